This is an optimization exercise on Yosys and OpenROAD, whose aim is small area and a short achievable clock period, not a production implementation.
Where RTL was checked, it was by simulation tests only, not by an equivalence proof against the original.
The runs stand in the order in which they began. Some may have run side by side, so a run need not build on the results above it, and the first need not be the original design.
Not every run is shown, and edits may drop behaviour that the tests do not exercise.
Only the layout flow was run in runs 2 to 9, 12, 13, 23, 24, 34 and 35; the RTL was not checked for function there.
Power and IR drop assume default switching activity.

## run.sh

```bash
#!/bin/bash
# synth_recipe.tcl (not shown) runs the flow's synth.tcl, then flattens the netlist and writes it again
# the make line also repeats each setting of config.mk as NAME=value (left out here)
make -C /OpenROAD-flow-scripts/flow DESIGN_CONFIG=/design/flow/config.mk WORK_HOME=/design/flow/orfs CLKGATE_MAP_FILE= SYNTH_SCRIPT=/design/flow/synth_recipe.tcl finish
```

## constraint.sdc

```tcl
create_clock -name core_clock -period 3.0 [get_ports {clk}]
set_input_delay 0.6000 -clock core_clock [delete_from_list [all_inputs] [get_ports {clk}]]
set_output_delay 0.6000 -clock core_clock [all_outputs]
set_load 0.01 [all_outputs]
```

## config.mk

```make
export PLATFORM = sky130hd
export DESIGN_NAME = fifo
export DESIGN_NICKNAME = fifo
export VERILOG_FILES = /design/flow/design.v
export SDC_FILE = /design/flow/constraint.sdc
export NUM_CORES = 4
export LEC_CHECK = 0
export CAP_MARGIN = 20
export CORE_MARGIN = 2
export CORE_UTILIZATION = 40
export SLEW_MARGIN = 20
```

## design.v

```verilog
`timescale 1ns / 1ps
module fifo(clk, rst, buf_in, buf_out, wr_en, rd_en, buf_empty, buf_full, fifo_counter);
input clk, rst, wr_en, rd_en;
input [7:0]buf_in;
output [7:0]buf_out;
output buf_full, buf_empty;
output [6:0]fifo_counter;
reg [7:0]buf_out;
reg buf_full, buf_empty;
reg [6:0]fifo_counter;
reg [6:0]rd_ptr, wr_ptr;
reg [7:0]buf_mem[63:0];
          always@(fifo_counter)begin
            buf_empty = (fifo_counter == 0);
            buf_full = (fifo_counter == 64); 
          end
          always@(posedge clk)begin
            if(rst)
              fifo_counter <= 0;
            else if((!buf_empty && rd_en) && (!buf_full && wr_en))
              fifo_counter <= fifo_counter;
            else if(!buf_full && wr_en)
              fifo_counter <= fifo_counter+1;
            else if(!buf_empty && rd_en)
              fifo_counter <= fifo_counter-1;
            else
              fifo_counter <= fifo_counter;
          end
          always@(posedge clk)begin
            if(!buf_full && wr_en)
              buf_mem[wr_ptr[5:0]] <= buf_in;
            else
             buf_mem[wr_ptr[5:0]] <=  buf_mem[wr_ptr[5:0]];
          end
          always@(posedge clk)begin
            if(rst)
              buf_out <= 0;
            else if(!buf_empty && rd_en)
              buf_out <= buf_mem[rd_ptr[5:0]];
            else
              buf_out <= buf_out;
          end
          always@(posedge clk)begin
            if(rst)begin
              rd_ptr <= 0;
              wr_ptr <= 0;
            end 
            else begin
            if(!buf_full && wr_en)
              wr_ptr <= wr_ptr+1;
            else 
              wr_ptr <= wr_ptr;
            if(!buf_empty && rd_en)
              rd_ptr <= rd_ptr+1;
            else
              rd_ptr <= rd_ptr;
           end
         end                
endmodule
```

==> summary.txt, run 1 <==
Floorplan
  – Row cnt: 84
  – Die H: 235 um
  – Initial Utilization: 0.405
  – Die Area: 55000 um2
  – I/O pin count: 29
  – Core ar.: 52600 um2
  – Die W: around 230 um

Finish
  – Share of post-route cells with drive strength above 1: 0.264
  – Design Area, Final: 24900 um2
  – Layout area overhead: 17.0%
  – Final nets: between 1000 and 1500

Global route
  – GR met3 Demand/Resource: 0.0321
  – Initial antenna violation count: 0
  – Largest net degree at the start of global routing: 65
  – GR Util met1: 0.248
  – M2 GR Usage: 0.280
  – GRT Max-Usage Layer: met2
  – First-pass GRT wire length: 72.2 mm
  – GRT Overall Usage: 0.176
  – Vias in the first global route: 11003
  – Grt ovf: 0

Synth
  – Top post-synthesis cells by count: edfxtp_1 (512), mux4_2 (102), nor2_1 (90)
  – Top-area cell type share of the netlist area: 0.723
  – Synth area leaders: edfxtp_1 (72%), mux4_2 (11%), mux2i_1 (3.7%)
  – Mapped Cells: between 1000 and 1500
  – Library cells used by synthesis: 55
  – Number of synthesized register bits: 539
  – Dominant cell type by area after synthesis: edfxtp_1
  – Post-synthesis sequential area ratio: 0.748
  – Most frequent cell after synthesis: edfxtp_1
  – Syn_area_per_cell: between 15 and 20 um2
  – Yosys warning count: 1
  – Synth Net Count: 1114
  – Synth Cell Area: 21300 um2
  – Number of synthesized flops with an enable pin: 512
  – Top FF cell, synth: edfxtp_1
  – Asr flop ratio synth: 0

Clocking
  – Root buffer cell: clkbuf_16
  – Clk slew on worst S/H paths: 0.06 ns
  – Num CTS Buffers: 55
  – CTS tree: built
  – Worst-Skew Late Latency: 0.60 ns
  – Total clock sinks: approximately 540
  – Post-CTS sizing: 0
  – Clock buffer depth: 3
  – Post-CTS Setup Repair Bufs: 0
  – CTS H-tree depth: 2
  – CTS Hold Buffers Added: 0

Timing
  – Clock Skew: ~0.018 ns
  – Actual slew at the worst max-slew pin: 1.05 ns
  – RSZ-0062 raised after global routing: no
  – Period Utilization, post-route: 0.906
  – Final hold violation count: 0
  – Minimum clock period: 2.72 ns
  – Fmax: 368 MHz
  – Count of final setup violators: 0
  – Worst hold slack: ~0.43 ns
  – Final worst slack: ~0.28 ns
  – Setup TNS: 0 ns
  – Slew HR: 0.302
  – Slew Viols, Final: 0

Route
  – Remaining DRCs: 0
  – Drt total wl: 48.1 mm
  – Wire per inst: 24.2 um
  – DR pass1 iterations: 5
  – Vias per inst: 5.42
  – Vias: 10764
  – Post-detailed-route count of antenna-violating nets: 0
  – DRT iter0 DRCs: 930

Power
  – Tot Pwr: 0.0189 W
  – Maximum VDD drop: approximately 0.44 mV
  – PwrDens: ~760 nW/um2
  – Static Leak: 8.08 nW

Worst setup path
  – Critical path's top delay family: simple AND/OR/NAND/NOR gates
  – Required @ worst endpoint: 2.40 ns
  – Max incr delay on CP: 0.54 ns
  – Crit-path cells: nor4_4, and3_1, clkdlybuf4s50_1
  – WS Path Type: reg2out
  – Max stage delay cell, worst path: clkdlybuf4s50_1
  – Reg2Reg Depth: 7
  – Worst Path Arrival: 2.12 ns
  – Buf/Inv on CP: 1
  – Critical Path End Type: output pin
  – CP startpoint kind: flop
  – WP depth: 3
  – Peak fanout along the critical path: 5

Min path
  – Hold crit path type: in2reg
  – Hold-critical path depth: 1

Place
  – PortBufs: 28
  – Placed instance area: roughly 23000 um2
  – DP Worst Slack: roughly 0.19 ns
  – DP HPWL: 30.5 mm
  – Gpl congestion: 0.779

Run status
  – Status: timing/DRC/antenna clean

Job
  – Max cap viols: 0
[path summary, 6_finish.rpt]
check                   from             to  slack, ns
min reg2reg       buf_out[1]     buf_out[1]       0.51
min                buf_in[7]  buf_mem[2][7]       0.43
max          fifo_counter[2]      buf_empty       0.28
max reg2reg        rd_ptr[0]     buf_out[4]       0.49
[cell type report]
class / count / area, um2
Clock inverter: 39 / 379
Sequential cell: 539 / 15900
Timing Repair Buffer: 158 / 1340
Antenna cell: 1 / 2.50
Fill cell: 4417 / 27700
Clock buffer: 65 / 1440
Tap cell: 688 / 861
Multi-Input combinational cell: 489 / 4920
Inverter: 7 / 26.3
[worst reg2reg max path, stage by stage (launching register included)]
cell and delay, ns:
dfxtp_4 0.45, buf_12 0.19, mux4_2 0.53, nand2_1 0.10, a21oi_1 0.08, a2111oi_0 0.58
a2111oi_0 0.21, a211o_1 0.26
[cells in the final DEF, fill, tap and decap left out, drive strengths merged, types with 4 or more instances in the layout]
| cell | instances |
|---|---|
| a2111oi | 6 |
| a211oi | 12 |
| a21oi | 21 |
| a22oi | 5 |
| a32oi | 7 |
| and3 | 5 |
| buf | 138 |
| bufinv | 7 |
| clkbuf | 65 |
| clkdlybuf4s50 | 20 |
| clkinv | 26 |
| clkinvlp | 4 |
| dfxtp | 27 |
| edfxtp | 512 |
| ha | 7 |
| inv | 9 |
| mux2i | 78 |
| mux4 | 103 |
| nand2 | 36 |
| nand3 | 12 |
| nand3b | 11 |
| nor2 | 90 |
| nor3 | 6 |
| o21ai | 16 |
| o221ai | 13 |
| o22ai | 19 |
| xnor2 | 7 |
| xor2 | 6 |
[per-stage QoR]
| step | utilization | std cells |
|---|---|---|
| after CTS | 0.474 | 1985 |
| after global placement | 0.439 | 1881 |
| after global routing | 0.474 | 1985 |
| final | 0.474 | 1986 |
| after floorplan | - | 1094 |
| after detailed placement | 0.439 | 1881 |
[power breakdown]
part / leakage, nW / internal, W / switching (W) / total (W)
combinational: 2.37 / 0.00173 / 0.00171 / 0.00344
sequential: 4.83 / 0.00837 / 0.000194 / 0.00857
clock: 0.888 / 0.00404 / 0.00281 / 0.00685
[state kept, by name (all words and copies together), names as in the netlist]
| signal | cells |
|---|---|
| buf_out | 8 |
| buf_mem | 512 |
| rd_ptr | 6 |
| wr_ptr | 6 |
| fifo_counter | 7 |
[logic make-up after synthesis]
| kind of cell | share of synthesized area |
|---|---|
| xor gates and xnor gates | 0.00535 |
| DFF | 0.748 |
| buffers and inverters | 0.0208 |
| and+or+nand+nor | 0.0388 |
| AOI/OAI and AO/OA | 0.0359 |
| muxes | 0.146 |
| adders and majority gates | 0.00506 |
[metal layers]
metal / vias to the layer above / share of wire
li1: 4764 / -
met3: 68 / 0.052
met4: 0 / 0.022
met2: 283 / 0.48
met1: 5649 / 0.45
met5: - / 0
==> inputs of run 2 (changes only) <==
==> design.v (replaced) <==
`timescale 1ns / 1ps
module fifo(clk, rst, buf_in, buf_out, wr_en, rd_en, buf_empty, buf_full, fifo_counter);
input clk, rst, wr_en, rd_en;
input [7:0] buf_in;
output [7:0] buf_out;
output buf_full, buf_empty;
output [6:0] fifo_counter;
reg [7:0] buf_out;
reg [6:0] fifo_counter;
reg empty_r;
reg [511:0] store;
wire full = fifo_counter[6];
wire wr = wr_en & ~full;
wire rd = rd_en & ~empty_r;
assign buf_full = full;
assign buf_empty = empty_r;
reg [7:0] head;
integer i;
always @* begin
  head = 8'd0;
  for (i = 0; i < 64; i = i + 1)
    if (fifo_counter[5:0] == ((i + 1) & 63))
      head = head | store[8*i +: 8];
end
always @(posedge clk)
  if (wr)
    store <= {store[503:0], buf_in};
wire [6:0] cnt_inc = fifo_counter + 7'd1;
wire [6:0] cnt_dec = fifo_counter - 7'd1;
wire cnt_is1 = (fifo_counter == 7'd1);
always @(posedge clk) begin
  if (rst) begin
    fifo_counter <= 7'd0;
    empty_r <= 1'b1;
    buf_out <= 8'd0;
  end else begin
    if (wr & ~rd)
      fifo_counter <= cnt_inc;
    else if (rd & ~wr)
      fifo_counter <= cnt_dec;
    if (wr)
      empty_r <= 1'b0;
    else if (rd & cnt_is1)
      empty_r <= 1'b1;
    if (rd)
      buf_out <= head;
  end
end
endmodule
==> run 2 against run 1 <==
Clock skew increased by 0.0043 ns. Clock-buffer cell count increased by 9. Highest routed layer is now met5. Core utilization increased by 0.67 points. Register-to-register slack got worse by 0.38 ns.
==> summary.txt, run 2 <==
Worst setup path
  – Peak fanout along the critical path: 12 (+7)
  – Reg2Reg Depth: 7 (unchanged)
  – Required @ worst endpoint: 3.51 ns (+1.11 ns)
  – Max incr delay on CP: 0.80 ns (+0.26 ns)
  – Critical Path End Type: flop
  – Max stage delay cell, worst path: nor2_1
  – Crit-path cells: ha_1, nand3b_2, nor2_1, a22oi_1, nand4_1, nor4_1, a311oi_1
  – Worst Path Arrival: 3.40 ns (+1.28 ns)
  – WS Path Type: reg2reg
  – CP startpoint kind: flop

Floorplan
  – Initial Utilization: 0.403 (-0.00139)
  – Die H: 228 um (-2.6%)
  – Row cnt: 82 (-2.4%)
  – Core ar.: 50000 um2 (-4.9%)
  – I/O pin count: 29 (unchanged)
  – Die W: 228 um (-2.6%)
  – Die Area: 52200 um2 (-5.2%)

Clocking
  – CTS tree: built
  – Root buffer cell: clkbuf_16
  – Post-CTS sizing: 0 (unchanged)
  – Num CTS Buffers: 53 (-3.6%)
  – Post-CTS Setup Repair Bufs: 0 (unchanged)
  – Clock buffer depth: 3 (unchanged)
  – Worst-Skew Late Latency: 0.60 ns (about the same)
  – CTS H-tree depth: 2 (unchanged)
  – CTS Hold Buffers Added: 0 (unchanged)
  – Clk slew on worst S/H paths: 0.07 ns (about the same)
  – Total clock sinks: 528 (-2.0%)

Power
  – Maximum VDD drop: 0.453 mV (+2.5%)
  – PwrDens: 976 nW/um2 (+29%)
  – Static Leak: 8.17 nW (+1.0%)

Synth
  – Simple-gate portion of the synthesized area: 0.0793 (+0.0406)
  – Number of synthesized flops with an enable pin: 512 (unchanged)
  – Synth Net Count: 1230 (+10%)
  – Post-synthesis sequential area ratio: 0.779 (+0.0305)
  – Top-area cell type share of the netlist area: 0.763 (+0.0400)
  – Syn_area_per_cell: 16.6 um2 (-14%)
  – Synth Cell Area: 20200 um2 (-5.2%)
  – Mux cell area share after synthesis: 0.0113 (-0.135)
  – Synth area leaders: edfxtp_1 (76%), a22oi_1 (3.2%), a32oi_1 (2.7%)
  – Mapped Cells: 1212 (+11%)
  – Yosys warning count: 1 (unchanged)
  – Asr flop ratio synth: 0 (unchanged)
  – Largest family of logic cells by synthesized area: compound AO/OA/AOI/OAI gates
  – Post-synthesis adder-cell area fraction: 0.00372 (-0.00133)
  – Most frequent cell after synthesis: edfxtp_1
  – Library cells used by synthesis: 58 (+5.5%)
  – Compound-Gate Fraction of Synth Area: 0.106 (+0.0705)
  – Top FF cell, synth: edfxtp_1
  – Top post-synthesis cells by count: edfxtp_1 (512), a22oi_1 (86), a32oi_1 (62)
  – Post-synthesis xor/xnor area fraction: 0.00174 (-0.00361)
  – Dominant cell type by area after synthesis: edfxtp_1
  – Number of synthesized register bits: 528 (-2.0%)

Global route
  – GRT Overall Usage: 0.261 (+0.0848)
  – Largest net degree at the start of global routing: 73 (+12%)
  – First-pass GRT wire length: 96.8 mm (+34%)
  – Vias in the first global route: 12940 (+18%)
  – Initial antenna violation count: 1 (+1)
  – Grt ovf: 0 (unchanged)

Route
  – Post-detailed-route count of antenna-violating nets: 0 (unchanged)
  – Vias: 13607 (+26%)
  – Vias per inst: 6.52 (+20%)
  – DRT iter0 DRCs: 2371 (+150%)
  – Wire per inst: 33.4 um (+38%)
  – DR pass1 iterations: 8 (+3)
  – Remaining DRCs: 0 (unchanged)
  – Drt total wl: 69.6 mm (+45%)

Finish
  – Share of post-route cells with drive strength above 1: 0.188 (-0.0756)
  – Final nets: 1387 (+9.2%)
  – Most frequent cells in the layout: edfxtp_1 (512), buf_4 (140), a22oi_1 (86), a32oi_1 (62), clkbuf_16 (55)
  – Commonest non-fill, non-tap cell in the layout: edfxtp_1
  – Fin cells: 2086 (+5.0%)
  – Largest register FFs: 512 (unchanged)
  – Design Area, Final: 24000 um2 (-3.6%)
  – Antenna cells: 0 (-1)
  – Layout area overhead: 19.1%

Timing
  – Slew HR: 0.168 (-0.134)
  – Count of final setup violators: 0 (unchanged)
  – Clock Skew: 0.0221 ns (+0.00427 ns)
  – Minimum clock period: 2.89 ns (+0.173 ns)
  – RSZ-0062 raised after global routing: no
  – Slew Viols, Final: 0 (unchanged)
  – Final hold violation count: 0 (unchanged)
  – Fmax: 346 MHz (-6.0%)
  – Actual slew at the worst max-slew pin: 1.24 ns (+0.196 ns)
  – Period Utilization, post-route: 0.963 (+0.0577)

Place
  – Gpl congestion: 0.979 (+26%)
  – Placed instance area: 22200 um2 (-4.0%)
  – Placed insts: 1986 (+5.6%)
  – PortBufs: 28 (unchanged)
  – DP HPWL: 48.5 mm (+59%)

Min path
  – Hold-critical path depth: 0 (-1)
  – Hold crit path type: reg2reg

Run status
  – Status: timing/DRC/antenna clean

Job
  – Max cap viols: 0 (unchanged)
## run 2: changes by cell type after synthesis, moves of 14 or more
cell      before  now
nand4_1        2   38
a32oi_1        7   62
mux4_2       102    0
and3_1         5   29
nand3_1       11   54
a22o_1         0   24
a22oi_1        5   86
o22ai_1       19    5
clkbuf_1      20   38
nor2_1        90   55
nor4_1         1   17
mux2i_1       78   16
## run 2: final timing paths
kind	slack [ns]	start	to
worst min register to register	0.44	store[195]	store[203]
worst min-delay path	0.44	store[195]	store[203]
worst max-delay path	0.11	fifo_counter[1]	buf_out[3]
worst max register to register	0.11	fifo_counter[1]	buf_out[3]
## run 2: through the flow
stage	hold slack [ns]	util	total power [W]	worst slack (ns)	TNS [ns]
after floorplan	0.417	-	0.0139	-6.81	-2973.50
after global placement	0.423	0.443	0.0163	0.164	0
after detailed placement	0.426	0.443	0.0163	0.193	0
after CTS	0.445	0.480	0.0233	0.241	0
after global routing	0.452	0.480	0.0240	0.0315	0
final	0.444	0.480	0.0234	0.110	0
## run 2: critical path: cells and delay by family, from the launching register on
kind,cells,cell delay [ns]
AO/OA/AOI/OAI,2,0.50
flip-flops,1,0.45
adder cells (fa/ha/maj),1,0.63
AND/OR/NAND/NOR,4,1.20
## run 2: cells by family (layout without fill, tap and decap cells)
group | count (synthesis) | count (layout)
compound gates | 277 | 277
xor+xnor | 4 | 4
fa+ha+maj | 6 | 6
buf+inv | 79 | 281
flops | 528 | 528
mux | 22 | 22
simple gates | 296 | 296
## run 2: layout make-up
type / count / area (um2)
flip-flops and latches: 528 / 15700
fillers: 4225 / 26000
clock inverters: 26 / 310
clock buffers: 74 / 1540
multi-input cells: 605 / 4140
inverters: 7 / 26.3
repair buffers: 174 / 1450
well taps: 672 / 841
## run 2: where the power goes
group	leakage, nW	switching (W)	internal, W
Combinational	2.15	0.00316	0.00144
Clock	0.908	0.00285	0.00411
Sequential	5.11	0.00138	0.0105
## run 2: metal layers
layer	GRT usage	up-vias	wire length, um
li1	-	5346	-
met1	0.361	6821	26300
met2	0.378	1189	29600
met3	0.0687	249	9410
met4	0.137	2	4300
met5	0	-	32
==> inputs of run 3 (changes only) <==
--- a/config.mk
+++ b/config.mk
@@ -9,3 +9,4 @@
 export CORE_MARGIN = 2
-export CORE_UTILIZATION = 40
+export CORE_UTILIZATION = 60
+export SETUP_SLACK_MARGIN = 1.2
 export SLEW_MARGIN = 20
==> run 3 against run 2 <==
Sequential power barely moved. Die area decreased by 33%. Critical path type unchanged. Synthesized cell count is the same. Via count grew 5.5%. Flip-flop and latch count stayed put. Power grew 3.0%. Area after synthesis is the same. Largest cell class unchanged.
==> summary.txt, run 3 <==
Power
  – Internal power: 0.0164 W (+1.9%)
  – Clock power frac: 0.257 (-0.040)
  – Static Leak: 8.64 nW (+5.8%)
  – Flop pwr share: 0.487 (-0.019)
  – Comb pwr share: 0.256 (+0.060)
  – Sw Ratio: 0.322 (+0.00679)
  – PwrDens: 962 nW/um2 (-1.5%)
  – Maximum VDD drop: 0.642 mV (+42%)
  – Net switching power: 0.00777 W (+5.2%)

Synth
  – Syn_area_per_cell: 16.6 um2 (unchanged)
  – Asr flop ratio synth: 0 (unchanged)
  – Synth Net Count: 1230 (unchanged)
  – Post-synthesis sequential area ratio: 0.779 (unchanged)
  – Number of synthesized register bits: 528 (unchanged)
  – Library cells used by synthesis: 58 (unchanged)
  – Dominant cell type by area after synthesis: edfxtp_1
  – Top FF cell, synth: edfxtp_1
  – Number of synthesized flops with an enable pin: 512 (unchanged)
  – Yosys warning count: 1 (unchanged)
  – Mapped Cells: 1212 (unchanged)
  – Top post-synthesis cells by count: edfxtp_1 (512), a22oi_1 (86), a32oi_1 (62)
  – Synth Cell Area: 20200 um2 (unchanged)
  – Top-area cell type share of the netlist area: 0.763 (unchanged)
  – Most frequent cell after synthesis: edfxtp_1
  – Synth area leaders: edfxtp_1 (76%), a22oi_1 (3.2%), a32oi_1 (2.7%)

Global route
  – Vias in the first global route: 13256 (+2.4%)
  – First-pass GRT wire length: 95.9 mm (-0.98%)
  – Initial antenna violation count: 0 (-1)
  – Grt ovf: 0 (unchanged)
  – GRT Overall Usage: 0.395 (+0.134)
  – Largest net degree at the start of global routing: 155 (+110%)

Finish
  – Final nets: 1463 (+5.5%)
  – Largest register FFs: 512 (unchanged)
  – Layout area overhead: 24.4%
  – Antenna cells: 0 (unchanged)
  – Commonest non-fill, non-tap cell in the layout: edfxtp_1
  – Fin cells: 1935 (-7.2%)
  – Most frequent cells in the layout: edfxtp_1 (512), buf_4 (160), a22oi_1 (79), clkbuf_16 (57), a32oi_1 (56)
  – Share of post-route cells with drive strength above 1: 0.296 (+0.108)
  – Design Area, Final: 25100 um2 (+4.5%)

Worst setup path
  – Required @ worst endpoint: 3.43 ns (-0.08 ns)
  – Critical Path End Type: flop
  – Peak fanout along the critical path: 7 (-5)
  – WS Path Type: reg2reg
  – Worst Path Arrival: 2.81 ns (-0.59 ns)
  – RR Endpoint: buf_out[7]
  – Max stage delay cell, worst path: dfxtp_4
  – R2R Setup Slk: 0.62 ns (+0.51 ns)
  – RR Startpoint: fifo_counter[1]
  – Max incr delay on CP: 0.40 ns (-0.40 ns)
  – CP startpoint kind: flop
  – Reg2Reg Depth: 9 (+2)
  – Crit-path cells: inv_4, ha_4, and3b_4, and2_4, buf_4, a32oi_1, nand4_1, nor4_2, a311oi_1

Clocking
  – Root buffer cell: clkbuf_16
  – Clk slew on worst S/H paths: 0.06 ns (about the same)
  – Clock buffer depth: 3 (unchanged)
  – CTS H-tree depth: 2 (unchanged)
  – CTS Hold Buffers Added: 0 (unchanged)
  – Num CTS Buffers: 52 (-1.9%)
  – Worst-Skew Late Latency: 0.62 ns (+0.02 ns)
  – Total clock sinks: 528 (unchanged)
  – CTS tree: built

Floorplan
  – I/O pin count: 29 (unchanged)
  – Core ar.: 33300 um2 (-33%)
  – Initial Utilization: 0.606 (+0.202)
  – Die Area: 35100 um2 (-33%)
  – Die W: 187 um (-18%)
  – Die H: 187 um (-18%)
  – Row cnt: 67 (-18%)

Route
  – Drt total wl: 69.9 mm (+0.33%)
  – Vias per inst: 7.42 (+14%)
  – Wire per inst: 36.1 um (+8.2%)
  – Remaining DRCs: 0 (unchanged)
  – DRT iter0 DRCs: 3062 (+29%)
  – Post-detailed-route count of antenna-violating nets: 0 (unchanged)
  – DR pass1 iterations: 6 (-2)
  – Vias: 14352 (+5.5%)

Timing
  – Worst hold slack: 0.443 ns (-0.00129 ns)
  – Slew Viols, Final: 0 (unchanged)
  – RSZ-0062 raised after global routing: yes
  – Period Utilization, post-route: 0.793 (-0.170)
  – Actual slew at the worst max-slew pin: 1.02 ns (-0.222 ns)
  – Slew HR: 0.316 (+0.149)
  – Clock Skew: 0.0318 ns (+0.00973 ns)
  – Count of final setup violators: 0 (unchanged)
  – Final worst slack: 0.621 ns (+0.510 ns)
  – Final hold violation count: 0 (unchanged)
  – Fmax: 420 MHz (+21%)
  – Minimum clock period: 2.38 ns (-0.510 ns)

Min path
  – Hold crit path type: reg2reg
  – Hold-critical path depth: 0 (unchanged)
  – Min-Delay Startpoint: store[92]
  – WHS Endpoint: store[100]

Run status
  – Status: timing/DRC/antenna clean

Place
  – DP HPWL: 45.7 mm (-5.9%)
  – DP Worst Slack: 0.355 ns (+0.161 ns)
  – PortBufs: 28 (unchanged)
  – Placed insts: 1736 (-13%)
  – Gpl congestion: 0.973 (-0.55%)
  – Placed instance area: 21800 um2 (-1.7%)

Job
  – Max cap viols: 0 (unchanged)
[run 3: cell count changes in the layout (fill, tap and decap cells not counted), moves of 8 or more]
cell             before  now
buf_4               140  160
nor4_2                0   10
clkinv_1              0    8
nor2_2                1   11
buf_6                 0   40
and3_4                0   12
nor2_4                1   10
and3_1               29   17
nor4_1               17    7
dfxtp_1              12    1
nor2_1               53   34
clkdlybuf4s50_1      28   10
clkbuf_1             10   20
buf_12                6   15
[run 3: cell families after synthesis]
logic type,Yosys count,share of synthesized area
AO/OA/AOI/OAI,277,0.106
XOR/XNOR,4,0.00174
adder cells (fa/ha/maj),6,0.00372
buffers and inverters,79,0.0188
flip-flops,528,0.779
multiplexers,22,0.0113
AND/OR/NAND/NOR,296,0.0793
[run 3: metrics by stage]
stage	util	total power, W	setup TNS [ns]
after floorplan	-	0.0140	-2973.50
after global placement	0.654	0.0162	0
after detailed placement	0.654	0.0162	0
after CTS	0.745	0.0235	0
after global routing	0.754	0.0246	0
final	0.754	0.0241	0
[run 3: power by group through the flow]
stage	clock, W	sequential (W)	combinational [W]
after global routing	0.00652	0.0118	0.00627
after CTS	0.00623	0.0117	0.00562
after global placement	0	0.0118	0.00437
after detailed placement	0	0.0118	0.00438
after floorplan	0	0.0115	0.00251
final	0.00620	0.0118	0.00617
[run 3: how the worst max path moves through the flow]
stage | start | endpoint | cells past startpoint | slack (ns)
2_1_floorplan | wr_en | fifo_counter[5] | 7 | -6.81
3_3_place_gp | rd_en | fifo_counter[2] | 9 | 0.40
3_5_place_dp | rd_en | buf_out[0] | 8 | 0.35
4_1_cts | fifo_counter[3] | fifo_counter[3] | 2 | 0.69
5_1_grt | fifo_counter[1] | buf_out[7] | 11 | 0.57
6_report | fifo_counter[1] | buf_out[7] | 9 | 0.62
[run 3: timing repair]
item	in CTS	in global routing
setup buffers	88	11
cloned	0	4
gates resized for setup	234	32
pin swaps	57	16
endpoints found under the setup margin	250	291
[run 3: area by class of cell]
| class | count | area (um2) |
|---|---|---|
| Tap cell | 448 | 561 |
| Sequential cell | 528 | 15700 |
| Inverter | 7 | 31.3 |
| Timing Repair Buffer | 251 | 2420 |
| Multi-Input combinational cell | 605 | 4740 |
| Clock inverter | 19 | 125 |
| Fill cell | 2019 | 8200 |
| Clock buffer | 77 | 1470 |
[run 3: layer usage]
layer,wire length (um),vias up,global-route usage,share of wire
li1,-,5495,-,-
met1,24900,7021,0.550,0.36
met2,28700,1513,0.549,0.41
met3,11400,323,0.142,0.16
met4,4800,0,0.209,0.069
met5,0,-,0,0
[run 3: critical path: cells and delay by family, from the launching register on]
| family | cells | cell delay, ns |
|---|---|---|
| adders and majority gates | 1 | 0.21 |
| buffers and inverters | 2 | 0.25 |
| and+or+nand+nor | 4 | 0.93 |
| DFF | 1 | 0.40 |
| AOI/OAI and AO/OA | 2 | 0.43 |
==> inputs of run 4 (changes only) <==
--- a/design.v
+++ b/design.v
@@ -11,2 +11,4 @@
 reg [511:0] store;
+reg [7:0] sel_lo;    
+reg [7:0] sel_hi;    
 wire full = fifo_counter[6];
@@ -16,9 +18,14 @@
 assign buf_empty = empty_r;
+reg [7:0] grp [0:7];
 reg [7:0] head;
-integer i;
+integer j, m;
 always @* begin
+  for (j = 0; j < 8; j = j + 1) begin
+    grp[j] = 8'd0;
+    for (m = 0; m < 8; m = m + 1)
+      grp[j] = grp[j] | ({8{sel_lo[m]}} & store[8*((8*j + m + 63) % 64) +: 8]);
+  end
   head = 8'd0;
-  for (i = 0; i < 64; i = i + 1)
-    if (fifo_counter[5:0] == ((i + 1) & 63))
-      head = head | store[8*i +: 8];
+  for (j = 0; j < 8; j = j + 1)
+    head = head | ({8{sel_hi[j]}} & grp[j]);
 end
@@ -27,4 +34,4 @@
     store <= {store[503:0], buf_in};
-wire [6:0] cnt_inc = fifo_counter + 7'd1;
-wire [6:0] cnt_dec = fifo_counter - 7'd1;
+wire inc = wr & ~rd;
+wire dec = rd & ~wr;
 wire cnt_is1 = (fifo_counter == 7'd1);
@@ -35,7 +42,16 @@
     buf_out <= 8'd0;
+    sel_lo <= 8'd1;
+    sel_hi <= 8'd1;
   end else begin
-    if (wr & ~rd)
-      fifo_counter <= cnt_inc;
-    else if (rd & ~wr)
-      fifo_counter <= cnt_dec;
+    if (inc) begin
+      fifo_counter <= fifo_counter + 7'd1;
+      sel_lo <= {sel_lo[6:0], sel_lo[7]};
+      if (sel_lo[7])
+        sel_hi <= {sel_hi[6:0], sel_hi[7]};
+    end else if (dec) begin
+      fifo_counter <= fifo_counter - 7'd1;
+      sel_lo <= {sel_lo[0], sel_lo[7:1]};
+      if (sel_lo[0])
+        sel_hi <= {sel_hi[0], sel_hi[7:1]};
+    end
     if (wr)
--- a/config.mk
+++ b/config.mk
@@ -9,4 +9,4 @@
 export CORE_MARGIN = 2
-export CORE_UTILIZATION = 60
-export SETUP_SLACK_MARGIN = 1.2
+export CORE_UTILIZATION = 65
+export SETUP_SLACK_MARGIN = 1.3
 export SLEW_MARGIN = 20
==> run 4 against run 3 <==
Highest routed layer unchanged. Non-clock buffer count fell by 108. Hold slack got worse by 0.0069 ns. Critical endpoint is now buf_out[1]. Area after synthesis fell by 2.0%. Final cell count fell by 14%.
==> summary.txt, run 4 <==
Route
  – Vias per inst: 7.17 (-3.3%)
  – Drt total wl: 50.9 mm (-27%)
  – Vias: 11873 (-17%)
  – DRT iter0 DRCs: 1801 (-41%)
  – Remaining DRCs: 0 (unchanged)
  – DR pass1 iterations: 6 (unchanged)
  – Post-detailed-route count of antenna-violating nets: 0 (unchanged)
  – Wire per inst: 30.8 um (-15%)

Synth
  – Synth Cell Area: 19800 um2 (-2.0%)
  – Yosys warning count: 2 (+1)
  – Number of synthesized flops with an enable pin: 512 (unchanged)
  – Number of synthesized register bits: 544 (+3.0%)
  – Post-synthesis sequential area ratio: 0.811 (+0.0322)
  – Top FF cell, synth: edfxtp_1
  – Most frequent cell after synthesis: edfxtp_1
  – Top-area cell type share of the netlist area: 0.778 (+0.0157)
  – Top post-synthesis cells by count: edfxtp_1 (512), a22oi_1 (272), nand4_1 (66)
  – Mapped Cells: 1101 (-9.2%)
  – Asr flop ratio synth: 0 (unchanged)
  – Synth area leaders: edfxtp_1 (78%), a22oi_1 (10%), dfxtp_1 (3.2%)
  – Synth Net Count: 1118 (-9.1%)
  – Library cells used by synthesis: 36 (-38%)
  – Dominant cell type by area after synthesis: edfxtp_1
  – Syn_area_per_cell: 17.9 um2 (+7.9%)

Global route
  – Vias in the first global route: 11486 (-13%)
  – Initial antenna violation count: 0 (unchanged)
  – Largest net degree at the start of global routing: 99 (-36%)
  – Grt ovf: 0 (unchanged)
  – First-pass GRT wire length: 73.2 mm (-24%)
  – GRT Overall Usage: 0.319 (-0.0756)

Worst setup path
  – Worst setup endpoint: buf_out[1]
  – Max stage delay cell, worst path: a222oi_1
  – R2R Setup Slk: 1.01 ns (+0.39 ns)
  – Crit path launch: sel_lo[4]
  – Crit-path cells: buf_12, buf_16, a22oi_2, nand4_1, a222oi_1, and3_4, a31oi_2
  – Reg2Reg Depth: 7 (-2)
  – Critical Path End Type: flop
  – RR Endpoint: buf_out[1]
  – Peak fanout along the critical path: 7 (unchanged)
  – RR Startpoint: sel_lo[4]
  – Required @ worst endpoint: 3.43 ns (about the same)
  – Worst Path Arrival: 2.42 ns (-0.39 ns)
  – CP startpoint kind: flop
  – WS Path Type: reg2reg
  – Max incr delay on CP: 0.46 ns (+0.06 ns)

Place
  – PortBufs: 28 (unchanged)
  – Gpl congestion: 0.771 (-21%)
  – Placed insts: 1470 (-15%)
  – DP HPWL: 22.1 mm (-52%)

Power
  – Comb pwr share: 0.172 (-0.084)
  – PwrDens: 948 nW/um2 (-1.5%)
  – Clock power frac: 0.288 (+0.031)
  – Flop pwr share: 0.541 (+0.054)
  – Net switching power: 0.00631 W (-19%)
  – Maximum VDD drop: 0.605 mV (-5.7%)
  – Static Leak: 8.00 nW (-7.4%)
  – Sw Ratio: 0.278 (-0.0440)
  – Internal power: 0.0164 W (+0.11%)

Timing
  – Slew HR: 0.266 (-0.0505)
  – Fmax: 503 MHz (+20%)
  – Minimum clock period: 1.99 ns (-0.392 ns)
  – Slew Viols, Final: 0 (unchanged)
  – Final hold violation count: 0 (unchanged)
  – RSZ-0062 raised after global routing: yes
  – Actual slew at the worst max-slew pin: 1.10 ns (+0.0775 ns)
  – Period Utilization, post-route: 0.662 (-0.131)
  – Clock Skew: 0.0148 ns (-0.0171 ns)
  – Count of final setup violators: 0 (unchanged)

Finish
  – Fill count: 1485 (-26%)
  – Largest register FFs: 512 (unchanged)
  – Most frequent cells in the layout: edfxtp_1 (512), a22oi_1 (224), nand4_1 (66), clkbuf_16 (55), buf_4 (54)
  – Antenna cells: 0 (unchanged)
  – Fin cells: 1655 (-14%)
  – Layout area overhead: 21.2%
  – Final nets: 1240 (-15%)
  – Commonest non-fill, non-tap cell in the layout: edfxtp_1
  – Fin util: 0.803 (+0.0499)
  – Share of post-route cells with drive strength above 1: 0.242 (-0.0540)

Clocking
  – Clk slew on worst S/H paths: 0.07 ns (about the same)
  – Num CTS Buffers: 52 (unchanged)
  – Clock buffer depth: 3 (unchanged)
  – CTS Hold Buffers Added: 0 (unchanged)
  – Root buffer cell: clkbuf_16
  – CTS H-tree depth: 2 (unchanged)
  – Total clock sinks: 544 (+3.0%)
  – CTS tree: built
  – Worst-Skew Late Latency: 0.56 ns (-0.06 ns)

Floorplan
  – Core ar.: 29800 um2 (-10%)
  – Die Area: 31800 um2 (-9.3%)
  – Initial Utilization: 0.663 (+0.0572)
  – Die H: 178 um (-4.8%)
  – Die W: 178 um (-4.8%)
  – I/O pin count: 29 (unchanged)
  – Row cnt: 63 (-6.0%)

Min path
  – Hold-critical path depth: 0 (unchanged)
  – Hold crit path type: reg2reg

Job
  – Max cap viols: 0 (unchanged)

Run status
  – Status: timing/DRC/antenna clean
==> run 4: worst min path at each step <==
stage	start	slack, ns	endpoint
after floorplan	store[93]	0.43	store[101]
after global placement	store[287]	0.43	store[295]
after detailed placement	store[391]	0.43	store[399]
after CTS	store[452]	0.43	store[460]
after global routing	store[96]	0.44	store[104]
final	store[452]	0.44	store[460]
==> run 4: cells by family (layout without fill, tap and decap cells) <==
| kind of cell | Yosys count | in the layout | share of synthesized area |
|---|---|---|---|
| buffers and inverters | 81 | 244 | 0.0183 |
| muxes | 16 | 16 | 0.00817 |
| DFF | 544 | 544 | 0.811 |
| AOI/OAI and AO/OA | 321 | 322 | 0.121 |
| and+or+nand+nor | 127 | 127 | 0.0352 |
| xor gates and xnor gates | 7 | 7 | 0.00310 |
| adders and majority gates | 5 | 5 | 0.00317 |
==> run 4: power groups by stage <==
stage / logic (W) / registers, W / clock network (W)
2_1_floorplan: 0.00193 / 0.0121 / 0
3_3_place_gp: 0.00267 / 0.0122 / 0
3_5_place_dp: 0.00272 / 0.0123 / 0
4_1_cts: 0.00360 / 0.0122 / 0.00656
5_1_grt: 0.00413 / 0.0124 / 0.00686
6_report: 0.00390 / 0.0123 / 0.00652
==> run 4: layout make-up <==
| class | count | area, um2 | area share |
|---|---|---|---|
| sequential | 544 | 16100 | 0.672 |
| multi-input combinational | 477 | 3790 | 0.158 |
| timing repair buffer | 143 | 1880 | 0.0786 |
| clock buffer | 66 | 1380 | 0.0574 |
| tap | 390 | 488 | 0.0204 |
| clock inverter | 30 | 294 | 0.0123 |
| inverter | 5 | 18.8 | 0.000784 |
==> run 4: layer usage <==
metal | vias to the layer above | track usage | wire [um]
li1 | 4880 | - | -
met1 | 6024 | 0.459 | 19600
met2 | 862 | 0.506 | 24400
met3 | 107 | 0.0575 | 5450
met4 | 0 | 0.103 | 1520
met5 | - | 0 | 0
==> run 4: critical path: cells and delay by family (launching register included) <==
kind | cells | cell delay [ns]
AOI/OAI and AO/OA | 3 | 0.69
and+or+nand+nor | 2 | 0.44
DFF | 1 | 0.43
buffers and inverters | 2 | 0.30
==> run 4: through the flow <==
| stage | area (um2) | TNS, ns | hold slack, ns | power (W) | setup slack (ns) |
|---|---|---|---|---|---|
| after detailed placement | 20500 | 0 | 0.434 | 0.0150 | 0.300 |
| after global placement | 20500 | 0 | 0.429 | 0.0149 | 0.365 |
| after CTS | 23700 | 0 | 0.433 | 0.0223 | 1.18 |
| final | 23900 | 0 | 0.436 | 0.0227 | 1.01 |
| after floorplan | 19800 | -3083.20 | 0.427 | 0.0140 | -6.90 |
| after global routing | 23900 | 0 | 0.438 | 0.0234 | 1.02 |
==> run 4: timing repair <==
item                                    in CTS  in global routing
gates resized for setup                    186                 40
pin swaps                                   43                 30
buffers inserted                            64                  8
cloned                                      14                  3
hold endpoints to repair                     0                  0
endpoints found under the setup margin     524                151
==> inputs of run 5 (changes only) <==
==> design.v (replaced) <==
`timescale 1ns / 1ps
module fifo(clk, rst, buf_in, buf_out, wr_en, rd_en, buf_empty, buf_full, fifo_counter);
input clk, rst, wr_en, rd_en;
input [7:0] buf_in;
output [7:0] buf_out;
output buf_full, buf_empty;
output [6:0] fifo_counter;
reg [7:0] buf_out;
reg [6:0] fifo_counter;
reg empty_r;
reg [511:0] store;
wire full = fifo_counter[6];
wire wr = wr_en & ~full;
wire rd = rd_en & ~empty_r;
assign buf_full = full;
assign buf_empty = empty_r;
wire [5:0] c = fifo_counter[5:0];
wire [7:0] sel_lo, sel_hi;
genvar k, j;
generate
  for (k = 0; k < 8; k = k + 1) begin : g_dec
    assign sel_lo[k] = (c[2:0] == k);
    assign sel_hi[k] = (c[5:3] == k);
  end
endgenerate
wire [7:0] grp [0:7];
wire [7:0] head;
generate
  for (j = 0; j < 8; j = j + 1) begin : g_grp
    reg [7:0] g;
    integer m;
    always @* begin
      g = 8'd0;
      for (m = 0; m < 8; m = m + 1)
        g = g | ({8{sel_lo[m]}} & store[8*((8*j + m + 63) % 64) +: 8]);
    end
    assign grp[j] = g;
  end
endgenerate
reg [7:0] h;
integer n;
always @* begin
  h = 8'd0;
  for (n = 0; n < 8; n = n + 1)
    h = h | ({8{sel_hi[n]}} & grp[n]);
end
assign head = h;
always @(posedge clk)
  if (wr)
    store <= {store[503:0], buf_in};
wire [6:0] cnt_inc = fifo_counter + 7'd1;
wire [6:0] cnt_dec = fifo_counter - 7'd1;
wire cnt_is1 = (fifo_counter == 7'd1);
always @(posedge clk) begin
  if (rst) begin
    fifo_counter <= 7'd0;
    empty_r <= 1'b1;
    buf_out <= 8'd0;
  end else begin
    if (wr & ~rd)
      fifo_counter <= cnt_inc;
    else if (rd & ~wr)
      fifo_counter <= cnt_dec;
    if (wr)
      empty_r <= 1'b0;
    else if (rd & cnt_is1)
      empty_r <= 1'b1;
    if (rd)
      buf_out <= head;
  end
end
endmodule
==> run 5 against run 4 <==
Cell area shrank 2.4%. Core utilization shrank 1.5 points. Sequential power shrank 3%. Wire length shrank 7.5%. Clock skew grew 0.0090 ns. Register-to-register slack lost 0.47 ns.
==> summary.txt, run 5 <==
Synth
  – Yosys warning count: 1 (-1)
  – Library cells used by synthesis: 53 (+47%)
  – Asr flop ratio synth: 0 (unchanged)
  – Top post-synthesis cells by count: edfxtp_1 (512), a222oi_1 (112), nand2_1 (52)
  – Number of synthesized flops with an enable pin: 512 (unchanged)
  – Mapped Cells: 1055 (-4.2%)
  – Top FF cell, synth: edfxtp_1
  – Synth area leaders: edfxtp_1 (79%), a222oi_1 (5.7%), a22oi_1 (1.8%)
  – Post-synthesis sequential area ratio: 0.803 (-0.00757)
  – Most frequent cell after synthesis: edfxtp_1
  – Syn_area_per_cell: 18.5 um2 (+3.2%)
  – Top-area cell type share of the netlist area: 0.787 (+0.00847)
  – Synth Cell Area: 19500 um2 (-1.1%)
  – Synth Net Count: 1075 (-3.8%)
  – Number of synthesized register bits: 528 (-2.9%)
  – Dominant cell type by area after synthesis: edfxtp_1

Worst setup path
  – Critical path's most frequent cell: a222oi_1
  – R2R Setup Slk: 0.55 ns (-0.47 ns)
  – Critical Path End Type: flop
  – Reg2Reg Depth: 8 (+1)
  – CP startpoint kind: flop
  – Max stage delay cell, worst path: a222oi_1
  – RR Startpoint: fifo_counter[0]
  – Max incr delay on CP: 0.56 ns (+0.10 ns)
  – Worst Path Arrival: 2.89 ns (+0.47 ns)
  – Required @ worst endpoint: 3.44 ns (about the same)
  – Crit-path cells: inv_4, ha_4, buf_6, a222oi_1, nand2_1, a222oi_1, o22a_1, a311oi_1
  – RR Endpoint: buf_out[5]
  – WS Path Type: reg2reg
  – Peak fanout along the critical path: 10 (+3)

Timing
  – Worst hold slack: 0.435 ns (-0.00104 ns)
  – Slew Viols, Final: 0 (unchanged)
  – Clock Skew: 0.0238 ns (+0.00899 ns)
  – Actual slew at the worst max-slew pin: 0.631 ns (-0.469 ns)
  – Final hold violation count: 0 (unchanged)
  – Fmax: 408 MHz (-19%)
  – Minimum clock period: 2.45 ns (+0.466 ns)
  – Count of final setup violators: 0 (unchanged)
  – Slew HR: 0.578 (+0.312)
  – RSZ-0062 raised after global routing: yes
  – Period Utilization, post-route: 0.818 (+0.155)
  – Setup TNS: 0 ns (unchanged)

Route
  – Highest Signal Layer: met5
  – Drt total wl: 47.1 mm (-7.5%)
  – DRT iter0 DRCs: 2046 (+14%)
  – Vias: 11579 (-2.5%)
  – Wire per inst: 29.3 um (-4.6%)
  – Met1 Wirelength: 18.8 mm (-3.9%)
  – WL met3: 4.74 mm (-13%)
  – DR pass1 iterations: 8 (+2)
  – Remaining DRCs: 0 (unchanged)
  – Post-detailed-route count of antenna-violating nets: 0 (unchanged)
  – Met2 WL: 22.0 mm (-9.9%)
  – Vias per inst: 7.21 (+0.50%)

Clocking
  – CTS H-tree depth: 2 (unchanged)
  – Root buffer cell: clkbuf_16
  – Total clock sinks: 528 (-2.9%)
  – Clock buffer depth: 3 (unchanged)
  – Clk slew on worst S/H paths: 0.06 ns (about the same)
  – Num CTS Buffers: 52 (unchanged)
  – CTS tree: built
  – Worst-Skew Late Latency: 0.57 ns (about the same)

Global route
  – Largest net degree at the start of global routing: 62 (-37%)
  – Grt ovf: 0 (unchanged)
  – Vias in the first global route: 11291 (-1.7%)
  – GRT Overall Usage: 0.302 (-0.0171)
  – Initial antenna violation count: 1 (+1)
  – First-pass GRT wire length: 70.4 mm (-3.8%)

Floorplan
  – Core ar.: 29600 um2 (-0.53%)
  – Die W: 177 um (-0.53%)
  – I/O pin count: 29 (unchanged)
  – Die Area: 31500 um2 (-1.1%)
  – Die H: 177 um (-0.53%)
  – Row cnt: 63 (unchanged)
  – Initial Utilization: 0.659 (-0.00365)

Finish
  – Fin cells: 1606 (-3.0%)
  – Fill count: 1550 (+4.4%)
  – Commonest non-fill, non-tap cell in the layout: edfxtp_1
  – Antenna cells: 0 (unchanged)
  – Layout area overhead: 19.6%
  – Largest register FFs: 512 (unchanged)
  – Share of post-route cells with drive strength above 1: 0.232 (-0.00999)
  – Area of the multi-input gates: 3640 um2 (-4.0%)
  – Most frequent cells in the layout: edfxtp_1 (512), a222oi_1 (112), buf_4 (68), clkbuf_16 (56), nand2_1 (52)
  – Storage element area: 15700 um2 (-2.2%)
  – Final nets: 1195 (-3.6%)

Min path
  – Hold-critical path depth: 0 (unchanged)
  – Min-Delay Startpoint: store[469]
  – Hold crit path type: reg2reg
  – WHS Endpoint: store[477]

Power
  – Maximum VDD drop: 0.894 mV (+48%)
  – Static Leak: 7.91 nW (-1.1%)
  – Tot Pwr: 0.0260 W (+15%)
  – PwrDens: 1110 nW/um2 (+17%)

Place
  – DP HPWL: 24.2 mm (+9.8%)
  – PortBufs: 28 (unchanged)
  – Placed insts: 1450 (-1.4%)
  – Gpl congestion: 0.787 (+2.1%)

Run status
  – Status: timing/DRC/antenna clean

Job
  – Max cap viols: 0 (unchanged)
[run 5: layout make-up]
cell class                      instances  share of cell area
Sequential cell                       528               0.673
Inverter                                5             0.00155
Clock buffer                           73              0.0634
Timing Repair Buffer                  144              0.0754
Tap cell                              390              0.0209
Clock inverter                         22              0.0101
Multi-Input combinational cell        444               0.156
[run 5: worst max path at each step]
stage                          startpoint               to  slack, ns  cells after the start
final                     fifo_counter[0]       buf_out[5]       0.55                      8
after global routing      fifo_counter[1]       buf_out[2]       0.50                      9
after CTS                 fifo_counter[1]       buf_out[2]       0.61                      9
after detailed placement            rd_en  fifo_counter[6]       0.29                     10
after global placement              rd_en  fifo_counter[6]       0.33                     10
after floorplan                     wr_en  fifo_counter[5]      -6.81                      7
[run 5: metal layers]
layer / vias to the layer above / global-route usage
li1: 4806 / -
met4: 2 / 0.106
met5: - / 0
met3: 109 / 0.0484
met1: 5899 / 0.457
met2: 763 / 0.457
[run 5: repair_timing]
action,4_1_cts,5_1_grt
setup buffers,43,6
endpoints found under the setup margin,453,217
resized for setup,128,16
pin swaps,26,20
hold buffers,0,0
cloned,10,2
[run 5: critical path: cells and delay by family, from the launching register on]
family / cells / cell delay, ns
AO/OA/AOI/OAI: 4 / 1.31
flip-flops: 1 / 0.39
buffers and inverters: 2 / 0.22
adder cells (fa/ha/maj): 1 / 0.21
AND/OR/NAND/NOR: 1 / 0.20
[run 5: per-stage QoR]
step	instance area [um2]	utilization	setup WS [ns]
floorplan	19800	-	-6.81
detailed placement	20600	0.696	0.285
global placement	20600	0.696	0.328
global route	23400	0.789	0.495
CTS	23200	0.783	0.615
finish	23400	0.789	0.547
[run 5: power by group]
part | internal, W | switching, W | total, W
clock network | 0.00386 | 0.00267 | 0.00653
registers | 0.0108 | 0.00111 | 0.0119
logic | 0.00340 | 0.00418 | 0.00758
total | 0.0180 | 0.00796 | 0.0260
[run 5: cell families after synthesis]
family,synth area share
muxes,0.0166
buffers and inverters,0.0222
xor gates and xnor gates,0.00269
adders and majority gates,0.00512
and+or+nand+nor,0.0252
AOI/OAI and AO/OA,0.125
DFF,0.803
==> inputs of run 6 (changes only) <==
==> design.v (replaced) <==
`timescale 1ns / 1ps
module fifo(clk, rst, buf_in, buf_out, wr_en, rd_en, buf_empty, buf_full, fifo_counter);
input clk, rst, wr_en, rd_en;
input [7:0] buf_in;
output [7:0] buf_out;
output buf_full, buf_empty;
output [6:0] fifo_counter;
reg [7:0] buf_out;
reg [6:0] fifo_counter;
reg empty_r;
reg [511:0] store;
reg [7:0] sel_lo;    
reg [7:0] sel_hi;    
wire full = fifo_counter[6];
wire wr = wr_en & ~full;
wire rd = rd_en & ~empty_r;
assign buf_full = full;
assign buf_empty = empty_r;
wire [7:0] head;
genvar b, j, q;
generate
  for (b = 0; b < 8; b = b + 1) begin : g_bit
    wire [7:0] grp;
    for (j = 0; j < 8; j = j + 1) begin : g_grp
      wire [7:0] d;
      for (q = 0; q < 8; q = q + 1) begin : g_ent
        assign d[q] = store[8*((8*j + q + 63) % 64) + b];
      end
      fifo_sel8 u_lo (.s(sel_lo), .d(d), .y(grp[j]));
    end
    fifo_sel8 u_hi (.s(sel_hi), .d(grp), .y(head[b]));
  end
endgenerate
always @(posedge clk)
  if (wr)
    store <= {store[503:0], buf_in};
wire inc = wr & ~rd;
wire dec = rd & ~wr;
wire cnt_is1 = (fifo_counter == 7'd1);
always @(posedge clk) begin
  if (rst) begin
    fifo_counter <= 7'd0;
    empty_r <= 1'b1;
    buf_out <= 8'd0;
    sel_lo <= 8'd1;
    sel_hi <= 8'd1;
  end else begin
    if (inc) begin
      fifo_counter <= fifo_counter + 7'd1;
      sel_lo <= {sel_lo[6:0], sel_lo[7]};
      if (sel_lo[7])
        sel_hi <= {sel_hi[6:0], sel_hi[7]};
    end else if (dec) begin
      fifo_counter <= fifo_counter - 7'd1;
      sel_lo <= {sel_lo[0], sel_lo[7:1]};
      if (sel_lo[0])
        sel_hi <= {sel_hi[0], sel_hi[7:1]};
    end
    if (wr)
      empty_r <= 1'b0;
    else if (rd & cnt_is1)
      empty_r <= 1'b1;
    if (rd)
      buf_out <= head;
  end
end
endmodule
module fifo_sel8(s, d, y);
input [7:0] s, d;
output y;
assign y = |(s & d);
endmodule
--- a/config.mk
+++ b/config.mk
@@ -10,3 +10,4 @@
 export CORE_UTILIZATION = 65
-export SETUP_SLACK_MARGIN = 1.3
+export SETUP_SLACK_MARGIN = 1.4
 export SLEW_MARGIN = 20
+export SYNTH_HIERARCHICAL = 1
==> run 6 against run 5 <==
Clock-buffer cell count up 3. Non-clock buffer count down 4. Largest power group unchanged. Combinational power is 35% lower. Flip-flop and latch count increased by 16.
==> summary.txt, run 6 <==
Route
  – Vias: 11815 (+2.0%)
  – DR pass1 iterations: 6 (-2)
  – Remaining DRCs: 0 (unchanged)
  – Wire per inst: 30.2 um (+2.8%)
  – Drt total wl: 50.1 mm (+6.2%)
  – Vias per inst: 7.12 (-1.3%)
  – DRT iter0 DRCs: 1611 (-21%)
  – Post-detailed-route count of antenna-violating nets: 0 (unchanged)

Clocking
  – Num CTS Buffers: 52 (unchanged)
  – CTS H-tree depth: 2 (unchanged)
  – Worst-Skew Late Latency: 0.58 ns (about the same)
  – Root buffer cell: clkbuf_16
  – CTS tree: built
  – Clk slew on worst S/H paths: 0.07 ns (about the same)
  – Clock buffer depth: 3 (unchanged)
  – CTS Hold Buffers Added: 0 (unchanged)
  – Total clock sinks: 544 (+3.0%)

Power
  – Static Leak: 7.95 nW (+0.47%)
  – PwrDens: 1010 nW/um2 (-8.9%)
  – Maximum VDD drop: 0.732 mV (-18%)

Place
  – Placed insts: 1488 (+2.6%)
  – PortBufs: 28 (unchanged)
  – DP HPWL: 22.5 mm (-7.2%)
  – Gpl congestion: 0.799 (+1.6%)

Timing
  – Slew Viols, Final: 0 (unchanged)
  – Minimum clock period: 1.88 ns (-0.577 ns)
  – Count of final setup violators: 0 (unchanged)
  – RSZ-0062 raised after global routing: yes
  – Final hold violation count: 0 (unchanged)
  – Slew HR: 0.239 (-0.338)
  – Clock Skew: 0.0229 ns (-0.000856 ns)
  – Setup TNS: 0 ns (unchanged)
  – Actual slew at the worst max-slew pin: 1.14 ns (+0.508 ns)
  – Fmax: 533 MHz (+31%)
  – Period Utilization, post-route: 0.626 (-0.192)

Global route
  – Initial antenna violation count: 0 (-1)
  – Grt ovf: 0 (unchanged)
  – Vias in the first global route: 11278 (-0.12%)
  – First-pass GRT wire length: 69.2 mm (-1.7%)
  – GRT Overall Usage: 0.303 (+0.00101)
  – Largest net degree at the start of global routing: 70 (+13%)

Min path
  – Min-Delay Startpoint: store[343]
  – Hold crit path type: reg2reg
  – WHS Endpoint: store[351]
  – Hold-critical path depth: 0 (unchanged)

Floorplan
  – Core ar.: 29600 um2 (-0.27%)
  – Initial Utilization: 0.658 (-0.000866)
  – I/O pin count: 29 (unchanged)
  – Die W: 177 um (-0.19%)
  – Die Area: 31300 um2 (-0.39%)
  – Die H: 177 um (-0.19%)
  – Row cnt: 63 (unchanged)

Synth
  – Top post-synthesis cells by count: edfxtp_1 (512), a22oi_1 (288), nand4_1 (74)
  – Synth Net Count: 1060 (-1.4%)
  – Post-synthesis sequential area ratio: 0.823 (+0.0197)
  – Mapped Cells: 1044 (-1.0%)
  – Most frequent cell after synthesis: edfxtp_1
  – Syn_area_per_cell: 18.6 um2 (+0.65%)
  – Number of synthesized register bits: 544 (+3.0%)
  – Yosys warning count: 7 (+6)
  – Library cells used by synthesis: 33 (-38%)
  – Synth Cell Area: 19500 um2 (-0.40%)
  – Top-area cell type share of the netlist area: 0.790 (+0.00314)
  – Number of synthesized flops with an enable pin: 512 (unchanged)
  – Asr flop ratio synth: 0 (unchanged)
  – Top FF cell, synth: edfxtp_1
  – Synth area leaders: edfxtp_1 (79%), a22oi_1 (11%), dfxtp_1 (3.3%)
  – Dominant cell type by area after synthesis: edfxtp_1

Finish
  – Commonest non-fill, non-tap cell in the layout: edfxtp_1
  – Final nets: 1243 (+4.0%)
  – Most frequent cells in the layout: edfxtp_1 (512), a22oi_1 (214), nand4_1 (74), a22oi_2 (74), clkbuf_16 (67)
  – Share of post-route cells with drive strength above 1: 0.262 (+0.0303)
  – Largest register FFs: 512 (unchanged)
  – Antenna cells: 0 (unchanged)
  – Fin cells: 1660 (+3.4%)
  – Layout area overhead: 23.8%

Worst setup path
  – R2R Setup Slk: 1.12 ns (+0.58 ns)
  – Critical Path End Type: flop
  – CP startpoint kind: flop
  – RR Endpoint: sel_hi[3]
  – WS Path Type: reg2reg
  – Worst Path Arrival: 2.34 ns (-0.55 ns)
  – Reg2Reg Depth: 10 (+2)
  – Peak fanout along the critical path: 7 (-3)
  – RR Startpoint: empty_r
  – Required @ worst endpoint: 3.46 ns (+0.02 ns)

Job
  – Max cap viols: 0 (unchanged)

Run status
  – Status: timing/DRC/antenna clean
run 6: worst max-delay path by stage:
stage	startpoint	endpoint	slack, ns	depth (start not counted)
floorplan	wr_en	fifo_counter[6]	-6.95	8
global placement	rd_en	fifo_counter[6]	0.12	8
detailed placement	rd_en	fifo_counter[6]	0.13	8
CTS	empty_r	fifo_counter[5]	1.20	8
global route	empty_r	sel_hi[3]	1.01	10
finish	empty_r	sel_hi[3]	1.12	10
run 6: critical path: stages, from the launching register on:
cell and delay (ns):
dfxtp_2 0.33, nor2b_4 0.14, inv_4 0.05, ha_4 0.18
buf_6 0.12, buf_8 0.13, nand2b_4 0.15, a21oi_4 0.18
buf_6 0.16, nor2_1 0.04, a211oi_1 0.29
run 6: kinds of logic (layout without fill, tap and decap cells):
family,count (synthesis),count (layout),share of synthesized area
buffers and inverters,16,242,0.00366
AND/OR/NAND/NOR,134,134,0.0375
multiplexers,15,15,0.00778
XOR/XNOR,5,5,0.00225
AO/OA/AOI/OAI,326,326,0.123
adder cells (fa/ha/maj),4,4,0.00257
flip-flops,544,544,0.823
run 6: repair_timing:
action | CTS | global route
setup endpoints to repair | 493 | 298
gates cloned | 9 | 13
pin swaps | 18 | 65
gates resized for setup | 169 | 130
buffers inserted | 36 | 17
run 6: report_power, final:
| part | total, W | internal, W | switching, W | leakage [nW] |
|---|---|---|---|---|
| Sequential | 0.0130 | 0.0114 | 0.00164 | 5.25 |
| Combinational | 0.00489 | 0.00212 | 0.00277 | 1.87 |
| Clock | 0.00651 | 0.00377 | 0.00273 | 0.830 |
| Total | 0.0244 | 0.0173 | 0.00715 | 7.95 |
run 6: per-layer routing:
layer	GRT usage	vias to the layer above	wire length [um]
met2	0.447	808	23000
li1	-	4884	-
met3	0.0623	134	6050
met4	0.120	0	1770
met5	0	-	0
met1	0.453	5989	19300
run 6: per-module statistics from Yosys, one instance, submodules excluded:
module / cells / cell area, um2 / copies in the design
fifo: 684 / 16800 / 1
fifo_sel8: 5 / 36.3 / 72
run 6: final cells by class:
class	instances	area [um2]
sequential	544	16100
fill	1451	5460
multi-input combinational	484	3870
timing repair buffer	140	1940
clock buffer	76	1480
tap	390	488
clock inverter	21	211
inverter	5	21.3
run 6: stage by stage:
step	hold slack [ns]	area (um2)	utilization	worst slack (ns)	power (W)
final	0.441	24100	0.815	1.12	0.0244
after global routing	0.446	24100	0.815	1.01	0.0252
after global placement	0.429	20600	0.697	0.117	0.0163
after floorplan	0.427	19500	-	-6.95	0.0145
after CTS	0.445	23100	0.782	1.20	0.0236
after detailed placement	0.433	20600	0.697	0.128	0.0164
==> inputs of run 7 (changes only) <==
--- a/config.mk
+++ b/config.mk
@@ -10,2 +10,4 @@
 export CORE_UTILIZATION = 65
+export CTS_CLUSTER_DIAMETER = 60
+export CTS_CLUSTER_SIZE = 22
 export SETUP_SLACK_MARGIN = 1.4
==> run 7 against run 6 <==
Power shrank 7.7%. Combinational power decreased by 9.0%. Clock power shrank 21%. Non-clock buffer count down 21. Critical path depth down 2. Cell area down 5.3%. Synthesized cell count is the same. Area after synthesis is the same. Hold slack gained 0.0045 ns. Clock-buffer cell count fell by 29. Register-to-register slack better by 0.02 ns.
==> summary.txt, run 7 <==
Run status
  – Status: timing/DRC/antenna clean

Place
  – Placed instance area: 20600 um2 (unchanged)
  – Gpl congestion: 0.799 (unchanged)
  – DP HPWL: 22.5 mm (unchanged)
  – Placed insts: 1488 (unchanged)
  – PortBufs: 28 (unchanged)

Min path
  – Hold crit path type: reg2reg

Worst setup path
  – Worst Path Arrival: 2.26 ns (-0.08 ns)
  – CP startpoint kind: primary input
  – Max stage delay cell, worst path: or4b_4
  – Crit-path cells: clkdlybuf4s15_2, nor2b_4, inv_4, ha_4, or4b_4, o22ai_2, a21oi_1, a31o_2
  – Peak fanout along the critical path: 4 (-3)
  – Max incr delay on CP: 0.50 ns (+0.17 ns)
  – Critical Path End Type: flop
  – WS Path Type: in2reg
  – Critical path's top delay family: simple AND/OR/NAND/NOR gates
  – Required @ worst endpoint: 3.40 ns (-0.06 ns)
  – Buf/Inv on CP: 2 (-2)

Clocking
  – Root buffer cell: clkbuf_16
  – CTS Hold Buffers Added: 0 (unchanged)
  – CTS H-tree depth: 2 (unchanged)
  – Total clock sinks: 544 (unchanged)
  – Num CTS Buffers: 35 (-33%)
  – Clk slew on worst S/H paths: 0.09 ns (+0.02 ns)
  – Clock buffer depth: 3 (unchanged)
  – Worst-Skew Late Latency: 0.53 ns (-0.05 ns)
  – CTS tree: built

Timing
  – Final hold violation count: 0 (unchanged)
  – Period Utilization, post-route: 0.620 (-0.00544)
  – Setup TNS: 0 ns (unchanged)
  – Count of final setup violators: 0 (unchanged)
  – Slew Viols, Final: 0 (unchanged)
  – Fmax: 538 MHz (+0.88%)
  – Slew HR: 0.310 (+0.0708)
  – Minimum clock period: 1.86 ns (-0.0163 ns)
  – RSZ-0062 raised after global routing: yes
  – Clock Skew: 0.0267 ns (+0.00378 ns)
  – Actual slew at the worst max-slew pin: 1.03 ns (-0.106 ns)

Global route
  – Vias in the first global route: 11085 (-1.7%)
  – GRT Overall Usage: 0.299 (-0.00378)
  – Largest net degree at the start of global routing: 70 (unchanged)
  – First-pass GRT wire length: 68.5 mm (-1.0%)
  – Grt ovf: 0 (unchanged)
  – Initial antenna violation count: 0 (unchanged)

Floorplan
  – Core ar.: 29600 um2 (unchanged)
  – I/O pin count: 29 (unchanged)
  – Die Area: 31300 um2 (unchanged)
  – Die W: 177 um (unchanged)
  – Row cnt: 63 (unchanged)
  – Initial Utilization: 0.658 (unchanged)
  – Die H: 177 um (unchanged)

Route
  – DRT iter0 DRCs: 1600 (-0.68%)
  – Highest Signal Layer: met4
  – Post-detailed-route count of antenna-violating nets: 0 (unchanged)
  – Remaining DRCs: 0 (unchanged)
  – Vias per inst: 7.09 (-0.40%)
  – Wire per inst: 29.3 um (-2.8%)
  – Drt total wl: 47.1 mm (-6.0%)
  – DR pass1 iterations: 6 (unchanged)
  – Vias: 11378 (-3.7%)
  – WL met3: 4.65 mm (-23%)
  – Met2 WL: 21.5 mm (-6.4%)
  – Met1 Wirelength: 19.0 mm (-1.2%)

Job
  – Max cap viols: 0 (unchanged)

Synth
  – Number of synthesized register bits: 544 (unchanged)
  – Top-area cell type share of the netlist area: 0.790 (unchanged)
  – Mapped Cells: 1044 (unchanged)
  – Yosys warning count: 7 (unchanged)
  – Synth area leaders: edfxtp_1 (79%), a22oi_1 (11%), dfxtp_1 (3.3%)
  – Syn_area_per_cell: 18.6 um2 (unchanged)
  – Library cells used by synthesis: 33 (unchanged)
  – Number of synthesized flops with an enable pin: 512 (unchanged)
  – Most frequent cell after synthesis: edfxtp_1
  – Synth Cell Area: 19500 um2 (unchanged)
  – Top FF cell, synth: edfxtp_1
  – Dominant cell type by area after synthesis: edfxtp_1
  – Top post-synthesis cells by count: edfxtp_1 (512), a22oi_1 (288), nand4_1 (74)
  – Asr flop ratio synth: 0 (unchanged)
  – Synth Net Count: 1060 (unchanged)
  – Post-synthesis sequential area ratio: 0.823 (unchanged)

Finish
  – Share of post-route cells with drive strength above 1: 0.188 (-0.0737)
  – Layout area overhead: 17.3%
  – Final nets: 1205 (-3.1%)
  – Most frequent cells in the layout: edfxtp_1 (512), a22oi_1 (276), nand4_1 (74), buf_4 (46), clkbuf_16 (39)
  – Largest register FFs: 512 (unchanged)
  – Commonest non-fill, non-tap cell in the layout: edfxtp_1
  – Design Area, Final: 22800 um2 (-5.3%)
  – Antenna cells: 0 (unchanged)
  – Fin cells: 1605 (-3.3%)

Power
  – Static Leak: 7.46 nW (-6.2%)
  – PwrDens: 987 nW/um2 (-2.6%)
  – Maximum VDD drop: 0.566 mV (-23%)
==> run 7: changes by cell type in the layout (fill, tap and decap cells not counted), sizes merged <==
cell           delta
clkbuf           -41
buf              -13
clkinv           -12
inv               +6
bufbuf            +2
clkdlybuf4s15     +2
clkinvlp          +1
==> run 7: path summary, 6_finish.rpt <==
| path | from | endpoint | slack [ns] | cells past startpoint |
|---|---|---|---|---|
| max | rd_en | fifo_counter[6] | 1.14 | 8 |
| min | store[323] | store[331] | 0.45 | 0 |
| max reg2reg | empty_r | fifo_counter[6] | 1.14 | 7 |
| min reg2reg | store[323] | store[331] | 0.45 | 0 |
==> run 7: layout make-up <==
type	instances	area, um2
inverters	5	21.3
repair buffers	119	1480
clock buffers	47	963
clock inverters	16	223
fillers	1681	6740
well taps	390	488
flip-flops and latches	544	16100
multi-input cells	484	3580
==> run 7: kinds of logic (layout without fill, tap and decap cells) <==
logic type	count (synthesis)	after routing	synth area share
mux	15	15	0.00778
buf+inv	16	187	0.00366
compound gates	326	326	0.123
fa+ha+maj	4	4	0.00257
flops	544	544	0.823
xor+xnor	5	5	0.00225
simple gates	134	134	0.0375
==> run 7: power breakdown <==
group	total, W	internal (W)	switching, W
clock network	0.00516	0.00268	0.00248
logic	0.00445	0.00188	0.00257
registers	0.0129	0.0113	0.00158
==> run 7: worst reg2reg max path, stage by stage (launching register included) <==
cell and delay (ns):
dfxtp_2 0.34, nor2b_4 0.15, inv_4 0.05, ha_4 0.18, or4b_4 0.50, o22ai_2 0.20
a21oi_1 0.10, a31o_2 0.22
==> run 7: metal layers <==
metal,vias up,global-route usage
met4,0,0.116
met2,673,0.440
met3,129,0.0468
li1,4793,-
met5,-,0
met1,5783,0.460
==> run 7: modules after synthesis, one instance, submodules excluded <==
module	flops+latches	cells inside	times used
fifo_sel8	0	5	72
fifo	544	684	1
==> run 7: timing repair <==
action,CTS,global route
endpoints found under the setup margin,548,134
resized for setup,151,54
cloned,9,1
setup buffers,34,10
pin swaps,18,19
==> run 7: metrics by stage <==
stage                     power, W  setup slack [ns]  hold slack [ns]  utilization
final                       0.0225              1.14            0.445        0.772
after global routing        0.0234              1.09            0.449        0.772
after CTS                   0.0221              1.15            0.446        0.762
after detailed placement    0.0164             0.128            0.433        0.697
after global placement      0.0163             0.117            0.429        0.697
after floorplan             0.0145             -6.95            0.427            -
==> inputs of run 8 (changes only) <==
==> design.v (replaced) <==
`timescale 1ns / 1ps
module fifo(clk, rst, buf_in, buf_out, wr_en, rd_en, buf_empty, buf_full, fifo_counter);
input clk, rst, wr_en, rd_en;
input [7:0] buf_in;
output [7:0] buf_out;
output buf_full, buf_empty;
output [6:0] fifo_counter;
reg [7:0] buf_out;
reg [6:0] fifo_counter;   
reg buf_full;             
reg buf_empty;            
reg [6:0] cnt;            
reg empty_r;              
reg [511:0] store;
reg [7:0] sel_lo;         
reg [7:0] sel_hi;         
wire wr = wr_en & ~cnt[6];
wire rd = rd_en & ~empty_r;
wire inc = wr & ~rd;
wire dec = rd & ~wr;
wire inc_hi = inc & sel_lo[7];
wire dec_hi = dec & sel_lo[0];
wire rd_last = rd_en & (cnt == 7'd1);
wire [7:0] head;
genvar b, j, q;
generate
  for (b = 0; b < 8; b = b + 1) begin : g_bit
    wire [7:0] grp;
    for (j = 0; j < 8; j = j + 1) begin : g_grp
      wire [7:0] d;
      for (q = 0; q < 8; q = q + 1) begin : g_ent
        assign d[q] = store[8*((8*j + q + 63) % 64) + b];
      end
      fifo_sel8 u_lo (.s(sel_lo), .d(d), .y(grp[j]));
    end
    fifo_sel8 u_hi (.s(sel_hi), .d(grp), .y(head[b]));
  end
endgenerate
always @(posedge clk)
  if (wr)
    store <= {store[503:0], buf_in};
wire [6:0] cnt_inc = cnt + 7'd1;
wire [6:0] cnt_dec = cnt - 7'd1;
wire up = inc & ~rst;
wire dn = dec & ~rst;
wire keep = ~inc & ~dec & ~rst;
wire up_hi = inc_hi & ~rst;
wire dn_hi = dec_hi & ~rst;
wire keep_hi = ~inc_hi & ~dec_hi & ~rst;
wire [6:0] cnt_nx, cnt_out_nx;
wire [7:0] lo_nx, hi_nx;
wire full_nx, empty_nx, empty_out_nx;
generate
  for (q = 0; q < 7; q = q + 1) begin : g_cnt
    fifo_upd u_c (.i(up), .d(dn), .h(keep), .a(cnt_inc[q]), .b(cnt_dec[q]), .c(cnt[q]),
                  .y(cnt_nx[q]));
    fifo_upd u_o (.i(up), .d(dn), .h(keep), .a(cnt_inc[q]), .b(cnt_dec[q]), .c(cnt[q]),
                  .y(cnt_out_nx[q]));
  end
  for (q = 0; q < 8; q = q + 1) begin : g_ring
    if (q == 0) begin : g_first
      fifo_upd_set u_l (.r(rst), .i(up), .d(dn), .h(keep), .a(sel_lo[7]), .b(sel_lo[1]),
                        .c(sel_lo[0]), .y(lo_nx[0]));
      fifo_upd_set u_h (.r(rst), .i(up_hi), .d(dn_hi), .h(keep_hi), .a(sel_hi[7]),
                        .b(sel_hi[1]), .c(sel_hi[0]), .y(hi_nx[0]));
    end else begin : g_rest
      fifo_upd u_l (.i(up), .d(dn), .h(keep), .a(sel_lo[q-1]), .b(sel_lo[(q+1)%8]),
                    .c(sel_lo[q]), .y(lo_nx[q]));
      fifo_upd u_h (.i(up_hi), .d(dn_hi), .h(keep_hi), .a(sel_hi[q-1]), .b(sel_hi[(q+1)%8]),
                    .c(sel_hi[q]), .y(hi_nx[q]));
    end
  end
endgenerate
fifo_upd u_full (.i(up), .d(dn), .h(keep), .a(cnt_inc[6]), .b(cnt_dec[6]), .c(cnt[6]),
                 .y(full_nx));
fifo_eupd u_e (.rst(rst), .wr(wr), .last(rd_last), .e(empty_r), .y(empty_nx));
fifo_eupd u_eo (.rst(rst), .wr(wr), .last(rd_last), .e(empty_r), .y(empty_out_nx));
always @(posedge clk) begin
  cnt <= cnt_nx;
  fifo_counter <= cnt_out_nx;
  buf_full <= full_nx;
  empty_r <= empty_nx;
  buf_empty <= empty_out_nx;
  sel_lo <= lo_nx;
  sel_hi <= hi_nx;
  if (rst)
    buf_out <= 8'd0;
  else if (rd)
    buf_out <= head;
end
endmodule
module fifo_sel8(s, d, y);
input [7:0] s, d;
output y;
assign y = |(s & d);
endmodule
module fifo_upd(i, d, h, a, b, c, y);
input i, d, h, a, b, c;
output y;
assign y = (i & a) | (d & b) | (h & c);
endmodule
module fifo_upd_set(r, i, d, h, a, b, c, y);
input r, i, d, h, a, b, c;
output y;
assign y = r | (i & a) | (d & b) | (h & c);
endmodule
module fifo_eupd(rst, wr, last, e, y);
input rst, wr, last, e;
output y;
assign y = rst | (~wr & (e | last));
endmodule
--- a/config.mk
+++ b/config.mk
@@ -12,3 +12,3 @@
 export CTS_CLUSTER_SIZE = 22
-export SETUP_SLACK_MARGIN = 1.4
+export SETUP_SLACK_MARGIN = 1.7
 export SLEW_MARGIN = 20
==> run 8 against run 7 <==
Hold slack improved by 0.0048 ns. Global-route usage rose by 6.3 points. Power fell by 24%. Wire length rose by 36%.
==> summary.txt, run 8 <==
Clocking
  – CTS H-tree depth: 2 (unchanged)
  – Worst-Skew Late Latency: 0.55 ns (+0.02 ns)
  – Num CTS Buffers: 35 (unchanged)
  – Clock buffer depth: 3 (unchanged)
  – Total clock sinks: 553 (+1.7%)
  – Root buffer cell: clkbuf_16
  – CTS tree: built
  – Clk slew on worst S/H paths: 0.09 ns (about the same)

Timing
  – Fmax: 472 MHz (-12%)
  – Final hold violation count: 0 (unchanged)
  – RSZ-0062 raised after global routing: yes
  – Final worst slack: 0.883 ns (-0.257 ns)
  – Slew Viols, Final: 0 (unchanged)
  – Count of final setup violators: 0 (unchanged)
  – Minimum clock period: 2.12 ns (+0.257 ns)
  – Actual slew at the worst max-slew pin: 1.03 ns (-0.00149 ns)
  – Slew HR: 0.311 (+0.000992)
  – Worst hold slack: 0.450 ns (+0.00478 ns)
  – Period Utilization, post-route: 0.706 (+0.0857)
  – Setup TNS: 0 ns (unchanged)
  – Clock Skew: 0.0199 ns (-0.00680 ns)

Synth
  – Number of synthesized register bits: 553 (+1.7%)
  – Simple-gate portion of the synthesized area: 0.0336 (-0.00391)
  – Top FF cell, synth: edfxtp_1
  – Mux cell area share after synthesis: 0 (-0.00778)
  – Number of synthesized flops with an enable pin: 512 (unchanged)
  – Asr flop ratio synth: 0 (unchanged)
  – Yosys warning count: 7 (unchanged)
  – Synth Net Count: 1067 (+0.66%)
  – Syn_area_per_cell: 18.8 um2 (+0.74%)
  – Synth area leaders: edfxtp_1 (78%), a22oi_1 (11%), dfxtp_1 (4.2%)
  – Largest family of logic cells by synthesized area: compound AO/OA/AOI/OAI gates
  – Mapped Cells: 1050 (+0.57%)
  – Post-synthesis sequential area ratio: 0.821 (-0.00157)
  – Top post-synthesis cells by count: edfxtp_1 (512), a22oi_1 (290), nand4_1 (72)
  – Synth Cell Area: 19700 um2 (+1.3%)
  – Most frequent cell after synthesis: edfxtp_1
  – Post-synthesis adder-cell area fraction: 0.00317 (+0.000601)
  – Library cells used by synthesis: 28 (-15%)
  – Post-synthesis xor/xnor area fraction: 0.00444 (+0.00219)
  – Dominant cell type by area after synthesis: edfxtp_1
  – Compound-Gate Fraction of Synth Area: 0.129 (+0.00595)
  – Top-area cell type share of the netlist area: 0.780 (-0.0103)

Worst setup path
  – Reg2Reg Depth: 7 (unchanged)
  – Critical Path End Type: flop
  – RR Endpoint: buf_out[3]
  – Worst Path Arrival: 2.54 ns (+0.28 ns)
  – Max stage delay cell, worst path: dfxtp_4
  – CP startpoint kind: flop
  – WS Path Type: reg2reg
  – Required @ worst endpoint: 3.42 ns (+0.02 ns)
  – Max incr delay on CP: 0.44 ns (-0.06 ns)
  – RR Startpoint: sel_lo[3]
  – Critical path's most frequent cell: nand4_1
  – R2R Setup Slk: 0.88 ns (-0.26 ns)
  – Crit-path cells: buf_12, a22oi_1, nand4_1, a22oi_2, nand4_1, nand2_1, a21oi_1
  – Peak fanout along the critical path: 27 (+23)

Finish
  – Most frequent cells in the layout: edfxtp_1 (512), a22oi_1 (256), buf_16 (73), nand4_1 (72), clkbuf_16 (50)
  – Share of post-route cells with drive strength above 1: 0.278 (+0.0899)
  – Fill count: 976 (-42%)
  – Largest register FFs: 512 (unchanged)
  – Final nets: 1354 (+12%)
  – Design Area, Final: 26300 um2 (+15%)
  – Commonest non-fill, non-tap cell in the layout: edfxtp_1
  – Antenna cells: 0 (unchanged)
  – Layout area overhead: 33.3%

Global route
  – Largest net degree at the start of global routing: 28 (-60%)
  – Initial antenna violation count: 0 (unchanged)
  – Grt ovf: 0 (unchanged)
  – First-pass GRT wire length: 82.4 mm (+20%)
  – GRT Overall Usage: 0.363 (+0.0630)
  – Vias in the first global route: 12674 (+14%)

Route
  – DR pass1 iterations: 8 (+2)
  – DRT iter0 DRCs: 2485 (+55%)
  – Wire per inst: 36.7 um (+25%)
  – Vias per inst: 7.75 (+9.3%)
  – Remaining DRCs: 0 (unchanged)
  – Vias: 13545 (+19%)
  – Drt total wl: 64.2 mm (+36%)
  – Post-detailed-route count of antenna-violating nets: 0 (unchanged)

Place
  – DP HPWL: 23.8 mm (+6.0%)
  – PortBufs: 28 (unchanged)
  – DP Worst Slack: 0.353 ns (+0.225 ns)
  – Placed instance area: 20900 um2 (+1.6%)
  – Gpl congestion: 0.797 (-0.26%)

Power
  – Static Leak: 9.24 nW (+24%)
  – PwrDens: 650 nW/um2 (-34%)
  – Tot Pwr: 0.0171 W (-24%)
  – Maximum VDD drop: 0.773 mV (+37%)

Floorplan
  – Core ar.: 29700 um2 (+0.53%)
  – Initial Utilization: 0.664 (+0.00514)
  – Die W: 178 um (+0.64%)
  – Row cnt: 63 (unchanged)
  – I/O pin count: 29 (unchanged)
  – Die H: 178 um (+0.64%)
  – Die Area: 31700 um2 (+1.3%)

Min path
  – Min-Delay Startpoint: store[47]
  – WHS Endpoint: store[55]
  – Hold-critical path depth: 0 (unchanged)
  – Hold crit path type: reg2reg

Run status
  – Status: timing/DRC/antenna clean

Job
  – Max cap viols: 0 (unchanged)
## run 8: critical path: cells and delay by family, from the launching register on
family,cells,cell delay (ns)
AND/OR/NAND/NOR,3,0.74
AO/OA/AOI/OAI,3,0.59
flip-flops,1,0.44
buffers and inverters,1,0.20
## run 8: area by class of cell
| cell class | count | area, um2 | area share |
|---|---|---|---|
| Clock inverter | 19 | 239 | 0.00909 |
| Inverter | 34 | 134 | 0.00509 |
| Sequential cell | 553 | 16300 | 0.619 |
| Clock buffer | 39 | 933 | 0.0355 |
| Multi-Input combinational cell | 462 | 3690 | 0.141 |
| Tap cell | 390 | 488 | 0.0186 |
| Timing Repair Buffer | 251 | 4530 | 0.172 |
## run 8: worst max-delay path by stage
stage	startpoint	cells past startpoint	endpoint
final	sel_lo[3]	7	buf_out[3]
after floorplan	wr_en	6	sel_hi[1]
after global routing	sel_lo[5]	8	buf_out[3]
after CTS	buf_out[5]	1	buf_out[5]
after global placement	wr_en	7	sel_lo[5]
after detailed placement	rd_en	7	fifo_counter[3]
## run 8: logic make-up (layout without fill, tap and decap cells)
logic type	count (synthesis)	in the layout
compound gates	332	332
xor+xnor	10	10
fa+ha+maj	5	5
buf+inv	38	343
flops	553	553
simple gates	112	115
## run 8: timing repair
item	CTS	global route
endpoints found under the setup margin	570	570
buffers inserted	85	15
resized for setup	278	74
gates cloned	72	17
pin swaps	41	50
hold buffers	0	0
endpoints found under the hold margin	0	0
## run 8: power by group
part,switching [W],total [W],internal (W)
logic,0.000946,0.00200,0.00105
registers,0.000495,0.00971,0.00922
clock network,0.00273,0.00538,0.00265
## run 8: Yosys stat by module, one instance, submodules excluded
module / times used / cell area [um2]
fifo_upd_set: 2 / 16.3
fifo_upd: 29 / 13.8
fifo_eupd: 2 / 15.0
fifo_sel8: 72 / 36.3
fifo: 1 / 16600
## run 8: per-stage QoR
stage,cells,utilization
after floorplan,1050,-
after detailed placement,1501,0.704
after global routing,1748,0.885
after global placement,1501,0.704
final,1748,0.885
after CTS,1716,0.858
## run 8: routing by layer
| layer | global-route usage | routed length (um) | part of all wire |
|---|---|---|---|
| met5 | 0 | 0 | 0 |
| met4 | 0.150 | 3710 | 0.058 |
| met3 | 0.0761 | 8300 | 0.13 |
| met2 | 0.582 | 31000 | 0.48 |
| met1 | 0.492 | 21200 | 0.33 |
==> inputs of run 9 (changes only) <==
--- a/config.mk
+++ b/config.mk
@@ -12,3 +12,3 @@
 export CTS_CLUSTER_SIZE = 22
-export SETUP_SLACK_MARGIN = 1.7
+export SETUP_SLACK_MARGIN = 1.4
 export SLEW_MARGIN = 20
==> run 9 against run 8 <==
Combinational power shrank 45%. Maximum frequency grew 19%. Final cell count fell by 8.1%. Power decreased by 6.8%. Still clean on timing, DRC and antenna. Wire length fell by 26%. Sequential share of layout area grew 8.0 points. Via count decreased by 15%. Highest routed layer unchanged. Flip-flop and latch count stayed put. Hold slack worse by 0.0014 ns. First-iteration DRC count decreased by 34%. Area after synthesis is the same.
==> summary.txt, run 9 <==
Finish
  – Antenna cells: 0 (unchanged)
  – Storage element area: 16300 um2 (about the same)
  – Share of post-route cells with drive strength above 1: 0.198 (-0.0803)
  – Largest register FFs: 512 (unchanged)
  – Fin cells: 1607 (-8.1%)
  – Layout area overhead: 18.0%
  – Final nets: 1209 (-11%)
  – Most frequent cells in the layout: edfxtp_1 (512), a22oi_1 (248), nand4_1 (72), clkbuf_16 (44), a22oi_2 (42)
  – Fill count: 1558 (+60%)
  – Commonest non-fill, non-tap cell in the layout: edfxtp_1
  – Area of the multi-input gates: 3700 um2 (+0.14%)

Clocking
  – Num CTS Buffers: 37 (+5.7%)
  – Clk slew on worst S/H paths: 0.09 ns (about the same)
  – CTS H-tree depth: 2 (unchanged)
  – CTS tree: built
  – CTS Hold Buffers Added: 0 (unchanged)
  – Root buffer cell: clkbuf_16
  – Clock buffer depth: 3 (unchanged)
  – Total clock sinks: 553 (unchanged)
  – Worst-Skew Late Latency: 0.54 ns (about the same)

Timing
  – Fmax: 564 MHz (+19%)
  – RSZ-0062 raised after global routing: yes
  – Setup TNS: 0 ns (unchanged)
  – Actual slew at the worst max-slew pin: 0.985 ns (-0.0463 ns)
  – Minimum clock period: 1.77 ns (-0.343 ns)
  – Worst hold slack: 0.449 ns (-0.00142 ns)
  – Count of final setup violators: 0 (unchanged)
  – Final hold violation count: 0 (unchanged)
  – Clock Skew: 0.0133 ns (-0.00657 ns)
  – Slew HR: 0.342 (+0.0309)
  – Slew Viols, Final: 0 (unchanged)
  – Final worst slack: 1.23 ns (+0.343 ns)
  – Period Utilization, post-route: 0.592 (-0.114)

Place
  – Gpl congestion: 0.750 (-6.0%)
  – DP HPWL: 22.8 mm (-4.2%)
  – PortBufs: 28 (unchanged)
  – DP Worst Slack: 0.347 ns (-0.00587 ns)
  – Placed insts: 1496 (-0.33%)

Synth
  – Synth area leaders: edfxtp_1 (78%), a22oi_1 (11%), dfxtp_1 (4.2%)
  – Mapped Cells: 1050 (unchanged)
  – Library cells used by synthesis: 28 (unchanged)
  – Number of synthesized flops with an enable pin: 512 (unchanged)
  – Top post-synthesis cells by count: edfxtp_1 (512), a22oi_1 (290), nand4_1 (72)
  – Number of synthesized register bits: 553 (unchanged)
  – Synth Cell Area: 19700 um2 (unchanged)
  – Dominant cell type by area after synthesis: edfxtp_1
  – Asr flop ratio synth: 0 (unchanged)
  – Most frequent cell after synthesis: edfxtp_1
  – Top-area cell type share of the netlist area: 0.780 (unchanged)
  – Synth Net Count: 1067 (unchanged)
  – Syn_area_per_cell: 18.8 um2 (unchanged)
  – Top FF cell, synth: edfxtp_1
  – Post-synthesis sequential area ratio: 0.821 (unchanged)
  – Yosys warning count: 7 (unchanged)

Worst setup path
  – Buf/Inv on CP: 1 (unchanged)
  – CP startpoint kind: flop
  – Critical path's top delay family: simple AND/OR/NAND/NOR gates
  – Critical path's most frequent cell: nand4_1
  – Crit-path cells: buf_12, a22oi_2, nand4_1, a22oi_1, nand4_1, nand2_1, a21oi_1
  – Max incr delay on CP: 0.44 ns (about the same)
  – Worst Path Arrival: 2.19 ns (-0.35 ns)
  – Critical Path End Type: flop
  – Required @ worst endpoint: 3.42 ns (about the same)
  – Max stage delay cell, worst path: dfxtp_4
  – WS Path Type: reg2reg
  – Peak fanout along the critical path: 7 (-74%)

Global route
  – Grt ovf: 0 (unchanged)
  – First-pass GRT wire length: 68.7 mm (-17%)
  – Initial antenna violation count: 0 (unchanged)
  – Vias in the first global route: 11295 (-11%)
  – GRT Overall Usage: 0.294 (-0.0682)
  – Largest net degree at the start of global routing: 135 (+380%)

Route
  – Drt total wl: 47.4 mm (-26%)
  – Vias: 11449 (-15%)
  – DRT iter0 DRCs: 1634 (-34%)
  – Post-detailed-route count of antenna-violating nets: 0 (unchanged)
  – Vias per inst: 7.12 (-8.1%)
  – Remaining DRCs: 0 (unchanged)
  – Wire per inst: 29.5 um (-20%)
  – DR pass1 iterations: 7 (-1)

Job
  – Max cap viols: 0 (unchanged)

Power
  – Maximum VDD drop: 0.618 mV (-20%)
  – Static Leak: 7.81 nW (-16%)
  – PwrDens: 685 nW/um2 (+5.3%)

Floorplan
  – I/O pin count: 29 (unchanged)
  – Die H: 178 um (unchanged)
  – Initial Utilization: 0.664 (unchanged)
  – Die Area: 31700 um2 (unchanged)
  – Row cnt: 63 (unchanged)
  – Die W: 178 um (unchanged)
  – Core ar.: 29700 um2 (unchanged)

Run status
  – Status: timing/DRC/antenna clean

Min path
  – Hold crit path type: reg2reg
[run 9: changes by cell type in the layout (fill, tap and decap cells not counted), moves of 3 or more]
cell / previous run / this run
dfxtp_2: 9 / 14
buf_4: 38 / 28
buf_6: 38 / 15
buf_12: 45 / 10
clkbuf_16: 50 / 44
clkbuf_1: 2 / 5
a22oi_1: 256 / 248
dfxtp_4: 16 / 11
clkinv_2: 0 / 5
buf_16: 73 / 16
a22oi_2: 34 / 42
buf_8: 23 / 9
[run 9: worst register-to-register path, stage by stage (launching register included)]
cell and delay [ns]:
dfxtp_4 0.44, buf_12 0.18, a22oi_2 0.19, nand4_1 0.14, a22oi_1 0.22, nand4_1 0.29
nand2_1 0.15, a21oi_1 0.07
[run 9: path summary, 6_finish.rpt]
path | from | to | slack, ns | cells after the start
min | store[369] | store[377] | 0.45 | 0
max reg2reg | sel_lo[5] | buf_out[6] | 1.23 | 7
max | sel_lo[5] | buf_out[6] | 1.23 | 7
min reg2reg | store[369] | store[377] | 0.45 | 0
[run 9: per-module statistics from Yosys (local to each module, per instance)]
module | flip-flops and latches | cells inside | area, um2
fifo | 553 | 622 | 16600
fifo_sel8 | 0 | 5 | 36.3
fifo_upd_set | 0 | 3 | 16.3
fifo_eupd | 0 | 2 | 15.0
fifo_upd | 0 | 2 | 13.8
[run 9: report_power, final]
group          internal, W  leakage (nW)  switching [W]
Combinational     0.000442          1.88       0.000660
Clock              0.00261         0.581        0.00261
Sequential         0.00922          5.34       0.000397
Total               0.0123          7.81        0.00366
[run 9: cells by family after synthesis]
group,share of synthesized area
AO/OA/AOI/OAI,0.129
XOR/XNOR,0.00444
adder cells (fa/ha/maj),0.00317
buffers and inverters,0.00819
flip-flops,0.821
AND/OR/NAND/NOR,0.0336
[run 9: metal layers]
metal,global-route usage,vias up,part of all wire
met5,0,-,0
met4,0.0972,0,0.028
met3,0.0712,83,0.10
met2,0.457,663,0.48
met1,0.419,5849,0.39
li1,-,4854,-
[run 9: layout make-up]
cell class,instances,share of cell area
Clock buffer,42,0.0406
Clock inverter,22,0.0109
Inverter,34,0.00570
Multi-Input combinational cell,462,0.159
Sequential cell,553,0.698
Tap cell,390,0.0210
Timing Repair Buffer,104,0.0645
[run 9: timing repair]
action	CTS	global route
cloned	14	10
gates resized for setup	178	48
pin swaps	46	49
setup buffers	17	6
endpoints found under the hold margin	0	0
endpoints found under the setup margin	533	361
[run 9: per-stage QoR]
stage	total power, W	util	instance area [um2]
3_5_place_dp	0.0106	0.701	20800
3_3_place_gp	0.0106	0.701	20800
6_report	0.0159	0.783	23300
2_1_floorplan	0.0103	-	19700
5_1_grt	0.0164	0.783	23300
4_1_cts	0.0159	0.767	22800
==> inputs of run 10 (changes only) <==
--- a/design.v
+++ b/design.v
@@ -23,3 +23,6 @@
 wire rd_last = rd_en & (cnt == 7'd1);
-wire [7:0] head;
+wire rd_go = rd & ~rst;
+wire rd_hold = ~rd & ~rst;
+wire [7:0] sel_rd = sel_hi & {8{rd_go}};
+wire [7:0] out_nx;
 genvar b, j, q;
@@ -35,3 +38,3 @@
     end
-    fifo_sel8 u_hi (.s(sel_hi), .d(grp), .y(head[b]));
+    fifo_sel8h u_hi (.s(sel_rd), .d(grp), .h(rd_hold), .q(buf_out[b]), .y(out_nx[b]));
   end
@@ -85,6 +88,3 @@
   sel_hi <= hi_nx;
-  if (rst)
-    buf_out <= 8'd0;
-  else if (rd)
-    buf_out <= head;
+  buf_out <= out_nx;
 end
@@ -95,2 +95,8 @@
 assign y = |(s & d);
+endmodule
+module fifo_sel8h(s, d, h, q, y);
+input [7:0] s, d;
+input h, q;
+output y;
+assign y = |(s & d) | (h & q);
 endmodule
==> flow/run.sh (new file) <==
#!/bin/bash
# The standard ORFS layout, with three changes:
#  - the port buffers are plain buf cells (buffer_ports would otherwise pick
#    a delay cell that the footprint-matching resizer can never swap out);
#  - the resizer may swap cells across footprints (MATCH_CELL_FOOTPRINT=0);
#  - clock tree synthesis inserts no dummy loads.
# The make output goes to standard.log; ORFS keeps each step's log under orfs/logs.
set -euo pipefail
export BUFFER_PORTS_ARGS="-buffer_cell sky130_fd_sc_hd__buf_2"
export CTS_ARGS="-sink_clustering_enable -repair_clock_nets -sink_clustering_size 22 -sink_clustering_max_diameter 60 -dont_use_dummy_load"
bash standard.sh MATCH_CELL_FOOTPRINT=0 finish > standard.log 2>&1
==> standard.sh (new file) <==
#!/bin/bash
# synth_recipe.tcl (not shown) runs the flow's synth.tcl, then flattens the netlist and writes it again
# the make line also repeats each setting of config.mk as NAME=value (left out here)
make -C /OpenROAD-flow-scripts/flow DESIGN_CONFIG=/design/flow/config.mk WORK_HOME=/design/flow/orfs CLKGATE_MAP_FILE= SYNTH_SCRIPT=/design/flow/synth_recipe.tcl "${@:-finish}"
--- a/config.mk
+++ b/config.mk
@@ -10,4 +10,2 @@
 export CORE_UTILIZATION = 65
-export CTS_CLUSTER_DIAMETER = 60
-export CTS_CLUSTER_SIZE = 22
 export SETUP_SLACK_MARGIN = 1.4
removed: run.sh
==> run 10 against run 9 <==
Sequential power barely moved. Via count grew 3.1%. Clock power decreased by 17%.
==> summary.txt, run 10 <==
Run status
  – Status: timing/DRC/antenna clean

Finish
  – Layout area overhead: 17.7%
  – Design Area, Final: 23200 um2 (-0.17%)
  – Fin cells: 1591 (-1.0%)
  – Antenna cells: 0 (unchanged)
  – Final nets: 1220 (+0.91%)
  – Fill count: 1590 (+2.1%)
  – Share of post-route cells with drive strength above 1: 0.209 (+0.0110)
  – Most frequent cells in the layout: edfxtp_1 (512), a22oi_1 (238), nand4_1 (64), clkbuf_16 (55), a222oi_1 (37)
  – Commonest non-fill, non-tap cell in the layout: edfxtp_1
  – Largest register FFs: 512 (unchanged)

Min path
  – WHS Endpoint: store[5]
  – Hold crit path type: in2reg
  – Hold-critical path depth: 1 (+1)
  – Min-Delay Startpoint: buf_in[5]

Synth
  – Synth area leaders: edfxtp_1 (78%), a22oi_1 (10%), dfxtp_1 (4.2%)
  – Top-area cell type share of the netlist area: 0.779 (-0.000939)
  – Top FF cell, synth: edfxtp_1
  – Dominant cell type by area after synthesis: edfxtp_1
  – Yosys warning count: 7 (unchanged)
  – Number of synthesized register bits: 553 (unchanged)
  – Mapped Cells: 1033 (-1.6%)
  – Top post-synthesis cells by count: edfxtp_1 (512), a22oi_1 (266), nand4_1 (64)
  – Asr flop ratio synth: 0 (unchanged)
  – Synth Cell Area: 19700 um2 (+0.12%)
  – Number of synthesized flops with an enable pin: 512 (unchanged)
  – Most frequent cell after synthesis: edfxtp_1
  – Synth Net Count: 1050 (-1.6%)
  – Syn_area_per_cell: 19.1 um2 (+1.8%)
  – Post-synthesis sequential area ratio: 0.820 (-0.000989)
  – Library cells used by synthesis: 26 (-7.1%)

Power
  – Net switching power: 0.00338 W (-7.8%)
  – Clock power frac: 0.287 (-0.040)
  – Tot Pwr: 0.0151 W (-5.5%)
  – Static Leak: 7.90 nW (+1.2%)
  – Flop pwr share: 0.638 (+0.035)
  – Sw Ratio: 0.224 (-0.00567)
  – Maximum VDD drop: 0.549 mV (-11%)
  – Internal power: 0.0117 W (-4.8%)
  – PwrDens: 648 nW/um2 (-5.3%)
  – Comb pwr share: 0.076 (+0.007)

Place
  – Placed instance area: 20700 um2 (-0.64%)
  – Placed insts: 1476 (-1.3%)
  – DP HPWL: 21.6 mm (-5.5%)
  – PortBufs: 28 (unchanged)
  – Gpl congestion: 0.742 (-1.0%)

Timing
  – Fmax: 565 MHz (+0.26%)
  – Count of final setup violators: 0 (unchanged)
  – Minimum clock period: 1.77 ns (-0.00464 ns)
  – Slew HR: 0.639 (+0.297)
  – Period Utilization, post-route: 0.590 (-0.00155)
  – Slew Viols, Final: 0 (unchanged)
  – Actual slew at the worst max-slew pin: 0.541 ns (-0.444 ns)
  – Setup TNS: 0 ns (unchanged)
  – RSZ-0062 raised after global routing: yes
  – Clock Skew: 0.0476 ns (+0.0343 ns)
  – Worst hold slack: 0.237 ns (-0.211 ns)
  – Final hold violation count: 0 (unchanged)

Floorplan
  – Row cnt: 63 (unchanged)
  – Die W: 178 um (about the same)
  – Initial Utilization: 0.663 (-0.000957)
  – Die H: 178 um (about the same)
  – I/O pin count: 29 (unchanged)
  – Die Area: 31800 um2 (+0.12%)
  – Core ar.: 29800 um2 (+0.27%)

Global route
  – Largest net degree at the start of global routing: 185 (+37%)
  – Grt ovf: 0 (unchanged)
  – GRT Max-Usage Layer: met2
  – GR Util met1: 0.470 (+0.0519)
  – Vias in the first global route: 11425 (+1.2%)
  – GRT Overall Usage: 0.318 (+0.0240)
  – Initial antenna violation count: 0 (unchanged)
  – M2 GR Usage: 0.490 (+0.0321)
  – GR met3 Demand/Resource: 0.0776 (+0.00639)
  – First-pass GRT wire length: 72.6 mm (+5.6%)

Clocking
  – CTS H-tree depth: 2 (unchanged)
  – Worst-Skew Late Latency: 0.54 ns (about the same)
  – Clk slew on worst S/H paths: 0.08 ns (about the same)
  – Clock buffer depth: 3 (unchanged)
  – CTS tree: built
  – Num CTS Buffers: 34 (-8.1%)
  – Total clock sinks: 553 (unchanged)
  – Root buffer cell: clkbuf_16

Route
  – DR pass1 iterations: 8 (+1)
  – Vias: 11808 (+3.1%)
  – DRT iter0 DRCs: 1652 (+1.1%)
  – Drt total wl: 51.4 mm (+8.5%)
  – Vias per inst: 7.42 (+4.2%)
  – Wire per inst: 32.3 um (+9.6%)
  – Post-detailed-route count of antenna-violating nets: 0 (unchanged)
  – Remaining DRCs: 0 (unchanged)

Worst setup path
  – Reg2Reg Depth: 5 (-2)
  – RR Endpoint: buf_out[0]
  – RR Startpoint: sel_lo[0]
  – Critical Path End Type: flop
  – CP startpoint kind: flop
  – Worst Path Arrival: 2.14 ns (-0.05 ns)
  – Required @ worst endpoint: 3.37 ns (-0.05 ns)
  – WS Path Type: reg2reg
  – Peak fanout along the critical path: 14 (+7)
  – R2R Setup Slk: 1.23 ns (about the same)

Job
  – Max cap viols: 0 (unchanged)
## run 10: changes by cell type in the layout (fill, tap and decap cells not counted), sizes merged, moves of 9 or more
cell    before  now
clkinv      12    0
buf         85  113
and2         1   10
nand3        3   12
nand2       21    4
a22oi      290  266
## run 10: per-layer routing
| layer | share of wire | vias to the layer above |
|---|---|---|
| li1 | - | 4830 |
| met1 | 0.38 | 6001 |
| met2 | 0.46 | 883 |
| met3 | 0.14 | 94 |
| met4 | 0.021 | 0 |
| met5 | 0 | - |
## run 10: power groups by stage
stage / clock [W] / sequential, W / combinational, W
after floorplan: 0 / 0.00980 / 0.000496
after global placement: 0 / 0.00974 / 0.000789
after detailed placement: 0 / 0.00976 / 0.000802
after CTS: 0.00434 / 0.00958 / 0.00103
after global routing: 0.00459 / 0.00967 / 0.00120
final: 0.00432 / 0.00960 / 0.00114
## run 10: logic make-up (layout without fill, tap and decap cells)
| family | count (synthesis) | after routing | synth area share |
|---|---|---|---|
| XOR/XNOR | 10 | 10 | 0.00444 |
| AO/OA/AOI/OAI | 324 | 324 | 0.132 |
| buffers and inverters | 36 | 203 | 0.00761 |
| adder cells (fa/ha/maj) | 5 | 5 | 0.00317 |
| flip-flops | 553 | 553 | 0.820 |
| AND/OR/NAND/NOR | 105 | 106 | 0.0328 |
## run 10: modules after synthesis, one instance, submodules excluded
| module | cells | area [um2] | copies in the design |
|---|---|---|---|
| fifo_upd | 2 | 13.8 | 29 |
| fifo_sel8 | 5 | 36.3 | 64 |
| fifo_eupd | 2 | 15.0 | 2 |
| fifo | 605 | 16600 | 1 |
| fifo_upd_set | 3 | 16.3 | 2 |
| fifo_sel8h | 5 | 46.3 | 8 |
## run 10: worst max-delay path, stage by stage (launching register included)
cell,delay (ns)
dfxtp_4,0.41
buf_12,0.19
a22oi_1,0.19
nand4_1,0.25
a222oi_1,0.49
nand3_1,0.12
## run 10: worst max path at each step
stage,from,to,cells after the start
finish,sel_lo[0],buf_out[0],5
detailed placement,wr_en,sel_hi[2],8
global placement,wr_en,sel_hi[4],8
floorplan,wr_en,sel_hi[1],6
CTS,cnt[6],store[213],4
global route,sel_lo[3],buf_out[0],5
## run 10: timing repair
action / CTS / global route
setup buffers: 38 / 5
pin swaps: 43 / 38
setup endpoints to repair: 542 / 543
cloned: 26 / 12
hold buffers: 0 / 0
gates resized for setup: 85 / 40
## run 10: cell type report
| class | count | area, um2 | share of cell area |
|---|---|---|---|
| clock buffers | 34 | 851 | 0.0366 |
| inverters | 34 | 131 | 0.00565 |
| multi-input cells | 445 | 3610 | 0.155 |
| flip-flops and latches | 553 | 16300 | 0.699 |
| well taps | 390 | 488 | 0.0210 |
| repair buffers | 135 | 1900 | 0.0819 |
## run 10: metrics by stage
stage	util	setup WS [ns]
after floorplan	-	-6.73
after global placement	0.695	0.696
after detailed placement	0.695	0.650
after CTS	0.767	1.18
after global routing	0.780	1.24
final	0.780	1.23
==> inputs of run 11 (changes only) <==
==> run.sh (new file) <==
#!/bin/bash
# synth_recipe.tcl (not shown) runs the flow's synth.tcl, then flattens the netlist and writes it again
# the make line also repeats each setting of config.mk as NAME=value (left out here)
make -C /OpenROAD-flow-scripts/flow DESIGN_CONFIG=/design/flow/config.mk WORK_HOME=/design/flow/orfs CLKGATE_MAP_FILE= SYNTH_SCRIPT=/design/flow/synth_recipe.tcl finish
--- a/config.mk
+++ b/config.mk
@@ -10,2 +10,4 @@
 export CORE_UTILIZATION = 65
+export CTS_CLUSTER_DIAMETER = 60
+export CTS_CLUSTER_SIZE = 22
 export SETUP_SLACK_MARGIN = 1.4
removed: flow/run.sh
removed: standard.sh
==> run 11 against run 10 <==
Still clean on timing, DRC and antenna. Wire length is 1.4% lower. Final cell count is 2.1% higher. Sequential share of layout area is 1.7 points lower. Register-to-register slack better by 0.09 ns. Clock-buffer cell count is 9 higher. Via count is 0.75% higher. Combinational power is 4% higher. Critical path type unchanged. Largest cell class unchanged.
==> summary.txt, run 11 <==
Finish
  – Commonest non-fill, non-tap cell in the layout: edfxtp_1
  – Largest register FFs: 512 (unchanged)
  – Final nets: 1228 (+0.66%)
  – Share of post-route cells with drive strength above 1: 0.239 (+0.0299)
  – Storage element area: 16300 um2 (about the same)
  – Antenna cells: 0 (unchanged)
  – Area of the multi-input gates: 3780 um2 (+4.8%)
  – Most frequent cells in the layout: edfxtp_1 (512), a22oi_1 (212), nand4_1 (64), a22oi_2 (54), clkbuf_16 (45)
  – Fill count: 1515 (-4.7%)
  – Fin cells: 1625 (+2.1%)
  – Layout area overhead: 20.7%
  – Fin util: 0.800 (+0.0202)

Synth
  – Top-area cell type share of the netlist area: 0.779 (unchanged)
  – Dominant cell type by area after synthesis: edfxtp_1
  – Synth area leaders: edfxtp_1 (78%), a22oi_1 (10%), dfxtp_1 (4.2%)
  – Library cells used by synthesis: 26 (unchanged)
  – Top post-synthesis cells by count: edfxtp_1 (512), a22oi_1 (266), nand4_1 (64)
  – Mapped Cells: 1033 (unchanged)
  – Synth Cell Area: 19700 um2 (unchanged)
  – Synth Net Count: 1050 (unchanged)
  – Top FF cell, synth: edfxtp_1
  – Number of synthesized register bits: 553 (unchanged)
  – Number of synthesized flops with an enable pin: 512 (unchanged)
  – Most frequent cell after synthesis: edfxtp_1
  – Post-synthesis sequential area ratio: 0.820 (unchanged)
  – Asr flop ratio synth: 0 (unchanged)
  – Yosys warning count: 7 (unchanged)
  – Syn_area_per_cell: 19.1 um2 (unchanged)

Worst setup path
  – WS Path Type: reg2reg
  – Critical Path End Type: flop
  – CP startpoint kind: flop
  – Peak fanout along the critical path: 8 (-6)
  – Worst Path Arrival: 2.08 ns (-0.06 ns)
  – Required @ worst endpoint: 3.39 ns (+0.02 ns)

Timing
  – Minimum clock period: 1.68 ns (-0.0857 ns)
  – Clock Skew: 0.0216 ns (-0.0261 ns)
  – Fmax: 594 MHz (+5.1%)
  – Final worst slack: 1.32 ns (+0.0857 ns)
  – Actual slew at the worst max-slew pin: 0.355 ns (-0.186 ns)
  – Slew Viols, Final: 0 (unchanged)
  – Final hold violation count: 0 (unchanged)
  – Slew HR: 0.763 (+0.124)
  – RSZ-0062 raised after global routing: yes
  – Period Utilization, post-route: 0.561 (-0.0286)
  – Count of final setup violators: 0 (unchanged)

Global route
  – GRT Overall Usage: 0.312 (-0.00587)
  – Largest net degree at the start of global routing: 63 (-66%)
  – Vias in the first global route: 11219 (-1.8%)
  – First-pass GRT wire length: 71.8 mm (-1.1%)
  – Grt ovf: 0 (unchanged)
  – Initial antenna violation count: 0 (unchanged)

Clocking
  – Total clock sinks: 553 (unchanged)
  – Num CTS Buffers: 35 (+2.9%)
  – Root buffer cell: clkbuf_16
  – Clk slew on worst S/H paths: 0.09 ns (about the same)
  – CTS Hold Buffers Added: 0 (unchanged)
  – Clock buffer depth: 3 (unchanged)
  – Worst-Skew Late Latency: 0.54 ns (about the same)
  – CTS H-tree depth: 2 (unchanged)
  – CTS tree: built

Route
  – DRT iter0 DRCs: 1956 (+18%)
  – DR pass1 iterations: 7 (-1)
  – Remaining DRCs: 0 (unchanged)
  – Wire per inst: 31.2 um (-3.5%)
  – Vias: 11897 (+0.75%)
  – Drt total wl: 50.7 mm (-1.4%)
  – Post-detailed-route count of antenna-violating nets: 0 (unchanged)
  – Vias per inst: 7.32 (-1.4%)

Place
  – Gpl congestion: 0.785 (+5.7%)
  – DP Worst Slack: 0.428 ns (-0.222 ns)
  – PortBufs: 28 (unchanged)
  – DP HPWL: 22.7 mm (+5.0%)
  – Placed insts: 1488 (+0.81%)

Floorplan
  – Initial Utilization: 0.663 (unchanged)
  – Die Area: 31800 um2 (unchanged)
  – Die W: 178 um (unchanged)
  – Core ar.: 29800 um2 (unchanged)
  – I/O pin count: 29 (unchanged)
  – Row cnt: 63 (unchanged)
  – Die H: 178 um (unchanged)

Power
  – Static Leak: 8.11 nW (+2.7%)
  – PwrDens: 671 nW/um2 (+3.5%)
  – Maximum VDD drop: 0.484 mV (-12%)

Job
  – Max cap viols: 0 (unchanged)

Run status
  – Status: timing/DRC/antenna clean

Min path
  – Hold crit path type: reg2reg
## run 11: cell counts after synthesis
No cell type changed its count.
## run 11: cell families after synthesis
logic type      count (synthesis)  share of synthesized area
flops                         553                      0.820
compound gates                324                      0.132
simple gates                  105                     0.0328
buf+inv                        36                    0.00761
xor+xnor                       10                    0.00444
fa+ha+maj                       5                    0.00317
## run 11: timing repair
action | 4_1_cts | 5_1_grt
setup buffers | 39 | 12
gates resized for setup | 183 | 66
pin swaps | 48 | 62
cloned | 16 | 9
endpoints found under the setup margin | 502 | 298
## run 11: where the power goes
group / total (W) / internal (W) / switching [W]
sequential: 0.00963 / 0.00921 / 0.000413
combinational: 0.00118 / 0.000486 / 0.000693
clock: 0.00518 / 0.00258 / 0.00261
## run 11: worst paths after layout
path,start,to,slack (ns),cells past startpoint
setup / recovery,sel_lo[2],buf_out[6],1.32,7
hold reg to reg,store[442],store[450],0.45,0
hold / removal,store[442],store[450],0.45,0
setup reg to reg,sel_lo[2],buf_out[6],1.32,7
## run 11: Yosys stat by module, one instance, submodules excluded
module,copies in the design,flip-flops and latches,cell area (um2)
fifo,1,553,16600
fifo_sel8h,8,0,46.3
fifo_sel8,64,0,36.3
fifo_upd_set,2,0,16.3
fifo_eupd,2,0,15.0
fifo_upd,29,0,13.8
## run 11: cell type report
cell class | instances | share of cell area
timing repair buffer | 140 | 0.0843
inverter | 34 | 0.00562
clock inverter | 18 | 0.00871
sequential | 553 | 0.682
tap | 390 | 0.0205
clock buffer | 43 | 0.0398
multi-input combinational | 447 | 0.159
## run 11: worst max-delay path, stage by stage, from the launching register on
cell and delay (ns):
dfxtp_4 0.40, buf_12 0.16, buf_16 0.16, a22oi_1 0.18
nand4_1 0.13, a22o_1 0.24, a221oi_2 0.16, nand3_1 0.12
## run 11: per-layer routing
layer  routed length, um  GRT usage  vias up
met1               19300      0.478     6030
met4                1250     0.0820        0
met5                   0          0        -
li1                    -          -     4887
met2               23500      0.466      884
met3                6600     0.0682       96
## run 11: through the flow
step	total power, W	TNS [ns]	hold WS (ns)	cell area, um2
floorplan	0.0103	-3186.64	0.427	19800
CTS	0.0159	0	0.449	23300
global placement	0.0106	0	0.429	20900
global route	0.0164	0	0.457	23800
detailed placement	0.0106	0	0.434	20900
finish	0.0160	0	0.446	23800
==> inputs of run 12 (changes only) <==
--- a/design.v
+++ b/design.v
@@ -14,3 +14,3 @@
 reg [511:0] store;
-reg [7:0] sel_lo;         
+reg [31:0] sel_lo;        
 reg [7:0] sel_hi;         
@@ -36,3 +36,3 @@
       end
-      fifo_sel8 u_lo (.s(sel_lo), .d(d), .y(grp[j]));
+      fifo_sel8 u_lo (.s(sel_lo[8*(b/2) +: 8]), .d(d), .y(grp[j]));
     end
@@ -53,3 +53,4 @@
 wire [6:0] cnt_nx, cnt_out_nx;
-wire [7:0] lo_nx, hi_nx;
+wire [31:0] lo_nx;
+wire [7:0] hi_nx;
 wire full_nx, empty_nx, empty_out_nx;
@@ -64,4 +65,2 @@
     if (q == 0) begin : g_first
-      fifo_upd_set u_l (.r(rst), .i(up), .d(dn), .h(keep), .a(sel_lo[7]), .b(sel_lo[1]),
-                        .c(sel_lo[0]), .y(lo_nx[0]));
       fifo_upd_set u_h (.r(rst), .i(up_hi), .d(dn_hi), .h(keep_hi), .a(sel_hi[7]),
@@ -69,6 +68,13 @@
     end else begin : g_rest
-      fifo_upd u_l (.i(up), .d(dn), .h(keep), .a(sel_lo[q-1]), .b(sel_lo[(q+1)%8]),
-                    .c(sel_lo[q]), .y(lo_nx[q]));
       fifo_upd u_h (.i(up_hi), .d(dn_hi), .h(keep_hi), .a(sel_hi[q-1]), .b(sel_hi[(q+1)%8]),
                     .c(sel_hi[q]), .y(hi_nx[q]));
+    end
+  end
+  for (q = 0; q < 32; q = q + 1) begin : g_lo
+    if (q % 8 == 0) begin : g_first
+      fifo_upd_set u_l (.r(rst), .i(up), .d(dn), .h(keep), .a(sel_lo[q+7]), .b(sel_lo[q+1]),
+                        .c(sel_lo[q]), .y(lo_nx[q]));
+    end else begin : g_rest
+      fifo_upd u_l (.i(up), .d(dn), .h(keep), .a(sel_lo[q-1]), .b(sel_lo[q-q%8+(q+1)%8]),
+                    .c(sel_lo[q]), .y(lo_nx[q]));
     end
==> run 12 against run 11 <==
Setup slack lost 0.027 ns. Via count decreased by 1.2%. Wire length shrank 11%. Largest power group unchanged.
==> summary.txt, run 12 <==
Run status
  – Status: timing/DRC/antenna clean

Clocking
  – CTS H-tree depth: 2 (unchanged)
  – CTS tree: built
  – CTS Hold Buffers Added: 0 (unchanged)
  – Total clock sinks: 577 (+4.3%)
  – Root buffer cell: clkbuf_16
  – Clock buffer depth: 3 (unchanged)
  – Num CTS Buffers: 37 (+5.7%)
  – Clk slew on worst S/H paths: 0.09 ns (about the same)
  – Worst-Skew Late Latency: 0.54 ns (about the same)

Floorplan
  – Core ar.: 31300 um2 (+5.1%)
  – Initial Utilization: 0.657 (-0.00593)
  – I/O pin count: 29 (unchanged)
  – Row cnt: 65 (+3.2%)
  – Die W: 182 um (+2.0%)
  – Die H: 182 um (+2.0%)
  – Die Area: 33100 um2 (+4.1%)

Worst setup path
  – Critical Path End Type: flop
  – WS Path Type: reg2reg
  – Peak fanout along the critical path: 8 (unchanged)
  – CP startpoint kind: flop
  – Buf/Inv on CP: 2 (unchanged)
  – Max incr delay on CP: 0.41 ns (about the same)
  – Crit-path cells: nand2b_4, buf_4, nor2_4, and2_4, buf_4, a222oi_1, nand3_1
  – Critical path's top delay family: simple AND/OR/NAND/NOR gates
  – Worst Path Arrival: 2.11 ns (+0.03 ns)
  – RR Endpoint: buf_out[2]
  – Required @ worst endpoint: 3.39 ns (about the same)
  – Critical path's most frequent cell: buf_4
  – R2R Setup Slk: 1.29 ns (-0.03 ns)
  – Reg2Reg Depth: 7 (unchanged)
  – RR Startpoint: empty_r
  – Max stage delay cell, worst path: a222oi_1

Place
  – Placed instance area: 21600 um2 (+3.0%)
  – Gpl congestion: 0.764 (-2.6%)
  – Placed insts: 1555 (+4.5%)
  – PortBufs: 28 (unchanged)
  – DP Worst Slack: 0.0648 ns (-0.363 ns)
  – DP HPWL: 22.8 mm (+0.81%)

Min path
  – Hold crit path type: reg2reg
  – WHS Endpoint: store[419]
  – Min-Delay Startpoint: store[411]
  – Hold-critical path depth: 0 (unchanged)

Synth
  – Top-area cell type share of the netlist area: 0.748 (-0.0310)
  – Top FF cell, synth: edfxtp_1
  – Yosys warning count: 7 (unchanged)
  – Number of synthesized flops with an enable pin: 512 (unchanged)
  – Library cells used by synthesis: 26 (unchanged)
  – Post-synthesis sequential area ratio: 0.811 (-0.00928)
  – Number of synthesized register bits: 577 (+4.3%)
  – Mapped Cells: 1108 (+7.3%)
  – Most frequent cell after synthesis: edfxtp_1
  – Synth Net Count: 1125 (+7.1%)
  – Asr flop ratio synth: 0 (unchanged)
  – Dominant cell type by area after synthesis: edfxtp_1
  – Syn_area_per_cell: 18.6 um2 (-2.9%)
  – Synth Cell Area: 20600 um2 (+4.1%)
  – Top post-synthesis cells by count: edfxtp_1 (512), a22oi_1 (269), dfxtp_1 (65)
  – Synth area leaders: edfxtp_1 (75%), a22oi_1 (9.8%), dfxtp_1 (6.3%)

Timing
  – Final hold violation count: 0 (unchanged)
  – Count of final setup violators: 0 (unchanged)
  – Final worst slack: 1.29 ns (-0.0274 ns)
  – Minimum clock period: 1.71 ns (+0.0274 ns)
  – Fmax: 584 MHz (-1.6%)
  – Worst hold slack: 0.441 ns (-0.00522 ns)
  – RSZ-0062 raised after global routing: yes
  – Slew HR: 0.643 (-0.120)
  – Slew Viols, Final: 0 (unchanged)
  – Period Utilization, post-route: 0.571 (+0.00913)
  – Actual slew at the worst max-slew pin: 0.536 ns (+0.181 ns)
  – Clock Skew: 0.0229 ns (+0.00134 ns)

Power
  – Net switching power: 0.00364 W (-1.9%)
  – Comb pwr share: 0.058 (-0.016)
  – Sw Ratio: 0.223 (-0.00940)
  – PwrDens: 689 nW/um2 (+2.7%)
  – Clock power frac: 0.330 (+0.006)
  – Maximum VDD drop: 0.615 mV (+27%)
  – Static Leak: 8.16 nW (+0.55%)
  – Internal power: 0.0127 W (+3.5%)
  – Flop pwr share: 0.612 (+0.010)

Global route
  – First-pass GRT wire length: 66.4 mm (-7.5%)
  – Grt ovf: 0 (unchanged)
  – Vias in the first global route: 11200 (-0.17%)
  – Initial antenna violation count: 1 (+1)
  – Largest net degree at the start of global routing: 76 (+21%)
  – GRT Overall Usage: 0.265 (-0.0473)

Finish
  – Layout area overhead: 15.4%
  – Storage element area: 16800 um2 (+3.4%)
  – Final nets: 1259 (+2.5%)
  – Most frequent cells in the layout: edfxtp_1 (512), a22oi_1 (257), nand4_1 (64), a222oi_1 (58), inv_1 (53)
  – Largest register FFs: 512 (unchanged)
  – Fin cells: 1670 (+2.8%)
  – Design Area, Final: 23700 um2 (-0.43%)
  – Fin util: 0.758 (-0.0420)
  – Area of the multi-input gates: 3860 um2 (+2.0%)
  – Fill count: 1763 (+16%)
  – Share of post-route cells with drive strength above 1: 0.195 (-0.0439)
  – Commonest non-fill, non-tap cell in the layout: edfxtp_1

Route
  – Vias: 11760 (-1.2%)
  – DR pass1 iterations: 9 (+2)
  – Drt total wl: 44.9 mm (-11%)
  – DRT iter0 DRCs: 1615 (-17%)
  – Vias per inst: 7.04 (-3.8%)
  – Post-detailed-route count of antenna-violating nets: 0 (unchanged)
  – Wire per inst: 26.9 um (-14%)
  – Remaining DRCs: 0 (unchanged)

Job
  – Max cap viols: 0 (unchanged)
run 12: cell count changes after synthesis, sizes merged:
cell / delta
a21oi: +3
nand2: +3
dfxtp: +24
a222oi: +21
inv: +21
a22oi: +3
run 12: cells by family (layout without fill, tap and decap cells):
family,Yosys count,count (layout),share of synthesized area
DFF,577,577,0.811
AOI/OAI and AO/OA,351,351,0.138
and+or+nand+nor,108,112,0.0320
buffers and inverters,57,212,0.0111
xor gates and xnor gates,10,10,0.00426
adders and majority gates,5,5,0.00304
other,0,1,0
run 12: metrics by stage:
stage	total power, W	TNS (ns)
2_1_floorplan	0.0107	-3347.17
6_report	0.0164	0
3_5_place_dp	0.0110	0
5_1_grt	0.0169	0
4_1_cts	0.0164	0
3_3_place_gp	0.0109	0
run 12: modules after synthesis (local to each module, per instance):
module / flops+latches / cell area, um2
fifo_sel8h: 0 / 46.3
fifo_eupd: 0 / 15.0
fifo_upd_set: 0 / 16.3
fifo: 577 / 17100
fifo_sel8: 0 / 36.3
fifo_upd: 0 / 13.8
run 12: power by group through the flow:
| stage | sequential [W] | clock [W] | combinational [W] |
|---|---|---|---|
| 2_1_floorplan | 0.0101 | 0 | 0.000522 |
| 3_3_place_gp | 0.0102 | 0 | 0.000750 |
| 3_5_place_dp | 0.0102 | 0 | 0.000763 |
| 4_1_cts | 0.0100 | 0.00549 | 0.000862 |
| 5_1_grt | 0.0101 | 0.00577 | 0.00103 |
| 6_report | 0.0100 | 0.00539 | 0.000951 |
run 12: what timing repair did:
| action | in CTS | in global routing |
|---|---|---|
| endpoints found under the hold margin | 0 | 0 |
| gates cloned | 8 | 5 |
| pin swaps | 31 | 27 |
| endpoints found under the setup margin | 573 | 437 |
| setup buffers | 8 | 29 |
| resized for setup | 170 | 60 |
run 12: final cells by class:
cell class / count / share of cell area
antenna: 1 / 0.000105
clock inverter: 25 / 0.0124
timing repair buffer: 93 / 0.0467
tap: 402 / 0.0212
clock buffer: 39 / 0.0397
inverter: 55 / 0.00886
multi-input combinational: 478 / 0.162
sequential: 577 / 0.709
run 12: worst max path at each step:
| stage | from | slack [ns] | to | cells after the start |
|---|---|---|---|---|
| 3_5_place_dp | wr_en | 0.06 | sel_hi[7] | 8 |
| 2_1_floorplan | wr_en | -6.73 | sel_hi[1] | 7 |
| 6_report | empty_r | 1.29 | buf_out[2] | 7 |
| 5_1_grt | cnt[6] | 1.20 | sel_hi[6] | 7 |
| 4_1_cts | cnt[6] | 1.31 | sel_hi[7] | 7 |
| 3_3_place_gp | wr_en | 0.12 | sel_hi[1] | 8 |
run 12: worst register-to-register path, cell delays in order (launching register included):
cell and delay [ns]:
dfxtp_2 0.33, nand2b_4 0.14, buf_4 0.12, nor2_4 0.05
and2_4 0.17, buf_4 0.17, a222oi_1 0.42, nand3_1 0.18
run 12: layer usage:
layer,routed length [um],GRT usage,part of all wire,vias to the layer above
met2,20800,0.396,0.46,628
li1,-,-,-,5098
met1,18800,0.412,0.42,5961
met5,0,0,0,-
met3,4190,0.0427,0.093,73
met4,1100,0.0790,0.024,0
==> inputs of run 13 (changes only) <==
==> flow/run.sh (new file) <==
#!/bin/bash
# The standard ORFS layout, with three changes:
#  - the port buffers are plain buf cells (buffer_ports would otherwise pick
#    a delay cell that the footprint-matching resizer can never swap out);
#  - the resizer may swap cells across footprints (MATCH_CELL_FOOTPRINT=0);
#  - clock tree synthesis inserts no dummy loads.
# The make output goes to standard.log; ORFS keeps each step's log under orfs/logs.
set -euo pipefail
export BUFFER_PORTS_ARGS="-buffer_cell sky130_fd_sc_hd__buf_2"
export CTS_ARGS="-sink_clustering_enable -repair_clock_nets -sink_clustering_size 22 -sink_clustering_max_diameter 60 -dont_use_dummy_load"
bash standard.sh MATCH_CELL_FOOTPRINT=0 finish > standard.log 2>&1
==> standard.sh (new file) <==
#!/bin/bash
# synth_recipe.tcl (not shown) runs the flow's synth.tcl, then flattens the netlist and writes it again
# the make line also repeats each setting of config.mk as NAME=value (left out here)
make -C /OpenROAD-flow-scripts/flow DESIGN_CONFIG=/design/flow/config.mk WORK_HOME=/design/flow/orfs CLKGATE_MAP_FILE= SYNTH_SCRIPT=/design/flow/synth_recipe.tcl "${@:-finish}"
--- a/config.mk
+++ b/config.mk
@@ -10,4 +10,2 @@
 export CORE_UTILIZATION = 65
-export CTS_CLUSTER_DIAMETER = 60
-export CTS_CLUSTER_SIZE = 22
 export SETUP_SLACK_MARGIN = 1.4
removed: run.sh
==> run 13 against run 12 <==
Clock-buffer cell count down 3. First-iteration DRC count up 7.0%. Clock power down 17%. Maximum frequency down 5.2%. Die area unchanged. Final cell count down 1.9%. Area after synthesis unchanged. Still clean. Largest cell class unchanged. Via count down 1.6%. Wire length up 1.1%.
==> summary.txt, run 13 <==
Power
  – Static Leak: 7.99 nW (-2.0%)
  – Maximum VDD drop: 0.577 mV (-6.1%)
  – Tot Pwr: 0.0155 W (-5.4%)
  – PwrDens: 664 nW/um2 (-3.7%)

Synth
  – Dominant cell type by area after synthesis: edfxtp_1
  – Synth Net Count: 1125 (unchanged)
  – Top FF cell, synth: edfxtp_1
  – Synth Cell Area: 20600 um2 (unchanged)
  – Yosys warning count: 7 (unchanged)
  – Synth area leaders: edfxtp_1 (75%), a22oi_1 (9.8%), dfxtp_1 (6.3%)
  – Number of synthesized register bits: 577 (unchanged)
  – Asr flop ratio synth: 0 (unchanged)
  – Most frequent cell after synthesis: edfxtp_1
  – Syn_area_per_cell: 18.6 um2 (unchanged)
  – Post-synthesis sequential area ratio: 0.811 (unchanged)
  – Number of synthesized flops with an enable pin: 512 (unchanged)
  – Top-area cell type share of the netlist area: 0.748 (unchanged)
  – Library cells used by synthesis: 26 (unchanged)
  – Top post-synthesis cells by count: edfxtp_1 (512), a22oi_1 (269), dfxtp_1 (65)
  – Mapped Cells: 1108 (unchanged)

Worst setup path
  – Worst Path Arrival: 2.20 ns (+0.09 ns)
  – CP startpoint kind: flop
  – WS Path Type: reg2reg
  – Critical Path End Type: flop
  – Required @ worst endpoint: 3.39 ns (about the same)
  – Peak fanout along the critical path: 8 (unchanged)
  – Reg2Reg Depth: 7 (unchanged)

Floorplan
  – Die H: 182 um (unchanged)
  – Die W: 182 um (unchanged)
  – Initial Utilization: 0.657 (unchanged)
  – Row cnt: 65 (unchanged)
  – Die Area: 33100 um2 (unchanged)
  – Core ar.: 31300 um2 (unchanged)
  – I/O pin count: 29 (unchanged)

Clocking
  – Num CTS Buffers: 36 (-2.7%)
  – Root buffer cell: clkbuf_16
  – CTS H-tree depth: 2 (unchanged)
  – Clk slew on worst S/H paths: 0.08 ns (about the same)
  – CTS Hold Buffers Added: 0 (unchanged)
  – Total clock sinks: 577 (unchanged)
  – Worst-Skew Late Latency: 0.53 ns (about the same)
  – CTS tree: built
  – Clock buffer depth: 3 (unchanged)

Timing
  – Count of final setup violators: 0 (unchanged)
  – Slew HR: 0.387 (-0.256)
  – Setup TNS: 0 ns (unchanged)
  – Fmax: 554 MHz (-5.2%)
  – Period Utilization, post-route: 0.602 (+0.0310)
  – RSZ-0062 raised after global routing: yes
  – Slew Viols, Final: 0 (unchanged)
  – Minimum clock period: 1.80 ns (+0.0930 ns)
  – Final hold violation count: 0 (unchanged)
  – Actual slew at the worst max-slew pin: 0.920 ns (+0.384 ns)
  – Clock Skew: 0.0281 ns (+0.00518 ns)

Finish
  – Commonest non-fill, non-tap cell in the layout: edfxtp_1
  – Share of post-route cells with drive strength above 1: 0.181 (-0.0144)
  – Most frequent cells in the layout: edfxtp_1 (512), a22oi_1 (263), nand4_1 (64), a222oi_1 (58), inv_1 (54)
  – Layout area overhead: 13.4%
  – Largest register FFs: 512 (unchanged)
  – Fill count: 1823 (+3.4%)
  – Fin cells: 1638 (-1.9%)
  – Final nets: 1254 (-0.40%)

Global route
  – GRT Overall Usage: 0.263 (-0.00210)
  – Vias in the first global route: 11054 (-1.3%)
  – Grt ovf: 0 (unchanged)
  – Largest net degree at the start of global routing: 222 (+190%)
  – Initial antenna violation count: 1 (unchanged)
  – First-pass GRT wire length: 65.9 mm (-0.78%)

Run status
  – Status: timing/DRC/antenna clean

Min path
  – Hold crit path type: in2reg
  – Hold-critical path depth: 1 (+1)

Route
  – Vias: 11575 (-1.6%)
  – DRT iter0 DRCs: 1728 (+7.0%)
  – Remaining DRCs: 0 (unchanged)
  – DR pass1 iterations: 9 (unchanged)
  – Wire per inst: 27.7 um (+3.1%)
  – Vias per inst: 7.07 (+0.35%)
  – Post-detailed-route count of antenna-violating nets: 0 (unchanged)
  – Drt total wl: 45.4 mm (+1.1%)

Place
  – Gpl congestion: 0.779 (+1.9%)
  – PortBufs: 28 (unchanged)
  – Placed insts: 1542 (-0.84%)
  – DP HPWL: 22.4 mm (-2.1%)

Job
  – Max cap viols: 0 (unchanged)
[run 13: final timing paths]
kind / from / end / slack, ns
hold / removal: buf_in[4] / store[4] / 0.24
setup reg to reg: cnt[6] / sel_hi[2] / 1.20
hold reg to reg: store[269] / store[277] / 0.44
setup / recovery: cnt[6] / sel_hi[2] / 1.20
[run 13: cells by family after synthesis]
family	after synthesis	share of synthesized area
flops	577	0.811
compound gates	351	0.138
simple gates	108	0.0320
buf+inv	57	0.0111
xor+xnor	10	0.00426
fa+ha+maj	5	0.00304
[run 13: layer usage]
layer,track usage,vias up,routed length (um)
met4,0.0823,0,1240
met3,0.0459,77,4180
met1,0.405,5851,19000
met2,0.393,589,21000
met5,0,-,0
li1,-,5058,-
[run 13: worst max-delay path: stages (launching register included)]
cell and delay [ns]:
dfxtp_4 0.36, nand2b_4 0.13, clkinvlp_4 0.17, ha_4 0.23, nor2b_4 0.17, and2_4 0.20
a222oi_1 0.32, inv_1 0.09
[run 13: metrics by stage]
step / hold WS (ns) / util / area (um2) / setup slack, ns
after global routing: 0.227 / 0.745 / 23300 / 1.12
final: 0.241 / 0.745 / 23300 / 1.20
after detailed placement: 0.433 / 0.681 / 21300 / 0.410
after floorplan: 0.427 / - / 20600 / -6.73
after global placement: 0.427 / 0.681 / 21300 / 0.464
after CTS: 0.223 / 0.727 / 22800 / 1.13
[run 13: layout make-up]
type,instances,area [um2],share of cell area
repair buffers,90,1040,0.0446
diodes,1,2.50,0.000107
multi-input cells,477,3840,0.165
clock buffers,36,901,0.0386
flip-flops and latches,577,16800,0.721
inverters,55,210,0.00901
well taps,402,503,0.0216
[run 13: repair_timing]
action                                 CTS  global route
cloned                                   9             5
gates resized for setup                110            41
buffers inserted                        12            33
endpoints found under the hold margin    0             0
setup endpoints to repair              504           494
pin swaps                               16            44
[run 13: power breakdown]
part	leakage [nW]	internal (W)	switching, W
registers	5.55	0.00954	0.000464
logic	1.99	0.000391	0.000577
clock network	0.444	0.00214	0.00236
total	7.99	0.0121	0.00340
[run 13: Yosys stat by module (local to each module, per instance)]
module	flip-flops and latches	copies in the design
fifo_upd_set	0	5
fifo_sel8	0	64
fifo_eupd	0	2
fifo	577	1
fifo_sel8h	0	8
fifo_upd	0	50
==> inputs of run 14 (changes only) <==
--- a/design.v
+++ b/design.v
@@ -14,3 +14,3 @@
 reg [511:0] store;
-reg [31:0] sel_lo;        
+reg [7:0] sel_lo;         
 reg [7:0] sel_hi;         
@@ -36,3 +36,3 @@
       end
-      fifo_sel8 u_lo (.s(sel_lo[8*(b/2) +: 8]), .d(d), .y(grp[j]));
+      fifo_sel8 u_lo (.s(sel_lo), .d(d), .y(grp[j]));
     end
@@ -53,4 +53,3 @@
 wire [6:0] cnt_nx, cnt_out_nx;
-wire [31:0] lo_nx;
-wire [7:0] hi_nx;
+wire [7:0] lo_nx, hi_nx;
 wire full_nx, empty_nx, empty_out_nx;
@@ -65,2 +64,4 @@
     if (q == 0) begin : g_first
+      fifo_upd_set u_l (.r(rst), .i(up), .d(dn), .h(keep), .a(sel_lo[7]), .b(sel_lo[1]),
+                        .c(sel_lo[0]), .y(lo_nx[0]));
       fifo_upd_set u_h (.r(rst), .i(up_hi), .d(dn_hi), .h(keep_hi), .a(sel_hi[7]),
@@ -68,13 +69,6 @@
     end else begin : g_rest
+      fifo_upd u_l (.i(up), .d(dn), .h(keep), .a(sel_lo[q-1]), .b(sel_lo[(q+1)%8]),
+                    .c(sel_lo[q]), .y(lo_nx[q]));
       fifo_upd u_h (.i(up_hi), .d(dn_hi), .h(keep_hi), .a(sel_hi[q-1]), .b(sel_hi[(q+1)%8]),
                     .c(sel_hi[q]), .y(hi_nx[q]));
-    end
-  end
-  for (q = 0; q < 32; q = q + 1) begin : g_lo
-    if (q % 8 == 0) begin : g_first
-      fifo_upd_set u_l (.r(rst), .i(up), .d(dn), .h(keep), .a(sel_lo[q+7]), .b(sel_lo[q+1]),
-                        .c(sel_lo[q]), .y(lo_nx[q]));
-    end else begin : g_rest
-      fifo_upd u_l (.i(up), .d(dn), .h(keep), .a(sel_lo[q-1]), .b(sel_lo[q-q%8+(q+1)%8]),
-                    .c(sel_lo[q]), .y(lo_nx[q]));
     end
==> run.sh (new file) <==
#!/bin/bash
# synth_recipe.tcl (not shown) runs the flow's synth.tcl, then flattens the netlist and writes it again
# the make line also repeats each setting of config.mk as NAME=value (left out here)
make -C /OpenROAD-flow-scripts/flow DESIGN_CONFIG=/design/flow/config.mk WORK_HOME=/design/flow/orfs CLKGATE_MAP_FILE= SYNTH_SCRIPT=/design/flow/synth_recipe.tcl finish
--- a/config.mk
+++ b/config.mk
@@ -10,3 +10,5 @@
 export CORE_UTILIZATION = 65
-export SETUP_SLACK_MARGIN = 1.4
+export CTS_CLUSTER_DIAMETER = 60
+export CTS_CLUSTER_SIZE = 22
+export SETUP_SLACK_MARGIN = 1.2
 export SLEW_MARGIN = 20
removed: flow/run.sh
removed: standard.sh
==> run 14 against run 13 <==
Clock skew is 0.017 ns lower. Non-clock buffer count is 5 higher. Power is 0.48% higher. Cell area is 2.7% lower. First-iteration DRC count is 11% higher. Flip-flop and latch count is 24 lower. Maximum frequency is 1.2% lower. Via count is 1.9% lower.
==> summary.txt, run 14 <==
Global route
  – Grt ovf: 0 (unchanged)
  – GRT Overall Usage: 0.281 (+0.0177)
  – Vias in the first global route: 10862 (-1.7%)
  – Largest net degree at the start of global routing: 93 (-58%)
  – Initial antenna violation count: 0 (-1)
  – First-pass GRT wire length: 65.9 mm (about the same)

Clocking
  – Total clock sinks: 553 (-4.2%)
  – Num CTS Buffers: 35 (-2.8%)
  – Root buffer cell: clkbuf_16
  – CTS tree: built
  – Worst-Skew Late Latency: 0.54 ns (about the same)
  – Clk slew on worst S/H paths: 0.08 ns (about the same)
  – CTS Hold Buffers Added: 0 (unchanged)
  – CTS H-tree depth: 2 (unchanged)
  – Clock buffer depth: 3 (unchanged)

Job
  – Max cap viols: 0 (unchanged)

Finish
  – Share of post-route cells with drive strength above 1: 0.151 (-0.0292)
  – Largest register FFs: 512 (unchanged)
  – Most frequent cells in the layout: edfxtp_1 (512), a22oi_1 (255), nand4_1 (64), clkbuf_16 (44), a222oi_1 (37)
  – Fill count: 1658 (-9.1%)
  – Design Area, Final: 22700 um2 (-2.7%)
  – Commonest non-fill, non-tap cell in the layout: edfxtp_1
  – Layout area overhead: 14.9%
  – Antenna cells: 0 (-1)
  – Final nets: 1181 (-5.8%)

Min path
  – Min-Delay Startpoint: store[155]
  – Hold crit path type: reg2reg

Route
  – Vias: 11359 (-1.9%)
  – DRT iter0 DRCs: 1920 (+11%)
  – Remaining DRCs: 0 (unchanged)
  – Drt total wl: 46.5 mm (+2.4%)
  – Vias per inst: 7.19 (+1.8%)
  – Wire per inst: 29.5 um (+6.3%)
  – Post-detailed-route count of antenna-violating nets: 0 (unchanged)
  – DR pass1 iterations: 8 (-1)

Power
  – Tot Pwr: 0.0155 W (+0.48%)
  – Static Leak: 7.67 nW (-4.1%)
  – Maximum VDD drop: 0.532 mV (-7.7%)
  – PwrDens: 686 nW/um2 (+3.3%)

Floorplan
  – Die Area: 31800 um2 (-3.9%)
  – Row cnt: 63 (-3.1%)
  – Core ar.: 29800 um2 (-4.8%)
  – Die H: 178 um (-2.0%)
  – I/O pin count: 29 (unchanged)
  – Die W: 178 um (-2.0%)
  – Initial Utilization: 0.663 (+0.00593)

Synth
  – Number of synthesized flops with an enable pin: 512 (unchanged)
  – Top FF cell, synth: edfxtp_1
  – Yosys warning count: 7 (unchanged)
  – Asr flop ratio synth: 0 (unchanged)
  – Synth Net Count: 1050 (-6.7%)
  – Post-synthesis sequential area ratio: 0.820 (+0.00928)
  – Synth Cell Area: 19700 um2 (-4.0%)
  – Dominant cell type by area after synthesis: edfxtp_1
  – Most frequent cell after synthesis: edfxtp_1
  – Mapped Cells: 1033 (-6.8%)
  – Library cells used by synthesis: 26 (unchanged)
  – Number of synthesized register bits: 553 (-4.2%)
  – Syn_area_per_cell: 19.1 um2 (+3.0%)
  – Top post-synthesis cells by count: edfxtp_1 (512), a22oi_1 (266), nand4_1 (64)
  – Synth area leaders: edfxtp_1 (78%), a22oi_1 (10%), dfxtp_1 (4.2%)
  – Top-area cell type share of the netlist area: 0.779 (+0.0310)

Place
  – DP HPWL: 23.2 mm (+3.8%)
  – Gpl congestion: 0.763 (-2.1%)
  – PortBufs: 28 (unchanged)
  – Placed instance area: 21000 um2 (-1.7%)

Worst setup path
  – Crit path launch: sel_lo[0]
  – RR Startpoint: sel_lo[0]
  – WS Path Type: reg2reg
  – Worst Path Arrival: 2.20 ns (about the same)
  – CP startpoint kind: flop
  – R2R Setup Slk: 1.17 ns (-0.02 ns)
  – Peak fanout along the critical path: 35 (+27)
  – Required @ worst endpoint: 3.38 ns (about the same)
  – Reg2Reg Depth: 5 (-2)
  – Worst setup endpoint: buf_out[4]
  – Critical Path End Type: flop
  – RR Endpoint: buf_out[4]

Timing
  – RSZ-0062 raised after global routing: yes
  – Fmax: 548 MHz (-1.2%)
  – Clock Skew: 0.0112 ns (-0.0169 ns)
  – Count of final setup violators: 0 (unchanged)
  – Period Utilization, post-route: 0.609 (+0.00715)
  – Actual slew at the worst max-slew pin: 0.522 ns (-0.398 ns)
  – Slew Viols, Final: 0 (unchanged)
  – Slew HR: 0.651 (+0.264)
  – Final hold violation count: 0 (unchanged)
  – Minimum clock period: 1.83 ns (+0.0214 ns)

Run status
  – Status: timing/DRC/antenna clean
-- run 14: metal layers --
| layer | wire length [um] | global-route usage | vias to the layer above | share of wire |
|---|---|---|---|---|
| met5 | 0 | 0 | - | 0 |
| met4 | 975 | 0.0671 | 0 | 0.021 |
| met1 | 18400 | 0.432 | 5665 | 0.39 |
| met3 | 5500 | 0.0571 | 84 | 0.12 |
| li1 | - | - | 4796 | - |
| met2 | 21700 | 0.422 | 814 | 0.47 |
-- run 14: worst max-delay path, stage by stage, from the launching register on --
cell      delay (ns)
dfxtp_4         0.39
buf_12          0.20
a22oi_2         0.23
nand4_1         0.19
a222oi_1        0.47
nand3_1         0.19
-- run 14: per-module statistics from Yosys, one instance, submodules excluded --
module,times used,cells inside,flops+latches
fifo,1,605,553
fifo_eupd,2,2,0
fifo_sel8,64,5,0
fifo_sel8h,8,5,0
fifo_upd,29,2,0
fifo_upd_set,2,3,0
-- run 14: repair_timing --
item | CTS | global route
buffers inserted | 14 | 9
endpoints found under the hold margin | 0 | 0
endpoints found under the setup margin | 382 | 239
cloned | 3 | 7
gates resized for setup | 53 | 33
pin swaps | 6 | 13
-- run 14: cells by family after synthesis --
family,Yosys count,share of synthesized area
flip-flops,553,0.820
AND/OR/NAND/NOR,105,0.0328
XOR/XNOR,10,0.00444
adder cells (fa/ha/maj),5,0.00317
buffers and inverters,36,0.00761
AO/OA/AOI/OAI,324,0.132
-- run 14: worst min path at each step --
| stage | end | depth (start not counted) |
|---|---|---|
| floorplan | store[104] | 0 |
| global placement | store[54] | 0 |
| detailed placement | store[140] | 0 |
| CTS | store[44] | 0 |
| global route | store[163] | 0 |
| finish | store[163] | 0 |
-- run 14: report_power, final --
part           switching [W]  internal, W  leakage [nW]
clock network        0.00254      0.00241         0.532
logic               0.000642     0.000351          1.80
registers           0.000384      0.00921          5.34
total                0.00357       0.0120          7.67
-- run 14: layout make-up --
class / instances / area (um2) / area share
sequential: 553 / 16200 / 0.716
multi-input combinational: 445 / 3500 / 0.154
timing repair buffer: 95 / 1200 / 0.0529
clock buffer: 44 / 952 / 0.0420
tap: 390 / 488 / 0.0215
clock inverter: 18 / 166 / 0.00734
inverter: 34 / 131 / 0.00579
-- run 14: per-stage QoR --
step                std cells  hold slack, ns  utilization  setup TNS [ns]  setup WS (ns)
finish                   1579           0.448        0.761               0           1.17
global route             1579           0.449        0.761               0           1.12
CTS                      1563           0.446        0.749               0           1.20
detailed placement       1484           0.433        0.703               0          0.484
global placement         1484           0.428        0.703               0          0.536
floorplan                1033           0.427            -        -3186.64          -6.73
==> inputs of run 15 (changes only) <==
--- a/config.mk
+++ b/config.mk
@@ -12,3 +12,3 @@
 export CTS_CLUSTER_SIZE = 22
-export SETUP_SLACK_MARGIN = 1.2
+export SETUP_SLACK_MARGIN = 1.55
 export SLEW_MARGIN = 20
==> run 15 against run 14 <==
Cell area up 13%. Critical endpoint is now buf_out[1]. Via count rose by 16%. Clock-buffer cell count did not move. Wire length grew 35%. Setup slack lost 0.077 ns. Still clean. Clock skew is 0.013 ns higher. Highest routed layer unchanged.
==> summary.txt, run 15 <==
Route
  – DRT iter0 DRCs: 2432 (+27%)
  – Drt total wl: 62.8 mm (+35%)
  – Vias per inst: 7.69 (+6.9%)
  – Wire per inst: 36.8 um (+25%)
  – Remaining DRCs: 0 (unchanged)
  – Vias: 13123 (+16%)
  – Post-detailed-route count of antenna-violating nets: 0 (unchanged)
  – DR pass1 iterations: 7 (-1)

Synth
  – Yosys warning count: 7 (unchanged)
  – Synth Cell Area: 19700 um2 (unchanged)
  – Mapped Cells: 1033 (unchanged)
  – Syn_area_per_cell: 19.1 um2 (unchanged)
  – Post-synthesis sequential area ratio: 0.820 (unchanged)
  – Most frequent cell after synthesis: edfxtp_1
  – Dominant cell type by area after synthesis: edfxtp_1
  – Asr flop ratio synth: 0 (unchanged)
  – Top-area cell type share of the netlist area: 0.779 (unchanged)
  – Synth Net Count: 1050 (unchanged)
  – Number of synthesized register bits: 553 (unchanged)
  – Top FF cell, synth: edfxtp_1
  – Library cells used by synthesis: 26 (unchanged)
  – Synth area leaders: edfxtp_1 (78%), a22oi_1 (10%), dfxtp_1 (4.2%)
  – Top post-synthesis cells by count: edfxtp_1 (512), a22oi_1 (266), nand4_1 (64)
  – Number of synthesized flops with an enable pin: 512 (unchanged)

Finish
  – Fill count: 1193 (-28%)
  – Area of the multi-input gates: 3790 um2 (+8.1%)
  – Largest register FFs: 512 (unchanged)
  – Fin cells: 1707 (+8.1%)
  – Storage element area: 16300 um2 (+0.17%)
  – Design Area, Final: 25600 um2 (+13%)
  – Layout area overhead: 29.5%
  – Commonest non-fill, non-tap cell in the layout: edfxtp_1
  – Share of post-route cells with drive strength above 1: 0.284 (+0.132)
  – Most frequent cells in the layout: edfxtp_1 (512), a22oi_1 (216), nand4_1 (64), clkbuf_16 (59), a22oi_2 (50)
  – Final nets: 1306 (+11%)
  – Fin util: 0.858 (+0.0971)

Floorplan
  – I/O pin count: 29 (unchanged)
  – Core ar.: 29800 um2 (unchanged)
  – Die W: 178 um (unchanged)
  – Die Area: 31800 um2 (unchanged)
  – Row cnt: 63 (unchanged)
  – Die H: 178 um (unchanged)
  – Initial Utilization: 0.663 (unchanged)

Timing
  – Slew HR: 0.737 (+0.0869)
  – Minimum clock period: 1.90 ns (+0.0768 ns)
  – RSZ-0062 raised after global routing: yes
  – Count of final setup violators: 0 (unchanged)
  – Fmax: 526 MHz (-4.0%)
  – Final hold violation count: 0 (unchanged)
  – Actual slew at the worst max-slew pin: 0.394 ns (-0.128 ns)
  – Period Utilization, post-route: 0.634 (+0.0256)
  – Clock Skew: 0.0239 ns (+0.0128 ns)
  – Slew Viols, Final: 0 (unchanged)

Worst setup path
  – WS Path Type: reg2reg
  – Crit-path cells: buf_12, buf_16, a22oi_2, nand4_1, a222oi_1, nand3_1
  – CP startpoint kind: flop
  – Crit path launch: sel_lo[5]
  – Max incr delay on CP: 0.44 ns (-0.03 ns)
  – Reg2Reg Depth: 6 (+1)
  – Worst Path Arrival: 2.31 ns (+0.11 ns)
  – RR Startpoint: sel_lo[5]
  – Max stage delay cell, worst path: a222oi_1
  – Worst setup endpoint: buf_out[1]
  – RR Endpoint: buf_out[1]
  – Critical Path End Type: flop
  – Critical path's top delay family: compound AO/OA/AOI/OAI gates
  – WP depth: 6 (+1)
  – Buf/Inv on CP: 2 (+1)
  – Peak fanout along the critical path: 10 (-71%)
  – R2R Setup Slk: 1.10 ns (-0.08 ns)
  – Required @ worst endpoint: 3.41 ns (+0.03 ns)

Global route
  – Vias in the first global route: 12228 (+13%)
  – GRT Overall Usage: 0.358 (+0.0769)
  – Initial antenna violation count: 1 (+1)
  – Grt ovf: 0 (unchanged)
  – Largest net degree at the start of global routing: 35 (-62%)
  – First-pass GRT wire length: 80.6 mm (+22%)

Clocking
  – Num CTS Buffers: 35 (unchanged)
  – CTS H-tree depth: 2 (unchanged)
  – Clock buffer depth: 3 (unchanged)
  – Root buffer cell: clkbuf_16
  – Total clock sinks: 553 (unchanged)
  – Clk slew on worst S/H paths: 0.09 ns (about the same)
  – CTS tree: built
  – Worst-Skew Late Latency: 0.55 ns (about the same)
  – CTS Hold Buffers Added: 0 (unchanged)

Job
  – Max cap viols: 0 (unchanged)

Place
  – Gpl congestion: 0.754 (-1.1%)
  – Placed insts: 1471 (-0.88%)
  – DP HPWL: 21.1 mm (-9.4%)
  – Placed instance area: 20800 um2 (-0.51%)
  – PortBufs: 28 (unchanged)

Min path
  – Hold crit path type: reg2reg

Run status
  – Status: timing/DRC/antenna clean

Power
  – Static Leak: 8.92 nW (+16%)
  – PwrDens: 646 nW/um2 (-5.8%)
  – Maximum VDD drop: 0.490 mV (-8.0%)
## run 15: per-module statistics from Yosys (local to each module, per instance)
module / flops+latches / cell area (um2)
fifo: 553 / 16600
fifo_upd: 0 / 13.8
fifo_eupd: 0 / 15.0
fifo_sel8h: 0 / 46.3
fifo_sel8: 0 / 36.3
fifo_upd_set: 0 / 16.3
## run 15: cell type report
class | instances | area share
clock buffer | 44 | 0.0360
sequential | 553 | 0.636
clock inverter | 18 | 0.00832
antenna | 3 | 0.000294
tap | 390 | 0.0191
timing repair buffer | 219 | 0.147
multi-input combinational | 446 | 0.148
inverter | 34 | 0.00524
## run 15: cell families (layout without fill, tap and decap cells)
kind of cell	after synthesis	count (layout)	synth area share
other	0	3	0
AND/OR/NAND/NOR	105	107	0.0328
XOR/XNOR	10	10	0.00444
buffers and inverters	36	315	0.00761
adder cells (fa/ha/maj)	5	5	0.00317
AO/OA/AOI/OAI	324	324	0.132
flip-flops	553	553	0.820
## run 15: power breakdown
group          switching [W]  internal [W]
registers           0.000459       0.00922
clock network        0.00264       0.00251
logic               0.000855      0.000827
total                0.00396        0.0126
## run 15: per-stage QoR
step,worst slack [ns],total power [W],TNS [ns],hold WS [ns]
after floorplan,-6.73,0.0103,-3186.61,0.427
after global placement,0.535,0.0106,0,0.429
after detailed placement,0.461,0.0106,0,0.433
after CTS,1.35,0.0160,0,0.444
after global routing,1.08,0.0168,0,0.458
final,1.10,0.0165,0,0.452
## run 15: worst min path at each step
stage / from / to / depth (start not counted) / slack (ns)
floorplan: store[96] / store[104] / 0 / 0.43
global placement: store[108] / store[116] / 0 / 0.43
detailed placement: store[485] / store[493] / 0 / 0.43
CTS: store[105] / store[113] / 0 / 0.44
global route: store[69] / store[77] / 0 / 0.46
finish: store[339] / store[347] / 0 / 0.45
## run 15: routing by layer
layer  wire [um]  global-route usage  share of wire
met1       21300               0.497           0.34
met2       28900               0.553           0.46
met3        9000              0.0846           0.14
met4        3660               0.152          0.058
met5           0                   0              0
## run 15: timing repair
item | 4_1_cts | 5_1_grt
cloned | 36 | 29
resized for setup | 194 | 102
setup endpoints to repair | 546 | 517
buffers inserted | 76 | 30
pin swaps | 32 | 55
==> inputs of run 16 (changes only) <==
--- a/design.v
+++ b/design.v
@@ -14,3 +14,3 @@
 reg [511:0] store;
-reg [7:0] sel_lo;         
+reg [31:0] sel_lo;        
 reg [7:0] sel_hi;         
@@ -18,6 +18,2 @@
 wire rd = rd_en & ~empty_r;
-wire inc = wr & ~rd;
-wire dec = rd & ~wr;
-wire inc_hi = inc & sel_lo[7];
-wire dec_hi = dec & sel_lo[0];
 wire rd_last = rd_en & (cnt == 7'd1);
@@ -36,3 +32,3 @@
       end
-      fifo_sel8 u_lo (.s(sel_lo), .d(d), .y(grp[j]));
+      fifo_sel8 u_lo (.s(sel_lo[8*(b/2) +: 8]), .d(d), .y(grp[j]));
     end
@@ -46,10 +42,22 @@
 wire [6:0] cnt_dec = cnt - 7'd1;
-wire up = inc & ~rst;
-wire dn = dec & ~rst;
-wire keep = ~inc & ~dec & ~rst;
-wire up_hi = inc_hi & ~rst;
-wire dn_hi = dec_hi & ~rst;
-wire keep_hi = ~inc_hi & ~dec_hi & ~rst;
+wire [3:0] up, dn, keep;      
+wire up_c, dn_c, keep_c;      
+wire up_o, dn_o, keep_o;      
+wire up_hi, dn_hi, keep_hi;   
+genvar k;
+generate
+  for (k = 0; k < 4; k = k + 1) begin : g_ctl
+    fifo_ctl u_k (.w(wr_en), .r(rd_en), .rst(rst), .full(cnt[6]), .empty(empty_r),
+                  .up(up[k]), .dn(dn[k]), .keep(keep[k]));
+  end
+endgenerate
+fifo_ctl u_ctl_c (.w(wr_en), .r(rd_en), .rst(rst), .full(cnt[6]), .empty(empty_r),
+                  .up(up_c), .dn(dn_c), .keep(keep_c));
+fifo_ctl u_ctl_o (.w(wr_en), .r(rd_en), .rst(rst), .full(cnt[6]), .empty(empty_r),
+                  .up(up_o), .dn(dn_o), .keep(keep_o));
+fifo_ctl_hi u_ctl_h (.w(wr_en), .r(rd_en), .rst(rst), .full(cnt[6]), .empty(empty_r),
+                     .eu(sel_lo[7]), .ed(sel_lo[0]), .up(up_hi), .dn(dn_hi), .keep(keep_hi));
 wire [6:0] cnt_nx, cnt_out_nx;
-wire [7:0] lo_nx, hi_nx;
+wire [31:0] lo_nx;
+wire [7:0] hi_nx;
 wire full_nx, empty_nx, empty_out_nx;
@@ -57,5 +65,5 @@
   for (q = 0; q < 7; q = q + 1) begin : g_cnt
-    fifo_upd u_c (.i(up), .d(dn), .h(keep), .a(cnt_inc[q]), .b(cnt_dec[q]), .c(cnt[q]),
+    fifo_upd u_c (.i(up_c), .d(dn_c), .h(keep_c), .a(cnt_inc[q]), .b(cnt_dec[q]), .c(cnt[q]),
                   .y(cnt_nx[q]));
-    fifo_upd u_o (.i(up), .d(dn), .h(keep), .a(cnt_inc[q]), .b(cnt_dec[q]), .c(cnt[q]),
+    fifo_upd u_o (.i(up_o), .d(dn_o), .h(keep_o), .a(cnt_inc[q]), .b(cnt_dec[q]), .c(cnt[q]),
                   .y(cnt_out_nx[q]));
@@ -64,4 +72,2 @@
     if (q == 0) begin : g_first
-      fifo_upd_set u_l (.r(rst), .i(up), .d(dn), .h(keep), .a(sel_lo[7]), .b(sel_lo[1]),
-                        .c(sel_lo[0]), .y(lo_nx[0]));
       fifo_upd_set u_h (.r(rst), .i(up_hi), .d(dn_hi), .h(keep_hi), .a(sel_hi[7]),
@@ -69,4 +75,2 @@
     end else begin : g_rest
-      fifo_upd u_l (.i(up), .d(dn), .h(keep), .a(sel_lo[q-1]), .b(sel_lo[(q+1)%8]),
-                    .c(sel_lo[q]), .y(lo_nx[q]));
       fifo_upd u_h (.i(up_hi), .d(dn_hi), .h(keep_hi), .a(sel_hi[q-1]), .b(sel_hi[(q+1)%8]),
@@ -75,4 +79,13 @@
   end
+  for (q = 0; q < 32; q = q + 1) begin : g_lo
+    if (q % 8 == 0) begin : g_first
+      fifo_upd_set u_l (.r(rst), .i(up[q/8]), .d(dn[q/8]), .h(keep[q/8]), .a(sel_lo[q+7]), .b(sel_lo[q+1]),
+                        .c(sel_lo[q]), .y(lo_nx[q]));
+    end else begin : g_rest
+      fifo_upd u_l (.i(up[q/8]), .d(dn[q/8]), .h(keep[q/8]), .a(sel_lo[q-1]), .b(sel_lo[q-q%8+(q+1)%8]),
+                    .c(sel_lo[q]), .y(lo_nx[q]));
+    end
+  end
 endgenerate
-fifo_upd u_full (.i(up), .d(dn), .h(keep), .a(cnt_inc[6]), .b(cnt_dec[6]), .c(cnt[6]),
+fifo_upd u_full (.i(up_o), .d(dn_o), .h(keep_o), .a(cnt_inc[6]), .b(cnt_dec[6]), .c(cnt[6]),
                  .y(full_nx));
@@ -102,2 +115,20 @@
 endmodule
+module fifo_ctl(w, r, rst, full, empty, up, dn, keep);
+input w, r, rst, full, empty;
+output up, dn, keep;
+wire wa = w & ~full;
+wire ra = r & ~empty;
+assign up = ~rst & wa & ~ra;
+assign dn = ~rst & ra & ~wa;
+assign keep = ~rst & ~(wa ^ ra);
+endmodule
+module fifo_ctl_hi(w, r, rst, full, empty, eu, ed, up, dn, keep);
+input w, r, rst, full, empty, eu, ed;
+output up, dn, keep;
+wire wa = w & ~full;
+wire ra = r & ~empty;
+assign up = ~rst & wa & ~ra & eu;
+assign dn = ~rst & ra & ~wa & ed;
+assign keep = ~rst & ~(wa & ~ra & eu) & ~(ra & ~wa & ed);
+endmodule
 module fifo_upd(i, d, h, a, b, c, y);
--- a/config.mk
+++ b/config.mk
@@ -12,3 +12,3 @@
 export CTS_CLUSTER_SIZE = 22
-export SETUP_SLACK_MARGIN = 1.55
+export SETUP_SLACK_MARGIN = 1.4
 export SLEW_MARGIN = 20
==> run 16 against run 15 <==
Still clean. Clock power grew 4.1%. Area after synthesis grew 5.6%. Flip-flop and latch count grew 24. Global-route usage shrank 9.7 points. First-iteration DRC count shrank 19%. Sequential share of layout area grew 5.0 points. Wire length shrank 27%. Setup slack gained 0.29 ns. Clock skew grew 0.0071 ns. Synthesized cell count grew 11%. Critical endpoint is now buf_out[7]. Largest power group unchanged. Highest routed layer unchanged.
==> summary.txt, run 16 <==
Worst setup path
  – Worst Path Arrival: 1.02 ns (-1.29 ns)
  – WS Path Type: reg2out
  – Crit-path cells: buf_6
  – Max incr delay on CP: 0.37 ns (-0.07 ns)
  – Max stage delay cell, worst path: dfxtp_4
  – Peak fanout along the critical path: 2 (-8)
  – Buf/Inv on CP: 1 (-1)
  – Required @ worst endpoint: 2.40 ns (-1.01 ns)
  – Critical Path End Type: output pin
  – Critical path's top delay family: flip-flops
  – CP startpoint kind: flop

Clocking
  – Root buffer cell: clkbuf_16
  – Num CTS Buffers: 37 (+5.7%)
  – CTS Hold Buffers Added: 0 (unchanged)
  – Worst-Skew Late Latency: 0.54 ns (about the same)
  – Clk slew on worst S/H paths: 0.08 ns (about the same)
  – CTS H-tree depth: 2 (unchanged)
  – Clock buffer depth: 3 (unchanged)
  – CTS tree: built
  – Total clock sinks: 577 (+4.3%)

Timing
  – Slew Viols, Final: 0 (unchanged)
  – Count of final setup violators: 0 (unchanged)
  – Period Utilization, post-route: 0.538 (-0.0958)
  – Actual slew at the worst max-slew pin: 0.560 ns (+0.166 ns)
  – Final worst slack: 1.38 ns (+0.287 ns)
  – Slew HR: 0.625 (-0.113)
  – RSZ-0062 raised after global routing: yes
  – Fmax: 619 MHz (+18%)
  – Final hold violation count: 0 (unchanged)
  – Setup TNS: 0 ns (unchanged)
  – Clock Skew: 0.0311 ns (+0.00715 ns)
  – Minimum clock period: 1.62 ns (-0.287 ns)

Job
  – Max cap viols: 0 (unchanged)

Route
  – DRT iter0 DRCs: 1971 (-19%)
  – Drt total wl: 46.0 mm (-27%)
  – Vias: 12151 (-7.4%)
  – DR pass1 iterations: 9 (+2)
  – Wire per inst: 26.2 um (-29%)
  – Vias per inst: 6.93 (-9.8%)
  – Remaining DRCs: 0 (unchanged)
  – Post-detailed-route count of antenna-violating nets: 0 (unchanged)

Finish
  – Most frequent cells in the layout: edfxtp_1 (512), a22oi_1 (241), buf_4 (70), nand4_1 (64), a222oi_1 (58)
  – Largest register FFs: 512 (unchanged)
  – Final nets: 1341 (+2.7%)
  – Commonest non-fill, non-tap cell in the layout: edfxtp_1
  – Layout area overhead: 17.8%
  – Share of post-route cells with drive strength above 1: 0.240 (-0.0440)
  – Fin cells: 1753 (+2.7%)
  – Antenna cells: 0 (-3)

Synth
  – Syn_area_per_cell: 18.1 um2 (-5.1%)
  – Compound-Gate Fraction of Synth Area: 0.137 (+0.00550)
  – Asr flop ratio synth: 0 (unchanged)
  – Mapped Cells: 1149 (+11%)
  – Yosys warning count: 7 (unchanged)
  – Most frequent cell after synthesis: edfxtp_1
  – Simple-gate portion of the synthesized area: 0.0436 (+0.0109)
  – Largest family of logic cells by synthesized area: compound AO/OA/AOI/OAI gates
  – Library cells used by synthesis: 33 (+27%)
  – Post-synthesis sequential area ratio: 0.800 (-0.0205)
  – Number of synthesized register bits: 577 (+4.3%)
  – Synth area leaders: edfxtp_1 (74%), a22oi_1 (9.7%), dfxtp_1 (6.2%)
  – Dominant cell type by area after synthesis: edfxtp_1
  – Post-synthesis xor/xnor area fraction: 0.00672 (+0.00229)
  – Top FF cell, synth: edfxtp_1
  – Mux cell area share after synthesis: 0 (unchanged)
  – Top post-synthesis cells by count: edfxtp_1 (512), a22oi_1 (269), dfxtp_1 (65)
  – Top-area cell type share of the netlist area: 0.737 (-0.0413)
  – Synth Cell Area: 20800 um2 (+5.6%)
  – Number of synthesized flops with an enable pin: 512 (unchanged)
  – Synth Net Count: 1164 (+11%)
  – Post-synthesis adder-cell area fraction: 0.00180 (-0.00137)

Place
  – DP HPWL: 24.0 mm (+14%)
  – Placed insts: 1602 (+8.9%)
  – DP Worst Slack: 0.416 ns (-0.0455 ns)
  – Gpl congestion: 0.825 (+9.4%)
  – PortBufs: 28 (unchanged)

Run status
  – Status: timing/DRC/antenna clean

Power
  – Static Leak: 8.59 nW (-3.7%)
  – Maximum VDD drop: 0.638 mV (+30%)
  – PwrDens: 670 nW/um2 (+3.7%)

Floorplan
  – Die Area: 33500 um2 (+5.5%)
  – I/O pin count: 29 (unchanged)
  – Core ar.: 31600 um2 (+5.9%)
  – Die H: 183 um (+2.7%)
  – Die W: 183 um (+2.7%)
  – Initial Utilization: 0.661 (-0.00189)
  – Row cnt: 65 (+3.2%)

Min path
  – Hold crit path type: reg2reg

Global route
  – Largest net degree at the start of global routing: 57 (+63%)
  – First-pass GRT wire length: 66.8 mm (-17%)
  – Vias in the first global route: 11486 (-6.1%)
  – GRT Overall Usage: 0.260 (-0.0973)
  – Grt ovf: 0 (unchanged)
  – Initial antenna violation count: 0 (-1)
==> run 16: cell count changes in the layout (fill, tap and decap cells not counted), moves of 22 or more <==
cell | before | now
buf_16 | 47 | 6
a22oi_1 | 216 | 241
buf_12 | 42 | 19
buf_4 | 47 | 70
dfxtp_4 | 15 | 38
a22oi_2 | 50 | 28
==> run 16: metrics by stage <==
| stage | util | cell area, um2 | power [W] | hold WS [ns] |
|---|---|---|---|---|
| 2_1_floorplan | - | 20900 | 0.0107 | 0.427 |
| 3_5_place_dp | 0.695 | 21900 | 0.0111 | 0.433 |
| 6_report | 0.778 | 24500 | 0.0164 | 0.440 |
| 5_1_grt | 0.778 | 24500 | 0.0170 | 0.458 |
| 3_3_place_gp | 0.695 | 21900 | 0.0110 | 0.428 |
| 4_1_cts | 0.744 | 23500 | 0.0164 | 0.438 |
==> run 16: layout make-up <==
class,instances,area (um2)
flip-flops and latches,577,16800
well taps,402,503
clock inverters,18,226
clock buffers,46,1000
multi-input cells,516,4230
fillers,1772,7010
inverters,54,203
repair buffers,140,1560
==> run 16: cell families (layout without fill, tap and decap cells) <==
family | after synthesis | count (layout)
flip-flops | 577 | 577
AO/OA/AOI/OAI | 353 | 353
AND/OR/NAND/NOR | 144 | 144
buffers and inverters | 56 | 258
XOR/XNOR | 16 | 16
adder cells (fa/ha/maj) | 3 | 3
==> run 16: worst paths after layout <==
path / start / to / slack (ns) / cells after the start
worst min register to register: store[434] / store[442] / 0.44 / 0
worst max register to register: sel_lo[5] / buf_out[0] / 1.40 / 5
worst max-delay path: buf_out[7] / buf_out[7] / 1.38 / 1
worst min-delay path: store[434] / store[442] / 0.44 / 0
==> run 16: repair_timing <==
action | in CTS | in global routing
gates cloned | 4 | 0
pin swaps | 7 | 45
endpoints found under the setup margin | 585 | 185
gates resized for setup | 164 | 100
setup buffers | 7 | 76
==> run 16: report_power, final <==
| group | internal (W) | switching (W) |
|---|---|---|
| clock | 0.00272 | 0.00265 |
| combinational | 0.000454 | 0.000632 |
| sequential | 0.00953 | 0.000465 |
| total | 0.0127 | 0.00374 |
==> run 16: modules after synthesis (local to each module, per instance) <==
module,flops+latches,cells inside,area [um2]
fifo,577,619,17000
fifo_ctl_hi,0,9,71.3
fifo_ctl,0,7,47.5
fifo_sel8h,0,5,46.3
fifo_sel8,0,5,36.3
fifo_upd_set,0,3,16.3
fifo_eupd,0,2,15.0
fifo_upd,0,2,13.8
==> run 16: metal layers <==
layer	share of wire	track usage	up-vias
li1	-	-	5321
met1	0.43	0.414	6079
met2	0.46	0.390	673
met3	0.097	0.0395	78
met4	0.022	0.0576	0
met5	0	0	-
==> inputs of run 17 (changes only) <==
==> flow/run.sh (new file) <==
#!/bin/bash
# The standard ORFS layout; only clock tree synthesis differs: it inserts
# no dummy loads and clusters up to 22 sinks within 60 um per leaf buffer.
# The make output goes to standard.log; ORFS keeps each step's log under orfs/logs.
set -euo pipefail
export CTS_ARGS="-sink_clustering_enable -repair_clock_nets -sink_clustering_size 22 -sink_clustering_max_diameter 60 -dont_use_dummy_load"
bash standard.sh finish > standard.log 2>&1
==> standard.sh (new file) <==
#!/bin/bash
# synth_recipe.tcl (not shown) runs the flow's synth.tcl, then flattens the netlist and writes it again
# the make line also repeats each setting of config.mk as NAME=value (left out here)
make -C /OpenROAD-flow-scripts/flow DESIGN_CONFIG=/design/flow/config.mk WORK_HOME=/design/flow/orfs CLKGATE_MAP_FILE= SYNTH_SCRIPT=/design/flow/synth_recipe.tcl "${@:-finish}"
removed: run.sh
==> run 17 against run 16 <==
Maximum frequency about the same. First-iteration DRC count fell by 22%. Register-to-register slack hardly changed. Critical path depth unchanged. Final cell count shrank 3.4%. Clock-buffer cell count down 9. Power shrank 5.1%. Clock skew rose by 0.0043 ns. Combinational power decreased by 4%. Setup slack improved by 0.00056 ns. Wire length decreased by 2.5%. Clock power decreased by 15%.
==> summary.txt, run 17 <==
Timing
  – Period Utilization, post-route: 0.538 (about the same)
  – Clock Skew: 0.0354 ns (+0.00432 ns)
  – Slew HR: 0.619 (-0.00559)
  – RSZ-0062 raised after global routing: yes
  – Count of final setup violators: 0 (unchanged)
  – Setup TNS: 0 ns (unchanged)
  – Minimum clock period: 1.61 ns (-0.000560 ns)
  – Final worst slack: 1.39 ns (+0.000560 ns)
  – Slew Viols, Final: 0 (unchanged)
  – Fmax: 619 MHz (about the same)
  – Actual slew at the worst max-slew pin: 0.569 ns (+0.00934 ns)
  – Final hold violation count: 0 (unchanged)
  – Worst hold slack: 0.422 ns (-0.0183 ns)

Global route
  – First-pass GRT wire length: 66.6 mm (-0.32%)
  – Largest net degree at the start of global routing: 57 (unchanged)
  – Grt ovf: 0 (unchanged)
  – Vias in the first global route: 11496 (+0.087%)
  – GRT Overall Usage: 0.259 (-0.000926)
  – Initial antenna violation count: 0 (unchanged)

Clocking
  – CTS tree: built
  – Clock buffer depth: 3 (unchanged)
  – Total clock sinks: 577 (unchanged)
  – Worst-Skew Late Latency: 0.54 ns (about the same)
  – Num CTS Buffers: 37 (unchanged)
  – CTS Hold Buffers Added: 0 (unchanged)
  – Clk slew on worst S/H paths: 0.09 ns (about the same)
  – CTS H-tree depth: 2 (unchanged)
  – Root buffer cell: clkbuf_16

Worst setup path
  – Max incr delay on CP: 0.37 ns (about the same)
  – Worst Path Arrival: 1.01 ns (about the same)
  – Peak fanout along the critical path: 2 (unchanged)
  – Required @ worst endpoint: 2.40 ns (about the same)
  – Critical path's top delay family: flip-flops
  – Reg2Reg Depth: 5 (unchanged)
  – WS Path Type: reg2out
  – Crit path launch: buf_out[7]
  – CP startpoint kind: flop
  – Buf/Inv on CP: 1 (unchanged)
  – RR Startpoint: sel_lo[27]
  – Max stage delay cell, worst path: dfxtp_4
  – WP depth: 1 (unchanged)
  – Worst setup endpoint: buf_out[7]
  – R2R Setup Slk: 1.40 ns (about the same)
  – Crit-path cells: buf_6
  – Critical Path End Type: output pin
  – RR Endpoint: buf_out[7]

Finish
  – Share of post-route cells with drive strength above 1: 0.193 (-0.0471)
  – Storage element area: 16800 um2 (about the same)
  – Layout area overhead: 14.2%
  – Fin util: 0.755 (-0.0232)
  – Antenna cells: 0 (unchanged)
  – Most frequent cells in the layout: edfxtp_1 (512), a22oi_1 (263), nand4_1 (64), a222oi_1 (58), inv_1 (53)
  – Area of the multi-input gates: 4130 um2 (-2.3%)
  – Fill count: 1843 (+4.0%)
  – Largest register FFs: 512 (unchanged)
  – Commonest non-fill, non-tap cell in the layout: edfxtp_1
  – Final nets: 1309 (-2.4%)

Floorplan
  – Initial Utilization: 0.661 (unchanged)
  – Die W: 183 um (unchanged)
  – Row cnt: 65 (unchanged)
  – Core ar.: 31600 um2 (unchanged)
  – Die H: 183 um (unchanged)
  – I/O pin count: 29 (unchanged)
  – Die Area: 33500 um2 (unchanged)

Route
  – Vias per inst: 7.01 (+1.1%)
  – Vias: 11869 (-2.3%)
  – DR pass1 iterations: 6 (-3)
  – Wire per inst: 26.4 um (+0.86%)
  – Post-detailed-route count of antenna-violating nets: 0 (unchanged)
  – Drt total wl: 44.8 mm (-2.5%)
  – DRT iter0 DRCs: 1536 (-22%)
  – Remaining DRCs: 0 (unchanged)

Place
  – PortBufs: 28 (unchanged)
  – Gpl congestion: 0.825 (unchanged)
  – DP HPWL: 24.0 mm (unchanged)
  – DP Worst Slack: 0.416 ns (unchanged)

Synth
  – Synth Cell Area: 20800 um2 (unchanged)
  – Syn_area_per_cell: 18.1 um2 (unchanged)
  – Most frequent cell after synthesis: edfxtp_1
  – Library cells used by synthesis: 33 (unchanged)
  – Number of synthesized flops with an enable pin: 512 (unchanged)
  – Top-area cell type share of the netlist area: 0.737 (unchanged)
  – Synth Net Count: 1164 (unchanged)
  – Mapped Cells: 1149 (unchanged)
  – Top FF cell, synth: edfxtp_1
  – Asr flop ratio synth: 0 (unchanged)
  – Synth area leaders: edfxtp_1 (74%), a22oi_1 (9.7%), dfxtp_1 (6.2%)
  – Yosys warning count: 7 (unchanged)
  – Post-synthesis sequential area ratio: 0.800 (unchanged)
  – Top post-synthesis cells by count: edfxtp_1 (512), a22oi_1 (269), dfxtp_1 (65)
  – Dominant cell type by area after synthesis: edfxtp_1
  – Number of synthesized register bits: 577 (unchanged)

Min path
  – Hold-critical path depth: 0 (unchanged)
  – Hold crit path type: reg2reg

Power
  – PwrDens: 655 nW/um2 (-2.1%)
  – Maximum VDD drop: 0.504 mV (-21%)
  – Static Leak: 8.25 nW (-3.9%)

Run status
  – Status: timing/DRC/antenna clean

Job
  – Max cap viols: 0 (unchanged)
==> run 17: modules after synthesis, one instance, submodules excluded <==
| module | area (um2) | cells |
|---|---|---|
| fifo_eupd | 15.0 | 2 |
| fifo_ctl | 47.5 | 7 |
| fifo_ctl_hi | 71.3 | 9 |
| fifo_sel8 | 36.3 | 5 |
| fifo_upd_set | 16.3 | 3 |
| fifo_upd | 13.8 | 2 |
| fifo_sel8h | 46.3 | 5 |
| fifo | 17000 | 619 |
==> run 17: layer usage <==
metal / up-vias / wire (um) / track usage
met3: 70 / 4190 / 0.0381
met4: 0 / 880 / 0.0589
li1: 5207 / - / -
met2: 633 / 20500 / 0.392
met1: 5959 / 19200 / 0.409
met5: - / 0 / 0
==> run 17: power by group <==
group | internal, W | switching [W] | total, W
Sequential | 0.00953 | 0.000465 | 0.0100
Combinational | 0.000437 | 0.000616 | 0.00105
Clock | 0.00219 | 0.00237 | 0.00456
Total | 0.0122 | 0.00345 | 0.0156
==> run 17: layout make-up <==
| class | instances | area share |
|---|---|---|
| repair buffers | 108 | 0.0514 |
| well taps | 402 | 0.0211 |
| multi-input cells | 516 | 0.173 |
| inverters | 54 | 0.00862 |
| clock buffers | 37 | 0.0389 |
| flip-flops and latches | 577 | 0.707 |
==> run 17: repair_timing <==
action,CTS,global route
endpoints found under the setup margin,573,202
cloned,4,2
setup buffers,7,42
pin swaps,4,20
gates resized for setup,158,65
==> run 17: metrics by stage <==
step                      power, W  cell area, um2  std cells
after CTS                   0.0156           23200       1650
after floorplan             0.0107           20900       1149
after global placement      0.0110           21900       1602
after global routing        0.0161           23800       1694
final                       0.0156           23800       1694
after detailed placement    0.0111           21900       1602
==> run 17: kinds of logic after synthesis <==
group	count (synthesis)	share of synthesized area
flops	577	0.800
xor+xnor	16	0.00672
fa+ha+maj	3	0.00180
buf+inv	56	0.0108
simple gates	144	0.0436
compound gates	353	0.137
==> run 17: how the worst min path moves through the flow <==
stage	startpoint	endpoint	slack, ns
final	store[131]	store[139]	0.42
after global routing	store[488]	store[496]	0.43
after CTS	store[64]	store[72]	0.42
after detailed placement	store[478]	store[486]	0.43
after global placement	store[481]	store[489]	0.43
after floorplan	store[96]	store[104]	0.43
==> run 17: worst reg2reg max path, delay by kind of cell, from the launching register on <==
kind,cells,cell delay (ns)
buffers and inverters,1,0.21
AO/OA/AOI/OAI,2,0.56
flip-flops,1,0.42
AND/OR/NAND/NOR,2,0.30
==> inputs of run 18 (changes only) <==
==> flow/run.sh (replaced) <==
#!/bin/bash
# The standard ORFS layout; only clock tree synthesis differs: it inserts
# no dummy loads and clusters up to 30 sinks within 80 um per leaf buffer.
# The make output goes to standard.log; ORFS keeps each step's log under orfs/logs.
set -euo pipefail
export CTS_ARGS="-sink_clustering_enable -repair_clock_nets -sink_clustering_size 30 -sink_clustering_max_diameter 80 -dont_use_dummy_load"
bash standard.sh finish > standard.log 2>&1
==> run 18 against run 17 <==
Still clean. First-iteration DRC count up 23%. Non-clock buffer count up 28. Clock-buffer cell count down 13. Critical endpoint is now buf_out[4]. Largest cell class unchanged. Highest routed layer unchanged.
==> summary.txt, run 18 <==
Power
  – Net switching power: 0.00334 W (-3.2%)
  – Static Leak: 8.25 nW (about the same)
  – Flop pwr share: 0.676 (+0.036)
  – Sw Ratio: 0.226 (+0.00498)
  – Clock power frac: 0.249 (-0.043)
  – Internal power: 0.0114 W (-6.0%)
  – PwrDens: 621 nW/um2 (-5.2%)
  – Comb pwr share: 0.076 (+0.009)
  – Tot Pwr: 0.0148 W (-5.4%)
  – Maximum VDD drop: 0.499 mV (-1.1%)

Worst setup path
  – Worst Path Arrival: 1.07 ns (+0.06 ns)
  – Crit-path cells: buf_6
  – Reg2Reg Depth: 7 (+2)
  – Critical path's top delay family: flip-flops
  – Critical Path End Type: output pin
  – Buf/Inv on CP: 1 (unchanged)
  – RR Startpoint: sel_lo[11]
  – CP startpoint kind: flop
  – Max incr delay on CP: 0.38 ns (about the same)
  – Max stage delay cell, worst path: dfxtp_4
  – R2R Setup Slk: 1.40 ns (about the same)
  – RR Endpoint: buf_out[2]
  – WS Path Type: reg2out
  – Peak fanout along the critical path: 2 (unchanged)
  – Required @ worst endpoint: 2.40 ns (about the same)

Place
  – Placed insts: 1602 (unchanged)
  – PortBufs: 28 (unchanged)
  – Gpl congestion: 0.825 (unchanged)
  – DP HPWL: 24.0 mm (unchanged)
  – Placed instance area: 21900 um2 (unchanged)
  – DP Worst Slack: 0.416 ns (unchanged)

Route
  – DR pass1 iterations: 9 (+3)
  – Vias per inst: 7.02 (+0.14%)
  – Vias: 11991 (+1.0%)
  – Wire per inst: 26.8 um (+1.2%)
  – DRT iter0 DRCs: 1883 (+23%)
  – Drt total wl: 45.7 mm (+2.1%)
  – Remaining DRCs: 0 (unchanged)
  – Post-detailed-route count of antenna-violating nets: 0 (unchanged)

Synth
  – Syn_area_per_cell: 18.1 um2 (unchanged)
  – Top FF cell, synth: edfxtp_1
  – Post-synthesis sequential area ratio: 0.800 (unchanged)
  – Synth Cell Area: 20800 um2 (unchanged)
  – Post-synthesis adder-cell area fraction: 0.00180 (unchanged)
  – Dominant cell type by area after synthesis: edfxtp_1
  – Yosys warning count: 7 (unchanged)
  – Top-area cell type share of the netlist area: 0.737 (unchanged)
  – Simple-gate portion of the synthesized area: 0.0436 (unchanged)
  – Top post-synthesis cells by count: edfxtp_1 (512), a22oi_1 (269), dfxtp_1 (65)
  – Number of synthesized register bits: 577 (unchanged)
  – Synth Net Count: 1164 (unchanged)
  – Synth area leaders: edfxtp_1 (74%), a22oi_1 (9.7%), dfxtp_1 (6.2%)
  – Mapped Cells: 1149 (unchanged)
  – Number of synthesized flops with an enable pin: 512 (unchanged)
  – Post-synthesis xor/xnor area fraction: 0.00672 (unchanged)
  – Asr flop ratio synth: 0 (unchanged)
  – Most frequent cell after synthesis: edfxtp_1
  – Compound-Gate Fraction of Synth Area: 0.137 (unchanged)
  – Largest family of logic cells by synthesized area: compound AO/OA/AOI/OAI gates
  – Mux cell area share after synthesis: 0 (unchanged)
  – Library cells used by synthesis: 33 (unchanged)

Clocking
  – CTS tree: built
  – Clk slew on worst S/H paths: 0.11 ns (+0.02 ns)
  – Worst-Skew Late Latency: 0.57 ns (+0.03 ns)
  – Num CTS Buffers: 24 (-35%)
  – CTS H-tree depth: 1 (-1)
  – Root buffer cell: clkbuf_16
  – CTS Hold Buffers Added: 0 (unchanged)
  – Clock buffer depth: 3 (unchanged)
  – Total clock sinks: 577 (unchanged)

Finish
  – Most frequent cells in the layout: edfxtp_1 (512), a22oi_1 (247), buf_4 (75), nand4_1 (64), a222oi_1 (58)
  – Largest register FFs: 512 (unchanged)
  – Commonest non-fill, non-tap cell in the layout: edfxtp_1
  – Fin cells: 1709 (+0.89%)
  – Layout area overhead: 14.1%
  – Final nets: 1324 (+1.1%)
  – Fill count: 1843 (unchanged)
  – Share of post-route cells with drive strength above 1: 0.216 (+0.0230)
  – Design Area, Final: 23800 um2 (-0.15%)
  – Antenna cells: 0 (unchanged)

Timing
  – Final hold violation count: 0 (unchanged)
  – Clock Skew: 0.0329 ns (-0.00249 ns)
  – Actual slew at the worst max-slew pin: 0.554 ns (-0.0152 ns)
  – Period Utilization, post-route: 0.557 (+0.0187)
  – Count of final setup violators: 0 (unchanged)
  – Fmax: 598 MHz (-3.4%)
  – Slew Viols, Final: 0 (unchanged)
  – Final worst slack: 1.33 ns (-0.0560 ns)
  – Worst hold slack: 0.432 ns (+0.00956 ns)
  – RSZ-0062 raised after global routing: yes
  – Minimum clock period: 1.67 ns (+0.0560 ns)
  – Slew HR: 0.629 (+0.00949)

Floorplan
  – Core ar.: 31600 um2 (unchanged)
  – Row cnt: 65 (unchanged)
  – Die H: 183 um (unchanged)
  – Die W: 183 um (unchanged)
  – Die Area: 33500 um2 (unchanged)
  – I/O pin count: 29 (unchanged)
  – Initial Utilization: 0.661 (unchanged)

Run status
  – Status: timing/DRC/antenna clean

Global route
  – First-pass GRT wire length: 65.8 mm (-1.2%)
  – Grt ovf: 0 (unchanged)
  – GRT Overall Usage: 0.256 (-0.00303)
  – Initial antenna violation count: 0 (unchanged)
  – Vias in the first global route: 11195 (-2.6%)
  – Largest net degree at the start of global routing: 57 (unchanged)

Min path
  – Min-Delay Startpoint: store[485]
  – Hold-critical path depth: 0 (unchanged)
  – WHS Endpoint: store[493]
  – Hold crit path type: reg2reg

Job
  – Max cap viols: 0 (unchanged)
## run 18: cells by family (layout without fill, tap and decap cells)
group                      Yosys count  count (layout)
xor gates and xnor gates            16              16
and+or+nand+nor                    144             144
AOI/OAI and AO/OA                  353             353
buffers and inverters               56             214
adders and majority gates            3               3
DFF                                577             577
## run 18: cell type report
class / instances / area, um2 / area share
Multi-Input combinational cell: 516 / 4210 / 0.177
Clock buffer: 24 / 601 / 0.0253
Tap cell: 402 / 503 / 0.0212
Sequential cell: 577 / 16800 / 0.708
Timing Repair Buffer: 136 / 1430 / 0.0600
Inverter: 54 / 203 / 0.00852
## run 18: power groups by stage
stage               registers (W)  clock network, W  logic [W]
floorplan                  0.0101                 0   0.000559
global placement           0.0102                 0   0.000851
detailed placement         0.0102                 0   0.000868
CTS                        0.0100           0.00373   0.000930
global route               0.0101           0.00397    0.00120
finish                    0.00998           0.00367    0.00112
## run 18: stage by stage
stage / TNS [ns] / util
finish: 0 / 0.754
global route: 0 / 0.754
CTS: 0 / 0.726
detailed placement: 0 / 0.695
global placement: 0 / 0.695
floorplan: -2938.30 / -
## run 18: how the worst max path moves through the flow
stage	startpoint	end	slack (ns)	depth (start not counted)
final	buf_out[4]	buf_out[4]	1.33	1
after CTS	buf_out[1]	buf_out[1]	1.31	1
after global placement	wr_en	sel_hi[3]	0.50	6
after detailed placement	wr_en	sel_hi[5]	0.42	6
after global routing	buf_out[4]	buf_out[4]	1.30	1
after floorplan	wr_en	store[0]	-5.72	1
## run 18: routing by layer
layer	wire length [um]	GRT usage	share of wire	up-vias
li1	-	-	-	5238
met1	19500	0.411	0.43	6048
met3	4660	0.0379	0.10	55
met2	20700	0.382	0.45	650
met5	0	0	0	-
met4	842	0.0531	0.018	0
## run 18: repair_timing
item / CTS / global route
hold endpoints to repair: 0 / 0
setup buffers: 8 / 72
endpoints found under the setup margin: 572 / 117
gates resized for setup: 182 / 70
gates cloned: 3 / 0
pin swaps: 8 / 47
## run 18: worst reg2reg max path: cells and delay by family, from the launching register on
family	cells	cell delay, ns
AND/OR/NAND/NOR	2	0.23
flip-flops	1	0.39
buffers and inverters	2	0.29
AO/OA/AOI/OAI	3	0.55
## run 18: per-module statistics from Yosys (local to each module, per instance), excerpt
module,times used,flip-flops and latches,cells inside,cell area (um2)
fifo_ctl,6,0,7,47.5
fifo,1,577,619,17000
fifo_upd_set,5,0,3,16.3
fifo_sel8h,8,0,5,46.3
fifo_sel8,64,0,5,36.3
fifo_eupd,2,0,2,15.0
==> inputs of run 19 (changes only) <==
==> flow/run.sh (replaced) <==
#!/bin/bash
# The standard ORFS layout with two changes: clock tree synthesis inserts
# no dummy loads, and the port buffers are plain buf cells (buffer_ports
# would otherwise pick a slow delay cell).
# The make output goes to standard.log; ORFS keeps each step's log under orfs/logs.
set -euo pipefail
export CTS_ARGS="-sink_clustering_enable -repair_clock_nets -sink_clustering_size 22 -sink_clustering_max_diameter 60 -dont_use_dummy_load"
export BUFFER_PORTS_ARGS="-buffer_cell sky130_fd_sc_hd__buf_2"
bash standard.sh finish > standard.log 2>&1
==> run 19 against run 18 <==
Area after synthesis unchanged. Critical endpoint is now buf_out[2]. Synthesized cell count is the same. Clock skew down 0.0047 ns. Setup slack gained 0.057 ns. Still clean. Non-clock buffer count down 51.
==> summary.txt, run 19 <==
Floorplan
  – Die W: 183 um (unchanged)
  – Die Area: 33500 um2 (unchanged)
  – I/O pin count: 29 (unchanged)
  – Core ar.: 31600 um2 (unchanged)
  – Die H: 183 um (unchanged)
  – Row cnt: 65 (unchanged)
  – Initial Utilization: 0.661 (unchanged)

Timing
  – RSZ-0062 raised after global routing: yes
  – Actual slew at the worst max-slew pin: 0.810 ns (+0.256 ns)
  – Count of final setup violators: 0 (unchanged)
  – Final hold violation count: 0 (unchanged)
  – Fmax: 619 MHz (+3.5%)
  – Worst hold slack: 0.243 ns (-0.188 ns)
  – Slew HR: 0.460 (-0.169)
  – Minimum clock period: 1.61 ns (-0.0566 ns)
  – Final worst slack: 1.39 ns (+0.0566 ns)
  – Clock Skew: 0.0282 ns (-0.00473 ns)
  – Slew Viols, Final: 0 (unchanged)
  – Period Utilization, post-route: 0.538 (-0.0189)

Synth
  – Top post-synthesis cells by count: edfxtp_1 (512), a22oi_1 (269), dfxtp_1 (65)
  – Mapped Cells: 1149 (unchanged)
  – Synth area leaders: edfxtp_1 (74%), a22oi_1 (9.7%), dfxtp_1 (6.2%)
  – Number of synthesized register bits: 577 (unchanged)
  – Synth Cell Area: 20800 um2 (unchanged)
  – Yosys warning count: 7 (unchanged)
  – Synth Net Count: 1164 (unchanged)
  – Most frequent cell after synthesis: edfxtp_1
  – Asr flop ratio synth: 0 (unchanged)
  – Top-area cell type share of the netlist area: 0.737 (unchanged)
  – Number of synthesized flops with an enable pin: 512 (unchanged)
  – Library cells used by synthesis: 33 (unchanged)
  – Top FF cell, synth: edfxtp_1
  – Dominant cell type by area after synthesis: edfxtp_1
  – Syn_area_per_cell: 18.1 um2 (unchanged)
  – Post-synthesis sequential area ratio: 0.800 (unchanged)

Place
  – PortBufs: 28 (unchanged)
  – Gpl congestion: 0.777 (-5.8%)
  – DP Worst Slack: 0.642 ns (+0.226 ns)
  – Placed instance area: 21600 um2 (-1.3%)
  – DP HPWL: 23.5 mm (-2.3%)

Route
  – Post-detailed-route count of antenna-violating nets: 0 (unchanged)
  – DRT iter0 DRCs: 1454 (-23%)
  – Drt total wl: 44.1 mm (-3.5%)
  – Vias per inst: 7.05 (+0.48%)
  – DR pass1 iterations: 6 (-3)
  – Remaining DRCs: 0 (unchanged)
  – Wire per inst: 26.4 um (-1.3%)
  – Vias: 11781 (-1.8%)

Finish
  – Area of the multi-input gates: 4130 um2 (-1.9%)
  – Final nets: 1286 (-2.9%)
  – Storage element area: 16800 um2 (about the same)
  – Antenna cells: 0 (unchanged)
  – Layout area overhead: 12.6%
  – Fill count: 1908 (+3.5%)
  – Largest register FFs: 512 (unchanged)
  – Design Area, Final: 23500 um2 (-1.3%)
  – Share of post-route cells with drive strength above 1: 0.189 (-0.0266)
  – Most frequent cells in the layout: edfxtp_1 (512), a22oi_1 (254), nand4_1 (64), a222oi_1 (58), inv_1 (53)
  – Commonest non-fill, non-tap cell in the layout: edfxtp_1

Power
  – Maximum VDD drop: 0.554 mV (+11%)
  – PwrDens: 661 nW/um2 (+6.4%)
  – Tot Pwr: 0.0155 W (+5.1%)
  – Static Leak: 8.07 nW (-2.1%)

Worst setup path
  – Required @ worst endpoint: 3.37 ns (+0.97 ns)
  – CP startpoint kind: flop
  – Worst Path Arrival: 1.99 ns (+0.92 ns)
  – Peak fanout along the critical path: 8 (+6)
  – Critical Path End Type: flop
  – WS Path Type: reg2reg

Global route
  – Initial antenna violation count: 0 (unchanged)
  – GR Util met1: 0.396 (-0.0148)
  – GR met3 Demand/Resource: 0.0365 (-0.00139)
  – First-pass GRT wire length: 65.9 mm (+0.24%)
  – GRT Overall Usage: 0.258 (+0.00143)
  – Grt ovf: 0 (unchanged)
  – M2 GR Usage: 0.396 (+0.0141)
  – GRT Max-Usage Layer: met1
  – Vias in the first global route: 11340 (+1.3%)
  – Largest net degree at the start of global routing: 78 (+37%)

Min path
  – Hold crit path type: in2reg

Job
  – Max cap viols: 0 (unchanged)

Clocking
  – Clock buffer depth: 3 (unchanged)
  – Clk slew on worst S/H paths: 0.08 ns (-0.03 ns)
  – Worst-Skew Late Latency: 0.53 ns (-0.04 ns)
  – CTS H-tree depth: 2 (+1)
  – CTS tree: built
  – Total clock sinks: 577 (unchanged)
  – Num CTS Buffers: 37 (+54%)
  – Root buffer cell: clkbuf_16
  – CTS Hold Buffers Added: 0 (unchanged)

Run status
  – Status: timing/DRC/antenna clean
## run 19: final timing paths
check | startpoint | end | depth (start not counted) | slack (ns)
worst max-delay path | sel_lo[13] | buf_out[2] | 6 | 1.39
worst min-delay path | buf_in[3] | store[3] | 1 | 0.24
worst max register to register | sel_lo[13] | buf_out[2] | 6 | 1.39
worst min register to register | store[17] | store[25] | 0 | 0.42
## run 19: stage by stage
stage,utilization,cells,TNS [ns]
finish,0.744,1671,0
global route,0.744,1671,0
CTS,0.730,1649,0
detailed placement,0.686,1590,0
global placement,0.686,1590,0
floorplan,-,1149,-2938.30
## run 19: final cells by class
class	instances	area share
flip-flops and latches	577	0.717
multi-input cells	516	0.176
clock buffers	37	0.0394
repair buffers	85	0.0375
well taps	402	0.0214
inverters	54	0.00863
## run 19: worst max-delay path, cell delays in order (launching register included)
cell      delay, ns
dfxtp_4        0.41
buf_4          0.15
a22oi_2        0.17
nand4_1        0.21
a22o_1         0.27
a221oi_2       0.16
nand3_1        0.10
## run 19: power by group
group | internal [W] | switching [W] | total, W | leakage (nW)
Combinational | 0.000386 | 0.000582 | 0.000968 | 2.06
Clock | 0.00219 | 0.00235 | 0.00455 | 0.456
Sequential | 0.00953 | 0.000473 | 0.0100 | 5.55
## run 19: routing by layer
metal,wire length [um],up-vias
li1,-,5182
met1,18900,5929
met2,20500,597
met3,3800,73
met4,1020,0
met5,0,-
## run 19: cell families (layout without fill, tap and decap cells)
group           Yosys count  after routing  synth area share
fa+ha+maj                 3              3           0.00180
flops                   577            577             0.800
xor+xnor                 16             16           0.00672
buf+inv                  56            176            0.0108
compound gates          353            353             0.137
simple gates            144            144            0.0436
## run 19: Yosys stat by module (local to each module, per instance), a selection
| module | flops+latches | copies in the design | cell area, um2 |
|---|---|---|---|
| fifo | 577 | 1 | 17000 |
| fifo_ctl | 0 | 6 | 47.5 |
| fifo_eupd | 0 | 2 | 15.0 |
| fifo_sel8 | 0 | 64 | 36.3 |
| fifo_sel8h | 0 | 8 | 46.3 |
| fifo_upd | 0 | 50 | 13.8 |
| fifo_upd_set | 0 | 5 | 16.3 |
## run 19: repair_timing
| item | in CTS | in global routing |
|---|---|---|
| pin swaps | 4 | 33 |
| gates resized for setup | 88 | 68 |
| endpoints found under the setup margin | 570 | 244 |
| buffers inserted | 19 | 20 |
| endpoints found under the hold margin | 0 | 0 |
| gates cloned | 3 | 2 |
==> inputs of run 20 (changes only) <==
==> flow/run.sh (replaced) <==
#!/bin/bash
# The standard ORFS layout with two changes: clock tree synthesis inserts
# no dummy loads and builds its tree from clkbuf_8 cells, and the port
# buffers are plain buf cells (buffer_ports would otherwise pick a slow
# delay cell).
# The make output goes to standard.log; ORFS keeps each step's log under orfs/logs.
set -euo pipefail
export CTS_ARGS="-sink_clustering_enable -repair_clock_nets -sink_clustering_size 16 -sink_clustering_max_diameter 50 -dont_use_dummy_load -buf_list sky130_fd_sc_hd__clkbuf_8"
export BUFFER_PORTS_ARGS="-buffer_cell sky130_fd_sc_hd__buf_2"
bash standard.sh finish > standard.log 2>&1
==> run 20 against run 19 <==
Clock-buffer cell count rose by 10. Final cell count rose by 1.1%. Still clean on timing, DRC and antenna. Critical path type is now reg2out. Global-route usage rose by 0.13 points. Register-to-register slack barely moved.
==> summary.txt, run 20 <==
Run status
  – Status: timing/DRC/antenna clean

Worst setup path
  – WP depth: 1 (-5)
  – Buf/Inv on CP: 1 (unchanged)
  – Worst Path Arrival: 1.08 ns (-0.91 ns)
  – Crit-path cells: buf_6
  – Required @ worst endpoint: 2.40 ns (-0.97 ns)
  – Critical Path End Type: output pin
  – WS Path Type: reg2out
  – Max incr delay on CP: 0.37 ns (-0.04 ns)
  – Peak fanout along the critical path: 2 (-6)
  – Reg2Reg Depth: 5 (-1)
  – CP startpoint kind: flop
  – Critical path's top delay family: flip-flops
  – Max stage delay cell, worst path: dfxtp_2

Place
  – Placed instance area: 21600 um2 (unchanged)
  – DP HPWL: 23.5 mm (unchanged)
  – Gpl congestion: 0.777 (unchanged)
  – PortBufs: 28 (unchanged)

Min path
  – Hold crit path type: in2reg
  – Hold-critical path depth: 1 (unchanged)

Finish
  – Antenna cells: 0 (unchanged)
  – Fin util: 0.740 (-0.00428)
  – Share of post-route cells with drive strength above 1: 0.205 (+0.0158)
  – Design Area, Final: 23300 um2 (-0.58%)
  – Largest register FFs: 512 (unchanged)
  – Most frequent cells in the layout: edfxtp_1 (512), a22oi_1 (251), nand4_1 (64), a222oi_1 (58), inv_1 (53)
  – Layout area overhead: 11.9%
  – Commonest non-fill, non-tap cell in the layout: edfxtp_1
  – Final nets: 1305 (+1.5%)

Synth
  – Top FF cell, synth: edfxtp_1
  – Top post-synthesis cells by count: edfxtp_1 (512), a22oi_1 (269), dfxtp_1 (65)
  – Syn_area_per_cell: 18.1 um2 (unchanged)
  – Yosys warning count: 7 (unchanged)
  – Dominant cell type by area after synthesis: edfxtp_1
  – Synth Net Count: 1164 (unchanged)
  – Most frequent cell after synthesis: edfxtp_1
  – Mapped Cells: 1149 (unchanged)
  – Number of synthesized flops with an enable pin: 512 (unchanged)
  – Synth area leaders: edfxtp_1 (74%), a22oi_1 (9.7%), dfxtp_1 (6.2%)
  – Library cells used by synthesis: 33 (unchanged)
  – Top-area cell type share of the netlist area: 0.737 (unchanged)
  – Asr flop ratio synth: 0 (unchanged)
  – Number of synthesized register bits: 577 (unchanged)
  – Synth Cell Area: 20800 um2 (unchanged)
  – Post-synthesis sequential area ratio: 0.800 (unchanged)

Floorplan
  – I/O pin count: 29 (unchanged)
  – Initial Utilization: 0.661 (unchanged)
  – Die H: 183 um (unchanged)
  – Die Area: 33500 um2 (unchanged)
  – Row cnt: 65 (unchanged)
  – Die W: 183 um (unchanged)
  – Core ar.: 31600 um2 (unchanged)

Clocking
  – CTS tree: built
  – Root buffer cell: clkbuf_8
  – CTS Hold Buffers Added: 0 (unchanged)
  – Clk slew on worst S/H paths: 0.10 ns (+0.02 ns)
  – CTS H-tree depth: 2 (unchanged)
  – Clock buffer depth: 3 (unchanged)
  – Total clock sinks: 577 (unchanged)
  – Worst-Skew Late Latency: 0.61 ns (+0.08 ns)
  – Num CTS Buffers: 47 (+27%)

Power
  – PwrDens: 629 nW/um2 (-4.8%)
  – Maximum VDD drop: 0.582 mV (+5.1%)
  – Static Leak: 8.01 nW (-0.75%)
  – Tot Pwr: 0.0147 W (-5.4%)

Global route
  – Vias in the first global route: 11364 (+0.21%)
  – Initial antenna violation count: 0 (unchanged)
  – Largest net degree at the start of global routing: 83 (+6.4%)
  – Grt ovf: 0 (unchanged)
  – First-pass GRT wire length: 66.2 mm (+0.32%)
  – GRT Overall Usage: 0.259 (+0.00133)

Route
  – Post-detailed-route count of antenna-violating nets: 0 (unchanged)
  – Drt total wl: 45.2 mm (+2.5%)
  – Remaining DRCs: 0 (unchanged)
  – Vias per inst: 7.07 (+0.34%)
  – Wire per inst: 26.8 um (+1.4%)
  – DR pass1 iterations: 8 (+2)
  – Vias: 11956 (+1.5%)
  – DRT iter0 DRCs: 1509 (+3.8%)

Timing
  – RSZ-0062 raised after global routing: yes
  – Period Utilization, post-route: 0.561 (+0.0234)
  – Slew HR: 0.464 (+0.00416)
  – Clock Skew: 0.0525 ns (+0.0243 ns)
  – Fmax: 594 MHz (-4.2%)
  – Final hold violation count: 0 (unchanged)
  – Setup TNS: 0 ns (unchanged)
  – Slew Viols, Final: 0 (unchanged)
  – Minimum clock period: 1.68 ns (+0.0701 ns)
  – Actual slew at the worst max-slew pin: 0.804 ns (-0.00624 ns)
  – Worst hold slack: 0.167 ns (-0.0768 ns)
  – Count of final setup violators: 0 (unchanged)

Job
  – Max cap viols: 0 (unchanged)
-- run 20: cell counts after synthesis --
Identical to the previous run, type by type.
-- run 20: final cells by class --
cell class                 count  area [um2]
fill                        1946        8220
sequential                   577       16800
multi-input combinational    516        4160
clock buffer                  47         647
timing repair buffer          94         991
tap                          402         503
inverter                      54         205
-- run 20: cells by family after synthesis --
| family | after synthesis | share of synthesized area |
|---|---|---|
| compound gates | 353 | 0.137 |
| xor+xnor | 16 | 0.00672 |
| fa+ha+maj | 3 | 0.00180 |
| buf+inv | 56 | 0.0108 |
| flops | 577 | 0.800 |
| simple gates | 144 | 0.0436 |
-- run 20: modules after synthesis (local to each module, per instance) --
module,copies in the design,flops+latches,cells
fifo_upd_set,5,0,3
fifo,1,577,619
fifo_eupd,2,0,2
fifo_upd,50,0,2
fifo_ctl_hi,1,0,9
fifo_sel8h,8,0,5
fifo_ctl,6,0,7
fifo_sel8,64,0,5
-- run 20: metal layers --
metal / global-route usage / wire (um) / vias up
met1: 0.397 / 18900 / 6032
met5: 0 / 0 / -
met3: 0.0463 / 4580 / 76
met4: 0.0730 / 1020 / 0
li1: - / - / 5192
met2: 0.391 / 20700 / 656
-- run 20: where the power goes --
part / internal (W) / switching [W] / leakage (nW)
sequential: 0.00954 / 0.000477 / 5.56
combinational: 0.000379 / 0.000581 / 2.12
clock: 0.00140 / 0.00231 / 0.338
-- run 20: worst paths after layout --
| path | endpoint | slack [ns] | startpoint |
|---|---|---|---|
| setup / recovery | buf_out[5] | 1.32 | buf_out[5] |
| hold / removal | store[4] | 0.17 | buf_in[4] |
| setup reg to reg | buf_out[6] | 1.40 | sel_lo[29] |
| hold reg to reg | store[338] | 0.43 | store[330] |
-- run 20: what timing repair did --
item | in CTS | in global routing
gates cloned | 2 | 2
pin swaps | 3 | 39
setup endpoints to repair | 578 | 336
setup buffers | 3 | 46
gates resized for setup | 88 | 89
-- run 20: through the flow --
stage                     setup WS, ns  cells
final                             1.32   1690
after global routing              1.27   1690
after CTS                         1.27   1642
after detailed placement         0.642   1590
after global placement           0.694   1590
after floorplan                  -5.72   1149
==> inputs of run 21 (changes only) <==
==> flow/run.sh (replaced) <==
#!/bin/bash
# The standard ORFS layout with two changes: clock tree synthesis inserts
# no dummy loads, and the port buffers are plain buf cells (buffer_ports
# would otherwise pick a slow delay cell).
# The make output goes to standard.log; ORFS keeps each step's log under orfs/logs.
set -euo pipefail
export CTS_ARGS="-sink_clustering_enable -repair_clock_nets -sink_clustering_size 22 -sink_clustering_max_diameter 60 -dont_use_dummy_load"
export BUFFER_PORTS_ARGS="-buffer_cell sky130_fd_sc_hd__buf_2"
bash standard.sh MATCH_CELL_FOOTPRINT=0 finish > standard.log 2>&1
==> run 21 against run 20 <==
Hold slack gained 0.076 ns. Power grew 5.7%. Wire length shrank 2.1%. Combinational power is essentially flat. Register-to-register slack is essentially flat. Setup slack gained 0.071 ns. Critical path depth is the same.
==> summary.txt, run 21 <==
Place
  – Gpl congestion: 0.777 (unchanged)
  – DP HPWL: 23.5 mm (unchanged)
  – PortBufs: 28 (unchanged)
  – Placed insts: 1590 (unchanged)

Worst setup path
  – Critical Path End Type: output pin
  – CP startpoint kind: flop
  – Required @ worst endpoint: 2.40 ns (about the same)
  – Crit-path cells: buf_6
  – Max stage delay cell, worst path: dfxtp_2
  – Peak fanout along the critical path: 2 (unchanged)
  – Buf/Inv on CP: 1 (unchanged)
  – WS Path Type: reg2out
  – Critical path's top delay family: flip-flops
  – Max incr delay on CP: 0.38 ns (about the same)
  – Worst Path Arrival: 1.01 ns (-0.07 ns)

Timing
  – RSZ-0062 raised after global routing: yes
  – Final hold violation count: 0 (unchanged)
  – Actual slew at the worst max-slew pin: 0.803 ns (-0.000452 ns)
  – Period Utilization, post-route: 0.538 (-0.0236)
  – Clock Skew: 0.0327 ns (-0.0197 ns)
  – Count of final setup violators: 0 (unchanged)
  – Minimum clock period: 1.61 ns (-0.0709 ns)
  – Setup TNS: 0 ns (unchanged)
  – Worst hold slack: 0.243 ns (+0.0764 ns)
  – Slew HR: 0.464 (about the same)
  – Slew Viols, Final: 0 (unchanged)
  – Fmax: 620 MHz (+4.4%)

Finish
  – Commonest non-fill, non-tap cell in the layout: edfxtp_1
  – Largest register FFs: 512 (unchanged)
  – Layout area overhead: 12.7%
  – Fin cells: 1674 (-0.95%)
  – Final nets: 1289 (-1.2%)
  – Share of post-route cells with drive strength above 1: 0.189 (-0.0155)
  – Most frequent cells in the layout: edfxtp_1 (512), a22oi_1 (256), nand4_1 (64), a222oi_1 (58), inv_1 (53)
  – Fin util: 0.744 (+0.00468)
  – Antenna cells: 0 (unchanged)

Synth
  – Post-synthesis sequential area ratio: 0.800 (unchanged)
  – Top post-synthesis cells by count: edfxtp_1 (512), a22oi_1 (269), dfxtp_1 (65)
  – Number of synthesized register bits: 577 (unchanged)
  – Synth Cell Area: 20800 um2 (unchanged)
  – Dominant cell type by area after synthesis: edfxtp_1
  – Synth area leaders: edfxtp_1 (74%), a22oi_1 (9.7%), dfxtp_1 (6.2%)
  – Syn_area_per_cell: 18.1 um2 (unchanged)
  – Yosys warning count: 7 (unchanged)
  – Top FF cell, synth: edfxtp_1
  – Number of synthesized flops with an enable pin: 512 (unchanged)
  – Library cells used by synthesis: 33 (unchanged)
  – Mapped Cells: 1149 (unchanged)
  – Synth Net Count: 1164 (unchanged)
  – Asr flop ratio synth: 0 (unchanged)
  – Most frequent cell after synthesis: edfxtp_1
  – Top-area cell type share of the netlist area: 0.737 (unchanged)

Power
  – Flop pwr share: 0.644 (-0.038)
  – Internal power: 0.0121 W (+7.0%)
  – Sw Ratio: 0.220 (-0.00917)
  – Net switching power: 0.00342 W (+1.5%)
  – Static Leak: 8.08 nW (+0.89%)
  – Tot Pwr: 0.0155 W (+5.7%)
  – Maximum VDD drop: 0.554 mV (-4.9%)
  – PwrDens: 661 nW/um2 (+5.1%)
  – Clock power frac: 0.294 (+0.041)
  – Comb pwr share: 0.062 (-0.003)

Global route
  – Vias in the first global route: 11299 (-0.57%)
  – Grt ovf: 0 (unchanged)
  – Initial antenna violation count: 0 (unchanged)
  – GRT Overall Usage: 0.258 (-0.00129)
  – Largest net degree at the start of global routing: 78 (-6.0%)
  – First-pass GRT wire length: 65.9 mm (-0.34%)

Job
  – Max cap viols: 0 (unchanged)

Floorplan
  – Core ar.: 31600 um2 (unchanged)
  – Row cnt: 65 (unchanged)
  – Initial Utilization: 0.661 (unchanged)
  – Die W: 183 um (unchanged)
  – Die Area: 33500 um2 (unchanged)
  – Die H: 183 um (unchanged)
  – I/O pin count: 29 (unchanged)

Route
  – Drt total wl: 44.3 mm (-2.1%)
  – Post-detailed-route count of antenna-violating nets: 0 (unchanged)
  – Remaining DRCs: 0 (unchanged)
  – Vias per inst: 7.02 (-0.78%)
  – Vias: 11751 (-1.7%)
  – Wire per inst: 26.5 um (-1.2%)
  – DRT iter0 DRCs: 1486 (-1.5%)
  – DR pass1 iterations: 8 (unchanged)

Min path
  – Hold crit path type: in2reg

Clocking
  – Num CTS Buffers: 37 (-21%)
  – Clock buffer depth: 3 (unchanged)
  – Root buffer cell: clkbuf_16
  – Worst-Skew Late Latency: 0.53 ns (-0.08 ns)
  – CTS tree: built
  – CTS H-tree depth: 2 (unchanged)
  – Clk slew on worst S/H paths: 0.08 ns (-0.02 ns)
  – Total clock sinks: 577 (unchanged)

Run status
  – Status: timing/DRC/antenna clean
[run 21: logic make-up (layout without fill, tap and decap cells)]
group	Yosys count	in the layout	synth area share
fa+ha+maj	3	3	0.00180
flops	577	577	0.800
compound gates	353	353	0.137
buf+inv	56	179	0.0108
xor+xnor	16	16	0.00672
simple gates	144	144	0.0436
[run 21: final timing paths]
check	cells after the start	end	slack (ns)	start
max reg2reg	6	buf_out[3]	1.41	sel_lo[8]
min	1	store[4]	0.24	buf_in[4]
max	1	buf_out[0]	1.39	buf_out[0]
min reg2reg	0	store[25]	0.43	store[17]
[run 21: layout make-up]
| cell class | instances | area [um2] |
|---|---|---|
| Sequential cell | 577 | 16800 |
| Fill cell | 1913 | 8070 |
| Multi-Input combinational cell | 516 | 4120 |
| Clock buffer | 37 | 926 |
| Timing Repair Buffer | 88 | 902 |
| Tap cell | 402 | 503 |
| Inverter | 54 | 203 |
[run 21: power groups by stage]
stage	Combinational (W)	Clock, W	Sequential [W]
6_report	0.000964	0.00456	0.0100
5_1_grt	0.00105	0.00490	0.0101
4_1_cts	0.000879	0.00465	0.0100
3_3_place_gp	0.000790	0	0.0102
3_5_place_dp	0.000801	0	0.0102
2_1_floorplan	0.000559	0	0.0101
[run 21: metrics by stage]
step                      worst slack [ns]  instance area, um2
after floorplan                      -5.72               20900
after global placement               0.694               21600
after detailed placement             0.642               21600
after CTS                             1.38               23000
after global routing                  1.29               23500
final                                 1.39               23500
[run 21: timing repair]
action / 4_1_cts / 5_1_grt
setup buffers: 19 / 22
hold buffers: 0 / 0
gates resized for setup: 86 / 69
pin swaps: 4 / 26
cloned: 3 / 3
endpoints found under the setup margin: 570 / 287
[run 21: per-module statistics from Yosys (local to each module, per instance)]
module | area (um2) | times used | cells
fifo | 17000 | 1 | 619
fifo_ctl | 47.5 | 6 | 7
fifo_ctl_hi | 71.3 | 1 | 9
fifo_eupd | 15.0 | 2 | 2
fifo_sel8 | 36.3 | 64 | 5
fifo_sel8h | 46.3 | 8 | 5
fifo_upd | 13.8 | 50 | 2
fifo_upd_set | 16.3 | 5 | 3
[run 21: per-layer routing]
metal  vias to the layer above  share of wire  wire [um]  track usage
li1                       5179              -          -            -
met1                      5923           0.43      18900        0.397
met2                       584           0.46      20400        0.396
met3                        65          0.090       4000       0.0361
met4                         0          0.023       1020       0.0694
met5                         -              0          0            0
==> inputs of run 22 (changes only) <==
--- a/flow/run.sh
+++ b/flow/run.sh
@@ -8,2 +8,2 @@
 export BUFFER_PORTS_ARGS="-buffer_cell sky130_fd_sc_hd__buf_2"
-bash standard.sh MATCH_CELL_FOOTPRINT=0 finish > standard.log 2>&1
+bash standard.sh finish > standard.log 2>&1
--- a/config.mk
+++ b/config.mk
@@ -9,3 +9,3 @@
 export CORE_MARGIN = 2
-export CORE_UTILIZATION = 65
+export CORE_UTILIZATION = 72
 export CTS_CLUSTER_DIAMETER = 60
==> run 22 against run 21 <==
Synthesized cell count stayed put. Clock skew is 0.013 ns higher. Global-route usage is 3.2 points higher. Area after synthesis stayed put. Sequential power hardly changed. Final cell count is 0.42% lower. Register-to-register slack hardly changed. Via count is 3.8% higher. First-iteration DRC count is 25% higher. Critical path type unchanged.
==> summary.txt, run 22 <==
Min path
  – Hold crit path type: in2reg
  – Hold-critical path depth: 1 (unchanged)
  – WHS Endpoint: store[7]
  – Min-Delay Startpoint: buf_in[7]

Route
  – Wire per inst: 27.3 um (+3.0%)
  – DRT iter0 DRCs: 1853 (+25%)
  – DR pass1 iterations: 7 (-1)
  – Vias: 12195 (+3.8%)
  – Drt total wl: 45.4 mm (+2.6%)
  – Remaining DRCs: 0 (unchanged)
  – Post-detailed-route count of antenna-violating nets: 0 (unchanged)
  – Vias per inst: 7.32 (+4.2%)

Floorplan
  – Initial Utilization: 0.728 (+0.0676)
  – Core ar.: 28600 um2 (-9.3%)
  – Die Area: 30300 um2 (-9.5%)
  – Die H: 174 um (-4.9%)
  – I/O pin count: 29 (unchanged)
  – Die W: 174 um (-4.9%)
  – Row cnt: 62 (-4.6%)

Timing
  – Slew HR: 0.508 (+0.0438)
  – Count of final setup violators: 0 (unchanged)
  – Setup TNS: 0 ns (unchanged)
  – Slew Viols, Final: 0 (unchanged)
  – Minimum clock period: 1.62 ns (+0.00742 ns)
  – Final hold violation count: 0 (unchanged)
  – Worst hold slack: 0.238 ns (-0.00519 ns)
  – Period Utilization, post-route: 0.540 (+0.00247)
  – Actual slew at the worst max-slew pin: 0.738 ns (-0.0658 ns)
  – Fmax: 617 MHz (-0.46%)
  – RSZ-0062 raised after global routing: yes
  – Clock Skew: 0.0461 ns (+0.0134 ns)
  – Final worst slack: 1.38 ns (-0.00742 ns)

Finish
  – Final nets: 1299 (+0.78%)
  – Most frequent cells in the layout: edfxtp_1 (512), a22oi_1 (255), nand4_1 (64), a222oi_1 (58), inv_1 (52)
  – Commonest non-fill, non-tap cell in the layout: edfxtp_1
  – Layout area overhead: 14.2%
  – Largest register FFs: 512 (unchanged)
  – Fill count: 1318 (-31%)
  – Share of post-route cells with drive strength above 1: 0.203 (+0.0133)
  – Fin cells: 1667 (-0.42%)
  – Fin util: 0.832 (+0.0876)

Synth
  – Library cells used by synthesis: 33 (unchanged)
  – Top-area cell type share of the netlist area: 0.737 (unchanged)
  – Syn_area_per_cell: 18.1 um2 (unchanged)
  – Number of synthesized flops with an enable pin: 512 (unchanged)
  – Asr flop ratio synth: 0 (unchanged)
  – Top post-synthesis cells by count: edfxtp_1 (512), a22oi_1 (269), dfxtp_1 (65)
  – Synth Cell Area: 20800 um2 (unchanged)
  – Synth area leaders: edfxtp_1 (74%), a22oi_1 (9.7%), dfxtp_1 (6.2%)
  – Synth Net Count: 1164 (unchanged)
  – Dominant cell type by area after synthesis: edfxtp_1
  – Number of synthesized register bits: 577 (unchanged)
  – Top FF cell, synth: edfxtp_1
  – Most frequent cell after synthesis: edfxtp_1
  – Post-synthesis sequential area ratio: 0.800 (unchanged)
  – Yosys warning count: 7 (unchanged)
  – Mapped Cells: 1149 (unchanged)

Power
  – PwrDens: 656 nW/um2 (-0.77%)
  – Static Leak: 8.22 nW (+1.7%)
  – Maximum VDD drop: 0.478 mV (-14%)

Worst setup path
  – Peak fanout along the critical path: 2 (unchanged)
  – WS Path Type: reg2out
  – R2R Setup Slk: 1.41 ns (about the same)
  – RR Endpoint: sel_lo[2]
  – Buf/Inv on CP: 1 (unchanged)
  – Crit-path cells: buf_6
  – RR Startpoint: empty_r
  – Critical Path End Type: output pin
  – CP startpoint kind: flop
  – Max incr delay on CP: 0.37 ns (about the same)
  – Reg2Reg Depth: 5 (-1)
  – Worst Path Arrival: 1.02 ns (about the same)
  – Max stage delay cell, worst path: dfxtp_4
  – Critical path's top delay family: flip-flops
  – Required @ worst endpoint: 2.40 ns (about the same)

Place
  – Gpl congestion: 0.845 (+8.8%)
  – PortBufs: 28 (unchanged)
  – DP Worst Slack: 0.699 ns (+0.0577 ns)
  – Placed insts: 1578 (-0.75%)
  – DP HPWL: 24.3 mm (+3.8%)

Clocking
  – Num CTS Buffers: 37 (unchanged)
  – Clock buffer depth: 3 (unchanged)
  – CTS Hold Buffers Added: 0 (unchanged)
  – CTS H-tree depth: 2 (unchanged)
  – Root buffer cell: clkbuf_16
  – Total clock sinks: 577 (unchanged)
  – Worst-Skew Late Latency: 0.54 ns (about the same)
  – CTS tree: built
  – Clk slew on worst S/H paths: 0.08 ns (about the same)

Global route
  – Initial antenna violation count: 1 (+1)
  – First-pass GRT wire length: 67.5 mm (+2.4%)
  – GR met3 Demand/Resource: 0.0494 (+0.0133)
  – GR Util met1: 0.440 (+0.0435)
  – M2 GR Usage: 0.455 (+0.0583)
  – Vias in the first global route: 11830 (+4.7%)
  – GRT Max-Usage Layer: met2
  – Largest net degree at the start of global routing: 61 (-22%)
  – Grt ovf: 0 (unchanged)
  – GRT Overall Usage: 0.290 (+0.0323)

Job
  – Max cap viols: 0 (unchanged)

Run status
  – Status: timing/DRC/antenna clean
==> run 22: power breakdown <==
group	switching, W	internal [W]	total, W
Sequential	0.000469	0.00954	0.0100
Clock	0.00235	0.00219	0.00454
Combinational	0.000634	0.000443	0.00108
==> run 22: cell families (layout without fill, tap and decap cells) <==
family	count (synthesis)	count (layout)	share of synthesized area
AOI/OAI and AO/OA	353	353	0.137
adders and majority gates	3	3	0.00180
and+or+nand+nor	144	144	0.0436
xor gates and xnor gates	16	16	0.00672
buffers and inverters	56	189	0.0108
DFF	577	577	0.800
other	0	1	0
==> run 22: how the worst max path moves through the flow <==
stage / from / to / slack, ns / depth (start not counted)
4_1_cts: buf_out[1] / buf_out[1] / 1.36 / 1
3_5_place_dp: rd_en / buf_out[1] / 0.70 / 5
5_1_grt: empty_r / sel_lo[10] / 1.31 / 5
2_1_floorplan: wr_en / store[0] / -5.72 / 1
3_3_place_gp: rd_en / buf_out[2] / 0.77 / 6
6_report: buf_out[1] / buf_out[1] / 1.38 / 1
==> run 22: final cells by class <==
cell class                 instances  area (um2)  share of cell area
antenna                            1        2.50            0.000105
clock buffer                      37         926              0.0389
inverter                          54         206             0.00867
tap                              384         480              0.0202
sequential                       577       16800               0.707
multi-input combinational        516        4200               0.176
timing repair buffer              98        1170              0.0491
==> run 22: what timing repair did <==
action,CTS,global route
setup buffers,10,34
gates cloned,3,4
resized for setup,98,79
pin swaps,6,33
endpoints found under the hold margin,0,0
setup endpoints to repair,517,313
==> run 22: metal layers <==
| layer | wire (um) | share of wire |
|---|---|---|
| met5 | 0 | 0 |
| met3 | 4550 | 0.10 |
| met2 | 21800 | 0.48 |
| met1 | 18300 | 0.40 |
| met4 | 860 | 0.019 |
==> run 22: modules after synthesis, one instance, submodules excluded <==
module | area [um2] | copies in the design | flops+latches | cells
fifo | 17000 | 1 | 577 | 619
fifo_ctl_hi | 71.3 | 1 | 0 | 9
fifo_ctl | 47.5 | 6 | 0 | 7
fifo_sel8h | 46.3 | 8 | 0 | 5
fifo_sel8 | 36.3 | 64 | 0 | 5
fifo_upd_set | 16.3 | 5 | 0 | 3
fifo_eupd | 15.0 | 2 | 0 | 2
fifo_upd | 13.8 | 50 | 0 | 2
==> run 22: per-stage QoR <==
step	total power, W	area [um2]
5_1_grt	0.0161	23800
2_1_floorplan	0.0107	20900
4_1_cts	0.0155	23000
3_5_place_dp	0.0110	21700
6_report	0.0156	23800
3_3_place_gp	0.0110	21700
==> inputs of run 23 (changes only) <==
--- a/design.v
+++ b/design.v
@@ -11,3 +11,3 @@
 reg buf_empty;            
-reg [6:0] cnt;            
+reg full_r;               
 reg empty_r;              
@@ -16,5 +16,6 @@
 reg [7:0] sel_hi;         
-wire wr = wr_en & ~cnt[6];
+wire wr = wr_en & ~full_r;
 wire rd = rd_en & ~empty_r;
-wire rd_last = rd_en & (cnt == 7'd1);
+wire rd_last = rd_en & sel_lo[1] & sel_hi[0];
+wire at63 = sel_lo[7] & sel_hi[7];
 wire rd_go = rd & ~rst;
@@ -40,7 +41,4 @@
     store <= {store[503:0], buf_in};
-wire [6:0] cnt_inc = cnt + 7'd1;
-wire [6:0] cnt_dec = cnt - 7'd1;
 wire [3:0] up, dn, keep;      
-wire up_c, dn_c, keep_c;      
-wire up_o, dn_o, keep_o;      
+wire up_f, dn_f, keep_f;      
 wire up_hi, dn_hi, keep_hi;   
@@ -49,3 +47,3 @@
   for (k = 0; k < 4; k = k + 1) begin : g_ctl
-    fifo_ctl u_k (.w(wr_en), .r(rd_en), .rst(rst), .full(cnt[6]), .empty(empty_r),
+    fifo_ctl u_k (.w(wr_en), .r(rd_en), .rst(rst), .full(full_r), .empty(empty_r),
                   .up(up[k]), .dn(dn[k]), .keep(keep[k]));
@@ -53,19 +51,10 @@
 endgenerate
-fifo_ctl u_ctl_c (.w(wr_en), .r(rd_en), .rst(rst), .full(cnt[6]), .empty(empty_r),
-                  .up(up_c), .dn(dn_c), .keep(keep_c));
-fifo_ctl u_ctl_o (.w(wr_en), .r(rd_en), .rst(rst), .full(cnt[6]), .empty(empty_r),
-                  .up(up_o), .dn(dn_o), .keep(keep_o));
-fifo_ctl_hi u_ctl_h (.w(wr_en), .r(rd_en), .rst(rst), .full(cnt[6]), .empty(empty_r),
+fifo_ctl u_ctl_f (.w(wr_en), .r(rd_en), .rst(rst), .full(full_r), .empty(empty_r),
+                  .up(up_f), .dn(dn_f), .keep(keep_f));
+fifo_ctl_hi u_ctl_h (.w(wr_en), .r(rd_en), .rst(rst), .full(full_r), .empty(empty_r),
                      .eu(sel_lo[7]), .ed(sel_lo[0]), .up(up_hi), .dn(dn_hi), .keep(keep_hi));
-wire [6:0] cnt_nx, cnt_out_nx;
 wire [31:0] lo_nx;
 wire [7:0] hi_nx;
-wire full_nx, empty_nx, empty_out_nx;
+wire full_nx, full_out_nx, cnt6_nx, empty_nx, empty_out_nx;
 generate
-  for (q = 0; q < 7; q = q + 1) begin : g_cnt
-    fifo_upd u_c (.i(up_c), .d(dn_c), .h(keep_c), .a(cnt_inc[q]), .b(cnt_dec[q]), .c(cnt[q]),
-                  .y(cnt_nx[q]));
-    fifo_upd u_o (.i(up_o), .d(dn_o), .h(keep_o), .a(cnt_inc[q]), .b(cnt_dec[q]), .c(cnt[q]),
-                  .y(cnt_out_nx[q]));
-  end
   for (q = 0; q < 8; q = q + 1) begin : g_ring
@@ -81,7 +70,7 @@
     if (q % 8 == 0) begin : g_first
-      fifo_upd_set u_l (.r(rst), .i(up[q/8]), .d(dn[q/8]), .h(keep[q/8]), .a(sel_lo[q+7]), .b(sel_lo[q+1]),
-                        .c(sel_lo[q]), .y(lo_nx[q]));
+      fifo_upd_set u_l (.r(rst), .i(up[q/8]), .d(dn[q/8]), .h(keep[q/8]), .a(sel_lo[q+7]),
+                        .b(sel_lo[q+1]), .c(sel_lo[q]), .y(lo_nx[q]));
     end else begin : g_rest
-      fifo_upd u_l (.i(up[q/8]), .d(dn[q/8]), .h(keep[q/8]), .a(sel_lo[q-1]), .b(sel_lo[q-q%8+(q+1)%8]),
-                    .c(sel_lo[q]), .y(lo_nx[q]));
+      fifo_upd u_l (.i(up[q/8]), .d(dn[q/8]), .h(keep[q/8]), .a(sel_lo[q-1]),
+                    .b(sel_lo[q-q%8+(q+1)%8]), .c(sel_lo[q]), .y(lo_nx[q]));
     end
@@ -89,10 +78,19 @@
 endgenerate
-fifo_upd u_full (.i(up_o), .d(dn_o), .h(keep_o), .a(cnt_inc[6]), .b(cnt_dec[6]), .c(cnt[6]),
-                 .y(full_nx));
+fifo_upd2 u_full (.i(up_f), .h(keep_f), .a(at63), .c(full_r), .y(full_nx));
+fifo_upd2 u_fo (.i(up_f), .h(keep_f), .a(at63), .c(full_r), .y(full_out_nx));
+fifo_upd2 u_c6 (.i(up_f), .h(keep_f), .a(at63), .c(full_r), .y(cnt6_nx));
 fifo_eupd u_e (.rst(rst), .wr(wr), .last(rd_last), .e(empty_r), .y(empty_nx));
 fifo_eupd u_eo (.rst(rst), .wr(wr), .last(rd_last), .e(empty_r), .y(empty_out_nx));
+wire [7:0] lo_n = lo_nx[7:0];
+wire [6:0] cnt_nx = {cnt6_nx,
+                     hi_nx[4] | hi_nx[5] | hi_nx[6] | hi_nx[7],
+                     hi_nx[2] | hi_nx[3] | hi_nx[6] | hi_nx[7],
+                     hi_nx[1] | hi_nx[3] | hi_nx[5] | hi_nx[7],
+                     lo_n[4] | lo_n[5] | lo_n[6] | lo_n[7],
+                     lo_n[2] | lo_n[3] | lo_n[6] | lo_n[7],
+                     lo_n[1] | lo_n[3] | lo_n[5] | lo_n[7]};
 always @(posedge clk) begin
-  cnt <= cnt_nx;
-  fifo_counter <= cnt_out_nx;
-  buf_full <= full_nx;
+  fifo_counter <= cnt_nx;
+  full_r <= full_nx;
+  buf_full <= full_out_nx;
   empty_r <= empty_nx;
@@ -138,2 +136,7 @@
 endmodule
+module fifo_upd2(i, h, a, c, y);
+input i, h, a, c;
+output y;
+assign y = (i & a) | (h & c);
+endmodule
 module fifo_upd_set(r, i, d, h, a, b, c, y);
--- a/flow/run.sh
+++ b/flow/run.sh
@@ -8,2 +8,2 @@
 export BUFFER_PORTS_ARGS="-buffer_cell sky130_fd_sc_hd__buf_2"
-bash standard.sh finish > standard.log 2>&1
+bash standard.sh MATCH_CELL_FOOTPRINT=0 finish > standard.log 2>&1
--- a/config.mk
+++ b/config.mk
@@ -9,3 +9,3 @@
 export CORE_MARGIN = 2
-export CORE_UTILIZATION = 72
+export CORE_UTILIZATION = 65
 export CTS_CLUSTER_DIAMETER = 60
==> run 23 against run 22 <==
Maximum frequency shrank 16%. Sequential share of layout area increased by 2.9 points. Sequential power decreased by 6%. Via count is 8.6% lower. Hold slack about the same. Critical path depth increased by 6. Clock skew down 0.013 ns. Critical endpoint is now fifo_counter[2]. Largest cell class unchanged.
==> summary.txt, run 23 <==
Run status
  – Status: timing/DRC/antenna clean

Worst setup path
  – Required @ worst endpoint: 3.41 ns (+1.01 ns)
  – Buf/Inv on CP: 2 (+1)
  – R2R Setup Slk: 1.07 ns (-0.34 ns)
  – WS Path Type: reg2reg
  – Max stage delay cell, worst path: or4_1
  – Crit-path cells: nand2b_4, xnor2_4, nor2_4, buf_4, a222oi_1, inv_1, or4_1
  – Max incr delay on CP: 0.47 ns (+0.10 ns)
  – Peak fanout along the critical path: 7 (+5)
  – Critical path's top delay family: simple AND/OR/NAND/NOR gates
  – Critical Path End Type: flop
  – Worst Path Arrival: 2.34 ns (+1.32 ns)
  – CP startpoint kind: flop

Power
  – Comb pwr share: 0.041 (-0.028)
  – Clock power frac: 0.307 (+0.016)
  – Internal power: 0.0115 W (-5.5%)
  – PwrDens: 641 nW/um2 (-2.3%)
  – Net switching power: 0.00301 W (-13%)
  – Maximum VDD drop: 0.530 mV (+11%)
  – Flop pwr share: 0.651 (+0.011)
  – Static Leak: 7.68 nW (-6.6%)
  – Sw Ratio: 0.207 (-0.0135)

Global route
  – Grt ovf: 0 (unchanged)
  – Initial antenna violation count: 0 (-1)
  – Vias in the first global route: 10673 (-9.8%)
  – First-pass GRT wire length: 64.1 mm (-5.1%)
  – GRT Overall Usage: 0.255 (-0.0353)
  – Largest net degree at the start of global routing: 63 (+3.3%)

Finish
  – Final nets: 1198 (-7.8%)
  – Area of the multi-input gates: 3710 um2 (-12%)
  – Share of post-route cells with drive strength above 1: 0.160 (-0.0432)
  – Design Area, Final: 22600 um2 (-4.9%)
  – Commonest non-fill, non-tap cell in the layout: edfxtp_1
  – Most frequent cells in the layout: edfxtp_1 (512), a22oi_1 (268), nand4_1 (64), a222oi_1 (43), clkbuf_16 (41)
  – Antenna cells: 0 (-1)
  – Storage element area: 16700 um2 (-1.0%)
  – Fill count: 1783 (+35%)
  – Largest register FFs: 512 (unchanged)
  – Layout area overhead: 11.6%

Floorplan
  – Die H: 181 um (+3.8%)
  – Row cnt: 64 (+3.2%)
  – Die Area: 32700 um2 (+7.7%)
  – Initial Utilization: 0.662 (-0.0665)
  – I/O pin count: 29 (unchanged)
  – Core ar.: 30700 um2 (+7.1%)
  – Die W: 181 um (+3.8%)

Route
  – DR pass1 iterations: 9 (+2)
  – WL met3: 3.64 mm (-20%)
  – Vias: 11141 (-8.6%)
  – Drt total wl: 42.4 mm (-6.7%)
  – Vias per inst: 7.05 (-3.6%)
  – Highest Signal Layer: met4
  – Met2 WL: 19.9 mm (-8.6%)
  – Met1 Wirelength: 18.0 mm (-1.5%)
  – DRT iter0 DRCs: 1627 (-12%)
  – Remaining DRCs: 0 (unchanged)
  – Wire per inst: 26.8 um (-1.6%)
  – Post-detailed-route count of antenna-violating nets: 0 (unchanged)

Timing
  – Minimum clock period: 1.93 ns (+0.306 ns)
  – RSZ-0062 raised after global routing: yes
  – Final worst slack: 1.07 ns (-0.306 ns)
  – Count of final setup violators: 0 (unchanged)
  – Period Utilization, post-route: 0.642 (+0.102)
  – Clock Skew: 0.0336 ns (-0.0126 ns)
  – Actual slew at the worst max-slew pin: 0.797 ns (+0.0594 ns)
  – Final hold violation count: 0 (unchanged)
  – Slew HR: 0.465 (-0.0437)
  – Fmax: 519 MHz (-16%)
  – Slew Viols, Final: 0 (unchanged)

Clocking
  – Root buffer cell: clkbuf_16
  – Total clock sinks: 571 (-1.0%)
  – Worst-Skew Late Latency: 0.54 ns (about the same)
  – Num CTS Buffers: 36 (-2.7%)
  – Clk slew on worst S/H paths: 0.08 ns (about the same)
  – CTS tree: built
  – CTS H-tree depth: 2 (unchanged)
  – Clock buffer depth: 3 (unchanged)

Place
  – DP HPWL: 23.5 mm (-3.4%)
  – PortBufs: 28 (unchanged)
  – Placed instance area: 21100 um2 (-2.7%)
  – DP Worst Slack: 0.555 ns (-0.145 ns)
  – Gpl congestion: 0.835 (-1.2%)

Synth
  – Mapped Cells: 1086 (-5.5%)
  – Synth Cell Area: 20300 um2 (-2.6%)
  – Yosys warning count: 7 (unchanged)
  – Syn_area_per_cell: 18.7 um2 (+3.0%)
  – Synth Net Count: 1098 (-5.7%)

Job
  – Max cap viols: 0 (unchanged)

Min path
  – Hold crit path type: in2reg
-- run 23: changes by cell type in the layout (fill, tap and decap cells not counted), moves of 13 or more --
cell,delta
a22oi_2,-13
a22oi_1,+13
inv_1,-16
dfxtp_2,+22
buf_4,-18
dfxtp_4,-22
a222oi_1,-15
-- run 23: worst paths after layout --
kind,startpoint,endpoint,cells after the start
max reg2reg,empty_r,fifo_counter[2],7
min reg2reg,store[463],store[471],0
max,empty_r,fifo_counter[2],7
min,buf_in[4],store[4],1
-- run 23: final cells by class --
class / instances / share of cell area
clock buffer: 36 / 0.0398
inverter: 36 / 0.00597
multi-input combinational: 479 / 0.164
sequential: 571 / 0.736
tap: 396 / 0.0219
timing repair buffer: 62 / 0.0331
-- run 23: timing repair --
item | CTS | global route
hold buffers | 0 | 0
pin swaps | 18 | 12
gates resized for setup | 105 | 20
setup buffers | 13 | 4
gates cloned | 4 | 1
endpoints found under the setup margin | 553 | 177
-- run 23: per-stage QoR --
| stage | TNS (ns) | utilization | std cells | power [W] | hold WS [ns] |
|---|---|---|---|---|---|
| finish | 0 | 0.738 | 1580 | 0.0145 | 0.238 |
| floorplan | -2938.49 | - | 1086 | 0.00990 | 0.427 |
| global route | 0 | 0.738 | 1580 | 0.0149 | 0.227 |
| CTS | 0 | 0.734 | 1575 | 0.0146 | 0.221 |
| global placement | 0 | 0.688 | 1522 | 0.0101 | 0.429 |
| detailed placement | 0 | 0.688 | 1522 | 0.0102 | 0.434 |
-- run 23: power by group through the flow --
stage	Combinational, W	Clock [W]	Sequential (W)
6_report	0.000599	0.00446	0.00945
5_1_grt	0.000645	0.00480	0.00950
4_1_cts	0.000586	0.00455	0.00945
3_5_place_dp	0.000530	0	0.00962
3_3_place_gp	0.000522	0	0.00962
2_1_floorplan	0.000331	0	0.00957
-- run 23: layer usage --
| layer | track usage | vias to the layer above |
|---|---|---|
| met5 | 0 | - |
| met4 | 0.0645 | 0 |
| li1 | - | 4895 |
| met1 | 0.394 | 5620 |
| met3 | 0.0395 | 76 |
| met2 | 0.390 | 550 |
==> inputs of run 24 (changes only) <==
--- a/flow/run.sh
+++ b/flow/run.sh
@@ -8,2 +8,2 @@
 export BUFFER_PORTS_ARGS="-buffer_cell sky130_fd_sc_hd__buf_2"
-bash standard.sh MATCH_CELL_FOOTPRINT=0 finish > standard.log 2>&1
+bash standard.sh finish > standard.log 2>&1
==> run 24 against run 23 <==
Cell area rose by 0.72%. Register-to-register slack worse by 0.09 ns. Area after synthesis stayed put. Critical path type unchanged. Clock power hardly changed. Clock skew shrank 0.0032 ns. Still clean. Critical endpoint is now fifo_counter[1]. Die area unchanged.
==> summary.txt, run 24 <==
Power
  – Maximum VDD drop: 0.530 mV (+0.12%)
  – PwrDens: 637 nW/um2 (-0.66%)
  – Static Leak: 7.74 nW (+0.78%)

Place
  – Placed insts: 1522 (unchanged)
  – PortBufs: 28 (unchanged)
  – Placed instance area: 21100 um2 (unchanged)
  – Gpl congestion: 0.835 (unchanged)
  – DP HPWL: 23.5 mm (unchanged)

Worst setup path
  – Worst Path Arrival: 2.41 ns (+0.07 ns)
  – Critical Path End Type: flop
  – Buf/Inv on CP: 2 (unchanged)
  – Max stage delay cell, worst path: or4_1
  – Crit-path cells: nor2b_4, xnor2_4, nor2_4, buf_4, a222oi_1, inv_1, or4_1
  – Critical path's top delay family: simple AND/OR/NAND/NOR gates
  – Max incr delay on CP: 0.48 ns (about the same)
  – CP startpoint kind: flop
  – Peak fanout along the critical path: 7 (unchanged)
  – Required @ worst endpoint: 3.39 ns (-0.02 ns)
  – WS Path Type: reg2reg

Finish
  – Most frequent cells in the layout: edfxtp_1 (512), a22oi_1 (265), nand4_1 (64), a222oi_1 (43), clkbuf_16 (39)
  – Fin cells: 1589 (+0.57%)
  – Largest register FFs: 512 (unchanged)
  – Antenna cells: 0 (unchanged)
  – Share of post-route cells with drive strength above 1: 0.169 (+0.00969)
  – Final nets: 1207 (+0.75%)
  – Commonest non-fill, non-tap cell in the layout: edfxtp_1
  – Design Area, Final: 22800 um2 (+0.72%)
  – Layout area overhead: 12.4%

Floorplan
  – Die Area: 32700 um2 (unchanged)
  – Initial Utilization: 0.662 (unchanged)
  – Die H: 181 um (unchanged)
  – Core ar.: 30700 um2 (unchanged)
  – Die W: 181 um (unchanged)
  – Row cnt: 64 (unchanged)
  – I/O pin count: 29 (unchanged)

Min path
  – Hold crit path type: in2reg

Route
  – Remaining DRCs: 0 (unchanged)
  – Drt total wl: 42.5 mm (+0.35%)
  – Vias: 11190 (+0.44%)
  – Wire per inst: 26.8 um (-0.22%)
  – DR pass1 iterations: 9 (unchanged)
  – DRT iter0 DRCs: 1432 (-12%)
  – Vias per inst: 7.04 (-0.13%)
  – Post-detailed-route count of antenna-violating nets: 0 (unchanged)

Global route
  – Initial antenna violation count: 0 (unchanged)
  – Largest net degree at the start of global routing: 84 (+33%)
  – GRT Overall Usage: 0.253 (-0.00170)
  – First-pass GRT wire length: 63.7 mm (-0.61%)
  – Vias in the first global route: 10617 (-0.52%)
  – Grt ovf: 0 (unchanged)

Clocking
  – Root buffer cell: clkbuf_16
  – Total clock sinks: 571 (unchanged)
  – Worst-Skew Late Latency: 0.53 ns (about the same)
  – Clock buffer depth: 3 (unchanged)
  – CTS H-tree depth: 2 (unchanged)
  – CTS tree: built
  – Num CTS Buffers: 36 (unchanged)
  – Clk slew on worst S/H paths: 0.08 ns (about the same)

Synth
  – Synth Cell Area: 20300 um2 (unchanged)
  – Yosys warning count: 7 (unchanged)
  – Syn_area_per_cell: 18.7 um2 (unchanged)
  – Mapped Cells: 1086 (unchanged)
  – Synth Net Count: 1098 (unchanged)

Timing
  – Actual slew at the worst max-slew pin: 0.798 ns (+0.000871 ns)
  – Clock Skew: 0.0304 ns (-0.00319 ns)
  – Minimum clock period: 2.02 ns (+0.0900 ns)
  – Period Utilization, post-route: 0.672 (+0.0300)
  – Count of final setup violators: 0 (unchanged)
  – RSZ-0062 raised after global routing: yes
  – Final hold violation count: 0 (unchanged)
  – Fmax: 496 MHz (-4.5%)
  – Slew HR: 0.464 (-0.000586)
  – Slew Viols, Final: 0 (unchanged)

Run status
  – Status: timing/DRC/antenna clean

Job
  – Max cap viols: 0 (unchanged)
-- run 24: cell count changes in the layout (fill, tap and decap cells not counted), sizes merged --
cell,previous run,this run
buf,57,68
clkbuf,41,39
-- run 24: power by group --
| group | internal (W) | switching, W | leakage [nW] |
|---|---|---|---|
| Clock | 0.00214 | 0.00232 | 0.444 |
| Combinational | 0.000241 | 0.000372 | 1.78 |
| Sequential | 0.00913 | 0.000319 | 5.52 |
-- run 24: final timing paths --
check,cells after the start,slack [ns],startpoint,endpoint
worst min register to register,0,0.41,store[463],store[471]
worst max register to register,7,0.98,full_r,fifo_counter[1]
worst max-delay path,7,0.98,full_r,fifo_counter[1]
worst min-delay path,1,0.24,buf_in[4],store[4]
-- run 24: cell type report --
class / count / area [um2]
sequential: 571 / 16700
fill: 1764 / 7860
multi-input combinational: 479 / 3750
clock buffer: 36 / 901
timing repair buffer: 71 / 866
tap: 396 / 495
inverter: 36 / 135
-- run 24: worst reg2reg max path: cells and delay by family, from the launching register on --
family / cells / cell delay, ns
buffers and inverters: 2 / 0.27
AND/OR/NAND/NOR: 3 / 0.78
flip-flops: 1 / 0.36
XOR/XNOR: 1 / 0.15
AO/OA/AOI/OAI: 1 / 0.33
-- run 24: per-stage QoR --
| stage | setup TNS, ns | power (W) | worst slack (ns) | hold WS (ns) | util |
|---|---|---|---|---|---|
| after floorplan | -2938.49 | 0.00990 | -5.72 | 0.427 | - |
| after global placement | 0 | 0.0101 | 0.624 | 0.429 | 0.688 |
| after detailed placement | 0 | 0.0102 | 0.555 | 0.434 | 0.688 |
| after CTS | 0 | 0.0146 | 1.17 | 0.221 | 0.733 |
| after global routing | 0 | 0.0150 | 0.858 | 0.227 | 0.744 |
| final | 0 | 0.0145 | 0.984 | 0.237 | 0.744 |
-- run 24: layer usage --
metal | up-vias | GRT usage | part of all wire
met5 | - | 0 | 0
met4 | 0 | 0.0629 | 0.021
met3 | 79 | 0.0393 | 0.088
met2 | 579 | 0.388 | 0.47
met1 | 5617 | 0.391 | 0.42
li1 | 4915 | - | -
-- run 24: timing repair --
action	CTS	global route
resized for setup	106	39
hold buffers	0	0
pin swaps	18	25
setup endpoints to repair	553	372
setup buffers	13	13
cloned	2	3
==> inputs of run 25 (changes only) <==
--- a/design.v
+++ b/design.v
@@ -83,10 +83,23 @@
 fifo_eupd u_eo (.rst(rst), .wr(wr), .last(rd_last), .e(empty_r), .y(empty_out_nx));
-wire [7:0] lo_n = lo_nx[7:0];
-wire [6:0] cnt_nx = {cnt6_nx,
-                     hi_nx[4] | hi_nx[5] | hi_nx[6] | hi_nx[7],
-                     hi_nx[2] | hi_nx[3] | hi_nx[6] | hi_nx[7],
-                     hi_nx[1] | hi_nx[3] | hi_nx[5] | hi_nx[7],
-                     lo_n[4] | lo_n[5] | lo_n[6] | lo_n[7],
-                     lo_n[2] | lo_n[3] | lo_n[6] | lo_n[7],
-                     lo_n[1] | lo_n[3] | lo_n[5] | lo_n[7]};
+wire [7:0] s3 = sel_lo[31:24];
+wire [2:0] lo_up = {s3[3] | s3[4] | s3[5] | s3[6], s3[1] | s3[2] | s3[5] | s3[6],
+                    s3[0] | s3[2] | s3[4] | s3[6]};
+wire [2:0] lo_dn = {s3[5] | s3[6] | s3[7] | s3[0], s3[3] | s3[4] | s3[7] | s3[0],
+                    s3[0] | s3[2] | s3[4] | s3[6]};
+wire [2:0] hi_up = {sel_hi[3] | sel_hi[4] | sel_hi[5] | sel_hi[6],
+                    sel_hi[1] | sel_hi[2] | sel_hi[5] | sel_hi[6],
+                    sel_hi[0] | sel_hi[2] | sel_hi[4] | sel_hi[6]};
+wire [2:0] hi_dn = {sel_hi[5] | sel_hi[6] | sel_hi[7] | sel_hi[0],
+                    sel_hi[3] | sel_hi[4] | sel_hi[7] | sel_hi[0],
+                    sel_hi[0] | sel_hi[2] | sel_hi[4] | sel_hi[6]};
+wire [6:0] cnt_nx;
+assign cnt_nx[6] = cnt6_nx;
+generate
+  for (q = 0; q < 3; q = q + 1) begin : g_cnt
+    fifo_upd u_lo (.i(up[3]), .d(dn[3]), .h(keep[3]), .a(lo_up[q]), .b(lo_dn[q]),
+                   .c(fifo_counter[q]), .y(cnt_nx[q]));
+    fifo_upd u_hi (.i(up_hi), .d(dn_hi), .h(keep_hi), .a(hi_up[q]), .b(hi_dn[q]),
+                   .c(fifo_counter[3 + q]), .y(cnt_nx[3 + q]));
+  end
+endgenerate
 always @(posedge clk) begin
==> run 25 against run 24 <==
Still clean. Wire length up 6.4%. Die area up 0.55%. Sequential share of layout area down 0.76 points. Core utilization up 0.84 points. Setup slack better by 0.39 ns. Final cell count up 2.3%. Synthesized cell count up 1.8%. Clock skew down 0.0018 ns. Area after synthesis up 0.56%. Critical endpoint is now buf_out[2].
==> summary.txt, run 25 <==
Route
  – DRT iter0 DRCs: 1593 (+11%)
  – Vias per inst: 7.15 (+1.5%)
  – DR pass1 iterations: 8 (-1)
  – Vias: 11623 (+3.9%)
  – Highest Signal Layer: met4
  – Drt total wl: 45.2 mm (+6.4%)
  – WL met3: 4.34 mm (+16%)
  – Met1 Wirelength: 18.7 mm (+4.8%)
  – Wire per inst: 27.8 um (+4.0%)
  – Remaining DRCs: 0 (unchanged)
  – Met2 WL: 20.7 mm (+3.2%)
  – Post-detailed-route count of antenna-violating nets: 0 (unchanged)

Timing
  – Slew Viols, Final: 0 (unchanged)
  – Fmax: 615 MHz (+24%)
  – Final hold violation count: 0 (unchanged)
  – Actual slew at the worst max-slew pin: 0.710 ns (-0.0882 ns)
  – Clock Skew: 0.0286 ns (-0.00180 ns)
  – Count of final setup violators: 0 (unchanged)
  – Worst hold slack: 0.233 ns (-0.00418 ns)
  – Period Utilization, post-route: 0.542 (-0.130)
  – Final worst slack: 1.37 ns (+0.390 ns)
  – RSZ-0062 raised after global routing: yes
  – Slew HR: 0.524 (+0.0603)
  – Minimum clock period: 1.63 ns (-0.390 ns)

Power
  – Static Leak: 7.91 nW (+2.2%)
  – Tot Pwr: 0.0146 W (+0.78%)
  – Maximum VDD drop: 0.480 mV (-9.5%)
  – PwrDens: 633 nW/um2 (-0.61%)

Synth
  – Synth Net Count: 1118 (+1.8%)
  – Synth Cell Area: 20400 um2 (+0.56%)
  – Yosys warning count: 7 (unchanged)
  – Mapped Cells: 1106 (+1.8%)
  – Syn_area_per_cell: 18.5 um2 (-1.3%)

Global route
  – Initial antenna violation count: 0 (unchanged)
  – Vias in the first global route: 10999 (+3.6%)
  – Grt ovf: 0 (unchanged)
  – GRT Overall Usage: 0.259 (+0.00563)
  – First-pass GRT wire length: 65.0 mm (+2.0%)
  – Largest net degree at the start of global routing: 110 (+31%)

Worst setup path
  – WS Path Type: reg2reg
  – Peak fanout along the critical path: 19 (+12)
  – Crit-path cells: a22oi_1, nand4_1, a222oi_1, nand3_1
  – Max stage delay cell, worst path: dfxtp_4
  – Worst Path Arrival: 2.02 ns (-0.39 ns)
  – Critical Path End Type: flop
  – Max incr delay on CP: 0.45 ns (-0.03 ns)
  – R2R Setup Slk: 1.37 ns (+0.39 ns)
  – Required @ worst endpoint: 3.39 ns (about the same)
  – CP startpoint kind: flop

Floorplan
  – I/O pin count: 29 (unchanged)
  – Core ar.: 30700 um2 (+0.26%)
  – Die Area: 32800 um2 (+0.55%)
  – Die H: 181 um (+0.27%)
  – Initial Utilization: 0.664 (+0.00198)
  – Die W: 181 um (+0.27%)
  – Row cnt: 64 (unchanged)

Place
  – Gpl congestion: 0.805 (-3.6%)
  – DP Worst Slack: 0.826 ns (+0.271 ns)
  – DP HPWL: 24.0 mm (+2.2%)
  – PortBufs: 28 (unchanged)

Finish
  – Largest register FFs: 512 (unchanged)
  – Storage element area: 16700 um2 (+0.34%)
  – Fin util: 0.752 (+0.00844)
  – Area of the multi-input gates: 3860 um2 (+2.9%)
  – Antenna cells: 0 (unchanged)
  – Most frequent cells in the layout: edfxtp_1 (512), a22oi_1 (255), nand4_1 (64), a222oi_1 (49), clkbuf_16 (43)
  – Commonest non-fill, non-tap cell in the layout: edfxtp_1
  – Final nets: 1244 (+3.1%)
  – Layout area overhead: 13.3%
  – Fill count: 1789 (+1.4%)
  – Share of post-route cells with drive strength above 1: 0.187 (+0.0177)

Clocking
  – Num CTS Buffers: 37 (+2.8%)
  – Clk slew on worst S/H paths: 0.08 ns (about the same)
  – CTS Hold Buffers Added: 0 (unchanged)
  – Total clock sinks: 571 (unchanged)
  – Root buffer cell: clkbuf_16
  – Clock buffer depth: 3 (unchanged)
  – Worst-Skew Late Latency: 0.53 ns (about the same)
  – CTS tree: built
  – CTS H-tree depth: 2 (unchanged)

Job
  – Max cap viols: 0 (unchanged)

Run status
  – Status: timing/DRC/antenna clean

Min path
  – Hold crit path type: in2reg
-- run 25: timing repair --
item / CTS / global route
endpoints found under the setup margin: 548 / 474
cloned: 0 / 8
pin swaps: 3 / 25
resized for setup: 101 / 52
buffers inserted: 1 / 41
-- run 25: path summary, 6_finish.rpt --
path | startpoint | endpoint | cells after the start
max | sel_lo[15] | buf_out[2] | 4
min | buf_in[6] | store[6] | 1
max reg2reg | sel_lo[15] | buf_out[2] | 4
min reg2reg | store[111] | store[119] | 0
-- run 25: area by class of cell --
| type | count | share of cell area |
|---|---|---|
| inverter | 42 | 0.00682 |
| clock buffer | 37 | 0.0400 |
| multi-input combinational | 493 | 0.167 |
| sequential | 571 | 0.723 |
| timing repair buffer | 87 | 0.0420 |
| tap | 396 | 0.0214 |
-- run 25: stage by stage --
| step | instances | area, um2 | setup TNS, ns |
|---|---|---|---|
| finish | 1626 | 23100 | 0 |
| global route | 1626 | 23100 | 0 |
| CTS | 1577 | 22400 | 0 |
| detailed placement | 1539 | 21200 | 0 |
| global placement | 1539 | 21200 | 0 |
| floorplan | 1106 | 20400 | -2938.49 |
-- run 25: metal layers --
metal  global-route usage  vias up
met1                0.396     5810
met4               0.0888        0
met2                0.386      666
met5                    0        -
li1                     -     5048
met3               0.0429       99
-- run 25: critical path, delay by kind of cell (launching register included) --
family	cells	cell delay [ns]
AND/OR/NAND/NOR	2	0.40
AO/OA/AOI/OAI	2	0.63
flip-flops	1	0.45
-- run 25: report_power, final --
part	switching (W)	total (W)	leakage, nW	internal [W]
Clock	0.00234	0.00453	0.456	0.00219
Sequential	0.000327	0.00945	5.52	0.00912
Combinational	0.000405	0.000654	1.94	0.000249
Total	0.00307	0.0146	7.91	0.0116
==> inputs of run 26 (changes only) <==
--- a/flow/run.sh
+++ b/flow/run.sh
@@ -8,2 +8,2 @@
 export BUFFER_PORTS_ARGS="-buffer_cell sky130_fd_sc_hd__buf_2"
-bash standard.sh finish > standard.log 2>&1
+bash standard.sh MATCH_CELL_FOOTPRINT=0 finish > standard.log 2>&1
==> run 26 against run 25 <==
Still clean. Clock skew unchanged. Via count unchanged. Register-to-register slack is essentially flat. Setup slack unchanged. Hold slack did not move. Synthesized cell count did not move. Clock-buffer cell count stayed put. Final cell count stayed put. Largest cell class unchanged.
==> summary.txt, run 26 <==
Worst setup path
  – Crit path launch: sel_lo[15]
  – WS Path Type: reg2reg
  – Peak fanout along the critical path: 19 (unchanged)
  – Critical Path End Type: flop
  – CP startpoint kind: flop
  – RR Startpoint: sel_lo[15]
  – Worst Path Arrival: 2.02 ns (about the same)
  – Required @ worst endpoint: 3.39 ns (about the same)

Power
  – Flop pwr share: 0.646 (about the same)
  – Internal power: 0.0116 W (unchanged)
  – Static Leak: 7.91 nW (unchanged)
  – PwrDens: 633 nW/um2 (unchanged)
  – Net switching power: 0.00307 W (unchanged)
  – Comb pwr share: 0.045 (about the same)
  – Clock power frac: 0.310 (about the same)
  – Sw Ratio: 0.210 (unchanged)
  – Tot Pwr: 0.0146 W (unchanged)
  – Maximum VDD drop: 0.480 mV (unchanged)

Clocking
  – Total clock sinks: 571 (unchanged)
  – Root buffer cell: clkbuf_16
  – CTS tree: built
  – Clock buffer depth: 3 (unchanged)
  – Num CTS Buffers: 37 (unchanged)
  – Clk slew on worst S/H paths: 0.08 ns (about the same)
  – CTS Hold Buffers Added: 0 (unchanged)
  – Worst-Skew Late Latency: 0.53 ns (about the same)
  – CTS H-tree depth: 2 (unchanged)

Route
  – DRT iter0 DRCs: 1593 (unchanged)
  – Drt total wl: 45.2 mm (unchanged)
  – Vias: 11623 (unchanged)
  – Remaining DRCs: 0 (unchanged)
  – Vias per inst: 7.15 (unchanged)
  – DR pass1 iterations: 8 (unchanged)
  – Wire per inst: 27.8 um (unchanged)
  – Post-detailed-route count of antenna-violating nets: 0 (unchanged)

Min path
  – Hold crit path type: in2reg
  – Min-Delay Startpoint: buf_in[6]

Floorplan
  – Row cnt: 64 (unchanged)
  – Die W: 181 um (unchanged)
  – Core ar.: 30700 um2 (unchanged)
  – Initial Utilization: 0.664 (unchanged)
  – Die Area: 32800 um2 (unchanged)
  – I/O pin count: 29 (unchanged)
  – Die H: 181 um (unchanged)

Job
  – Max cap viols: 0 (unchanged)

Timing
  – Slew Viols, Final: 0 (unchanged)
  – Worst hold slack: 0.233 ns (unchanged)
  – Period Utilization, post-route: 0.542 (unchanged)
  – Actual slew at the worst max-slew pin: 0.710 ns (unchanged)
  – Final worst slack: 1.37 ns (unchanged)
  – Minimum clock period: 1.63 ns (unchanged)
  – Count of final setup violators: 0 (unchanged)
  – RSZ-0062 raised after global routing: yes
  – Clock Skew: 0.0286 ns (unchanged)
  – Slew HR: 0.524 (unchanged)
  – Final hold violation count: 0 (unchanged)
  – Fmax: 615 MHz (unchanged)

Finish
  – Fin cells: 1626 (unchanged)
  – Final nets: 1244 (unchanged)
  – Antenna cells: 0 (unchanged)
  – Most frequent cells in the layout: edfxtp_1 (512), a22oi_1 (255), nand4_1 (64), a222oi_1 (49), clkbuf_16 (43)
  – Largest register FFs: 512 (unchanged)
  – Commonest non-fill, non-tap cell in the layout: edfxtp_1
  – Layout area overhead: 13.3% (unchanged)
  – Fin util: 0.752 (unchanged)
  – Share of post-route cells with drive strength above 1: 0.187 (unchanged)

Global route
  – Initial antenna violation count: 0 (unchanged)
  – Largest net degree at the start of global routing: 110 (unchanged)
  – Vias in the first global route: 10999 (unchanged)
  – GRT Overall Usage: 0.259 (unchanged)
  – First-pass GRT wire length: 65.0 mm (unchanged)
  – Grt ovf: 0 (unchanged)

Synth
  – Yosys warning count: 7 (unchanged)
  – Synth Net Count: 1118 (unchanged)
  – Synth Cell Area: 20400 um2 (unchanged)
  – Mapped Cells: 1106 (unchanged)
  – Syn_area_per_cell: 18.5 um2 (unchanged)

Place
  – DP HPWL: 24.0 mm (unchanged)
  – DP Worst Slack: 0.826 ns (unchanged)
  – Placed insts: 1539 (unchanged)
  – PortBufs: 28 (unchanged)
  – Gpl congestion: 0.805 (unchanged)

Run status
  – Status: timing/DRC/antenna clean
-- run 26: what timing repair did --
action,CTS,global route
pin swaps,3,25
setup buffers,1,41
gates cloned,0,8
gates resized for setup,101,52
setup endpoints to repair,548,474
-- run 26: area by class of cell --
type / count / area (um2)
tap: 396 / 495
multi-input combinational: 493 / 3860
clock buffer: 37 / 926
timing repair buffer: 87 / 971
fill: 1789 / 7620
sequential: 571 / 16700
inverter: 42 / 158
-- run 26: final timing paths --
kind | to | slack [ns] | cells past startpoint
setup / recovery | buf_out[2] | 1.37 | 4
setup reg to reg | buf_out[2] | 1.37 | 4
hold reg to reg | store[119] | 0.42 | 0
hold / removal | store[6] | 0.23 | 1
-- run 26: worst max-delay path, cell delays in order, from the launching register on --
cell and delay (ns):
dfxtp_4 0.45, a22oi_1 0.19, nand4_1 0.29, a222oi_1 0.44, nand3_1 0.11
-- run 26: routing by layer --
metal / track usage / wire length, um / up-vias
li1: - / - / 5048
met1: 0.396 / 18700 / 5810
met2: 0.386 / 20700 / 666
met3: 0.0429 / 4340 / 99
met4: 0.0888 / 1520 / 0
met5: 0 / 0 / -
-- run 26: metrics by stage --
stage | cell area, um2 | TNS [ns]
floorplan | 20400 | -2938.49
global placement | 21200 | 0
detailed placement | 21200 | 0
CTS | 22400 | 0
global route | 23100 | 0
finish | 23100 | 0
-- run 26: power groups by stage --
stage                     sequential [W]  combinational [W]  clock (W)
after floorplan                  0.00957           0.000342          0
after global placement           0.00963           0.000532          0
after detailed placement         0.00964           0.000541          0
after CTS                        0.00947           0.000557    0.00461
after global routing             0.00950           0.000698    0.00489
final                            0.00945           0.000654    0.00453
==> inputs of run 27 (changes only) <==
--- a/config.mk
+++ b/config.mk
@@ -12,3 +12,3 @@
 export CTS_CLUSTER_SIZE = 22
-export SETUP_SLACK_MARGIN = 1.4
+export SETUP_SLACK_MARGIN = 1.45
 export SLEW_MARGIN = 20
==> run 27 against run 26 <==
First-iteration DRC count is 14% higher. Core utilization is 2.1 points higher. Register-to-register slack about the same. Clock skew grew 0.00089 ns. Hold slack improved by 0.00073 ns. Final cell count rose by 2.6%. Critical path type unchanged. Largest cell class unchanged.
==> summary.txt, run 27 <==
Worst setup path
  – Worst Path Arrival: 2.02 ns (about the same)
  – Required @ worst endpoint: 3.39 ns (about the same)
  – R2R Setup Slk: 1.38 ns (about the same)
  – Max incr delay on CP: 0.42 ns (-0.03 ns)
  – Peak fanout along the critical path: 5 (-14)
  – Critical Path End Type: flop
  – Reg2Reg Depth: 5 (+1)
  – Crit-path cells: buf_12, a22oi_2, nand4_1, a222oi_1, nand3_1
  – RR Startpoint: sel_lo[14]
  – CP startpoint kind: flop
  – RR Endpoint: buf_out[2]
  – WS Path Type: reg2reg
  – Max stage delay cell, worst path: a222oi_1

Place
  – DP HPWL: 24.0 mm (unchanged)
  – Placed insts: 1539 (unchanged)
  – PortBufs: 28 (unchanged)
  – Gpl congestion: 0.805 (unchanged)
  – DP Worst Slack: 0.826 ns (unchanged)

Route
  – Post-detailed-route count of antenna-violating nets: 0 (unchanged)
  – DR pass1 iterations: 7 (-1)
  – Vias: 11976 (+3.0%)
  – Drt total wl: 47.5 mm (+5.0%)
  – DRT iter0 DRCs: 1816 (+14%)
  – Wire per inst: 28.5 um (+2.4%)
  – Vias per inst: 7.18 (+0.44%)
  – Remaining DRCs: 0 (unchanged)

Synth
  – Yosys warning count: 7 (unchanged)
  – Synth Net Count: 1118 (unchanged)
  – Synth Cell Area: 20400 um2 (unchanged)
  – Mapped Cells: 1106 (unchanged)
  – Syn_area_per_cell: 18.5 um2 (unchanged)

Global route
  – Vias in the first global route: 11391 (+3.6%)
  – Largest net degree at the start of global routing: 110 (unchanged)
  – M2 GR Usage: 0.419 (+0.0334)
  – GR met3 Demand/Resource: 0.0405 (-0.00242)
  – GRT Max-Usage Layer: met2
  – Grt ovf: 0 (unchanged)
  – Initial antenna violation count: 0 (unchanged)
  – GR Util met1: 0.416 (+0.0206)
  – First-pass GRT wire length: 68.6 mm (+5.5%)
  – GRT Overall Usage: 0.274 (+0.0152)

Clocking
  – Clk slew on worst S/H paths: 0.09 ns (about the same)
  – CTS Hold Buffers Added: 0 (unchanged)
  – Worst-Skew Late Latency: 0.53 ns (about the same)
  – Clock buffer depth: 3 (unchanged)
  – CTS tree: built
  – CTS H-tree depth: 2 (unchanged)
  – Num CTS Buffers: 37 (unchanged)
  – Total clock sinks: 571 (unchanged)
  – Root buffer cell: clkbuf_16

Finish
  – Antenna cells: 0 (unchanged)
  – Most frequent cells in the layout: edfxtp_1 (512), a22oi_1 (238), nand4_1 (64), buf_4 (57), a222oi_1 (49)
  – Share of post-route cells with drive strength above 1: 0.233 (+0.0465)
  – Layout area overhead: 16.5%
  – Fin util: 0.773 (+0.0213)
  – Fill count: 1689 (-5.6%)
  – Area of the multi-input gates: 4010 um2 (+3.9%)
  – Final nets: 1286 (+3.4%)
  – Storage element area: 16700 um2 (about the same)
  – Fin cells: 1668 (+2.6%)
  – Largest register FFs: 512 (unchanged)
  – Commonest non-fill, non-tap cell in the layout: edfxtp_1

Floorplan
  – Die W: 181 um (unchanged)
  – Die Area: 32800 um2 (unchanged)
  – Core ar.: 30700 um2 (unchanged)
  – I/O pin count: 29 (unchanged)
  – Die H: 181 um (unchanged)
  – Row cnt: 64 (unchanged)
  – Initial Utilization: 0.664 (unchanged)

Min path
  – Hold-critical path depth: 1 (unchanged)
  – Min-Delay Startpoint: buf_in[6]
  – Hold crit path type: in2reg
  – WHS Endpoint: store[6]

Timing
  – Period Utilization, post-route: 0.541 (-0.000963)
  – Slew HR: 0.629 (+0.105)
  – Actual slew at the worst max-slew pin: 0.553 ns (-0.156 ns)
  – RSZ-0062 raised after global routing: yes
  – Worst hold slack: 0.233 ns (+0.000725 ns)
  – Minimum clock period: 1.62 ns (-0.00289 ns)
  – Clock Skew: 0.0295 ns (+0.000888 ns)
  – Setup TNS: 0 ns (unchanged)
  – Count of final setup violators: 0 (unchanged)
  – Slew Viols, Final: 0 (unchanged)
  – Final worst slack: 1.38 ns (+0.00289 ns)
  – Fmax: 616 MHz (+0.18%)
  – Final hold violation count: 0 (unchanged)

Job
  – Max cap viols: 0 (unchanged)

Power
  – Maximum VDD drop: 0.479 mV (-0.24%)
  – PwrDens: 620 nW/um2 (-2.1%)
  – Static Leak: 8.25 nW (+4.2%)

Run status
  – Status: timing/DRC/antenna clean
==> run 27: layer usage <==
layer | share of wire | wire length [um]
met5 | 0 | 0
met4 | 0.028 | 1350
met2 | 0.47 | 22300
met3 | 0.099 | 4710
met1 | 0.40 | 19200
==> run 27: timing repair <==
item,4_1_cts,5_1_grt
setup buffers,32,50
cloned,8,2
resized for setup,125,76
pin swaps,6,56
endpoints found under the setup margin,552,170
==> run 27: final cells by class <==
| type | count | share of cell area |
|---|---|---|
| timing repair buffer | 129 | 0.0620 |
| inverter | 42 | 0.00663 |
| clock buffer | 37 | 0.0389 |
| tap | 396 | 0.0208 |
| sequential | 571 | 0.703 |
| multi-input combinational | 493 | 0.169 |
==> run 27: how the worst max path moves through the flow <==
stage	start	endpoint	slack (ns)	cells past startpoint
finish	sel_lo[14]	buf_out[2]	1.38	5
global route	full_r	sel_hi[1]	1.36	5
CTS	buf_out[6]	buf_out[6]	1.38	1
detailed placement	wr_en	store[26]	0.83	4
global placement	wr_en	store[26]	0.85	4
floorplan	wr_en	store[0]	-5.72	1
==> run 27: worst max-delay path, delay by kind of cell, from the launching register on <==
| family | cells | cell delay (ns) |
|---|---|---|
| compound gates | 2 | 0.57 |
| buf+inv | 1 | 0.14 |
| flops | 1 | 0.39 |
| simple gates | 2 | 0.38 |
==> run 27: metrics by stage <==
step                      cell area, um2  power [W]
final                              23800     0.0147
after global routing               23800     0.0152
after CTS                          22900     0.0147
after detailed placement           21200     0.0102
after global placement             21200     0.0102
after floorplan                    20400    0.00991
==> run 27: report_power, final <==
part	switching, W	internal [W]	leakage (nW)
sequential	0.000305	0.00912	5.52
combinational	0.000465	0.000301	2.27
clock	0.00235	0.00219	0.456
==> inputs of run 28 (changes only) <==
--- a/config.mk
+++ b/config.mk
@@ -12,3 +12,3 @@
 export CTS_CLUSTER_SIZE = 22
-export SETUP_SLACK_MARGIN = 1.45
+export SETUP_SLACK_MARGIN = 1.3
 export SLEW_MARGIN = 20
==> run 28 against run 27 <==
Core utilization decreased by 4.7 points. Global-route usage decreased by 1.6 points. Flip-flop and latch count unchanged. Combinational power decreased by 28%. Clock skew increased by 0.00068 ns. Power decreased by 1.8%. Cell area decreased by 6.1%. Critical path depth decreased by 2. Sequential share of layout area increased by 4.3 points. Area after synthesis unchanged. Still clean on timing, DRC and antenna. Clock-buffer cell count decreased by 1. Non-clock buffer count decreased by 83.
==> summary.txt, run 28 <==
Route
  – DRT iter0 DRCs: 1556 (-14%)
  – WL met3: 3.46 mm (-27%)
  – Vias per inst: 7.19 (about the same)
  – Remaining DRCs: 0 (unchanged)
  – Met2 WL: 19.9 mm (-11%)
  – Met1 Wirelength: 18.1 mm (-5.5%)
  – DR pass1 iterations: 9 (+2)
  – Highest Signal Layer: met4
  – Post-detailed-route count of antenna-violating nets: 0 (unchanged)
  – Drt total wl: 42.6 mm (-10%)
  – Wire per inst: 26.9 um (-5.7%)
  – Vias: 11384 (-4.9%)

Clocking
  – Clk slew on worst S/H paths: 0.08 ns (about the same)
  – Clock buffer depth: 3 (unchanged)
  – CTS H-tree depth: 2 (unchanged)
  – Root buffer cell: clkbuf_16
  – Total clock sinks: 571 (unchanged)
  – CTS Hold Buffers Added: 0 (unchanged)
  – Worst-Skew Late Latency: 0.54 ns (about the same)
  – Num CTS Buffers: 36 (-2.7%)
  – CTS tree: built

Job
  – Max cap viols: 0 (unchanged)

Power
  – Maximum VDD drop: 0.442 mV (-7.7%)
  – Static Leak: 7.58 nW (-8.1%)
  – PwrDens: 648 nW/um2 (+4.6%)

Floorplan
  – Initial Utilization: 0.664 (unchanged)
  – Die H: 181 um (unchanged)
  – Die W: 181 um (unchanged)
  – Core ar.: 30700 um2 (unchanged)
  – Row cnt: 64 (unchanged)
  – Die Area: 32800 um2 (unchanged)
  – I/O pin count: 29 (unchanged)

Place
  – DP HPWL: 24.3 mm (+1.1%)
  – Gpl congestion: 0.771 (-4.2%)
  – PortBufs: 28 (unchanged)

Timing
  – Count of final setup violators: 0 (unchanged)
  – Worst hold slack: 0.239 ns (+0.00584 ns)
  – Actual slew at the worst max-slew pin: 0.573 ns (+0.0194 ns)
  – Slew HR: 0.618 (-0.0109)
  – Minimum clock period: 1.74 ns (+0.114 ns)
  – RSZ-0062 raised after global routing: yes
  – Final hold violation count: 0 (unchanged)
  – Clock Skew: 0.0301 ns (+0.000681 ns)
  – Slew Viols, Final: 0 (unchanged)
  – Fmax: 576 MHz (-6.6%)
  – Period Utilization, post-route: 0.579 (+0.0381)

Global route
  – GRT Overall Usage: 0.258 (-0.0157)
  – Vias in the first global route: 10886 (-4.4%)
  – Initial antenna violation count: 0 (unchanged)
  – Grt ovf: 0 (unchanged)
  – Largest net degree at the start of global routing: 98 (-11%)
  – First-pass GRT wire length: 64.7 mm (-5.6%)

Finish
  – Largest register FFs: 512 (unchanged)
  – Fin util: 0.727 (-0.0469)
  – Share of post-route cells with drive strength above 1: 0.136 (-0.0980)
  – Final nets: 1202 (-6.5%)
  – Antenna cells: 0 (unchanged)
  – Most frequent cells in the layout: edfxtp_1 (512), a22oi_1 (268), nand4_1 (64), a222oi_1 (49), inv_1 (42)
  – Commonest non-fill, non-tap cell in the layout: edfxtp_1
  – Layout area overhead: 9.45%

Worst setup path
  – WS Path Type: reg2reg
  – Critical Path End Type: flop
  – Peak fanout along the critical path: 92 (+87)
  – Worst Path Arrival: 1.90 ns (-0.12 ns)
  – Required @ worst endpoint: 3.16 ns (-0.23 ns)
  – CP startpoint kind: flop

Synth
  – Synth Net Count: 1118 (unchanged)
  – Yosys warning count: 7 (unchanged)
  – Mapped Cells: 1106 (unchanged)
  – Synth Cell Area: 20400 um2 (unchanged)
  – Syn_area_per_cell: 18.5 um2 (unchanged)

Min path
  – Hold crit path type: in2reg

Run status
  – Status: timing/DRC/antenna clean
[run 28: routing by layer]
metal | track usage | vias to the layer above
li1 | - | 4945
met1 | 0.399 | 5799
met2 | 0.392 | 562
met3 | 0.0323 | 78
met4 | 0.0842 | 0
met5 | 0 | -
[run 28: final timing paths]
check / from / to / slack [ns] / cells past startpoint
hold / removal: buf_in[1] / store[1] / 0.24 / 1
setup reg to reg: full_r / store[109] / 1.26 / 3
setup / recovery: full_r / store[109] / 1.26 / 3
hold reg to reg: store[70] / store[78] / 0.42 / 0
[run 28: worst max-delay path, stage by stage, from the launching register on]
cell and delay, ns:
dfxtp_2 0.44, nor2b_4 0.17, buf_12 0.24, buf_12 0.39
[run 28: area by class of cell]
type | count | area, um2
Multi-Input combinational cell | 493 | 3770
Clock buffer | 36 | 901
Inverter | 42 | 158
Tap cell | 396 | 495
Fill cell | 1885 | 8410
Timing Repair Buffer | 46 | 348
Sequential cell | 571 | 16700
[run 28: power by group]
part | total, W | internal, W | switching, W
Clock | 0.00447 | 0.00214 | 0.00233
Combinational | 0.000551 | 0.000194 | 0.000357
Sequential | 0.00946 | 0.00913 | 0.000328
[run 28: repair_timing]
item / 4_1_cts / 5_1_grt
pin swaps: 1 / 3
setup endpoints to repair: 402 / 309
gates cloned: 0 / 0
buffers inserted: 0 / 1
gates resized for setup: 40 / 42
[run 28: stage by stage]
step                cells  instance area (um2)  setup slack [ns]   TNS, ns  power [W]
floorplan            1106                20400             -5.72  -2938.49    0.00991
global placement     1547                21300             0.929         0     0.0102
detailed placement   1547                21300             0.909         0     0.0102
CTS                  1583                22200              1.30         0     0.0146
global route         1584                22300              1.22         0     0.0149
finish               1584                22300              1.26         0     0.0145
==> inputs of run 29 (changes only) <==
==> flow/run.sh (replaced) <==
#!/bin/bash
# The standard ORFS layout with three changes: clock tree synthesis
# inserts no dummy loads; the port buffers are plain buf cells (buffer_ports
# would otherwise pick a slow delay cell); and the resizer may swap cells
# across footprints (MATCH_CELL_FOOTPRINT=0).
# The make output goes to standard.log; ORFS keeps each step's log under orfs/logs.
set -euo pipefail
export CTS_ARGS="-sink_clustering_enable -repair_clock_nets -sink_clustering_size 22 -sink_clustering_max_diameter 90 -dont_use_dummy_load"
export BUFFER_PORTS_ARGS="-buffer_cell sky130_fd_sc_hd__buf_2"
bash standard.sh MATCH_CELL_FOOTPRINT=0 finish > standard.log 2>&1
--- a/config.mk
+++ b/config.mk
@@ -12,3 +12,3 @@
 export CTS_CLUSTER_SIZE = 22
-export SETUP_SLACK_MARGIN = 1.3
+export SETUP_SLACK_MARGIN = 1.4
 export SLEW_MARGIN = 20
==> run 29 against run 28 <==
Cell area rose by 5.3%. Largest power group unchanged. Via count rose by 4.7%. Synthesized cell count did not move. Flip-flop and latch count did not move. Sequential power barely moved. First-iteration DRC count rose by 16%. Core utilization rose by 3.9 points. Still clean on timing, DRC and antenna.
==> summary.txt, run 29 <==
Timing
  – RSZ-0062 raised after global routing: yes
  – Actual slew at the worst max-slew pin: 0.583 ns (+0.00986 ns)
  – Fmax: 597 MHz (+3.7%)
  – Worst hold slack: 0.191 ns (-0.0478 ns)
  – Clock Skew: 0.0182 ns (-0.0119 ns)
  – Slew HR: 0.612 (-0.00657)
  – Minimum clock period: 1.68 ns (-0.0614 ns)
  – Slew Viols, Final: 0 (unchanged)
  – Count of final setup violators: 0 (unchanged)
  – Period Utilization, post-route: 0.559 (-0.0205)
  – Final worst slack: 1.32 ns (+0.0614 ns)
  – Setup TNS: 0 ns (unchanged)
  – Final hold violation count: 0 (unchanged)

Clocking
  – Total clock sinks: 571 (unchanged)
  – CTS H-tree depth: 1 (-1)
  – CTS Hold Buffers Added: 0 (unchanged)
  – Clock buffer depth: 3 (unchanged)
  – CTS tree: built
  – Clk slew on worst S/H paths: 0.09 ns (about the same)
  – Root buffer cell: clkbuf_16
  – Worst-Skew Late Latency: 0.58 ns (+0.04 ns)
  – Num CTS Buffers: 29 (-19%)

Route
  – DRT iter0 DRCs: 1806 (+16%)
  – DR pass1 iterations: 13 (+4)
  – Wire per inst: 28.3 um (+5.5%)
  – Vias per inst: 7.17 (-0.25%)
  – Post-detailed-route count of antenna-violating nets: 0 (unchanged)
  – Drt total wl: 47.1 mm (+11%)
  – Vias: 11915 (+4.7%)
  – Remaining DRCs: 0 (unchanged)

Power
  – Clock power frac: 0.281 (-0.028)
  – Internal power: 0.0111 W (-2.9%)
  – Maximum VDD drop: 0.438 mV (-0.83%)
  – Net switching power: 0.00302 W (+0.16%)
  – PwrDens: 601 nW/um2 (-7.3%)
  – Flop pwr share: 0.666 (+0.013)
  – Sw Ratio: 0.214 (+0.00524)
  – Comb pwr share: 0.053 (+0.015)
  – Static Leak: 8.11 nW (+7.0%)

Worst setup path
  – Critical Path End Type: output pin
  – Max incr delay on CP: 0.38 ns (-0.06 ns)
  – WS Path Type: reg2out
  – Buf/Inv on CP: 1 (-1)
  – CP startpoint kind: flop
  – Required @ worst endpoint: 2.40 ns (-0.76 ns)
  – Worst Path Arrival: 1.08 ns (-0.82 ns)
  – Peak fanout along the critical path: 2 (-98%)
  – Crit-path cells: buf_6
  – Critical path's top delay family: flip-flops
  – Max stage delay cell, worst path: dfxtp_4
  – R2R Setup Slk: 1.36 ns (+0.10 ns)

Global route
  – GRT Overall Usage: 0.257 (-0.00106)
  – First-pass GRT wire length: 64.9 mm (+0.29%)
  – Largest net degree at the start of global routing: 110 (+12%)
  – Initial antenna violation count: 0 (unchanged)
  – Grt ovf: 0 (unchanged)
  – Vias in the first global route: 10984 (+0.90%)

Floorplan
  – I/O pin count: 29 (unchanged)
  – Die H: 181 um (unchanged)
  – Die W: 181 um (unchanged)
  – Die Area: 32800 um2 (unchanged)
  – Row cnt: 64 (unchanged)
  – Initial Utilization: 0.664 (unchanged)
  – Core ar.: 30700 um2 (unchanged)

Place
  – Placed insts: 1539 (-0.52%)
  – Gpl congestion: 0.805 (+4.4%)
  – PortBufs: 28 (unchanged)
  – Placed instance area: 21200 um2 (-0.20%)
  – DP Worst Slack: 0.826 ns (-0.0830 ns)
  – DP HPWL: 24.0 mm (-1.1%)

Synth
  – Yosys warning count: 7 (unchanged)
  – Mapped Cells: 1106 (unchanged)
  – Synth Net Count: 1118 (unchanged)
  – Syn_area_per_cell: 18.5 um2 (unchanged)
  – Synth Cell Area: 20400 um2 (unchanged)

Finish
  – Commonest non-fill, non-tap cell in the layout: edfxtp_1
  – Design Area, Final: 23500 um2 (+5.3%)
  – Layout area overhead: 15.3%
  – Largest register FFs: 512 (unchanged)
  – Antenna cells: 0 (unchanged)
  – Most frequent cells in the layout: edfxtp_1 (512), a22oi_1 (238), nand4_1 (64), buf_4 (55), a222oi_1 (49)
  – Final nets: 1280 (+6.5%)
  – Share of post-route cells with drive strength above 1: 0.224 (+0.0880)
  – Fin cells: 1662 (+4.9%)

Job
  – Max cap viols: 0 (unchanged)

Run status
  – Status: timing/DRC/antenna clean

Min path
  – Hold crit path type: in2reg
==> run 29: stage by stage <==
step | total power [W] | util
3_5_place_dp | 0.0102 | 0.690
4_1_cts | 0.0141 | 0.724
6_report | 0.0141 | 0.765
3_3_place_gp | 0.0102 | 0.690
5_1_grt | 0.0146 | 0.765
2_1_floorplan | 0.00991 | -
==> run 29: final timing paths <==
kind / start / end / cells past startpoint
worst min-delay path: buf_in[4] / store[4] / 1
worst max register to register: sel_lo[16] / buf_out[5] / 6
worst max-delay path: buf_out[6] / buf_out[6] / 1
worst min register to register: store[86] / store[94] / 0
==> run 29: routing by layer <==
layer / vias up / share of wire / track usage / routed length, um
met5: - / 0 / 0 / 0
met4: 0 / 0.025 / 0.0751 / 1180
met3: 82 / 0.10 / 0.0393 / 4930
met2: 746 / 0.47 / 0.391 / 22100
met1: 5983 / 0.40 / 0.395 / 18900
li1: 5104 / - / - / -
==> run 29: layout make-up <==
| cell class | instances | area, um2 |
|---|---|---|
| tap | 396 | 495 |
| fill | 1708 | 7220 |
| timing repair buffer | 131 | 1480 |
| multi-input combinational | 493 | 3950 |
| inverter | 42 | 158 |
| sequential | 571 | 16700 |
| clock buffer | 29 | 726 |
==> run 29: what timing repair did <==
action | CTS | global route
resized for setup | 103 | 93
setup buffers | 2 | 83
gates cloned | 1 | 8
setup endpoints to repair | 551 | 451
pin swaps | 3 | 46
==> run 29: power by group through the flow <==
stage	Sequential [W]	Clock (W)	Combinational, W
floorplan	0.00957	0	0.000342
global placement	0.00963	0	0.000532
detailed placement	0.00964	0	0.000541
CTS	0.00947	0.00404	0.000566
global route	0.00948	0.00430	0.000785
finish	0.00943	0.00397	0.000745
==> inputs of run 30 (changes only) <==
--- a/design.v
+++ b/design.v
@@ -14,3 +14,3 @@
 reg [511:0] store;
-reg [31:0] sel_lo;        
+reg [23:0] sel_lo;        
 reg [7:0] sel_hi;         
@@ -33,3 +33,3 @@
       end
-      fifo_sel8 u_lo (.s(sel_lo[8*(b/2) +: 8]), .d(d), .y(grp[j]));
+      fifo_sel8 u_lo (.s(sel_lo[8*(b/3) +: 8]), .d(d), .y(grp[j]));
     end
@@ -41,3 +41,3 @@
     store <= {store[503:0], buf_in};
-wire [3:0] up, dn, keep;      
+wire [2:0] up, dn, keep;      
 wire up_f, dn_f, keep_f;      
@@ -46,3 +46,3 @@
 generate
-  for (k = 0; k < 4; k = k + 1) begin : g_ctl
+  for (k = 0; k < 3; k = k + 1) begin : g_ctl
     fifo_ctl u_k (.w(wr_en), .r(rd_en), .rst(rst), .full(full_r), .empty(empty_r),
@@ -55,3 +55,3 @@
                      .eu(sel_lo[7]), .ed(sel_lo[0]), .up(up_hi), .dn(dn_hi), .keep(keep_hi));
-wire [31:0] lo_nx;
+wire [23:0] lo_nx;
 wire [7:0] hi_nx;
@@ -68,3 +68,3 @@
   end
-  for (q = 0; q < 32; q = q + 1) begin : g_lo
+  for (q = 0; q < 24; q = q + 1) begin : g_lo
     if (q % 8 == 0) begin : g_first
@@ -83,3 +83,3 @@
 fifo_eupd u_eo (.rst(rst), .wr(wr), .last(rd_last), .e(empty_r), .y(empty_out_nx));
-wire [7:0] s3 = sel_lo[31:24];
+wire [7:0] s3 = sel_lo[23:16];
 wire [2:0] lo_up = {s3[3] | s3[4] | s3[5] | s3[6], s3[1] | s3[2] | s3[5] | s3[6],
@@ -98,3 +98,3 @@
   for (q = 0; q < 3; q = q + 1) begin : g_cnt
-    fifo_upd u_lo (.i(up[3]), .d(dn[3]), .h(keep[3]), .a(lo_up[q]), .b(lo_dn[q]),
+    fifo_upd u_lo (.i(up[2]), .d(dn[2]), .h(keep[2]), .a(lo_up[q]), .b(lo_dn[q]),
                    .c(fifo_counter[q]), .y(cnt_nx[q]));
--- a/flow/run.sh
+++ b/flow/run.sh
@@ -7,3 +7,3 @@
 set -euo pipefail
-export CTS_ARGS="-sink_clustering_enable -repair_clock_nets -sink_clustering_size 22 -sink_clustering_max_diameter 90 -dont_use_dummy_load"
+export CTS_ARGS="-sink_clustering_enable -repair_clock_nets -sink_clustering_size 22 -sink_clustering_max_diameter 60 -dont_use_dummy_load"
 export BUFFER_PORTS_ARGS="-buffer_cell sky130_fd_sc_hd__buf_2"
==> run 30 against run 29 <==
Wire length shrank 7.9%. Flip-flop and latch count decreased by 8. Hold slack gained 0.043 ns. Clock skew is 0.012 ns higher. Clock power rose by 13%. Largest cell class unchanged. Highest routed layer unchanged.
==> summary.txt, run 30 <==
Worst setup path
  – Required @ worst endpoint: 3.39 ns (+0.99 ns)
  – Peak fanout along the critical path: 15 (+13)
  – Reg2Reg Depth: 6 (unchanged)
  – RR Endpoint: buf_out[2]
  – Critical Path End Type: flop
  – R2R Setup Slk: 1.38 ns (+0.02 ns)
  – Worst setup endpoint: buf_out[2]
  – Crit-path cells: buf_4, a22oi_1, nand4_1, a22o_1, a221oi_2, nand3_1
  – Max incr delay on CP: 0.32 ns (-0.06 ns)
  – RR Startpoint: sel_lo[2]
  – Max stage delay cell, worst path: dfxtp_1
  – Worst Path Arrival: 2.00 ns (+0.92 ns)
  – CP startpoint kind: flop
  – WS Path Type: reg2reg
  – Crit path launch: sel_lo[2]

Clocking
  – Num CTS Buffers: 37 (+28%)
  – Worst-Skew Late Latency: 0.54 ns (-0.04 ns)
  – Clk slew on worst S/H paths: 0.08 ns (about the same)
  – CTS Hold Buffers Added: 0 (unchanged)
  – Clock buffer depth: 3 (unchanged)
  – Total clock sinks: 563 (-1.4%)
  – CTS tree: built
  – Root buffer cell: clkbuf_16
  – CTS H-tree depth: 2 (+1)

Finish
  – Fill count: 1749 (+2.4%)
  – Most frequent cells in the layout: edfxtp_1 (512), a22oi_1 (256), nand4_1 (64), a222oi_1 (42), clkbuf_16 (40)
  – Share of post-route cells with drive strength above 1: 0.180 (-0.0431)
  – Largest register FFs: 512 (unchanged)
  – Final nets: 1222 (-4.5%)
  – Commonest non-fill, non-tap cell in the layout: edfxtp_1
  – Antenna cells: 0 (unchanged)
  – Layout area overhead: 13.5%
  – Fin util: 0.747 (-0.0179)
  – Fin cells: 1604 (-3.5%)

Power
  – Comb pwr share: 0.046 (-0.007)
  – Maximum VDD drop: 0.539 mV (+23%)
  – Clock power frac: 0.311 (+0.030)
  – Tot Pwr: 0.0144 W (+2.0%)
  – Internal power: 0.0114 W (+2.9%)
  – Net switching power: 0.00298 W (-1.5%)
  – Static Leak: 7.79 nW (-3.9%)
  – Flop pwr share: 0.644 (-0.022)
  – PwrDens: 633 nW/um2 (+5.2%)
  – Sw Ratio: 0.206 (-0.00734)

Global route
  – Initial antenna violation count: 0 (unchanged)
  – First-pass GRT wire length: 65.4 mm (+0.70%)
  – GRT Overall Usage: 0.264 (+0.00713)
  – Vias in the first global route: 11013 (+0.26%)
  – Grt ovf: 0 (unchanged)
  – Largest net degree at the start of global routing: 110 (unchanged)

Synth
  – Mapped Cells: 1074 (-2.9%)
  – Synth Net Count: 1086 (-2.9%)
  – Yosys warning count: 7 (unchanged)
  – Syn_area_per_cell: 18.7 um2 (+1.4%)
  – Synth Cell Area: 20100 um2 (-1.6%)

Timing
  – Count of final setup violators: 0 (unchanged)
  – Slew HR: 0.623 (+0.0110)
  – Final hold violation count: 0 (unchanged)
  – Minimum clock period: 1.62 ns (-0.0611 ns)
  – Fmax: 619 MHz (+3.8%)
  – Worst hold slack: 0.234 ns (+0.0427 ns)
  – RSZ-0062 raised after global routing: yes
  – Setup TNS: 0 ns (unchanged)
  – Clock Skew: 0.0303 ns (+0.0121 ns)
  – Actual slew at the worst max-slew pin: 0.563 ns (-0.0195 ns)
  – Period Utilization, post-route: 0.538 (-0.0204)
  – Slew Viols, Final: 0 (unchanged)

Route
  – DRT iter0 DRCs: 1831 (+1.4%)
  – Post-detailed-route count of antenna-violating nets: 0 (unchanged)
  – Wire per inst: 27.0 um (-4.6%)
  – Vias: 11435 (-4.0%)
  – DR pass1 iterations: 8 (-5)
  – Drt total wl: 43.4 mm (-7.9%)
  – Vias per inst: 7.13 (-0.56%)
  – Remaining DRCs: 0 (unchanged)

Floorplan
  – Die Area: 32300 um2 (-1.5%)
  – I/O pin count: 29 (unchanged)
  – Die W: 180 um (-0.77%)
  – Row cnt: 64 (unchanged)
  – Initial Utilization: 0.659 (-0.00527)
  – Die H: 180 um (-0.77%)
  – Core ar.: 30500 um2 (-0.78%)

Run status
  – Status: timing/DRC/antenna clean

Place
  – DP HPWL: 24.1 mm (+0.47%)
  – PortBufs: 28 (unchanged)
  – Placed insts: 1533 (-0.39%)
  – Gpl congestion: 0.788 (-2.1%)

Job
  – Max cap viols: 0 (unchanged)

Min path
  – Hold crit path type: in2reg
run 30: how the worst min path moves through the flow:
stage	startpoint	to	depth (start not counted)
after floorplan	store[96]	store[104]	0
after global placement	store[199]	store[207]	0
after detailed placement	store[135]	store[143]	0
after CTS	buf_in[5]	store[5]	1
after global routing	buf_in[5]	store[5]	1
final	buf_in[5]	store[5]	1
run 30: critical path, delay by kind of cell (launching register included):
kind	cells	cell delay, ns
buffers and inverters	1	0.21
AO/OA/AOI/OAI	3	0.66
AND/OR/NAND/NOR	2	0.29
flip-flops	1	0.32
run 30: power by group through the flow:
| stage | Clock (W) | Sequential (W) | Combinational (W) |
|---|---|---|---|
| final | 0.00448 | 0.00928 | 0.000658 |
| after global routing | 0.00483 | 0.00933 | 0.000709 |
| after CTS | 0.00458 | 0.00928 | 0.000630 |
| after detailed placement | 0 | 0.00946 | 0.000593 |
| after global placement | 0 | 0.00945 | 0.000584 |
| after floorplan | 0 | 0.00946 | 0.000330 |
run 30: area by class of cell:
| class | instances | area [um2] | share of cell area |
|---|---|---|---|
| timing repair buffer | 97 | 1060 | 0.0466 |
| sequential | 563 | 16500 | 0.723 |
| tap | 396 | 495 | 0.0217 |
| inverter | 35 | 131 | 0.00576 |
| clock buffer | 37 | 926 | 0.0406 |
| multi-input combinational | 476 | 3700 | 0.162 |
run 30: metal layers:
layer	GRT usage	vias to the layer above	wire length, um
li1	-	4936	-
met1	0.408	5863	18700
met2	0.394	568	20100
met3	0.0502	68	3590
met4	0.0732	0	974
met5	0	-	0
run 30: what timing repair did:
item,4_1_cts,5_1_grt
setup endpoints to repair,563,387
setup buffers,15,16
gates cloned,3,0
pin swaps,8,16
gates resized for setup,76,48
run 30: through the flow:
stage,worst slack [ns],cell area [um2]
floorplan,-5.72,20100
global placement,0.879,21100
detailed placement,0.857,21100
CTS,1.38,22500
global route,1.36,22800
finish,1.38,22800
==> inputs of run 31 (changes only) <==
--- a/config.mk
+++ b/config.mk
@@ -12,2 +12,3 @@
 export CTS_CLUSTER_SIZE = 22
+export PLACE_DENSITY = 0.75
 export SETUP_SLACK_MARGIN = 1.4
==> run 31 against run 30 <==
Still clean. Sequential share of layout area is 2.0 points lower. Combinational power rose by 17%. Area after synthesis stayed put. Power rose by 0.75%. First-iteration DRC count decreased by 1.0%. Core utilization is 2.3 points higher. Flip-flop and latch count unchanged. Maximum frequency decreased by 8.3%. Synthesized cell count unchanged. Sequential power is essentially flat. Wire length up 10%. Final cell count rose by 1.6%. Critical path type unchanged.
==> summary.txt, run 31 <==
Clocking
  – CTS Hold Buffers Added: 0 (unchanged)
  – Clk slew on worst S/H paths: 0.08 ns (about the same)
  – CTS H-tree depth: 2 (unchanged)
  – Worst-Skew Late Latency: 0.54 ns (about the same)
  – Clock buffer depth: 3 (unchanged)
  – Num CTS Buffers: 36 (-2.7%)
  – Total clock sinks: 563 (unchanged)
  – Root buffer cell: clkbuf_16
  – CTS tree: built

Place
  – DP Worst Slack: 0.930 ns (+0.0727 ns)
  – DP HPWL: 24.9 mm (+3.3%)
  – Placed instance area: 21100 um2 (-0.30%)
  – Gpl congestion: 0.809 (+2.7%)
  – Placed insts: 1528 (-0.33%)
  – PortBufs: 28 (unchanged)

Finish
  – Layout area overhead: 17.0%
  – Commonest non-fill, non-tap cell in the layout: edfxtp_1
  – Most frequent cells in the layout: edfxtp_1 (512), a22oi_1 (206), nand4_1 (64), a22oi_2 (62), clkbuf_16 (44)
  – Design Area, Final: 23500 um2 (+3.1%)
  – Fin cells: 1629 (+1.6%)
  – Final nets: 1247 (+2.0%)
  – Antenna cells: 0 (unchanged)
  – Fin util: 0.770 (+0.0229)
  – Share of post-route cells with drive strength above 1: 0.245 (+0.0645)
  – Largest register FFs: 512 (unchanged)
  – Fill count: 1554 (-11%)

Worst setup path
  – WS Path Type: reg2reg
  – Required @ worst endpoint: 3.37 ns (-0.02 ns)
  – Max incr delay on CP: 0.39 ns (+0.07 ns)
  – Critical path's top delay family: compound AO/OA/AOI/OAI gates
  – Worst Path Arrival: 2.14 ns (+0.14 ns)
  – CP startpoint kind: flop
  – Crit-path cells: buf_12, a22oi_2, nand4_1, a22o_1, a221oi_2, nand3_1
  – Peak fanout along the critical path: 7 (-8)
  – Critical Path End Type: flop
  – Buf/Inv on CP: 1 (unchanged)
  – Max stage delay cell, worst path: dfxtp_4

Job
  – Max cap viols: 0 (unchanged)

Global route
  – First-pass GRT wire length: 69.6 mm (+6.5%)
  – Vias in the first global route: 11490 (+4.3%)
  – Largest net degree at the start of global routing: 87 (-21%)
  – Grt ovf: 0 (unchanged)
  – Initial antenna violation count: 1 (+1)
  – GRT Overall Usage: 0.283 (+0.0184)

Synth
  – Synth Net Count: 1086 (unchanged)
  – Yosys warning count: 7 (unchanged)
  – Syn_area_per_cell: 18.7 um2 (unchanged)
  – Synth Cell Area: 20100 um2 (unchanged)
  – Mapped Cells: 1074 (unchanged)

Floorplan
  – Initial Utilization: 0.659 (unchanged)
  – Row cnt: 64 (unchanged)
  – Core ar.: 30500 um2 (unchanged)
  – Die W: 180 um (unchanged)
  – Die H: 180 um (unchanged)
  – I/O pin count: 29 (unchanged)
  – Die Area: 32300 um2 (unchanged)

Route
  – DRT iter0 DRCs: 1812 (-1.0%)
  – Post-detailed-route count of antenna-violating nets: 0 (unchanged)
  – Remaining DRCs: 0 (unchanged)
  – DR pass1 iterations: 6 (-2)
  – Vias: 12021 (+5.1%)
  – Vias per inst: 7.38 (+3.5%)
  – Wire per inst: 29.4 um (+8.8%)
  – Drt total wl: 47.9 mm (+10%)

Min path
  – Hold crit path type: in2reg

Power
  – PwrDens: 618 nW/um2 (-2.2%)
  – Static Leak: 8.00 nW (+2.6%)
  – Maximum VDD drop: 0.557 mV (+3.3%)

Timing
  – Slew Viols, Final: 0 (unchanged)
  – Clock Skew: 0.0487 ns (+0.0184 ns)
  – Final worst slack: 1.24 ns (-0.147 ns)
  – Period Utilization, post-route: 0.587 (+0.0490)
  – Minimum clock period: 1.76 ns (+0.147 ns)
  – Fmax: 568 MHz (-8.3%)
  – Slew HR: 0.594 (-0.0285)
  – Count of final setup violators: 0 (unchanged)
  – Final hold violation count: 0 (unchanged)
  – RSZ-0062 raised after global routing: yes
  – Actual slew at the worst max-slew pin: 0.609 ns (+0.0458 ns)

Run status
  – Status: timing/DRC/antenna clean
-- run 31: changes by cell type in the layout (fill, tap and decap cells not counted), sizes merged --
cell | before | now
buf | 92 | 115
clkbuf | 42 | 44
-- run 31: metrics by stage --
| stage | TNS, ns | hold WS (ns) | power [W] |
|---|---|---|---|
| after CTS | 0 | 0.227 | 0.0145 |
| after global placement | 0 | 0.428 | 0.0100 |
| after floorplan | -2938.95 | 0.427 | 0.00979 |
| after detailed placement | 0 | 0.433 | 0.0101 |
| after global routing | 0 | 0.234 | 0.0149 |
| final | 0 | 0.234 | 0.0145 |
-- run 31: timing repair --
item,in CTS,in global routing
endpoints found under the setup margin,521,229
buffers inserted,41,15
pin swaps,17,64
cloned,3,6
gates resized for setup,125,100
-- run 31: where the power goes --
group	internal, W	leakage [nW]	total [W]	switching, W
Sequential	0.00902	5.45	0.00930	0.000286
Combinational	0.000296	2.10	0.000769	0.000473
Clock	0.00214	0.444	0.00446	0.00232
Total	0.0114	8.00	0.0145	0.00308
-- run 31: worst register-to-register path, stage by stage (launching register included) --
cell and delay, ns:
dfxtp_4 0.39, buf_12 0.16, a22oi_2 0.17, nand4_1 0.22, a22o_1 0.27, a221oi_2 0.24
nand3_1 0.16
-- run 31: final timing paths --
kind / start / endpoint / slack (ns) / depth (start not counted)
worst max-delay path: sel_lo[2] / buf_out[0] / 1.24 / 6
worst min-delay path: buf_in[0] / store[0] / 0.23 / 1
worst min register to register: store[398] / store[406] / 0.42 / 0
worst max register to register: sel_lo[2] / buf_out[0] / 1.24 / 6
-- run 31: area by class of cell --
type	instances	area, um2	area share
flip-flops and latches	563	16500	0.703
multi-input cells	476	3980	0.169
repair buffers	123	1470	0.0627
clock buffers	36	901	0.0383
well taps	396	495	0.0211
inverters	35	131	0.00559
-- run 31: per-layer routing --
layer	routed length, um	global-route usage
met3	5350	0.0567
met2	22300	0.423
met5	11	0
met1	18500	0.422
met4	1680	0.104
==> inputs of run 32 (changes only) <==
--- a/config.mk
+++ b/config.mk
@@ -9,6 +9,5 @@
 export CORE_MARGIN = 2
-export CORE_UTILIZATION = 65
+export CORE_UTILIZATION = 58
 export CTS_CLUSTER_DIAMETER = 60
 export CTS_CLUSTER_SIZE = 22
-export PLACE_DENSITY = 0.75
 export SETUP_SLACK_MARGIN = 1.4
==> run 32 against run 31 <==
Wire length decreased by 2.9%. Critical path depth fell by 5. Area after synthesis is the same. Non-clock buffer count decreased by 19. Clock skew shrank 0.017 ns. Largest cell class unchanged. Global-route usage is 3.7 points lower. Still clean.
==> summary.txt, run 32 <==
Run status
  – Status: timing/DRC/antenna clean

Worst setup path
  – Critical path's top delay family: flip-flops
  – Crit-path cells: buf_6
  – Worst Path Arrival: 1.03 ns (-1.11 ns)
  – Buf/Inv on CP: 1 (unchanged)
  – Required @ worst endpoint: 2.40 ns (-0.97 ns)
  – Max stage delay cell, worst path: dfxtp_4
  – Peak fanout along the critical path: 2 (-5)
  – CP startpoint kind: flop
  – WS Path Type: reg2out
  – Critical Path End Type: output pin
  – Max incr delay on CP: 0.37 ns (-0.02 ns)

Timing
  – Count of final setup violators: 0 (unchanged)
  – Final hold violation count: 0 (unchanged)
  – Clock Skew: 0.0315 ns (-0.0173 ns)
  – Minimum clock period: 1.63 ns (-0.131 ns)
  – RSZ-0062 raised after global routing: yes
  – Setup TNS: 0 ns (unchanged)
  – Actual slew at the worst max-slew pin: 0.666 ns (+0.0573 ns)
  – Fmax: 613 MHz (+8.0%)
  – Slew Viols, Final: 0 (unchanged)
  – Slew HR: 0.553 (-0.0406)
  – Final worst slack: 1.37 ns (+0.131 ns)
  – Period Utilization, post-route: 0.544 (-0.0437)

Place
  – PortBufs: 28 (unchanged)
  – DP Worst Slack: 0.869 ns (-0.0614 ns)
  – Placed insts: 1595 (+4.4%)
  – DP HPWL: 24.2 mm (-3.1%)
  – Gpl congestion: 0.773 (-4.5%)

Finish
  – Fill count: 2220 (+43%)
  – Fin util: 0.677 (-0.0928)
  – Commonest non-fill, non-tap cell in the layout: edfxtp_1
  – Largest register FFs: 512 (unchanged)
  – Fin cells: 1670 (+2.5%)
  – Final nets: 1229 (-1.4%)
  – Share of post-route cells with drive strength above 1: 0.201 (-0.0441)
  – Antenna cells: 0 (unchanged)
  – Most frequent cells in the layout: edfxtp_1 (512), a22oi_1 (243), nand4_1 (64), clkbuf_16 (43), a222oi_1 (42)
  – Layout area overhead: 15.6%

Job
  – Max cap viols: 0 (unchanged)

Clocking
  – Total clock sinks: 563 (unchanged)
  – Clock buffer depth: 3 (unchanged)
  – Worst-Skew Late Latency: 0.55 ns (about the same)
  – CTS H-tree depth: 2 (unchanged)
  – CTS Hold Buffers Added: 0 (unchanged)
  – Clk slew on worst S/H paths: 0.08 ns (about the same)
  – Root buffer cell: clkbuf_16
  – Num CTS Buffers: 37 (+2.8%)
  – CTS tree: built

Synth
  – Synth Cell Area: 20100 um2 (unchanged)
  – Synth Net Count: 1086 (unchanged)
  – Mapped Cells: 1074 (unchanged)
  – Yosys warning count: 7 (unchanged)
  – Syn_area_per_cell: 18.7 um2 (unchanged)

Route
  – DRT iter0 DRCs: 1502 (-17%)
  – DR pass1 iterations: 6 (unchanged)
  – Wire per inst: 27.8 um (-5.3%)
  – Post-detailed-route count of antenna-violating nets: 0 (unchanged)
  – Drt total wl: 46.5 mm (-2.9%)
  – Vias: 11430 (-4.9%)
  – Vias per inst: 6.84 (-7.3%)
  – Remaining DRCs: 0 (unchanged)

Floorplan
  – Die Area: 36100 um2 (+12%)
  – Die H: 190 um (+5.7%)
  – Core ar.: 34300 um2 (+12%)
  – Initial Utilization: 0.586 (-0.0726)
  – I/O pin count: 29 (unchanged)
  – Row cnt: 68 (+6.3%)
  – Die W: 190 um (+5.7%)

Power
  – Sw Ratio: 0.210 (-0.00157)
  – Internal power: 0.0115 W (+0.35%)
  – Flop pwr share: 0.638 (-0.002)
  – PwrDens: 627 nW/um2 (+1.3%)
  – Clock power frac: 0.312 (+0.005)
  – Comb pwr share: 0.050 (-0.003)
  – Net switching power: 0.00306 W (-0.59%)
  – Static Leak: 7.88 nW (-1.5%)
  – Maximum VDD drop: 0.550 mV (-1.4%)

Global route
  – Vias in the first global route: 10774 (-6.2%)
  – First-pass GRT wire length: 66.4 mm (-4.6%)
  – Initial antenna violation count: 0 (-1)
  – Largest net degree at the start of global routing: 74 (-15%)
  – Grt ovf: 0 (unchanged)
  – GRT Overall Usage: 0.246 (-0.0370)

Min path
  – Hold crit path type: in2reg
[run 32: metrics by stage]
stage	hold WS [ns]	cell area [um2]	total power, W
5_1_grt	0.205	23200	0.0150
3_5_place_dp	0.433	21300	0.0101
3_3_place_gp	0.428	21300	0.0101
6_report	0.223	23200	0.0146
2_1_floorplan	0.427	20100	0.00979
4_1_cts	0.205	22600	0.0146
[run 32: worst paths after layout]
check                  start               to  slack [ns]  cells past startpoint
max          fifo_counter[0]  fifo_counter[0]        1.37                      1
min                buf_in[4]         store[4]        0.22                      1
max reg2reg        sel_lo[8]       buf_out[3]        1.43                      6
min reg2reg        store[11]        store[19]        0.43                      0
[run 32: power groups by stage]
stage	clock network [W]	logic, W	registers (W)
floorplan	0	0.000330	0.00946
global placement	0	0.000585	0.00947
detailed placement	0	0.000594	0.00947
CTS	0.00467	0.000625	0.00930
global route	0.00491	0.000774	0.00934
finish	0.00454	0.000723	0.00929
[run 32: area by class of cell]
cell class | instances | area (um2) | area share
clock buffers | 37 | 926 | 0.0399
inverters | 35 | 131 | 0.00566
well taps | 455 | 569 | 0.0245
flip-flops and latches | 563 | 16500 | 0.710
multi-input cells | 476 | 3780 | 0.163
repair buffers | 104 | 1320 | 0.0569
[run 32: repair_timing]
action                     4_1_cts  5_1_grt
setup endpoints to repair      523       62
pin swaps                        6       28
resized for setup               81       79
cloned                           0        6
buffers inserted                14       18
[run 32: metal layers]
metal | wire, um | track usage
met5 | 0 | 0
met4 | 1070 | 0.0686
met3 | 4370 | 0.0417
met2 | 20800 | 0.361
met1 | 20200 | 0.385
==> inputs of run 33 (changes only) <==
--- a/flow/run.sh
+++ b/flow/run.sh
@@ -7,3 +7,3 @@
 set -euo pipefail
-export CTS_ARGS="-sink_clustering_enable -repair_clock_nets -sink_clustering_size 22 -sink_clustering_max_diameter 60 -dont_use_dummy_load"
+export CTS_ARGS="-sink_clustering_enable -repair_clock_nets -sink_clustering_size 18 -sink_clustering_max_diameter 50 -dont_use_dummy_load"
 export BUFFER_PORTS_ARGS="-buffer_cell sky130_fd_sc_hd__buf_2"
--- a/config.mk
+++ b/config.mk
@@ -9,3 +9,3 @@
 export CORE_MARGIN = 2
-export CORE_UTILIZATION = 58
+export CORE_UTILIZATION = 65
 export CTS_CLUSTER_DIAMETER = 60
==> run 33 against run 32 <==
Combinational power is 7.9% lower. Maximum frequency hardly changed. Via count down 0.51%. Power up 2.5%. First-iteration DRC count is 17% higher. Core utilization grew 7.7 points. Final cell count decreased by 3.6%.
==> summary.txt, run 33 <==
Run status
  – Status: timing/DRC/antenna clean

Floorplan
  – Core ar.: 30500 um2 (-11%)
  – I/O pin count: 29 (unchanged)
  – Die H: 180 um (-5.4%)
  – Die Area: 32300 um2 (-11%)
  – Row cnt: 64 (-5.9%)
  – Die W: 180 um (-5.4%)
  – Initial Utilization: 0.659 (+0.0726)

Power
  – Maximum VDD drop: 0.505 mV (-8.1%)
  – PwrDens: 648 nW/um2 (+3.5%)
  – Clock power frac: 0.333 (+0.021)
  – Internal power: 0.0119 W (+3.1%)
  – Static Leak: 7.87 nW (about the same)
  – Net switching power: 0.00307 W (about the same)
  – Sw Ratio: 0.206 (-0.00495)
  – Tot Pwr: 0.0149 W (+2.5%)
  – Flop pwr share: 0.623 (-0.015)
  – Comb pwr share: 0.045 (-0.005)

Finish
  – Largest register FFs: 512 (unchanged)
  – Storage element area: 16500 um2 (about the same)
  – Most frequent cells in the layout: edfxtp_1 (512), a22oi_1 (253), nand4_1 (64), clkbuf_16 (47), a222oi_1 (42)
  – Area of the multi-input gates: 3720 um2 (-1.5%)
  – Fin util: 0.754 (+0.0766)
  – Share of post-route cells with drive strength above 1: 0.189 (-0.0114)
  – Fill count: 1707 (-23%)
  – Antenna cells: 0 (unchanged)
  – Commonest non-fill, non-tap cell in the layout: edfxtp_1
  – Final nets: 1228 (-0.081%)
  – Layout area overhead: 14.5%

Worst setup path
  – Critical Path End Type: flop
  – RR Startpoint: sel_lo[2]
  – Reg2Reg Depth: 6 (unchanged)
  – Required @ worst endpoint: 3.40 ns (+1.00 ns)
  – Worst setup endpoint: buf_out[2]
  – Crit-path cells: buf_6, a22oi_1, nand4_1, a22o_1, a221oi_2, nand3_1
  – WP depth: 6 (+5)
  – Worst Path Arrival: 2.03 ns (+1.00 ns)
  – Buf/Inv on CP: 1 (unchanged)
  – Max stage delay cell, worst path: dfxtp_1
  – Max incr delay on CP: 0.34 ns (-0.03 ns)
  – R2R Setup Slk: 1.37 ns (-0.06 ns)
  – Crit path launch: sel_lo[2]
  – CP startpoint kind: flop
  – RR Endpoint: buf_out[2]
  – Critical path's top delay family: compound AO/OA/AOI/OAI gates
  – WS Path Type: reg2reg
  – Peak fanout along the critical path: 15 (+13)

Global route
  – Vias in the first global route: 10995 (+2.1%)
  – Grt ovf: 0 (unchanged)
  – Initial antenna violation count: 0 (unchanged)
  – First-pass GRT wire length: 65.1 mm (-2.0%)
  – Largest net degree at the start of global routing: 110 (+49%)
  – GRT Overall Usage: 0.263 (+0.0176)

Timing
  – Clock Skew: 0.0297 ns (-0.00174 ns)
  – Final hold violation count: 0 (unchanged)
  – Slew HR: 0.598 (+0.0446)
  – Actual slew at the worst max-slew pin: 0.603 ns (-0.0633 ns)
  – Count of final setup violators: 0 (unchanged)
  – RSZ-0062 raised after global routing: yes
  – Slew Viols, Final: 0 (unchanged)
  – Period Utilization, post-route: 0.543 (about the same)
  – Minimum clock period: 1.63 ns (-0.00106 ns)
  – Final worst slack: 1.37 ns (+0.00106 ns)
  – Fmax: 614 MHz (about the same)

Synth
  – Synth Cell Area: 20100 um2 (unchanged)
  – Synth Net Count: 1086 (unchanged)
  – Yosys warning count: 7 (unchanged)
  – Syn_area_per_cell: 18.7 um2 (unchanged)
  – Mapped Cells: 1074 (unchanged)

Clocking
  – CTS H-tree depth: 2 (unchanged)
  – Clk slew on worst S/H paths: 0.07 ns (about the same)
  – CTS Hold Buffers Added: 0 (unchanged)
  – Num CTS Buffers: 44 (+19%)
  – CTS tree: built
  – Clock buffer depth: 3 (unchanged)
  – Root buffer cell: clkbuf_16
  – Worst-Skew Late Latency: 0.55 ns (about the same)
  – Total clock sinks: 563 (unchanged)

Route
  – Drt total wl: 43.6 mm (-6.2%)
  – Vias per inst: 7.06 (+3.2%)
  – Vias: 11372 (-0.51%)
  – Remaining DRCs: 0 (unchanged)
  – Post-detailed-route count of antenna-violating nets: 0 (unchanged)
  – DRT iter0 DRCs: 1759 (+17%)
  – DR pass1 iterations: 8 (+2)
  – Wire per inst: 27.1 um (-2.7%)

Place
  – DP Worst Slack: 0.857 ns (-0.0113 ns)
  – PortBufs: 28 (unchanged)
  – DP HPWL: 24.1 mm (-0.14%)
  – Gpl congestion: 0.788 (+1.9%)

Job
  – Max cap viols: 0 (unchanged)

Min path
  – Hold crit path type: in2reg
-- run 33: how the worst min path moves through the flow --
| stage | startpoint | to | slack, ns | cells after the start |
|---|---|---|---|---|
| floorplan | store[96] | store[104] | 0.43 | 0 |
| global placement | store[199] | store[207] | 0.43 | 0 |
| detailed placement | store[135] | store[143] | 0.43 | 0 |
| CTS | buf_in[0] | store[0] | 0.20 | 1 |
| global route | buf_in[5] | store[5] | 0.20 | 1 |
| finish | buf_in[5] | store[5] | 0.22 | 1 |
-- run 33: per-layer routing --
layer  up-vias  track usage  routed length (um)
li1       4942            -                   -
met1      5726        0.404               18400
met2       624        0.392               20300
met3        80       0.0557                4060
met4         0       0.0706                 914
met5         -            0                   0
-- run 33: cell type report --
cell class | instances | share of cell area
Sequential cell | 563 | 0.717
Timing Repair Buffer | 96 | 0.0462
Multi-Input combinational cell | 476 | 0.162
Clock buffer | 44 | 0.0479
Tap cell | 396 | 0.0215
Inverter | 35 | 0.00571
-- run 33: per-stage QoR --
stage                     instance area [um2]  instances  TNS [ns]  hold slack (ns)
after CTS                               22600       1586         0            0.201
after floorplan                         20100       1074  -2938.95            0.427
after detailed placement                21100       1533         0            0.433
final                                   23000       1610         0            0.221
after global placement                  21100       1533         0            0.430
after global routing                    23000       1610         0            0.202
-- run 33: power by group through the flow --
stage	clock [W]	sequential, W	combinational [W]
after floorplan	0	0.00946	0.000330
after global placement	0	0.00945	0.000584
after detailed placement	0	0.00946	0.000593
after CTS	0.00506	0.00929	0.000627
after global routing	0.00534	0.00933	0.000714
final	0.00496	0.00929	0.000666
-- run 33: repair_timing --
| action | CTS | global route |
|---|---|---|
| resized for setup | 79 | 56 |
| buffers inserted | 6 | 24 |
| setup endpoints to repair | 566 | 373 |
| cloned | 3 | 0 |
| pin swaps | 7 | 22 |
==> inputs of run 34 (changes only) <==
--- a/design.v
+++ b/design.v
@@ -124,3 +124,23 @@
 output y;
-assign y = |(s & d) | (h & q);
+wire [3:0] n;
+fifo_aoi22 u_0 (.a(s[0]), .b(d[0]), .c(s[1]), .d(d[1]), .y(n[0]));
+fifo_aoi22 u_1 (.a(s[2]), .b(d[2]), .c(s[3]), .d(d[3]), .y(n[1]));
+fifo_aoi22 u_2 (.a(s[4]), .b(d[4]), .c(s[5]), .d(d[5]), .y(n[2]));
+fifo_aoi222 u_3 (.a(s[6]), .b(d[6]), .c(s[7]), .d(d[7]), .e(h), .f(q), .y(n[3]));
+fifo_nand4 u_n (.a(n[0]), .b(n[1]), .c(n[2]), .d(n[3]), .y(y));
+endmodule
+module fifo_aoi22(a, b, c, d, y);
+input a, b, c, d;
+output y;
+assign y = ~((a & b) | (c & d));
+endmodule
+module fifo_aoi222(a, b, c, d, e, f, y);
+input a, b, c, d, e, f;
+output y;
+assign y = ~((a & b) | (c & d) | (e & f));
+endmodule
+module fifo_nand4(a, b, c, d, y);
+input a, b, c, d;
+output y;
+assign y = ~(a & b & c & d);
 endmodule
--- a/flow/run.sh
+++ b/flow/run.sh
@@ -7,3 +7,3 @@
 set -euo pipefail
-export CTS_ARGS="-sink_clustering_enable -repair_clock_nets -sink_clustering_size 18 -sink_clustering_max_diameter 50 -dont_use_dummy_load"
+export CTS_ARGS="-sink_clustering_enable -repair_clock_nets -sink_clustering_size 22 -sink_clustering_max_diameter 60 -dont_use_dummy_load"
 export BUFFER_PORTS_ARGS="-buffer_cell sky130_fd_sc_hd__buf_2"
==> run 34 against run 33 <==
Sequential share of layout area down 1.2 points. Register-to-register slack about the same. Global-route usage up 1.2 points. Flip-flop and latch count unchanged. Clock-buffer cell count down 7. Cell area up 1.9%. Core utilization up 1.2 points. Area after synthesis up 0.30%. Largest cell class unchanged.
==> summary.txt, run 34 <==
Run status
  – Status: timing/DRC/antenna clean

Clocking
  – Worst-Skew Late Latency: 0.54 ns (about the same)
  – CTS H-tree depth: 2 (unchanged)
  – Num CTS Buffers: 37 (-16%)
  – CTS tree: built
  – Total clock sinks: 563 (unchanged)
  – Clock buffer depth: 3 (unchanged)
  – Root buffer cell: clkbuf_16
  – CTS Hold Buffers Added: 0 (unchanged)
  – Clk slew on worst S/H paths: 0.08 ns (about the same)

Synth
  – Yosys warning count: 7 (unchanged)
  – Synth Net Count: 1086 (unchanged)
  – Mapped Cells: 1074 (unchanged)
  – Synth Cell Area: 20200 um2 (+0.30%)
  – Syn_area_per_cell: 18.8 um2 (+0.30%)

Timing
  – Period Utilization, post-route: 0.545 (+0.00216)
  – RSZ-0062 raised after global routing: yes
  – Slew HR: 0.604 (+0.00621)
  – Count of final setup violators: 0 (unchanged)
  – Minimum clock period: 1.64 ns (+0.00648 ns)
  – Slew Viols, Final: 0 (unchanged)
  – Setup TNS: 0 ns (unchanged)
  – Final worst slack: 1.36 ns (-0.00648 ns)
  – Actual slew at the worst max-slew pin: 0.594 ns (-0.00932 ns)
  – Final hold violation count: 0 (unchanged)
  – Clock Skew: 0.0352 ns (+0.00550 ns)
  – Fmax: 611 MHz (-0.40%)

Power
  – Static Leak: 7.99 nW (+1.4%)
  – PwrDens: 622 nW/um2 (-4.0%)
  – Maximum VDD drop: 0.577 mV (+14%)

Min path
  – WHS Endpoint: store[5]
  – Min-Delay Startpoint: buf_in[5]
  – Hold crit path type: in2reg
  – Hold-critical path depth: 1 (unchanged)

Finish
  – Share of post-route cells with drive strength above 1: 0.224 (+0.0342)
  – Design Area, Final: 23400 um2 (+1.9%)
  – Final nets: 1248 (+1.6%)
  – Fin cells: 1630 (+1.2%)
  – Fin util: 0.766 (+0.0120)
  – Commonest non-fill, non-tap cell in the layout: edfxtp_1
  – Antenna cells: 0 (unchanged)
  – Layout area overhead: 16.3%
  – Most frequent cells in the layout: edfxtp_1 (512), a22oi_1 (238), nand4_1 (72), clkbuf_16 (50), a22oi_2 (46)
  – Largest register FFs: 512 (unchanged)

Route
  – Post-detailed-route count of antenna-violating nets: 0 (unchanged)
  – Wire per inst: 28.4 um (+4.9%)
  – Remaining DRCs: 0 (unchanged)
  – DR pass1 iterations: 8 (unchanged)
  – Drt total wl: 46.3 mm (+6.2%)
  – Vias per inst: 7.13 (+0.94%)
  – Vias: 11621 (+2.2%)
  – DRT iter0 DRCs: 1999 (+14%)

Place
  – Placed instance area: 21200 um2 (+0.20%)
  – PortBufs: 28 (unchanged)
  – DP HPWL: 24.8 mm (+2.9%)
  – Gpl congestion: 0.775 (-1.6%)
  – Placed insts: 1529 (-0.26%)
  – DP Worst Slack: 0.834 ns (-0.0236 ns)

Worst setup path
  – RR Startpoint: sel_lo[15]
  – CP startpoint kind: flop
  – Required @ worst endpoint: 3.38 ns (-0.02 ns)
  – Max stage delay cell, worst path: dfxtp_4
  – Reg2Reg Depth: 5 (-1)
  – Peak fanout along the critical path: 5 (-10)
  – WS Path Type: reg2reg
  – Critical Path End Type: flop
  – R2R Setup Slk: 1.36 ns (about the same)
  – RR Endpoint: buf_out[4]
  – Buf/Inv on CP: 1 (unchanged)
  – Max incr delay on CP: 0.40 ns (+0.06 ns)
  – Critical path's top delay family: compound AO/OA/AOI/OAI gates
  – Crit-path cells: buf_12, a22oi_1, nand4_1, a222oi_1, nand4_1
  – Worst Path Arrival: 2.02 ns (about the same)
  – Critical path's most frequent cell: nand4_1

Floorplan
  – Die H: 180 um (+0.14%)
  – Initial Utilization: 0.659 (about the same)
  – Row cnt: 64 (unchanged)
  – I/O pin count: 29 (unchanged)
  – Die W: 180 um (+0.14%)
  – Core ar.: 30600 um2 (+0.26%)
  – Die Area: 32400 um2 (+0.29%)

Global route
  – Grt ovf: 0 (unchanged)
  – Initial antenna violation count: 0 (unchanged)
  – GRT Overall Usage: 0.275 (+0.0116)
  – Largest net degree at the start of global routing: 37 (-66%)
  – Vias in the first global route: 11008 (+0.12%)
  – First-pass GRT wire length: 67.9 mm (+4.4%)

Job
  – Max cap viols: 0 (unchanged)
[run 34: worst reg2reg max path, stage by stage (launching register included)]
cell	delay [ns]
dfxtp_4	0.40
buf_12	0.15
a22oi_1	0.14
nand4_1	0.31
a222oi_1	0.35
nand4_1	0.14
[run 34: metrics by stage]
stage	total power, W	hold WS [ns]
finish	0.0146	0.240
global route	0.0150	0.228
CTS	0.0146	0.220
detailed placement	0.0101	0.434
global placement	0.0101	0.428
floorplan	0.00980	0.427
[run 34: power breakdown]
group	internal, W	switching (W)
Combinational	0.000293	0.000470
Sequential	0.00902	0.000279
Clock	0.00219	0.00233
[run 34: timing repair]
item                       in CTS  in global routing
setup buffers                  22                 29
pin swaps                       7                 32
setup endpoints to repair     518                302
gates cloned                    9                  4
resized for setup             120                 45
[run 34: worst max-delay path by stage]
| stage | from | to | slack [ns] | cells past startpoint |
|---|---|---|---|---|
| finish | sel_lo[15] | buf_out[4] | 1.36 | 5 |
| global route | sel_lo[11] | buf_out[4] | 1.31 | 5 |
| CTS | buf_out[6] | buf_out[6] | 1.37 | 1 |
| detailed placement | wr_en | store[436] | 0.83 | 4 |
| global placement | wr_en | store[84] | 0.90 | 4 |
| floorplan | wr_en | store[0] | -5.72 | 1 |
[run 34: layout make-up]
class,instances,area (um2)
flip-flops and latches,563,16500
inverters,35,131
fillers,1672,7160
repair buffers,123,1550
well taps,396,495
multi-input cells,476,3810
clock buffers,37,926
[run 34: per-layer routing]
| layer | global-route usage | part of all wire |
|---|---|---|
| met5 | 0.00593 | 0 |
| met4 | 0.0700 | 0.025 |
| met2 | 0.417 | 0.47 |
| met3 | 0.0532 | 0.097 |
| met1 | 0.420 | 0.41 |
==> inputs of run 35 (changes only) <==
--- a/design.v
+++ b/design.v
@@ -14,3 +14,3 @@
 reg [511:0] store;
-reg [23:0] sel_lo;        
+reg [15:0] sel_lo;        
 reg [7:0] sel_hi;         
@@ -33,3 +33,3 @@
       end
-      fifo_sel8 u_lo (.s(sel_lo[8*(b/3) +: 8]), .d(d), .y(grp[j]));
+      fifo_sel8 u_lo (.s(sel_lo[8*(b/4) +: 8]), .d(d), .y(grp[j]));
     end
@@ -41,3 +41,3 @@
     store <= {store[503:0], buf_in};
-wire [2:0] up, dn, keep;      
+wire [1:0] up, dn, keep;      
 wire up_f, dn_f, keep_f;      
@@ -46,3 +46,3 @@
 generate
-  for (k = 0; k < 3; k = k + 1) begin : g_ctl
+  for (k = 0; k < 2; k = k + 1) begin : g_ctl
     fifo_ctl u_k (.w(wr_en), .r(rd_en), .rst(rst), .full(full_r), .empty(empty_r),
@@ -55,3 +55,3 @@
                      .eu(sel_lo[7]), .ed(sel_lo[0]), .up(up_hi), .dn(dn_hi), .keep(keep_hi));
-wire [23:0] lo_nx;
+wire [15:0] lo_nx;
 wire [7:0] hi_nx;
@@ -68,3 +68,3 @@
   end
-  for (q = 0; q < 24; q = q + 1) begin : g_lo
+  for (q = 0; q < 16; q = q + 1) begin : g_lo
     if (q % 8 == 0) begin : g_first
@@ -83,3 +83,3 @@
 fifo_eupd u_eo (.rst(rst), .wr(wr), .last(rd_last), .e(empty_r), .y(empty_out_nx));
-wire [7:0] s3 = sel_lo[23:16];
+wire [7:0] s3 = sel_lo[15:8];
 wire [2:0] lo_up = {s3[3] | s3[4] | s3[5] | s3[6], s3[1] | s3[2] | s3[5] | s3[6],
@@ -98,3 +98,3 @@
   for (q = 0; q < 3; q = q + 1) begin : g_cnt
-    fifo_upd u_lo (.i(up[2]), .d(dn[2]), .h(keep[2]), .a(lo_up[q]), .b(lo_dn[q]),
+    fifo_upd u_lo (.i(up[1]), .d(dn[1]), .h(keep[1]), .a(lo_up[q]), .b(lo_dn[q]),
                    .c(fifo_counter[q]), .y(cnt_nx[q]));
@@ -124,23 +124,3 @@
 output y;
-wire [3:0] n;
-fifo_aoi22 u_0 (.a(s[0]), .b(d[0]), .c(s[1]), .d(d[1]), .y(n[0]));
-fifo_aoi22 u_1 (.a(s[2]), .b(d[2]), .c(s[3]), .d(d[3]), .y(n[1]));
-fifo_aoi22 u_2 (.a(s[4]), .b(d[4]), .c(s[5]), .d(d[5]), .y(n[2]));
-fifo_aoi222 u_3 (.a(s[6]), .b(d[6]), .c(s[7]), .d(d[7]), .e(h), .f(q), .y(n[3]));
-fifo_nand4 u_n (.a(n[0]), .b(n[1]), .c(n[2]), .d(n[3]), .y(y));
-endmodule
-module fifo_aoi22(a, b, c, d, y);
-input a, b, c, d;
-output y;
-assign y = ~((a & b) | (c & d));
-endmodule
-module fifo_aoi222(a, b, c, d, e, f, y);
-input a, b, c, d, e, f;
-output y;
-assign y = ~((a & b) | (c & d) | (e & f));
-endmodule
-module fifo_nand4(a, b, c, d, y);
-input a, b, c, d;
-output y;
-assign y = ~(a & b & c & d);
+assign y = |(s & d) | (h & q);
 endmodule
==> run 35 against run 34 <==
Final cell count is 3.0% lower. Register-to-register slack got worse by 0.02 ns. Critical path depth stayed put. Via count down 0.18%. Sequential share of layout area up 0.43 points. Setup slack lost 0.016 ns. Critical endpoint is now buf_out[1]. Clock-buffer cell count fell by 2. Core utilization increased by 0.59 points. Synthesized cell count decreased by 3.0%. Sequential power fell by 1%.
==> summary.txt, run 35 <==
Run status
  – Status: timing/DRC/antenna clean

Timing
  – Actual slew at the worst max-slew pin: 0.705 ns (+0.112 ns)
  – Slew HR: 0.527 (-0.0770)
  – Minimum clock period: 1.65 ns (+0.0157 ns)
  – Setup TNS: 0 ns (unchanged)
  – Final hold violation count: 0 (unchanged)
  – Period Utilization, post-route: 0.551 (+0.00522)
  – Count of final setup violators: 0 (unchanged)
  – RSZ-0062 raised after global routing: yes
  – Clock Skew: 0.0349 ns (-0.000381 ns)
  – Slew Viols, Final: 0 (unchanged)
  – Fmax: 605 MHz (-0.95%)
  – Final worst slack: 1.35 ns (-0.0157 ns)

Power
  – Static Leak: 7.76 nW (-2.9%)
  – Maximum VDD drop: 0.604 mV (+4.7%)
  – PwrDens: 621 nW/um2 (-0.18%)

Worst setup path
  – Required @ worst endpoint: 3.39 ns (about the same)
  – Critical Path End Type: flop
  – R2R Setup Slk: 1.35 ns (-0.02 ns)
  – Reg2Reg Depth: 5 (unchanged)
  – RR Startpoint: sel_lo[0]
  – RR Endpoint: buf_out[1]
  – WS Path Type: reg2reg
  – CP startpoint kind: flop
  – Peak fanout along the critical path: 6 (+1)
  – Worst Path Arrival: 2.04 ns (+0.02 ns)

Route
  – DR pass1 iterations: 9 (+1)
  – Vias per inst: 7.34 (+2.9%)
  – Wire per inst: 29.7 um (+4.6%)
  – Post-detailed-route count of antenna-violating nets: 0 (unchanged)
  – Vias: 11600 (-0.18%)
  – Met2 WL: 20.7 mm (-3.9%)
  – Drt total wl: 47.0 mm (+1.5%)
  – WL met3: 5.49 mm (+22%)
  – Highest Signal Layer: met4
  – Remaining DRCs: 0 (unchanged)
  – Met1 Wirelength: 19.5 mm (+2.5%)
  – DRT iter0 DRCs: 1998 (-0.050%)

Global route
  – Largest net degree at the start of global routing: 49 (+32%)
  – Initial antenna violation count: 0 (unchanged)
  – Vias in the first global route: 11117 (+0.99%)
  – First-pass GRT wire length: 67.4 mm (-0.83%)
  – GRT Overall Usage: 0.287 (+0.0126)
  – Grt ovf: 0 (unchanged)

Finish
  – Share of post-route cells with drive strength above 1: 0.218 (-0.00536)
  – Layout area overhead: 16.3% (about the same)
  – Storage element area: 16300 um2 (-1.2%)
  – Fin util: 0.772 (+0.00587)
  – Area of the multi-input gates: 3750 um2 (-1.5%)
  – Final nets: 1205 (-3.4%)
  – Fill count: 1639 (-2.0%)
  – Largest register FFs: 512 (unchanged)
  – Design Area, Final: 23000 um2 (-1.8%)
  – Most frequent cells in the layout: edfxtp_1 (512), a22oi_1 (224), nand4_1 (64), clkbuf_16 (47), a22oi_2 (43)
  – Commonest non-fill, non-tap cell in the layout: edfxtp_1
  – Antenna cells: 0 (unchanged)

Floorplan
  – Die W: 178 um (-0.93%)
  – Row cnt: 63 (-1.6%)
  – Die H: 178 um (-0.93%)
  – Initial Utilization: 0.664 (+0.00477)
  – Die Area: 31800 um2 (-1.8%)
  – I/O pin count: 29 (unchanged)
  – Core ar.: 29800 um2 (-2.6%)

Clocking
  – Root buffer cell: clkbuf_16
  – Num CTS Buffers: 35 (-5.4%)
  – Total clock sinks: 555 (-1.4%)
  – Worst-Skew Late Latency: 0.53 ns (about the same)
  – CTS Hold Buffers Added: 0 (unchanged)
  – CTS tree: built
  – Clk slew on worst S/H paths: 0.08 ns (about the same)
  – CTS H-tree depth: 2 (unchanged)
  – Clock buffer depth: 3 (unchanged)

Min path
  – Hold-critical path depth: 1 (unchanged)
  – Hold crit path type: in2reg
  – WHS Endpoint: store[1]
  – Min-Delay Startpoint: buf_in[1]

Synth
  – Synth Net Count: 1054 (-2.9%)
  – Mapped Cells: 1042 (-3.0%)
  – Synth Cell Area: 19800 um2 (-1.9%)
  – Syn_area_per_cell: 19.0 um2 (+1.1%)
  – Yosys warning count: 7 (unchanged)

Place
  – PortBufs: 28 (unchanged)
  – DP Worst Slack: 0.720 ns (-0.114 ns)
  – Placed instance area: 20900 um2 (-1.4%)
  – DP HPWL: 23.3 mm (-6.3%)
  – Gpl congestion: 0.789 (+1.7%)

Job
  – Max cap viols: 0 (unchanged)
==> run 35: what timing repair did <==
action / 4_1_cts / 5_1_grt
cloned: 9 / 3
resized for setup: 84 / 70
pin swaps: 8 / 51
setup buffers: 28 / 12
setup endpoints to repair: 468 / 55
==> run 35: per-stage QoR <==
stage,hold WS (ns),power [W],instances
after floorplan,0.427,0.00966,1042
after global placement,0.428,0.00990,1494
after detailed placement,0.434,0.00992,1494
after CTS,0.222,0.0143,1566
after global routing,0.226,0.0147,1581
final,0.237,0.0143,1581
==> run 35: power by group <==
part / switching [W] / internal [W]
sequential: 0.000264 / 0.00891
clock: 0.00229 / 0.00208
combinational: 0.000455 / 0.000288
total: 0.00300 / 0.0113
==> run 35: final cells by class <==
| class | instances | share of cell area |
|---|---|---|
| Clock buffer | 35 | 0.0381 |
| Tap cell | 390 | 0.0212 |
| Inverter | 28 | 0.00457 |
| Sequential cell | 555 | 0.709 |
| Timing Repair Buffer | 114 | 0.0634 |
| Multi-Input combinational cell | 459 | 0.163 |
==> run 35: worst max path at each step <==
| stage | start | endpoint | slack (ns) | depth (start not counted) |
|---|---|---|---|---|
| after floorplan | wr_en | store[0] | -5.72 | 1 |
| after global routing | sel_lo[0] | buf_out[1] | 1.32 | 5 |
| after detailed placement | rst | buf_out[2] | 0.72 | 6 |
| after global placement | rst | buf_out[0] | 0.67 | 4 |
| final | sel_lo[0] | buf_out[1] | 1.35 | 5 |
| after CTS | buf_out[1] | buf_out[1] | 1.37 | 1 |
==> run 35: metal layers <==
| metal | vias up | GRT usage |
|---|---|---|
| li1 | 4838 | - |
| met3 | 85 | 0.0648 |
| met5 | - | 0 |
| met2 | 786 | 0.409 |
| met1 | 5891 | 0.453 |
| met4 | 0 | 0.0837 |
==> run 35: worst max-delay path, stage by stage (launching register included) <==
cell and delay [ns]:
dfxtp_4 0.39, buf_12 0.16, a22oi_2 0.20, nand4_1 0.21
a222oi_1 0.40, nand3_1 0.17

==> what the ideal ports hide <==
Ports are ideal in the flow. The routed layouts listed here were re-timed in OpenROAD. Step 1, drivers: a clkbuf_16 drives clk and a buf_2 each remaining input, both assumed. Step 2, shift: input delay + t, output delay - t, t = (earliest + latest rising clock arrival at the registers) / 2. This alone moves slack from input paths to output paths. Three values: no drivers, after step 1, after step 2; two values: the first two.
| run | t (ns) | setup WS [ns] | cell pins on the clock port's net |
|---|---|---|---|
| run 1 | 0.655 | 0.283 / 0.225 / 0.188 | 1 |
| run 2 | 0.650 | 0.110 / 0.110 / 0.110 | 1 |
| run 3 | 0.653 | 0.621 / 0.621 / 0.583 | 1 |
| run 4 | 0.612 | 1.013 / 1.013 / 0.640 | 1 |
| run 5 | 0.612 | 0.547 / 0.547 / 0.547 | 1 |
| run 6 | 0.620 | 1.123 / 1.123 / 0.642 | 1 |
| run 7 | 0.574 | 1.140 / 1.143 / 0.586 | 1 |
| run 8 | 0.595 | 0.883 / 0.883 / 0.797 | 1 |
| run 9 | 0.581 | 1.225 / 1.225 / 0.859 | 1 |
| run 10 | 0.569 | 1.230 / 1.230 / 0.842 | 1 |
| run 11 | 0.587 | 1.316 / 1.316 / 0.852 | 1 |
| run 12 | 0.579 | 1.288 / 1.288 / 0.728 | 1 |
| run 13 | 0.566 | 1.195 / 1.195 / 0.834 | 1 |
| run 14 | 0.578 | 1.174 / 1.167 / 0.801 | 1 |
| run 15 | 0.594 | 1.097 / 1.097 / 0.715 | 1 |
| run 16 | 0.581 | 1.385 / 1.329 / 0.840 | 1 |
| run 17 | 0.576 | 1.385 / 1.331 / 0.885 | 1 |
| run 18 | 0.614 | 1.329 / 1.274 / 0.893 | 1 |
| run 19 | 0.571 | 1.386 / 1.337 / 0.907 | 1 |
| run 20 | 0.639 | 1.316 / 1.265 / 0.851 | 1 |
| run 21 | 0.572 | 1.386 / 1.333 / 0.888 | 1 |
| run 22 | 0.564 | 1.379 / 1.329 / 0.912 | 1 |
| run 23 | 0.572 | 1.073 / 1.073 / 0.522 | 1 |
| run 24 | 0.572 | 0.984 / 0.984 / 0.417 | 1 |
| run 25 | 0.571 | 1.374 / 1.325 / 0.977 | 1 |
| run 26 | 0.571 | 1.374 / 1.325 / 0.977 | 1 |
| run 27 | 0.568 | 1.377 / 1.336 / 0.968 | 1 |
| run 28 | 0.571 | 1.263 / 1.263 / 0.869 | 1 |
| run 29 | 0.618 | 1.324 / 1.276 / 0.875 | 1 |
| run 30 | 0.575 | 1.385 / 1.347 / 0.908 | 1 |
| run 31 | 0.572 | 1.238 / 1.238 / 0.911 | 1 |
| run 32 | 0.583 | 1.369 / 1.315 / 1.011 | 1 |
| run 33 | 0.587 | 1.370 / 1.325 / 0.957 | 1 |
| run 34 | 0.575 | 1.364 / 1.329 / 0.873 | 1 |
| run 35 | 0.571 | 1.348 / 1.329 / 0.890 | 1 |
After both steps setup and hold are still met in every run listed. For run 24, which loses most, drivers alone change the setup slack by 0.000 ns; drivers and shift together by -0.567 ns.
